This design comes from an exercise in tuning for small area, a short achievable clock period and few clock cycles per item on the open sky130 flow, not from production work.
At most, simulation tests tie the RTL to the original design; equivalence was not proved.
Runs are listed by start time; runs that overlapped did not see each other's results, and the first one shown may already differ from the original design.
The series may have gaps, and a smaller design here may also do less where the tests do not look.
Only the layout flow was run in run 34; the RTL was not checked for function there.

==> design/flow/design.v <==
module datapath_decode (
    input  wire [2:0] op,
    output reg        w_en,
    output reg  [1:0] w_data_sel,
    output reg  [1:0] alu_op
);
    always_comb begin
        w_en = (op != 3'b000);
        case (op)
            3'b010:  w_data_sel = 2'b00;
            3'b011:  w_data_sel = 2'b01;
            default: w_data_sel = 2'b10;
        endcase
        case (op)
            3'b100:  alu_op = 2'b01;
            3'b101:  alu_op = 2'b10;
            3'b110:  alu_op = 2'b11;
            default: alu_op = 2'b00;
        endcase
    end
endmodule
module alu (
    input  wire [16:0] src1_data,
    input  wire [16:0] src2_data,
    input  wire [1:0]  alu_op,
    output reg  [16:0] result,
    output reg         overflow
);
    reg [31:0] full_mult;
    reg [17:0] large_sum;
    reg [17:0] large_dif;
    always_comb begin
        full_mult = src1_data[15:0] * src2_data[15:0];
        large_sum = {src1_data[16], src1_data} + {src2_data[16], src2_data};
        large_dif = {src1_data[16], src1_data} - {src2_data[16], src2_data};
        case (alu_op)
            2'b00: begin
                result   = src1_data;
                overflow = 1'b0;
            end
            2'b01: begin
                result   = large_sum[16:0];
                overflow = large_sum[17] ^ large_sum[16];
            end
            2'b10: begin
                result   = large_dif[16:0];
                overflow = large_dif[17] ^ large_dif[16];
            end
            default: begin
                result   = {1'b0, full_mult[30:15]};
                overflow = full_mult[31];
            end
        endcase
    end
endmodule
module flex_sreg #(parameter NUM_BITS = 17) (
    input  wire                clk,
    input  wire                n_reset,
    input  wire                write_enable,
    input  wire [NUM_BITS-1:0] new_value,
    output reg  [NUM_BITS-1:0] current_value
);
    always_ff @(posedge clk, negedge n_reset) begin
        if (n_reset == 1'b0)
            current_value <= '0;
        else if (write_enable)
            current_value <= new_value;
    end
endmodule
module register_file (
    input  wire        clk,
    input  wire        n_reset,
    input  wire        w_en,
    input  wire [3:0]  r1_sel,
    input  wire [3:0]  r2_sel,
    input  wire [3:0]  w_sel,
    input  wire [16:0] w_data,
    output reg  [16:0] r1_data,
    output reg  [16:0] r2_data,
    output reg  [16:0] outreg_data
);
    wire [16:0] regs_matrix [15:0];
    genvar i;
    generate
        for (i = 0; i < 16; i = i + 1) begin : genblk1
            flex_sreg #(.NUM_BITS(17)) REGX (
                .clk(clk), .n_reset(n_reset),
                .write_enable(w_en && (w_sel == i)),
                .new_value(w_data),
                .current_value(regs_matrix[i])
            );
        end
    endgenerate
    always_comb begin
        r1_data     = regs_matrix[r1_sel];
        r2_data     = regs_matrix[r2_sel];
        outreg_data = regs_matrix[0];
    end
endmodule
module datapath (
    input  wire        clk,
    input  wire        n_reset,
    input  wire [2:0]  op,
    input  wire [3:0]  src1,
    input  wire [3:0]  src2,
    input  wire [3:0]  dest,
    input  wire [15:0] ext_data1,
    input  wire [15:0] ext_data2,
    output wire [16:0] outreg_data,
    output wire        overflow
);
    wire        w_en;
    wire [1:0]  w_data_sel;
    wire [1:0]  alu_op;
    wire [16:0] src1_data;
    wire [16:0] src2_data;
    wire [16:0] alu_result;
    reg  [16:0] dest_data;
    datapath_decode DEC (.op(op), .w_en(w_en), .w_data_sel(w_data_sel), .alu_op(alu_op));
    alu CORE (.src1_data(src1_data), .src2_data(src2_data), .alu_op(alu_op),
              .result(alu_result), .overflow(overflow));
    always_comb begin
        case (w_data_sel)
            2'b00:   dest_data = {1'b0, ext_data1};
            2'b01:   dest_data = {1'b0, ext_data2};
            default: dest_data = alu_result;
        endcase
    end
    register_file RF (.clk(clk), .n_reset(n_reset), .w_en(w_en), .r1_sel(src1),
                      .r2_sel(src2), .w_sel(dest), .w_data(dest_data),
                      .r1_data(src1_data), .r2_data(src2_data),
                      .outreg_data(outreg_data));
endmodule
module flex_counter #(parameter NUM_CNT_BITS = 4)(input wire clk, input wire n_rst, input wire clear, input wire count_enable, input wire [NUM_CNT_BITS-1:0]rollover_val, output reg [NUM_CNT_BITS-1:0]count_out, output reg rollover_flag);
reg [NUM_CNT_BITS-1:0]next_count;
reg next_rollover_flag;
always_ff @ (posedge clk, negedge n_rst) begin
    if(1'b0 == n_rst) begin
        count_out <= '0;
        rollover_flag <= '0;
    end
    else begin
        rollover_flag <= next_rollover_flag;
        count_out <=next_count;
    end
end
always_comb begin
    next_count = '0;
    next_rollover_flag = '0;
    if (clear == 1'b1)begin
        next_count = '0;
        next_rollover_flag = 1'b0;
    end
    else if(count_enable == 1'b1) begin
        if (rollover_val == count_out+1)begin
            next_count = count_out+1;
            next_rollover_flag = '1;
        end
        else if (rollover_val == count_out) begin
            next_count = 10'd1;
            next_rollover_flag = 1'b0;
        end
        else begin
            next_count = count_out+1;
            next_rollover_flag = '0;
        end
    end
    else begin 
        next_count = count_out;
       next_rollover_flag = rollover_flag; 
    end
end
endmodule
module counter(
    input wire clk,
    input wire n_rst,
    input wire cnt_up,
    input wire clear,
    output reg one_k_samples
);
reg [9:0] count_out;
    flex_counter #(.NUM_CNT_BITS(10)) 
    flex_counter1(
        .clk(clk),
        .n_rst(n_rst),
        .clear(clear),
        .count_enable(cnt_up),
        .rollover_val(10'd1000),
        .count_out(count_out),
        .rollover_flag(one_k_samples)
    );
endmodule
module magnitude (input wire[16:0] in, output reg[15:0] out);
    always_comb begin
        out = '0;
        if (in[16] == 1'b1) begin
            out = ~in[15:0] + 1;
        end
        else if (in[16] == 1'b0) begin
            out = in[15:0];
        end
    end
endmodule
module controller (input wire clk, input wire n_rst, input wire dr, input wire lc, input wire overflow,
                   output reg cnt_up, output reg clear, output reg modwait, output reg[2:0] op,
                   output reg[3:0] src1, output reg[3:0] src2, output reg[3:0] dest, output reg err,
                   output reg ff_done
                  );
typedef enum bit [4:0] {
    IDLE, LOAD1, WAIT1, LOAD2,
    WAIT2, LOAD3, WAIT3, LOAD4,
    STORE, ZERO, SORT1, SORT2, SORT3,
    SORT4, MUL1, MUL2, MUL3, MUL4, 
    ADD1, SUB1, ADD2, SUB2, EIDLE} stateType;
    stateType next_state;
    stateType state;
    reg next_clear;
    reg next_cnt_up;
    reg next_modwait;
    reg [2:0]next_op;
    reg [3:0]next_src1;
    reg [3:0]next_src2;
    reg [3:0]next_dest;
    reg next_err;
    reg next_ff_done;
    always_ff @(posedge clk, negedge n_rst) begin
        if(1'b0 == n_rst) begin
            state <= IDLE;
            clear <= '0;
            cnt_up <= '0;
            modwait <= '0;
            op <= '0;
            src1 <= '0;
            src2 <= '0;
            dest <= '0;
            err <= '0;
        end
        else begin
            state <= next_state;
            clear <= next_clear;
            cnt_up <= next_cnt_up;
            modwait <= next_modwait;
            op <= next_op; 
            src1 <= next_src1;
            src2 <= next_src2;
            dest <= next_dest;
            err <= next_err;
        end
    end
    always_comb begin
        next_state = state;
        next_clear = clear;
        next_cnt_up = cnt_up;
        next_modwait = modwait;
        next_op = op;
        next_src1 = src1;
        next_src2 = src2;
        next_dest = dest;
        next_err = err;
        ff_done = '0;
        case(state)
            IDLE: begin
                if (lc == 1'b1) begin
                    next_state = LOAD1;
                    next_clear = '1;
                    next_cnt_up = '0;
                    next_modwait = '1;
                    next_op = 3'b011;
                    next_src1 = '0;
                    next_src2 = '0;
                    next_dest = 4'd10;
                    next_err = '0;
                end
                else if (dr ==1'b1) begin
                    next_state = STORE;
                    next_clear = '0;
                    next_cnt_up = '0;
                    next_modwait = '1;
                    next_op = 3'b010;
                    next_src1 = '0;
                    next_src2 = '0;
                    next_dest = 4'd5;
                    next_err = '0; 
                    ff_done = 1'b0;
                end
                else begin
                    next_state = IDLE;
                    next_clear = '0;
                    next_cnt_up = '0;
                    next_modwait = '0;
                    next_op = '0;
                    next_src1 = '0;
                    next_src2 = '0;
                    next_dest = '0;
                    next_err = '0;  
                    ff_done = 1'b0;
                end
            end
            LOAD1: begin
                    next_state = WAIT1;
                    next_clear = '0;
                    next_cnt_up = '0;
                    next_modwait = '0;
                    next_op = '0;
                    next_src1 = '0;
                    next_src2 = '0;
                    next_dest = '0;
                    next_err = '0;
            end
            WAIT1: begin
                if (lc == 1'b1) begin
                    next_state = LOAD2;
                    next_clear = '0;
                    next_cnt_up = '0;
                    next_modwait = '1;
                    next_op = 3'b011;
                    next_src1 = '0;
                    next_src2 = '0;
                    next_dest = 4'd9;
                    next_err = '0;
                end
                else begin
                    next_state = WAIT1;
                    next_clear = '0;
                    next_cnt_up = '0;
                    next_modwait = '0;
                    next_op = '0;
                    next_src1 = '0;
                    next_src2 = '0;
                    next_dest = '0;
                    next_err = '0;               
                end
            end
            LOAD2: begin
                    next_state = WAIT2;
                    next_clear = '0;
                    next_cnt_up = '0;
                    next_modwait = '0;
                    next_op = '0;
                    next_src1 = '0;
                    next_src2 = '0;
                    next_dest = '0;
                    next_err = '0;
            end
            WAIT2:begin
                if (lc == 1'b1) begin
                    next_state = LOAD3;
                    next_clear = '0;
                    next_cnt_up = '0;
                    next_modwait = '1;
                    next_op = 3'b011;
                    next_src1 = '0;
                    next_src2 = '0;
                    next_dest = 4'd8;
                    next_err = '0;
                end
                else begin
                    next_state = WAIT2;
                    next_clear = '0;
                    next_cnt_up = '0;
                    next_modwait = '0;
                    next_op = '0;
                    next_src1 = '0;
                    next_src2 = '0;
                    next_dest = '0;
                    next_err = '0;               
                end
            end
            LOAD3: begin
                next_state = WAIT3;
                next_clear = '0;
                next_cnt_up = '0;
                next_modwait = '0;
                next_op = '0;
                next_src1 = '0;
                next_src2 = '0;
                next_dest = '0;
                next_err = '0;     
            end
            WAIT3: begin
                if (lc == 1'b1) begin
                    next_state = LOAD4;
                    next_clear = '0;
                    next_cnt_up = '0;
                    next_modwait = '1;
                    next_op = 3'b011;
                    next_src1 = '0;
                    next_src2 = '0;
                    next_dest = 4'd7;
                    next_err = '0;
                end
                else begin
                    next_state = WAIT3;
                    next_clear = '0;
                    next_cnt_up = '0;
                    next_modwait = '0;
                    next_op = '0;
                    next_src1 = '0;
                    next_src2 = '0;
                    next_dest = '0;
                    next_err = '0;               
                end
            end
            LOAD4: begin
                next_state = IDLE;
                next_clear = '0;
                next_cnt_up = '0;
                next_modwait = '0;
                next_op = '0;
                next_src1 = '0;
                next_src2 = '0;
                next_dest = '0;
                next_err = '0;     
            end
            STORE: begin
                if (dr == 1'b1) begin
                    next_state = ZERO;
                    next_clear = '0;
                    next_cnt_up = '1;
                    next_modwait = '1;
                    next_op = 3'b101;
                    next_src1 = 4'd11;
                    next_src2 = 4'd11;
                    next_dest = 4'd0;
                    next_err = '0;
                end
                else if (dr ==1'b0) begin
                    next_state = EIDLE;
                    next_clear = '0;
                    next_cnt_up = '0;
                    next_modwait = '0;
                    next_op = '0;
                    next_src1 = '0;
                    next_src2 = '0;
                    next_dest = '0;
                    next_err = '1;               
                end
            end
            ZERO: begin
                next_state = SORT1;
                next_clear = '0;
                next_cnt_up = '0;
                next_op = 3'b001;
                next_src1 = 4'd2;
                next_src2 = '0;
                next_dest = 4'd1;
                next_err = '0;     
            end
            SORT1: begin
                next_state = SORT2;
                next_clear = '0;
                next_cnt_up = '0;
                next_op = 3'b001;
                next_src1 = 4'd3;
                next_src2 = '0;
                next_dest = 4'd2;
                next_err = '0; 
                ff_done = 1'b1;
            end
            SORT2: begin
                next_state = SORT3;
                next_clear = '0;
                next_cnt_up = '0;
                next_op = 3'b001;
                next_src1 = 4'd4;
                next_src2 = '0;
                next_dest = 4'd3;
                next_err = '0;     
            end
            SORT3: begin
                next_state = SORT4;
                next_clear = '0;
                next_cnt_up = '0;
                next_op = 3'b001;
                next_src1 = 4'd5;
                next_src2 = '0;
                next_dest = 4'd4;
                next_err = '0;     
            end
            SORT4: begin
             next_state = MUL1;
                next_clear = '0;
                next_cnt_up = '0;
                next_op = 3'b110;
                next_src1 = 4'd1;
                next_src2 = 4'd7;
                next_dest = 4'd6;
                next_err = '0;     
            end
            MUL1: begin
             next_state = ADD1;
                next_clear = '0;
                next_cnt_up = '0;
                next_op = 3'b100;
                next_src1 = 4'd0;
                next_src2 = 4'd6;
                next_dest = 4'd0;
                next_err = '0;     
            end
            MUL2: begin
             next_state = SUB1;
                next_clear = '0;
                next_cnt_up = '0;
                next_op = 3'b101;
                next_src1 = 4'd0;
                next_src2 = 4'd6;
                next_dest = 4'd0;
                next_err = '0;     
            end
            MUL3: begin
             next_state = ADD2;
                next_clear = '0;
                next_cnt_up = '0;
                next_op = 3'b100;
                next_src1 = 4'd0;
                next_src2 = 4'd6;
                next_dest = 4'd0;
                next_err = '0;     
            end
            MUL4: begin
             next_state = SUB2;
                next_clear = '0;
                next_cnt_up = '0;
                next_op = 3'b101;
                next_src1 = 4'd0;
                next_src2 = 4'd6;
                next_dest = 4'd0;
                next_err = '0;     
            end
            ADD1: begin
                 if (overflow == 1'b1) begin
                    next_state = EIDLE;
                    next_clear = '0;
                    next_cnt_up = '0;
                    next_modwait = '0;
                    next_op = '0;
                    next_src1 = '0;
                    next_src2 = '0;
                    next_dest = '0;
                    next_err = '1;
                end
                else if (overflow ==1'b0) begin
                    next_state = MUL2;
                    next_clear = '0;
                    next_cnt_up = '0;
                    next_op = 3'b110;
                    next_src1 = 4'd2;
                    next_src2 = 4'd8;
                    next_dest = 4'd6;
                    next_err = '0;               
                end   
            end
            SUB1: begin
                 if (overflow == 1'b1) begin
                    next_state = EIDLE;
                    next_clear = '0;
                    next_cnt_up = '0;
                    next_modwait = '0;
                    next_op = '0;
                    next_src1 = '0;
                    next_src2 = '0;
                    next_dest = '0;
                    next_err = '1;
                end
                else if (overflow == 1'b0) begin
                    next_state = MUL3;
                    next_clear = '0;
                    next_cnt_up = '0;
                    next_op = 3'b110;
                    next_src1 = 4'd3;
                    next_src2 = 4'd9;
                    next_dest = 4'd6;
                    next_err = '0;               
                end   
            end
            ADD2: begin
                 if (overflow == 1'b1) begin
                    next_state = EIDLE;
                    next_clear = '0;
                    next_cnt_up = '0;
                    next_modwait = '0;
                    next_op = '0;
                    next_src1 = '0;
                    next_src2 = '0;
                    next_dest = '0;
                    next_err = '1;
                end
                else if (overflow ==1'b0) begin
                    next_state = MUL4;
                    next_clear = '0;
                    next_cnt_up = '0;
                    next_op = 3'b110;
                    next_src1 = 4'd4;
                    next_src2 = 4'd10;
                    next_dest = 4'd6;
                    next_err = '0;               
                end  
            end
            SUB2: begin
                if (overflow == 1'b1) begin
                    next_state = EIDLE;
                    next_clear = '0;
                    next_cnt_up = '0;
                    next_modwait = '0;
                    next_op = '0;
                    next_src1 = '0;
                    next_src2 = '0;
                    next_dest = '0;
                    next_err = '1;
                end
                else if (overflow == 1'b0) begin
                    next_state = IDLE;
                    next_clear = '0;
                    next_cnt_up = '0;
                    next_modwait = '0;
                    next_op = '0;
                    next_src1 = '0;
                    next_src2 = '0;
                    next_dest = '0;
                    next_err = '0; 
                end
            end
            EIDLE: begin
                if (lc == 1'b1) begin
                    next_state = LOAD1;
                    next_clear = '1;
                    next_cnt_up = '0;
                    next_modwait = '1;
                    next_op = 3'b011;
                    next_src1 = '0;
                    next_src2 = '0;
                    next_dest = 4'd10;
                    next_err = '0;
                end
                else if (dr == 1'b1) begin
                    next_state = STORE;
                    next_clear = '0;
                    next_cnt_up = '0;
                    next_modwait = '1;
                    next_op = 3'b010;
                    next_src1 = '0;
                    next_src2 = '0;
                    next_dest = 4'd5;
                    next_err = '0;
                end
                else if (dr ==1'b0) begin
                    next_state = EIDLE;
                    next_clear = '0;
                    next_cnt_up = '0;
                    next_modwait = '0;
                    next_op = '0;
                    next_src1 = '0;
                    next_src2 = '0;
                    next_dest = '0;
                    next_err = '1;               
                end    
            end 
        endcase
    end
endmodule
module fir_filter (input wire clk, input wire n_reset, input wire[15:0] sample_data,
                   input wire[15:0] fir_coefficient, input wire load_coeff, input wire data_ready,
                   output reg one_k_samples, output reg modwait, output reg[15:0] fir_out, output reg err,
                   output reg ff_done
                  );
logic [16:0] outreg_data;
logic [2:0]op;
logic [3:0]src1;
logic [3:0]src2;
logic [3:0]dest;
logic overflow;
logic clear;
logic cnt_up;
controller control(
    .clk(clk),
    .n_rst(n_reset),
    .dr(data_ready),
    .lc(load_coeff),
    .overflow(overflow),
    .cnt_up(cnt_up),
    .clear(clear),
    .modwait(modwait),
    .op(op),
    .src1(src1),
    .src2(src2),
    .dest(dest),
    .err(err),
    .ff_done(ff_done)
);
counter count(
    .clk(clk),
    .n_rst(n_reset),
    .cnt_up(cnt_up),
    .clear(clear),
    .one_k_samples(one_k_samples)
);
datapath dat(
    .clk(clk),
    .n_reset(n_reset),
    .op(op),
    .src1(src1),
    .src2(src2),
    .dest(dest),
    .ext_data1(sample_data),
    .ext_data2(fir_coefficient),
    .outreg_data(outreg_data),
    .overflow(overflow)
);
magnitude mag(
    .in(outreg_data),
    .out(fir_out)
);
endmodule
module coefficient_loader(
    input wire clk, input wire n_reset,
    input wire new_coefficient_set,
    input wire modwait,
    output reg load_coeff,
    output reg [1:0] coefficient_num,
    output reg cl_done, output reg cl_busy
);
typedef enum bit [3:0] {
    IDLE, LOAD1, WAIT1, LOAD2,
    WAIT2, LOAD3, WAIT3, LOAD4, WAIT4} stateType;
    stateType next_state;
    stateType state;
    reg [1:0] next_coff_num;
    reg next_load_coeff;
    reg next_cl_done;
    reg next_cl_busy;
always_ff @ (posedge clk, negedge n_reset) begin
    if (n_reset == 1'b0) begin
        state <= IDLE;
        coefficient_num <= '0;
        load_coeff <= '0;
        cl_busy <= '0;
    end
    else begin
        state <= next_state;
        coefficient_num <= next_coff_num;
        load_coeff <= next_load_coeff;
        cl_busy <= next_cl_busy;
    end
end
always_comb begin
    next_state = state;
    next_coff_num = coefficient_num;
    next_load_coeff = load_coeff;
    cl_done = 1'b0;
    next_cl_busy = cl_busy;
    case(state)
        IDLE: begin
            if (new_coefficient_set == 1'b1) begin
                next_state = LOAD1;
                next_coff_num = '0;
                next_load_coeff = 1'b1;
                cl_done = '0;
                next_cl_busy = 1'b1;
            end
            else begin
                next_state = IDLE;
                next_coff_num = '0;
                next_load_coeff = '0;
                cl_done = '0;
                next_cl_busy = 1'b0;
            end
        end
        LOAD1: begin
            next_state = WAIT1;
            next_load_coeff = 1'b0;
            next_cl_busy = 1'b1;
        end
        WAIT1: begin
            if(modwait == 1'b1) begin
                next_state = WAIT1;
                next_load_coeff = 1'b0;
                next_cl_busy = 1'b1;
            end
            else if(modwait == 1'b0) begin
                next_state = LOAD2;
                next_coff_num = 2'b01;
                next_load_coeff = 1'b1;
                next_cl_busy = 1'b1;
            end
        end
        LOAD2: begin
            next_state = WAIT2;
            next_load_coeff = 1'b0;
            next_cl_busy = 1'b1;
        end
        WAIT2: begin
            if(modwait == 1'b1) begin
                next_state = WAIT2;
                next_load_coeff = 1'b0;
                next_cl_busy = 1'b1;
            end
            else if(modwait == 1'b0) begin
                next_state = LOAD3;
                next_coff_num = 2'b10;
                next_load_coeff = 1'b1;
                next_cl_busy = 1'b1;
            end
        end
        LOAD3: begin
            next_state = WAIT3;
            next_load_coeff = 1'b0;
            next_cl_busy = 1'b1;
        end
        WAIT3: begin
            if(modwait == 1'b1) begin
                next_state = WAIT3;
                next_load_coeff = 1'b0;
                next_cl_busy = 1'b1;
            end
            else if(modwait == 1'b0) begin
                next_state = LOAD4;
                next_coff_num = 2'b11;
                next_load_coeff = 1'b1; 
                next_cl_busy = 1'b1;
            end
        end
        LOAD4: begin
            next_state = WAIT4;
            next_load_coeff = 1'b0;
            next_cl_busy = 1'b1;
        end
        WAIT4: begin
            next_state = IDLE;
            cl_done = 1'b1;
            next_cl_busy = 1'b0;
        end
    endcase
end
endmodule
module ahb_lite_slave (
    input wire clk, input wire n_rst,
    input wire [1:0] coefficient_num, input wire modwait,
    input wire [15:0] fir_out, input wire err, input wire hsel,
    input wire [3:0] haddr, input wire hsize, input wire cl_done, input wire cl_busy,
    input wire ff_done,
    input wire [1:0] htrans, input wire hwrite, input wire [15:0] hwdata,
    output reg [15:0] sample_data, output reg data_ready, 
    output reg new_coefficient_set, output reg [15:0] fir_coefficient,
    output reg [15:0] hrdata, output reg hresp
    );
    reg [4:0] read_select;
    reg [4:0] write_select;
    reg [4:0] next_write_select;
    reg [4:0] next_read_select;
    reg [15:0] f_zero;
    reg [15:0] next_f_zero;
    reg [15:0] f_one;
    reg [15:0] next_f_one;   
    reg [15:0] f_two;
    reg [15:0] next_f_two;  
    reg [15:0] f_three;
    reg [15:0] next_f_three; 
    reg [15:0] sample_data_temp;
    reg [15:0] next_sample_data_temp;
    reg new_coff_set_temp;
    reg next_new_coff_set_temp;
    reg next_data_ready;
    reg busy;
    always_ff @ (posedge clk, negedge n_rst) begin
        if (n_rst == 1'b0) begin
            f_zero <= '0;
            f_one <= '0;
            f_two <= '0;
            f_three <= '0;
            sample_data_temp <= '0;
            new_coff_set_temp <= '0;
            write_select <= '0;
            read_select <= '0;
            data_ready <= '0;
        end
        else begin
            f_zero <= next_f_zero;
            f_one <= next_f_one;
            f_two <= next_f_two;
            f_three <= next_f_three;
            write_select <= next_write_select;
            read_select <= next_read_select;
            sample_data_temp <= next_sample_data_temp;
            new_coff_set_temp <= next_new_coff_set_temp;
            data_ready <= next_data_ready;
        end
    end
    always_comb begin : SET_OUTPUTS
        fir_coefficient = '0;
        if(new_coff_set_temp == 1'b1) begin
            if (coefficient_num == 2'd0) begin
                fir_coefficient = f_zero;
            end
            else if (coefficient_num == 2'd1) begin
                fir_coefficient = f_one;
            end
             else if (coefficient_num == 2'd2) begin
                fir_coefficient = f_two;
            end 
             else if (coefficient_num == 2'd3) begin
                fir_coefficient = f_three;
            end
        end
        sample_data = sample_data_temp;
        new_coefficient_set = new_coff_set_temp;
    end 
    always_comb begin: ADDRESS_MAPPING
        hresp = 1'b0;
        next_write_select = '0;
        next_read_select = '0;
        if(hsel && (htrans != 1'b0)) begin
            if (hwrite == 1'b1) begin
                if(haddr == 4'd4) begin
                    if (hsize == 1'b1) begin
                        next_write_select = 5'd1;
                    end
                    else if(hsize == 1'b0) begin
                        next_write_select = 5'd2;
                    end
                end
                else if(haddr == 4'd5) begin
                     if (hsize == 1'b1) begin
                        next_write_select = 5'd3;
                    end
                    else if(hsize == 1'b0) begin
                        next_write_select = 5'd4;
                    end                  
                end
                else if(haddr == 4'd6) begin
                     if (hsize == 1'b1) begin
                        next_write_select = 5'd5;
                    end
                    else if(hsize == 1'b0) begin
                        next_write_select = 5'd6;
                    end                  
                end
                else if(haddr == 4'd7) begin
                     if (hsize == 1'b1) begin
                        next_write_select = 5'd7;
                    end
                    else if(hsize == 1'b0) begin
                        next_write_select = 5'd8;
                    end                  
                end
                else if(haddr == 4'd8) begin
                     if (hsize == 1'b1) begin
                        next_write_select = 5'd9;
                    end
                    else if(hsize == 1'b0) begin
                        next_write_select = 5'd10;
                    end                 
                end
                else if(haddr == 4'd9) begin
                     if (hsize == 1'b1) begin
                        next_write_select = 5'd11;
                    end
                    else if(hsize == 1'b0) begin
                        next_write_select = 5'd12;
                    end                 
                end
                else if(haddr == 4'd10) begin
                     if (hsize == 1'b1) begin
                        next_write_select = 5'd13;
                    end
                    else if(hsize == 1'b0) begin
                        next_write_select = 5'd14;
                    end                  
                end
                else if(haddr == 4'd11) begin
                     if (hsize == 1'b1) begin
                        next_write_select = 5'd15;
                    end
                    else if(hsize == 1'b0) begin
                        next_write_select = 5'd16;
                    end                
                end
                else if(haddr == 4'd12) begin
                     if (hsize == 1'b1) begin
                        next_write_select = 5'd17;
                    end
                    else if(hsize == 1'b0) begin
                        next_write_select = 5'd18;
                    end                
                end
                else if(haddr == 4'd13) begin
                     if (hsize == 1'b1) begin
                        next_write_select = 5'd19;
                    end
                    else if(hsize == 1'b0) begin
                        next_write_select = 5'd20;
                    end            
                end
                else if(haddr == 4'd14) begin
                    next_write_select = 5'd21;                
                end
                else begin
                    hresp = 1'b1;
                end
            end
            else if(hwrite == 1'b0) begin
                 if(haddr == 4'd0) begin
                    if (hsize == 1'b1) begin
                        next_read_select = 5'd1;     
                    end
                    else if(hsize == 1'b0) begin
                        next_read_select = 5'd2;
                    end
                end
                else if(haddr == 4'd1) begin
                     if (hsize == 1'b1) begin
                        next_read_select = 5'd3;     
                    end
                    else if(hsize == 1'b0) begin
                        next_read_select = 5'd4;
                    end              
                end
                else if(haddr == 4'd2) begin
                     if (hsize == 1'b1) begin
                        next_read_select = 5'd5;     
                    end
                    else if(hsize == 1'b0) begin
                        next_read_select = 5'd6;
                    end                  
                end
                else if(haddr == 4'd3) begin
                     if (hsize == 1'b1) begin
                        next_read_select = 5'd7;     
                    end
                    else if(hsize == 1'b0) begin
                        next_read_select = 5'd8;
                    end                 
                end
                else if(haddr == 4'd4) begin
                     if (hsize == 1'b1) begin
                        next_read_select = 5'd9;     
                    end
                    else if(hsize == 1'b0) begin
                        next_read_select = 5'd10;
                    end           
                end
                else if(haddr == 4'd5) begin
                     if (hsize == 1'b1) begin
                        next_read_select = 5'd11;     
                    end
                    else if(hsize == 1'b0) begin
                        next_read_select = 5'd12;
                    end                 
                end
                else if(haddr == 4'd6) begin
                     if (hsize == 1'b1) begin
                        next_read_select = 5'd13;     
                    end
                    else if(hsize == 1'b0) begin
                        next_read_select = 5'd14;
                    end                 
                end
                else if(haddr == 4'd7) begin
                     if (hsize == 1'b1) begin
                        next_read_select = 5'd15;     
                    end
                    else if(hsize == 1'b0) begin
                        next_read_select = 5'd16;
                    end            
                end
                else if(haddr == 4'd8) begin
                     if (hsize == 1'b1) begin
                        next_read_select = 5'd17;     
                    end
                    else if(hsize == 1'b0) begin
                        next_read_select = 5'd18;
                    end                
                end
                else if(haddr == 4'd9) begin
                     if (hsize == 1'b1) begin
                        next_read_select = 5'd19;     
                    end
                    else if(hsize == 1'b0) begin
                        next_read_select = 5'd20;
                    end                  
                end
                else if(haddr == 4'd10) begin
                     if (hsize == 1'b1) begin
                        next_read_select = 5'd21;     
                    end
                    else if(hsize == 1'b0) begin
                        next_read_select = 5'd22;
                    end                  
                end
                else if(haddr == 4'd11) begin
                     if (hsize == 1'b1) begin
                        next_read_select = 5'd23;     
                    end
                    else if(hsize == 1'b0) begin
                        next_read_select = 5'd24;
                    end                 
                end
                else if(haddr == 4'd12) begin
                     if (hsize == 1'b1) begin
                        next_read_select = 5'd25;     
                    end
                    else if(hsize == 1'b0) begin
                        next_read_select = 5'd26;
                    end               
                end
                else if(haddr == 4'd13) begin
                     if (hsize == 1'b1) begin
                        next_read_select = 5'd27;     
                    end
                    else if(hsize == 1'b0) begin
                        next_read_select = 5'd28;
                    end                  
                end
                else if(haddr == 4'd14) begin
                    next_read_select = 5'd29;                 
                end
                else begin
                    hresp = 1'b1;
                end
            end
        end
    end
    always_comb begin: HRDATA
        hrdata = '0;
        if(read_select == 5'd1) begin
            hrdata = {7'd0, err, 7'd0, busy};
        end
        else if (read_select == 5'd2) begin
            hrdata = {15'd0, busy};
        end
        else if(read_select == 5'd3) begin
            hrdata = {7'd0, err, 7'd0, busy};
        end
        else if (read_select == 5'd4) begin
            hrdata = {7'd0, err, 8'd0};
        end
        else if(read_select == 5'd5) begin
            hrdata = fir_out;
        end
        else if (read_select ==5'd6) begin
            hrdata = {8'd0,fir_out[7:0]};
        end
        else if(read_select == 5'd7) begin
            hrdata = fir_out;
        end
        else if (read_select == 5'd8) begin
            hrdata = {fir_out[15:8], 8'd0};
        end
        else if(read_select == 5'd9) begin
            hrdata = sample_data;
        end
        else if (read_select == 5'd10) begin
            hrdata = {8'd0, sample_data[7:0]};
        end
        else if(read_select == 5'd11) begin
            hrdata = sample_data;
        end
        else if (read_select == 5'd12) begin
            hrdata = {sample_data[15:8], 8'd0};
        end
        else if(read_select == 5'd13) begin
            hrdata = f_zero;
        end
        else if (read_select == 5'd14) begin
            hrdata = {8'd0, f_zero[7:0]};
        end
        else if(read_select == 5'd15) begin
            hrdata = f_zero;
        end
        else if (read_select == 5'd16) begin
            hrdata = {f_zero[15:8], 8'd0};
        end
        else if(read_select == 5'd17) begin
            hrdata = f_one;
        end
        else if (read_select == 5'd18) begin
            hrdata = {8'd0, f_one[7:0]};
        end
        else if(read_select == 5'd19) begin
            hrdata = f_one;
        end
        else if (read_select == 5'd20) begin
            hrdata = {f_one[15:8], 8'd0};
        end
        else if(read_select == 5'd21) begin
            hrdata = f_two;
        end
        else if (read_select == 5'd22) begin
            hrdata = {8'd0, f_two[7:0]};
        end
        else if(read_select == 5'd23) begin
            hrdata = f_two;
        end
        else if (read_select == 5'd24) begin
            hrdata = {f_two[15:8], 8'd0};
        end
        else if(read_select == 5'd25) begin
            hrdata = f_three;
        end
        else if (read_select == 5'd26) begin
            hrdata = {8'd0, f_three[7:0]};
        end
        else if(read_select == 5'd27) begin
            hrdata = f_three;
        end
        else if (read_select == 5'd28) begin
            hrdata = {f_three[15:8], 8'd0};
        end
        else if(read_select == 5'd29) begin
            hrdata = {15'd0, new_coefficient_set};
        end
    end
    always_comb begin: HWDATA
        busy = 1'b0;
        next_data_ready = data_ready; 
        next_sample_data_temp = sample_data_temp;
        next_f_zero = f_zero;
        next_f_one = f_one;
        next_f_two = f_two;
        next_f_three = f_three;
        if(write_select == 5'd1) begin
            next_sample_data_temp = hwdata;
            next_data_ready = 1'b1;
        end
        if (write_select == 5'd2) begin
            next_sample_data_temp[7:0] = hwdata[7:0];
            next_data_ready = 1'b1;
        end
        if(write_select == 5'd3) begin
            next_sample_data_temp = hwdata;
            next_data_ready = 1'b1;
        end
        if (write_select == 5'd4) begin
            next_sample_data_temp[15:8] = hwdata[15:8];
            next_data_ready = 1'b1;
        end
        if(write_select == 5'd5) begin
            next_f_zero = hwdata;
        end
        if (write_select == 5'd6) begin
            next_f_zero[7:0] = hwdata[7:0];
        end
        if(write_select == 5'd7) begin
            next_f_zero = hwdata;
        end
        if (write_select == 5'd8) begin
            next_f_zero[15:8] = hwdata[15:8];
        end
        if(write_select == 5'd9) begin
            next_f_one = hwdata;
        end
        if (write_select == 5'd10) begin
            next_f_one[7:0] = hwdata[7:0];
        end
        if(write_select == 5'd11) begin
            next_f_one = hwdata;
        end
        if (write_select == 5'd12) begin
            next_f_one[15:8] = hwdata[15:8];
        end
        if(write_select == 5'd13) begin
            next_f_two = hwdata;
        end
        if (write_select == 5'd14) begin
            next_f_two[7:0] = hwdata[7:0];
        end
        if(write_select == 5'd15) begin
            next_f_two = hwdata;
        end
        if (write_select == 5'd16) begin
            next_f_two[15:8] = hwdata[15:8];
        end
        if(write_select == 5'd17) begin
            next_f_three = hwdata;
        end
        if (write_select == 5'd18) begin
            next_f_three[7:0] = hwdata[7:0];
        end
        if(write_select == 5'd19) begin
            next_f_three = hwdata;
        end
        if (write_select == 5'd20) begin
            next_f_three[15:8] = hwdata[15:8];
        end
        if(write_select == 5'd21) begin
            next_new_coff_set_temp = hwdata[0];
        end
        else begin
            next_new_coff_set_temp = new_coff_set_temp;;
        end
        if(cl_done == 1'b1) begin
            next_new_coff_set_temp = 1'b0;
        end
        if(ff_done == 1'b1) begin
            next_data_ready = 1'b0;
        end
        busy = modwait | data_ready | new_coff_set_temp | cl_busy;
    end
endmodule
module ahb_lite_fir_filter (
    input wire clk, input wire n_rst, input wire hsel,
    input wire [3:0] haddr, input wire hsize, 
    input wire [1:0] htrans, input wire hwrite,
    input wire [15:0] hwdata, output reg [15:0] hrdata,
    output reg hresp
    );
    reg [15:0] sample_data;
    reg data_ready;
    reg new_coefficient_set;
    reg [1:0] coefficient_num;
    reg [15:0] fir_coefficient;
    reg modwait;
    reg [15:0] fir_out;
    reg err;
    reg load_coeff;
    reg one_k_samples;
    reg ff_done;
    reg cl_done;
    reg cl_busy;
    ahb_lite_slave als(
        .clk(clk), .n_rst(n_rst),
        .sample_data(sample_data), .data_ready(data_ready),
        .new_coefficient_set(new_coefficient_set),
        .coefficient_num(coefficient_num),
        .fir_coefficient(fir_coefficient), .modwait(modwait),
        .fir_out(fir_out), .err(err), .hsel(hsel),
        .haddr(haddr), .hsize(hsize), .htrans(htrans),
        .hwrite(hwrite), .hwdata(hwdata), .hrdata(hrdata),
        .hresp(hresp), .cl_done(cl_done), .cl_busy(cl_busy),
        .ff_done(ff_done)
    );
    fir_filter ff(
        .clk(clk), .n_reset(n_rst), .sample_data(sample_data),
        .data_ready(data_ready), .fir_coefficient(fir_coefficient),
        .load_coeff(load_coeff), .one_k_samples(one_k_samples), 
        .modwait(modwait), .fir_out(fir_out), .err(err),
        .ff_done(ff_done)
    );
    coefficient_loader cl (
        .clk(clk), .n_reset(n_rst),
        .new_coefficient_set(new_coefficient_set),
        .modwait(modwait), .load_coeff(load_coeff),
        .coefficient_num(coefficient_num),
        .cl_done(cl_done), .cl_busy(cl_busy)
    );
endmodule
==> design/flow/run.sh <==
#!/bin/bash
# synth_recipe.tcl (not shown) runs the flow's synth.tcl, then flattens the netlist and writes it again
# the make line also repeats each setting of config.mk as NAME=value (left out here)
make -C /OpenROAD-flow-scripts/flow DESIGN_CONFIG=/design/flow/config.mk WORK_HOME=/design/flow/orfs CLKGATE_MAP_FILE= SYNTH_SCRIPT=/design/flow/synth_recipe.tcl finish
==> design/flow/config.mk <==
export PLATFORM = sky130hd
export DESIGN_NAME = ahb_lite_fir_filter
export DESIGN_NICKNAME = ahb_lite_fir_filter
export VERILOG_FILES = /design/flow/design.v
export SDC_FILE = /design/flow/constraint.sdc
export NUM_CORES = 4
export LEC_CHECK = 0
export CAP_MARGIN = 20
export CORE_MARGIN = 2
export CORE_UTILIZATION = 40
export SLEW_MARGIN = 20
==> design/flow/constraint.sdc <==
create_clock -name core_clock -period 11.0 [get_ports {clk}]
set_input_delay 2.2000 -clock core_clock [delete_from_list [all_inputs] [get_ports {clk}]]
set_output_delay 2.2000 -clock core_clock [all_outputs]
set_load 0.01 [all_outputs]
==> impl_metrics.toml, run 1 <==
[yosys]
synth_edf_count = 0
synth_compound_area_share_pct = 19.3
yosys_register_bits = 394
synth_top_cell_by_area = "dfrtp_1"
synth_area_leaders = "dfrtp_1, fa_1, mux2_2"
synth_fa_ha_area_share_pct = 18.0
synthSimpleGateAreaFrac_pct = 14.8
synth_mux_area_share_pct = 8.58
synth_nets = 3731
ys_warn_count = 10
seq_area_frac_synth_pct = 31.6
synth-xor-area-share_pct = 1.23
synth_area_sq_mm = 0.0312
synth_top_family_by_area = "compound AO/OA/AOI/OAI gates"
syn_area_per_cell_sq_um = 9.25
synth_top_area_share_pct = 31.6
dominantRegCellSynth = "dfrtp_1"
synthCells = 3373
async_flop_share_pct = 100
ys_types = 95

[die]
core_sq_mm = 0.0773
num_rows = 102
initial_utilization_pct = 40.3
die_x_microns = 283
fp.dieH_microns = 283
pin_count = 44
die_area_sq_mm = 0.0803

[sta]
fin_skew_ps = 50.8
period_needed_ps = 10370
fin_tns_setup_ps = 0
tightest_slew_ps = 1200
timing.final.crit_share_pct = 94.3
setup_viol = 0
finalHoldViolCount = 0
rsz0062_at_grt = "no"
slew_headroom_pct = 20.1
finalMaxSlewViolations = 0
fmax_mhz = 96.4

[global_routing]
grt_usage_pct = 27.7
grt_max_degree = 184
first_global_vias = 26700
antenna_found_initial = 3
grt_first_pass_wirelength_microns = 171000
grt_overflow = 0

[cts]
clock-sinks = 394
cts_buffers = 43
path_clk_slew_ps = 60
ctsLongestPathBuffers = 3
cts.repair.resized = 0
clock-root-buffer = "clkbuf_16"
cts_tree = "yes"
cts-hold-fix-buffers = 0
clk_latency_ps = 620
htreeDepth = 2
cts_setup_buffers = 0

[routing]
drt-total-wl_microns = 112000
via_count = 27200
drt_iter0_drc = 3104
drt_pass1_iterations = 8
detail_route.wl_per_cell_microns = 25.3
drcViolationCount = 0
viasPerCell = 6.13
antenna_left = 0

[setup_path]
worstSetupPathType = "flip-flop to flip-flop"
cp_max_fo = 24
cp-start-kind = "flip-flop"
cp_slowest_stage_delay_ps = 820
rr_startpoint = "ff.control.src2[0]"
cpMostUsedCell = "fa_1"
crit_start = "ff.control.src2[0]"
critPathSlowestCell = "dfrtp_1"
worst_r2r_path_depth = 28
required_ps = 11450
cp-end-kind = "flip-flop"
worstPathArrival_ps = 10830

[finish]
fillers = 7538
antennaDiodeCount = 0
regArea_sq_mm = 0.00986
area_growth_pct = 10.9
multi_input_area_sq_mm = 0.0195
drive_gt1_share_pct = 13.4
layout.nets = 3719

[hold_path]
worstHoldPathCells = 2
holdCritStartpoint = "ff.dat.RF.genblk1[15].REGX.current_value[5]"
hold_path.class = "flip-flop to flip-flop"

[placed_design]
port_buffers = 43
dpl.hpwl_microns = 80300
gp_congestion = 0.969

[job]
max_cap_violations = 0

[run_status]
status = "complete, no violations"
==> cells in the final DEF, fill, tap and decap left out, types with 17 or more instances in the layout <==
cell type        synthesis  final
a21o_1                  27     27
a21oi_1                251    251
a221oi_1                68     68
a222oi_1                23     23
a22o_1                  64     64
a22oi_1                115    114
and2_1                  85     85
and3_1                  17     17
buf_4                    2    117
clkbuf_16                0     43
clkdlybuf4s50_1          0     42
dfrtp_1                394    394
fa_1                   195    195
ha_1                   136    136
inv_1                  293    293
mux2_2                 175    175
mux2i_1                 33     33
nand2_1                307    307
nand2b_1                27     27
nand3_1                 71     69
nand4_1                 31     31
nor2_1                 297    286
nor2b_1                 26     26
nor3_1                  50     36
o21ai_0                132    132
o22a_1                  23     23
xnor2_1                 29     29
==> kinds of logic after synthesis <==
kind of cell,count (synthesis)
compound gates,875
xor+xnor,44
fa+ha+maj,331
buf+inv,515
flops,394
mux,225
simple gates,989
==> cells in the mapped netlist, types with 6 or more instances <==
| library cell | n |
|---|---|
| nand2_1 | 307 |
| o211ai_1 | 14 |
| nor2_1 | 297 |
| dfrtp_1 | 394 |
| a221o_1 | 7 |
| nor3_1 | 50 |
| buf_2 | 25 |
| o31ai_1 | 15 |
| xor2_1 | 15 |
| nand4_1 | 31 |
| clkbuf_1 | 174 |
| a221oi_1 | 68 |
| o22ai_1 | 9 |
| mux2i_1 | 33 |
| ha_1 | 136 |
| and3_1 | 17 |
| or3_1 | 15 |
| mux4_2 | 16 |
| xnor2_1 | 29 |
| or2_2 | 8 |
| o21a_1 | 10 |
| nor2b_1 | 26 |
| a211oi_1 | 15 |
| a31oi_1 | 15 |
| a21boi_0 | 6 |
| nand2b_1 | 27 |
| fa_1 | 195 |
| a22oi_1 | 115 |
| buf_1 | 13 |
| nor4_1 | 9 |
| nand3_1 | 71 |
| o21ai_0 | 132 |
| inv_1 | 293 |
| o311ai_0 | 6 |
| and2_1 | 85 |
| nor3b_1 | 7 |
| a222oi_1 | 23 |
| mux2_2 | 175 |
| o21bai_1 | 9 |
| nand3b_1 | 11 |
| a21o_1 | 27 |
| a22o_1 | 64 |
| o22a_1 | 23 |
| a21oi_1 | 251 |
==> state kept, by name, summed over array words and instances (netlist names), 5 cells and up <==
register	flops
ff.dat.RF.genblk1.REGX.current_value	272
als.f_one	16
als.f_three	16
als.f_two	16
als.f_zero	16
als.sample_data_temp	16
als.read_select	5
als.write_select	5
ff.control.state	5
==> cell type report <==
| class | instances | share of cell area, % |
|---|---|---|
| multi-input cells | 2464 | 56.4 |
| flip-flops and latches | 394 | 28.5 |
| repair buffers | 162 | 3.93 |
| well taps | 1040 | 3.76 |
| clock buffers | 55 | 3.35 |
| inverters | 296 | 3.22 |
| clock inverters | 24 | 0.857 |
==> metal layers <==
metal  up-vias  global-route usage (%)  routed length [microns]
li1      11900                       -                        -
met1     13600                    38.5                    46900
met2      1428                    42.6                    49700
met3       296                    4.25                     9960
met4         2                    12.8                     5760
met5         -                       0                       15
==> path summary, 6_finish.rpt <==
| kind | end | slack (ps) |
|---|---|---|
| min reg2reg | ff.dat.RF.genblk1[15].REGX.current_value[5] | 520 |
| min in group asynchronous | ff.dat.RF.genblk1[2].REGX.current_value[0] | 1550 |
| min | ff.dat.RF.genblk1[15].REGX.current_value[5] | 520 |
| max reg2reg | ff.dat.RF.genblk1[3].REGX.current_value[10] | 630 |
| max | ff.dat.RF.genblk1[3].REGX.current_value[10] | 630 |
| max in group asynchronous | ff.dat.RF.genblk1[7].REGX.current_value[9] | 7080 |
==> worst max-delay path: cells and delay by family, from the launching register on <==
kind,cells,cell delay (ps)
fa+ha+maj,8,3590
simple gates,7,2560
compound gates,7,2150
mux,1,500
buf+inv,5,570
flops,1,820
==> per-stage QoR <==
| step | hold WS (ps) | std cells | setup slack (ps) | util, % | area [sq um] |
|---|---|---|---|---|---|
| 2_1_floorplan | 466 | 3373 | 2330 | - | 31200 |
| 3_3_place_gp | 495 | 4355 | 955 | 42.8 | 33100 |
| 3_5_place_dp | 504 | 4355 | 889 | 42.8 | 33100 |
| 4_1_cts | 517 | 4434 | 869 | 44.7 | 34600 |
| 5_1_grt | 540 | 4435 | 264 | 44.8 | 34600 |
| 6_report | 520 | 4435 | 628 | 44.8 | 34600 |
Testbench counts, summed over its fixed seeds: cycles 28,952, samples 1,600.
Power of run 1 is left out: the tool's default activity adds up to more than one toggle a clock period on the data nets, which glitch-free logic cannot reach.
==> run 2, diff against run 1 <==
==> design/flow/design.v (replaced) <==
module mul_csa (
  input  wire [15:0] x,
  input  wire [8:0]  one,
  input  wire [8:0]  two,
  input  wire [7:0]  neg,
  output wire [30:0] a,
  output wire [30:0] b
);
  wire pp0_0 = ((one[0] & x[0])) ^ neg[0];
  wire pp0_1 = ((one[0] & x[1]) | (two[0] & x[0])) ^ neg[0];
  wire pp0_2 = ((one[0] & x[2]) | (two[0] & x[1])) ^ neg[0];
  wire pp0_3 = ((one[0] & x[3]) | (two[0] & x[2])) ^ neg[0];
  wire pp0_4 = ((one[0] & x[4]) | (two[0] & x[3])) ^ neg[0];
  wire pp0_5 = ((one[0] & x[5]) | (two[0] & x[4])) ^ neg[0];
  wire pp0_6 = ((one[0] & x[6]) | (two[0] & x[5])) ^ neg[0];
  wire pp0_7 = ((one[0] & x[7]) | (two[0] & x[6])) ^ neg[0];
  wire pp0_8 = ((one[0] & x[8]) | (two[0] & x[7])) ^ neg[0];
  wire pp0_9 = ((one[0] & x[9]) | (two[0] & x[8])) ^ neg[0];
  wire pp0_10 = ((one[0] & x[10]) | (two[0] & x[9])) ^ neg[0];
  wire pp0_11 = ((one[0] & x[11]) | (two[0] & x[10])) ^ neg[0];
  wire pp0_12 = ((one[0] & x[12]) | (two[0] & x[11])) ^ neg[0];
  wire pp0_13 = ((one[0] & x[13]) | (two[0] & x[12])) ^ neg[0];
  wire pp0_14 = ((one[0] & x[14]) | (two[0] & x[13])) ^ neg[0];
  wire pp0_15 = ((one[0] & x[15]) | (two[0] & x[14])) ^ neg[0];
  wire pp0_16 = ((two[0] & x[15])) ^ neg[0];
  wire ns0 = ~neg[0];
  wire pp1_0 = ((one[1] & x[0])) ^ neg[1];
  wire pp1_1 = ((one[1] & x[1]) | (two[1] & x[0])) ^ neg[1];
  wire pp1_2 = ((one[1] & x[2]) | (two[1] & x[1])) ^ neg[1];
  wire pp1_3 = ((one[1] & x[3]) | (two[1] & x[2])) ^ neg[1];
  wire pp1_4 = ((one[1] & x[4]) | (two[1] & x[3])) ^ neg[1];
  wire pp1_5 = ((one[1] & x[5]) | (two[1] & x[4])) ^ neg[1];
  wire pp1_6 = ((one[1] & x[6]) | (two[1] & x[5])) ^ neg[1];
  wire pp1_7 = ((one[1] & x[7]) | (two[1] & x[6])) ^ neg[1];
  wire pp1_8 = ((one[1] & x[8]) | (two[1] & x[7])) ^ neg[1];
  wire pp1_9 = ((one[1] & x[9]) | (two[1] & x[8])) ^ neg[1];
  wire pp1_10 = ((one[1] & x[10]) | (two[1] & x[9])) ^ neg[1];
  wire pp1_11 = ((one[1] & x[11]) | (two[1] & x[10])) ^ neg[1];
  wire pp1_12 = ((one[1] & x[12]) | (two[1] & x[11])) ^ neg[1];
  wire pp1_13 = ((one[1] & x[13]) | (two[1] & x[12])) ^ neg[1];
  wire pp1_14 = ((one[1] & x[14]) | (two[1] & x[13])) ^ neg[1];
  wire pp1_15 = ((one[1] & x[15]) | (two[1] & x[14])) ^ neg[1];
  wire pp1_16 = ((two[1] & x[15])) ^ neg[1];
  wire ns1 = ~neg[1];
  wire pp2_0 = ((one[2] & x[0])) ^ neg[2];
  wire pp2_1 = ((one[2] & x[1]) | (two[2] & x[0])) ^ neg[2];
  wire pp2_2 = ((one[2] & x[2]) | (two[2] & x[1])) ^ neg[2];
  wire pp2_3 = ((one[2] & x[3]) | (two[2] & x[2])) ^ neg[2];
  wire pp2_4 = ((one[2] & x[4]) | (two[2] & x[3])) ^ neg[2];
  wire pp2_5 = ((one[2] & x[5]) | (two[2] & x[4])) ^ neg[2];
  wire pp2_6 = ((one[2] & x[6]) | (two[2] & x[5])) ^ neg[2];
  wire pp2_7 = ((one[2] & x[7]) | (two[2] & x[6])) ^ neg[2];
  wire pp2_8 = ((one[2] & x[8]) | (two[2] & x[7])) ^ neg[2];
  wire pp2_9 = ((one[2] & x[9]) | (two[2] & x[8])) ^ neg[2];
  wire pp2_10 = ((one[2] & x[10]) | (two[2] & x[9])) ^ neg[2];
  wire pp2_11 = ((one[2] & x[11]) | (two[2] & x[10])) ^ neg[2];
  wire pp2_12 = ((one[2] & x[12]) | (two[2] & x[11])) ^ neg[2];
  wire pp2_13 = ((one[2] & x[13]) | (two[2] & x[12])) ^ neg[2];
  wire pp2_14 = ((one[2] & x[14]) | (two[2] & x[13])) ^ neg[2];
  wire pp2_15 = ((one[2] & x[15]) | (two[2] & x[14])) ^ neg[2];
  wire pp2_16 = ((two[2] & x[15])) ^ neg[2];
  wire ns2 = ~neg[2];
  wire pp3_0 = ((one[3] & x[0])) ^ neg[3];
  wire pp3_1 = ((one[3] & x[1]) | (two[3] & x[0])) ^ neg[3];
  wire pp3_2 = ((one[3] & x[2]) | (two[3] & x[1])) ^ neg[3];
  wire pp3_3 = ((one[3] & x[3]) | (two[3] & x[2])) ^ neg[3];
  wire pp3_4 = ((one[3] & x[4]) | (two[3] & x[3])) ^ neg[3];
  wire pp3_5 = ((one[3] & x[5]) | (two[3] & x[4])) ^ neg[3];
  wire pp3_6 = ((one[3] & x[6]) | (two[3] & x[5])) ^ neg[3];
  wire pp3_7 = ((one[3] & x[7]) | (two[3] & x[6])) ^ neg[3];
  wire pp3_8 = ((one[3] & x[8]) | (two[3] & x[7])) ^ neg[3];
  wire pp3_9 = ((one[3] & x[9]) | (two[3] & x[8])) ^ neg[3];
  wire pp3_10 = ((one[3] & x[10]) | (two[3] & x[9])) ^ neg[3];
  wire pp3_11 = ((one[3] & x[11]) | (two[3] & x[10])) ^ neg[3];
  wire pp3_12 = ((one[3] & x[12]) | (two[3] & x[11])) ^ neg[3];
  wire pp3_13 = ((one[3] & x[13]) | (two[3] & x[12])) ^ neg[3];
  wire pp3_14 = ((one[3] & x[14]) | (two[3] & x[13])) ^ neg[3];
  wire pp3_15 = ((one[3] & x[15]) | (two[3] & x[14])) ^ neg[3];
  wire pp3_16 = ((two[3] & x[15])) ^ neg[3];
  wire ns3 = ~neg[3];
  wire pp4_0 = ((one[4] & x[0])) ^ neg[4];
  wire pp4_1 = ((one[4] & x[1]) | (two[4] & x[0])) ^ neg[4];
  wire pp4_2 = ((one[4] & x[2]) | (two[4] & x[1])) ^ neg[4];
  wire pp4_3 = ((one[4] & x[3]) | (two[4] & x[2])) ^ neg[4];
  wire pp4_4 = ((one[4] & x[4]) | (two[4] & x[3])) ^ neg[4];
  wire pp4_5 = ((one[4] & x[5]) | (two[4] & x[4])) ^ neg[4];
  wire pp4_6 = ((one[4] & x[6]) | (two[4] & x[5])) ^ neg[4];
  wire pp4_7 = ((one[4] & x[7]) | (two[4] & x[6])) ^ neg[4];
  wire pp4_8 = ((one[4] & x[8]) | (two[4] & x[7])) ^ neg[4];
  wire pp4_9 = ((one[4] & x[9]) | (two[4] & x[8])) ^ neg[4];
  wire pp4_10 = ((one[4] & x[10]) | (two[4] & x[9])) ^ neg[4];
  wire pp4_11 = ((one[4] & x[11]) | (two[4] & x[10])) ^ neg[4];
  wire pp4_12 = ((one[4] & x[12]) | (two[4] & x[11])) ^ neg[4];
  wire pp4_13 = ((one[4] & x[13]) | (two[4] & x[12])) ^ neg[4];
  wire pp4_14 = ((one[4] & x[14]) | (two[4] & x[13])) ^ neg[4];
  wire pp4_15 = ((one[4] & x[15]) | (two[4] & x[14])) ^ neg[4];
  wire pp4_16 = ((two[4] & x[15])) ^ neg[4];
  wire ns4 = ~neg[4];
  wire pp5_0 = ((one[5] & x[0])) ^ neg[5];
  wire pp5_1 = ((one[5] & x[1]) | (two[5] & x[0])) ^ neg[5];
  wire pp5_2 = ((one[5] & x[2]) | (two[5] & x[1])) ^ neg[5];
  wire pp5_3 = ((one[5] & x[3]) | (two[5] & x[2])) ^ neg[5];
  wire pp5_4 = ((one[5] & x[4]) | (two[5] & x[3])) ^ neg[5];
  wire pp5_5 = ((one[5] & x[5]) | (two[5] & x[4])) ^ neg[5];
  wire pp5_6 = ((one[5] & x[6]) | (two[5] & x[5])) ^ neg[5];
  wire pp5_7 = ((one[5] & x[7]) | (two[5] & x[6])) ^ neg[5];
  wire pp5_8 = ((one[5] & x[8]) | (two[5] & x[7])) ^ neg[5];
  wire pp5_9 = ((one[5] & x[9]) | (two[5] & x[8])) ^ neg[5];
  wire pp5_10 = ((one[5] & x[10]) | (two[5] & x[9])) ^ neg[5];
  wire pp5_11 = ((one[5] & x[11]) | (two[5] & x[10])) ^ neg[5];
  wire pp5_12 = ((one[5] & x[12]) | (two[5] & x[11])) ^ neg[5];
  wire pp5_13 = ((one[5] & x[13]) | (two[5] & x[12])) ^ neg[5];
  wire pp5_14 = ((one[5] & x[14]) | (two[5] & x[13])) ^ neg[5];
  wire pp5_15 = ((one[5] & x[15]) | (two[5] & x[14])) ^ neg[5];
  wire pp5_16 = ((two[5] & x[15])) ^ neg[5];
  wire ns5 = ~neg[5];
  wire pp6_0 = ((one[6] & x[0])) ^ neg[6];
  wire pp6_1 = ((one[6] & x[1]) | (two[6] & x[0])) ^ neg[6];
  wire pp6_2 = ((one[6] & x[2]) | (two[6] & x[1])) ^ neg[6];
  wire pp6_3 = ((one[6] & x[3]) | (two[6] & x[2])) ^ neg[6];
  wire pp6_4 = ((one[6] & x[4]) | (two[6] & x[3])) ^ neg[6];
  wire pp6_5 = ((one[6] & x[5]) | (two[6] & x[4])) ^ neg[6];
  wire pp6_6 = ((one[6] & x[6]) | (two[6] & x[5])) ^ neg[6];
  wire pp6_7 = ((one[6] & x[7]) | (two[6] & x[6])) ^ neg[6];
  wire pp6_8 = ((one[6] & x[8]) | (two[6] & x[7])) ^ neg[6];
  wire pp6_9 = ((one[6] & x[9]) | (two[6] & x[8])) ^ neg[6];
  wire pp6_10 = ((one[6] & x[10]) | (two[6] & x[9])) ^ neg[6];
  wire pp6_11 = ((one[6] & x[11]) | (two[6] & x[10])) ^ neg[6];
  wire pp6_12 = ((one[6] & x[12]) | (two[6] & x[11])) ^ neg[6];
  wire pp6_13 = ((one[6] & x[13]) | (two[6] & x[12])) ^ neg[6];
  wire pp6_14 = ((one[6] & x[14]) | (two[6] & x[13])) ^ neg[6];
  wire pp6_15 = ((one[6] & x[15]) | (two[6] & x[14])) ^ neg[6];
  wire pp6_16 = ((two[6] & x[15])) ^ neg[6];
  wire ns6 = ~neg[6];
  wire pp7_0 = ((one[7] & x[0])) ^ neg[7];
  wire pp7_1 = ((one[7] & x[1]) | (two[7] & x[0])) ^ neg[7];
  wire pp7_2 = ((one[7] & x[2]) | (two[7] & x[1])) ^ neg[7];
  wire pp7_3 = ((one[7] & x[3]) | (two[7] & x[2])) ^ neg[7];
  wire pp7_4 = ((one[7] & x[4]) | (two[7] & x[3])) ^ neg[7];
  wire pp7_5 = ((one[7] & x[5]) | (two[7] & x[4])) ^ neg[7];
  wire pp7_6 = ((one[7] & x[6]) | (two[7] & x[5])) ^ neg[7];
  wire pp7_7 = ((one[7] & x[7]) | (two[7] & x[6])) ^ neg[7];
  wire pp7_8 = ((one[7] & x[8]) | (two[7] & x[7])) ^ neg[7];
  wire pp7_9 = ((one[7] & x[9]) | (two[7] & x[8])) ^ neg[7];
  wire pp7_10 = ((one[7] & x[10]) | (two[7] & x[9])) ^ neg[7];
  wire pp7_11 = ((one[7] & x[11]) | (two[7] & x[10])) ^ neg[7];
  wire pp7_12 = ((one[7] & x[12]) | (two[7] & x[11])) ^ neg[7];
  wire pp7_13 = ((one[7] & x[13]) | (two[7] & x[12])) ^ neg[7];
  wire pp7_14 = ((one[7] & x[14]) | (two[7] & x[13])) ^ neg[7];
  wire pp7_15 = ((one[7] & x[15]) | (two[7] & x[14])) ^ neg[7];
  wire pp7_16 = ((two[7] & x[15])) ^ neg[7];
  wire ns7 = ~neg[7];
  wire pp8_0 = one[8] & x[0];
  wire pp8_1 = one[8] & x[1];
  wire pp8_2 = one[8] & x[2];
  wire pp8_3 = one[8] & x[3];
  wire pp8_4 = one[8] & x[4];
  wire pp8_5 = one[8] & x[5];
  wire pp8_6 = one[8] & x[6];
  wire pp8_7 = one[8] & x[7];
  wire pp8_8 = one[8] & x[8];
  wire pp8_9 = one[8] & x[9];
  wire pp8_10 = one[8] & x[10];
  wire pp8_11 = one[8] & x[11];
  wire pp8_12 = one[8] & x[12];
  wire pp8_13 = one[8] & x[13];
  wire pp8_14 = one[8] & x[14];
  wire pp8_15 = one[8] & x[15];
  wire s1 = pp0_10 ^ pp1_8;
  wire c2 = pp0_10 & pp1_8;
  wire s3 = pp0_11 ^ pp1_9;
  wire c4 = pp0_11 & pp1_9;
  wire s5 = pp0_12 ^ pp1_10 ^ pp2_8;
  wire c6 = (pp0_12 & pp1_10) | (pp2_8 & (pp0_12 ^ pp1_10));
  wire s7 = pp3_6 ^ pp4_4;
  wire c8 = pp3_6 & pp4_4;
  wire s9 = pp0_13 ^ pp1_11 ^ pp2_9;
  wire c10 = (pp0_13 & pp1_11) | (pp2_9 & (pp0_13 ^ pp1_11));
  wire s11 = pp3_7 ^ pp4_5;
  wire c12 = pp3_7 & pp4_5;
  wire s13 = pp0_14 ^ pp1_12 ^ pp2_10;
  wire c14 = (pp0_14 & pp1_12) | (pp2_10 & (pp0_14 ^ pp1_12));
  wire s15 = pp3_8 ^ pp4_6 ^ pp5_4;
  wire c16 = (pp3_8 & pp4_6) | (pp5_4 & (pp3_8 ^ pp4_6));
  wire s17 = pp6_2 ^ pp7_0;
  wire c18 = pp6_2 & pp7_0;
  wire s19 = pp0_15 ^ pp1_13 ^ pp2_11;
  wire c20 = (pp0_15 & pp1_13) | (pp2_11 & (pp0_15 ^ pp1_13));
  wire s21 = pp3_9 ^ pp4_7 ^ pp5_5;
  wire c22 = (pp3_9 & pp4_7) | (pp5_5 & (pp3_9 ^ pp4_7));
  wire s23 = pp6_3 ^ pp7_1;
  wire c24 = pp6_3 & pp7_1;
  wire s25 = pp0_16 ^ pp1_14 ^ pp2_12;
  wire c26 = (pp0_16 & pp1_14) | (pp2_12 & (pp0_16 ^ pp1_14));
  wire s27 = pp3_10 ^ pp4_8 ^ pp5_6;
  wire c28 = (pp3_10 & pp4_8) | (pp5_6 & (pp3_10 ^ pp4_8));
  wire s29 = pp6_4 ^ pp7_2 ^ pp8_0;
  wire c30 = (pp6_4 & pp7_2) | (pp8_0 & (pp6_4 ^ pp7_2));
  wire s31 = neg[0] ^ pp1_15 ^ pp2_13;
  wire c32 = (neg[0] & pp1_15) | (pp2_13 & (neg[0] ^ pp1_15));
  wire s33 = pp3_11 ^ pp4_9 ^ pp5_7;
  wire c34 = (pp3_11 & pp4_9) | (pp5_7 & (pp3_11 ^ pp4_9));
  wire s35 = pp6_5 ^ pp7_3 ^ pp8_1;
  wire c36 = (pp6_5 & pp7_3) | (pp8_1 & (pp6_5 ^ pp7_3));
  wire s37 = neg[0] ^ pp1_16 ^ pp2_14;
  wire c38 = (neg[0] & pp1_16) | (pp2_14 & (neg[0] ^ pp1_16));
  wire s39 = pp3_12 ^ pp4_10 ^ pp5_8;
  wire c40 = (pp3_12 & pp4_10) | (pp5_8 & (pp3_12 ^ pp4_10));
  wire s41 = pp6_6 ^ pp7_4 ^ pp8_2;
  wire c42 = (pp6_6 & pp7_4) | (pp8_2 & (pp6_6 ^ pp7_4));
  wire s43 = ns0 ^ ns1 ^ pp2_15;
  wire c44 = (ns0 & ns1) | (pp2_15 & (ns0 ^ ns1));
  wire s45 = pp3_13 ^ pp4_11 ^ pp5_9;
  wire c46 = (pp3_13 & pp4_11) | (pp5_9 & (pp3_13 ^ pp4_11));
  wire s47 = pp6_7 ^ pp7_5 ^ pp8_3;
  wire c48 = (pp6_7 & pp7_5) | (pp8_3 & (pp6_7 ^ pp7_5));
  wire s49 = 1'b1 ^ pp2_16 ^ pp3_14;
  wire c50 = (1'b1 & pp2_16) | (pp3_14 & (1'b1 ^ pp2_16));
  wire s51 = pp4_12 ^ pp5_10 ^ pp6_8;
  wire c52 = (pp4_12 & pp5_10) | (pp6_8 & (pp4_12 ^ pp5_10));
  wire s53 = pp7_6 ^ pp8_4;
  wire c54 = pp7_6 & pp8_4;
  wire s55 = ns2 ^ pp3_15 ^ pp4_13;
  wire c56 = (ns2 & pp3_15) | (pp4_13 & (ns2 ^ pp3_15));
  wire s57 = pp5_11 ^ pp6_9 ^ pp7_7;
  wire c58 = (pp5_11 & pp6_9) | (pp7_7 & (pp5_11 ^ pp6_9));
  wire s59 = 1'b1 ^ pp3_16 ^ pp4_14;
  wire c60 = (1'b1 & pp3_16) | (pp4_14 & (1'b1 ^ pp3_16));
  wire s61 = pp5_12 ^ pp6_10;
  wire c62 = pp5_12 & pp6_10;
  wire s63 = ns3 ^ pp4_15 ^ pp5_13;
  wire c64 = (ns3 & pp4_15) | (pp5_13 & (ns3 ^ pp4_15));
  wire s65 = 1'b1 ^ pp4_16;
  wire c66 = 1'b1 & pp4_16;
  wire s67 = pp0_6 ^ pp1_4;
  wire c68 = pp0_6 & pp1_4;
  wire s69 = pp0_7 ^ pp1_5;
  wire c70 = pp0_7 & pp1_5;
  wire s71 = pp0_8 ^ pp1_6 ^ pp2_4;
  wire c72 = (pp0_8 & pp1_6) | (pp2_4 & (pp0_8 ^ pp1_6));
  wire s73 = pp3_2 ^ pp4_0;
  wire c74 = pp3_2 & pp4_0;
  wire s75 = pp0_9 ^ pp1_7 ^ pp2_5;
  wire c76 = (pp0_9 & pp1_7) | (pp2_5 & (pp0_9 ^ pp1_7));
  wire s77 = pp3_3 ^ pp4_1;
  wire c78 = pp3_3 & pp4_1;
  wire s79 = pp2_6 ^ pp3_4 ^ pp4_2;
  wire c80 = (pp2_6 & pp3_4) | (pp4_2 & (pp2_6 ^ pp3_4));
  wire s81 = pp5_0 ^ neg[5] ^ s1;
  wire c82 = (pp5_0 & neg[5]) | (s1 & (pp5_0 ^ neg[5]));
  wire s83 = pp2_7 ^ pp3_5 ^ pp4_3;
  wire c84 = (pp2_7 & pp3_5) | (pp4_3 & (pp2_7 ^ pp3_5));
  wire s85 = pp5_1 ^ c2 ^ s3;
  wire c86 = (pp5_1 & c2) | (s3 & (pp5_1 ^ c2));
  wire s87 = pp5_2 ^ pp6_0 ^ neg[6];
  wire c88 = (pp5_2 & pp6_0) | (neg[6] & (pp5_2 ^ pp6_0));
  wire s89 = c4 ^ s5 ^ s7;
  wire c90 = (c4 & s5) | (s7 & (c4 ^ s5));
  wire s91 = pp5_3 ^ pp6_1 ^ c6;
  wire c92 = (pp5_3 & pp6_1) | (c6 & (pp5_3 ^ pp6_1));
  wire s93 = c8 ^ s9 ^ s11;
  wire c94 = (c8 & s9) | (s11 & (c8 ^ s9));
  wire s95 = neg[7] ^ c10 ^ c12;
  wire c96 = (neg[7] & c10) | (c12 & (neg[7] ^ c10));
  wire s97 = s13 ^ s15 ^ s17;
  wire c98 = (s13 & s15) | (s17 & (s13 ^ s15));
  wire s99 = c14 ^ c16 ^ c18;
  wire c100 = (c14 & c16) | (c18 & (c14 ^ c16));
  wire s101 = s19 ^ s21 ^ s23;
  wire c102 = (s19 & s21) | (s23 & (s19 ^ s21));
  wire s103 = c20 ^ c22 ^ c24;
  wire c104 = (c20 & c22) | (c24 & (c20 ^ c22));
  wire s105 = s25 ^ s27 ^ s29;
  wire c106 = (s25 & s27) | (s29 & (s25 ^ s27));
  wire s107 = c26 ^ c28 ^ c30;
  wire c108 = (c26 & c28) | (c30 & (c26 ^ c28));
  wire s109 = s31 ^ s33 ^ s35;
  wire c110 = (s31 & s33) | (s35 & (s31 ^ s33));
  wire s111 = c32 ^ c34 ^ c36;
  wire c112 = (c32 & c34) | (c36 & (c32 ^ c34));
  wire s113 = s37 ^ s39 ^ s41;
  wire c114 = (s37 & s39) | (s41 & (s37 ^ s39));
  wire s115 = c38 ^ c40 ^ c42;
  wire c116 = (c38 & c40) | (c42 & (c38 ^ c40));
  wire s117 = s43 ^ s45 ^ s47;
  wire c118 = (s43 & s45) | (s47 & (s43 ^ s45));
  wire s119 = c44 ^ c46 ^ c48;
  wire c120 = (c44 & c46) | (c48 & (c44 ^ c46));
  wire s121 = s49 ^ s51 ^ s53;
  wire c122 = (s49 & s51) | (s53 & (s49 ^ s51));
  wire s123 = pp8_5 ^ c50 ^ c52;
  wire c124 = (pp8_5 & c50) | (c52 & (pp8_5 ^ c50));
  wire s125 = c54 ^ s55 ^ s57;
  wire c126 = (c54 & s55) | (s57 & (c54 ^ s55));
  wire s127 = pp7_8 ^ pp8_6 ^ c56;
  wire c128 = (pp7_8 & pp8_6) | (c56 & (pp7_8 ^ pp8_6));
  wire s129 = c58 ^ s59 ^ s61;
  wire c130 = (c58 & s59) | (s61 & (c58 ^ s59));
  wire s131 = pp6_11 ^ pp7_9 ^ pp8_7;
  wire c132 = (pp6_11 & pp7_9) | (pp8_7 & (pp6_11 ^ pp7_9));
  wire s133 = c60 ^ c62 ^ s63;
  wire c134 = (c60 & c62) | (s63 & (c60 ^ c62));
  wire s135 = pp5_14 ^ pp6_12 ^ pp7_10;
  wire c136 = (pp5_14 & pp6_12) | (pp7_10 & (pp5_14 ^ pp6_12));
  wire s137 = pp8_8 ^ c64 ^ s65;
  wire c138 = (pp8_8 & c64) | (s65 & (pp8_8 ^ c64));
  wire s139 = ns4 ^ pp5_15 ^ pp6_13;
  wire c140 = (ns4 & pp5_15) | (pp6_13 & (ns4 ^ pp5_15));
  wire s141 = pp7_11 ^ pp8_9 ^ c66;
  wire c142 = (pp7_11 & pp8_9) | (c66 & (pp7_11 ^ pp8_9));
  wire s143 = 1'b1 ^ pp5_16 ^ pp6_14;
  wire c144 = (1'b1 & pp5_16) | (pp6_14 & (1'b1 ^ pp5_16));
  wire s145 = pp7_12 ^ pp8_10;
  wire c146 = pp7_12 & pp8_10;
  wire s147 = ns5 ^ pp6_15 ^ pp7_13;
  wire c148 = (ns5 & pp6_15) | (pp7_13 & (ns5 ^ pp6_15));
  wire s149 = 1'b1 ^ pp6_16;
  wire c150 = 1'b1 & pp6_16;
  wire s151 = pp0_4 ^ pp1_2;
  wire c152 = pp0_4 & pp1_2;
  wire s153 = pp0_5 ^ pp1_3;
  wire c154 = pp0_5 & pp1_3;
  wire s155 = pp2_2 ^ pp3_0 ^ neg[3];
  wire c156 = (pp2_2 & pp3_0) | (neg[3] & (pp2_2 ^ pp3_0));
  wire s157 = pp2_3 ^ pp3_1 ^ c68;
  wire c158 = (pp2_3 & pp3_1) | (c68 & (pp2_3 ^ pp3_1));
  wire s159 = neg[4] ^ c70 ^ s71;
  wire c160 = (neg[4] & c70) | (s71 & (neg[4] ^ c70));
  wire s161 = c72 ^ c74 ^ s75;
  wire c162 = (c72 & c74) | (s75 & (c72 ^ c74));
  wire s163 = c76 ^ c78 ^ s79;
  wire c164 = (c76 & c78) | (s79 & (c76 ^ c78));
  wire s165 = c80 ^ c82 ^ s83;
  wire c166 = (c80 & c82) | (s83 & (c80 ^ c82));
  wire s167 = c84 ^ c86 ^ s87;
  wire c168 = (c84 & c86) | (s87 & (c84 ^ c86));
  wire s169 = c88 ^ c90 ^ s91;
  wire c170 = (c88 & c90) | (s91 & (c88 ^ c90));
  wire s171 = c92 ^ c94 ^ s95;
  wire c172 = (c92 & c94) | (s95 & (c92 ^ c94));
  wire s173 = c96 ^ c98 ^ s99;
  wire c174 = (c96 & c98) | (s99 & (c96 ^ c98));
  wire s175 = c100 ^ c102 ^ s103;
  wire c176 = (c100 & c102) | (s103 & (c100 ^ c102));
  wire s177 = c104 ^ c106 ^ s107;
  wire c178 = (c104 & c106) | (s107 & (c104 ^ c106));
  wire s179 = c108 ^ c110 ^ s111;
  wire c180 = (c108 & c110) | (s111 & (c108 ^ c110));
  wire s181 = c112 ^ c114 ^ s115;
  wire c182 = (c112 & c114) | (s115 & (c112 ^ c114));
  wire s183 = c116 ^ c118 ^ s119;
  wire c184 = (c116 & c118) | (s119 & (c116 ^ c118));
  wire s185 = c120 ^ c122 ^ s123;
  wire c186 = (c120 & c122) | (s123 & (c120 ^ c122));
  wire s187 = c124 ^ c126 ^ s127;
  wire c188 = (c124 & c126) | (s127 & (c124 ^ c126));
  wire s189 = c128 ^ c130 ^ s131;
  wire c190 = (c128 & c130) | (s131 & (c128 ^ c130));
  wire s191 = c132 ^ c134 ^ s135;
  wire c192 = (c132 & c134) | (s135 & (c132 ^ c134));
  wire s193 = c136 ^ c138 ^ s139;
  wire c194 = (c136 & c138) | (s139 & (c136 ^ c138));
  wire s195 = c140 ^ c142 ^ s143;
  wire c196 = (c140 & c142) | (s143 & (c140 ^ c142));
  wire s197 = pp8_11 ^ c144 ^ c146;
  wire c198 = (pp8_11 & c144) | (c146 & (pp8_11 ^ c144));
  wire s199 = pp7_14 ^ pp8_12 ^ c148;
  wire c200 = (pp7_14 & pp8_12) | (c148 & (pp7_14 ^ pp8_12));
  wire s201 = ns6 ^ pp7_15 ^ pp8_13;
  wire c202 = (ns6 & pp7_15) | (pp8_13 & (ns6 ^ pp7_15));
  wire s203 = 1'b1 ^ pp7_16;
  wire c204 = 1'b1 & pp7_16;
  wire s205 = pp0_2 ^ pp1_0;
  wire c206 = pp0_2 & pp1_0;
  wire s207 = pp0_3 ^ pp1_1;
  wire c208 = pp0_3 & pp1_1;
  wire s209 = pp2_0 ^ neg[2] ^ s151;
  wire c210 = (pp2_0 & neg[2]) | (s151 & (pp2_0 ^ neg[2]));
  wire s211 = pp2_1 ^ c152 ^ s153;
  wire c212 = (pp2_1 & c152) | (s153 & (pp2_1 ^ c152));
  wire s213 = s67 ^ c154 ^ s155;
  wire c214 = (s67 & c154) | (s155 & (s67 ^ c154));
  wire s215 = s69 ^ c156 ^ s157;
  wire c216 = (s69 & c156) | (s157 & (s69 ^ c156));
  wire s217 = s73 ^ c158 ^ s159;
  wire c218 = (s73 & c158) | (s159 & (s73 ^ c158));
  wire s219 = s77 ^ c160 ^ s161;
  wire c220 = (s77 & c160) | (s161 & (s77 ^ c160));
  wire s221 = s81 ^ c162 ^ s163;
  wire c222 = (s81 & c162) | (s163 & (s81 ^ c162));
  wire s223 = s85 ^ c164 ^ s165;
  wire c224 = (s85 & c164) | (s165 & (s85 ^ c164));
  wire s225 = s89 ^ c166 ^ s167;
  wire c226 = (s89 & c166) | (s167 & (s89 ^ c166));
  wire s227 = s93 ^ c168 ^ s169;
  wire c228 = (s93 & c168) | (s169 & (s93 ^ c168));
  wire s229 = s97 ^ c170 ^ s171;
  wire c230 = (s97 & c170) | (s171 & (s97 ^ c170));
  wire s231 = s101 ^ c172 ^ s173;
  wire c232 = (s101 & c172) | (s173 & (s101 ^ c172));
  wire s233 = s105 ^ c174 ^ s175;
  wire c234 = (s105 & c174) | (s175 & (s105 ^ c174));
  wire s235 = s109 ^ c176 ^ s177;
  wire c236 = (s109 & c176) | (s177 & (s109 ^ c176));
  wire s237 = s113 ^ c178 ^ s179;
  wire c238 = (s113 & c178) | (s179 & (s113 ^ c178));
  wire s239 = s117 ^ c180 ^ s181;
  wire c240 = (s117 & c180) | (s181 & (s117 ^ c180));
  wire s241 = s121 ^ c182 ^ s183;
  wire c242 = (s121 & c182) | (s183 & (s121 ^ c182));
  wire s243 = s125 ^ c184 ^ s185;
  wire c244 = (s125 & c184) | (s185 & (s125 ^ c184));
  wire s245 = s129 ^ c186 ^ s187;
  wire c246 = (s129 & c186) | (s187 & (s129 ^ c186));
  wire s247 = s133 ^ c188 ^ s189;
  wire c248 = (s133 & c188) | (s189 & (s133 ^ c188));
  wire s249 = s137 ^ c190 ^ s191;
  wire c250 = (s137 & c190) | (s191 & (s137 ^ c190));
  wire s251 = s141 ^ c192 ^ s193;
  wire c252 = (s141 & c192) | (s193 & (s141 ^ c192));
  wire s253 = s145 ^ c194 ^ s195;
  wire c254 = (s145 & c194) | (s195 & (s145 ^ c194));
  wire s255 = s147 ^ c196 ^ s197;
  wire c256 = (s147 & c196) | (s197 & (s147 ^ c196));
  wire s257 = s149 ^ c198 ^ s199;
  wire c258 = (s149 & c198) | (s199 & (s149 ^ c198));
  wire s259 = c150 ^ c200 ^ s201;
  wire c260 = (c150 & c200) | (s201 & (c150 ^ c200));
  wire s261 = pp8_14 ^ c202 ^ s203;
  wire c262 = (pp8_14 & c202) | (s203 & (pp8_14 ^ c202));
  assign a[0] = pp0_0;
  assign b[0] = neg[0];
  assign a[1] = pp0_1;
  assign b[1] = 1'b0;
  assign a[2] = neg[1];
  assign b[2] = s205;
  assign a[3] = c206;
  assign b[3] = s207;
  assign a[4] = c208;
  assign b[4] = s209;
  assign a[5] = c210;
  assign b[5] = s211;
  assign a[6] = c212;
  assign b[6] = s213;
  assign a[7] = c214;
  assign b[7] = s215;
  assign a[8] = c216;
  assign b[8] = s217;
  assign a[9] = c218;
  assign b[9] = s219;
  assign a[10] = c220;
  assign b[10] = s221;
  assign a[11] = c222;
  assign b[11] = s223;
  assign a[12] = c224;
  assign b[12] = s225;
  assign a[13] = c226;
  assign b[13] = s227;
  assign a[14] = c228;
  assign b[14] = s229;
  assign a[15] = c230;
  assign b[15] = s231;
  assign a[16] = c232;
  assign b[16] = s233;
  assign a[17] = c234;
  assign b[17] = s235;
  assign a[18] = c236;
  assign b[18] = s237;
  assign a[19] = c238;
  assign b[19] = s239;
  assign a[20] = c240;
  assign b[20] = s241;
  assign a[21] = c242;
  assign b[21] = s243;
  assign a[22] = c244;
  assign b[22] = s245;
  assign a[23] = c246;
  assign b[23] = s247;
  assign a[24] = c248;
  assign b[24] = s249;
  assign a[25] = c250;
  assign b[25] = s251;
  assign a[26] = c252;
  assign b[26] = s253;
  assign a[27] = c254;
  assign b[27] = s255;
  assign a[28] = c256;
  assign b[28] = s257;
  assign a[29] = c258;
  assign b[29] = s259;
  assign a[30] = c260;
  assign b[30] = s261;
endmodule
module booth_enc (
    input  wire [15:0] c,
    output wire [8:0]  one,
    output wire [8:0]  two,
    output wire [7:0]  neg
);
    wire [18:0] ce = {2'b00, c, 1'b0};
    genvar j;
    generate
        for (j = 0; j < 9; j = j + 1) begin : g
            wire b2 = ce[2*j+2];
            wire b1 = ce[2*j+1];
            wire b0 = ce[2*j];
            assign one[j] = b1 ^ b0;
            assign two[j] = (b2 & ~b1 & ~b0) | (~b2 & b1 & b0);
            if (j < 8) begin : gn
                assign neg[j] = b2;
            end
        end
    endgenerate
endmodule
module ahb_lite_fir_filter (
    input  wire        clk,
    input  wire        n_rst,
    input  wire        hsel,
    input  wire [3:0]  haddr,
    input  wire        hsize,
    input  wire [1:0]  htrans,
    input  wire        hwrite,
    input  wire [15:0] hwdata,
    output reg  [15:0] hrdata,
    output reg         hresp
);
    wire xfer = hsel & (htrans != 2'b00);
    always @(*) begin
        hresp = 1'b0;
        if (xfer) begin
            if (hwrite) hresp = (haddr[3:2] == 2'b00) | (haddr == 4'd15);
            else        hresp = (haddr == 4'd15);
        end
    end
    wire wr_ok = xfer & hwrite & (haddr[3:2] != 2'b00) & (haddr != 4'd15);
    reg        wv;           
    reg [3:0]  wa;
    reg        ws;
    reg [3:0]  ra;           
    reg        rs;
    always @(posedge clk, negedge n_rst) begin
        if (!n_rst) wv <= 1'b0;
        else        wv <= wr_ok;
    end
    always @(posedge clk) begin
        wa <= haddr;
        ws <= hsize;
        ra <= haddr;
        rs <= hsize;
    end
    wire w_lo  = ws | ~wa[0];
    wire w_hi  = ws | wa[0];
    wire s_wr  = wv & (wa[3:1] == 3'd2);               
    wire ld    = wv & (wa == 4'd14) & hwdata[0];       
    wire [3:0] f_wr;
    assign f_wr[0] = wv & (wa[3:1] == 3'd3);
    assign f_wr[1] = wv & (wa[3:1] == 3'd4);
    assign f_wr[2] = wv & (wa[3:1] == 3'd5);
    assign f_wr[3] = wv & (wa[3:1] == 3'd6);
    reg [15:0] F0, F1, F2, F3;       
    reg [15:0] C0, C1, C2, C3;       
    reg [15:0] S, H1, H2;            
    reg [15:0] result;
    reg        err;
    wire hw_lo = s_wr & w_lo;
    wire hw_hi = s_wr & w_hi;
    always @(posedge clk, negedge n_rst) begin
        if (!n_rst) begin
            F0 <= 16'd0; F1 <= 16'd0; F2 <= 16'd0; F3 <= 16'd0;
        end else begin
            if (f_wr[0] & w_lo) F0[7:0]  <= hwdata[7:0];
            if (f_wr[0] & w_hi) F0[15:8] <= hwdata[15:8];
            if (f_wr[1] & w_lo) F1[7:0]  <= hwdata[7:0];
            if (f_wr[1] & w_hi) F1[15:8] <= hwdata[15:8];
            if (f_wr[2] & w_lo) F2[7:0]  <= hwdata[7:0];
            if (f_wr[2] & w_hi) F2[15:8] <= hwdata[15:8];
            if (f_wr[3] & w_lo) F3[7:0]  <= hwdata[7:0];
            if (f_wr[3] & w_hi) F3[15:8] <= hwdata[15:8];
        end
    end
    always @(posedge clk, negedge n_rst) begin
        if (!n_rst) begin
            C0 <= 16'd0; C1 <= 16'd0; C2 <= 16'd0; C3 <= 16'd0;
        end else if (ld) begin
            C0 <= F0; C1 <= F1; C2 <= F2; C3 <= F3;
        end
    end
    localparam J_IDLE = 3'd0, J_L3 = 3'd1, J_L2 = 3'd2, J_W2 = 3'd3, J_T1 = 3'd4;
    localparam T_NONE = 3'd0, T_P0 = 3'd1, T_L3 = 3'd2, T_L2 = 3'd3, T_W2 = 3'd4, T_T1 = 3'd5;
    reg        pend;         
    reg        acc_ok;       
    reg [2:0]  jq;           
    reg        shifted;      
    reg        msh;          
    reg [1:0]  mbk;          
    reg [2:0]  tag;          
    reg [17:0] ACC;          
    reg [15:0] M3;           
    wire complete_now = pend & acc_ok & (tag == T_P0);
    wire sh    = shifted & ~complete_now;
    wire [2:0] jq_eff = complete_now ? J_W2 : jq;
    wire step  = ~s_wr & (jq_eff != J_IDLE);
    wire [15:0] age0 = sh ? H1 : S;
    wire [15:0] age1 = sh ? H2 : H1;
    reg  [15:0] xo;          
    reg  [15:0] ca;
    reg  [2:0]  tag_n;
    always @(*) begin
        xo = S; ca = C0; tag_n = T_P0;
        if (step) begin
            case (jq_eff)
                J_L3:    begin xo = H2;   ca = C3; tag_n = T_L3; end
                J_L2:    begin xo = age1; ca = C2; tag_n = T_L2; end
                J_W2:    begin xo = age1; ca = C2; tag_n = T_W2; end
                default: begin xo = age0; ca = C1; tag_n = T_T1; end
            endcase
        end
        if (ld) tag_n = T_NONE;
    end
    wire [15:0] xa = {hw_hi ? hwdata[15:8] : xo[15:8], hw_lo ? hwdata[7:0] : xo[7:0]};
    wire [8:0] a_one, a_two;
    wire [7:0] a_neg;
    booth_enc ENCA (.c(ca), .one(a_one), .two(a_two), .neg(a_neg));
    wire [30:0] ma_a, ma_b;
    mul_csa MA (.x(xa), .one(a_one), .two(a_two), .neg(a_neg), .a(ma_a), .b(ma_b));
    reg [30:0] pa, pb;
    always @(posedge clk) begin
        pa <= ma_a;
        pb <= ma_b;
    end
    wire [31:0] U   = {1'b0, pa} + {1'b0, pb};
    wire [15:0] T   = U[30:15];
    wire        w   = U[31];
    wire [15:0] lo  = {1'b0, pa[14:0]} + {1'b0, pb[14:0]};
    wire        cin = lo[15];
    wire [15:0] ph  = pa[30:15];
    wire [15:0] qh  = pb[30:15];
    wire [15:0] nk  = ~ACC[15:0];
    wire [16:0] sv  = {1'b0, ph ^ qh ^ nk};
    wire [16:0] cv  = {(ph & qh) | (ph & nk) | (qh & nk), 1'b0};
    wire [18:0] R2  = {1'b0, sv, cin} + {1'b0, cv, 1'b1};
    wire [17:0] R   = R2[18:1];
    wire ovf3  = ~ACC[17] & ACC[16];
    wire err4  = ACC[17] & (w ? R[17] : (R[17] | R[16]));
    wire err_n = ovf3 | err4;
    wire [17:0] acc4 = ACC - {2'b00, T};
    wire [15:0] res_n = acc4[17] ? (~acc4[15:0] + 16'd1) : acc4[15:0];
    wire        mb_act = (mbk != 2'd3);
    wire [1:0]  mb_c   = mbk;
    wire [18:0] c3e    = {2'b00, C3, 1'b0};
    reg  [6:0]  cw;
    always @(*) begin
        case (mb_c)
            2'd0:    cw = c3e[6:0];
            2'd1:    cw = c3e[12:6];
            default: cw = c3e[18:12];
        endcase
    end
    wire [15:0] xm = msh ? H2 : H1;
    reg  [2:0]  mneg, mone, mtwo;
    integer q;
    always @(*) begin
        for (q = 0; q < 3; q = q + 1) begin
            mone[q] = cw[2*q+1] ^ cw[2*q];
            mtwo[q] = (cw[2*q+2] & ~cw[2*q+1] & ~cw[2*q]) | (~cw[2*q+2] & cw[2*q+1] & cw[2*q]);
            mneg[q] = cw[2*q+2];
        end
    end
    wire [16:0] mg0 = ({17{mone[0]}} & {1'b0, xm}) | ({17{mtwo[0]}} & {xm, 1'b0});
    wire [16:0] mg1 = ({17{mone[1]}} & {1'b0, xm}) | ({17{mtwo[1]}} & {xm, 1'b0});
    wire [16:0] mg2 = ({17{mone[2]}} & {1'b0, xm}) | ({17{mtwo[2]}} & {xm, 1'b0});
    reg         mbp;                 
    reg  [20:0] mbacc;
    wire [26:0] r0 = {{8{mneg[0]}}, mg0 ^ {17{mneg[0]}}, 1'b0, (mb_c != 2'd0) & mbp};
    wire [26:0] r1 = {{6{mneg[1]}}, mg1 ^ {17{mneg[1]}}, 1'b0, mneg[0], 2'b00};
    wire [26:0] r2 = {{4{mneg[2]}}, mg2 ^ {17{mneg[2]}}, 1'b0, mneg[1], 4'b0000};
    wire [26:0] r3 = (mb_c == 2'd0) ? 27'd0 : {{6{mbacc[20]}}, mbacc};
    wire [26:0] k1s = r0 ^ r1 ^ r2;
    wire [26:0] k1c = {((r0 & r1) | (r0 & r2) | (r1 & r2)), 1'b0};
    wire [26:0] k2s = k1s ^ k1c ^ r3;
    wire [26:0] k2c = {((k1s & k1c) | (k1s & r3) | (k1c & r3)), 1'b0};
    wire [26:0] mbsum = k2s + k2c;
    always @(posedge clk) begin
        if (mb_act) begin
            mbacc <= mbsum[26:6];
            mbp   <= mneg[2];
        end
    end
    reg [2:0] jq_n;
    always @(*) begin
        if (step) begin
            case (jq_eff)
                J_L3:    jq_n = J_L2;
                J_L2:    jq_n = J_T1;
                J_W2:    jq_n = J_T1;
                default: jq_n = J_IDLE;
            endcase
        end else begin
            jq_n = jq_eff;
        end
    end
    always @(posedge clk) begin
        if (tag == T_L3)      ACC <= {2'b00, T};
        else if (tag == T_L2) ACC <= ACC - {2'b00, T};
        else if (tag == T_W2) ACC <= {2'b00, M3} - {2'b00, T};
        else if (tag == T_T1) ACC <= ACC + {2'b00, T};
        if (mb_act && mb_c == 2'd2) M3 <= mbsum[20:5];
    end
    always @(posedge clk, negedge n_rst) begin
        if (!n_rst) begin
            S <= 16'd0; H1 <= 16'd0; H2 <= 16'd0;
            result <= 16'd0; err <= 1'b0;
            pend <= 1'b0; acc_ok <= 1'b0;
            jq <= J_L3; shifted <= 1'b0; msh <= 1'b0; mbk <= 2'd0; tag <= T_NONE;
        end else begin
            tag <= tag_n;
            if (s_wr) begin
                S  <= xa;
                H1 <= S;
                H2 <= H1;
                pend <= 1'b1;
            end
            if (complete_now) begin
                err <= err_n;
                result <= res_n;
                pend <= 1'b0;
            end
            if (complete_now) acc_ok <= 1'b0;
            else if (tag == T_T1) acc_ok <= 1'b1;
            jq <= jq_n;
            if (complete_now)  shifted <= 1'b0;
            else if (s_wr)     shifted <= 1'b1;
            if (complete_now)  msh <= 1'b0;
            else if (s_wr)     msh <= 1'b1;
            if (complete_now) mbk <= 2'd0;
            else if (mb_act)  mbk <= (mb_c == 2'd2) ? 2'd3 : mb_c + 2'd1;
            if (ld) begin
                err <= 1'b0;
                acc_ok <= 1'b0;
                jq <= J_L3;
                shifted <= 1'b0;
                msh <= 1'b0;
                mbk <= 2'd0;
            end
        end
    end
    wire busy_o = pend & ~complete_now;
    wire err_o  = complete_now ? err_n : err;
    reg [15:0] rv;
    always @(*) begin
        case (ra[3:1])
            3'd0:    rv = {7'd0, err_o, 7'd0, busy_o};
            3'd1:    rv = result;
            3'd2:    rv = S;
            3'd3:    rv = F0;
            3'd4:    rv = F1;
            3'd5:    rv = F2;
            3'd6:    rv = F3;
            default: rv = 16'd0;
        endcase
        hrdata[15:8] = (rs | ra[0])  ? rv[15:8] : 8'd0;
        hrdata[7:0]  = (rs | ~ra[0]) ? rv[7:0]  : 8'd0;
    end
endmodule
==> impl_metrics.toml, run 2 <==
[sta]
slew_headroom_pct = 19.7
period_needed_ps = 7290
timing.final.crit_share_pct = 66.3
fmax_mhz = 137
tightest_slew_ps = 1200
finalMaxSlewViolations = 0
rsz0062_at_grt = "no"
setup_viol = 0
fin_skew_ps = 26.1
fin_tns_setup_ps = 0
finalHoldViolCount = 0

[cts]
clock-root-buffer = "clkbuf_16"
cts_setup_buffers = 0
cts_tree = "yes"
clk_latency_ps = 590
cts_buffers = 37
path_clk_slew_ps = 70
cts.repair.resized = 0
ctsLongestPathBuffers = 3
clock-sinks = 327
cts-hold-fix-buffers = 0
htreeDepth = 2

[run_status]
status = "complete, no violations"

[yosys]
yosys-top-cells-count = "o21ai_0, a21oi_1, nand2_1"
synthCells = 3454
yosys_register_bits = 327
synth_top_family_by_area = "compound AO/OA/AOI/OAI gates"
synth_top_area_share_pct = 17.3
synth_fa_ha_area_share_pct = 17.1
synth_nets = 3787
ys_types = 87
ys_warn_count = 1
seq_area_frac_synth_pct = 27.5
synth_area_leaders = "dfrtp_1, fa_1, ha_1"
synth_compound_area_share_pct = 26.6
dominantRegCellSynth = "dfrtp_1"
syn_area_per_cell_sq_um = 8.53
synth.most_common_cell = "o21ai_0"
async_flop_share_pct = 62.7
synth_mux_area_share_pct = 6.55
synth-xor-area-share_pct = 2.97
synth_edf_count = 54
synth_area_sq_mm = 0.0295
synthSimpleGateAreaFrac_pct = 11.8
synth_top_cell_by_area = "dfrtp_1"

[finish]
antennaDiodeCount = 0
final_common_cell = "o21ai_0"
reg_top3 = "pa (31), pb (30), mbacc (21)"
layout.nets = 3665
regArea_sq_mm = 0.00811
largest_register_ffs = 31
final_cell_mix = "o21ai_0, a21oi_1, nand2_1, inv_1, dfrtp_1"
fillers = 7058
drive_gt1_share_pct = 10.1
largest-register = "pa"
area_growth_pct = 8.78
multi_input_area_sq_mm = 0.0193

[die]
die_area_sq_mm = 0.0758
pin_count = 44
die_x_microns = 275
initial_utilization_pct = 40.4
num_rows = 99
core_sq_mm = 0.0730
fp.dieH_microns = 275

[global_routing]
grt_max_degree = 82
first_global_vias = 24400
grt_first_pass_wirelength_microns = 150000
grt_usage_pct = 25.5
antenna_found_initial = 2
grt_overflow = 0

[setup_path]
crit_path_cell_trace = "fa_1, inv_1, ha_1, nand3_1, nor4_1, nand4_1, o2111ai_1, a31oi_1, o21ai_0, o21ai_0, a21oi_1, clkdlybuf4s50_1"
worstPathArrival_ps = 5090
cp_max_fo = 4
worstSetupPathType = "flip-flop to output port"
critical_path.top_delay_family = "compound AO/OA/AOI/OAI gates"
cpMostUsedCell = "o21ai_0"
cp_slowest_stage_delay_ps = 580
required_ps = 8800
cp-start-kind = "flip-flop"
cp-end-kind = "output port"
critPathSlowestCell = "fa_1"
timing.critical_path.buf_inv = 2

[routing]
detail_route.wl_per_cell_microns = 22.8
drt_pass1_iterations = 6
via_count = 26700
drt_iter0_drc = 3154
drcViolationCount = 0
viasPerCell = 6.19
antenna_left = 0
drt-total-wl_microns = 98400

[placed_design]
port_buffers = 43
dpl.hpwl_microns = 71100
gp_congestion = 0.908

[job]
max_cap_violations = 0

[hold_path]
hold_path.class = "flip-flop to flip-flop"
==> run 2: path summary, 6_finish.rpt <==
path	slack [ps]	start	endpoint	depth (start not counted)
max in group asynchronous	7980	n_rst	mbk[1]	2
min in group asynchronous	1650	n_rst	C1[6]	1
worst min register to register	510	C2[5]	C2[5]	1
worst max-delay path	3710	ACC[15]	hrdata[8]	12
worst min-delay path	510	C2[5]	C2[5]	1
worst max register to register	3820	tag[0]	pb[21]	18
==> run 2: final cells by class <==
class                           instances  share of cell area (%)
Timing Repair Buffer                  107                    2.96
Tap cell                              959                    3.74
Clock buffer                           45                    3.21
Multi-Input combinational cell       2574                    60.4
Clock inverter                         22                    1.07
Sequential cell                       327                    25.3
Inverter                              285                    3.34
==> run 2: logic make-up after synthesis <==
group           count (synthesis)
compound gates               1231
xor+xnor                      100
fa+ha+maj                     308
buf+inv                       553
flops                         327
mux                           174
simple gates                  761
==> run 2: layer usage <==
layer  share of wire (%)  vias to the layer above  GRT usage, %
met5               0.012                        -             0
met4                 4.8                        2          11.1
met3                 8.8                      218          4.33
met2                  44                     1325          38.6
met1                  43                    12900          35.8
li1                    -                    12300             -
==> run 2: stage by stage <==
step / setup slack, ps / instance area (sq um) / hold slack [ps] / instances / util [%]
2_1_floorplan: 5460 / 29500 / 450 / 3454 / -
3_3_place_gp: 4110 / 30600 / 490 / 4250 / 42.0
3_5_place_dp: 4010 / 30600 / 497 / 4250 / 42.0
4_1_cts: 3700 / 32000 / 510 / 4317 / 43.9
5_1_grt: 3390 / 32000 / 515 / 4319 / 43.9
6_report: 3710 / 32000 / 510 / 4319 / 43.9
Testbench counts for the RTL of run 2, summed over its fixed seeds: cycles 4,880, samples 1,600.
Power of run 2 is not shown: the default activity estimate is doubtful for this run.
==> run 3, diff against run 2 <==
--- a/design/flow/config.mk
+++ b/design/flow/config.mk
@@ -10,2 +10,3 @@
 export CORE_UTILIZATION = 40
+export SETUP_SLACK_MARGIN = 4.5
 export SLEW_MARGIN = 20
==> impl_metrics.toml, run 3 <==
[cts]
clock-sinks = 327
cts_buffers = 37
htreeDepth = 2
path_clk_slew_ps = 70
clock-root-buffer = "clkbuf_16"
clk_latency_ps = 590
cts_tree = "yes"
ctsLongestPathBuffers = 3

[setup_path]
timing.critical_path.buf_inv = 5
crit_path_cell_trace = "buf_4, nor4bb_1, buf_4, a21oi_2, buf_4, a21oi_2, mux2i_1, o21a_1, a31oi_1, o21ai_0, fa_1, fa_1, inv_1, fa_1, inv_1, fa_1"
critPathSlowestCell = "o21a_1"
required_ps = 11450
critical_path.top_delay_family = "compound AO/OA/AOI/OAI gates"
cp-end-kind = "flip-flop"
worstPathArrival_ps = 6740
cp-start-kind = "flip-flop"
worstSetupPathType = "flip-flop to flip-flop"
cp_slowest_stage_delay_ps = 800
cpMostUsedCell = "fa_1"
cp_max_fo = 33

[placed_design]
gp_congestion = 0.908
port_buffers = 43
dpl.hpwl_microns = 71100
place_area_sq_mm = 0.0306

[sta]
tightest_slew_ps = 1210
slew_headroom_pct = 19.2
finalHoldViolCount = 0
timing.final.crit_share_pct = 57.2
finalMaxSlewViolations = 0
setup_viol = 0
rsz0062_at_grt = "yes"
fmax_mhz = 159
fin_skew_ps = 26.1
worst_hold_slack_ps = 509
period_needed_ps = 6290
fin_tns_setup_ps = 0

[finish]
antennaDiodeCount = 0
design_area_sq_mm = 0.0323
final_common_cell = "o21ai_0"
largest-register = "pa"
largest_register_ffs = 31
layout.nets = 3673
area_growth_pct = 9.50
drive_gt1_share_pct = 11.0
final_cell_mix = "o21ai_0, a21oi_1, nand2_1, inv_1, dfrtp_1"
fillers = 7045
reg_top3 = "pa (31), pb (30), mbacc (21)"

[global_routing]
grt_usage_pct = 25.5
grt_overflow = 0
grt_max_degree = 82
first_global_vias = 24500
antenna_found_initial = 2
grt_first_pass_wirelength_microns = 151000

[die]
initial_utilization_pct = 40.4
num_rows = 99
fp.dieH_microns = 275
core_sq_mm = 0.0730
pin_count = 44
die_area_sq_mm = 0.0758
die_x_microns = 275

[run_status]
status = "complete, no violations"

[yosys]
synth_nets = 3787
ys_warn_count = 1
synth_top_area_share_pct = 17.3
ys_types = 87
seq_area_frac_synth_pct = 27.5
synth.most_common_cell = "o21ai_0"
synth_area_sq_mm = 0.0295
dominantRegCellSynth = "dfrtp_1"
yosys-top-cells-count = "o21ai_0, a21oi_1, nand2_1"
synthCells = 3454
syn_area_per_cell_sq_um = 8.53
synth_edf_count = 54
yosys_register_bits = 327
async_flop_share_pct = 62.7
synth_top_cell_by_area = "dfrtp_1"
synth_area_leaders = "dfrtp_1, fa_1, ha_1"

[routing]
antenna_left = 0
via_count = 26600
drt_pass1_iterations = 7
drt-total-wl_microns = 98800
viasPerCell = 6.15
drcViolationCount = 0
drt_iter0_drc = 3212
detail_route.wl_per_cell_microns = 22.8

[hold_path]
hold_path.class = "flip-flop to flip-flop"

[job]
max_cap_violations = 0
## run 3: kinds of logic (layout without fill, tap and decap cells)
kind of cell | Yosys count | in the layout | share of synthesized area (%)
buf+inv | 553 | 466 | 7.39
mux | 174 | 174 | 6.55
compound gates | 1231 | 1231 | 26.6
xor+xnor | 100 | 100 | 2.97
flops | 327 | 327 | 27.5
fa+ha+maj | 308 | 308 | 17.1
simple gates | 761 | 762 | 11.8
## run 3: path summary, 6_finish.rpt
kind	slack, ps	endpoint	cells past startpoint	start
worst min-delay path	510	C1[15]	1	C1[15]
max in group asynchronous	7970	mbk[1]	2	n_rst
min in group asynchronous	1650	C1[6]	1	n_rst
worst max register to register	4710	pb[18]	16	tag[0]
worst max-delay path	4710	pb[18]	16	tag[0]
worst min register to register	510	C1[15]	1	C1[15]
## run 3: metrics by stage
step	instances	setup WS, ps	util, %
floorplan	3454	5460	-
global placement	4250	4110	42.0
detailed placement	4250	4010	42.0
CTS	4323	4390	44.0
global route	4327	4500	44.2
finish	4327	4710	44.2
## run 3: layout make-up
| type | count | area, sq um | area share [%] |
|---|---|---|---|
| timing repair inverter | 1 | 5.00 | 0.0155 |
| clock buffer | 45 | 1030 | 3.18 |
| multi-input combinational | 2575 | 19500 | 60.4 |
| clock inverter | 22 | 342 | 1.06 |
| tap | 959 | 1200 | 3.72 |
| inverter | 285 | 1080 | 3.34 |
| timing repair buffer | 113 | 1020 | 3.17 |
| sequential | 327 | 8110 | 25.2 |
## run 3: timing repair
item                       4_1_cts  5_1_grt
setup buffers                    6        0
gates cloned                     0        2
setup endpoints to repair       45       40
hold buffers                     0        0
resized for setup               15       25
pin swaps                        3        4
## run 3: metal layers
metal  global-route usage (%)  up-vias  wire length (microns)
met5                        0        -                     11
met2                     38.4     1298                  43000
met1                     35.6    12800                  42400
li1                         -    12300                      -
met4                     11.6        2                   4980
met3                     4.67      219                   8460
Power of run 3 is not shown: the default activity estimate is doubtful for this run.
==> run 4, diff against run 3 <==
--- a/design/flow/design.v
+++ b/design/flow/design.v
@@ -534,4 +534,7 @@
     end
-    wire wr_ok = xfer & hwrite & (haddr[3:2] != 2'b00) & (haddr != 4'd15);
+    wire wr_ok    = xfer & hwrite & (haddr[3:2] != 2'b00) & (haddr != 4'd15);
+    wire s_wr_nx  = wr_ok & (haddr[3:1] == 3'd2);
     reg        wv;           
+    reg        hw_lo;        
+    reg        hw_hi;
     reg [3:0]  wa;
@@ -541,4 +544,9 @@
     always @(posedge clk, negedge n_rst) begin
-        if (!n_rst) wv <= 1'b0;
-        else        wv <= wr_ok;
+        if (!n_rst) begin
+            wv <= 1'b0; hw_lo <= 1'b0; hw_hi <= 1'b0;
+        end else begin
+            wv    <= wr_ok;
+            hw_lo <= s_wr_nx & (hsize | ~haddr[0]);
+            hw_hi <= s_wr_nx & (hsize | haddr[0]);
+        end
     end
@@ -552,3 +560,3 @@
     wire w_hi  = ws | wa[0];
-    wire s_wr  = wv & (wa[3:1] == 3'd2);               
+    wire s_wr  = hw_lo | hw_hi;                        
     wire ld    = wv & (wa == 4'd14) & hwdata[0];       
@@ -564,4 +572,2 @@
     reg        err;
-    wire hw_lo = s_wr & w_lo;
-    wire hw_hi = s_wr & w_hi;
     always @(posedge clk, negedge n_rst) begin
@@ -588,3 +594,3 @@
     localparam J_IDLE = 3'd0, J_L3 = 3'd1, J_L2 = 3'd2, J_W2 = 3'd3, J_T1 = 3'd4;
-    localparam T_NONE = 3'd0, T_P0 = 3'd1, T_L3 = 3'd2, T_L2 = 3'd3, T_W2 = 3'd4, T_T1 = 3'd5;
+    localparam T_NONE = 3'd0, T_P0 = 3'd5, T_L3 = 3'd1, T_L2 = 3'd2, T_W2 = 3'd3, T_T1 = 3'd4;
     reg        pend;         
@@ -596,2 +602,5 @@
     reg [2:0]  tag;          
+    reg [2:0]  mop;          
+    reg        sx_s, sx_h1, sx_h2;           
+    reg        sc0, sc1, sc2, sc3;           
     reg [17:0] ACC;          
@@ -599,22 +608,5 @@
     wire complete_now = pend & acc_ok & (tag == T_P0);
-    wire sh    = shifted & ~complete_now;
-    wire [2:0] jq_eff = complete_now ? J_W2 : jq;
-    wire step  = ~s_wr & (jq_eff != J_IDLE);
-    wire [15:0] age0 = sh ? H1 : S;
-    wire [15:0] age1 = sh ? H2 : H1;
-    reg  [15:0] xo;          
-    reg  [15:0] ca;
-    reg  [2:0]  tag_n;
-    always @(*) begin
-        xo = S; ca = C0; tag_n = T_P0;
-        if (step) begin
-            case (jq_eff)
-                J_L3:    begin xo = H2;   ca = C3; tag_n = T_L3; end
-                J_L2:    begin xo = age1; ca = C2; tag_n = T_L2; end
-                J_W2:    begin xo = age1; ca = C2; tag_n = T_W2; end
-                default: begin xo = age0; ca = C1; tag_n = T_T1; end
-            endcase
-        end
-        if (ld) tag_n = T_NONE;
-    end
+    wire step = (mop != T_P0);
+    wire [15:0] xo = ({16{sx_s}} & S) | ({16{sx_h1}} & H1) | ({16{sx_h2}} & H2);
+    wire [15:0] ca = ({16{sc0}} & C0) | ({16{sc1}} & C1) | ({16{sc2}} & C2) | ({16{sc3}} & C3);
     wire [15:0] xa = {hw_hi ? hwdata[15:8] : xo[15:8], hw_lo ? hwdata[7:0] : xo[7:0]};
@@ -645,25 +637,11 @@
     wire err_n = ovf3 | err4;
-    wire [17:0] acc4 = ACC - {2'b00, T};
-    wire [15:0] res_n = acc4[17] ? (~acc4[15:0] + 16'd1) : acc4[15:0];
+    wire        a_sub = (tag == T_P0) | (tag == T_L2) | (tag == T_W2);
+    wire [17:0] a_op  = (tag == T_W2) ? {2'b00, M3} : (tag == T_L3) ? 18'd0 : ACC;
+    wire [18:0] a_s2  = {a_op, 1'b1} + {{2'b00, T} ^ {18{a_sub}}, a_sub};
+    wire [17:0] a_sum = a_s2[18:1];
+    wire [17:0] nacc4 = {2'b00, T} - ACC;
+    wire [15:0] res_n = a_sum[17] ? nacc4[15:0] : a_sum[15:0];
     wire        mb_act = (mbk != 2'd3);
-    wire [1:0]  mb_c   = mbk;
-    wire [18:0] c3e    = {2'b00, C3, 1'b0};
-    reg  [6:0]  cw;
-    always @(*) begin
-        case (mb_c)
-            2'd0:    cw = c3e[6:0];
-            2'd1:    cw = c3e[12:6];
-            default: cw = c3e[18:12];
-        endcase
-    end
     wire [15:0] xm = msh ? H2 : H1;
-    reg  [2:0]  mneg, mone, mtwo;
-    integer q;
-    always @(*) begin
-        for (q = 0; q < 3; q = q + 1) begin
-            mone[q] = cw[2*q+1] ^ cw[2*q];
-            mtwo[q] = (cw[2*q+2] & ~cw[2*q+1] & ~cw[2*q]) | (~cw[2*q+2] & cw[2*q+1] & cw[2*q]);
-            mneg[q] = cw[2*q+2];
-        end
-    end
+    reg  [2:0]  mneg, mone, mtwo;    
     wire [16:0] mg0 = ({17{mone[0]}} & {1'b0, xm}) | ({17{mtwo[0]}} & {xm, 1'b0});
@@ -673,6 +651,6 @@
     reg  [20:0] mbacc;
-    wire [26:0] r0 = {{8{mneg[0]}}, mg0 ^ {17{mneg[0]}}, 1'b0, (mb_c != 2'd0) & mbp};
+    wire [26:0] r0 = {{8{mneg[0]}}, mg0 ^ {17{mneg[0]}}, 1'b0, (mbk != 2'd0) & mbp};
     wire [26:0] r1 = {{6{mneg[1]}}, mg1 ^ {17{mneg[1]}}, 1'b0, mneg[0], 2'b00};
     wire [26:0] r2 = {{4{mneg[2]}}, mg2 ^ {17{mneg[2]}}, 1'b0, mneg[1], 4'b0000};
-    wire [26:0] r3 = (mb_c == 2'd0) ? 27'd0 : {{6{mbacc[20]}}, mbacc};
+    wire [26:0] r3 = (mbk == 2'd0) ? 27'd0 : {{6{mbacc[20]}}, mbacc};
     wire [26:0] k1s = r0 ^ r1 ^ r2;
@@ -687,2 +665,4 @@
         end
+        if (mb_act && mbk == 2'd2) M3 <= mbsum[20:5];
+        if (tag == T_L3 || tag == T_L2 || tag == T_W2 || tag == T_T1) ACC <= a_sum;
     end
@@ -690,19 +670,50 @@
     always @(*) begin
-        if (step) begin
-            case (jq_eff)
-                J_L3:    jq_n = J_L2;
-                J_L2:    jq_n = J_T1;
-                J_W2:    jq_n = J_T1;
-                default: jq_n = J_IDLE;
-            endcase
-        end else begin
-            jq_n = jq_eff;
+        if (ld)        jq_n = J_L3;
+        else if (step) jq_n = (mop == T_L3) ? J_L2 : (mop == T_T1) ? J_IDLE : J_T1;
+        else           jq_n = complete_now ? J_W2 : jq;
+    end
+    wire [2:0] tag_n    = ld ? T_NONE : mop;
+    wire       pend_n   = s_wr | (pend & ~complete_now);
+    wire       acc_ok_n = ~ld & ~complete_now & (acc_ok | (tag == T_T1));
+    wire       shift_n  = ~ld & ~complete_now & (shifted | s_wr);
+    wire [1:0] mbk_n    = (ld | complete_now) ? 2'd0 : (mbk == 2'd3) ? 2'd3 : mbk + 2'd1;
+    wire       cpl_nx = pend_n & acc_ok_n & (tag_n == T_P0);
+    wire [2:0] jq_nx  = cpl_nx ? J_W2 : jq_n;
+    wire       sh_nx  = shift_n & ~cpl_nx;
+    reg  [2:0] mop_n;
+    always @(*) begin
+        if (s_wr_nx) mop_n = T_P0;
+        else case (jq_nx)
+            J_L3:    mop_n = T_L3;
+            J_L2:    mop_n = T_L2;
+            J_W2:    mop_n = T_W2;
+            J_T1:    mop_n = T_T1;
+            default: mop_n = T_P0;
+        endcase
+    end
+    wire [15:0] c3_n = ld ? F3 : C3;
+    wire [18:0] c3e  = {2'b00, c3_n, 1'b0};
+    reg  [6:0]  cw;
+    always @(*) begin
+        case (mbk_n)
+            2'd0:    cw = c3e[6:0];
+            2'd1:    cw = c3e[12:6];
+            default: cw = c3e[18:12];
+        endcase
+    end
+    reg [2:0] mneg_n, mone_n, mtwo_n;
+    integer q;
+    always @(*) begin
+        for (q = 0; q < 3; q = q + 1) begin
+            mone_n[q] = cw[2*q+1] ^ cw[2*q];
+            mtwo_n[q] = (cw[2*q+2] & ~cw[2*q+1] & ~cw[2*q]) | (~cw[2*q+2] & cw[2*q+1] & cw[2*q]);
+            mneg_n[q] = cw[2*q+2];
         end
     end
-    always @(posedge clk) begin
-        if (tag == T_L3)      ACC <= {2'b00, T};
-        else if (tag == T_L2) ACC <= ACC - {2'b00, T};
-        else if (tag == T_W2) ACC <= {2'b00, M3} - {2'b00, T};
-        else if (tag == T_T1) ACC <= ACC + {2'b00, T};
-        if (mb_act && mb_c == 2'd2) M3 <= mbsum[20:5];
+    always @(posedge clk, negedge n_rst) begin
+        if (!n_rst) begin
+            mone <= 3'd0; mtwo <= 3'd0; mneg <= 3'd0;
+        end else begin
+            mone <= mone_n; mtwo <= mtwo_n; mneg <= mneg_n;
+        end
     end
@@ -714,4 +725,6 @@
             jq <= J_L3; shifted <= 1'b0; msh <= 1'b0; mbk <= 2'd0; tag <= T_NONE;
+            mop <= T_L3;
+            sx_s <= 1'b0; sx_h1 <= 1'b0; sx_h2 <= 1'b1;
+            sc0 <= 1'b0; sc1 <= 1'b0; sc2 <= 1'b0; sc3 <= 1'b1;
         end else begin
-            tag <= tag_n;
             if (s_wr) begin
@@ -720,3 +733,2 @@
                 H2 <= H1;
-                pend <= 1'b1;
             end
@@ -725,21 +737,19 @@
                 result <= res_n;
-                pend <= 1'b0;
-            end
-            if (complete_now) acc_ok <= 1'b0;
-            else if (tag == T_T1) acc_ok <= 1'b1;
-            jq <= jq_n;
-            if (complete_now)  shifted <= 1'b0;
-            else if (s_wr)     shifted <= 1'b1;
-            if (complete_now)  msh <= 1'b0;
-            else if (s_wr)     msh <= 1'b1;
-            if (complete_now) mbk <= 2'd0;
-            else if (mb_act)  mbk <= (mb_c == 2'd2) ? 2'd3 : mb_c + 2'd1;
-            if (ld) begin
-                err <= 1'b0;
-                acc_ok <= 1'b0;
-                jq <= J_L3;
-                shifted <= 1'b0;
-                msh <= 1'b0;
-                mbk <= 2'd0;
             end
+            if (ld) err <= 1'b0;
+            pend    <= pend_n;
+            acc_ok  <= acc_ok_n;
+            jq      <= jq_n;
+            shifted <= shift_n;
+            msh     <= ~ld & ~complete_now & (msh | s_wr);
+            mbk     <= mbk_n;
+            tag     <= tag_n;
+            mop     <= mop_n;
+            sx_s    <= (mop_n == T_P0) | ((mop_n == T_T1) & ~sh_nx);
+            sx_h1   <= ((mop_n == T_T1) & sh_nx) | (((mop_n == T_L2) | (mop_n == T_W2)) & ~sh_nx);
+            sx_h2   <= (mop_n == T_L3) | (((mop_n == T_L2) | (mop_n == T_W2)) & sh_nx);
+            sc0     <= (mop_n == T_P0);
+            sc1     <= (mop_n == T_T1);
+            sc2     <= (mop_n == T_L2) | (mop_n == T_W2);
+            sc3     <= (mop_n == T_L3);
         end
--- a/design/flow/config.mk
+++ b/design/flow/config.mk
@@ -10,3 +10,3 @@
 export CORE_UTILIZATION = 40
-export SETUP_SLACK_MARGIN = 4.5
+export SETUP_SLACK_MARGIN = 5
 export SLEW_MARGIN = 20
==> impl_metrics.toml, run 4 <==
[sta]
slew_headroom_pct = 27.4
worst_hold_slack_ps = 476
tightest_slew_ps = 1090
rsz0062_at_grt = "yes"
fin_tns_setup_ps = 0
setup_viol = 0
fin_skew_ps = 45.2
period_needed_ps = 6030
fmax_mhz = 166
timing.final.crit_share_pct = 54.9
finalMaxSlewViolations = 0
finalHoldViolCount = 0

[yosys]
synth_top_area_share_pct = 20.2
yosys_register_bits = 349
synthCells = 3127
synth_top_cell_by_area = "dfrtp_1"
ys_types = 89
synth_edf_count = 56
yosys-top-cells-count = "nand2_1, inv_1, dfrtp_1"
seq_area_frac_synth_pct = 31.4
syn_area_per_cell_sq_um = 8.85
dominantRegCellSynth = "dfrtp_1"
synth_nets = 3437
async_flop_share_pct = 65.0
ys_warn_count = 1
synth_area_sq_mm = 0.0277
synth_area_leaders = "dfrtp_1, fa_1, edfxtp_1"
synth.most_common_cell = "nand2_1"

[finish]
drive_gt1_share_pct = 11.2
fillers = 6639
final_core_util_pct = 44.7
final_common_cell = "nand2_1"
largest-register = "pa"
area_growth_pct = 10.7
final_cell_mix = "nand2_1, inv_1, dfrtp_1, a21oi_1, o21ai_0"
reg_top3 = "pa (31), pb (30), mbacc (21)"
layout.nets = 3362
largest_register_ffs = 31

[die]
pin_count = 44
core_sq_mm = 0.0686
die_area_sq_mm = 0.0713
num_rows = 96
die_x_microns = 267
fp.dieH_microns = 267
initial_utilization_pct = 40.3

[cts]
ctsLongestPathBuffers = 3
path_clk_slew_ps = 60
clk_latency_ps = 600
cts_tree = "yes"
clock-root-buffer = "clkbuf_16"
cts-hold-fix-buffers = 0
cts_buffers = 40
htreeDepth = 2
clock-sinks = 349

[setup_path]
required_ps = 8800
timing.rr.end = "pb[17]"
cp_max_fo = 2
crit_end = "hrdata[8]"
r2r_slack_ps = 5240
crit_start = "pa[5]"
cp-end-kind = "output port"
rr_startpoint = "sc3"
worstSetupPathType = "flip-flop to output port"
worst_r2r_path_depth = 14
cp-start-kind = "flip-flop"
worstPathArrival_ps = 3830

[routing]
drcViolationCount = 0
antenna_left = 0
detail_route.wl_per_cell_microns = 21.8
drt-total-wl_microns = 87700
via_count = 23300
drt_iter0_drc = 2359
drt_pass1_iterations = 8
viasPerCell = 5.79

[placed_design]
port_buffers = 43
dpl.hpwl_microns = 63900
gp_congestion = 0.935

[job]
max_cap_violations = 0

[hold_path]
worstHoldPathCells = 2
hold_path.class = "flip-flop to flip-flop"

[global_routing]
first_global_vias = 21800
grt_max_degree = 86
antenna_found_initial = 1
grt_usage_pct = 24.4
grt_first_pass_wirelength_microns = 133000
grt_overflow = 0

[run_status]
status = "complete, no violations"
==> run 4: area by class of cell <==
class	instances	area, sq um	area share [%]
antenna	1	2.50	0.00817
clock buffer	57	1160	3.79
clock inverter	16	196	0.641
inverter	298	1120	3.65
multi-input combinational	2253	17400	56.7
sequential	349	8690	28.4
tap	931	1160	3.80
timing repair buffer	110	933	3.05
==> run 4: worst min-delay path by stage <==
stage	start	end	slack (ps)
global placement	C2[14]	C2[14]	460
detailed placement	C0[3]	C0[3]	460
CTS	C2[5]	C2[5]	480
global route	C2[5]	C2[5]	500
floorplan	C0[3]	C0[3]	450
finish	C2[5]	C2[5]	480
==> run 4: through the flow <==
step	cells	area [sq um]	setup WS (ps)
2_1_floorplan	3127	27700	5620
3_3_place_gp	3928	28900	4290
3_5_place_dp	3928	28900	4320
4_1_cts	4012	30500	4980
5_1_grt	4014	30600	4820
6_report	4015	30600	4970
==> run 4: metal layers <==
metal	track usage, %	up-vias	routed length (microns)
li1	-	10800	-
met3	4.47	211	6760
met1	33.2	11200	37200
met5	0	-	0
met4	12.4	0	4820
met2	37.1	1063	38900
==> run 4: repair_timing <==
action                     in CTS  in global routing
buffers inserted               11                  2
pin swaps                      23                 14
setup endpoints to repair      17                  9
gates resized for setup        42                 18
==> run 4: cells by family (layout without fill, tap and decap cells) <==
family          Yosys count  after routing  share of synthesized area (%)
buf+inv                 525            481                           7.24
compound gates          887            887                           20.6
other cells               0              1                              0
mux                     188            188                           7.42
simple gates            753            753                           11.7
fa+ha+maj               283            283                           17.1
xor+xnor                142            142                           4.54
flops                   349            349                           31.4
==> run 4: critical path, cell delays in order, from the launching register on <==
cell       delay, ps
dfxtp_1          300
ha_1             310
and4_4           210
a2111oi_4        340
buf_4            190
nor4_2            70
o41ai_2          300
buf_4            170
nand3_1           90
o211ai_1         150
nand2b_4         190
o2111ai_4        150
a2111o_1         440
a21oi_2          190
buf_2            160
Testbench counts for the RTL of run 4, summed over its fixed seeds: cycles 4,880, samples 1,600.
Power of run 4 is not shown: the default activity estimate is doubtful for this run.
==> run 5, diff against run 4 <==
--- a/design/flow/design.v
+++ b/design/flow/design.v
@@ -572,6 +572,25 @@
     reg        err;
+    reg [1:0] zf0, zf1, zf2, zf3;    
+    reg [1:0] zc0, zc1, zc2, zc3;    
+    reg       zs, zh1, zh2, zr;      
     always @(posedge clk, negedge n_rst) begin
         if (!n_rst) begin
-            F0 <= 16'd0; F1 <= 16'd0; F2 <= 16'd0; F3 <= 16'd0;
+            zf0 <= 2'b11; zf1 <= 2'b11; zf2 <= 2'b11; zf3 <= 2'b11;
+            zc0 <= 2'b11; zc1 <= 2'b11; zc2 <= 2'b11; zc3 <= 2'b11;
         end else begin
+            if (f_wr[0] & w_lo) zf0[0] <= 1'b0;
+            if (f_wr[0] & w_hi) zf0[1] <= 1'b0;
+            if (f_wr[1] & w_lo) zf1[0] <= 1'b0;
+            if (f_wr[1] & w_hi) zf1[1] <= 1'b0;
+            if (f_wr[2] & w_lo) zf2[0] <= 1'b0;
+            if (f_wr[2] & w_hi) zf2[1] <= 1'b0;
+            if (f_wr[3] & w_lo) zf3[0] <= 1'b0;
+            if (f_wr[3] & w_hi) zf3[1] <= 1'b0;
+            if (ld) begin
+                zc0 <= zf0; zc1 <= zf1; zc2 <= zf2; zc3 <= zf3;
+            end
+        end
+    end
+    always @(posedge clk) begin
+        begin
             if (f_wr[0] & w_lo) F0[7:0]  <= hwdata[7:0];
@@ -586,6 +605,4 @@
     end
-    always @(posedge clk, negedge n_rst) begin
-        if (!n_rst) begin
-            C0 <= 16'd0; C1 <= 16'd0; C2 <= 16'd0; C3 <= 16'd0;
-        end else if (ld) begin
+    always @(posedge clk) begin
+        if (ld) begin
             C0 <= F0; C1 <= F1; C2 <= F2; C3 <= F3;
@@ -593,2 +610,7 @@
     end
+    wire [15:0] F0v = {zf0[1] ? 8'd0 : F0[15:8], zf0[0] ? 8'd0 : F0[7:0]};
+    wire [15:0] F1v = {zf1[1] ? 8'd0 : F1[15:8], zf1[0] ? 8'd0 : F1[7:0]};
+    wire [15:0] F2v = {zf2[1] ? 8'd0 : F2[15:8], zf2[0] ? 8'd0 : F2[7:0]};
+    wire [15:0] F3v = {zf3[1] ? 8'd0 : F3[15:8], zf3[0] ? 8'd0 : F3[7:0]};
+    wire [15:0] C3v = {zc3[1] ? 8'd0 : C3[15:8], zc3[0] ? 8'd0 : C3[7:0]};
     localparam J_IDLE = 3'd0, J_L3 = 3'd1, J_L2 = 3'd2, J_W2 = 3'd3, J_T1 = 3'd4;
@@ -606,7 +628,13 @@
     reg [17:0] ACC;          
-    reg [15:0] M3;           
     wire complete_now = pend & acc_ok & (tag == T_P0);
     wire step = (mop != T_P0);
-    wire [15:0] xo = ({16{sx_s}} & S) | ({16{sx_h1}} & H1) | ({16{sx_h2}} & H2);
-    wire [15:0] ca = ({16{sc0}} & C0) | ({16{sc1}} & C1) | ({16{sc2}} & C2) | ({16{sc3}} & C3);
+    wire gs  = sx_s  & ~zs;
+    wire gh1 = sx_h1 & ~zh1;
+    wire gh2 = sx_h2 & ~zh2;
+    wire [15:0] xo = ({16{gs}} & S) | ({16{gh1}} & H1) | ({16{gh2}} & H2);
+    wire [7:0] ca_lo = ({8{sc0 & ~zc0[0]}} & C0[7:0]) | ({8{sc1 & ~zc1[0]}} & C1[7:0])
+                     | ({8{sc2 & ~zc2[0]}} & C2[7:0]) | ({8{sc3 & ~zc3[0]}} & C3[7:0]);
+    wire [7:0] ca_hi = ({8{sc0 & ~zc0[1]}} & C0[15:8]) | ({8{sc1 & ~zc1[1]}} & C1[15:8])
+                     | ({8{sc2 & ~zc2[1]}} & C2[15:8]) | ({8{sc3 & ~zc3[1]}} & C3[15:8]);
+    wire [15:0] ca = {ca_hi, ca_lo};
     wire [15:0] xa = {hw_hi ? hwdata[15:8] : xo[15:8], hw_lo ? hwdata[7:0] : xo[7:0]};
@@ -625,4 +653,3 @@
     wire        w   = U[31];
-    wire [15:0] lo  = {1'b0, pa[14:0]} + {1'b0, pb[14:0]};
-    wire        cin = lo[15];
+    wire        cin = U[15] ^ pa[15] ^ pb[15];
     wire [15:0] ph  = pa[30:15];
@@ -644,3 +671,3 @@
     wire        mb_act = (mbk != 2'd3);
-    wire [15:0] xm = msh ? H2 : H1;
+    wire [15:0] xm = ({16{~msh & ~zh1}} & H1) | ({16{msh & ~zh2}} & H2);
     reg  [2:0]  mneg, mone, mtwo;    
@@ -650,3 +677,4 @@
     reg         mbp;                 
-    reg  [20:0] mbacc;
+    reg  [21:0] mbacc;
+    wire [15:0] M3 = mbacc[15:0];
     wire [26:0] r0 = {{8{mneg[0]}}, mg0 ^ {17{mneg[0]}}, 1'b0, (mbk != 2'd0) & mbp};
@@ -654,3 +682,3 @@
     wire [26:0] r2 = {{4{mneg[2]}}, mg2 ^ {17{mneg[2]}}, 1'b0, mneg[1], 4'b0000};
-    wire [26:0] r3 = (mbk == 2'd0) ? 27'd0 : {{6{mbacc[20]}}, mbacc};
+    wire [26:0] r3 = (mbk == 2'd0) ? 27'd0 : {{6{mbacc[21]}}, mbacc[21:1]};
     wire [26:0] k1s = r0 ^ r1 ^ r2;
@@ -662,6 +690,5 @@
         if (mb_act) begin
-            mbacc <= mbsum[26:6];
+            mbacc <= mbsum[26:5];
             mbp   <= mneg[2];
         end
-        if (mb_act && mbk == 2'd2) M3 <= mbsum[20:5];
         if (tag == T_L3 || tag == T_L2 || tag == T_W2 || tag == T_T1) ACC <= a_sum;
@@ -693,3 +720,3 @@
     end
-    wire [15:0] c3_n = ld ? F3 : C3;
+    wire [15:0] c3_n = ld ? F3v : C3v;
     wire [18:0] c3e  = {2'b00, c3_n, 1'b0};
@@ -721,4 +748,4 @@
         if (!n_rst) begin
-            S <= 16'd0; H1 <= 16'd0; H2 <= 16'd0;
-            result <= 16'd0; err <= 1'b0;
+            zs <= 1'b1; zh1 <= 1'b1; zh2 <= 1'b1; zr <= 1'b1;
+            err <= 1'b0;
             pend <= 1'b0; acc_ok <= 1'b0;
@@ -730,5 +757,5 @@
             if (s_wr) begin
-                S  <= xa;
-                H1 <= S;
-                H2 <= H1;
+                zs  <= 1'b0;
+                zh1 <= zs;
+                zh2 <= zh1;
             end
@@ -736,3 +763,3 @@
                 err <= err_n;
-                result <= res_n;
+                zr  <= 1'b0;
             end
@@ -756,2 +783,10 @@
     end
+    always @(posedge clk) begin
+        if (s_wr) begin
+            S  <= xa;
+            H1 <= S;
+            H2 <= H1;
+        end
+        if (complete_now) result <= res_n;
+    end
     wire busy_o = pend & ~complete_now;
@@ -762,8 +797,8 @@
             3'd0:    rv = {7'd0, err_o, 7'd0, busy_o};
-            3'd1:    rv = result;
-            3'd2:    rv = S;
-            3'd3:    rv = F0;
-            3'd4:    rv = F1;
-            3'd5:    rv = F2;
-            3'd6:    rv = F3;
+            3'd1:    rv = zr ? 16'd0 : result;
+            3'd2:    rv = zs ? 16'd0 : S;
+            3'd3:    rv = F0v;
+            3'd4:    rv = F1v;
+            3'd5:    rv = F2v;
+            3'd6:    rv = F3v;
             default: rv = 16'd0;
==> impl_metrics.toml, run 5 <==
[run_status]
status = "complete, no violations"

[cts]
ctsLongestPathBuffers = 3
clock-sinks = 354
clk_latency_ps = 600
cts_buffers = 40
clock-root-buffer = "clkbuf_16"
cts-hold-fix-buffers = 0
htreeDepth = 2
cts_tree = "yes"
path_clk_slew_ps = 60

[hold_path]
holdPathEnd = "C0[14]"
holdCritStartpoint = "F0[14]"
worstHoldPathCells = 0
hold_path.class = "flip-flop to flip-flop"

[sta]
setup_ws_ps = 4980
setup_viol = 0
fmax_mhz = 166
tightest_slew_ps = 1120
fin_skew_ps = 38.3
period_needed_ps = 6020
finalHoldViolCount = 0
finalMaxSlewViolations = 0
rsz0062_at_grt = "yes"
slew_headroom_pct = 25.4
timing.final.crit_share_pct = 54.7
fin_tns_setup_ps = 0

[placed_design]
pre_cts_slack_ps = 4350
port_buffers = 43
dpl.hpwl_microns = 61100
gp_congestion = 0.943

[yosys]
synth_nets = 2953
synth_top_cell_by_area = "edfxtp_1"
synth_edf_count = 233
async_flop_share_pct = 15.5
ys_warn_count = 1
synth_top_area_share_pct = 26.8
yosys_register_bits = 354
seq_area_frac_synth_pct = 37.2
yosys-top-cells-count = "inv_1, edfxtp_1, nand2_1"
synth.most_common_cell = "inv_1"
synthCells = 2643
synth_area_sq_mm = 0.0261
dominantRegCellSynth = "edfxtp_1"
ys_types = 82
synth_area_leaders = "edfxtp_1, fa_1, ha_1"
syn_area_per_cell_sq_um = 9.88

[global_routing]
grt_overflow = 0
first_global_vias = 20700
antenna_found_initial = 1
grt_max_degree = 57
grt_first_pass_wirelength_microns = 127000
grt_usage_pct = 24.6

[routing]
drcViolationCount = 0
drt-total-wl_microns = 84900
antenna_left = 0
drt_iter0_drc = 2963
viasPerCell = 6.07
drt_pass1_iterations = 6
detail_route.wl_per_cell_microns = 24.2
via_count = 21300

[finish]
final_cell_mix = "inv_1, edfxtp_1, nand2_1, o21ai_0, a21oi_1"
drive_gt1_share_pct = 10.5
largest_register_ffs = 31
reg_top3 = "pa (31), pb (30), mbacc (22)"
layout.nets = 2934
area_growth_pct = 12.1
final_common_cell = "inv_1"
largest-register = "pa"
fillers = 6098
antennaDiodeCount = 0

[die]
num_rows = 93
pin_count = 44
fp.dieH_microns = 259
die_x_microns = 259
initial_utilization_pct = 40.5
die_area_sq_mm = 0.0673
core_sq_mm = 0.0645

[setup_path]
worst_r2r_path_depth = 21
cp-start-kind = "flip-flop"
rr_startpoint = "pa[15]"
r2r_slack_ps = 5220
cp-end-kind = "output port"
worstSetupPathType = "flip-flop to output port"
required_ps = 8800
worstPathArrival_ps = 3820
timing.rr.end = "result[5]"
cp_max_fo = 2

[job]
max_cap_violations = 0
[run 5: changes by cell type in the layout (fill, tap and decap cells not counted), moves of 29 or more]
| cell | delta |
|---|---|
| nand2_1 | -222 |
| edfxtp_1 | +177 |
| mux2_2 | -121 |
| nor2_1 | -38 |
| dfrtp_1 | -191 |
| a22o_1 | +31 |
| o22ai_1 | -33 |
| a22oi_1 | -29 |
[run 5: repair_timing]
| action | CTS | global route |
|---|---|---|
| pin swaps | 22 | 5 |
| buffers inserted | 9 | 7 |
| hold endpoints to repair | 0 | 0 |
| gates resized for setup | 32 | 25 |
| setup endpoints to repair | 4 | 39 |
| gates cloned | 1 | 6 |
[run 5: layout make-up]
cell class | instances | area (sq um) | area share (%)
clock inverter | 19 | 239 | 0.817
sequential | 354 | 9730 | 33.3
clock buffer | 55 | 1200 | 4.11
tap | 855 | 1070 | 3.66
multi-input combinational | 1809 | 14800 | 50.7
timing repair inverter | 7 | 40.0 | 0.137
inverter | 299 | 1170 | 4.00
timing repair buffer | 113 | 978 | 3.34
[run 5: per-stage QoR]
step | instance area (sq um) | instances | hold slack [ps] | utilization, %
5_1_grt | 29300 | 3511 | 454 | 45.4
4_1_cts | 29000 | 3497 | 441 | 45.0
3_5_place_dp | 27400 | 3413 | 434 | 42.4
6_report | 29300 | 3511 | 446 | 45.4
2_1_floorplan | 26100 | 2643 | 425 | -
3_3_place_gp | 27400 | 3413 | 430 | 42.4
[run 5: logic make-up after synthesis]
group	synth area share [%]
AO/OA/AOI/OAI	22.2
XOR/XNOR	5.10
adder cells (fa/ha/maj)	18.1
buffers and inverters	6.98
flip-flops	37.2
multiplexers	1.84
AND/OR/NAND/NOR	8.52
[run 5: critical path, stage by stage, from the launching register on]
cell       delay (ps)
edfxtp_1          420
fa_1              520
inv_2              50
ha_4              210
a21o_1            200
a211oi_4          220
o221ai_2          130
a21oi_2           200
nor3_2             60
a2bb2oi_2         200
o22ai_2           130
nor3b_4           400
o31ai_4           120
a21o_1            220
buf_2             140
[run 5: metal layers]
| metal | track usage, % | vias to the layer above | part of all wire, % |
|---|---|---|---|
| li1 | - | 9482 | - |
| met1 | 33.8 | 10500 | 42 |
| met2 | 39.1 | 1168 | 45 |
| met3 | 5.13 | 180 | 9.9 |
| met4 | 7.61 | 0 | 3.0 |
| met5 | 0 | - | 0 |
[run 5: worst max-delay path by stage]
stage	to	cells after the start	start
global placement	pb[14]	14	hwdata[10]
finish	hrdata[8]	14	ACC[6]
global route	hrdata[8]	14	ACC[6]
floorplan	pb[13]	13	hwdata[10]
detailed placement	pb[14]	14	hwdata[10]
CTS	hrdata[8]	15	pb[28]
Testbench counts for the RTL of run 5, summed over its fixed seeds: cycles 4,880, samples 1,600.
Power of run 5 is left out: the tool's default activity adds up to more than one toggle a clock period on the data nets, which glitch-free logic cannot reach.
==> run 6, diff against run 5 <==
--- a/design/flow/design.v
+++ b/design/flow/design.v
@@ -5,4 +5,5 @@
   input  wire [7:0]  neg,
-  output wire [30:0] a,
-  output wire [30:0] b
+  output wire [22:0] a,
+  output wire [22:0] b,
+  output wire        cl
 );
@@ -168,10 +169,10 @@
   wire pp8_15 = one[8] & x[15];
-  wire s1 = pp0_10 ^ pp1_8;
-  wire c2 = pp0_10 & pp1_8;
+  wire s1 = neg[5] ^ pp0_10;
+  wire c2 = neg[5] & pp0_10;
   wire s3 = pp0_11 ^ pp1_9;
   wire c4 = pp0_11 & pp1_9;
-  wire s5 = pp0_12 ^ pp1_10 ^ pp2_8;
-  wire c6 = (pp0_12 & pp1_10) | (pp2_8 & (pp0_12 ^ pp1_10));
-  wire s7 = pp3_6 ^ pp4_4;
-  wire c8 = pp3_6 & pp4_4;
+  wire s5 = neg[6] ^ pp0_12 ^ pp1_10;
+  wire c6 = (neg[6] & pp0_12) | (pp1_10 & (neg[6] ^ pp0_12));
+  wire s7 = pp2_8 ^ pp3_6;
+  wire c8 = pp2_8 & pp3_6;
   wire s9 = pp0_13 ^ pp1_11 ^ pp2_9;
@@ -180,8 +181,8 @@
   wire c12 = pp3_7 & pp4_5;
-  wire s13 = pp0_14 ^ pp1_12 ^ pp2_10;
-  wire c14 = (pp0_14 & pp1_12) | (pp2_10 & (pp0_14 ^ pp1_12));
-  wire s15 = pp3_8 ^ pp4_6 ^ pp5_4;
-  wire c16 = (pp3_8 & pp4_6) | (pp5_4 & (pp3_8 ^ pp4_6));
-  wire s17 = pp6_2 ^ pp7_0;
-  wire c18 = pp6_2 & pp7_0;
+  wire s13 = neg[7] ^ pp0_14 ^ pp1_12;
+  wire c14 = (neg[7] & pp0_14) | (pp1_12 & (neg[7] ^ pp0_14));
+  wire s15 = pp2_10 ^ pp3_8 ^ pp4_6;
+  wire c16 = (pp2_10 & pp3_8) | (pp4_6 & (pp2_10 ^ pp3_8));
+  wire s17 = pp5_4 ^ pp6_2;
+  wire c18 = pp5_4 & pp6_2;
   wire s19 = pp0_15 ^ pp1_13 ^ pp2_11;
@@ -234,10 +235,10 @@
   wire c66 = 1'b1 & pp4_16;
-  wire s67 = pp0_6 ^ pp1_4;
-  wire c68 = pp0_6 & pp1_4;
+  wire s67 = neg[3] ^ pp0_6;
+  wire c68 = neg[3] & pp0_6;
   wire s69 = pp0_7 ^ pp1_5;
   wire c70 = pp0_7 & pp1_5;
-  wire s71 = pp0_8 ^ pp1_6 ^ pp2_4;
-  wire c72 = (pp0_8 & pp1_6) | (pp2_4 & (pp0_8 ^ pp1_6));
-  wire s73 = pp3_2 ^ pp4_0;
-  wire c74 = pp3_2 & pp4_0;
+  wire s71 = neg[4] ^ pp0_8 ^ pp1_6;
+  wire c72 = (neg[4] & pp0_8) | (pp1_6 & (neg[4] ^ pp0_8));
+  wire s73 = pp2_4 ^ pp3_2;
+  wire c74 = pp2_4 & pp3_2;
   wire s75 = pp0_9 ^ pp1_7 ^ pp2_5;
@@ -246,6 +247,6 @@
   wire c78 = pp3_3 & pp4_1;
-  wire s79 = pp2_6 ^ pp3_4 ^ pp4_2;
-  wire c80 = (pp2_6 & pp3_4) | (pp4_2 & (pp2_6 ^ pp3_4));
-  wire s81 = pp5_0 ^ neg[5] ^ s1;
-  wire c82 = (pp5_0 & neg[5]) | (s1 & (pp5_0 ^ neg[5]));
+  wire s79 = pp1_8 ^ pp2_6 ^ pp3_4;
+  wire c80 = (pp1_8 & pp2_6) | (pp3_4 & (pp1_8 ^ pp2_6));
+  wire s81 = pp4_2 ^ pp5_0 ^ s1;
+  wire c82 = (pp4_2 & pp5_0) | (s1 & (pp4_2 ^ pp5_0));
   wire s83 = pp2_7 ^ pp3_5 ^ pp4_3;
@@ -254,4 +255,4 @@
   wire c86 = (pp5_1 & c2) | (s3 & (pp5_1 ^ c2));
-  wire s87 = pp5_2 ^ pp6_0 ^ neg[6];
-  wire c88 = (pp5_2 & pp6_0) | (neg[6] & (pp5_2 ^ pp6_0));
+  wire s87 = pp4_4 ^ pp5_2 ^ pp6_0;
+  wire c88 = (pp4_4 & pp5_2) | (pp6_0 & (pp4_4 ^ pp5_2));
   wire s89 = c4 ^ s5 ^ s7;
@@ -262,4 +263,4 @@
   wire c94 = (c8 & s9) | (s11 & (c8 ^ s9));
-  wire s95 = neg[7] ^ c10 ^ c12;
-  wire c96 = (neg[7] & c10) | (c12 & (neg[7] ^ c10));
+  wire s95 = pp7_0 ^ c10 ^ c12;
+  wire c96 = (pp7_0 & c10) | (c12 & (pp7_0 ^ c10));
   wire s97 = s13 ^ s15 ^ s17;
@@ -318,12 +319,12 @@
   wire c150 = 1'b1 & pp6_16;
-  wire s151 = pp0_4 ^ pp1_2;
-  wire c152 = pp0_4 & pp1_2;
+  wire s151 = neg[2] ^ pp0_4;
+  wire c152 = neg[2] & pp0_4;
   wire s153 = pp0_5 ^ pp1_3;
   wire c154 = pp0_5 & pp1_3;
-  wire s155 = pp2_2 ^ pp3_0 ^ neg[3];
-  wire c156 = (pp2_2 & pp3_0) | (neg[3] & (pp2_2 ^ pp3_0));
+  wire s155 = pp1_4 ^ pp2_2 ^ pp3_0;
+  wire c156 = (pp1_4 & pp2_2) | (pp3_0 & (pp1_4 ^ pp2_2));
   wire s157 = pp2_3 ^ pp3_1 ^ c68;
   wire c158 = (pp2_3 & pp3_1) | (c68 & (pp2_3 ^ pp3_1));
-  wire s159 = neg[4] ^ c70 ^ s71;
-  wire c160 = (neg[4] & c70) | (s71 & (neg[4] ^ c70));
+  wire s159 = pp4_0 ^ c70 ^ s71;
+  wire c160 = (pp4_0 & c70) | (s71 & (pp4_0 ^ c70));
   wire s161 = c72 ^ c74 ^ s75;
@@ -332,6 +333,6 @@
   wire c164 = (c76 & c78) | (s79 & (c76 ^ c78));
-  wire s165 = c80 ^ c82 ^ s83;
-  wire c166 = (c80 & c82) | (s83 & (c80 ^ c82));
-  wire s167 = c84 ^ c86 ^ s87;
-  wire c168 = (c84 & c86) | (s87 & (c84 ^ c86));
+  wire s165 = c80 ^ s83 ^ c82;
+  wire c166 = (c80 & s83) | (c82 & (c80 ^ s83));
+  wire s167 = c84 ^ s87 ^ c86;
+  wire c168 = (c84 & s87) | (c86 & (c84 ^ s87));
   wire s169 = c88 ^ c90 ^ s91;
@@ -356,10 +357,10 @@
   wire c188 = (c124 & c126) | (s127 & (c124 ^ c126));
-  wire s189 = c128 ^ c130 ^ s131;
-  wire c190 = (c128 & c130) | (s131 & (c128 ^ c130));
-  wire s191 = c132 ^ c134 ^ s135;
-  wire c192 = (c132 & c134) | (s135 & (c132 ^ c134));
-  wire s193 = c136 ^ c138 ^ s139;
-  wire c194 = (c136 & c138) | (s139 & (c136 ^ c138));
-  wire s195 = c140 ^ c142 ^ s143;
-  wire c196 = (c140 & c142) | (s143 & (c140 ^ c142));
+  wire s189 = s131 ^ c128 ^ c130;
+  wire c190 = (s131 & c128) | (c130 & (s131 ^ c128));
+  wire s191 = c132 ^ s135 ^ c134;
+  wire c192 = (c132 & s135) | (c134 & (c132 ^ s135));
+  wire s193 = c136 ^ s139 ^ c138;
+  wire c194 = (c136 & s139) | (c138 & (c136 ^ s139));
+  wire s195 = c140 ^ s143 ^ s145;
+  wire c196 = (c140 & s143) | (s145 & (c140 ^ s143));
   wire s197 = pp8_11 ^ c144 ^ c146;
@@ -372,8 +373,8 @@
   wire c204 = 1'b1 & pp7_16;
-  wire s205 = pp0_2 ^ pp1_0;
-  wire c206 = pp0_2 & pp1_0;
+  wire s205 = neg[1] ^ pp0_2;
+  wire c206 = neg[1] & pp0_2;
   wire s207 = pp0_3 ^ pp1_1;
   wire c208 = pp0_3 & pp1_1;
-  wire s209 = pp2_0 ^ neg[2] ^ s151;
-  wire c210 = (pp2_0 & neg[2]) | (s151 & (pp2_0 ^ neg[2]));
+  wire s209 = pp1_2 ^ pp2_0 ^ s151;
+  wire c210 = (pp1_2 & pp2_0) | (s151 & (pp1_2 ^ pp2_0));
   wire s211 = pp2_1 ^ c152 ^ s153;
@@ -420,4 +421,4 @@
   wire c252 = (s141 & c192) | (s193 & (s141 ^ c192));
-  wire s253 = s145 ^ c194 ^ s195;
-  wire c254 = (s145 & c194) | (s195 & (s145 ^ c194));
+  wire s253 = c142 ^ s195 ^ c194;
+  wire c254 = (c142 & s195) | (c194 & (c142 ^ s195));
   wire s255 = s147 ^ c196 ^ s197;
@@ -426,68 +427,56 @@
   wire c258 = (s149 & c198) | (s199 & (s149 ^ c198));
-  wire s259 = c150 ^ c200 ^ s201;
-  wire c260 = (c150 & c200) | (s201 & (c150 ^ c200));
+  wire s259 = c150 ^ s201 ^ c200;
+  wire c260 = (c150 & s201) | (c200 & (c150 ^ s201));
   wire s261 = pp8_14 ^ c202 ^ s203;
   wire c262 = (pp8_14 & c202) | (s203 & (pp8_14 ^ c202));
-  assign a[0] = pp0_0;
-  assign b[0] = neg[0];
-  assign a[1] = pp0_1;
-  assign b[1] = 1'b0;
-  assign a[2] = neg[1];
-  assign b[2] = s205;
-  assign a[3] = c206;
-  assign b[3] = s207;
-  assign a[4] = c208;
-  assign b[4] = s209;
-  assign a[5] = c210;
-  assign b[5] = s211;
-  assign a[6] = c212;
-  assign b[6] = s213;
-  assign a[7] = c214;
-  assign b[7] = s215;
-  assign a[8] = c216;
-  assign b[8] = s217;
-  assign a[9] = c218;
-  assign b[9] = s219;
-  assign a[10] = c220;
-  assign b[10] = s221;
-  assign a[11] = c222;
-  assign b[11] = s223;
-  assign a[12] = c224;
-  assign b[12] = s225;
-  assign a[13] = c226;
-  assign b[13] = s227;
-  assign a[14] = c228;
-  assign b[14] = s229;
-  assign a[15] = c230;
-  assign b[15] = s231;
-  assign a[16] = c232;
-  assign b[16] = s233;
-  assign a[17] = c234;
-  assign b[17] = s235;
-  assign a[18] = c236;
-  assign b[18] = s237;
-  assign a[19] = c238;
-  assign b[19] = s239;
-  assign a[20] = c240;
-  assign b[20] = s241;
-  assign a[21] = c242;
-  assign b[21] = s243;
-  assign a[22] = c244;
-  assign b[22] = s245;
-  assign a[23] = c246;
-  assign b[23] = s247;
-  assign a[24] = c248;
-  assign b[24] = s249;
-  assign a[25] = c250;
-  assign b[25] = s251;
-  assign a[26] = c252;
-  assign b[26] = s253;
-  assign a[27] = c254;
-  assign b[27] = s255;
-  assign a[28] = c256;
-  assign b[28] = s257;
-  assign a[29] = c258;
-  assign b[29] = s259;
-  assign a[30] = c260;
-  assign b[30] = s261;
+  wire [7:0] la = {c214, c212, c210, c208, c206, pp1_0, pp0_1, neg[0]};
+  wire [7:0] lb = {s215, s213, s211, s209, s207, s205, 1'b0, pp0_0};
+  wire [8:0] ls = {1'b0, la} + {1'b0, lb};
+  assign cl = ls[8];
+  assign a[0] = c216;
+  assign b[0] = s217;
+  assign a[1] = c218;
+  assign b[1] = s219;
+  assign a[2] = c220;
+  assign b[2] = s221;
+  assign a[3] = c222;
+  assign b[3] = s223;
+  assign a[4] = c224;
+  assign b[4] = s225;
+  assign a[5] = c226;
+  assign b[5] = s227;
+  assign a[6] = c228;
+  assign b[6] = s229;
+  assign a[7] = c230;
+  assign b[7] = s231;
+  assign a[8] = c232;
+  assign b[8] = s233;
+  assign a[9] = c234;
+  assign b[9] = s235;
+  assign a[10] = c236;
+  assign b[10] = s237;
+  assign a[11] = c238;
+  assign b[11] = s239;
+  assign a[12] = c240;
+  assign b[12] = s241;
+  assign a[13] = c242;
+  assign b[13] = s243;
+  assign a[14] = c244;
+  assign b[14] = s245;
+  assign a[15] = c246;
+  assign b[15] = s247;
+  assign a[16] = c248;
+  assign b[16] = s249;
+  assign a[17] = c250;
+  assign b[17] = s251;
+  assign a[18] = c252;
+  assign b[18] = s253;
+  assign a[19] = c254;
+  assign b[19] = s255;
+  assign a[20] = c256;
+  assign b[20] = s257;
+  assign a[21] = c258;
+  assign b[21] = s259;
+  assign a[22] = c260;
+  assign b[22] = s261;
 endmodule
@@ -643,15 +632,19 @@
     booth_enc ENCA (.c(ca), .one(a_one), .two(a_two), .neg(a_neg));
-    wire [30:0] ma_a, ma_b;
-    mul_csa MA (.x(xa), .one(a_one), .two(a_two), .neg(a_neg), .a(ma_a), .b(ma_b));
-    reg [30:0] pa, pb;
+    wire [22:0] ma_a, ma_b;
+    wire        ma_c;
+    mul_csa MA (.x(xa), .one(a_one), .two(a_two), .neg(a_neg), .a(ma_a), .b(ma_b), .cl(ma_c));
+    reg [22:0] pa, pb;
+    reg        pcl;
     always @(posedge clk) begin
-        pa <= ma_a;
-        pb <= ma_b;
+        pa  <= ma_a;
+        pb  <= ma_b;
+        pcl <= ma_c;
     end
-    wire [31:0] U   = {1'b0, pa} + {1'b0, pb};
-    wire [15:0] T   = U[30:15];
-    wire        w   = U[31];
-    wire        cin = U[15] ^ pa[15] ^ pb[15];
-    wire [15:0] ph  = pa[30:15];
-    wire [15:0] qh  = pb[30:15];
+    wire [24:0] U2  = {1'b0, pa, 1'b1} + {1'b0, pb, pcl};
+    wire [23:0] U   = U2[24:1];
+    wire [15:0] T   = U[22:7];
+    wire        w   = U[23];
+    wire        cin = U[7] ^ pa[7] ^ pb[7];
+    wire [15:0] ph  = pa[22:7];
+    wire [15:0] qh  = pb[22:7];
     wire [15:0] nk  = ~ACC[15:0];
==> impl_metrics.toml, run 6 <==
[sta]
fin_tns_setup_ps = 0
rsz0062_at_grt = "no"
setup_viol = 0
period_needed_ps = 5890
fmax_mhz = 170
setup_ws_ps = 5110
finalMaxSlewViolations = 0
finalHoldViolCount = 0
tightest_slew_ps = 1250
fin_skew_ps = 54.5
slew_headroom_pct = 15.9
timing.final.crit_share_pct = 53.5

[yosys]
ys_warn_count = 1
synthCells = 2663
yosys_register_bits = 340
synth.most_common_cell = "inv_1"
synth_top_area_share_pct = 27.1
synth_top_cell_by_area = "edfxtp_1"
synth_area_leaders = "edfxtp_1, fa_1, ha_1"
synth_area_sq_mm = 0.0258
async_flop_share_pct = 16.2
seq_area_frac_synth_pct = 36.6
synth_edf_count = 233
ys_types = 73
syn_area_per_cell_sq_um = 9.68
yosys-top-cells-count = "inv_1, edfxtp_1, nand2_1"
synth_nets = 2976
dominantRegCellSynth = "edfxtp_1"

[cts]
cts_buffers = 39
ctsLongestPathBuffers = 3
path_clk_slew_ps = 60
htreeDepth = 2
clock-root-buffer = "clkbuf_16"
cts-hold-fix-buffers = 0
clk_latency_ps = 600
clock-sinks = 340
cts_tree = "yes"

[routing]
detail_route.wl_per_cell_microns = 23.4
viasPerCell = 6.02
drcViolationCount = 0
via_count = 21200
drt_iter0_drc = 2893
antenna_left = 0
drt_pass1_iterations = 7
drt-total-wl_microns = 82600

[job]
max_cap_violations = 0

[run_status]
status = "complete, no violations"

[finish]
antennaDiodeCount = 0
drive_gt1_share_pct = 9.35
layout.nets = 2958
final_common_cell = "inv_1"
reg_top3 = "pa (23), pb (23), mbacc (22)"
area_growth_pct = 11.6
final_core_util_pct = 44.9
final_cell_mix = "inv_1, edfxtp_1, nand2_1, a21oi_1, o21ai_0"

[die]
num_rows = 93
die_x_microns = 258
pin_count = 44
die_area_sq_mm = 0.0665
core_sq_mm = 0.0641
initial_utilization_pct = 40.2
fp.dieH_microns = 258

[setup_path]
required_ps = 11450
cp_slowest_stage_delay_ps = 590
worstPathArrival_ps = 6340
worstSetupPathType = "input port to flip-flop"
cpMostUsedCell = "fa_1"
critPathSlowestCell = "clkdlybuf4s50_1"
cp-end-kind = "flip-flop"
crit_path_cell_trace = "clkdlybuf4s50_1, mux2i_2, buf_4, clkinvlp_4, o221ai_1, a21oi_1, fa_1, inv_1, fa_1, fa_1, inv_1, fa_1, inv_1"
cp-start-kind = "input port"
cp_max_fo = 21

[global_routing]
grt_overflow = 0
grt_first_pass_wirelength_microns = 126000
first_global_vias = 20700
antenna_found_initial = 0
grt_usage_pct = 24.5
grt_max_degree = 87

[placed_design]
gp_congestion = 0.906
dpl.hpwl_microns = 59600
port_buffers = 43
pre_cts_slack_ps = 4410

[hold_path]
hold_path.class = "flip-flop to flip-flop"
run 6: changes by cell type in the layout (fill, tap and decap cells not counted), sizes merged, moves of 9 or more:
cell / change
nor2: +22
maj3: +9
a21oi: +15
nand3: +20
a221oi: +17
o221ai: -18
nand2: +10
dfxtp: -14
o21ai: -13
a31oi: +9
o22ai: -12
clkbuf: -11
run 6: stage by stage:
step | area, sq um | hold slack (ps) | cells
2_1_floorplan | 25800 | 417 | 2663
3_3_place_gp | 27200 | 429 | 3440
3_5_place_dp | 27200 | 425 | 3442
4_1_cts | 28600 | 441 | 3517
5_1_grt | 28800 | 453 | 3530
6_report | 28800 | 439 | 3530
run 6: cell type report:
type | count | area [sq um]
sequential | 340 | 9450
clock buffer | 44 | 1000
tap | 855 | 1070
timing repair buffer | 117 | 981
clock inverter | 27 | 293
inverter | 298 | 1160
multi-input combinational | 1846 | 14800
fill | 5982 | 35300
timing repair inverter | 3 | 17.5
run 6: per-layer routing:
layer / track usage (%) / vias to the layer above / wire [microns]
met1: 33.5 / 10400 / 34100
li1: - / 9519 / -
met3: 3.91 / 205 / 7640
met4: 7.92 / 0 / 2890
met5: 0 / - / 0
met2: 39.9 / 1143 / 38000
run 6: kinds of logic after synthesis:
logic type	Yosys count	synth area share, %
compound gates	841	21.6
xor+xnor	146	4.99
fa+ha+maj	295	19.0
buf+inv	477	6.96
flops	340	36.6
mux	38	1.59
simple gates	526	9.28
run 6: worst paths after layout:
path | start | endpoint | slack [ps] | cells past startpoint
setup / recovery | hwdata[8] | pb[14] | 5110 | 13
hold / removal | F2[0] | C2[0] | 440 | 0
setup reg to reg | sc3 | pb[14] | 5120 | 13
hold reg to reg | F2[0] | C2[0] | 440 | 0
max in group asynchronous | n_rst | mtwo[0] | 8760 | 2
min in group asynchronous | n_rst | hw_hi | 1740 | 2
run 6: worst max-delay path, delay by kind of cell:
family	cells	cell delay, ps
adders and majority gates	4	1950
buffers and inverters	6	1480
muxes	1	250
AOI/OAI and AO/OA	2	440
run 6: repair_timing:
item | CTS | global route
resized for setup | 15 | 27
setup endpoints to repair | 1 | 25
cloned | 0 | 3
pin swaps | 6 | 6
setup buffers | 4 | 9
Testbench counts for the RTL of run 6, summed over its fixed seeds: cycles 4,880, samples 1,600.
Power of run 6 is left out for the same reason.
==> run 7, diff against run 6 <==
--- a/design/flow/design.v
+++ b/design/flow/design.v
@@ -503,2 +503,29 @@
 endmodule
+module prefix16 (
+    input  wire [15:0] g,
+    input  wire [15:0] p,
+    output wire        G,
+    output wire        P
+);
+    wire [7:0] ga, pa;
+    wire [3:0] gb, pb;
+    wire [1:0] gc, pc;
+    genvar i;
+    generate
+        for (i = 0; i < 8; i = i + 1) begin : l1
+            assign ga[i] = g[2*i+1] | (p[2*i+1] & g[2*i]);
+            assign pa[i] = p[2*i+1] & p[2*i];
+        end
+        for (i = 0; i < 4; i = i + 1) begin : l2
+            assign gb[i] = ga[2*i+1] | (pa[2*i+1] & ga[2*i]);
+            assign pb[i] = pa[2*i+1] & pa[2*i];
+        end
+        for (i = 0; i < 2; i = i + 1) begin : l3
+            assign gc[i] = gb[2*i+1] | (pb[2*i+1] & gb[2*i]);
+            assign pc[i] = pb[2*i+1] & pb[2*i];
+        end
+    endgenerate
+    assign G = gc[1] | (pc[1] & gc[0]);
+    assign P = pc[1] & pc[0];
+endmodule
 module ahb_lite_fir_filter (
@@ -645,4 +672,4 @@
     wire [15:0] T   = U[22:7];
-    wire        w   = U[23];
-    wire        cin = U[7] ^ pa[7] ^ pb[7];
+    wire [7:0]  lo2 = {1'b0, pa[6:0]} + {1'b0, pb[6:0]} + {7'd0, pcl};
+    wire        cin = lo2[7];
     wire [15:0] ph  = pa[22:7];
@@ -650,8 +677,15 @@
     wire [15:0] nk  = ~ACC[15:0];
-    wire [16:0] sv  = {1'b0, ph ^ qh ^ nk};
-    wire [16:0] cv  = {(ph & qh) | (ph & nk) | (qh & nk), 1'b0};
-    wire [18:0] R2  = {1'b0, sv, cin} + {1'b0, cv, 1'b1};
-    wire [17:0] R   = R2[18:1];
-    wire ovf3  = ~ACC[17] & ACC[16];
-    wire err4  = ACC[17] & (w ? R[17] : (R[17] | R[16]));
+    wire [15:0] sv  = ph ^ qh ^ nk;
+    wire [15:0] cm  = (ph & qh) | (ph & nk) | (qh & nk);
+    wire [15:0] g1 = ph & qh;
+    wire [15:0] p1 = ph | qh;
+    wire [15:0] g2 = sv & {cm[14:0], 1'b0};
+    wire [15:0] p2 = sv | {cm[14:0], 1'b0};
+    wire gw, pw, gr, pr;
+    prefix16 PW (.g(g1), .p(p1), .G(gw), .P(pw));
+    prefix16 PR (.g(g2), .p(p2), .G(gr), .P(pr));
+    wire w    = gw | (pw & cin);
+    wire c16  = gr | (pr & cin);
+    wire ovf3 = ~ACC[17] & ACC[16];
+    wire err4 = ACC[17] & (w ? (cm[15] & c16) : (cm[15] | c16));
     wire err_n = ovf3 | err4;
==> impl_metrics.toml, run 7 <==
[yosys]
synth_area_leaders = "edfxtp_1, fa_1, ha_1"
synth_top_area_share_pct = 26.7
seq_area_frac_synth_pct = 36.0
synthCells = 2739
synth_edf_count = 233
syn_area_per_cell_sq_um = 9.58
yosys-top-cells-count = "inv_1, nand2_1, edfxtp_1"
synth_fa_ha_area_share_pct = 18.4
synth_top_cell_by_area = "edfxtp_1"
dominantRegCellSynth = "edfxtp_1"
synth_area_sq_mm = 0.0262
async_flop_share_pct = 16.2
ys_types = 81
synth-xor-area-share_pct = 4.77
synth.most_common_cell = "inv_1"
synth_nets = 3053
synth_top_family_by_area = "compound AO/OA/AOI/OAI gates"
synth_compound_area_share_pct = 22.3
synth_mux_area_share_pct = 1.72
yosys_register_bits = 340
synthSimpleGateAreaFrac_pct = 9.99
ys_warn_count = 1

[finish]
layout.nets = 3036
fillers = 6244
area_growth_pct = 11.2
final_common_cell = "inv_1"
reg_top3 = "pa (23), pb (23), mbacc (22)"
drive_gt1_share_pct = 9.30
antennaDiodeCount = 0
final_cell_mix = "inv_1, edfxtp_1, nand2_1, a21oi_1, o21ai_0"

[die]
initial_utilization_pct = 40.6
die_x_microns = 260
num_rows = 93
die_area_sq_mm = 0.0677
core_sq_mm = 0.0647
pin_count = 44
fp.dieH_microns = 260

[sta]
finalMaxSlewViolations = 0
finalHoldViolCount = 0
timing.final.crit_share_pct = 54.6
fin_skew_ps = 15.3
rsz0062_at_grt = "yes"
period_needed_ps = 6010
slew_headroom_pct = 20.5
fin_tns_setup_ps = 0
fmax_mhz = 166
tightest_slew_ps = 1190
setup_viol = 0

[setup_path]
crit_start = "ACC[11]"
crit_end = "hrdata[8]"
timing.rr.end = "pb[11]"
worstSetupPathType = "flip-flop to output port"
cp-start-kind = "flip-flop"
rr_startpoint = "zc0[1]"
worst_r2r_path_depth = 17
cp-end-kind = "output port"
required_ps = 8800
worstPathArrival_ps = 3810
r2r_slack_ps = 5230
cp_max_fo = 3

[routing]
drcViolationCount = 0
drt_iter0_drc = 2952
route.met2.wl_microns = 39500
drt-total-wl_microns = 88600
via_count = 22000
detail_route.wl_per_cell_microns = 24.6
antenna_left = 0
top_layer_used = "met4"
met3RoutedLength_microns = 8840
viasPerCell = 6.11
drt_pass1_iterations = 7
wl_met1_microns = 36800

[placed_design]
port_buffers = 43
dpl.hpwl_microns = 63200
gp_congestion = 0.939

[global_routing]
grt_usage_pct = 25.7
grt_first_pass_wirelength_microns = 132000
grt_overflow = 0
first_global_vias = 21300
antenna_found_initial = 0
grt_max_degree = 77

[cts]
cts-hold-fix-buffers = 0
path_clk_slew_ps = 60
clk_latency_ps = 580
clock-root-buffer = "clkbuf_16"
htreeDepth = 2
cts_buffers = 38
clock-sinks = 340
ctsLongestPathBuffers = 3
cts_tree = "yes"

[job]
max_cap_violations = 0

[run_status]
status = "complete, no violations"

[hold_path]
hold_path.class = "flip-flop to flip-flop"
## run 7: changes by cell type after synthesis, moves of 7 or more
cell / before / now
a21o_1: 32 / 19
o311ai_0: 1 / 8
nand2_1: 223 / 235
mux2_1: 9 / 0
o21ai_0: 181 / 197
a21oi_1: 199 / 219
xnor2_1: 105 / 115
maj3_1: 9 / 2
nor2_1: 126 / 143
a31oi_1: 32 / 24
xor2_1: 40 / 26
mux2_4: 1 / 9
a22oi_1: 86 / 98
o221ai_1: 57 / 50
## run 7: area by class of cell
class,count,area (sq um),share of cell area [%]
tap,855,1070,3.67
inverter,289,1120,3.82
multi-input combinational,1926,15200,52.1
clock buffer,48,1010,3.46
timing repair buffer,121,1010,3.46
clock inverter,22,290,0.995
sequential,340,9440,32.4
timing repair inverter,6,32.5,0.111
## run 7: cell families after synthesis
logic type	count (synthesis)
DFF	340
xor gates and xnor gates	142
buffers and inverters	473
and+or+nand+nor	571
AOI/OAI and AO/OA	885
muxes	39
adders and majority gates	289
## run 7: worst min path at each step
stage          startpoint  endpoint  cells after the start
2_1_floorplan      F3[10]    C3[10]                      0
3_3_place_gp        F2[1]     C2[1]                      0
3_5_place_dp        F2[0]     C2[0]                      0
4_1_cts            F3[11]    C3[11]                      0
5_1_grt             F0[9]     C0[9]                      0
6_report           F1[13]    C1[13]                      0
## run 7: repair_timing
item                                    in CTS  in global routing
hold endpoints to repair                     0                  0
pin swaps                                    2                  5
buffers inserted                             1                 11
endpoints found under the setup margin      25                 31
cloned                                       1                  5
gates resized for setup                      9                 17
## run 7: metrics by stage
| stage | cells | util (%) | hold WS, ps | setup WS [ps] | cell area [sq um] |
|---|---|---|---|---|---|
| floorplan | 2739 | - | 425 | 5510 | 26200 |
| global placement | 3518 | 42.8 | 430 | 4100 | 27700 |
| detailed placement | 3518 | 42.8 | 436 | 4100 | 27700 |
| CTS | 3590 | 44.8 | 449 | 4890 | 29000 |
| global route | 3607 | 45.1 | 452 | 4900 | 29200 |
| finish | 3607 | 45.1 | 450 | 4990 | 29200 |
## run 7: worst max-delay path, stage by stage, from the launching register on
cell and delay, ps:
edfxtp_1 350, inv_1 90, fa_1 570, nor2_1 80
or4_1 510, o21ai_0 140, maj3_1 230, o221ai_1 100
a21oi_1 200, and4b_1 240, o22ai_1 170, nand2_2 190
o22ai_2 170, clkbuf_2 180
## run 7: per-layer routing
layer	track usage, %	vias to the layer above
met1	35.3	10700
met5	0	-
met4	9.06	0
met2	40.6	1290
li1	-	9818
met3	4.90	219
Testbench counts for the RTL of run 7, summed over its fixed seeds: cycles 4,880, samples 1,600.
Power of run 7 is left out for the same reason.
==> run 8, diff against run 7 <==
--- a/design/flow/design.v
+++ b/design/flow/design.v
@@ -586,3 +586,4 @@
     reg [15:0] S, H1, H2;            
-    reg [15:0] result;
+    reg [15:0] result;               
+    reg        rneg;                 
     reg        err;
@@ -695,4 +696,2 @@
     wire [17:0] a_sum = a_s2[18:1];
-    wire [17:0] nacc4 = {2'b00, T} - ACC;
-    wire [15:0] res_n = a_sum[17] ? nacc4[15:0] : a_sum[15:0];
     wire        mb_act = (mbk != 2'd3);
@@ -816,3 +815,6 @@
         end
-        if (complete_now) result <= res_n;
+        if (complete_now) begin
+            result <= a_sum[15:0];
+            rneg   <= a_sum[17];
+        end
     end
@@ -820,2 +822,3 @@
     wire err_o  = complete_now ? err_n : err;
+    wire [15:0] rmag = rneg ? (~result + 16'd1) : result;
     reg [15:0] rv;
@@ -824,3 +827,3 @@
             3'd0:    rv = {7'd0, err_o, 7'd0, busy_o};
-            3'd1:    rv = zr ? 16'd0 : result;
+            3'd1:    rv = zr ? 16'd0 : rmag;
             3'd2:    rv = zs ? 16'd0 : S;
==> impl_metrics.toml, run 8 <==
[yosys]
synth_area_leaders = "edfxtp_1, fa_1, ha_1"
synth_nets = 2843
synth.most_common_cell = "inv_1"
async_flop_share_pct = 16.1
ys_types = 75
synth_area_sq_mm = 0.0250
seq_area_frac_synth_pct = 37.9
yosys-top-cells-count = "inv_1, edfxtp_1, nand2_1"
synth_edf_count = 234
dominantRegCellSynth = "edfxtp_1"
yosys_register_bits = 341
synthCells = 2544
ys_warn_count = 1
synth_top_area_share_pct = 28.1
synth_top_cell_by_area = "edfxtp_1"
syn_area_per_cell_sq_um = 9.82

[die]
die_area_sq_mm = 0.0645
fp.dieH_microns = 254
initial_utilization_pct = 40.5
num_rows = 91
die_x_microns = 254
core_sq_mm = 0.0617
pin_count = 44

[sta]
slew_headroom_pct = 24.5
tightest_slew_ps = 1130
fin_skew_ps = 53.4
period_needed_ps = 5900
finalHoldViolCount = 0
fmax_mhz = 169
finalMaxSlewViolations = 0
timing.final.crit_share_pct = 53.7
setup_viol = 0
rsz0062_at_grt = "yes"
fin_tns_setup_ps = 0

[global_routing]
grt_usage_pct = 26.7
grt_max_degree = 77
first_global_vias = 20100
antenna_found_initial = 0
grt_overflow = 0
grt_first_pass_wirelength_microns = 129000

[setup_path]
cp-end-kind = "output port"
required_ps = 8800
cp_slowest_stage_delay_ps = 580
crit_start = "ACC[9]"
worstPathArrival_ps = 3700
rr_startpoint = "sc3"
cp_max_fo = 2
cp-start-kind = "flip-flop"
crit_path_cell_trace = "inv_1, fa_1, o22a_1, o21ai_1, o221ai_2, a21oi_1, o311a_1, o21a_1, maj3_2, o21a_2, o22ai_2, dlygate4sd2_1"
critPathSlowestCell = "fa_1"
worstSetupPathType = "flip-flop to output port"

[finish]
drive_gt1_share_pct = 9.08
final_core_util_pct = 45.3
area_growth_pct = 12.0
antennaDiodeCount = 0
fillers = 5878
final_common_cell = "inv_1"
final_cell_mix = "inv_1, edfxtp_1, nand2_1, a21oi_1, fa_1"
reg_top3 = "pa (23), pb (23), mbacc (22)"
layout.nets = 2823

[placed_design]
dpl.hpwl_microns = 61200
gp_congestion = 0.958
port_buffers = 43

[run_status]
status = "complete, no violations"

[routing]
viasPerCell = 6.12
drcViolationCount = 0
antenna_left = 0
detail_route.wl_per_cell_microns = 25.4
via_count = 20800
drt_pass1_iterations = 8
drt_iter0_drc = 2620
drt-total-wl_microns = 86300

[cts]
path_clk_slew_ps = 70
clock-sinks = 341
htreeDepth = 2
clock-root-buffer = "clkbuf_16"
cts-hold-fix-buffers = 0
cts_tree = "yes"
cts_buffers = 40
ctsLongestPathBuffers = 3
clk_latency_ps = 600

[job]
max_cap_violations = 0

[hold_path]
holdCritStartpoint = "F3[2]"
hold_path.class = "flip-flop to flip-flop"
==> run 8: changes by cell type in the layout (fill, tap and decap cells not counted), sizes merged, moves of 12 or more <==
cell,change
ha,-14
a221oi,-43
a21oi,-37
o21ai,+13
inv,-16
nor2,-18
buf,-22
a22oi,-12
o22ai,+27
nand2,-41
o221ai,+36
nand3,-16
==> run 8: path summary, 6_finish.rpt <==
kind                        endpoint  slack [ps]  cells past startpoint
max                        hrdata[8]        5100                     12
min                            C3[2]         440                      0
max reg2reg                    pb[9]        5140                     15
min reg2reg                    C3[2]         440                      0
max in group asynchronous      jq[1]        8780                      2
min in group asynchronous        sc0        1750                      2
==> run 8: layout make-up <==
class | count | area, sq um | area share, %
Clock buffer | 45 | 1040 | 3.72
Tap cell | 837 | 1050 | 3.74
Multi-Input combinational cell | 1764 | 14000 | 50.1
Timing Repair inverter | 4 | 22.5 | 0.0805
Sequential cell | 341 | 9470 | 33.9
Clock inverter | 28 | 439 | 1.57
Inverter | 274 | 1070 | 3.83
Timing Repair Buffer | 99 | 857 | 3.06
==> run 8: cells by family (layout without fill, tap and decap cells) <==
family                     after synthesis  after routing  share of synthesized area (%)
adders and majority gates              274            274                           18.6
DFF                                    341            341                           37.9
muxes                                   28             29                           1.18
xor gates and xnor gates               146            146                           5.12
AOI/OAI and AO/OA                      836            836                           21.8
buffers and inverters                  440            450                           6.62
and+or+nand+nor                        479            479                           8.75
==> run 8: through the flow <==
| step | cells | hold WS, ps | setup slack, ps | area, sq um |
|---|---|---|---|---|
| after detailed placement | 3305 | 426 | 4310 | 26300 |
| after global placement | 3305 | 423 | 3960 | 26300 |
| after global routing | 3392 | 452 | 4990 | 28000 |
| after floorplan | 2544 | 418 | 5420 | 25000 |
| final | 3392 | 441 | 5100 | 28000 |
| after CTS | 3379 | 439 | 4920 | 27800 |
==> run 8: critical path, delay by kind of cell (launching register included) <==
| kind | cells | cell delay, ps |
|---|---|---|
| flip-flops | 1 | 350 |
| AO/OA/AOI/OAI | 8 | 1450 |
| adder cells (fa/ha/maj) | 2 | 930 |
| buffers and inverters | 2 | 370 |
==> run 8: layer usage <==
layer  up-vias  routed length (microns)  track usage, %
li1       9115                        -               -
met1     10300                    37000            37.6
met2      1155                    37800            40.7
met3       212                     7680            4.81
met4         0                     3890            10.5
met5         -                        0               0
==> run 8: repair_timing <==
item,4_1_cts,5_1_grt
setup endpoints to repair,9,20
resized for setup,8,15
gates cloned,1,4
pin swaps,0,1
buffers inserted,0,9
Testbench counts for the RTL of run 8, summed over its fixed seeds: cycles 4,880, samples 1,600.
Power of run 8 is left out for the same reason.
==> run 9, diff against run 8 <==
==> design/flow/flow/run.sh (new file) <==
#!/bin/bash
bash standard.sh SETUP_SLACK_MARGIN=5.7 finish > standard.log 2>&1
==> design/flow/standard.sh (new file) <==
#!/bin/bash
# synth_recipe.tcl (not shown) runs the flow's synth.tcl, then flattens the netlist and writes it again
# the make line also repeats each setting of config.mk as NAME=value (left out here)
make -C /OpenROAD-flow-scripts/flow DESIGN_CONFIG=/design/flow/config.mk WORK_HOME=/design/flow/orfs CLKGATE_MAP_FILE= SYNTH_SCRIPT=/design/flow/synth_recipe.tcl "${@:-finish}"
removed: design/flow/run.sh
==> impl_metrics.toml, run 9 <==
[yosys]
synth_fa_ha_area_share_pct = 18.6
ys_types = 75
synth_top_cell_by_area = "edfxtp_1"
synth_compound_area_share_pct = 21.8
synth.most_common_cell = "inv_1"
synthCells = 2544
async_flop_share_pct = 16.1
yosys_register_bits = 341
synth_mux_area_share_pct = 1.18
synth_nets = 2843
synth_area_sq_mm = 0.0250
dominantRegCellSynth = "edfxtp_1"
yosys-top-cells-count = "inv_1, edfxtp_1, nand2_1"
synth_top_area_share_pct = 28.1
ys_warn_count = 1
synthSimpleGateAreaFrac_pct = 8.75
synth-xor-area-share_pct = 5.12
synth_area_leaders = "edfxtp_1, fa_1, ha_1"
synth_edf_count = 234
syn_area_per_cell_sq_um = 9.82
synth_top_family_by_area = "compound AO/OA/AOI/OAI gates"
seq_area_frac_synth_pct = 37.9

[global_routing]
grt_first_pass_wirelength_microns = 128000
grt_overflow = 0
grt.met3_usage_pct = 5.17
grt_use_met2_pct = 41.0
grt_max_degree = 86
first_global_vias = 20200
grt_util_met1_pct = 36.2
antenna_found_initial = 1
busiest_layer = "met2"
grt_usage_pct = 26.4

[sta]
setup_ws_ps = 5510
timing.final.crit_share_pct = 49.9
fmax_mhz = 182
finalHoldViolCount = 0
worst_hold_slack_ps = 438
fin_tns_setup_ps = 0
tightest_slew_ps = 1120
rsz0062_at_grt = "yes"
slew_headroom_pct = 24.8
period_needed_ps = 5490
fin_skew_ps = 37.8
setup_viol = 0
finalMaxSlewViolations = 0

[hold_path]
worstHoldPathCells = 0
holdPathEnd = "C3[9]"
hold_path.class = "flip-flop to flip-flop"
holdCritStartpoint = "F3[9]"

[setup_path]
worstPathArrival_ps = 3290
required_ps = 8800
worst_r2r_path_depth = 15
cp-start-kind = "flip-flop"
r2r_slack_ps = 5790
worstSetupPathType = "flip-flop to output port"
cp-end-kind = "output port"
cp_slowest_stage_delay_ps = 570
cp_max_fo = 3
critPathSlowestCell = "fa_2"
rr_startpoint = "sc1"
crit_path_cell_trace = "inv_1, fa_2, a31oi_1, o221ai_2, nor2_1, o311a_1, o21a_1, maj3_2, o21a_4, o22ai_2, buf_2"
timing.rr.end = "pb[7]"

[cts]
clk_latency_ps = 580
cts_buffers = 38
ctsLongestPathBuffers = 3
htreeDepth = 2
cts_tree = "yes"
clock-sinks = 341
clock-root-buffer = "clkbuf_16"
path_clk_slew_ps = 70

[routing]
drt_iter0_drc = 2915
detail_route.wl_per_cell_microns = 24.8
via_count = 20900
viasPerCell = 6.10
drcViolationCount = 0
drt-total-wl_microns = 85100
antenna_left = 0
drt_pass1_iterations = 9

[die]
fp.dieH_microns = 254
core_sq_mm = 0.0617
pin_count = 44
initial_utilization_pct = 40.5
num_rows = 91
die_x_microns = 254
die_area_sq_mm = 0.0645

[finish]
final_core_util_pct = 46.2
final_cell_mix = "inv_1, edfxtp_1, nand2_1, a21oi_1, fa_1"
area_growth_pct = 14.0
antennaDiodeCount = 0
fillers = 5840
final_common_cell = "inv_1"
drive_gt1_share_pct = 12.8
reg_top3 = "pa (23), pb (23), mbacc (22)"
layout.nets = 2860

[placed_design]
pre_cts_slack_ps = 4410
port_buffers = 43
gp_congestion = 0.925
dpl.hpwl_microns = 59900

[run_status]
status = "complete, no violations"

[job]
max_cap_violations = 0
## run 9: cell counts after synthesis
No cell type changed its count.
## run 9: how the worst max path moves through the flow
stage / start / end / slack, ps / depth (start not counted)
after floorplan: hwdata[14] / pb[14] / 5650 / 11
after global placement: hwdata[7] / pb[13] / 4430 / 13
after detailed placement: hwdata[7] / pb[13] / 4410 / 13
after CTS: ACC[9] / hrdata[8] / 5440 / 12
after global routing: ACC[9] / hrdata[8] / 5360 / 12
final: ACC[10] / hrdata[8] / 5510 / 11
## run 9: critical path: cells and delay by family, from the launching register on
family                     cells  cell delay, ps
AOI/OAI and AO/OA              6            1160
adders and majority gates      2             920
DFF                            1             340
buffers and inverters          2             230
and+or+nand+nor                1              70
## run 9: cell type report
type | count | area (sq um) | share of cell area (%)
multi-input combinational | 1763 | 14300 | 50.2
sequential | 341 | 9470 | 33.3
timing repair buffer | 135 | 1190 | 4.16
inverter | 274 | 1100 | 3.88
clock buffer | 49 | 1090 | 3.82
tap | 837 | 1050 | 3.68
clock inverter | 20 | 229 | 0.804
timing repair inverter | 8 | 55.1 | 0.193
## run 9: repair_timing
| action | 4_1_cts | 5_1_grt |
|---|---|---|
| cloned | 14 | 1 |
| endpoints found under the setup margin | 62 | 43 |
| pin swaps | 19 | 5 |
| resized for setup | 129 | 57 |
| buffers inserted | 29 | 13 |
| hold buffers | 0 | 0 |
## run 9: through the flow
stage	instances	area, sq um
floorplan	2544	25000
global placement	3300	26300
detailed placement	3300	26300
CTS	3412	28200
global route	3427	28500
finish	3427	28500
## run 9: cells by family (layout without fill, tap and decap cells)
kind of cell               Yosys count  count (layout)
xor gates and xnor gates           146             146
muxes                               28              28
DFF                                341             341
buffers and inverters              440             486
adders and majority gates          274             274
AOI/OAI and AO/OA                  836             836
and+or+nand+nor                    479             479
## run 9: per-layer routing
metal / routed length (microns) / vias to the layer above / part of all wire, %
met2: 38000 / 1186 / 45
met1: 35400 / 10300 / 42
met4: 3710 / 0 / 4.4
li1: - / 9178 / -
met3: 7970 / 225 / 9.4
met5: 0 / - / 0
Power of run 9 is left out for the same reason.
==> run 10, diff against run 9 <==
==> design/flow/flow/run.sh (replaced) <==
#!/bin/bash
bash standard.sh SETUP_SLACK_MARGIN=6.3 finish > standard.log 2>&1
==> impl_metrics.toml, run 10 <==
[setup_path]
cp-start-kind = "flip-flop"
cpMostUsedCell = "nand2_1"
timing.critical_path.buf_inv = 1
critPathSlowestCell = "or4_4"
critical_path.top_delay_family = "simple AND/OR/NAND/NOR gates"
cp-end-kind = "output port"
crit_path_cell_trace = "nor3_2, nand2_1, or3_4, or4_4, o31ai_2, xnor2_1, nand2_1, a31oi_1, dlygate4sd2_1"
cp_slowest_stage_delay_ps = 470
worstSetupPathType = "flip-flop to output port"
worstPathArrival_ps = 3290
cp_max_fo = 3
required_ps = 8800

[routing]
drcViolationCount = 0
drt_pass1_iterations = 6
antenna_left = 0
via_count = 21600
detail_route.wl_per_cell_microns = 25.1
drt-total-wl_microns = 88400
drt_iter0_drc = 3170
viasPerCell = 6.14

[cts]
cts-hold-fix-buffers = 0
path_clk_slew_ps = 60
clk_latency_ps = 590
htreeDepth = 2
cts_buffers = 38
clock-root-buffer = "clkbuf_16"
cts_tree = "yes"
clock-sinks = 341
ctsLongestPathBuffers = 3

[yosys]
dominantRegCellSynth = "edfxtp_1"
yosys-top-cells-count = "inv_1, edfxtp_1, nand2_1"
synth_top_cell_by_area = "edfxtp_1"
synth_area_leaders = "edfxtp_1, fa_1, ha_1"
async_flop_share_pct = 16.1
ys_types = 75
synth_edf_count = 234
synth_top_area_share_pct = 28.1
synthCells = 2544
yosys_register_bits = 341
syn_area_per_cell_sq_um = 9.82
synth_area_sq_mm = 0.0250
synth.most_common_cell = "inv_1"
ys_warn_count = 1
synth_nets = 2843
seq_area_frac_synth_pct = 37.9

[sta]
timing.final.crit_share_pct = 49.9
period_needed_ps = 5490
finalHoldViolCount = 0
finalMaxSlewViolations = 0
tightest_slew_ps = 1040
fin_tns_setup_ps = 0
slew_headroom_pct = 30.4
setup_viol = 0
rsz0062_at_grt = "yes"
fin_skew_ps = 34.8
fmax_mhz = 182

[job]
max_cap_violations = 0

[run_status]
status = "complete, no violations"

[placed_design]
gp_congestion = 0.944
dpl.hpwl_microns = 60500
dpl.cell_count = 3298
port_buffers = 43

[finish]
area_growth_pct = 23.7
final_core_util_pct = 50.1
fillers = 5596
reg_top3 = "pa (23), pb (23), mbacc (22)"
regArea_sq_mm = 0.00948
multi_input_area_sq_mm = 0.0155
layout.nets = 2956
final_common_cell = "edfxtp_1"
antennaDiodeCount = 0
final_cell_mix = "edfxtp_1, inv_1, nand2_1, a21oi_1, buf_4"
drive_gt1_share_pct = 25.7
fin_cells = 3524

[die]
pin_count = 44
die_x_microns = 254
num_rows = 91
core_sq_mm = 0.0617
die_area_sq_mm = 0.0645
fp.dieH_microns = 254
initial_utilization_pct = 40.5

[global_routing]
grt_overflow = 0
first_global_vias = 20900
grt_usage_pct = 26.9
antenna_found_initial = 0
grt_first_pass_wirelength_microns = 131000
grt_max_degree = 77

[hold_path]
hold_path.class = "flip-flop to flip-flop"
==> run 10: area by class of cell <==
type | instances | share of cell area [%]
timing repair buffer | 231 | 7.68
clock buffer | 48 | 3.33
inverter | 274 | 3.71
tap | 837 | 3.39
multi-input combinational | 1765 | 50.1
clock inverter | 22 | 0.951
timing repair inverter | 6 | 0.105
sequential | 341 | 30.7
==> run 10: cell families after synthesis <==
logic type                 count (synthesis)  share of synthesized area [%]
muxes                                     28                           1.18
and+or+nand+nor                          479                           8.75
AOI/OAI and AO/OA                        836                           21.8
xor gates and xnor gates                 146                           5.12
adders and majority gates                274                           18.6
buffers and inverters                    440                           6.62
DFF                                      341                           37.9
==> run 10: path summary, 6_finish.rpt <==
| path | startpoint | to | slack (ps) | depth (start not counted) |
|---|---|---|---|---|
| min | F1[11] | C1[11] | 440 | 0 |
| min in group asynchronous | n_rst | sc0 | 1760 | 2 |
| max reg2reg | sc0 | pb[6] | 6200 | 15 |
| max in group asynchronous | n_rst | mneg[0] | 8720 | 2 |
| min reg2reg | F1[11] | C1[11] | 440 | 0 |
| max | result[4] | hrdata[15] | 5510 | 9 |
==> run 10: through the flow <==
step                hold WS, ps  setup slack, ps  cell area [sq um]
finish                      436             5510              30900
global route                453             5370              30900
CTS                         433             5460              29900
detailed placement          429             4320              26500
global placement            421             4320              26500
floorplan                   418             5950              25500
==> run 10: layer usage <==
metal	GRT usage [%]	routed length [microns]	vias up
met5	0	0	-
met4	14.0	5870	0
met3	5.06	8550	339
met2	40.9	38300	1403
met1	36.6	35700	10500
li1	-	-	9390
==> run 10: repair_timing <==
item | 4_1_cts | 5_1_grt
setup buffers | 102 | 37
pin swaps | 106 | 95
endpoints found under the setup margin | 87 | 70
gates cloned | 13 | 3
resized for setup | 438 | 180
Power of run 10 is left out for the same reason.
==> run 11, diff against run 10 <==
==> design/flow/flow/run.sh (replaced) <==
#!/bin/bash
bash standard.sh SETUP_SLACK_MARGIN=5.7 finish > standard.log 2>&1
--- a/design/flow/config.mk
+++ b/design/flow/config.mk
@@ -7,2 +7,3 @@
 export LEC_CHECK = 0
+export ABC_AREA = 1
 export CAP_MARGIN = 20
==> impl_metrics.toml, run 11 <==
[sta]
finalHoldViolCount = 0
fin_skew_ps = 37.4
worst_hold_slack_ps = 443
slew_headroom_pct = 30.1
finalMaxSlewViolations = 0
fin_tns_setup_ps = 0
rsz0062_at_grt = "yes"
period_needed_ps = 5200
tightest_slew_ps = 1050
fmax_mhz = 192
timing.final.crit_share_pct = 47.3
setup_viol = 0
setup_ws_ps = 5800

[yosys]
synth_nets = 3035
ys_types = 61
syn_area_per_cell_sq_um = 9.21
synth_area_leaders = "edfxtp_1, fa_1, xor2_1"
seq_area_frac_synth_pct = 37.6
synthCells = 2736
synth_top_area_share_pct = 27.9
synth_edf_count = 234
ys_warn_count = 1
synth_area_sq_mm = 0.0252
yosys_register_bits = 341
async_flop_share_pct = 16.1
synth.most_common_cell = "inv_1"
dominantRegCellSynth = "edfxtp_1"
yosys-top-cells-count = "inv_1, nand2_1, edfxtp_1"
synth_top_cell_by_area = "edfxtp_1"

[cts]
clock-root-buffer = "clkbuf_16"
cts_buffers = 41
cts_tree = "yes"
htreeDepth = 2
ctsLongestPathBuffers = 3
clock-sinks = 341
cts-hold-fix-buffers = 0
path_clk_slew_ps = 60
clk_latency_ps = 600

[finish]
antennaDiodeCount = 0
area_growth_pct = 13.5
layout.nets = 3107
reg_top3 = "pa (23), pb (23), mbacc (22)"
final_common_cell = "inv_1"
fillers = 5951
regArea_sq_mm = 0.00948
final_cell_mix = "inv_1, nand2_1, edfxtp_1, xor2_1, o22ai_1"
drive_gt1_share_pct = 10.3
multi_input_area_sq_mm = 0.0136
fin_cells = 3687

[setup_path]
crit_start = "htrans[1]"
rr_startpoint = "zc2[1]"
worstSetupPathType = "input port to output port"
worstPathArrival_ps = 3000
r2r_slack_ps = 5890
cp-end-kind = "output port"
cp_max_fo = 2
required_ps = 8800
cp-start-kind = "input port"

[placed_design]
dpl.cell_count = 3574
pre_cts_slack_ps = 4780
port_buffers = 43
gp_congestion = 0.909
dpl.hpwl_microns = 56500

[routing]
viasPerCell = 5.39
drt_pass1_iterations = 7
drt_iter0_drc = 1832
antenna_left = 0
via_count = 19900
drt-total-wl_microns = 75200
detail_route.wl_per_cell_microns = 20.4
drcViolationCount = 0

[global_routing]
grt_use_met2_pct = 37.1
antenna_found_initial = 0
grt_first_pass_wirelength_microns = 115000
grt.met3_usage_pct = 3.36
grt_max_degree = 78
busiest_layer = "met2"
grt_overflow = 0
grt_util_met1_pct = 32.9
first_global_vias = 19500
grt_usage_pct = 23.2

[die]
num_rows = 92
initial_utilization_pct = 40.2
core_sq_mm = 0.0626
fp.dieH_microns = 255
die_area_sq_mm = 0.0650
pin_count = 44
die_x_microns = 255

[hold_path]
holdCritStartpoint = "F0[1]"
hold_path.class = "flip-flop to flip-flop"

[run_status]
status = "complete, no violations"

[job]
max_cap_violations = 0
==> run 11: changes by cell type after synthesis, moves of 83 or more <==
| cell | before | now |
|---|---|---|
| nand2_1 | 194 | 373 |
| o221ai_1 | 86 | 3 |
| xnor2_1 | 127 | 33 |
| xor2_1 | 19 | 215 |
| nand3_1 | 22 | 111 |
| o22ai_1 | 87 | 187 |
| a22oi_1 | 86 | 3 |
| a21oi_1 | 184 | 101 |
| clkbuf_1 | 151 | 31 |
| inv_1 | 258 | 498 |
==> run 11: worst max-delay path: stages <==
cell,delay (ps)
clkdlybuf4s50_1,450
o21ai_1,100
a21oi_2,110
buf_2,140
==> run 11: what timing repair did <==
action	in CTS	in global routing
resized for setup	41	69
gates cloned	0	1
setup endpoints to repair	40	43
setup buffers	11	24
pin swaps	5	20
==> run 11: layer usage <==
| metal | share of wire [%] | vias up |
|---|---|---|
| met5 | 0 | - |
| met4 | 2.8 | 0 |
| met3 | 7.6 | 124 |
| met2 | 46 | 805 |
| met1 | 44 | 9735 |
| li1 | - | 9216 |
==> run 11: kinds of logic after synthesis <==
group,share of synthesized area [%]
adders and majority gates,18.3
AOI/OAI and AO/OA,13.3
and+or+nand+nor,12.7
xor gates and xnor gates,8.62
buffers and inverters,9.42
DFF,37.6
==> run 11: cell type report <==
type / instances / area share, %
Inverter: 521 / 6.94
Timing Repair Buffer: 109 / 3.55
Sequential cell: 341 / 33.2
Tap cell: 846 / 3.70
Clock inverter: 22 / 1.16
Multi-Input combinational cell: 1794 / 47.6
Clock buffer: 54 / 3.90
==> run 11: final timing paths <==
| check | to | cells after the start |
|---|---|---|
| worst min-delay path | C0[1] | 0 |
| min in group asynchronous | sc0 | 2 |
| worst min register to register | C0[1] | 0 |
| worst max-delay path | hresp | 4 |
| worst max register to register | pb[14] | 17 |
| max in group asynchronous | mbk[0] | 2 |
==> run 11: through the flow <==
step | cell area [sq um] | utilization [%]
2_1_floorplan | 25200 | -
3_3_place_gp | 26500 | 42.3
3_5_place_dp | 26500 | 42.3
4_1_cts | 28200 | 45.0
5_1_grt | 28600 | 45.7
6_report | 28600 | 45.7
Power of run 11 is left out for the same reason.
==> run 12, diff against run 11 <==
==> design/flow/flow/run.sh (replaced) <==
#!/bin/bash
bash standard.sh SETUP_SLACK_MARGIN=6.3 finish > standard.log 2>&1
==> impl_metrics.toml, run 12 <==
[run_status]
status = "complete, no violations"

[yosys]
synth_edf_count = 234
ys_types = 61
synthCells = 2736
synth.most_common_cell = "inv_1"
synth_nets = 3035
synth_area_leaders = "edfxtp_1, fa_1, xor2_1"
seq_area_frac_synth_pct = 37.6
yosys-top-cells-count = "inv_1, nand2_1, edfxtp_1"
yosys_register_bits = 341
synth_area_sq_mm = 0.0252
syn_area_per_cell_sq_um = 9.21
synth_top_cell_by_area = "edfxtp_1"
ys_warn_count = 1
async_flop_share_pct = 16.1
dominantRegCellSynth = "edfxtp_1"
synth_top_area_share_pct = 27.9

[cts]
ctsLongestPathBuffers = 3
cts_tree = "yes"
clk_latency_ps = 610
clock-sinks = 341
path_clk_slew_ps = 60
cts-hold-fix-buffers = 0
clock-root-buffer = "clkbuf_16"
htreeDepth = 2
cts_buffers = 41

[setup_path]
cp_max_fo = 2
cp-start-kind = "flip-flop"
worstSetupPathType = "flip-flop to output port"
critical_path.top_delay_family = "simple AND/OR/NAND/NOR gates"
cp-end-kind = "output port"
required_ps = 8800
critPathSlowestCell = "fa_1"
crit_path_cell_trace = "inv_2, fa_1, inv_1, nand2_1, o21ai_2, nor2_2, inv_1, nor2_1, nand3_1, nand3_2, nand2_2, nand2_2, nand2_2, nand2_1, nand2_1, a21oi_2, buf_2"
worstPathArrival_ps = 2900
cp_slowest_stage_delay_ps = 570
timing.critical_path.buf_inv = 4

[sta]
timing.final.crit_share_pct = 46.4
finalMaxSlewViolations = 0
slew_headroom_pct = 23.6
fin_tns_setup_ps = 0
setup_ws_ps = 5900
fin_skew_ps = 49.4
tightest_slew_ps = 1140
period_needed_ps = 5100
fmax_mhz = 196
setup_viol = 0
rsz0062_at_grt = "yes"
finalHoldViolCount = 0

[finish]
final_cell_mix = "inv_1, nand2_1, edfxtp_1, xor2_1, o22ai_1"
drive_gt1_share_pct = 20.9
layout.nets = 3241
area_growth_pct = 21.5
reg_top3 = "pa (23), pb (23), mbacc (22)"
fin_cells = 3821
final_common_cell = "inv_1"
antennaDiodeCount = 0
final_core_util_pct = 48.9

[routing]
via_count = 20600
viasPerCell = 5.40
detail_route.wl_per_cell_microns = 20.6
drcViolationCount = 0
drt_iter0_drc = 1926
antenna_left = 0
drt_pass1_iterations = 6
drt-total-wl_microns = 78900

[global_routing]
grt_max_degree = 78
grt_first_pass_wirelength_microns = 119000
grt_usage_pct = 24.1
first_global_vias = 20400
antenna_found_initial = 1
grt_overflow = 0

[die]
die_x_microns = 255
fp.dieH_microns = 255
core_sq_mm = 0.0626
pin_count = 44
initial_utilization_pct = 40.2
num_rows = 92
die_area_sq_mm = 0.0650

[job]
max_cap_violations = 0

[placed_design]
dpl.hpwl_microns = 56600
gp_congestion = 0.922
port_buffers = 43
dpl.cell_count = 3568
pre_cts_slack_ps = 4930

[hold_path]
hold_path.class = "flip-flop to flip-flop"
-- run 12: path summary, 6_finish.rpt --
check / to / startpoint / cells past startpoint / slack, ps
min: C0[0] / F0[0] / 0 / 420
max in group asynchronous: mneg[0] / n_rst / 2 / 8730
min in group asynchronous: sc1 / n_rst / 2 / 1730
min reg2reg: C0[0] / F0[0] / 0 / 420
max reg2reg: pb[14] / sc3 / 17 / 6450
max: hrdata[8] / ACC[6] / 17 / 5900
-- run 12: per-stage QoR --
step           hold slack, ps  instance area (sq um)
2_1_floorplan             426                  25600
3_3_place_gp              428                  26700
3_5_place_dp              434                  26700
4_1_cts                   421                  29800
5_1_grt                   439                  30600
6_report                  418                  30600
-- run 12: cell type report --
type | instances | area (sq um)
clock inverter | 21 | 204
tap | 846 | 1060
clock buffer | 55 | 1150
sequential | 341 | 9490
timing repair inverter | 1 | 5.00
inverter | 521 | 2020
timing repair buffer | 242 | 2360
fill | 5734 | 32000
multi-input combinational | 1794 | 14300
-- run 12: cells by family (layout without fill, tap and decap cells) --
kind of cell / Yosys count / count (layout) / synth area share, %
AO/OA/AOI/OAI: 522 / 522 / 13.3
XOR/XNOR: 248 / 248 / 8.62
adder cells (fa/ha/maj): 272 / 272 / 18.3
buffers and inverters: 601 / 840 / 9.42
flip-flops: 341 / 341 / 37.6
AND/OR/NAND/NOR: 752 / 752 / 12.7
-- run 12: worst reg2reg max path, stage by stage, from the launching register on --
cell      delay, ps
dfstp_2         560
nand2_2         150
inv_1           160
nand2_1         110
nand4_4         220
clkinv_8        190
nor2_2          190
inv_1            90
nand2_2         360
o22ai_2         170
xor2_1          180
fa_1            510
inv_1            60
fa_2            360
fa_1            530
inv_2            40
fa_1            500
inv_1            40
-- run 12: routing by layer --
layer | global-route usage, % | vias to the layer above | wire, microns
li1 | - | 9499 | -
met1 | 32.2 | 10000 | 32700
met2 | 38.1 | 902 | 35900
met3 | 4.99 | 192 | 6540
met4 | 10.3 | 0 | 3750
met5 | 0 | - | 0
-- run 12: repair_timing --
| action | CTS | global route |
|---|---|---|
| endpoints found under the setup margin | 90 | 64 |
| cloned | 4 | 5 |
| gates resized for setup | 237 | 178 |
| setup buffers | 125 | 42 |
| pin swaps | 60 | 67 |
Power of run 12 is left out for the same reason.
==> run 13, diff against run 12 <==
==> design/flow/flow/run.sh (replaced) <==
#!/bin/bash
bash standard.sh SETUP_SLACK_MARGIN=5.7 finish > standard.log 2>&1
--- a/design/flow/config.mk
+++ b/design/flow/config.mk
@@ -11,2 +11,3 @@
 export CORE_UTILIZATION = 40
+export CTS_BUF_LIST = sky130_fd_sc_hd__clkbuf_4 sky130_fd_sc_hd__clkbuf_8
 export SETUP_SLACK_MARGIN = 5
==> impl_metrics.toml, run 13 <==
[finish]
drive_gt1_share_pct = 11.8
area_growth_pct = 13.3
layout.nets = 3128
fin_cells = 3728
reg_top3 = "pa (23), pb (23), mbacc (22)"
final_common_cell = "inv_1"
final_cell_mix = "inv_1, nand2_1, edfxtp_1, xor2_1, o22ai_1"
design_area_sq_mm = 0.0286

[setup_path]
cp_max_fo = 2
r2r_slack_ps = 5770
worst_r2r_path_depth = 17
timing.rr.end = "pb[14]"
cpMostUsedCell = "nand2_1"
cp_slowest_stage_delay_ps = 480
critPathSlowestCell = "fa_1"
crit_path_cell_trace = "fa_1, nand2_2, o21a_1, nand2_2, nor2_2, nand3_1, nand3_1, nand2_1, nand2_2, nand2_1, nand2_1, nand2_1, a21oi_4, buf_6"
critical_path.top_delay_family = "simple AND/OR/NAND/NOR gates"
cp-start-kind = "flip-flop"
timing.critical_path.buf_inv = 1
worstSetupPathType = "flip-flop to output port"
rr_startpoint = "zc2[1]"
worstPathArrival_ps = 3100
cp-end-kind = "output port"
required_ps = 8800

[yosys]
synth_nets = 3035
synth.most_common_cell = "inv_1"
ys_warn_count = 1
synthCells = 2736
async_flop_share_pct = 16.1
synth_top_cell_by_area = "edfxtp_1"
yosys-top-cells-count = "inv_1, nand2_1, edfxtp_1"
seq_area_frac_synth_pct = 37.6
synth_area_leaders = "edfxtp_1, fa_1, xor2_1"
synth_edf_count = 234
yosys_register_bits = 341
syn_area_per_cell_sq_um = 9.21
synth_top_area_share_pct = 27.9
dominantRegCellSynth = "edfxtp_1"
ys_types = 61
synth_area_sq_mm = 0.0252

[sta]
tightest_slew_ps = 1080
setup_ws_ps = 5700
timing.final.crit_share_pct = 48.2
fmax_mhz = 189
fin_tns_setup_ps = 0
finalHoldViolCount = 0
finalMaxSlewViolations = 0
fin_skew_ps = 72.0
slew_headroom_pct = 28.0
rsz0062_at_grt = "yes"
setup_viol = 0
period_needed_ps = 5300

[die]
initial_utilization_pct = 40.2
fp.dieH_microns = 255
core_sq_mm = 0.0626
die_x_microns = 255
pin_count = 44
num_rows = 92
die_area_sq_mm = 0.0650

[global_routing]
grt_overflow = 0
first_global_vias = 19700
grt.met3_usage_pct = 3.70
grt_first_pass_wirelength_microns = 116000
antenna_found_initial = 1
grt_usage_pct = 23.3
grt_util_met1_pct = 33.1
grt_max_degree = 78
grt_use_met2_pct = 37.0
busiest_layer = "met2"

[placed_design]
gp_congestion = 0.909
place_area_sq_mm = 0.0265
port_buffers = 43
dpl.cell_count = 3574
dpl.hpwl_microns = 56500
pre_cts_slack_ps = 4780

[run_status]
status = "complete, no violations"

[cts]
cts_buffers = 61
clock-root-buffer = "clkbuf_8"
clk_latency_ps = 720
path_clk_slew_ps = 60
htreeDepth = 2
cts-hold-fix-buffers = 0
cts_tree = "yes"
clock-sinks = 341
ctsLongestPathBuffers = 3

[hold_path]
worstHoldPathCells = 0
holdCritStartpoint = "S[13]"
holdPathEnd = "H1[13]"
hold_path.class = "flip-flop to flip-flop"

[routing]
drt_pass1_iterations = 5
viasPerCell = 5.37
via_count = 20000
detail_route.wl_per_cell_microns = 20.3
drt_iter0_drc = 1893
drcViolationCount = 0
drt-total-wl_microns = 75700
antenna_left = 0

[job]
max_cap_violations = 0
==> run 13: cell counts after synthesis <==
Identical to the previous run, type by type.
==> run 13: metrics by stage <==
stage / util [%] / hold WS (ps)
6_report: 45.6 / 422
5_1_grt: 45.6 / 439
4_1_cts: 45.0 / 417
3_5_place_dp: 42.3 / 433
3_3_place_gp: 42.3 / 430
2_1_floorplan: - / 426
==> run 13: kinds of logic after synthesis <==
logic type                 synth area share (%)
AOI/OAI and AO/OA                          13.3
xor gates and xnor gates                   8.62
adders and majority gates                  18.3
buffers and inverters                      9.42
DFF                                        37.6
and+or+nand+nor                            12.7
==> run 13: worst max path at each step <==
| stage | slack (ps) | to | start | cells after the start |
|---|---|---|---|---|
| 6_report | 5700 | hrdata[8] | ACC[15] | 14 |
| 5_1_grt | 5520 | hrdata[8] | ACC[6] | 17 |
| 4_1_cts | 5450 | hrdata[8] | ACC[15] | 14 |
| 3_5_place_dp | 4780 | pb[14] | hwdata[7] | 11 |
| 3_3_place_gp | 4910 | pb[14] | hwdata[7] | 11 |
| 2_1_floorplan | 5790 | pb[6] | hwdata[8] | 11 |
==> run 13: worst reg2reg max path, stage by stage (launching register included) <==
cell and delay (ps):
dfstp_2 540, or2_1 310, inv_2 120, nand2_1 70, nand3_1 120, a21oi_4 650, inv_4 240, nand2_1 160
nand2_2 310, o22ai_1 350, xor2_1 120, fa_1 510, inv_1 70, fa_1 420, fa_1 530, inv_1 70
fa_1 490, inv_1 40
==> run 13: layout make-up <==
class,instances,area (sq um)
well taps,846,1060
inverters,521,1990
fillers,6000,34100
clock buffers,83,1090
multi-input cells,1794,13600
flip-flops and latches,341,9480
diodes,1,2.50
clock inverters,32,325
repair buffers,110,978
==> run 13: repair_timing <==
action,in CTS,in global routing
gates cloned,0,0
resized for setup,52,59
pin swaps,6,16
endpoints found under the setup margin,41,43
setup buffers,12,26
==> run 13: metal layers <==
metal,vias up,share of wire [%]
li1,9272,-
met1,9746,44
met2,888,45
met3,130,8.2
met4,0,2.5
met5,-,0
Power of run 13 is left out for the same reason.
==> run 14, diff against run 13 <==
--- a/design/flow/config.mk
+++ b/design/flow/config.mk
@@ -11,3 +11,2 @@
 export CORE_UTILIZATION = 40
-export CTS_BUF_LIST = sky130_fd_sc_hd__clkbuf_4 sky130_fd_sc_hd__clkbuf_8
 export SETUP_SLACK_MARGIN = 5
==> impl_metrics.toml, run 14 <==
[run_status]
status = "complete, no violations"

[yosys]
async_flop_share_pct = 16.1
yosys-top-cells-count = "inv_1, nand2_1, edfxtp_1"
synth_top_area_share_pct = 27.9
synthSimpleGateAreaFrac_pct = 12.7
synth_fa_ha_area_share_pct = 18.3
synth_area_leaders = "edfxtp_1, fa_1, xor2_1"
synth_compound_area_share_pct = 13.3
synth-xor-area-share_pct = 8.62
dominantRegCellSynth = "edfxtp_1"
ys_warn_count = 1
synth_top_family_by_area = "adder cells"
synth_edf_count = 234
yosys_register_bits = 341
synth_nets = 3035
synth.most_common_cell = "inv_1"
syn_area_per_cell_sq_um = 9.21
synth_top_cell_by_area = "edfxtp_1"
ys_types = 61
synthCells = 2736
synth_area_sq_mm = 0.0252
synth_mux_area_share_pct = 0
seq_area_frac_synth_pct = 37.6

[global_routing]
grt_usage_pct = 23.2
grt_overflow = 0
antenna_found_initial = 0
first_global_vias = 19500
grt_max_degree = 78
grt_first_pass_wirelength_microns = 115000

[finish]
fillers = 5951
antennaDiodeCount = 0
design_area_sq_mm = 0.0286
layout.nets = 3107
drive_gt1_share_pct = 10.3
area_growth_pct = 13.5
final_cell_mix = "inv_1, nand2_1, edfxtp_1, xor2_1, o22ai_1"
final_common_cell = "inv_1"
reg_top3 = "pa (23), pb (23), mbacc (22)"

[routing]
wl_met1_microns = 33100
drcViolationCount = 0
route.met2.wl_microns = 34200
drt_iter0_drc = 1832
drt_pass1_iterations = 7
viasPerCell = 5.39
detail_route.wl_per_cell_microns = 20.4
met3RoutedLength_microns = 5740
drt-total-wl_microns = 75200
via_count = 19900
antenna_left = 0
top_layer_used = "met4"

[sta]
setup_viol = 0
timing.final.crit_share_pct = 47.3
tightest_slew_ps = 1050
period_needed_ps = 5200
fin_tns_setup_ps = 0
finalHoldViolCount = 0
fmax_mhz = 192
rsz0062_at_grt = "yes"
fin_skew_ps = 37.4
slew_headroom_pct = 30.1
finalMaxSlewViolations = 0

[cts]
cts-hold-fix-buffers = 0
clock-root-buffer = "clkbuf_16"
cts_tree = "yes"
ctsLongestPathBuffers = 3
htreeDepth = 2
path_clk_slew_ps = 60
clock-sinks = 341
cts_buffers = 41
clk_latency_ps = 600

[die]
die_x_microns = 255
num_rows = 92
pin_count = 44
initial_utilization_pct = 40.2
core_sq_mm = 0.0626
die_area_sq_mm = 0.0650
fp.dieH_microns = 255

[setup_path]
worstSetupPathType = "input port to output port"
required_ps = 8800
cp-start-kind = "input port"
cp_max_fo = 2
cp_slowest_stage_delay_ps = 450
worstPathArrival_ps = 3000
cp-end-kind = "output port"
crit_path_cell_trace = "clkdlybuf4s50_1, o21ai_1, a21oi_2, buf_2"
critPathSlowestCell = "clkdlybuf4s50_1"

[placed_design]
place_area_sq_mm = 0.0265
gp_congestion = 0.909
dpl.hpwl_microns = 56500
port_buffers = 43

[hold_path]
hold_path.class = "flip-flop to flip-flop"

[job]
max_cap_violations = 0
run 14: critical path, delay by kind of cell:
| family | cells | cell delay, ps |
|---|---|---|
| buffers and inverters | 2 | 590 |
| AO/OA/AOI/OAI | 2 | 210 |
run 14: final timing paths:
kind,start,cells after the start,slack (ps),endpoint
setup / recovery,htrans[1],4,5800,hresp
hold / removal,F0[1],0,440,C0[1]
setup reg to reg,zc2[1],17,5890,pb[14]
hold reg to reg,F0[1],0,440,C0[1]
max in group asynchronous,n_rst,2,8780,mbk[0]
min in group asynchronous,n_rst,2,1740,sc0
run 14: logic make-up (layout without fill, tap and decap cells):
group                      after synthesis  count (layout)
and+or+nand+nor                        752             752
AOI/OAI and AO/OA                      522             522
buffers and inverters                  601             706
DFF                                    341             341
adders and majority gates              272             272
xor gates and xnor gates               248             248
run 14: repair_timing:
| action | CTS | global route |
|---|---|---|
| setup endpoints to repair | 40 | 43 |
| buffers inserted | 11 | 24 |
| gates cloned | 0 | 1 |
| pin swaps | 5 | 20 |
| gates resized for setup | 41 | 69 |
run 14: metrics by stage:
| step | worst slack [ps] | hold WS (ps) | util [%] | cells |
|---|---|---|---|---|
| after CTS | 5560 | 446 | 45.0 | 3661 |
| after global placement | 4910 | 430 | 42.3 | 3574 |
| final | 5800 | 443 | 45.7 | 3687 |
| after detailed placement | 4780 | 433 | 42.3 | 3574 |
| after floorplan | 5790 | 426 | - | 2736 |
| after global routing | 5650 | 460 | 45.7 | 3687 |
run 14: cell type report:
class,count,area (sq um),area share [%]
inverter,521,1980,6.94
clock inverter,22,333,1.16
clock buffer,54,1110,3.90
tap,846,1060,3.70
timing repair buffer,109,1010,3.55
sequential,341,9480,33.2
multi-input combinational,1794,13600,47.6
run 14: routing by layer:
layer,global-route usage [%],vias up
met2,37.1,805
met4,6.47,0
met3,3.36,124
met5,0,-
li1,-,9216
met1,32.9,9735
Power of run 14 is left out for the same reason.
==> run 15, diff against run 14 <==
--- a/design/flow/config.mk
+++ b/design/flow/config.mk
@@ -10,3 +10,3 @@
 export CORE_MARGIN = 2
-export CORE_UTILIZATION = 40
+export CORE_UTILIZATION = 50
 export SETUP_SLACK_MARGIN = 5
==> impl_metrics.toml, run 15 <==
[global_routing]
grt_max_degree = 56
grt_first_pass_wirelength_microns = 116000
antenna_found_initial = 0
grt_usage_pct = 28.8
grt_overflow = 0
first_global_vias = 19200

[routing]
drt_pass1_iterations = 6
drcViolationCount = 0
via_count = 20100
viasPerCell = 5.70
antenna_left = 0
drt_iter0_drc = 2569
drt-total-wl_microns = 75600
detail_route.wl_per_cell_microns = 21.5

[die]
initial_utilization_pct = 50.4
num_rows = 82
die_x_microns = 228
pin_count = 44
core_sq_mm = 0.0500
fp.dieH_microns = 228
die_area_sq_mm = 0.0522

[setup_path]
worstSetupPathType = "input port to output port"
cp-end-kind = "output port"
required_ps = 8800
cp_max_fo = 2
worstPathArrival_ps = 3030
cp-start-kind = "input port"

[yosys]
synth_top_area_share_pct = 27.9
synth_edf_count = 234
yosys-top-cells-count = "inv_1, nand2_1, edfxtp_1"
seq_area_frac_synth_pct = 37.6
synth_top_cell_by_area = "edfxtp_1"
synthCells = 2736
ys_warn_count = 1
synth_area_sq_mm = 0.0252
syn_area_per_cell_sq_um = 9.21
async_flop_share_pct = 16.1
synth_area_leaders = "edfxtp_1, fa_1, xor2_1"
synth_nets = 3035
dominantRegCellSynth = "edfxtp_1"
synth.most_common_cell = "inv_1"
yosys_register_bits = 341
ys_types = 61

[finish]
area_growth_pct = 13.4
antennaDiodeCount = 0
final_cell_mix = "inv_1, nand2_1, edfxtp_1, xor2_1, o22ai_1"
final_common_cell = "inv_1"
layout.nets = 3119
drive_gt1_share_pct = 10.9
reg_top3 = "pa (23), pb (23), mbacc (22)"
final_core_util_pct = 57.2

[job]
max_cap_violations = 0

[sta]
setup_viol = 0
timing.final.crit_share_pct = 47.6
slew_headroom_pct = 28.8
finalHoldViolCount = 0
fin_tns_setup_ps = 0
period_needed_ps = 5230
fmax_mhz = 191
tightest_slew_ps = 1070
finalMaxSlewViolations = 0
rsz0062_at_grt = "yes"
fin_skew_ps = 68.5

[cts]
path_clk_slew_ps = 70
cts_tree = "yes"
cts-hold-fix-buffers = 0
clock-root-buffer = "clkbuf_16"
cts_buffers = 40
clock-sinks = 341
ctsLongestPathBuffers = 3
htreeDepth = 2
clk_latency_ps = 620

[placed_design]
dpl.hpwl_microns = 56800
port_buffers = 43
gp_congestion = 0.946

[run_status]
status = "complete, no violations"

[hold_path]
hold_path.class = "flip-flop to flip-flop"
-- run 15: cell counts after synthesis --
No cell type changed its count.
-- run 15: cells by family (layout without fill, tap and decap cells) --
logic type,after synthesis,in the layout,synth area share (%)
DFF,341,341,37.6
buffers and inverters,601,717,9.42
xor gates and xnor gates,248,248,8.62
adders and majority gates,272,272,18.3
and+or+nand+nor,752,752,12.7
AOI/OAI and AO/OA,522,522,13.3
-- run 15: through the flow --
step / instances / setup WS [ps] / cell area (sq um) / hold WS [ps]
2_1_floorplan: 2736 / 5790 / 25200 / 426
3_3_place_gp: 3395 / 4830 / 26300 / 431
3_5_place_dp: 3395 / 4780 / 26300 / 433
4_1_cts: 3479 / 5700 / 28000 / 410
5_1_grt: 3524 / 5680 / 28600 / 412
6_report: 3524 / 5770 / 28600 / 404
-- run 15: area by class of cell --
| class | count | area [sq um] |
|---|---|---|
| inverters | 521 | 1980 |
| flip-flops and latches | 341 | 9480 |
| clock buffers | 60 | 1330 |
| fillers | 4498 | 21400 |
| multi-input cells | 1794 | 13700 |
| well taps | 672 | 841 |
| clock inverters | 14 | 178 |
| repair buffers | 122 | 1110 |
-- run 15: path summary, 6_finish.rpt --
check                               start       to  slack, ps  cells past startpoint
max in group asynchronous           n_rst  mone[0]       8760                      2
worst max-delay path            htrans[1]    hresp       5770                      4
worst max register to register     zc2[0]    pb[6]       5840                     18
worst min-delay path                 S[6]    H1[6]        400                      0
min in group asynchronous           n_rst      sc1       1730                      2
worst min register to register       S[6]    H1[6]        400                      0
-- run 15: what timing repair did --
action,in CTS,in global routing
endpoints found under the setup margin,39,47
pin swaps,9,18
gates resized for setup,49,54
setup buffers,10,44
hold endpoints to repair,0,0
-- run 15: per-layer routing --
metal  global-route usage, %  wire, microns
met5                       0              0
met4                    6.29           1520
met3                    3.78           5950
met2                    45.2          34300
met1                    42.8          33900
-- run 15: critical path, cell delays in order --
cell and delay (ps):
clkdlybuf4s50_1 450, o21ai_0 110, a21oi_1 130, buf_2 150
Power of run 15 is left out for the same reason.
==> run 16, diff against run 15 <==
==> design/flow/flow/run.sh (replaced) <==
#!/bin/bash
bash standard.sh SETUP_SLACK_MARGIN=5.7 CTS_BUF_LIST=sky130_fd_sc_hd__clkbuf_8 finish > standard.log 2>&1
--- a/design/flow/config.mk
+++ b/design/flow/config.mk
@@ -10,3 +10,3 @@
 export CORE_MARGIN = 2
-export CORE_UTILIZATION = 50
+export CORE_UTILIZATION = 40
 export SETUP_SLACK_MARGIN = 5
==> impl_metrics.toml, run 16 <==
[run_status]
status = "complete, no violations"

[yosys]
synth_area_sq_mm = 0.0252
yosys_register_bits = 341
synth_area_leaders = "edfxtp_1, fa_1, xor2_1"
syn_area_per_cell_sq_um = 9.21
ys_types = 61
synth_nets = 3035
seq_area_frac_synth_pct = 37.6
dominantRegCellSynth = "edfxtp_1"
yosys-top-cells-count = "inv_1, nand2_1, edfxtp_1"
ys_warn_count = 1
synth.most_common_cell = "inv_1"
synthCells = 2736
synth_top_cell_by_area = "edfxtp_1"
synth_edf_count = 234
async_flop_share_pct = 16.1
synth_top_area_share_pct = 27.9

[finish]
final_cell_mix = "inv_1, nand2_1, edfxtp_1, xor2_1, o22ai_1"
drive_gt1_share_pct = 11.5
final_common_cell = "inv_1"
fillers = 6008
area_growth_pct = 13.2
layout.nets = 3128
reg_top3 = "pa (23), pb (23), mbacc (22)"

[setup_path]
required_ps = 8800
cp_max_fo = 2
worstPathArrival_ps = 3100
crit_start = "ACC[15]"
cp-end-kind = "output port"
critPathSlowestCell = "fa_1"
rr_startpoint = "zc2[1]"
timing.critical_path.buf_inv = 1
cpMostUsedCell = "nand2_1"
cp_slowest_stage_delay_ps = 480
critical_path.top_delay_family = "simple AND/OR/NAND/NOR gates"
crit_path_cell_trace = "fa_1, nand2_2, o21a_1, nand2_2, nor2_2, nand3_1, nand3_1, nand2_1, nand2_2, nand2_1, nand2_1, nand2_1, a21oi_4, buf_6"
cp-start-kind = "flip-flop"
worstSetupPathType = "flip-flop to output port"

[routing]
antenna_left = 0
via_count = 19900
drcViolationCount = 0
detail_route.wl_per_cell_microns = 20.3
drt_pass1_iterations = 6
viasPerCell = 5.35
drt_iter0_drc = 1877
drt-total-wl_microns = 75600

[cts]
path_clk_slew_ps = 60
clock-root-buffer = "clkbuf_8"
clk_latency_ps = 720
cts-hold-fix-buffers = 0
cts_tree = "yes"
cts_buffers = 61
htreeDepth = 2
ctsLongestPathBuffers = 3
clock-sinks = 341

[sta]
finalMaxSlewViolations = 0
setup_viol = 0
fmax_mhz = 189
period_needed_ps = 5300
rsz0062_at_grt = "yes"
fin_tns_setup_ps = 0
setup_ws_ps = 5700
fin_skew_ps = 68.6
finalHoldViolCount = 0
tightest_slew_ps = 1050
slew_headroom_pct = 30.2
timing.final.crit_share_pct = 48.2

[die]
num_rows = 92
initial_utilization_pct = 40.2
die_area_sq_mm = 0.0650
die_x_microns = 255
core_sq_mm = 0.0626
pin_count = 44
fp.dieH_microns = 255

[global_routing]
antenna_found_initial = 1
first_global_vias = 19700
grt_max_degree = 78
grt_overflow = 0
grt_usage_pct = 23.3
grt_first_pass_wirelength_microns = 116000

[placed_design]
pre_cts_slack_ps = 4780
port_buffers = 43
dpl.hpwl_microns = 56500
gp_congestion = 0.909

[hold_path]
holdCritStartpoint = "S[13]"
hold_path.class = "flip-flop to flip-flop"

[job]
max_cap_violations = 0
[run 16: cell counts after synthesis]
Identical to the previous run, type by type.
[run 16: repair_timing]
item | in CTS | in global routing
setup endpoints to repair | 41 | 43
buffers inserted | 12 | 26
gates resized for setup | 52 | 59
pin swaps | 6 | 16
endpoints found under the hold margin | 0 | 0
[run 16: per-stage QoR]
stage / utilization [%] / hold WS (ps) / area [sq um] / std cells
2_1_floorplan: - / 426 / 25200 / 2736
3_3_place_gp: 42.3 / 430 / 26500 / 3574
3_5_place_dp: 42.3 / 433 / 26500 / 3574
4_1_cts: 44.9 / 417 / 28100 / 3701
5_1_grt: 45.6 / 439 / 28500 / 3728
6_report: 45.6 / 415 / 28500 / 3728
[run 16: area by class of cell]
cell class / count / area (sq um) / area share (%)
Multi-Input combinational cell: 1794 / 13600 / 47.8
Sequential cell: 341 / 9480 / 33.2
Inverter: 521 / 1990 / 6.97
Tap cell: 846 / 1060 / 3.71
Clock buffer: 75 / 1030 / 3.62
Timing Repair Buffer: 110 / 978 / 3.43
Clock inverter: 40 / 355 / 1.25
Antenna cell: 1 / 2.50 / 0.00877
[run 16: routing by layer]
metal / GRT usage (%) / share of wire, %
met5: 0 / 0
met4: 6.38 / 2.5
met2: 37.0 / 45
met1: 33.1 / 44
met3: 3.72 / 7.9
[run 16: cells by family after synthesis]
family	Yosys count	synth area share [%]
AND/OR/NAND/NOR	752	12.7
buffers and inverters	601	9.42
AO/OA/AOI/OAI	522	13.3
flip-flops	341	37.6
adder cells (fa/ha/maj)	272	18.3
XOR/XNOR	248	8.62
[run 16: path summary, 6_finish.rpt]
| path | cells past startpoint | slack (ps) | end |
|---|---|---|---|
| min reg2reg | 0 | 410 | H1[13] |
| max reg2reg | 17 | 5800 | pb[14] |
| min in group asynchronous | 2 | 1640 | sc2 |
| max | 14 | 5700 | hrdata[8] |
| max in group asynchronous | 2 | 8890 | mbk[1] |
| min | 0 | 410 | H1[13] |
Power of run 16 is left out for the same reason.
==> run 17, diff against run 16 <==
==> design/flow/flow/run.sh (replaced) <==
#!/bin/bash
bash standard.sh SETUP_SLACK_MARGIN=5.5 finish > standard.log 2>&1
==> impl_metrics.toml, run 17 <==
[run_status]
status = "complete, no violations"

[sta]
finalHoldViolCount = 0
fin_skew_ps = 37.4
slew_headroom_pct = 29.0
timing.final.crit_share_pct = 49.2
finalMaxSlewViolations = 0
fmax_mhz = 185
period_needed_ps = 5410
tightest_slew_ps = 1060
setup_ws_ps = 5590
setup_viol = 0
fin_tns_setup_ps = 0
rsz0062_at_grt = "yes"

[setup_path]
rr_startpoint = "zh1"
required_ps = 8800
critical_path.top_delay_family = "buffers and inverters"
cp_slowest_stage_delay_ps = 600
crit_path_cell_trace = "inv_1, ha_1, inv_1, nor3_4, nand3_1, o21ai_2, nand2_1, o21ai_0, nand3_1, a41oi_1, clkdlybuf4s50_1"
worst_r2r_path_depth = 19
crit_end = "hrdata[14]"
crit_start = "result[1]"
cp_max_fo = 4
cp_num_cells = 11
worstPathArrival_ps = 3210
r2r_slack_ps = 5740
cp-start-kind = "flip-flop"
cp-end-kind = "output port"
timing.rr.end = "mbacc[14]"
timing.critical_path.buf_inv = 3
worstSetupPathType = "flip-flop to output port"
critPathSlowestCell = "clkdlybuf4s50_1"

[cts]
ctsLongestPathBuffers = 3
htreeDepth = 2
path_clk_slew_ps = 60
cts_buffers = 41
clock-sinks = 341
clock-root-buffer = "clkbuf_16"
clk_latency_ps = 600
cts-hold-fix-buffers = 0
cts_tree = "yes"

[yosys]
ys_types = 61
synth_area_sq_mm = 0.0252
dominantRegCellSynth = "edfxtp_1"
seq_area_frac_synth_pct = 37.6
synth_top_area_share_pct = 27.9
synth_nets = 3035
synth_area_leaders = "edfxtp_1, fa_1, xor2_1"
synthCells = 2736
synth_edf_count = 234
synth_top_cell_by_area = "edfxtp_1"
synth.most_common_cell = "inv_1"
async_flop_share_pct = 16.1
syn_area_per_cell_sq_um = 9.21
yosys-top-cells-count = "inv_1, nand2_1, edfxtp_1"
ys_warn_count = 1
yosys_register_bits = 341

[global_routing]
first_global_vias = 19400
grt_overflow = 0
grt_max_degree = 78
grt_usage_pct = 23.1
grt_first_pass_wirelength_microns = 115000
antenna_found_initial = 0

[routing]
via_count = 19800
drt-total-wl_microns = 74500
detail_route.wl_per_cell_microns = 20.3
drt_iter0_drc = 1946
antenna_left = 0
drcViolationCount = 0
drt_pass1_iterations = 5
viasPerCell = 5.40

[finish]
drive_gt1_share_pct = 8.45
final_cell_mix = "inv_1, nand2_1, edfxtp_1, xor2_1, o22ai_1"
antennaDiodeCount = 0
final_common_cell = "inv_1"
final_core_util_pct = 45.0
area_growth_pct = 11.8
reg_top3 = "pa (23), pb (23), mbacc (22)"
layout.nets = 3083

[die]
fp.dieH_microns = 255
pin_count = 44
core_sq_mm = 0.0626
die_x_microns = 255
die_area_sq_mm = 0.0650
num_rows = 92
initial_utilization_pct = 40.2

[hold_path]
hold_path.class = "flip-flop to flip-flop"

[placed_design]
gp_congestion = 0.909
port_buffers = 43
pre_cts_slack_ps = 4780
dpl.hpwl_microns = 56500

[job]
max_cap_violations = 0
==> run 17: cell counts after synthesis <==
Identical to the previous run, type by type.
==> run 17: worst min path at each step <==
stage,start,end,slack (ps),depth (start not counted)
2_1_floorplan,S[11],H1[11],430,0
3_3_place_gp,F2[14],C2[14],430,0
3_5_place_dp,H1[15],H2[15],430,0
4_1_cts,H1[15],H2[15],450,0
5_1_grt,F3[8],C3[8],460,0
6_report,F0[1],C0[1],440,0
==> run 17: timing repair <==
action,in CTS,in global routing
resized for setup,23,21
pin swaps,0,8
cloned,0,0
setup buffers,0,12
setup endpoints to repair,26,33
==> run 17: logic make-up (layout without fill, tap and decap cells) <==
| family | Yosys count | count (layout) | synth area share [%] |
|---|---|---|---|
| compound gates | 522 | 522 | 13.3 |
| xor+xnor | 248 | 248 | 8.62 |
| buf+inv | 601 | 682 | 9.42 |
| flops | 341 | 341 | 37.6 |
| fa+ha+maj | 272 | 272 | 18.3 |
| simple gates | 752 | 752 | 12.7 |
==> run 17: per-stage QoR <==
stage | std cells | hold slack, ps | area (sq um)
CTS | 3650 | 446 | 28000
global placement | 3574 | 430 | 26500
floorplan | 2736 | 426 | 25200
finish | 3663 | 441 | 28200
detailed placement | 3574 | 433 | 26500
global route | 3663 | 458 | 28200
==> run 17: cell type report <==
type	count	area, sq um
Multi-Input combinational cell	1794	13500
Tap cell	846	1060
Fill cell	6004	34400
Inverter	521	1980
Sequential cell	341	9470
Clock buffer	54	1110
Timing Repair Buffer	85	759
Clock inverter	22	333
==> run 17: per-layer routing <==
layer	part of all wire (%)	vias up	global-route usage (%)
met5	0	-	0
met4	2.6	0	6.60
met3	7.6	126	3.47
met2	45	823	36.9
met1	44	9656	32.7
li1	-	9171	-
Power of run 17 is left out for the same reason.
==> run 18, diff against run 17 <==
==> design/flow/flow/run.sh (replaced) <==
#!/bin/bash
bash standard.sh SETUP_SLACK_MARGIN=5.9 finish > standard.log 2>&1
==> impl_metrics.toml, run 18 <==
[die]
num_rows = 92
core_sq_mm = 0.0626
die_x_microns = 255
initial_utilization_pct = 40.2
die_area_sq_mm = 0.0650
fp.dieH_microns = 255
pin_count = 44

[cts]
clock-sinks = 341
clk_latency_ps = 600
cts_buffers = 40
path_clk_slew_ps = 60
cts_tree = "yes"
clock-root-buffer = "clkbuf_16"
htreeDepth = 2
cts-hold-fix-buffers = 0
ctsLongestPathBuffers = 3

[placed_design]
gp_congestion = 0.903
port_buffers = 43
dpl.cell_count = 3578
dpl.hpwl_microns = 56600

[yosys]
synth_fa_ha_area_share_pct = 18.3
synth_edf_count = 234
synth_top_family_by_area = "adder cells"
yosys-top-cells-count = "inv_1, nand2_1, edfxtp_1"
async_flop_share_pct = 16.1
synth-xor-area-share_pct = 8.62
synth_area_sq_mm = 0.0252
synth_area_leaders = "edfxtp_1, fa_1, xor2_1"
syn_area_per_cell_sq_um = 9.21
synth_mux_area_share_pct = 0
ys_types = 61
ys_warn_count = 1
synthSimpleGateAreaFrac_pct = 12.7
synthCells = 2736
yosys_register_bits = 341
synth_top_cell_by_area = "edfxtp_1"
synth_compound_area_share_pct = 13.3
synth.most_common_cell = "inv_1"
synth_top_area_share_pct = 27.9
dominantRegCellSynth = "edfxtp_1"
synth_nets = 3035
seq_area_frac_synth_pct = 37.6

[global_routing]
first_global_vias = 19900
grt_max_degree = 78
antenna_found_initial = 0
grt_first_pass_wirelength_microns = 116000
grt_overflow = 0
grt_usage_pct = 23.4

[setup_path]
rr_startpoint = "zc1[0]"
crit_end = "hrdata[12]"
cp-start-kind = "flip-flop"
cp_num_cells = 13
timing.critical_path.buf_inv = 4
required_ps = 8800
crit_path_cell_trace = "inv_1, ha_1, inv_1, nor3_4, nand3_1, o21ai_2, nand2_1, nor2_1, inv_1, a21oi_1, o21ai_2, a31oi_1, dlygate4sd2_1"
critPathSlowestCell = "edfxtp_1"
r2r_slack_ps = 6070
worst_r2r_path_depth = 18
cpMostUsedCell = "inv_1"
cp_max_fo = 4
crit_start = "result[0]"
critical_path.top_delay_family = "compound AO/OA/AOI/OAI gates"
cp_slowest_stage_delay_ps = 420
worstPathArrival_ps = 2890
timing.rr.end = "pb[16]"
worstSetupPathType = "flip-flop to output port"
cp-end-kind = "output port"

[sta]
timing.final.crit_share_pct = 46.3
fin_skew_ps = 74.6
tightest_slew_ps = 1030
finalHoldViolCount = 0
setup_viol = 0
fin_tns_setup_ps = 0
fmax_mhz = 196
slew_headroom_pct = 31.1
finalMaxSlewViolations = 0
period_needed_ps = 5090
rsz0062_at_grt = "yes"

[finish]
final_cell_mix = "inv_1, nand2_1, edfxtp_1, xor2_1, o22ai_1"
drive_gt1_share_pct = 12.0
reg_top3 = "pa (23), pb (23), mbacc (22)"
area_growth_pct = 14.6
antennaDiodeCount = 0
fin_cells = 3703
layout.nets = 3124
final_common_cell = "inv_1"

[routing]
drt_iter0_drc = 1704
detail_route.wl_per_cell_microns = 20.4
via_count = 19900
viasPerCell = 5.36
drcViolationCount = 0
antenna_left = 0
drt_pass1_iterations = 7
drt-total-wl_microns = 75500

[run_status]
status = "complete, no violations"

[job]
max_cap_violations = 0

[hold_path]
hold_path.class = "flip-flop to flip-flop"
run 18: cell counts after synthesis:
Identical to the previous run, type by type.
run 18: cell type report:
type | count | area (sq um)
fill | 5979 | 33700
tap | 846 | 1060
clock buffer | 43 | 1030
timing repair buffer | 127 | 1230
clock inverter | 31 | 365
multi-input combinational | 1794 | 13700
sequential | 341 | 9480
inverter | 521 | 1990
run 18: routing by layer:
layer	vias to the layer above	wire length (microns)	GRT usage (%)
met4	0	1840	6.73
met5	-	0	0
met3	125	5440	3.20
met1	9698	33300	32.7
li1	9265	-	-
met2	767	34900	38.0
run 18: cells by family (layout without fill, tap and decap cells):
family,count (synthesis),after routing
fa+ha+maj,272,272
buf+inv,601,722
xor+xnor,248,248
compound gates,522,522
flops,341,341
simple gates,752,752
run 18: per-stage QoR:
step | cell area (sq um) | util [%] | hold WS (ps) | setup WS, ps
2_1_floorplan | 25200 | - | 426 | 5910
5_1_grt | 28900 | 46.1 | 455 | 5770
4_1_cts | 28500 | 45.5 | 448 | 5640
3_5_place_dp | 26500 | 42.4 | 433 | 4800
3_3_place_gp | 26500 | 42.4 | 430 | 4780
6_report | 28900 | 46.1 | 446 | 5910
run 18: worst min-delay path by stage:
stage | startpoint | slack, ps | cells after the start | to
after floorplan | S[11] | 430 | 0 | H1[11]
after global placement | F3[8] | 430 | 0 | C3[8]
after detailed placement | F3[9] | 430 | 0 | C3[9]
after CTS | F3[4] | 450 | 0 | C3[4]
after global routing | F3[9] | 460 | 0 | C3[9]
final | F1[6] | 450 | 0 | C1[6]
run 18: worst reg2reg max path: cells and delay by family, from the launching register on:
family	cells	cell delay, ps
AO/OA/AOI/OAI	2	670
AND/OR/NAND/NOR	6	990
buffers and inverters	5	590
XOR/XNOR	1	190
adder cells (fa/ha/maj)	4	1760
flip-flops	1	530
run 18: repair_timing:
item,in CTS,in global routing
gates resized for setup,90,100
gates cloned,0,0
endpoints found under the setup margin,58,49
pin swaps,15,28
setup buffers,35,15
Power of run 18 is left out for the same reason.
==> run 19, diff against run 18 <==
==> design/flow/flow/run.sh (replaced) <==
#!/bin/bash
bash standard.sh SETUP_SLACK_MARGIN=5.7 "BUFFER_PORTS_ARGS=-buffer_cell sky130_fd_sc_hd__buf_2" finish > standard.log 2>&1
==> impl_metrics.toml, run 19 <==
[sta]
tightest_slew_ps = 1040
fin_skew_ps = 51.4
fmax_mhz = 190
timing.final.crit_share_pct = 47.9
finalMaxSlewViolations = 0
slew_headroom_pct = 30.8
finalHoldViolCount = 0
period_needed_ps = 5270
setup_viol = 0
fin_tns_setup_ps = 0
rsz0062_at_grt = "yes"

[yosys]
synth.most_common_cell = "inv_1"
synth_nets = 3035
seq_area_frac_synth_pct = 37.6
synth_top_area_share_pct = 27.9
dominantRegCellSynth = "edfxtp_1"
synthCells = 2736
yosys-top-cells-count = "inv_1, nand2_1, edfxtp_1"
async_flop_share_pct = 16.1
synth_area_sq_mm = 0.0252
ys_types = 61
ys_warn_count = 1
synth_edf_count = 234
yosys_register_bits = 341
syn_area_per_cell_sq_um = 9.21
synth_top_cell_by_area = "edfxtp_1"
synth_area_leaders = "edfxtp_1, fa_1, xor2_1"

[cts]
htreeDepth = 2
cts_buffers = 40
clock-sinks = 341
clk_latency_ps = 610
clock-root-buffer = "clkbuf_16"
ctsLongestPathBuffers = 3
cts_tree = "yes"
path_clk_slew_ps = 60

[finish]
final_cell_mix = "inv_1, nand2_1, edfxtp_1, xor2_1, o22ai_1"
antennaDiodeCount = 0
drive_gt1_share_pct = 9.55
layout.nets = 3074
area_growth_pct = 10.1
final_common_cell = "inv_1"
reg_top3 = "pa (23), pb (23), mbacc (22)"

[setup_path]
cp_slowest_stage_delay_ps = 650
crit_path_cell_trace = "inv_1, nor2_1, inv_1, nor2_1, nand2_1, o21ai_0, a211oi_1, o21ai_0, inv_1, a21oi_4, buf_6"
timing.rr.end = "pb[14]"
worstPathArrival_ps = 3070
worstSetupPathType = "flip-flop to output port"
r2r_slack_ps = 5820
cp-end-kind = "output port"
required_ps = 8800
cp-start-kind = "flip-flop"
cp_max_fo = 9
cpMostUsedCell = "inv_1"
critPathSlowestCell = "a211oi_1"
rr_startpoint = "zc2[1]"
critical_path.top_delay_family = "compound AO/OA/AOI/OAI gates"
timing.critical_path.buf_inv = 4
worst_r2r_path_depth = 16
cp_num_cells = 11

[hold_path]
worstHoldPathCells = 0
holdCritStartpoint = "S[1]"
holdPathEnd = "H1[1]"
hold_path.class = "flip-flop to flip-flop"

[routing]
drt-total-wl_microns = 73700
via_count = 19600
drt_iter0_drc = 2027
drt_pass1_iterations = 6
detail_route.wl_per_cell_microns = 20.2
antenna_left = 0
drcViolationCount = 0
viasPerCell = 5.36

[global_routing]
grt_max_degree = 78
grt_first_pass_wirelength_microns = 114000
first_global_vias = 19600
antenna_found_initial = 2
grt_overflow = 0
grt_usage_pct = 23.0

[placed_design]
port_buffers = 43
gp_congestion = 0.919
dpl.hpwl_microns = 56200

[die]
core_sq_mm = 0.0626
initial_utilization_pct = 40.2
fp.dieH_microns = 255
num_rows = 92
die_area_sq_mm = 0.0650
die_x_microns = 255
pin_count = 44

[job]
max_cap_violations = 0

[run_status]
status = "complete, no violations"
-- run 19: cell types whose count changed in the layout (fill, tap and decap cells not counted), moves of 6 or more --
cell            change
buf_6               -6
dlymetal6s2s_1     -18
buf_12             -11
nor2_1              +9
nand2_1            +13
nand2_2             -9
dlygate4sd2_1      -11
a21oi_1             +7
buf_4              -31
clkbuf_1           +10
buf_2              +37
-- run 19: cells by family after synthesis --
kind of cell / share of synthesized area, %
buf+inv: 9.42
xor+xnor: 8.62
flops: 37.6
compound gates: 13.3
fa+ha+maj: 18.3
simple gates: 12.7
-- run 19: per-layer routing --
metal,track usage [%],up-vias,part of all wire [%]
li1,-,9140,-
met1,32.7,9499,45
met2,36.6,833,45
met3,3.04,116,7.6
met4,6.85,0,2.5
met5,0,-,0
-- run 19: what timing repair did --
action | CTS | global route
endpoints found under the setup margin | 22 | 25
buffers inserted | 0 | 2
hold buffers | 0 | 0
pin swaps | 0 | 6
resized for setup | 8 | 28
-- run 19: per-stage QoR --
stage	cell area, sq um	std cells	setup slack, ps	hold slack [ps]	utilization (%)
2_1_floorplan	25200	2736	5790	426	-
3_3_place_gp	26300	3577	5250	430	42.0
3_5_place_dp	26300	3577	5240	435	42.0
4_1_cts	27600	3651	5620	435	44.1
5_1_grt	27700	3653	5590	450	44.3
6_report	27700	3653	5730	438	44.3
-- run 19: how the worst max path moves through the flow --
stage               slack (ps)       start        end
floorplan                 5790   hwdata[8]      pb[6]
global placement          5250  hwdata[11]      pb[6]
detailed placement        5240  hwdata[11]     pb[14]
CTS                       5620      ACC[6]  hrdata[8]
global route              5590      ACC[6]  hrdata[8]
finish                    5730       ra[2]  hrdata[8]
-- run 19: layout make-up --
type | instances | area, sq um
Timing Repair Buffer | 77 | 477
Multi-Input combinational cell | 1794 | 13400
Tap cell | 846 | 1060
Sequential cell | 341 | 9480
Clock buffer | 54 | 1090
Inverter | 521 | 1980
Fill cell | 6012 | 34900
Clock inverter | 20 | 214
Power of run 19 is left out for the same reason.
==> run 20, diff against run 19 <==
==> design/flow/flow/run.sh (replaced) <==
#!/bin/bash
bash standard.sh SETUP_SLACK_MARGIN=5.7 finish > standard.log 2>&1
--- a/design/flow/config.mk
+++ b/design/flow/config.mk
@@ -11,2 +11,4 @@
 export CORE_UTILIZATION = 40
+export CTS_CLUSTER_DIAMETER = 120
+export CTS_CLUSTER_SIZE = 22
 export SETUP_SLACK_MARGIN = 5
==> impl_metrics.toml, run 20 <==
[run_status]
status = "complete, no violations"

[global_routing]
grt_first_pass_wirelength_microns = 114000
grt_usage_pct = 22.9
antenna_found_initial = 0
grt_max_degree = 78
grt_overflow = 0
first_global_vias = 19300

[yosys]
synth_edf_count = 234
synth-xor-area-share_pct = 8.62
synth_top_cell_by_area = "edfxtp_1"
synth_mux_area_share_pct = 0
synth_compound_area_share_pct = 13.3
synth_top_area_share_pct = 27.9
ys_types = 61
async_flop_share_pct = 16.1
dominantRegCellSynth = "edfxtp_1"
synth_area_leaders = "edfxtp_1, fa_1, xor2_1"
synthCells = 2736
seq_area_frac_synth_pct = 37.6
synth_top_family_by_area = "adder cells"
synth_fa_ha_area_share_pct = 18.3
yosys-top-cells-count = "inv_1, nand2_1, edfxtp_1"
synth_area_sq_mm = 0.0252
syn_area_per_cell_sq_um = 9.21
synth_nets = 3035
synthSimpleGateAreaFrac_pct = 12.7
ys_warn_count = 1
synth.most_common_cell = "inv_1"
yosys_register_bits = 341

[finish]
regArea_sq_mm = 0.00948
layout.nets = 3090
area_growth_pct = 10.5
antennaDiodeCount = 0
fin_cells = 3652
final_common_cell = "inv_1"
fillers = 6053
final_cell_mix = "inv_1, nand2_1, edfxtp_1, xor2_1, o22ai_1"
drive_gt1_share_pct = 8.84
design_area_sq_mm = 0.0278
multi_input_area_sq_mm = 0.0136
reg_top3 = "pa (23), pb (23), mbacc (22)"

[setup_path]
worstPathArrival_ps = 3010
cp_max_fo = 2
worstSetupPathType = "flip-flop to output port"
critPathSlowestCell = "fa_1"
cpMostUsedCell = "nand2_1"
cp_slowest_stage_delay_ps = 600
required_ps = 8800
cp-start-kind = "flip-flop"
cp-end-kind = "output port"
critical_path.top_delay_family = "simple AND/OR/NAND/NOR gates"
crit_path_cell_trace = "inv_1, fa_1, nor2_1, nor2_1, nand2_1, nor2_2, nand3_1, nand3_1, nand2_1, nand2_2, nand2_1, nand2_1, nand2_1, a21oi_4, buf_6"
timing.critical_path.buf_inv = 2

[sta]
finalHoldViolCount = 0
timing.final.crit_share_pct = 47.4
fin_tns_setup_ps = 0
fin_skew_ps = 43.2
period_needed_ps = 5210
slew_headroom_pct = 27.8
rsz0062_at_grt = "yes"
finalMaxSlewViolations = 0
worst_hold_slack_ps = 441
fmax_mhz = 192
setup_viol = 0
tightest_slew_ps = 1080

[die]
initial_utilization_pct = 40.2
core_sq_mm = 0.0626
die_x_microns = 255
fp.dieH_microns = 255
num_rows = 92
die_area_sq_mm = 0.0650
pin_count = 44

[cts]
clk_latency_ps = 580
clock-sinks = 341
cts-hold-fix-buffers = 0
cts_tree = "yes"
clock-root-buffer = "clkbuf_16"
cts_buffers = 21
path_clk_slew_ps = 90
htreeDepth = 1
ctsLongestPathBuffers = 3

[job]
max_cap_violations = 0

[routing]
viasPerCell = 5.41
detail_route.wl_per_cell_microns = 20.4
drt_iter0_drc = 1918
antenna_left = 0
drt_pass1_iterations = 5
via_count = 19800
drcViolationCount = 0
drt-total-wl_microns = 74700

[hold_path]
hold_path.class = "flip-flop to flip-flop"

[placed_design]
dpl.cell_count = 3574
place_area_sq_mm = 0.0265
dpl.hpwl_microns = 56500
port_buffers = 43
gp_congestion = 0.909
-- run 20: cell counts after synthesis --
No cell type changed its count.
-- run 20: what timing repair did --
item | CTS | global route
cloned | 0 | 1
pin swaps | 5 | 17
setup buffers | 10 | 28
setup endpoints to repair | 41 | 45
resized for setup | 42 | 60
-- run 20: kinds of logic after synthesis --
family          after synthesis
compound gates              522
simple gates                752
buf+inv                     601
xor+xnor                    248
flops                       341
fa+ha+maj                   272
-- run 20: worst paths after layout --
kind,cells after the start,slack [ps],startpoint,to
setup reg to reg,17,5890,zc2[1],pb[14]
setup / recovery,15,5790,ACC[11],hrdata[8]
hold reg to reg,0,440,F2[8],C2[8]
hold / removal,0,440,F2[8],C2[8]
max in group asynchronous,2,8770,n_rst,err
min in group asynchronous,2,1760,n_rst,hw_hi
-- run 20: routing by layer --
metal / part of all wire [%] / GRT usage, % / up-vias
li1: - / - / 9163
met1: 45 / 33.0 / 9664
met2: 45 / 36.7 / 812
met3: 7.5 / 2.92 / 111
met4: 2.5 / 5.43 / 0
met5: 0 / 0 / -
-- run 20: metrics by stage --
step           util (%)  worst slack (ps)
6_report           44.4              5790
5_1_grt            44.4              5610
4_1_cts            43.7              5560
3_5_place_dp       42.3              4780
3_3_place_gp       42.3              4910
2_1_floorplan         -              5790
-- run 20: cell type report --
cell class	count	area share (%)
Inverter	521	7.12
Clock inverter	6	0.342
Timing Repair Buffer	112	3.83
Multi-Input combinational cell	1794	48.8
Tap cell	846	3.80
Sequential cell	341	34.0
Clock buffer	32	2.04
Power of run 20 is left out for the same reason.
==> run 21, diff against run 20 <==
==> design/flow/flow/run.sh (replaced) <==
#!/bin/bash
bash standard.sh SETUP_SLACK_MARGIN=5.7 "BUFFER_PORTS_ARGS=-buffer_cell sky130_fd_sc_hd__buf_2" finish > standard.log 2>&1
==> impl_metrics.toml, run 21 <==
[run_status]
status = "complete, no violations"

[yosys]
synth_area_sq_mm = 0.0252
synth_top_cell_by_area = "edfxtp_1"
async_flop_share_pct = 16.1
yosys_register_bits = 341
yosys-top-cells-count = "inv_1, nand2_1, edfxtp_1"
ys_types = 61
dominantRegCellSynth = "edfxtp_1"
synthCells = 2736
synth.most_common_cell = "inv_1"
seq_area_frac_synth_pct = 37.6
synth_area_leaders = "edfxtp_1, fa_1, xor2_1"
ys_warn_count = 1
synth_nets = 3035
syn_area_per_cell_sq_um = 9.21
synth_top_area_share_pct = 27.9
synth_edf_count = 234

[sta]
setup_ws_ps = 5750
finalMaxSlewViolations = 0
slew_headroom_pct = 31.5
fin_skew_ps = 33.8
rsz0062_at_grt = "yes"
tightest_slew_ps = 1030
fmax_mhz = 191
finalHoldViolCount = 0
timing.final.crit_share_pct = 47.7
period_needed_ps = 5250
setup_viol = 0
fin_tns_setup_ps = 0
worst_hold_slack_ps = 442

[global_routing]
first_global_vias = 19300
grt_overflow = 0
grt_usage_pct = 22.6
grt_first_pass_wirelength_microns = 113000
antenna_found_initial = 1
grt_max_degree = 78

[cts]
cts_buffers = 20
clock-sinks = 341
ctsLongestPathBuffers = 3
clk_latency_ps = 580
clock-root-buffer = "clkbuf_16"
path_clk_slew_ps = 90
cts_tree = "yes"
htreeDepth = 1

[placed_design]
dpl.hpwl_microns = 56200
gp_congestion = 0.919
port_buffers = 43
pre_cts_slack_ps = 5240

[setup_path]
cp-end-kind = "output port"
timing.critical_path.buf_inv = 4
cp_slowest_stage_delay_ps = 630
critical_path.top_delay_family = "buffers and inverters"
required_ps = 8800
cp_max_fo = 9
crit_path_cell_trace = "inv_1, nor2_1, inv_1, nor2_1, nand2_1, clkinvlp_4, a211oi_1, nor2_1, buf_2"
cpMostUsedCell = "nor2_1"
critPathSlowestCell = "a211oi_1"
cp-start-kind = "flip-flop"
worstPathArrival_ps = 3050
worstSetupPathType = "flip-flop to output port"

[hold_path]
hold_path.class = "flip-flop to flip-flop"

[routing]
drt_iter0_drc = 2016
drcViolationCount = 0
detail_route.wl_per_cell_microns = 20.2
drt-total-wl_microns = 73000
drt_pass1_iterations = 5
antenna_left = 0
via_count = 19500
viasPerCell = 5.40

[die]
num_rows = 92
die_area_sq_mm = 0.0650
pin_count = 44
core_sq_mm = 0.0626
die_x_microns = 255
fp.dieH_microns = 255
initial_utilization_pct = 40.2

[finish]
reg_top3 = "pa (23), pb (23), mbacc (22)"
fillers = 6078
layout.nets = 3054
regArea_sq_mm = 0.00947
final_cell_mix = "inv_1, nand2_1, edfxtp_1, xor2_1, o22ai_1"
area_growth_pct = 7.39
final_common_cell = "inv_1"
drive_gt1_share_pct = 8.31
multi_input_area_sq_mm = 0.0134
final_core_util_pct = 43.2

[job]
max_cap_violations = 0
==> run 21: layer usage <==
layer	share of wire, %	track usage, %
met3	7.7	2.42
met4	2.0	5.28
met2	46	36.5
met1	45	32.7
met5	0	0
==> run 21: logic make-up (layout without fill, tap and decap cells) <==
group,after synthesis,count (layout),synth area share (%)
buffers and inverters,601,634,9.42
XOR/XNOR,248,248,8.62
adder cells (fa/ha/maj),272,272,18.3
AO/OA/AOI/OAI,522,522,13.3
flip-flops,341,341,37.6
AND/OR/NAND/NOR,752,752,12.7
other,0,1,0
==> run 21: worst paths after layout <==
| path | from | endpoint | slack (ps) | depth (start not counted) |
|---|---|---|---|---|
| worst max-delay path | ra[2] | hrdata[3] | 5750 | 9 |
| worst min-delay path | F2[8] | C2[8] | 440 | 0 |
| worst max register to register | zc2[1] | pb[14] | 5830 | 16 |
| worst min register to register | F2[8] | C2[8] | 440 | 0 |
| max in group asynchronous | n_rst | mbk[1] | 8760 | 2 |
| min in group asynchronous | n_rst | sc1 | 1750 | 2 |
==> run 21: layout make-up <==
cell class | instances | area share [%]
flip-flops and latches | 341 | 35.0
repair buffers | 77 | 1.76
clock buffers | 32 | 2.09
diodes | 1 | 0.00925
multi-input cells | 1794 | 49.7
well taps | 846 | 3.91
inverters | 521 | 7.33
clock inverters | 4 | 0.194
==> run 21: through the flow <==
stage / cell area (sq um) / cells
after detailed placement: 26300 / 3577
after global routing: 27100 / 3615
after CTS: 26900 / 3613
after floorplan: 25200 / 2736
after global placement: 26300 / 3577
final: 27100 / 3616
==> run 21: repair_timing <==
| action | 4_1_cts | 5_1_grt |
|---|---|---|
| gates resized for setup | 7 | 27 |
| gates cloned | 0 | 0 |
| setup buffers | 0 | 2 |
| hold buffers | 0 | 0 |
| pin swaps | 0 | 4 |
| setup endpoints to repair | 20 | 24 |
Power of run 21 is left out for the same reason.
==> run 22, diff against run 21 <==
==> design/flow/flow/run.sh (replaced) <==
#!/bin/bash
bash standard.sh SETUP_SLACK_MARGIN=6.0 "BUFFER_PORTS_ARGS=-buffer_cell sky130_fd_sc_hd__buf_2" finish > standard.log 2>&1
==> impl_metrics.toml, run 22 <==
[cts]
htreeDepth = 1
clock-sinks = 341
path_clk_slew_ps = 100
cts_tree = "yes"
cts-hold-fix-buffers = 0
ctsLongestPathBuffers = 3
cts_buffers = 20
clk_latency_ps = 590
clock-root-buffer = "clkbuf_16"

[yosys]
synth_top_cell_by_area = "edfxtp_1"
synth_nets = 3035
synthCells = 2736
synth.most_common_cell = "inv_1"
syn_area_per_cell_sq_um = 9.21
async_flop_share_pct = 16.1
synth_top_area_share_pct = 27.9
dominantRegCellSynth = "edfxtp_1"
ys_warn_count = 1
yosys-top-cells-count = "inv_1, nand2_1, edfxtp_1"
ys_types = 61
seq_area_frac_synth_pct = 37.6
synth_area_sq_mm = 0.0252
yosys_register_bits = 341
synth_area_leaders = "edfxtp_1, fa_1, xor2_1"
synth_edf_count = 234

[die]
num_rows = 92
die_x_microns = 255
fp.dieH_microns = 255
initial_utilization_pct = 40.2
pin_count = 44
core_sq_mm = 0.0626
die_area_sq_mm = 0.0650

[global_routing]
grt_overflow = 0
grt_max_degree = 78
first_global_vias = 19400
grt_usage_pct = 22.8
grt_first_pass_wirelength_microns = 114000
antenna_found_initial = 0

[sta]
period_needed_ps = 5000
fmax_mhz = 200
tightest_slew_ps = 1060
worst_hold_slack_ps = 430
finalMaxSlewViolations = 0
setup_ws_ps = 6000
fin_skew_ps = 48.8
setup_viol = 0
rsz0062_at_grt = "yes"
timing.final.crit_share_pct = 45.5
slew_headroom_pct = 29.0
finalHoldViolCount = 0
fin_tns_setup_ps = 0

[setup_path]
cp_max_fo = 2
required_ps = 8800
timing.critical_path.buf_inv = 2
worstPathArrival_ps = 2800
cp_slowest_stage_delay_ps = 480
critPathSlowestCell = "fa_1"
worstSetupPathType = "flip-flop to output port"
critical_path.top_delay_family = "simple AND/OR/NAND/NOR gates"
cp-end-kind = "output port"
cp-start-kind = "flip-flop"
crit_path_cell_trace = "inv_1, fa_1, nand2_1, o21a_1, nand2_2, nor2_4, nand3_2, nand3_2, nand2_2, nand2_4, nand2_4, nand2_2, nand2_2, a21oi_4, buf_6"
cpMostUsedCell = "nand2_2"

[finish]
fin_cells = 3669
antennaDiodeCount = 0
fillers = 6061
reg_top3 = "pa (23), pb (23), mbacc (22)"
drive_gt1_share_pct = 11.9
final_common_cell = "inv_1"
area_growth_pct = 10.6
final_cell_mix = "inv_1, nand2_1, edfxtp_1, xor2_1, o22ai_1"
layout.nets = 3108

[routing]
detail_route.wl_per_cell_microns = 20.2
met3RoutedLength_microns = 4990
drt_iter0_drc = 1884
drt_pass1_iterations = 5
top_layer_used = "met4"
route.met2.wl_microns = 34000
via_count = 19700
antenna_left = 0
wl_met1_microns = 33100
viasPerCell = 5.37
drt-total-wl_microns = 74300
drcViolationCount = 0

[placed_design]
pre_cts_slack_ps = 5260
gp_congestion = 0.943
dpl.hpwl_microns = 56300
port_buffers = 43
dpl.cell_count = 3569

[hold_path]
hold_path.class = "flip-flop to flip-flop"

[run_status]
status = "complete, no violations"

[job]
max_cap_violations = 0
==> run 22: cell types whose count changed in the layout (fill, tap and decap cells not counted), sizes merged <==
cell / previous run / this run
clkbuf: 32 / 31
diode: 1 / 0
clkinvlp: 5 / 6
buf: 77 / 131
clkinv: 9 / 10
inv: 511 / 510
==> run 22: area by class of cell <==
cell class	count	area (sq um)	area share (%)
clock buffers	31	563	2.02
clock inverters	5	68.8	0.247
inverters	521	1990	7.13
multi-input cells	1794	13700	49.3
flip-flops and latches	341	9480	34.0
well taps	846	1060	3.80
repair buffers	131	978	3.51
==> run 22: cell families (layout without fill, tap and decap cells) <==
| kind of cell | Yosys count | count (layout) | share of synthesized area, % |
|---|---|---|---|
| AOI/OAI and AO/OA | 522 | 522 | 13.3 |
| xor gates and xnor gates | 248 | 248 | 8.62 |
| adders and majority gates | 272 | 272 | 18.3 |
| buffers and inverters | 601 | 688 | 9.42 |
| DFF | 341 | 341 | 37.6 |
| and+or+nand+nor | 752 | 752 | 12.7 |
==> run 22: worst paths after layout <==
| check | startpoint | end | slack [ps] | cells past startpoint |
|---|---|---|---|---|
| setup / recovery | pa[22] | hrdata[8] | 6000 | 15 |
| hold / removal | F3[4] | C3[4] | 430 | 0 |
| setup reg to reg | zh1 | pb[9] | 6170 | 14 |
| hold reg to reg | F3[4] | C3[4] | 430 | 0 |
| max in group asynchronous | n_rst | mneg[1] | 8710 | 2 |
| min in group asynchronous | n_rst | sc2 | 1760 | 2 |
==> run 22: layer usage <==
metal  GRT usage [%]  vias up
met2            36.9      779
met1            32.5     9621
li1                -     9194
met5               0        -
met3            2.53      108
met4            6.17        0
==> run 22: metrics by stage <==
| stage | util [%] | instance area (sq um) |
|---|---|---|
| after global placement | 42.0 | 26300 |
| after floorplan | - | 25300 |
| final | 44.5 | 27900 |
| after CTS | 43.5 | 27200 |
| after global routing | 44.5 | 27900 |
| after detailed placement | 42.0 | 26300 |
==> run 22: what timing repair did <==
item / CTS / global route
pin swaps: 23 / 26
cloned: 0 / 0
gates resized for setup: 49 / 62
setup buffers: 15 / 49
endpoints found under the setup margin: 51 / 50
endpoints found under the hold margin: 0 / 0
Power of run 22 is left out for the same reason.
==> run 23, diff against run 22 <==
==> design/flow/flow/run.sh (replaced) <==
#!/bin/bash
bash standard.sh SETUP_SLACK_MARGIN=6.4 "BUFFER_PORTS_ARGS=-buffer_cell sky130_fd_sc_hd__buf_2" finish > standard.log 2>&1
==> impl_metrics.toml, run 23 <==
[setup_path]
cp-start-kind = "flip-flop"
worstSetupPathType = "flip-flop to output port"
cpMostUsedCell = "nand2_2"
r2r_slack_ps = 6460
critPathSlowestCell = "fa_1"
timing.rr.end = "pb[9]"
crit_end = "hrdata[8]"
crit_path_cell_trace = "inv_2, fa_1, nor2_2, nor2_2, nand2_2, nor2_4, nand3_2, nand3_2, nand2_2, nand2_2, nand2_2, nand2_2, nand2_1, a21oi_2, buf_2"
rr_startpoint = "zh1"
cp_max_fo = 2
worst_r2r_path_depth = 17
required_ps = 8800
worstPathArrival_ps = 2920
crit_start = "ACC[11]"
cp_slowest_stage_delay_ps = 610
cp-end-kind = "output port"

[cts]
cts_buffers = 20
clk_latency_ps = 610
cts-hold-fix-buffers = 0
path_clk_slew_ps = 110
cts_tree = "yes"
htreeDepth = 1
clock-sinks = 341
ctsLongestPathBuffers = 3
clock-root-buffer = "clkbuf_16"

[sta]
tightest_slew_ps = 1140
finalHoldViolCount = 0
setup_viol = 0
setup_ws_ps = 5880
finalMaxSlewViolations = 0
fin_tns_setup_ps = 0
fmax_mhz = 195
fin_skew_ps = 54.5
slew_headroom_pct = 24.2
rsz0062_at_grt = "yes"
timing.final.crit_share_pct = 46.6
period_needed_ps = 5120

[routing]
viasPerCell = 5.43
drt_pass1_iterations = 5
wl_met1_microns = 33800
via_count = 20500
detail_route.wl_per_cell_microns = 20.9
antenna_left = 0
route.met2.wl_microns = 36100
drt-total-wl_microns = 78600
top_layer_used = "met4"
drcViolationCount = 0
drt_iter0_drc = 1912
met3RoutedLength_microns = 5620

[global_routing]
grt_first_pass_wirelength_microns = 118000
grt_overflow = 0
antenna_found_initial = 2
first_global_vias = 20300
grt_max_degree = 78
grt_usage_pct = 23.5

[finish]
layout.nets = 3207
antennaDiodeCount = 0
area_growth_pct = 19.9
drive_gt1_share_pct = 21.9
fin_cells = 3768
final_cell_mix = "inv_1, nand2_1, edfxtp_1, xor2_1, o22ai_1"
reg_top3 = "pa (23), pb (23), mbacc (22)"
final_common_cell = "inv_1"

[placed_design]
port_buffers = 43
dpl.hpwl_microns = 56700
dpl.cell_count = 3567
pre_cts_slack_ps = 5470
gp_congestion = 0.949

[yosys]
syn_area_per_cell_sq_um = 9.21
yosys-top-cells-count = "inv_1, nand2_1, edfxtp_1"
ys_types = 61
synthSimpleGateAreaFrac_pct = 12.7
ys_warn_count = 1
synth_mux_area_share_pct = 0
synth_area_sq_mm = 0.0252
synth.most_common_cell = "inv_1"
synth_fa_ha_area_share_pct = 18.3
synth_top_family_by_area = "adder cells"
synthCells = 2736
synth-xor-area-share_pct = 8.62
synth_top_cell_by_area = "edfxtp_1"
synth_edf_count = 234
synth_nets = 3035
yosys_register_bits = 341
dominantRegCellSynth = "edfxtp_1"
synth_compound_area_share_pct = 13.3
synth_top_area_share_pct = 27.9
async_flop_share_pct = 16.1
seq_area_frac_synth_pct = 37.6
synth_area_leaders = "edfxtp_1, fa_1, xor2_1"

[run_status]
status = "complete, no violations"

[die]
num_rows = 92
initial_utilization_pct = 40.2
pin_count = 44
fp.dieH_microns = 255
die_x_microns = 255
core_sq_mm = 0.0626
die_area_sq_mm = 0.0650

[job]
max_cap_violations = 0

[hold_path]
hold_path.class = "flip-flop to flip-flop"
run 23: cell families after synthesis:
family,count (synthesis)
compound gates,522
xor+xnor,248
fa+ha+maj,272
buf+inv,601
flops,341
simple gates,752
run 23: final cells by class:
type	count	area (sq um)
repair buffers	230	2310
multi-input cells	1794	14700
inverters	521	2030
clock inverters	4	71.3
fillers	5782	32400
well taps	846	1060
flip-flops and latches	341	9480
clock buffers	32	546
run 23: worst max-delay path, delay by kind of cell (launching register included):
| kind | cells | cell delay (ps) |
|---|---|---|
| AND/OR/NAND/NOR | 11 | 950 |
| adder cells (fa/ha/maj) | 1 | 610 |
| flip-flops | 1 | 360 |
| buffers and inverters | 2 | 210 |
| AO/OA/AOI/OAI | 1 | 170 |
run 23: layer usage:
metal,track usage [%],vias up
met5,0,-
met4,7.05,0
met3,3.13,187
met2,38.3,878
met1,32.8,10000
li1,-,9398
run 23: how the worst min path moves through the flow:
stage | end | cells after the start | startpoint | slack (ps)
finish | C3[8] | 0 | F3[8] | 450
global route | C3[8] | 0 | F3[8] | 450
CTS | H1[11] | 0 | S[11] | 440
detailed placement | C3[9] | 0 | F3[9] | 430
global placement | C2[9] | 0 | F2[9] | 430
floorplan | H1[11] | 0 | S[11] | 430
run 23: per-stage QoR:
stage / hold slack (ps) / utilization (%) / area [sq um]
2_1_floorplan: 426 / - / 25600
4_1_cts: 436 / 45.9 / 28700
3_5_place_dp: 433 / 42.4 / 26500
5_1_grt: 449 / 48.3 / 30200
3_3_place_gp: 429 / 42.4 / 26500
6_report: 448 / 48.3 / 30200
run 23: what timing repair did:
item	4_1_cts	5_1_grt
pin swaps	66	105
gates resized for setup	147	226
buffers inserted	100	60
setup endpoints to repair	75	56
cloned	2	3
Power of run 23 is left out for the same reason.
==> run 24, diff against run 23 <==
==> design/flow/flow/run.sh (replaced) <==
#!/bin/bash
bash standard.sh SETUP_SLACK_MARGIN=6.15 "BUFFER_PORTS_ARGS=-buffer_cell sky130_fd_sc_hd__buf_2" finish > standard.log 2>&1
==> impl_metrics.toml, run 24 <==
[run_status]
status = "complete, no violations"

[setup_path]
cp_num_cells = 15
cp_slowest_stage_delay_ps = 590
critical_path.top_delay_family = "simple AND/OR/NAND/NOR gates"
worst_r2r_path_depth = 18
crit_start = "ACC[11]"
required_ps = 8800
timing.critical_path.buf_inv = 2
worstSetupPathType = "flip-flop to output port"
worstPathArrival_ps = 2830
critPathSlowestCell = "fa_1"
cp_max_fo = 2
rr_startpoint = "zc2[0]"
crit_path_cell_trace = "inv_1, fa_1, nor2_1, nor2_1, nand2_1, nor2_2, nand3_1, nand3_1, nand2_2, nand2_4, nand2_2, nand2_1, nand2_1, a21oi_2, buf_2"
cp-start-kind = "flip-flop"
cpMostUsedCell = "nand2_1"
cp-end-kind = "output port"

[routing]
antenna_left = 0
drcViolationCount = 0
drt_iter0_drc = 1838
drt-total-wl_microns = 74900
detail_route.wl_per_cell_microns = 20.3
viasPerCell = 5.36
drt_pass1_iterations = 5
via_count = 19800

[sta]
timing.final.crit_share_pct = 45.7
tightest_slew_ps = 1100
worst_hold_slack_ps = 437
fmax_mhz = 199
finalMaxSlewViolations = 0
slew_headroom_pct = 26.7
finalHoldViolCount = 0
fin_tns_setup_ps = 0
period_needed_ps = 5030
rsz0062_at_grt = "yes"
setup_viol = 0
fin_skew_ps = 61.7

[die]
core_sq_mm = 0.0626
num_rows = 92
die_area_sq_mm = 0.0650
pin_count = 44
initial_utilization_pct = 40.2
die_x_microns = 255
fp.dieH_microns = 255

[yosys]
synth_area_sq_mm = 0.0252
synth_area_leaders = "edfxtp_1, fa_1, xor2_1"
ys_warn_count = 1
synth_edf_count = 234
synth_nets = 3035
synth_top_cell_by_area = "edfxtp_1"
yosys_register_bits = 341
synth_top_area_share_pct = 27.9
synthCells = 2736
yosys-top-cells-count = "inv_1, nand2_1, edfxtp_1"
dominantRegCellSynth = "edfxtp_1"
ys_types = 61
seq_area_frac_synth_pct = 37.6
syn_area_per_cell_sq_um = 9.21
synth.most_common_cell = "inv_1"
async_flop_share_pct = 16.1

[hold_path]
worstHoldPathCells = 0
holdCritStartpoint = "F1[4]"
hold_path.class = "flip-flop to flip-flop"

[global_routing]
grt_first_pass_wirelength_microns = 114000
grt_usage_pct = 22.8
first_global_vias = 19300
grt_max_degree = 66
antenna_found_initial = 0
grt_overflow = 0

[finish]
final_cell_mix = "inv_1, nand2_1, edfxtp_1, xor2_1, o22ai_1"
antennaDiodeCount = 0
final_common_cell = "inv_1"
layout.nets = 3134
final_core_util_pct = 45.3
reg_top3 = "pa (23), pb (23), mbacc (22)"
area_growth_pct = 12.7
fillers = 6017
drive_gt1_share_pct = 14.0

[cts]
clock-sinks = 341
htreeDepth = 1
cts_buffers = 20
ctsLongestPathBuffers = 3
cts_tree = "yes"
path_clk_slew_ps = 90
cts-hold-fix-buffers = 0
clock-root-buffer = "clkbuf_16"
clk_latency_ps = 610

[job]
max_cap_violations = 0

[placed_design]
port_buffers = 43
dpl.hpwl_microns = 56800
gp_congestion = 0.950
[run 24: cell counts after synthesis]
Identical to the previous run, type by type.
[run 24: layout make-up]
| cell class | instances | area (sq um) | area share (%) |
|---|---|---|---|
| inverters | 521 | 2000 | 7.05 |
| flip-flops and latches | 341 | 9480 | 33.4 |
| multi-input cells | 1794 | 13900 | 49.0 |
| well taps | 846 | 1060 | 3.73 |
| repair inverters | 2 | 12.5 | 0.0441 |
| repair buffers | 155 | 1290 | 4.55 |
| clock buffers | 32 | 566 | 1.99 |
| clock inverters | 4 | 85.1 | 0.300 |
[run 24: path summary, 6_finish.rpt]
check | endpoint | slack, ps
max in group asynchronous | mneg[1] | 8730
min in group asynchronous | sc0 | 1750
worst min-delay path | C1[4] | 440
worst max register to register | pb[11] | 6330
worst min register to register | C1[4] | 440
worst max-delay path | hrdata[8] | 5970
[run 24: cells by family after synthesis]
family | Yosys count | share of synthesized area (%)
DFF | 341 | 37.6
AOI/OAI and AO/OA | 522 | 13.3
buffers and inverters | 601 | 9.42
xor gates and xnor gates | 248 | 8.62
adders and majority gates | 272 | 18.3
and+or+nand+nor | 752 | 12.7
[run 24: worst reg2reg max path: stages, from the launching register on]
cell	delay (ps)
dfstp_2	540
or2_1	230
inv_2	100
nand2_1	60
o21ai_0	70
nor2_1	160
buf_4	270
inv_4	150
or2_1	280
nand2_1	90
nand2_2	190
o22ai_1	220
xor2_1	270
fa_1	490
fa_1	440
inv_1	80
fa_1	400
inv_1	80
fa_1	400
[run 24: per-layer routing]
metal  track usage, %  vias to the layer above  wire, microns
met5                0                        -              0
met4             6.33                        0           2390
met3             2.76                      120           5100
met2             37.0                      815          34000
met1             32.3                     9601          33400
li1                 -                     9268              -
[run 24: what timing repair did]
action                     4_1_cts  5_1_grt
gates cloned                     0        2
buffers inserted                42       48
pin swaps                       41       23
setup endpoints to repair       56       53
resized for setup               79       65
[run 24: metrics by stage]
step / cells / worst slack, ps / cell area, sq um
floorplan: 2736 / 6110 / 25500
global placement: 3566 / 5470 / 26400
detailed placement: 3567 / 5460 / 26400
CTS: 3645 / 5920 / 27700
global route: 3695 / 5750 / 28400
finish: 3695 / 5970 / 28400
Power of run 24 is left out for the same reason.
==> run 25, diff against run 24 <==
==> design/flow/flow/run.sh (replaced) <==
#!/bin/bash
bash standard.sh SETUP_SLACK_MARGIN=6.0 "BUFFER_PORTS_ARGS=-buffer_cell sky130_fd_sc_hd__buf_2" finish > standard.log 2>&1
--- a/design/flow/config.mk
+++ b/design/flow/config.mk
@@ -13,2 +13,3 @@
 export CTS_CLUSTER_SIZE = 22
+export PLACE_DENSITY = 0.7
 export SETUP_SLACK_MARGIN = 5
==> impl_metrics.toml, run 25 <==
[global_routing]
grt_usage_pct = 21.4
grt_first_pass_wirelength_microns = 109000
grt_overflow = 0
grt_max_degree = 76
antenna_found_initial = 0
first_global_vias = 19200

[cts]
cts_buffers = 21
path_clk_slew_ps = 110
cts-hold-fix-buffers = 0
htreeDepth = 1
clock-sinks = 341
ctsLongestPathBuffers = 3
clk_latency_ps = 580
clock-root-buffer = "clkbuf_16"
cts_tree = "yes"

[setup_path]
critical_path.top_delay_family = "simple AND/OR/NAND/NOR gates"
required_ps = 8800
cpMostUsedCell = "nand2_2"
critPathSlowestCell = "fa_1"
worst_r2r_path_depth = 17
timing.rr.end = "pb[6]"
crit_path_cell_trace = "fa_1, nand2_1, o21a_1, nand2_2, nor2_4, nand3_2, nand3_2, nand2_2, nand2_2, nand2_2, nand2_2, nand2_2, a21oi_2, buf_2"
cp_max_fo = 2
worstPathArrival_ps = 2780
crit_start = "ACC[15]"
rr_startpoint = "zc2[0]"
cp-start-kind = "flip-flop"
cp_slowest_stage_delay_ps = 500
timing.critical_path.buf_inv = 1
cp-end-kind = "output port"
r2r_slack_ps = 6160
worstSetupPathType = "flip-flop to output port"

[yosys]
syn_area_per_cell_sq_um = 9.21
yosys_register_bits = 341
synth_top_area_share_pct = 27.9
ys_types = 61
synth_compound_area_share_pct = 13.3
seq_area_frac_synth_pct = 37.6
synth-xor-area-share_pct = 8.62
synth.most_common_cell = "inv_1"
synthCells = 2736
dominantRegCellSynth = "edfxtp_1"
synth_nets = 3035
synth_area_sq_mm = 0.0252
synth_area_leaders = "edfxtp_1, fa_1, xor2_1"
synthSimpleGateAreaFrac_pct = 12.7
synth_fa_ha_area_share_pct = 18.3
async_flop_share_pct = 16.1
synth_mux_area_share_pct = 0
synth_top_cell_by_area = "edfxtp_1"
ys_warn_count = 1
synth_edf_count = 234
synth_top_family_by_area = "adder cells"
yosys-top-cells-count = "inv_1, nand2_1, edfxtp_1"

[die]
die_area_sq_mm = 0.0650
die_x_microns = 255
core_sq_mm = 0.0626
pin_count = 44
fp.dieH_microns = 255
initial_utilization_pct = 40.2
num_rows = 92

[sta]
timing.final.crit_share_pct = 45.3
finalMaxSlewViolations = 0
tightest_slew_ps = 1110
rsz0062_at_grt = "yes"
fmax_mhz = 201
slew_headroom_pct = 26.2
fin_tns_setup_ps = 0
fin_skew_ps = 51.3
period_needed_ps = 4980
worst_hold_slack_ps = 436
finalHoldViolCount = 0
setup_viol = 0

[routing]
antenna_left = 0
drt_pass1_iterations = 5
via_count = 19600
drcViolationCount = 0
viasPerCell = 5.39
drt-total-wl_microns = 69100
detail_route.wl_per_cell_microns = 19.0
drt_iter0_drc = 2215

[placed_design]
dpl.hpwl_microns = 52500
gp_congestion = 0.921
port_buffers = 43

[hold_path]
holdCritStartpoint = "F3[15]"
worstHoldPathCells = 0
hold_path.class = "flip-flop to flip-flop"
holdPathEnd = "C3[15]"

[finish]
area_growth_pct = 9.60
layout.nets = 3081
reg_top3 = "pa (23), pb (23), mbacc (22)"
antennaDiodeCount = 0
drive_gt1_share_pct = 10.8
final_cell_mix = "inv_1, nand2_1, edfxtp_1, xor2_1, o22ai_1"
fillers = 5997
final_common_cell = "inv_1"
multi_input_area_sq_mm = 0.0137
regArea_sq_mm = 0.00948

[run_status]
status = "complete, no violations"

[job]
max_cap_violations = 0
==> run 25: cell counts after synthesis <==
No cell type changed its count.
==> run 25: worst max path at each step <==
stage                end  depth (start not counted)  slack, ps
5_1_grt        hrdata[8]                         17       5860
6_report       hrdata[8]                         14       6020
2_1_floorplan     pb[14]                         11       6010
4_1_cts           pb[14]                         11       5960
3_3_place_gp      pb[14]                         11       5400
3_5_place_dp      pb[14]                         11       5360
==> run 25: cells by family (layout without fill, tap and decap cells) <==
| logic type | Yosys count | after routing |
|---|---|---|
| compound gates | 522 | 522 |
| xor+xnor | 248 | 248 |
| fa+ha+maj | 272 | 272 |
| flops | 341 | 341 |
| simple gates | 752 | 752 |
| buf+inv | 601 | 662 |
==> run 25: layout make-up <==
type,instances,share of cell area (%)
multi-input cells,1794,49.6
flip-flops and latches,341,34.3
inverters,521,7.20
well taps,846,3.83
repair buffers,103,2.68
clock buffers,33,2.07
clock inverters,5,0.344
==> run 25: what timing repair did <==
item / in CTS / in global routing
resized for setup: 45 / 52
endpoints found under the setup margin: 47 / 48
setup buffers: 4 / 33
pin swaps: 23 / 28
==> run 25: through the flow <==
stage	instances	setup WS, ps	utilization [%]	area [sq um]
finish	3643	6020	44.1	27600
global route	3643	5860	44.1	27600
CTS	3609	5960	43.3	27100
detailed placement	3567	5360	42.0	26300
global placement	3567	5400	42.0	26300
floorplan	2736	6010	-	25300
==> run 25: layer usage <==
metal / wire length (microns) / GRT usage, %
met1: 29300 / 29.5
met2: 31800 / 34.8
met3: 6060 / 3.60
met4: 1950 / 5.96
met5: 0 / 0
Power of run 25 is left out for the same reason.
==> run 26, diff against run 25 <==
--- a/design/flow/config.mk
+++ b/design/flow/config.mk
@@ -7,3 +7,3 @@
 export LEC_CHECK = 0
-export ABC_AREA = 1
+export ABC_AREA = 0
 export CAP_MARGIN = 20
@@ -13,3 +13,2 @@
 export CTS_CLUSTER_SIZE = 22
-export PLACE_DENSITY = 0.7
 export SETUP_SLACK_MARGIN = 5
==> impl_metrics.toml, run 26 <==
[cts]
clock-sinks = 341
htreeDepth = 1
clk_latency_ps = 580
cts_buffers = 20
cts-hold-fix-buffers = 0
ctsLongestPathBuffers = 3
cts_tree = "yes"
path_clk_slew_ps = 100
clock-root-buffer = "clkbuf_16"

[placed_design]
gp_congestion = 0.953
dpl.hpwl_microns = 60000
port_buffers = 43

[global_routing]
grt.met3_usage_pct = 3.57
grt_use_met2_pct = 39.6
grt_max_degree = 86
grt_first_pass_wirelength_microns = 125000
grt_usage_pct = 25.6
grt_overflow = 0
busiest_layer = "met2"
first_global_vias = 19700
grt_util_met1_pct = 35.9
antenna_found_initial = 0

[die]
die_x_microns = 254
pin_count = 44
die_area_sq_mm = 0.0645
num_rows = 91
initial_utilization_pct = 40.5
fp.dieH_microns = 254
core_sq_mm = 0.0617

[routing]
via_count = 20600
antenna_left = 0
drt_iter0_drc = 2546
drt-total-wl_microns = 84500
viasPerCell = 6.05
drt_pass1_iterations = 6
drcViolationCount = 0
detail_route.wl_per_cell_microns = 24.8

[yosys]
async_flop_share_pct = 16.1
synthCells = 2544
synth_nets = 2843
ys_warn_count = 1
dominantRegCellSynth = "edfxtp_1"
synth_edf_count = 234
yosys-top-cells-count = "inv_1, edfxtp_1, nand2_1"
ys_types = 75
synth_area_leaders = "edfxtp_1, fa_1, ha_1"
synth.most_common_cell = "inv_1"
synth_top_cell_by_area = "edfxtp_1"
syn_area_per_cell_sq_um = 9.82
yosys_register_bits = 341
synth_area_sq_mm = 0.0250
seq_area_frac_synth_pct = 37.9
synth_top_area_share_pct = 28.1

[finish]
area_growth_pct = 12.7
final_cell_mix = "inv_1, edfxtp_1, nand2_1, a21oi_1, fa_1"
layout.nets = 2855
final_core_util_pct = 45.6
final_common_cell = "inv_1"
antennaDiodeCount = 0
fillers = 5831
drive_gt1_share_pct = 14.8
reg_top3 = "pa (23), pb (23), mbacc (22)"

[sta]
timing.final.crit_share_pct = 51.1
slew_headroom_pct = 19.5
period_needed_ps = 5620
fin_tns_setup_ps = 0
rsz0062_at_grt = "yes"
fmax_mhz = 178
finalMaxSlewViolations = 0
fin_skew_ps = 30.0
tightest_slew_ps = 1210
finalHoldViolCount = 0
setup_viol = 0

[setup_path]
worstSetupPathType = "flip-flop to output port"
cp-start-kind = "flip-flop"
worstPathArrival_ps = 3420
cp-end-kind = "output port"
required_ps = 8800
cp_max_fo = 2

[run_status]
status = "complete, no violations"

[job]
max_cap_violations = 0

[hold_path]
hold_path.class = "flip-flop to flip-flop"
[run 26: cell types whose count changed after synthesis, moves of 89 or more]
| cell | change |
|---|---|
| clkbuf_1 | +120 |
| inv_1 | -240 |
| nand2_1 | -179 |
| nand3_1 | -89 |
| o22ai_1 | -100 |
| xnor2_1 | +94 |
| xor2_1 | -196 |
[run 26: cell families after synthesis]
logic type	after synthesis	share of synthesized area [%]
AOI/OAI and AO/OA	836	21.8
and+or+nand+nor	479	8.75
buffers and inverters	440	6.62
DFF	341	37.9
adders and majority gates	274	18.6
xor gates and xnor gates	146	5.12
muxes	28	1.18
[run 26: layout make-up]
| class | instances | area, sq um | share of cell area, % |
|---|---|---|---|
| multi-input combinational | 1764 | 14500 | 51.7 |
| timing repair buffer | 152 | 1330 | 4.72 |
| timing repair inverter | 3 | 22.5 | 0.0800 |
| inverter | 274 | 1120 | 3.97 |
| tap | 837 | 1050 | 3.72 |
| clock inverter | 4 | 67.6 | 0.240 |
| clock buffer | 32 | 546 | 1.94 |
| sequential | 341 | 9480 | 33.7 |
[run 26: through the flow]
step | instance area, sq um | hold WS (ps) | cells | setup WS [ps]
after CTS | 27300 | 441 | 3368 | 5350
after detailed placement | 26100 | 426 | 3299 | 4460
final | 28100 | 438 | 3407 | 5380
after floorplan | 25200 | 418 | 2544 | 5850
after global routing | 28100 | 455 | 3407 | 5280
after global placement | 26100 | 423 | 3299 | 4540
[run 26: worst paths after layout]
check | start | end | slack [ps] | cells past startpoint
hold / removal | F3[12] | C3[12] | 440 | 0
max in group asynchronous | n_rst | mneg[0] | 8740 | 2
hold reg to reg | F3[12] | C3[12] | 440 | 0
min in group asynchronous | n_rst | sc0 | 1740 | 2
setup reg to reg | sc3 | pb[16] | 6100 | 14
setup / recovery | ACC[11] | hrdata[8] | 5380 | 12
[run 26: worst max-delay path: stages, from the launching register on]
cell and delay, ps:
edfxtp_1 420, inv_2 70, fa_1 510, o22a_1 170
o21ai_2 80, o221ai_2 190, nor2_1 70, o311a_1 330
o21a_1 140, maj3_2 360, o21a_4 240, o22ai_2 100
buf_2 160
[run 26: timing repair]
item	in CTS	in global routing
gates resized for setup	96	123
buffers inserted	29	34
cloned	4	5
pin swaps	24	26
setup endpoints to repair	65	39
[run 26: metal layers]
metal | vias up | routed length (microns)
met2 | 1223 | 37200
li1 | 9153 | -
met1 | 10000 | 35100
met3 | 219 | 7790
met4 | 0 | 4470
met5 | - | 0
Power of run 26 is left out for the same reason.
==> run 27, diff against run 26 <==
--- a/design/flow/config.mk
+++ b/design/flow/config.mk
@@ -7,4 +7,4 @@
 export LEC_CHECK = 0
-export ABC_AREA = 0
-export CAP_MARGIN = 20
+export ABC_AREA = 1
+export CAP_MARGIN = 10
 export CORE_MARGIN = 2
@@ -13,3 +13,4 @@
 export CTS_CLUSTER_SIZE = 22
+export PLACE_DENSITY = 0.7
 export SETUP_SLACK_MARGIN = 5
-export SLEW_MARGIN = 20
+export SLEW_MARGIN = 10
==> impl_metrics.toml, run 27 <==
[die]
initial_utilization_pct = 40.2
num_rows = 92
fp.dieH_microns = 255
pin_count = 44
die_x_microns = 255
die_area_sq_mm = 0.0650
core_sq_mm = 0.0626

[setup_path]
worst_r2r_path_depth = 17
worstSetupPathType = "flip-flop to output port"
required_ps = 8800
worstPathArrival_ps = 2780
cpMostUsedCell = "nand2_2"
cp_max_fo = 2
timing.rr.end = "pb[6]"
crit_path_cell_trace = "fa_1, nand2_1, buf_4, nand3_1, nand3_1, nor2_2, nand3_2, nand2_2, nand2_2, nand2_2, nand2_2, nand2_2, a21oi_2, buf_2"
cp-end-kind = "output port"
cp_slowest_stage_delay_ps = 550
cp-start-kind = "flip-flop"
critPathSlowestCell = "fa_1"
r2r_slack_ps = 6120
rr_startpoint = "zc2[0]"

[placed_design]
gp_congestion = 0.921
dpl.hpwl_microns = 52500
port_buffers = 43

[finish]
area_growth_pct = 9.56
final_common_cell = "inv_1"
final_cell_mix = "inv_1, nand2_1, edfxtp_1, xor2_1, o22ai_1"
layout.nets = 3079
reg_top3 = "pa (23), pb (23), mbacc (22)"
drive_gt1_share_pct = 10.7
antennaDiodeCount = 0

[sta]
period_needed_ps = 4980
slew_headroom_pct = 25.8
fin_tns_setup_ps = 0
finalHoldViolCount = 0
rsz0062_at_grt = "yes"
setup_viol = 0
fin_skew_ps = 50.6
tightest_slew_ps = 1110
timing.final.crit_share_pct = 45.3
finalMaxSlewViolations = 0
fmax_mhz = 201

[global_routing]
antenna_found_initial = 0
grt_first_pass_wirelength_microns = 109000
first_global_vias = 19200
grt_usage_pct = 21.4
grt_max_degree = 76
grt_overflow = 0

[yosys]
ys_types = 61
synth_area_leaders = "edfxtp_1, fa_1, xor2_1"
synth_area_sq_mm = 0.0252
ys_warn_count = 1
synth_top_area_share_pct = 27.9
synth.most_common_cell = "inv_1"
synthCells = 2736
synth_nets = 3035
syn_area_per_cell_sq_um = 9.21
seq_area_frac_synth_pct = 37.6
dominantRegCellSynth = "edfxtp_1"
synth_edf_count = 234
yosys-top-cells-count = "inv_1, nand2_1, edfxtp_1"
synth_top_cell_by_area = "edfxtp_1"
yosys_register_bits = 341
async_flop_share_pct = 16.1

[job]
max_cap_violations = 0

[cts]
ctsLongestPathBuffers = 3
clock-root-buffer = "clkbuf_16"
cts_tree = "yes"
clock-sinks = 341
htreeDepth = 1
path_clk_slew_ps = 110
cts-hold-fix-buffers = 0
cts_buffers = 21
clk_latency_ps = 580

[routing]
viasPerCell = 5.38
drt_pass1_iterations = 6
detail_route.wl_per_cell_microns = 19.0
antenna_left = 0
drt_iter0_drc = 2395
drcViolationCount = 0
via_count = 19600
drt-total-wl_microns = 69100

[hold_path]
holdCritStartpoint = "F3[15]"
hold_path.class = "flip-flop to flip-flop"
worstHoldPathCells = 0
holdPathEnd = "C3[15]"

[run_status]
status = "complete, no violations"
run 27: cell count changes after synthesis, sizes merged, moves of 80 or more:
cell / before / now
a22oi: 86 / 3
clkbuf: 151 / 31
xnor2: 127 / 33
nand3: 22 / 111
a21oi: 184 / 104
inv: 270 / 513
o221ai: 86 / 3
o21ai: 211 / 112
o22ai: 87 / 216
nand2: 194 / 389
xor2: 19 / 215
run 27: how the worst max path moves through the flow:
stage / start / end / slack (ps) / depth (start not counted)
2_1_floorplan: hwdata[12] / pb[14] / 6010 / 11
3_5_place_dp: hwdata[7] / pb[14] / 5360 / 11
5_1_grt: ACC[4] / hrdata[8] / 5880 / 16
3_3_place_gp: hwdata[7] / pb[14] / 5400 / 11
4_1_cts: hwdata[6] / pb[14] / 5960 / 11
6_report: ACC[15] / hrdata[8] / 6020 / 14
run 27: cell families (layout without fill, tap and decap cells):
| group | after synthesis | in the layout | share of synthesized area (%) |
|---|---|---|---|
| xor gates and xnor gates | 248 | 248 | 8.62 |
| AOI/OAI and AO/OA | 522 | 522 | 13.3 |
| buffers and inverters | 601 | 660 | 9.42 |
| and+or+nand+nor | 752 | 752 | 12.7 |
| DFF | 341 | 341 | 37.6 |
| adders and majority gates | 272 | 272 | 18.3 |
run 27: critical path: cells and delay by family (launching register included):
family | cells | cell delay, ps
AND/OR/NAND/NOR | 10 | 840
adder cells (fa/ha/maj) | 1 | 550
AO/OA/AOI/OAI | 1 | 50
buffers and inverters | 2 | 320
flip-flops | 1 | 460
run 27: per-stage QoR:
stage / instances / area, sq um / util [%] / setup slack, ps / hold WS [ps]
after detailed placement: 3567 / 26300 / 42.0 / 5360 / 433
after global routing: 3641 / 27600 / 44.1 / 5880 / 441
final: 3641 / 27600 / 44.1 / 6020 / 436
after global placement: 3567 / 26300 / 42.0 / 5400 / 428
after floorplan: 2736 / 25300 / - / 6010 / 426
after CTS: 3609 / 27100 / 43.3 / 5960 / 438
run 27: layer usage:
layer,GRT usage [%],vias to the layer above,share of wire (%)
li1,-,9141,-
met1,29.5,9406,42
met2,34.8,909,46
met3,3.60,145,9.1
met4,5.96,0,2.9
met5,0,-,0
run 27: timing repair:
item / 4_1_cts / 5_1_grt
pin swaps: 23 / 22
setup endpoints to repair: 47 / 48
cloned: 0 / 0
resized for setup: 45 / 54
setup buffers: 4 / 32
run 27: layout make-up:
type                    count  area [sq um]
clock buffers              33           571
fillers                  5999         35000
well taps                 846          1060
repair buffers            101           726
multi-input cells        1794         13700
inverters                 521          1990
flip-flops and latches    341          9480
clock inverters             5          95.1
Power of run 27 is left out for the same reason.
==> run 28, diff against run 27 <==
--- a/design/flow/config.mk
+++ b/design/flow/config.mk
@@ -8,3 +8,3 @@
 export ABC_AREA = 1
-export CAP_MARGIN = 10
+export CAP_MARGIN = 20
 export CORE_MARGIN = 2
@@ -13,4 +13,4 @@
 export CTS_CLUSTER_SIZE = 22
-export PLACE_DENSITY = 0.7
+export PLACE_DENSITY = 0.8
 export SETUP_SLACK_MARGIN = 5
-export SLEW_MARGIN = 10
+export SLEW_MARGIN = 20
==> impl_metrics.toml, run 28 <==
[run_status]
status = "complete, no violations"

[die]
core_sq_mm = 0.0626
initial_utilization_pct = 40.2
num_rows = 92
pin_count = 44
die_x_microns = 255
fp.dieH_microns = 255
die_area_sq_mm = 0.0650

[global_routing]
first_global_vias = 19600
grt_first_pass_wirelength_microns = 107000
grt_usage_pct = 20.9
grt_max_degree = 78
grt_overflow = 0
antenna_found_initial = 0

[cts]
cts-hold-fix-buffers = 0
clk_latency_ps = 570
clock-sinks = 341
cts_tree = "yes"
clock-root-buffer = "clkbuf_16"
cts_buffers = 19
ctsLongestPathBuffers = 3
path_clk_slew_ps = 100
htreeDepth = 1

[yosys]
synth.most_common_cell = "inv_1"
yosys-top-cells-count = "inv_1, nand2_1, edfxtp_1"
synth_area_leaders = "edfxtp_1, fa_1, xor2_1"
async_flop_share_pct = 16.1
ys_types = 61
dominantRegCellSynth = "edfxtp_1"
synth_area_sq_mm = 0.0252
ys_warn_count = 1
synth_top_cell_by_area = "edfxtp_1"
yosys_register_bits = 341
synth_nets = 3035
syn_area_per_cell_sq_um = 9.21
synth_edf_count = 234
seq_area_frac_synth_pct = 37.6
synthCells = 2736
synth_top_area_share_pct = 27.9

[hold_path]
holdCritStartpoint = "H1[1]"
hold_path.class = "flip-flop to flip-flop"

[routing]
detail_route.wl_per_cell_microns = 18.9
viasPerCell = 5.53
drcViolationCount = 0
drt_pass1_iterations = 8
drt_iter0_drc = 2930
via_count = 20100
antenna_left = 0
drt-total-wl_microns = 69000

[sta]
finalMaxSlewViolations = 0
period_needed_ps = 4970
timing.final.crit_share_pct = 45.1
fmax_mhz = 201
slew_headroom_pct = 25.4
rsz0062_at_grt = "yes"
fin_skew_ps = 33.2
setup_viol = 0
finalHoldViolCount = 0
fin_tns_setup_ps = 0
tightest_slew_ps = 1120

[finish]
fillers = 5754
final_common_cell = "inv_1"
layout.nets = 3079
area_growth_pct = 9.11
reg_top3 = "pa (23), pb (23), mbacc (22)"
multi_input_area_sq_mm = 0.0137
final_cell_mix = "inv_1, nand2_1, edfxtp_1, xor2_1, o22ai_1"
regArea_sq_mm = 0.00948
drive_gt1_share_pct = 10.2

[setup_path]
cp_slowest_stage_delay_ps = 580
required_ps = 8800
cpMostUsedCell = "nand2_2"
rr_startpoint = "zc2[1]"
crit_start = "ACC[5]"
worstSetupPathType = "flip-flop to output port"
cp_max_fo = 2
cp-start-kind = "flip-flop"
worstPathArrival_ps = 2770
crit_path_cell_trace = "inv_2, fa_1, or2_4, nand2_1, nor2_1, inv_1, nor2_2, nand3_1, nand3_1, nand2_2, nand2_2, nand2_2, nand2_2, nand2_2, a21oi_2, buf_2"
cp-end-kind = "output port"
critPathSlowestCell = "fa_1"

[placed_design]
port_buffers = 43
gp_congestion = 0.975
dpl.hpwl_microns = 51600

[job]
max_cap_violations = 0
[run 28: cell count changes in the layout (fill, tap and decap cells not counted), sizes merged]
cell and delta:
diode +1, clkinvlp -1, bufinv -1, clkinv +1
buf +2, clkbuf -1, inv -2
[run 28: per-layer routing]
layer | track usage [%] | share of wire [%]
met5 | 0 | 0
met4 | 7.13 | 4.0
met3 | 5.10 | 11
met2 | 34.3 | 46
met1 | 26.9 | 39
[run 28: path summary, 6_finish.rpt]
| path | end | cells after the start | slack [ps] |
|---|---|---|---|
| setup / recovery | hrdata[8] | 16 | 6030 |
| hold / removal | H2[1] | 0 | 450 |
| setup reg to reg | pb[14] | 16 | 6050 |
| hold reg to reg | H2[1] | 0 | 450 |
| max in group asynchronous | mneg[1] | 2 | 8680 |
| min in group asynchronous | sc2 | 2 | 1780 |
[run 28: cell type report]
| class | instances | area share (%) |
|---|---|---|
| Timing Repair Buffer | 103 | 2.79 |
| Inverter | 521 | 7.20 |
| Tap cell | 846 | 3.85 |
| Sequential cell | 341 | 34.5 |
| Multi-Input combinational cell | 1794 | 49.7 |
| Clock inverter | 2 | 0.0910 |
| Antenna cell | 1 | 0.00910 |
| Clock buffer | 32 | 1.91 |
[run 28: cells by family (layout without fill, tap and decap cells)]
kind of cell	count (synthesis)	after routing	share of synthesized area, %
flip-flops	341	341	37.6
AO/OA/AOI/OAI	522	522	13.3
buffers and inverters	601	658	9.42
XOR/XNOR	248	248	8.62
adder cells (fa/ha/maj)	272	272	18.3
other	0	1	0
AND/OR/NAND/NOR	752	752	12.7
[run 28: repair_timing]
item                       CTS  global route
gates cloned                 0             0
setup endpoints to repair   49            48
pin swaps                   20            18
buffers inserted             9            31
resized for setup           41            43
[run 28: through the flow]
stage               setup WS (ps)  cells  hold WS (ps)  util, %  cell area [sq um]
floorplan                    6010   2736           426        -              25300
global placement             5460   3565           428     41.9              26300
detailed placement           5340   3565           434     41.9              26300
CTS                          5940   3608           451     43.1              27000
global route                 5910   3639           462     43.9              27500
finish                       6030   3640           448     43.9              27500
[run 28: worst max-delay path, delay by kind of cell (launching register included)]
kind                       cells  cell delay [ps]
buffers and inverters          3              280
and+or+nand+nor               11              860
adders and majority gates      1              580
AOI/OAI and AO/OA              1              140
DFF                            1              360
Power of run 28 is left out for the same reason.
==> run 29, diff against run 28 <==
--- a/design/flow/design.v
+++ b/design/flow/design.v
@@ -586,4 +586,3 @@
     reg [15:0] S, H1, H2;            
-    reg [15:0] result;               
-    reg        rneg;                 
+    reg [15:0] result;
     reg        err;
@@ -696,2 +695,4 @@
     wire [17:0] a_sum = a_s2[18:1];
+    wire [17:0] nacc4 = {2'b00, T} - ACC;
+    wire [15:0] res_n = a_sum[17] ? nacc4[15:0] : a_sum[15:0];
     wire        mb_act = (mbk != 2'd3);
@@ -815,6 +816,3 @@
         end
-        if (complete_now) begin
-            result <= a_sum[15:0];
-            rneg   <= a_sum[17];
-        end
+        if (complete_now) result <= res_n;
     end
@@ -822,3 +820,2 @@
     wire err_o  = complete_now ? err_n : err;
-    wire [15:0] rmag = rneg ? (~result + 16'd1) : result;
     reg [15:0] rv;
@@ -827,3 +824,3 @@
             3'd0:    rv = {7'd0, err_o, 7'd0, busy_o};
-            3'd1:    rv = zr ? 16'd0 : rmag;
+            3'd1:    rv = zr ? 16'd0 : result;
             3'd2:    rv = zs ? 16'd0 : S;
--- a/design/flow/config.mk
+++ b/design/flow/config.mk
@@ -8,3 +8,3 @@
 export ABC_AREA = 1
-export CAP_MARGIN = 20
+export CAP_MARGIN = 10
 export CORE_MARGIN = 2
@@ -13,4 +13,4 @@
 export CTS_CLUSTER_SIZE = 22
-export PLACE_DENSITY = 0.8
+export PLACE_DENSITY = 0.7
 export SETUP_SLACK_MARGIN = 5
-export SLEW_MARGIN = 20
+export SLEW_MARGIN = 10
==> impl_metrics.toml, run 29 <==
[run_status]
status = "complete, no violations"

[yosys]
synth_area_leaders = "edfxtp_1, fa_1, xor2_1"
synthCells = 2841
synth_edf_count = 233
synth_top_cell_by_area = "edfxtp_1"
synth.most_common_cell = "inv_1"
synth_nets = 3155
ys_types = 71
dominantRegCellSynth = "edfxtp_1"
yosys-top-cells-count = "inv_1, nand2_1, edfxtp_1, xor2_1, o22ai_1"
synth_area_sq_mm = 0.0259
ys_warn_count = 1
seq_area_frac_synth_pct = 36.5
async_flop_share_pct = 16.2
yosys_register_bits = 340
syn_area_per_cell_sq_um = 9.12
synth_top_area_share_pct = 27.0

[setup_path]
worstPathArrival_ps = 2980
required_ps = 8800
cp-start-kind = "flip-flop"
cp_max_fo = 3
cp-end-kind = "output port"
worstSetupPathType = "flip-flop to output port"

[sta]
period_needed_ps = 5180
timing.final.crit_share_pct = 47.1
finalMaxSlewViolations = 0
worst_hold_slack_ps = 442
setup_viol = 0
fin_skew_ps = 30.1
fmax_mhz = 193
finalHoldViolCount = 0
tightest_slew_ps = 1140
slew_headroom_pct = 23.9
rsz0062_at_grt = "yes"
fin_tns_setup_ps = 0

[die]
fp.dieH_microns = 258
die_x_microns = 258
initial_utilization_pct = 40.3
pin_count = 44
die_area_sq_mm = 0.0668
core_sq_mm = 0.0642
num_rows = 93

[cts]
clock-sinks = 340
cts_buffers = 21
clock-root-buffer = "clkbuf_16"
path_clk_slew_ps = 100
cts-hold-fix-buffers = 0
cts_tree = "yes"
ctsLongestPathBuffers = 3
htreeDepth = 1
clk_latency_ps = 570

[finish]
drive_gt1_share_pct = 9.76
final_common_cell = "inv_1"
layout.nets = 3177
fillers = 6127
final_cell_mix = "inv_1, nand2_1, edfxtp_1, xor2_1, o22ai_1"
fin_cells = 3733
area_growth_pct = 8.33
final_core_util_pct = 43.7
antennaDiodeCount = 0
reg_top3 = "pa (23), pb (23), mbacc (22)"

[placed_design]
gp_congestion = 0.969
port_buffers = 43
dpl.hpwl_microns = 53800
dpl.cell_count = 3675

[global_routing]
grt_max_degree = 68
grt_overflow = 0
first_global_vias = 19600
antenna_found_initial = 1
grt_usage_pct = 20.6
grt_first_pass_wirelength_microns = 110000

[routing]
drt_pass1_iterations = 7
drt-total-wl_microns = 70200
detail_route.wl_per_cell_microns = 18.8
via_count = 20300
viasPerCell = 5.44
antenna_left = 0
drcViolationCount = 0
drt_iter0_drc = 1797

[hold_path]
hold_path.class = "flip-flop to flip-flop"

[job]
max_cap_violations = 0
[run 29: cell count changes in the layout (fill, tap and decap cells not counted), sizes merged, moves of 10 or more]
| cell | previous run | this run |
|---|---|---|
| buf | 103 | 83 |
| nand3 | 111 | 133 |
| nor2 | 181 | 193 |
| o22ai | 216 | 228 |
| inv | 510 | 520 |
| nand2 | 389 | 400 |
| ha | 110 | 124 |
| xor2 | 215 | 233 |
[run 29: what timing repair did]
| action | in CTS | in global routing |
|---|---|---|
| resized for setup | 43 | 30 |
| setup buffers | 4 | 16 |
| endpoints found under the setup margin | 30 | 59 |
| pin swaps | 7 | 8 |
[run 29: stage by stage]
stage                     instance area [sq um]  setup slack (ps)
final                                     28100              5820
after detailed placement                  26900              5270
after CTS                                 27800              5840
after floorplan                           25900              5990
after global placement                    26900              5330
after global routing                      28100              5720
[run 29: worst max-delay path, cell delays in order (launching register included)]
cell	delay, ps
edfxtp_1	470
fa_1	530
nand2_1	70
o21a_1	130
nand2_2	90
inv_1	60
a21oi_2	160
nand3_2	130
a21oi_1	150
nand2_1	100
nand2_4	110
nand2_2	70
nand2_2	80
a21oi_2	60
buf_2	180
[run 29: worst paths after layout]
| path | from | endpoint | slack (ps) | cells after the start |
|---|---|---|---|---|
| setup / recovery | ACC[15] | hrdata[8] | 5820 | 14 |
| hold / removal | F0[12] | C0[12] | 440 | 0 |
| setup reg to reg | msh | mbacc[19] | 6120 | 20 |
| hold reg to reg | F0[12] | C0[12] | 440 | 0 |
| max in group asynchronous | n_rst | mneg[1] | 8710 | 2 |
| min in group asynchronous | n_rst | err | 1770 | 2 |
[run 29: logic make-up (layout without fill, tap and decap cells)]
logic type / after synthesis / after routing / share of synthesized area [%]
DFF: 340 / 340 / 36.5
buffers and inverters: 615 / 652 / 9.40
and+or+nand+nor: 799 / 799 / 13.4
adders and majority gates: 287 / 287 / 18.6
AOI/OAI and AO/OA: 542 / 542 / 13.4
xor gates and xnor gates: 258 / 258 / 8.78
[run 29: area by class of cell]
type / instances / area, sq um / share of cell area [%]
Sequential cell: 340 / 9450 / 33.7
Inverter: 531 / 2010 / 7.18
Clock inverter: 6 / 77.6 / 0.276
Clock buffer: 32 / 592 / 2.11
Tap cell: 855 / 1070 / 3.81
Timing Repair Buffer: 83 / 578 / 2.06
Multi-Input combinational cell: 1886 / 14300 / 50.9
[run 29: layer usage]
| metal | GRT usage (%) | part of all wire (%) | vias up |
|---|---|---|---|
| met5 | 0 | 0.013 | - |
| met4 | 6.65 | 3.3 | 2 |
| met3 | 2.62 | 8.2 | 157 |
| met2 | 33.6 | 46 | 942 |
| met1 | 28.6 | 42 | 9734 |
| li1 | - | - | 9457 |
Testbench counts for the RTL of run 29, summed over its fixed seeds: cycles 4,880, samples 1,600.
Power of run 29 is left out for the same reason.
==> run 30, diff against run 29 <==
--- a/design/flow/design.v
+++ b/design/flow/design.v
@@ -586,3 +586,4 @@
     reg [15:0] S, H1, H2;            
-    reg [15:0] result;
+    reg [15:0] result;               
+    reg        rneg;                 
     reg        err;
@@ -695,4 +696,2 @@
     wire [17:0] a_sum = a_s2[18:1];
-    wire [17:0] nacc4 = {2'b00, T} - ACC;
-    wire [15:0] res_n = a_sum[17] ? nacc4[15:0] : a_sum[15:0];
     wire        mb_act = (mbk != 2'd3);
@@ -816,3 +815,6 @@
         end
-        if (complete_now) result <= res_n;
+        if (complete_now) begin
+            result <= a_sum[15:0];
+            rneg   <= a_sum[17];
+        end
     end
@@ -820,2 +822,3 @@
     wire err_o  = complete_now ? err_n : err;
+    wire [15:0] rmag = rneg ? (~result + 16'd1) : result;
     reg [15:0] rv;
@@ -824,3 +827,3 @@
             3'd0:    rv = {7'd0, err_o, 7'd0, busy_o};
-            3'd1:    rv = zr ? 16'd0 : result;
+            3'd1:    rv = zr ? 16'd0 : rmag;
             3'd2:    rv = zs ? 16'd0 : S;
--- a/design/flow/config.mk
+++ b/design/flow/config.mk
@@ -8,3 +8,3 @@
 export ABC_AREA = 1
-export CAP_MARGIN = 10
+export CAP_MARGIN = 20
 export CORE_MARGIN = 2
@@ -15,2 +15,2 @@
 export SETUP_SLACK_MARGIN = 5
-export SLEW_MARGIN = 10
+export SLEW_MARGIN = 20
==> impl_metrics.toml, run 30 <==
[setup_path]
required_ps = 8800
cp-start-kind = "flip-flop"
rr_startpoint = "zc2[0]"
worstSetupPathType = "flip-flop to output port"
crit_start = "ACC[15]"
cp-end-kind = "output port"
cp_max_fo = 2
worstPathArrival_ps = 2780

[global_routing]
antenna_found_initial = 0
grt_overflow = 0
grt_usage_pct = 21.4
first_global_vias = 19200
grt_max_degree = 76
grt_first_pass_wirelength_microns = 109000

[routing]
via_count = 19600
drt_pass1_iterations = 5
drt_iter0_drc = 2215
viasPerCell = 5.39
detail_route.wl_per_cell_microns = 19.0
antenna_left = 0
drt-total-wl_microns = 69100
drcViolationCount = 0

[die]
fp.dieH_microns = 255
die_area_sq_mm = 0.0650
pin_count = 44
die_x_microns = 255
initial_utilization_pct = 40.2
core_sq_mm = 0.0626
num_rows = 92

[placed_design]
dpl.hpwl_microns = 52500
place_area_sq_mm = 0.0263
gp_congestion = 0.921
port_buffers = 43

[yosys]
synthCells = 2736
ys_warn_count = 1
async_flop_share_pct = 16.1
synth_area_sq_mm = 0.0252
synth_area_leaders = "edfxtp_1, fa_1, xor2_1"
synth_top_area_share_pct = 27.9
synth_nets = 3035
dominantRegCellSynth = "edfxtp_1"
synth_top_cell_by_area = "edfxtp_1"
yosys_register_bits = 341
synth_edf_count = 234
synth.most_common_cell = "inv_1"
yosys-top-cells-count = "inv_1, nand2_1, edfxtp_1"
syn_area_per_cell_sq_um = 9.21
ys_types = 61
seq_area_frac_synth_pct = 37.6

[finish]
area_growth_pct = 9.60
antennaDiodeCount = 0
final_common_cell = "inv_1"
fillers = 5997
drive_gt1_share_pct = 10.8
final_core_util_pct = 44.1
reg_top3 = "pa (23), pb (23), mbacc (22)"
layout.nets = 3081
final_cell_mix = "inv_1, nand2_1, edfxtp_1, xor2_1, o22ai_1"
design_area_sq_mm = 0.0276

[cts]
path_clk_slew_ps = 110
htreeDepth = 1
cts_buffers = 21
cts_tree = "yes"
clock-sinks = 341
clock-root-buffer = "clkbuf_16"
ctsLongestPathBuffers = 3
cts-hold-fix-buffers = 0
clk_latency_ps = 580

[sta]
fin_tns_setup_ps = 0
finalMaxSlewViolations = 0
finalHoldViolCount = 0
timing.final.crit_share_pct = 45.3
rsz0062_at_grt = "yes"
period_needed_ps = 4980
fin_skew_ps = 51.3
setup_viol = 0
slew_headroom_pct = 26.2
tightest_slew_ps = 1110
fmax_mhz = 201

[run_status]
status = "complete, no violations"

[hold_path]
holdCritStartpoint = "F3[15]"
hold_path.class = "flip-flop to flip-flop"

[job]
max_cap_violations = 0
## run 30: cell count changes after synthesis, moves of 7 or more
cell / change
xor2_1: -18
nand2_2: +8
xnor2_1: +9
nand2_1: -20
o22ai_1: -22
a21o_1: -8
ha_1: -14
o22ai_2: +10
nand3_1: -17
a41oi_1: -7
o21ai_0: +10
## run 30: kinds of logic after synthesis
kind of cell,Yosys count,share of synthesized area (%)
AOI/OAI and AO/OA,522,13.3
xor gates and xnor gates,248,8.62
and+or+nand+nor,752,12.7
buffers and inverters,601,9.42
DFF,341,37.6
adders and majority gates,272,18.3
## run 30: final cells by class
cell class              count  area (sq um)  area share, %
multi-input cells        1794         13700           49.6
flip-flops and latches    341          9480           34.3
inverters                 521          1990           7.20
well taps                 846          1060           3.83
repair buffers            103           741           2.68
clock buffers              33           571           2.07
clock inverters             5          95.1          0.344
## run 30: worst paths after layout
path / end / cells past startpoint / slack [ps]
max reg2reg: pb[6] / 17 / 6160
max: hrdata[8] / 14 / 6020
min: C3[15] / 0 / 440
max in group asynchronous: mneg[1] / 2 / 8690
min in group asynchronous: hw_hi / 2 / 1760
min reg2reg: C3[15] / 0 / 440
## run 30: timing repair
item | in CTS | in global routing
setup buffers | 4 | 33
endpoints found under the setup margin | 47 | 48
resized for setup | 45 | 52
cloned | 0 | 0
pin swaps | 23 | 28
## run 30: critical path, cell delays in order (launching register included)
cell and delay (ps):
edfxtp_1 470, fa_1 500, nand2_1 100, o21a_1 160
nand2_2 100, nor2_4 120, nand3_2 90, nand3_2 90
nand2_2 60, nand2_2 80, nand2_2 70, nand2_2 80
nand2_2 50, a21oi_2 120, buf_2 140
## run 30: metrics by stage
stage | worst slack [ps] | hold WS (ps) | cells
6_report | 6020 | 436 | 3643
5_1_grt | 5860 | 441 | 3643
4_1_cts | 5960 | 438 | 3609
3_5_place_dp | 5360 | 433 | 3567
3_3_place_gp | 5400 | 428 | 3567
2_1_floorplan | 6010 | 426 | 2736
## run 30: per-layer routing
metal  vias to the layer above  track usage, %  wire [microns]
met3                       124            3.60            6060
li1                       9156               -               -
met4                         0            5.96            1950
met5                         -               0               0
met1                      9442            29.5           29300
met2                       926            34.8           31800
Testbench counts for the RTL of run 30, summed over its fixed seeds: cycles 4,880, samples 1,600.
Power of run 30 is left out for the same reason.
==> run 31, diff against run 30 <==
==> design/flow/flow/run.sh (replaced) <==
#!/bin/bash
bash standard.sh SETUP_SLACK_MARGIN=5.85 "BUFFER_PORTS_ARGS=-buffer_cell sky130_fd_sc_hd__buf_2" finish > standard.log 2>&1
==> impl_metrics.toml, run 31 <==
[yosys]
synth.most_common_cell = "inv_1"
synth_top_cell_by_area = "edfxtp_1"
synthCells = 2736
synth_area_sq_mm = 0.0252
syn_area_per_cell_sq_um = 9.21
synth_top_area_share_pct = 27.9
async_flop_share_pct = 16.1
yosys-top-cells-count = "inv_1, nand2_1, edfxtp_1"
synth_edf_count = 234
seq_area_frac_synth_pct = 37.6
yosys_register_bits = 341
ys_warn_count = 1
synth_nets = 3035
dominantRegCellSynth = "edfxtp_1"
synth_area_leaders = "edfxtp_1, fa_1, xor2_1"
ys_types = 61

[sta]
finalHoldViolCount = 0
fin_skew_ps = 74.7
slew_headroom_pct = 26.7
fmax_mhz = 197
rsz0062_at_grt = "no"
setup_viol = 0
fin_tns_setup_ps = 0
timing.final.crit_share_pct = 46.0
tightest_slew_ps = 1100
finalMaxSlewViolations = 0
period_needed_ps = 5060

[setup_path]
cp-end-kind = "output port"
timing.critical_path.buf_inv = 5
required_ps = 8800
critical_path.top_delay_family = "buffers and inverters"
cp_slowest_stage_delay_ps = 440
critPathSlowestCell = "nor2_2"
cp_max_fo = 7
crit_path_cell_trace = "inv_1, nor2_1, inv_1, nor2_2, clkinvlp_4, buf_4, o21ai_0, a221oi_1, o221a_2, nor2_1, buf_2"
cp-start-kind = "flip-flop"
worstPathArrival_ps = 2860
worstSetupPathType = "flip-flop to output port"

[die]
core_sq_mm = 0.0626
initial_utilization_pct = 40.2
die_x_microns = 255
pin_count = 44
die_area_sq_mm = 0.0650
fp.dieH_microns = 255
num_rows = 92

[global_routing]
grt_overflow = 0
grt_first_pass_wirelength_microns = 107000
antenna_found_initial = 0
grt_usage_pct = 21.2
grt_max_degree = 78
first_global_vias = 19100

[placed_design]
dpl.hpwl_microns = 52800
gp_congestion = 0.934
port_buffers = 43

[hold_path]
hold_path.class = "flip-flop to flip-flop"

[cts]
ctsLongestPathBuffers = 3
path_clk_slew_ps = 100
htreeDepth = 1
clk_latency_ps = 600
clock-sinks = 341
clock-root-buffer = "clkbuf_16"
cts_buffers = 20
cts_tree = "yes"

[routing]
viasPerCell = 5.38
drt_iter0_drc = 1980
via_count = 19500
detail_route.wl_per_cell_microns = 19.1
drt-total-wl_microns = 69000
antenna_left = 0
drt_pass1_iterations = 6
drcViolationCount = 0

[job]
max_cap_violations = 0

[finish]
final_cell_mix = "inv_1, nand2_1, edfxtp_1, xor2_1, o22ai_1"
area_growth_pct = 7.86
reg_top3 = "pa (23), pb (23), mbacc (22)"
antennaDiodeCount = 0
layout.nets = 3055
drive_gt1_share_pct = 9.35
final_common_cell = "inv_1"

[run_status]
status = "complete, no violations"
==> run 31: cell counts after synthesis <==
No cell type changed its count.
==> run 31: worst reg2reg max path, cell delays in order (launching register included) <==
cell and delay, ps:
dfstp_2 540, or2_1 320, inv_2 100, nand2_1 110
nand4_4 270, inv_4 380, nor2_1 130, a21oi_2 620
o22ai_1 180, xor2_1 200, fa_1 520, inv_1 50
fa_1 390, inv_1 80, fa_1 420, inv_1 100
fa_1 410
==> run 31: what timing repair did <==
action,in CTS,in global routing
cloned,0,0
resized for setup,16,52
pin swaps,3,20
endpoints found under the setup margin,43,45
hold buffers,0,0
setup buffers,0,10
==> run 31: cell type report <==
class / count / area [sq um]
clock buffers: 31 / 542
clock inverters: 5 / 71.3
fillers: 6087 / 35400
inverters: 521 / 1980
multi-input cells: 1794 / 13600
flip-flops and latches: 341 / 9480
well taps: 846 / 1060
repair buffers: 78 / 490
==> run 31: worst paths after layout <==
kind / cells after the start / slack, ps / to / startpoint
min in group asynchronous: 2 / 1730 / wv / n_rst
min: 0 / 440 / C0[4] / F0[4]
min reg2reg: 0 / 440 / C0[4] / F0[4]
max: 11 / 5940 / hrdata[6] / ra[2]
max in group asynchronous: 2 / 8740 / mbk[1] / n_rst
max reg2reg: 16 / 6010 / pb[13] / zc2[1]
==> run 31: kinds of logic after synthesis <==
family	count (synthesis)	synth area share [%]
flops	341	37.6
xor+xnor	248	8.62
simple gates	752	12.7
compound gates	522	13.3
fa+ha+maj	272	18.3
buf+inv	601	9.42
==> run 31: routing by layer <==
metal | up-vias | GRT usage, % | wire [microns]
met1 | 9406 | 29.8 | 29300
li1 | 9098 | - | -
met5 | - | 0 | 0
met2 | 856 | 34.1 | 31500
met3 | 112 | 3.51 | 6090
met4 | 0 | 5.81 | 2040
==> run 31: through the flow <==
step           worst slack [ps]  hold WS, ps  util (%)  std cells  instance area (sq um)
4_1_cts                    5860          445      43.0       3606                  26900
2_1_floorplan              5860          426         -       2736                  25200
6_report                   5940          437      43.4       3616                  27200
3_5_place_dp               5310          432      41.9       3570                  26300
5_1_grt                    5820          444      43.4       3616                  27200
3_3_place_gp               5330          427      41.9       3570                  26300
Power of run 31 is left out for the same reason.
==> run 32, diff against run 31 <==
==> design/flow/flow/run.sh (replaced) <==
#!/bin/bash
bash standard.sh SETUP_SLACK_MARGIN=6.0 "BUFFER_PORTS_ARGS=-buffer_cell sky130_fd_sc_hd__buf_2" finish > standard.log 2>&1
--- a/design/flow/config.mk
+++ b/design/flow/config.mk
@@ -12,3 +12,3 @@
 export CTS_CLUSTER_DIAMETER = 120
-export CTS_CLUSTER_SIZE = 22
+export CTS_CLUSTER_SIZE = 24
 export PLACE_DENSITY = 0.7
==> impl_metrics.toml, run 32 <==
[run_status]
status = "complete, no violations"

[routing]
wl_met1_microns = 29000
drt_iter0_drc = 2351
route.met2.wl_microns = 31700
viasPerCell = 5.40
antenna_left = 0
top_layer_used = "met4"
drcViolationCount = 0
met3RoutedLength_microns = 6310
via_count = 19600
detail_route.wl_per_cell_microns = 19.0
drt_pass1_iterations = 5
drt-total-wl_microns = 69000

[global_routing]
first_global_vias = 19100
antenna_found_initial = 0
grt_usage_pct = 21.3
grt_overflow = 0
grt_max_degree = 76
grt_first_pass_wirelength_microns = 108000

[cts]
clk_latency_ps = 590
cts-hold-fix-buffers = 0
clock-sinks = 341
clock-root-buffer = "clkbuf_16"
ctsLongestPathBuffers = 3
cts_tree = "yes"
path_clk_slew_ps = 110
htreeDepth = 1
cts_buffers = 18

[sta]
timing.final.crit_share_pct = 45.2
finalMaxSlewViolations = 0
fin_tns_setup_ps = 0
rsz0062_at_grt = "yes"
tightest_slew_ps = 1130
finalHoldViolCount = 0
fin_skew_ps = 62.0
setup_viol = 0
slew_headroom_pct = 24.7
fmax_mhz = 201
period_needed_ps = 4970

[setup_path]
timing.critical_path.buf_inv = 2
critPathSlowestCell = "fa_1"
cp_slowest_stage_delay_ps = 550
cp-end-kind = "output port"
cpMostUsedCell = "nand2_2"
crit_start = "ACC[15]"
critical_path.top_delay_family = "simple AND/OR/NAND/NOR gates"
worstPathArrival_ps = 2770
required_ps = 8800
crit_path_cell_trace = "fa_1, nand2_1, buf_4, nand3_1, nand3_1, nor2_2, nand3_2, nand2_2, nand2_2, nand2_2, nand2_2, nand2_2, a21oi_2, buf_2"
cp-start-kind = "flip-flop"
worstSetupPathType = "flip-flop to output port"
cp_max_fo = 2
rr_startpoint = "zh2"

[yosys]
synth.most_common_cell = "inv_1"
async_flop_share_pct = 16.1
synth_edf_count = 234
synth_nets = 3035
synthCells = 2736
dominantRegCellSynth = "edfxtp_1"
seq_area_frac_synth_pct = 37.6
synth_top_area_share_pct = 27.9
syn_area_per_cell_sq_um = 9.21
synth_area_sq_mm = 0.0252
ys_types = 61
yosys_register_bits = 341
synth_top_cell_by_area = "edfxtp_1"
synth_area_leaders = "edfxtp_1, fa_1, xor2_1"
yosys-top-cells-count = "inv_1, nand2_1, edfxtp_1"
ys_warn_count = 1

[die]
fp.dieH_microns = 255
die_area_sq_mm = 0.0650
core_sq_mm = 0.0626
initial_utilization_pct = 40.2
num_rows = 92
pin_count = 44
die_x_microns = 255

[placed_design]
dpl.hpwl_microns = 52500
dpl.cell_count = 3567
gp_congestion = 0.921
port_buffers = 43

[finish]
fin_cells = 3639
fillers = 6011
drive_gt1_share_pct = 10.9
reg_top3 = "pa (23), pb (23), mbacc (22)"
final_cell_mix = "inv_1, nand2_1, edfxtp_1, xor2_1, o22ai_1"
layout.nets = 3080
antennaDiodeCount = 0
final_common_cell = "inv_1"
area_growth_pct = 9.26

[hold_path]
hold_path.class = "flip-flop to flip-flop"
holdCritStartpoint = "F2[9]"

[job]
max_cap_violations = 0
run 32: worst reg2reg max path, cell delays in order (launching register included):
cell and delay (ps):
dfstp_2 380, inv_1 140, nand2_2 260, o21ai_1 400, inv_1 220, o22ai_1 230, xor2_1 140, fa_1 490
inv_1 50, fa_1 480, inv_1 40, ha_1 390, nand2_1 90, nor2_1 150, nand4_1 90, nor2_1 140
nor2_2 100, o31ai_1 450, a21oi_1 180, xnor2_1 180
run 32: logic make-up (layout without fill, tap and decap cells):
group	Yosys count	in the layout	synth area share [%]
flops	341	341	37.6
xor+xnor	248	248	8.62
fa+ha+maj	272	272	18.3
buf+inv	601	658	9.42
compound gates	522	522	13.3
simple gates	752	752	12.7
run 32: cell type report:
class | count | area (sq um) | area share (%)
clock buffer | 28 | 488 | 1.77
inverter | 521 | 1990 | 7.24
tap | 846 | 1060 | 3.85
clock inverter | 4 | 58.8 | 0.214
timing repair buffer | 105 | 743 | 2.70
multi-input combinational | 1794 | 13700 | 49.8
sequential | 341 | 9480 | 34.4
run 32: repair_timing:
item,CTS,global route
gates resized for setup,48,57
setup buffers,8,32
pin swaps,23,26
setup endpoints to repair,50,51
run 32: stage by stage:
step	area (sq um)	hold slack (ps)	util, %	worst slack (ps)
2_1_floorplan	25300	426	-	6010
3_3_place_gp	26300	428	42.0	5400
3_5_place_dp	26300	433	42.0	5360
4_1_cts	27000	455	43.1	5930
5_1_grt	27500	461	44.0	5910
6_report	27500	454	44.0	6030
run 32: path summary, 6_finish.rpt:
check | to | slack [ps] | depth (start not counted)
setup / recovery | hrdata[8] | 6030 | 14
hold / removal | C2[9] | 450 | 0
setup reg to reg | mbacc[17] | 6110 | 19
hold reg to reg | C2[9] | 450 | 0
max in group asynchronous | mtwo[1] | 8720 | 2
min in group asynchronous | hw_lo | 1750 | 2
run 32: per-layer routing:
| metal | track usage (%) | up-vias |
|---|---|---|
| li1 | - | 9142 |
| met1 | 29.5 | 9425 |
| met2 | 34.6 | 948 |
| met3 | 3.58 | 133 |
| met4 | 5.70 | 0 |
| met5 | 0 | - |
Power of run 32 is left out for the same reason.
==> run 33, diff against run 32 <==
==> design/flow/flow/run.sh (replaced) <==
#!/bin/bash
bash standard.sh SETUP_SLACK_MARGIN=6.0 "BUFFER_PORTS_ARGS=-buffer_cell sky130_fd_sc_hd__buf_4" finish > standard.log 2>&1
--- a/design/flow/config.mk
+++ b/design/flow/config.mk
@@ -12,3 +12,3 @@
 export CTS_CLUSTER_DIAMETER = 120
-export CTS_CLUSTER_SIZE = 24
+export CTS_CLUSTER_SIZE = 22
 export PLACE_DENSITY = 0.7
==> impl_metrics.toml, run 33 <==
[cts]
ctsLongestPathBuffers = 3
htreeDepth = 1
path_clk_slew_ps = 110
clk_latency_ps = 580
clock-sinks = 341
cts_buffers = 21
cts_tree = "yes"
clock-root-buffer = "clkbuf_16"

[routing]
via_count = 19800
drt_pass1_iterations = 5
viasPerCell = 5.44
detail_route.wl_per_cell_microns = 19.2
antenna_left = 0
drt_iter0_drc = 2150
drt-total-wl_microns = 69800
drcViolationCount = 0

[finish]
design_area_sq_mm = 0.0277
fin_cells = 3642
reg_top3 = "pa (23), pb (23), mbacc (22)"
final_cell_mix = "inv_1, nand2_1, edfxtp_1, xor2_1, o22ai_1"
area_growth_pct = 9.81
layout.nets = 3080
fillers = 6005
antennaDiodeCount = 0
drive_gt1_share_pct = 10.7
final_common_cell = "inv_1"

[sta]
fin_tns_setup_ps = 0
rsz0062_at_grt = "yes"
slew_headroom_pct = 24.7
finalMaxSlewViolations = 0
setup_viol = 0
fin_skew_ps = 37.7
period_needed_ps = 5050
timing.final.crit_share_pct = 45.9
fmax_mhz = 198
finalHoldViolCount = 0
setup_ws_ps = 5950
tightest_slew_ps = 1130

[global_routing]
grt_max_degree = 56
first_global_vias = 19200
grt_util_met1_pct = 29.9
antenna_found_initial = 1
grt.met3_usage_pct = 2.98
grt_first_pass_wirelength_microns = 108000
grt_use_met2_pct = 34.3
busiest_layer = "met2"
grt_overflow = 0
grt_usage_pct = 21.3

[yosys]
async_flop_share_pct = 16.1
synthCells = 2736
seq_area_frac_synth_pct = 37.6
synth_mux_area_share_pct = 0
synth_fa_ha_area_share_pct = 18.3
synth_top_family_by_area = "adder cells"
yosys_register_bits = 341
synth_top_area_share_pct = 27.9
synth.most_common_cell = "inv_1"
syn_area_per_cell_sq_um = 9.21
synth_edf_count = 234
synth-xor-area-share_pct = 8.62
ys_warn_count = 1
dominantRegCellSynth = "edfxtp_1"
ys_types = 61
synth_nets = 3035
synthSimpleGateAreaFrac_pct = 12.7
synth_top_cell_by_area = "edfxtp_1"
yosys-top-cells-count = "inv_1, nand2_1, edfxtp_1"
synth_area_sq_mm = 0.0252
synth_compound_area_share_pct = 13.3
synth_area_leaders = "edfxtp_1, fa_1, xor2_1"

[setup_path]
crit_path_cell_trace = "fa_1, nand2_1, o21a_1, nand2_2, a21oi_1, nor2_2, nand3_2, nand2_2, nand2_2, nand2_2, nand2_2, nand2_2, a21oi_2, buf_4"
cp_max_fo = 2
cp-end-kind = "output port"
cpMostUsedCell = "nand2_2"
critPathSlowestCell = "fa_1"
worstSetupPathType = "flip-flop to output port"
worstPathArrival_ps = 2850
required_ps = 8800
cp-start-kind = "flip-flop"
cp_slowest_stage_delay_ps = 540

[die]
pin_count = 44
fp.dieH_microns = 255
die_x_microns = 255
initial_utilization_pct = 40.2
die_area_sq_mm = 0.0650
num_rows = 92
core_sq_mm = 0.0626

[placed_design]
dpl.cell_count = 3565
gp_congestion = 0.915
place_area_sq_mm = 0.0264
pre_cts_slack_ps = 5280
port_buffers = 43
dpl.hpwl_microns = 52600

[hold_path]
hold_path.class = "flip-flop to flip-flop"

[run_status]
status = "complete, no violations"

[job]
max_cap_violations = 0
## run 33: cells by family after synthesis
logic type / Yosys count
DFF: 341
buffers and inverters: 601
xor gates and xnor gates: 248
adders and majority gates: 272
AOI/OAI and AO/OA: 522
and+or+nand+nor: 752
## run 33: metrics by stage
step / utilization (%) / hold WS, ps
after floorplan: - / 426
after global placement: 42.1 / 429
after detailed placement: 42.1 / 432
after CTS: 43.6 / 453
after global routing: 44.2 / 464
final: 44.2 / 452
## run 33: final timing paths
| kind | from | to | slack [ps] | cells past startpoint |
|---|---|---|---|---|
| max | ACC[15] | hrdata[8] | 5950 | 14 |
| min | F2[15] | C2[15] | 450 | 0 |
| max reg2reg | zh2 | mbacc[19] | 6130 | 21 |
| min reg2reg | F2[15] | C2[15] | 450 | 0 |
| max in group asynchronous | n_rst | mneg[1] | 8770 | 1 |
| min in group asynchronous | n_rst | hw_hi | 1680 | 1 |
## run 33: cell type report
class / count / area, sq um / share of cell area (%)
clock inverters: 5 / 67.6 / 0.244
multi-input cells: 1794 / 13700 / 49.5
inverters: 521 / 2000 / 7.21
well taps: 846 / 1060 / 3.83
clock buffers: 33 / 571 / 2.06
repair buffers: 102 / 816 / 2.95
flip-flops and latches: 341 / 9480 / 34.3
## run 33: timing repair
item,in CTS,in global routing
setup endpoints to repair,46,50
resized for setup,53,44
buffers inserted,11,28
pin swaps,24,21
hold buffers,0,0
## run 33: critical path, delay by kind of cell (launching register included)
family,cells,cell delay [ps]
fa+ha+maj,1,540
compound gates,3,250
buf+inv,1,200
flops,1,450
simple gates,9,830
## run 33: layer usage
layer  part of all wire, %  vias up
met1                    42     9550
li1                      -     9142
met4                   3.2        0
met3                   8.8      133
met5                     0        -
met2                    46      979
Power of run 33 is left out for the same reason.
==> run 34, diff against run 33 <==
--- a/design/flow/design.v
+++ b/design/flow/design.v
@@ -673,4 +673,3 @@
     wire [15:0] T   = U[22:7];
-    wire [7:0]  lo2 = {1'b0, pa[6:0]} + {1'b0, pb[6:0]} + {7'd0, pcl};
-    wire        cin = lo2[7];
+    wire        cin = U[7] ^ pa[7] ^ pb[7];
     wire [15:0] ph  = pa[22:7];
@@ -680,10 +679,7 @@
     wire [15:0] cm  = (ph & qh) | (ph & nk) | (qh & nk);
-    wire [15:0] g1 = ph & qh;
-    wire [15:0] p1 = ph | qh;
     wire [15:0] g2 = sv & {cm[14:0], 1'b0};
     wire [15:0] p2 = sv | {cm[14:0], 1'b0};
-    wire gw, pw, gr, pr;
-    prefix16 PW (.g(g1), .p(p1), .G(gw), .P(pw));
+    wire gr, pr;
     prefix16 PR (.g(g2), .p(p2), .G(gr), .P(pr));
-    wire w    = gw | (pw & cin);
+    wire w    = U[23];
     wire c16  = gr | (pr & cin);
==> design/flow/flow/run.sh (replaced) <==
#!/bin/bash
bash standard.sh SETUP_SLACK_MARGIN=6.0 "BUFFER_PORTS_ARGS=-buffer_cell sky130_fd_sc_hd__buf_2" finish > standard.log 2>&1
==> impl_metrics.toml, run 34 <==
[finish]
drive_gt1_share_pct = 12.0
reg_top3 = "pa (23), pb (23), mbacc (22)"
fin_cells = 3465
area_growth_pct = 9.20
final_cell_mix = "inv_1, nand2_1, edfxtp_1, xor2_1, fa_1"
layout.nets = 2943
final_common_cell = "inv_1"

[routing]
antenna_left = 0
drt_pass1_iterations = 5
drt_iter0_drc = 2218
via_count = 19100
drt-total-wl_microns = 67800
viasPerCell = 5.52
detail_route.wl_per_cell_microns = 19.6
drcViolationCount = 0

[cts]
clock-sinks = 341
clock-root-buffer = "clkbuf_16"
path_clk_slew_ps = 90
cts_tree = "yes"
cts_buffers = 20
ctsLongestPathBuffers = 3
htreeDepth = 1
clk_latency_ps = 560

[placed_design]
port_buffers = 43
dpl.cell_count = 3387
dpl.hpwl_microns = 51600
gp_congestion = 0.925

[setup_path]
required_ps = 8800
rr_startpoint = "zc0[1]"
r2r_slack_ps = 6200
cp_max_fo = 2
cp-start-kind = "flip-flop"
timing.rr.end = "pb[14]"
cp-end-kind = "output port"
worstPathArrival_ps = 2920
worstSetupPathType = "flip-flop to output port"
worst_r2r_path_depth = 17

[die]
initial_utilization_pct = 40.3
die_x_microns = 253
num_rows = 91
die_area_sq_mm = 0.0638
fp.dieH_microns = 253
core_sq_mm = 0.0614
pin_count = 44

[hold_path]
worstHoldPathCells = 0
holdPathEnd = "C1[0]"
hold_path.class = "flip-flop to flip-flop"
holdCritStartpoint = "F1[0]"

[sta]
finalMaxSlewViolations = 0
finalHoldViolCount = 0
slew_headroom_pct = 23.3
tightest_slew_ps = 1150
fin_tns_setup_ps = 0
fmax_mhz = 195
setup_viol = 0
fin_skew_ps = 25.0
rsz0062_at_grt = "yes"
timing.final.crit_share_pct = 46.5
period_needed_ps = 5120

[yosys]
synth_top_family_by_area = "adder cells"
yosys_register_bits = 341
ys_types = 66
async_flop_share_pct = 16.1
ys_warn_count = 1
synth_edf_count = 234
synth_top_area_share_pct = 28.4
synth_area_sq_mm = 0.0247
synth_compound_area_share_pct = 14.4
yosys-top-cells-count = "inv_1, nand2_1, edfxtp_1"
seq_area_frac_synth_pct = 38.3
synthCells = 2620
synth_area_leaders = "edfxtp_1, fa_1, xor2_1"
synth-xor-area-share_pct = 8.71
synthSimpleGateAreaFrac_pct = 12.1
syn_area_per_cell_sq_um = 9.44
synth_nets = 2903
synth_fa_ha_area_share_pct = 17.9
synth_mux_area_share_pct = 0
synth_top_cell_by_area = "edfxtp_1"
dominantRegCellSynth = "edfxtp_1"
synth.most_common_cell = "inv_1"

[global_routing]
first_global_vias = 18600
grt_max_degree = 56
grt_overflow = 0
antenna_found_initial = 1
grt_usage_pct = 21.1
grt_first_pass_wirelength_microns = 106000

[run_status]
status = "complete, no violations"

[job]
max_cap_violations = 0
-- run 34: cell types whose count changed in the layout (fill, tap and decap cells not counted), moves of 15 or more --
cell and change:
buf_2 +41, buf_4 -42, ha_1 -15, inv_1 -78
nand2_1 -28, nand3_1 -21, o211ai_1 +16, o21ai_0 +23
o22ai_1 -27
-- run 34: critical path, stage by stage, from the launching register on --
cell	delay, ps
edfxtp_1	380
inv_2	120
fa_1	420
or2_2	300
o21ai_0	100
nor2_2	60
nand2_1	80
a21oi_1	60
nor2_1	80
nand2_1	80
nand2_1	90
nand3_2	110
nand2_4	110
nand2_4	60
nand2_2	70
a21oi_2	50
buf_2	180
-- run 34: cell type report --
| class | instances | area (sq um) |
|---|---|---|
| antenna | 1 | 2.50 |
| inverter | 446 | 1700 |
| timing repair buffer | 102 | 717 |
| clock buffer | 31 | 542 |
| clock inverter | 5 | 57.6 |
| fill | 5725 | 34400 |
| sequential | 341 | 9480 |
| multi-input combinational | 1749 | 13500 |
| tap | 790 | 988 |
-- run 34: kinds of logic after synthesis --
kind of cell,Yosys count
AO/OA/AOI/OAI,554
flip-flops,341
adder cells (fa/ha/maj),256
XOR/XNOR,246
buffers and inverters,530
AND/OR/NAND/NOR,693
-- run 34: worst max-delay path by stage --
stage	to	slack, ps	cells after the start	start
after floorplan	pb[6]	5970	11	hwdata[11]
after global placement	pb[8]	5160	14	hwdata[15]
after detailed placement	pb[8]	5120	14	hwdata[15]
after CTS	hrdata[8]	5720	16	pb[22]
after global routing	hrdata[8]	5710	17	ACC[13]
final	hrdata[8]	5880	16	ACC[5]
-- run 34: per-layer routing --
layer | GRT usage [%] | up-vias | wire length (microns)
li1 | - | 8851 | -
met1 | 29.1 | 9261 | 28100
met2 | 33.6 | 873 | 30800
met3 | 4.02 | 131 | 6590
met4 | 6.81 | 0 | 2300
met5 | 0 | - | 0
-- run 34: repair_timing --
action,in CTS,in global routing
gates resized for setup,38,68
setup buffers,6,35
pin swaps,14,22
endpoints found under the setup margin,30,53
hold buffers,0,0
-- run 34: stage by stage --
step	instance area, sq um	hold WS, ps	worst slack (ps)	utilization, %
after floorplan	24800	422	5970	-
after global placement	25700	429	5160	41.8
after detailed placement	25700	434	5120	41.8
after CTS	26400	453	5720	43.1
after global routing	27000	462	5710	44.0
final	27000	450	5880	44.0
Power of run 34 is left out for the same reason.

## port drivers added, routing unchanged
In the flow no input, the clock included, has a driving cell. The finished layouts below were timed again as built, in two steps.
Step 1: set_driving_cell puts a clkbuf_16 on clk and a buf_2 on each other input, an assumption about the parent block.
Step 2, shift: input delay + t, output delay - t, t = (earliest + latest rising clock arrival at the registers) / 2. This alone moves slack from input paths to output paths.
a / b / c = no drivers / after step 1 / after step 2; a / b = the first two.
| run | t (ns) | setup WS [ns] | hold WS [ns] | worst setup path after step 2 | worst data-port slew with drivers (ns) |
|---|---|---|---|---|---|
| run 1 | 0.657 | 0.628 / 0.628 / 0.628 | 0.520 / 0.520 / 0.520 | register to register | 0.06 |
| run 2 | 0.643 | 3.706 / 3.641 / 3.818 | 0.510 / 0.510 / 0.510 | register to register | 0.04 |
| run 3 | 0.642 | 4.708 / 4.708 / 4.181 | 0.509 / 0.509 / 0.509 | input to register | 0.04 |
| run 4 | 0.642 | 4.966 / 4.903 / 4.462 | 0.476 / 0.476 / 0.476 | input to register | 0.05 |
| run 5 | 0.648 | 4.985 / 4.922 / 4.521 | 0.446 / 0.446 / 0.446 | input to register | 0.05 |
| run 6 | 0.633 | 5.112 / 5.087 / 4.518 | 0.439 / 0.439 / 0.439 | input to register | 0.04 |
| run 7 | 0.640 | 4.993 / 4.929 / 4.451 | 0.450 / 0.450 / 0.450 | input to register | 0.04 |
| run 8 | 0.635 | 5.097 / 5.034 / 4.511 | 0.441 / 0.441 / 0.441 | input to register | 0.05 |
| run 9 | 0.611 | 5.508 / 5.453 / 5.195 | 0.438 / 0.438 / 0.438 | input to register | 0.04 |
| run 10 | 0.625 | 5.509 / 5.455 / 5.469 | 0.436 / 0.436 / 0.436 | input to register | 0.06 |
| run 11 | 0.646 | 5.799 / 5.766 / 5.242 | 0.443 / 0.443 / 0.443 | input to register | 0.04 |
| run 12 | 0.645 | 5.901 / 5.837 / 5.711 | 0.418 / 0.418 / 0.418 | input to register | 0.05 |
| run 13 | 0.741 | 5.702 / 5.645 / 5.066 | 0.422 / 0.422 / 0.422 | input to register | 0.04 |
| run 14 | 0.646 | 5.799 / 5.766 / 5.242 | 0.443 / 0.443 / 0.443 | input to register | 0.04 |
| run 15 | 0.650 | 5.766 / 5.739 / 5.177 | 0.404 / 0.404 / 0.404 | input to register | 0.04 |
| run 16 | 0.740 | 5.699 / 5.642 / 5.078 | 0.415 / 0.415 / 0.415 | input to register | 0.04 |
| run 17 | 0.644 | 5.588 / 5.528 / 4.990 | 0.441 / 0.441 / 0.441 | input to register | 0.04 |
| run 18 | 0.625 | 5.909 / 5.849 / 5.405 | 0.446 / 0.446 / 0.446 | input to register | 0.07 |
| run 19 | 0.642 | 5.726 / 5.666 / 5.257 | 0.438 / 0.438 / 0.438 | input to register | 0.04 |
| run 20 | 0.620 | 5.789 / 5.729 / 5.267 | 0.441 / 0.441 / 0.441 | input to register | 0.04 |
| run 21 | 0.626 | 5.753 / 5.690 / 5.299 | 0.442 / 0.442 / 0.442 | input to register | 0.04 |
| run 22 | 0.631 | 5.996 / 5.934 / 5.470 | 0.430 / 0.430 / 0.430 | input to register | 0.04 |
| run 23 | 0.645 | 5.875 / 5.811 / 5.740 | 0.448 / 0.448 / 0.448 | input to register | 0.06 |
| run 24 | 0.636 | 5.974 / 5.911 / 5.700 | 0.437 / 0.437 / 0.437 | input to register | 0.05 |
| run 25 | 0.619 | 6.021 / 5.955 / 5.519 | 0.436 / 0.436 / 0.436 | input to register | 0.05 |
| run 26 | 0.637 | 5.380 / 5.315 / 5.435 | 0.438 / 0.438 / 0.438 | input to register | 0.06 |
| run 27 | 0.619 | 6.020 / 5.955 / 5.515 | 0.436 / 0.436 / 0.436 | input to register | 0.05 |
| run 28 | 0.615 | 6.034 / 5.970 / 5.491 | 0.448 / 0.448 / 0.448 | input to register | 0.07 |
| run 29 | 0.609 | 5.816 / 5.764 / 5.495 | 0.442 / 0.442 / 0.442 | input to register | 0.05 |
| run 30 | 0.619 | 6.021 / 5.955 / 5.519 | 0.436 / 0.436 / 0.436 | input to register | 0.05 |
| run 31 | 0.631 | 5.937 / 5.873 / 5.448 | 0.437 / 0.437 / 0.437 | input to register | 0.05 |
| run 32 | 0.621 | 6.030 / 5.969 / 5.491 | 0.454 / 0.454 / 0.454 | input to register | 0.05 |
| run 33 | 0.619 | 5.946 / 5.883 / 5.481 | 0.452 / 0.452 / 0.452 | input to register | 0.05 |
| run 34 | 0.611 | 5.883 / 5.825 / 5.556 | 0.450 / 0.450 / 0.450 | input to register | 0.03 |
After both steps every run listed still meets setup and hold. The setup slack of run 13, which loses most, moves by -0.057 ns with the drivers and by -0.636 ns with both steps.
